Context: an optimization exercise on an open-source flow, tuned for small area and a short achievable clock period. The choices shown serve that exercise and are no tape-out recipe. At most, simulation tests tie the RTL to the original design; equivalence was not proved. Runs are listed by start time; runs that overlapped did not see each other's results, and the first one shown may already differ from the original design. Not every run is shown, and edits may drop behaviour that the tests do not exercise. For runs 2 to 8, 14, 18, 19 and 21, only the layout was checked, not whether the RTL still works. The clock port is modelled as an ideal driver, which makes a skipped or thinned clock tree look cheaper than it is; a real chip needs a root buffer or a tree. Power and IR drop assume default switching activity.

<file path="config.mk">
export PLATFORM = sky130hd
export DESIGN_NAME = fifo_sync
export DESIGN_NICKNAME = fifo_sync
export VERILOG_FILES = /design/flow/design.v
export SDC_FILE = /design/flow/constraint.sdc
export NUM_CORES = 4
export LEC_CHECK = 0
export CAP_MARGIN = 20
export CORE_MARGIN = 2
export CORE_UTILIZATION = 40
export SLEW_MARGIN = 20
</file>
<file path="constraint.sdc">
create_clock -name core_clock -period 4.3 [get_ports {clk}]
set_input_delay 0.8600 -clock core_clock [delete_from_list [all_inputs] [get_ports {clk}]]
set_output_delay 0.8600 -clock core_clock [all_outputs]
set_load 0.01 [all_outputs]
</file>
<file path="design.v">
module fifo_sync #(
    parameter int WIDTH = 32,
    parameter int DEPTH = 16    
)(
    input  logic                 clk,
    input  logic                 rst_n,
    input  logic                 wr_en,
    input  logic [WIDTH-1:0]     wr_data,
    output logic                 full,
    input  logic                 rd_en,
    output logic [WIDTH-1:0]     rd_data,
    output logic                 empty,
    output logic [$clog2(DEPTH+1)-1:0] level
);
    localparam int PTR_W = $clog2(DEPTH);
    logic [WIDTH-1:0] mem [0:DEPTH-1];
    logic [PTR_W-1:0] wr_ptr, rd_ptr;
    logic [$clog2(DEPTH+1)-1:0] count;
    logic push, pop;
    assign push = wr_en && !full;
    assign pop  = rd_en && !empty;
    always_ff @(posedge clk or negedge rst_n) begin
        if (!rst_n) begin
            wr_ptr <= 0;
            rd_ptr <= 0;
            count <= 0;
        end else begin
            if (push) begin
                mem[wr_ptr] <= wr_data;
                wr_ptr <= wr_ptr + 1;
            end
            if (pop) begin
                rd_ptr <= rd_ptr + 1;
            end
            case ({push, pop})
                2'b10: count <= count + 1;
                2'b01: count <= count - 1;
                default: count <= count;
            endcase
        end
    end
    assign rd_data = mem[rd_ptr];
    assign full = (count == DEPTH);
    assign empty = (count == 0);
    assign level = count;
endmodule
</file>
<file path="run.sh">
#!/bin/bash
# synth_recipe.tcl (not shown) runs the flow's synth.tcl, then flattens the netlist and writes it again
# the make line also repeats each setting of config.mk as NAME=value (left out here)
make -C /OpenROAD-flow-scripts/flow DESIGN_CONFIG=/design/flow/config.mk WORK_HOME=/design/flow/orfs CLKGATE_MAP_FILE= SYNTH_SCRIPT=/design/flow/synth_recipe.tcl finish
</file>
==> flow_metrics.env, run 1 <==
export IMPL_status="timing/DRC/antenna clean"
export IMPL_final_hold_violation_count=0
export IMPL_avgSynthCellArea_um2=16.41
export IMPL_rsz0062_at_grt="no"
export IMPL_syn_area_um2=20140
export IMPL_synth_cells=1227
export IMPL_final_layout_size_suffix_gt1_share_pct=11.56
export IMPL_cp_max_fo=50
export IMPL_whs_ps=538.3
export IMPL_drc=0
export IMPL_wl_per_cell_um=24.34
export IMPL_cts_hold_buffers=0
export IMPL_cap_violations=0
export IMPL_clock_skew_ps=10.61
export IMPL_layout_commonest_cell="edfxtp_1"
export IMPL_arrival_ps=3290
export IMPL_cts_buffer_depth=3
export IMPL_cts_tree="done"
export IMPL_grt_pass1_wl_um=74110
export IMPL_ys_seq_area_share_pct=77.96
export IMPL_synth_enable_flop_cells=512
export IMPL_core_area_um2=49970
export IMPL_groute_usage_overall_pct=18.77
export IMPL_clk_pin_slew_ps=60
export IMPL_area_growth_pct=18.15
export IMPL_die_height_um=228.4
export IMPL_start_kind="register"
export IMPL_ctsRootBufferMaster="clkbuf_16"
export IMPL_cts_made_buffers=53
export IMPL_n_antenna_cell=0
export IMPL_h_tree_depth=2
export IMPL_synth_area_leaders="edfxtp_1 (76%), a22oi_1 (2.7%), mux2i_1 (2.2%)"
export IMPL_ys_async_sr_fraction_pct=2.476
export IMPL_layout_common_cells="edfxtp_1 (512), a21oi_1 (82), nor2_1 (73), a22oi_1 (73), clkdlybuf4s50_1 (73)"
export IMPL_clock_fmax_mhz=240.9
export IMPL_die_w_um=228.4
export IMPL_vias=11636
export IMPL_finalSetupViolCount=0
export IMPL_gr_total_overflow=0
export IMPL_p_per_area_nw_per_um2=686.3
export IMPL_p_leak_nw=7.628
export IMPL_io_pins=75
export IMPL_wl_um=49820
export IMPL_die_area_um2=52160
export IMPL_yosysWarnings=2
export IMPL_clock_sinks=525
export IMPL_max_slew_margin_rel_pct=48.21
export IMPL_yosysTopAreaCellShare_pct=76.34
export IMPL_place_hpwl_um=27490
export IMPL_clk_latency_ps=570
export IMPL_synth_nets=1276
export IMPL_antenna_found_initial=0
export IMPL_synth_seq_cells=525
export IMPL_period_share_pct=96.52
export IMPL_row_count=82
export IMPL_tns_ps=0
export IMPL_synth_top_cell_by_area="edfxtp_1"
export IMPL_end_kind="output pin"
export IMPL_hold_class="reg2reg"
export IMPL_synth_cell_types=47
export IMPL_portBuffers=74
export IMPL_grt_pass1_vias=11675
export IMPL_critPathKind="reg2out"
export IMPL_drt_iter0_markers=1049
export IMPL_ant_nets=0
export IMPL_ir_drop_mv=0.4773
export IMPL_drv_slew=0
export IMPL_cp_required_ps=3440
export IMPL_layout_nets=1381
export IMPL_grt_max_degree=114
export IMPL_multi_input_area_um2=4168
export IMPL_viasPerCell=5.684
export IMPL_gp_congestion=0.7434
export IMPL_seq_area_um2=15710
export IMPL_period_minus_slack_ps=4150
export IMPL_initial_core_util_pct=40.31
export IMPL_tightest_slew_ps=774.9
export IMPL_fillers=4253
export IMPL_drt_pass1_iterations=5
export IMPL_synth_flop_cell="edfxtp_1"
-- cell type report --
type / instances / share of cell area (%)
timing repair buffer: 137 / 5.968
inverter: 12 / 0.1893
tap: 672 / 3.534
clock inverter: 27 / 0.7414
multi-input combinational: 603 / 17.52
sequential: 525 / 66.01
clock buffer: 71 / 6.037
-- metal layers --
layer	GRT usage, %	vias to the layer above	wire length, µm
li1	-	5154	-
met2	30.47	413	23720
met5	0	-	0
met4	4.514	0	832
met1	26.51	6003	21850
met3	3.194	66	3410
-- flip-flops by register name (all words and copies together), names as in the netlist --
name    count
mem       512
count       5
rd_ptr      4
wr_ptr      4
-- cells in the mapped netlist (all sizes together) (2+ instances only) --
cell     number
ha           12
a22oi        73
mux2i        45
xor2          2
nor2b         7
a222oi       13
nand4         2
nor3          4
a2111oi      22
a211o         7
and2          3
dfrtp        13
nand3        20
a31oi        15
a21oi        82
a311oi       12
o32a          9
edfxtp      512
xnor2         8
o211ai        3
nand2b        4
o22ai        17
a221oi       37
nand3b        7
inv          12
nor2         85
a22o         20
clkbuf       40
a21o          8
o21ai        18
buf          47
nand2        59
-- per-stage QoR --
step / cell area, µm² / total power [mW] / instances / utilization (%) / setup slack [ps]
after floorplan: 20140 / 9.434 / 1227 / - / 204.6
after global placement: 22060 / 11.89 / 1942 / 44.14 / 396.9
after detailed placement: 22060 / 11.95 / 1942 / 44.14 / 340.4
after CTS: 23720 / 16.31 / 2045 / 47.47 / 5.384
after global routing: 23790 / 17.04 / 2047 / 47.62 / 10.10
final: 23790 / 16.33 / 2047 / 47.62 / 149.5
-- power breakdown --
part           switching, mW  internal (mW)
Clock                   1.85           2.46
Combinational           3.51           2.43
Sequential             0.144           5.94
Total                   5.50           10.8
-- path summary, 6_finish.rpt --
kind | start | endpoint | slack, ps | cells past startpoint
worst max register to register | count[0] | count[4] | 1220 | 12
worst min register to register | count[4] | count[4] | 540 | 1
min in group asynchronous | rst_n | count[3] | 590 | 1
worst min-delay path | count[4] | count[4] | 540 | 1
worst max-delay path | rd_ptr[0] | rd_data[16] | 150 | 9
max in group asynchronous | rst_n | rd_ptr[3] | 3200 | 2
-- logic make-up after synthesis --
family          after synthesis  share of synthesized area [%]
flops                       525                          77.96
buf+inv                      99                          2.094
fa+ha+maj                    13                         0.8449
simple gates                195                          4.175
compound gates              340                          12.26
xor+xnor                     10                         0.4349
mux                          45                          2.237
-- timing repair --
| action | CTS | global route |
|---|---|---|
| buffers inserted | 5 | 1 |
| resized for setup | 4 | 9 |
| pin swaps | 2 | 2 |
| cloned | 0 | 1 |
| endpoints found under the setup margin | 17 | 14 |
| endpoints found under the hold margin | 0 | 0 |
-- critical path: stages (launching register included) --
cell and delay, ps:
dfrtp_1 420, inv_1 170, ha_2 290, buf_12 290, inv_1 90, nor2_1 110
buf_4 290, a222oi_1 140, a31oi_1 280, clkdlybuf4s50_1 590
==> run 2: changes to the inputs <==
==> design.v (replaced) <==
module fifo_sync #(
    parameter int WIDTH = 32,
    parameter int DEPTH = 16    
)(
    input  logic                 clk,
    input  logic                 rst_n,
    input  logic                 wr_en,
    input  logic [WIDTH-1:0]     wr_data,
    output logic                 full,
    input  logic                 rd_en,
    output logic [WIDTH-1:0]     rd_data,
    output logic                 empty,
    output logic [$clog2(DEPTH+1)-1:0] level
);
    localparam int PTR_W = $clog2(DEPTH);
    localparam int MDEPTH = DEPTH - 1;        
    logic [WIDTH-1:0] mem [0:MDEPTH-1];
    logic [WIDTH-1:0] head;
    logic [PTR_W-1:0]            wr_ptr;            
    logic [MDEPTH-1:0]           rd_sel;            
    logic [$clog2(DEPTH+1)-1:0]  count;
    logic                        empty_r;           
    logic                        le1_r;             
    logic push, pop;
    assign push = wr_en && !count[PTR_W];
    assign pop  = rd_en && !empty_r;
    logic mem_push, mem_pop;
    assign mem_push = push && !(empty_r || (le1_r && rd_en));
    assign mem_pop  = pop && !le1_r;
    always_ff @(posedge clk) begin
        if (wr_en && !count[PTR_W]) mem[wr_ptr] <= wr_data;
    end
    always_ff @(posedge clk) begin
        if (rd_en || empty_r) head <= head_d;
    end
    logic [WIDTH-1:0] head_d;
    always_comb begin
        head_d = wr_data & {WIDTH{le1_r}};
        for (int i = 0; i < MDEPTH; i++)
            head_d = head_d | (mem[i] & {WIDTH{rd_sel[i] && !le1_r}});
    end
    always_ff @(posedge clk or negedge rst_n) begin
        if (!rst_n) begin
            wr_ptr  <= '0;
            rd_sel  <= MDEPTH'(1);
            count   <= '0;
            empty_r <= 1'b1;
            le1_r   <= 1'b1;
        end else begin
            if (mem_push) wr_ptr <= (wr_ptr == PTR_W'(MDEPTH-1)) ? '0 : wr_ptr + 1'b1;
            if (mem_pop)  rd_sel <= {rd_sel[MDEPTH-2:0], rd_sel[MDEPTH-1]};
            if (push && !pop) begin
                count   <= count + 1'b1;
                empty_r <= 1'b0;
                le1_r   <= empty_r;
            end else if (pop && !push) begin
                count   <= count - 1'b1;
                empty_r <= (count == 1);
                le1_r   <= (count <= 2);
            end
        end
    end
    assign rd_data = head;
    assign full    = count[PTR_W];
    assign empty   = empty_r;
    assign level   = count;
endmodule
--- a/config.mk
+++ b/config.mk
@@ -9,3 +9,4 @@
 export CORE_MARGIN = 2
 export CORE_UTILIZATION = 40
+export SETUP_SLACK_MARGIN = 2.0
 export SLEW_MARGIN = 20
==> run 2 against run 1 <==
  * Combinational power down 76%
  * Clock skew up 4.4 ps
  * Non-clock buffer count down 19
  * Count of clock-buffer cells in the layout fell by 3
  * Utilization shrank 0.11 points
  * First-iteration DRC count down 3.1%
  * Flip-flop and latch count up 13
  * Area after synthesis down 2.3%
  * Hold slack worse by 9.9 ps
  * Register-to-register slack better by 750 ps
  * Fmax up 78%
  * Final cell count decreased by 9.3%
==> flow_metrics.env, run 2 <==
export IMPL_status="timing/DRC/antenna clean"
export IMPL_cts_made_buffers=53
export IMPL_synth_area_leaders="edfxtp_1 (78%), a22oi_1 (3.7%), dfrtp_1 (2.9%)"
export IMPL_tns_ps=0
export IMPL_clk_pin_slew_ps=60
export IMPL_max_slew_margin_rel_pct=34.26
export IMPL_largest_register_ffs=480
export IMPL_avgSynthCellArea_um2=18.72
export IMPL_area_growth_pct=17.69
export IMPL_synth_mux_area_share_pct=0.9665
export IMPL_grt_pass1_vias=10775
export IMPL_critPathKind="reg2reg"
export IMPL_cts_tree="done"
export IMPL_design_area_um2=23160
export IMPL_synth_enable_flop_cells=512
export IMPL_synth_compound_area_share_pct=12.11
export IMPL_wl_um=47340
export IMPL_power_switching_mw=3.087
export IMPL_clock_fmax_mhz=429.2
export IMPL_final_layout_size_suffix_gt1_share_pct=14.17
export IMPL_initial_core_util_pct=40.37
export IMPL_die_w_um=225.8
export IMPL_die_area_um2=50980
export IMPL_synthAdderAreaFrac_pct=0.3179
export IMPL_grt_pass1_wl_um=70340
export IMPL_top_regs="mem (480), head (32), rd_sel (15)"
export IMPL_pwr_share_clk_pct=35.7
export IMPL_h_tree_depth=2
export IMPL_layout_nets=1190
export IMPL_swShare_pct=24.69
export IMPL_drv_slew=0
export IMPL_post_dp_cell_area_um2=21370
export IMPL_gr_total_overflow=0
export IMPL_vias=10561
export IMPL_stdcell_count=1857
export IMPL_core_area_um2=48750
export IMPL_clock_sinks=538
export IMPL_start_kind="register"
export IMPL_p_leak_nw=7.333
export IMPL_hold_class="reg2reg"
export IMPL_layout_common_cells="edfxtp_1 (512), a22oi_1 (96), a22o_1 (64), a221oi_1 (64), clkbuf_16 (53)"
export IMPL_rsz0062_at_grt="yes"
export IMPL_tightest_slew_ps=986.2
export IMPL_yosys_top_cells_count="edfxtp_1 (512), a22oi_1 (96), a221oi_1 (64), a22o_1 (64), buf_2 (47)"
export IMPL_cap_violations=0
export IMPL_portBuffers=74
export IMPL_fillers=4061
export IMPL_final_hold_violation_count=0
export IMPL_drt_iter0_markers=1017
export IMPL_end_kind="register"
export IMPL_period_share_pct=54.19
export IMPL_groute_usage_overall_pct=18.81
export IMPL_synth_flop_cell="edfxtp_1"
export IMPL_clk_latency_ps=590
export IMPL_synth_top_cell_by_area="edfxtp_1"
export IMPL_viasPerCell=5.687
export IMPL_drt_pass1_iterations=5
export IMPL_p_int_mw=9.415
export IMPL_clock_skew_ps=15.05
export IMPL_yosysTopAreaCellShare_pct=78.13
export IMPL_pwr_share_comb_pct=11.6
export IMPL_fin_util_pct=47.51
export IMPL_grt_max_degree=40
export IMPL_arrival_ps=2680
export IMPL_syn_area_um2=19680
export IMPL_synth_nets=1092
export IMPL_n_antenna_cell=0
export IMPL_io_pins=75
export IMPL_ctsRootBufferMaster="clkbuf_16"
export IMPL_finalSetupViolCount=0
export IMPL_period_minus_slack_ps=2330
export IMPL_ir_drop_mv=0.3326
export IMPL_cp_max_fo=18
export IMPL_gp_congestion=0.7482
export IMPL_synth_cells=1051
export IMPL_cts_buffer_depth=3
export IMPL_row_count=81
export IMPL_ys_async_sr_fraction_pct=4.833
export IMPL_antenna_found_initial=0
export IMPL_synth_xor_area_share_pct=0.2225
export IMPL_yosys_area_share_simple_pct=2.423
export IMPL_yosysWarnings=1
export IMPL_drc=0
export IMPL_dp_cells=1747
export IMPL_ant_nets=0
export IMPL_ys_seq_area_share_pct=81.46
export IMPL_seqPwrFrac_pct=52.7
export IMPL_p_per_area_nw_per_um2=539.8
export IMPL_largest_register="mem"
export IMPL_place_hpwl_um=25990
export IMPL_wl_per_cell_um=25.49
export IMPL_cp_required_ps=4650
export IMPL_die_height_um=225.8
export IMPL_synth_most_common_cell="edfxtp_1"
export IMPL_synth_seq_cells=538
export IMPL_synth_top_family_by_area="compound AO/OA/AOI/OAI gates"
export IMPL_layout_commonest_cell="edfxtp_1"
export IMPL_synth_cell_types=39
-- run 2: cell types whose count changed after synthesis, sizes merged, moves of 32 or more --
cell	change
nor2	-70
a32oi	+32
a21oi	-47
nand2	-53
and4	+32
mux2i	-44
a22o	+44
-- run 2: cell families after synthesis --
family / count (synthesis)
mux: 17
simple gates: 72
fa+ha+maj: 5
buf+inv: 111
compound gates: 303
xor+xnor: 5
flops: 538
-- run 2: worst paths after layout --
path                            slack (ps)  cells past startpoint        end      start
worst max-delay path                  1970                      4   head[27]  rd_sel[9]
worst min-delay path                   530                      1   count[2]   count[2]
worst max register to register        1970                      4   head[27]  rd_sel[9]
worst min register to register         530                      1   count[2]   count[2]
max in group asynchronous             3310                      2  rd_sel[0]      rst_n
min in group asynchronous              660                      2   count[4]      rst_n
-- run 2: power groups by stage --
stage               Sequential, mW  Clock, mW  Combinational [mW]
global route                  6.64       4.75                1.58
finish                        6.59       4.46                1.45
global placement              6.70          0                1.48
CTS                           6.59       4.56                1.47
detailed placement            6.71          0                1.50
floorplan                     6.60          0               0.805
-- run 2: per-layer routing --
| layer | GRT usage (%) | part of all wire, % | vias to the layer above |
|---|---|---|---|
| li1 | - | - | 4601 |
| met1 | 25.54 | 43 | 5461 |
| met2 | 30.66 | 48 | 412 |
| met3 | 3.409 | 6.5 | 87 |
| met4 | 6.409 | 3.0 | 0 |
| met5 | 0 | 0 | - |
-- run 2: timing repair --
action / CTS / global route
hold buffers: 0 / 0
pin swaps: 4 / 1
buffers inserted: 9 / 2
setup endpoints to repair: 279 / 120
resized for setup: 50 / 11
-- run 2: layout make-up --
cell class / count / area [µm²] / area share, %
flip-flops and latches: 538 / 16040 / 69.27
clock inverters: 31 / 250.2 / 1.081
well taps: 664 / 830.8 / 3.587
repair buffers: 118 / 1152 / 4.976
inverters: 36 / 135.1 / 0.5835
multi-input cells: 402 / 3324 / 14.36
clock buffers: 68 / 1423 / 6.143
-- run 2: per-stage QoR --
step / setup WS, ps / total power, mW / hold WS, ps
global placement: 1254 / 8.185 / 544.6
CTS: 1970 / 12.62 / 525.5
floorplan: 1653 / 7.404 / 549.0
finish: 1970 / 12.50 / 528.4
global route: 1977 / 12.96 / 546.3
detailed placement: 1185 / 8.212 / 557.1
-- run 2: worst max-delay path, cell delays in order, from the launching register on --
cell,delay [ps]
dfrtp_1,910
buf_4,430
a22o_1,220
a221oi_1,70
a32oi_1,450
==> run 3: changes to the inputs <==
--- a/config.mk
+++ b/config.mk
@@ -9,4 +9,3 @@
 export CORE_MARGIN = 2
 export CORE_UTILIZATION = 40
-export SETUP_SLACK_MARGIN = 2.0
 export SLEW_MARGIN = 20
==> run 3 against run 2 <==
  * Still clean on timing, DRC and antenna
  * Area after synthesis stayed put
  * Die area unchanged
  * Via count shrank 0.31%
  * Global-route usage grew 0.24 points
  * First-iteration DRC count fell by 1.6%
  * Final cell count decreased by 0.97%
  * Design area down 1.3%
  * Critical path depth rose by 1
  * Sequential share of layout area is 0.87 points higher
  * Count of clock-buffer cells in the layout shrank 6
  * Largest power group unchanged
==> flow_metrics.env, run 3 <==
export IMPL_wl_met1_um=20100
export IMPL_n_antenna_cell=0
export IMPL_gp_congestion=0.7632
export IMPL_cp_required_ps=4570
export IMPL_cts_resized_gates=0
export IMPL_final_hold_violation_count=0
export IMPL_layout_commonest_cell="edfxtp_1"
export IMPL_grt_pass1_vias=10640
export IMPL_seq_area_um2=16030
export IMPL_synth_cells=1051
export IMPL_ctsRootBufferMaster="clkbuf_16"
export IMPL_grt_pass1_wl_um=70900
export IMPL_synth_area_leaders="edfxtp_1 (78%), a22oi_1 (3.7%), dfrtp_1 (2.9%)"
export IMPL_stdcell_count=1839
export IMPL_clock_fmax_mhz=373.5
export IMPL_row_count=81
export IMPL_critPathKind="in2reg"
export IMPL_cap_violations=0
export IMPL_ant_nets=0
export IMPL_cts_buffer_depth=3
export IMPL_layout_common_cells="edfxtp_1 (512), a22oi_1 (96), clkdlybuf4s50_1 (74)"
export IMPL_drt_pass1_iterations=5
export IMPL_post_dp_cell_area_um2=21260
export IMPL_h_tree_depth=2
export IMPL_die_area_um2=50980
export IMPL_clock_sinks=538
export IMPL_power_switching_mw=3.088
export IMPL_p_per_area_nw_per_um2=540.8
export IMPL_yosys_top_cells_count="edfxtp_1 (512), a22oi_1 (96), a221oi_1 (64), a22o_1 (64), buf_2 (47)"
export IMPL_synth_flop_cell="edfxtp_1"
export IMPL_final_layout_size_suffix_gt1_share_pct=11.91
export IMPL_period_minus_slack_ps=2677
export IMPL_avgSynthCellArea_um2=18.72
export IMPL_dr_max_layer_used="met4"
export IMPL_place_hpwl_um=27690
export IMPL_wl_um=47930
export IMPL_arrival_ps=2950
export IMPL_io_pins=75
export IMPL_seqPwrFrac_pct=53.0
export IMPL_core_area_um2=48750
export IMPL_status="timing/DRC/antenna clean"
export IMPL_cts_tree="done"
export IMPL_pre_cts_slack_ps=997.8
export IMPL_synth_most_common_cell="edfxtp_1"
export IMPL_yosysTopAreaCellShare_pct=78.13
export IMPL_viasPerCell=5.725
export IMPL_area_growth_pct=16.15
export IMPL_max_slew_margin_rel_pct=29.99
export IMPL_die_w_um=225.8
export IMPL_swShare_pct=24.98
export IMPL_power_total_mw=12.36
export IMPL_ys_seq_area_share_pct=81.46
export IMPL_clock_skew_ps=17.51
export IMPL_gr_total_overflow=0
export IMPL_start_kind="input pin"
export IMPL_ys_async_sr_fraction_pct=4.833
export IMPL_fillers=4084
export IMPL_fin_util_pct=46.89
export IMPL_end_kind="register"
export IMPL_top_regs="mem (480), head (32), rd_sel (15)"
export IMPL_pwr_share_clk_pct=35.0
export IMPL_grt_max_degree=35
export IMPL_synth_enable_flop_cells=512
export IMPL_groute_usage_overall_pct=19.05
export IMPL_cts_made_buffers=53
export IMPL_drv_slew=0
export IMPL_design_area_um2=22860
export IMPL_portBuffers=74
export IMPL_p_int_mw=9.272
export IMPL_syn_area_um2=19680
export IMPL_synth_seq_cells=538
export IMPL_tightest_slew_ps=1050
export IMPL_period_share_pct=62.27
export IMPL_cts_hold_buffers=0
export IMPL_wl_per_cell_um=26.06
export IMPL_largest_register_ffs=480
export IMPL_die_height_um=225.8
export IMPL_dr_wl_met3_um=2512
export IMPL_vias=10528
export IMPL_synth_top_cell_by_area="edfxtp_1"
export IMPL_wl_met2_um=24300
export IMPL_synth_cell_types=39
export IMPL_finalSetupViolCount=0
export IMPL_initial_core_util_pct=40.37
export IMPL_hold_class="reg2reg"
export IMPL_dp_cells=1747
export IMPL_multi_input_area_um2=3262
export IMPL_yosysWarnings=1
export IMPL_tns_ps=0
export IMPL_layout_nets=1179
export IMPL_largest_register="mem"
export IMPL_drc=0
export IMPL_pwr_share_comb_pct=12.0
export IMPL_synth_nets=1092
export IMPL_clk_latency_ps=610
export IMPL_rsz0062_at_grt="no"
export IMPL_drt_iter0_markers=1001
export IMPL_antenna_found_initial=0
export IMPL_cts_setup_buffers=0
export IMPL_whs_ps=546.2
export IMPL_p_leak_nw=7.113
export IMPL_worst_slack_ps=1623
export IMPL_cp_max_fo=18
export IMPL_ir_drop_mv=0.3012
export IMPL_clk_pin_slew_ps=60
==> run 3: area by class of cell <==
cell class / count / share of cell area, %
timing repair buffer: 107 / 4.379
inverter: 36 / 0.5912
clock inverter: 30 / 0.9306
multi-input combinational: 402 / 14.27
sequential: 538 / 70.15
clock buffer: 62 / 6.044
tap: 664 / 3.635
==> run 3: worst paths after layout <==
check / slack, ps / depth (start not counted) / end / start
max: 1620 / 5 / mem[5][5] / wr_en
min: 550 / 1 / count[4] / count[4]
max reg2reg: 1800 / 4 / mem[5][5] / count[4]
min reg2reg: 550 / 1 / count[4] / count[4]
max in group asynchronous: 3000 / 2 / rd_sel[0] / rst_n
min in group asynchronous: 620 / 1 / count[0] / rst_n
==> run 3: worst max-delay path, stage by stage <==
cell	delay [ps]
clkdlybuf4s50_1	460
nand2b_1	160
or3_1	510
nor2_4	540
buf_4	400
==> run 3: cells by family after synthesis <==
logic type / count (synthesis) / synth area share, %
DFF: 538 / 81.46
muxes: 17 / 0.9665
and+or+nand+nor: 72 / 2.423
AOI/OAI and AO/OA: 303 / 12.11
buffers and inverters: 111 / 2.499
xor gates and xnor gates: 5 / 0.2225
adders and majority gates: 5 / 0.3179
==> run 3: power groups by stage <==
stage	clock network, mW	logic (mW)	registers [mW]
floorplan	0	0.710	6.61
global placement	0	1.50	6.65
detailed placement	0	1.51	6.66
CTS	4.39	1.52	6.55
global route	4.59	1.61	6.59
finish	4.32	1.49	6.55
==> run 3: per-layer routing <==
layer	vias up	global-route usage, %
met4	0	5.191
met1	5502	24.87
met3	69	3.123
met2	380	33.01
li1	4577	-
met5	-	0
==> run 4: changes to the inputs <==
--- a/config.mk
+++ b/config.mk
@@ -9,3 +9,4 @@
 export CORE_MARGIN = 2
 export CORE_UTILIZATION = 40
+export SETUP_SLACK_MARGIN = 2.2
 export SLEW_MARGIN = 20
==> run 4 against run 3 <==
  * Still clean
  * Final cell count rose by 2.1%
  * Register-to-register slack improved by 450 ps
  * Design area rose by 3.1%
  * Combinational power rose by 7%
  * First-iteration DRC count rose by 16%
  * Global-route usage rose by 0.68 points
  * Count of clock-buffer cells in the layout fell by 4
  * Synthesized cell count did not move
  * Flip-flop and latch count did not move
  * Power rose by 6.0%
  * Utilization rose by 1.5 points
  * Critical path type is now reg2out
  * Largest power group unchanged
  * Highest routed layer unchanged
==> flow_metrics.env, run 4 <==
export IMPL_status="timing/DRC/antenna clean"
export IMPL_dp_cells=1752
export IMPL_cts_tree="done"
export IMPL_drc=0
export IMPL_top_regs="mem (480), head (32), rd_sel (15)"
export IMPL_groute_usage_overall_pct=19.73
export IMPL_seq_area_um2=16060
export IMPL_io_pins=75
export IMPL_clk_latency_ps=600
export IMPL_max_slew_margin_rel_pct=42.33
export IMPL_ir_drop_mv=0.3034
export IMPL_startpoint="count[4]"
export IMPL_r2r_cells=4
export IMPL_design_area_um2=23570
export IMPL_gp_congestion=0.7698
export IMPL_grt_pass1_wl_um=73070
export IMPL_p_int_mw=9.885
export IMPL_portBuffers=74
export IMPL_clock_sinks=538
export IMPL_hold_class="in2async"
export IMPL_synth_flop_cell="edfxtp_1"
export IMPL_tns_ps=0
export IMPL_avgSynthCellArea_um2=18.72
export IMPL_fillers=4021
export IMPL_endpoint="level[4]"
export IMPL_cp_required_ps=3440
export IMPL_row_count=81
export IMPL_grt_max_degree=35
export IMPL_synth_cell_types=39
export IMPL_finalSetupViolCount=0
export IMPL_layout_common_cells="edfxtp_1 (512), a22oi_1 (96), a22o_1 (64)"
export IMPL_power_switching_mw=3.212
export IMPL_multi_input_area_um2=3361
export IMPL_power_total_mw=13.10
export IMPL_clk_pin_slew_ps=60
export IMPL_rsz0062_at_grt="yes"
export IMPL_clock_fmax_mhz=456.1
export IMPL_synth_enable_flop_cells=512
export IMPL_r2r_start="rd_sel[3]"
export IMPL_pre_cts_slack_ps=1164
export IMPL_cts_made_buffers=54
export IMPL_cap_violations=0
export IMPL_post_dp_cell_area_um2=21380
export IMPL_yosys_top_cells_count="edfxtp_1 (512), a22oi_1 (96), a221oi_1 (64), a22o_1 (64), buf_2 (47)"
export IMPL_clock_skew_ps=16.60
export IMPL_worst_slack_ps=2108
export IMPL_wl_per_cell_um=26.44
export IMPL_layout_nets=1212
export IMPL_die_height_um=225.8
export IMPL_ys_async_sr_fraction_pct=4.833
export IMPL_vias=10775
export IMPL_critical_path_max_stage_delay_ps=400
export IMPL_drt_iter0_markers=1161
export IMPL_reg2reg_to="head[9]"
export IMPL_stdcell_count=1877
export IMPL_antenna_found_initial=0
export IMPL_drv_slew=0
export IMPL_final_hold_violation_count=0
export IMPL_r2r_slack_ps=2250
export IMPL_h_tree_depth=2
export IMPL_synth_most_common_cell="edfxtp_1"
export IMPL_largest_register_ffs=480
export IMPL_wl_um=49640
export IMPL_core_area_um2=48750
export IMPL_ant_nets=0
export IMPL_end_kind="output pin"
export IMPL_place_hpwl_um=27020
export IMPL_synth_nets=1092
export IMPL_slowest_stage="dfrtp_1"
export IMPL_final_layout_size_suffix_gt1_share_pct=20.61
export IMPL_area_growth_pct=19.79
export IMPL_synth_seq_cells=538
export IMPL_p_per_area_nw_per_um2=555.6
export IMPL_p_leak_nw=7.495
export IMPL_synth_cells=1051
export IMPL_pwr_share_comb_pct=12.1
export IMPL_swShare_pct=24.53
export IMPL_gr_total_overflow=0
export IMPL_period_minus_slack_ps=2192
export IMPL_n_antenna_cell=0
export IMPL_critPathKind="reg2out"
export IMPL_synth_top_cell_by_area="edfxtp_1"
export IMPL_worstPathCellList="buf_6, buf_6, buf_6"
export IMPL_layout_commonest_cell="edfxtp_1"
export IMPL_cp_max_fo=3
export IMPL_syn_area_um2=19680
export IMPL_initial_core_util_pct=40.37
export IMPL_fin_util_pct=48.36
export IMPL_cts_buffer_depth=3
export IMPL_yosysTopAreaCellShare_pct=78.13
export IMPL_drt_pass1_iterations=5
export IMPL_start_kind="register"
export IMPL_ctsRootBufferMaster="clkbuf_16"
export IMPL_whs_ps=254.6
export IMPL_tightest_slew_ps=865.0
export IMPL_seqPwrFrac_pct=50.1
export IMPL_period_share_pct=50.98
export IMPL_largest_register="mem"
export IMPL_arrival_ps=1330
export IMPL_ys_seq_area_share_pct=81.46
export IMPL_die_w_um=225.8
export IMPL_pwr_share_clk_pct=37.8
export IMPL_yosysWarnings=1
export IMPL_synth_area_leaders="edfxtp_1 (78%), a22oi_1 (3.7%), dfrtp_1 (2.9%)"
export IMPL_die_area_um2=50980
export IMPL_grt_pass1_vias=11034
export IMPL_worst_path_most_repeated_cell="buf_6"
export IMPL_viasPerCell=5.741
run 4: cell counts after synthesis:
No cell type changed its count.
run 4: metal layers:
| layer | vias up | track usage (%) | part of all wire (%) |
|---|---|---|---|
| met5 | - | 0 | 0 |
| met4 | 0 | 5.298 | 2.0 |
| met3 | 71 | 3.643 | 6.1 |
| met2 | 390 | 33.33 | 49 |
| met1 | 5656 | 26.27 | 43 |
| li1 | 4658 | - | - |
run 4: power groups by stage:
stage / Combinational, mW / Sequential [mW] / Clock (mW)
after floorplan: 0.810 / 6.60 / 0
after detailed placement: 1.51 / 6.70 / 0
after global routing: 1.72 / 6.61 / 5.22
after CTS: 1.59 / 6.57 / 5.03
final: 1.59 / 6.56 / 4.95
after global placement: 1.49 / 6.69 / 0
run 4: repair_timing:
item | 4_1_cts | 5_1_grt
hold buffers | 0 | 0
setup endpoints to repair | 504 | 205
buffers inserted | 19 | 6
pin swaps | 6 | 1
gates resized for setup | 147 | 32
cloned | 2 | 0
run 4: final cells by class:
type                    instances  area share [%]
clock buffers                  58           5.796
well taps                     664           3.524
inverters                      36          0.5733
flip-flops and latches        538           68.14
repair buffers                139           5.579
clock inverters                40           2.134
multi-input cells             402           14.26
run 4: worst min path at each step:
stage	from	end	slack, ps
2_1_floorplan	empty_r	le1_r	550
3_3_place_gp	count[3]	count[3]	540
3_5_place_dp	count[3]	count[3]	550
4_1_cts	rst_n	count[4]	250
5_1_grt	rst_n	wr_ptr[3]	290
6_report	rst_n	count[4]	250
run 4: cell families (layout without fill, tap and decap cells):
kind of cell | Yosys count | in the layout | share of synthesized area (%)
adders and majority gates | 5 | 5 | 0.3179
AOI/OAI and AO/OA | 303 | 303 | 12.11
muxes | 17 | 17 | 0.9665
xor gates and xnor gates | 5 | 5 | 0.2225
DFF | 538 | 538 | 81.46
and+or+nand+nor | 72 | 72 | 2.423
buffers and inverters | 111 | 273 | 2.499
run 4: critical path: cells and delay by family, from the launching register on:
family,cells,cell delay [ps]
buffers and inverters,3,330
DFF,1,400
==> run 5: changes to the inputs <==
--- a/config.mk
+++ b/config.mk
@@ -9,4 +9,4 @@
 export CORE_MARGIN = 2
 export CORE_UTILIZATION = 40
-export SETUP_SLACK_MARGIN = 2.2
+export SETUP_SLACK_MARGIN = 3.0
 export SLEW_MARGIN = 20
==> run 5 against run 4 <==
  * Still clean
  * Sequential power about the same
  * Register-to-register slack worse by 110 ps
  * Die area unchanged
  * Global-route usage is 5.0 points higher
  * Fmax rose by 1.5%
  * Sequential share of layout area is 11 points lower
  * Design area is 19% higher
  * Utilization up 9.4 points
  * Critical endpoint is now mem[7][7]
==> flow_metrics.env, run 5 <==
export IMPL_arrival_ps=2470
export IMPL_cts_hold_buffers=0
export IMPL_gr_total_overflow=0
export IMPL_io_pins=75
export IMPL_die_height_um=225.8
export IMPL_seqPwrFrac_pct=46.0
export IMPL_period_minus_slack_ps=2159
export IMPL_drv_slew=0
export IMPL_p_per_area_nw_per_um2=505.5
export IMPL_synth_enable_flop_cells=512
export IMPL_die_w_um=225.8
export IMPL_wl_um=65400
export IMPL_clk_pin_slew_ps=60
export IMPL_synth_most_common_cell="edfxtp_1"
export IMPL_gp_congestion=0.7246
export IMPL_end_kind="register"
export IMPL_groute_usage_overall_pct=24.69
export IMPL_tightest_slew_ps=660.0
export IMPL_viasPerCell=6.017
export IMPL_worstPathCellList="nand2b_4, buf_12, or3_4, buf_4, buf_6, nor2_4, buf_12, clkbuf_16"
export IMPL_grt_max_degree=33
export IMPL_critical_path_max_stage_delay_ps=440
export IMPL_synth_cells=1051
export IMPL_synth_seq_cells=538
export IMPL_synth_top_cell_by_area="edfxtp_1"
export IMPL_design_area_um2=28150
export IMPL_power_switching_mw=3.731
export IMPL_synth_area_leaders="edfxtp_1 (78%), a22oi_1 (3.7%), dfrtp_1 (2.9%)"
export IMPL_status="timing/DRC/antenna clean"
export IMPL_p_int_mw=10.50
export IMPL_pwr_share_clk_pct=32.2
export IMPL_layout_nets=1424
export IMPL_ys_seq_area_share_pct=81.46
export IMPL_h_tree_depth=2
export IMPL_hold_class="reg2reg"
export IMPL_yosys_top_cells_count="edfxtp_1 (512), a22oi_1 (96), a221oi_1 (64), a22o_1 (64), buf_2 (47)"
export IMPL_stdcell_count=2088
export IMPL_pwr_share_comb_pct=21.8
export IMPL_cp_buffers_inverters=5
export IMPL_swShare_pct=26.21
export IMPL_syn_area_um2=19680
export IMPL_place_hpwl_um=26610
export IMPL_drc=0
export IMPL_synth_nets=1092
export IMPL_post_dp_cell_area_um2=21840
export IMPL_drt_pass1_iterations=6
export IMPL_vias=12563
export IMPL_synth_flop_cell="edfxtp_1"
export IMPL_cts_made_buffers=55
export IMPL_cts_buffer_depth=3
export IMPL_grt_pass1_vias=12257
export IMPL_clk_latency_ps=610
export IMPL_cts_tree="done"
export IMPL_p_leak_nw=9.542
export IMPL_wl_per_cell_um=31.32
export IMPL_clock_skew_ps=19.79
export IMPL_fillers=3487
export IMPL_top_regs="mem (480), head (32), rd_sel (15)"
export IMPL_initial_core_util_pct=40.37
export IMPL_largest_register="mem"
export IMPL_finalSetupViolCount=0
export IMPL_rsz0062_at_grt="yes"
export IMPL_die_area_um2=50980
export IMPL_area_growth_pct=43.08
export IMPL_yosysWarnings=1
export IMPL_power_total_mw=14.23
export IMPL_clock_fmax_mhz=463.2
export IMPL_critPathKind="reg2reg"
export IMPL_max_slew_margin_rel_pct=56.00
export IMPL_cp_required_ps=4610
export IMPL_antenna_found_initial=1
export IMPL_startpoint="count[4]"
export IMPL_row_count=81
export IMPL_ir_drop_mv=0.3378
export IMPL_final_layout_size_suffix_gt1_share_pct=40.97
export IMPL_grt_pass1_wl_um=88570
export IMPL_slowest_stage="dfrtp_2"
export IMPL_drt_iter0_markers=1734
export IMPL_period_share_pct=50.21
export IMPL_ant_nets=0
export IMPL_ys_async_sr_fraction_pct=4.833
export IMPL_layout_commonest_cell="edfxtp_1"
export IMPL_ctsRootBufferMaster="clkbuf_16"
export IMPL_final_hold_violation_count=0
export IMPL_cap_violations=0
export IMPL_r2r_start="count[4]"
export IMPL_layout_common_cells="edfxtp_1 (512), buf_12 (93), a22oi_1 (68)"
export IMPL_largest_register_ffs=480
export IMPL_avgSynthCellArea_um2=18.72
export IMPL_clock_sinks=538
export IMPL_crit_family="buffers and inverters"
export IMPL_tns_ps=0
export IMPL_dp_cells=1753
export IMPL_cp_max_fo=8
export IMPL_synth_cell_types=39
export IMPL_portBuffers=74
export IMPL_start_kind="register"
export IMPL_min_from="rd_sel[2]"
export IMPL_core_area_um2=48750
export IMPL_worst_path_most_repeated_cell="buf_12"
export IMPL_yosysTopAreaCellShare_pct=78.13
[run 5: layout make-up]
type / count / area, µm² / area share [%]
diodes: 1 / 2.502 / 0.008888
clock buffers: 76 / 1455 / 5.168
clock inverters: 21 / 220.2 / 0.7822
inverters: 36 / 138.9 / 0.4933
multi-input cells: 403 / 4234 / 15.04
flip-flops and latches: 538 / 16090 / 57.15
well taps: 664 / 830.8 / 2.951
repair buffers: 349 / 5182 / 18.41
[run 5: power by group through the flow]
stage / Clock, mW / Combinational (mW) / Sequential, mW
global route: 4.83 / 3.21 / 6.57
finish: 4.59 / 3.10 / 6.54
global placement: 0 / 1.55 / 6.72
CTS: 4.60 / 2.74 / 6.52
floorplan: 0 / 0.870 / 6.62
detailed placement: 0 / 1.56 / 6.73
[run 5: logic make-up (layout without fill, tap and decap cells)]
family / Yosys count / in the layout / share of synthesized area [%]
flops: 538 / 538 / 81.46
buf+inv: 111 / 482 / 2.499
xor+xnor: 5 / 5 / 0.2225
compound gates: 303 / 303 / 12.11
mux: 17 / 17 / 0.9665
fa+ha+maj: 5 / 5 / 0.3179
other cells: 0 / 1 / 0
simple gates: 72 / 73 / 2.423
[run 5: timing repair]
item                       CTS  global route
gates resized for setup    472            66
setup buffers              144            38
pin swaps                   81            57
setup endpoints to repair  999           699
gates cloned                44            11
[run 5: routing by layer]
| layer | routed length [µm] | GRT usage, % | vias up |
|---|---|---|---|
| met3 | 6729 | 4.567 | 178 |
| met5 | 0 | 0 | - |
| li1 | - | - | 5109 |
| met2 | 30340 | 37.75 | 783 |
| met4 | 3202 | 11.28 | 0 |
| met1 | 25130 | 34.51 | 6493 |
[run 5: final timing paths]
kind | to | slack (ps) | depth (start not counted)
min in group asynchronous | count[4] | 640 | 2
hold reg to reg | rd_sel[3] | 600 | 1
setup / recovery | mem[7][7] | 2140 | 8
max in group asynchronous | le1_r | 3350 | 2
hold / removal | rd_sel[3] | 600 | 1
setup reg to reg | mem[7][7] | 2140 | 8
[run 5: stage by stage]
step | setup slack (ps) | hold slack, ps | utilization (%)
6_report | 2141 | 595.9 | 57.76
5_1_grt | 2116 | 606.4 | 57.75
4_1_cts | 2184 | 568.0 | 55.76
3_5_place_dp | 1197 | 506.2 | 44.81
3_3_place_gp | 1209 | 501.8 | 44.81
2_1_floorplan | 1655 | 524.0 | -
==> run 6: changes to the inputs <==
==> flow/run.sh (new file) <==
#!/bin/bash
# Standard ORFS layout with faster port buffers and sizing free to change
# cell footprints; each tool's output goes to the ORFS logs and standard.log.
set -e
bash standard.sh MATCH_CELL_FOOTPRINT=0 \
  "BUFFER_PORTS_ARGS=-buffer_cell sky130_fd_sc_hd__buf_2" \
  SETUP_SLACK_MARGIN=2.4 finish > standard.log 2>&1
==> standard.sh (new file) <==
#!/bin/bash
# synth_recipe.tcl (not shown) runs the flow's synth.tcl, then flattens the netlist and writes it again
# the make line also repeats each setting of config.mk as NAME=value (left out here)
make -C /OpenROAD-flow-scripts/flow DESIGN_CONFIG=/design/flow/config.mk WORK_HOME=/design/flow/orfs CLKGATE_MAP_FILE= SYNTH_SCRIPT=/design/flow/synth_recipe.tcl "${@:-finish}"
--- a/config.mk
+++ b/config.mk
@@ -9,4 +9,3 @@
 export CORE_MARGIN = 2
 export CORE_UTILIZATION = 40
-export SETUP_SLACK_MARGIN = 3.0
 export SLEW_MARGIN = 20
removed: run.sh
==> run 6 against run 5 <==
  * Critical endpoint is now rd_data[27]
  * Critical path depth fell by 7
  * Still clean on timing, DRC and antenna
  * Clock power is 6.8% lower
  * Sequential share of layout area is 11 points higher
  * Setup slack improved by 26 ps
  * Final cell count is 9.0% lower
  * Fmax rose by 1.2%
  * Die area unchanged
  * Global-route usage fell by 4.5 points
  * Via count is 13% lower
  * Utilization shrank 9.2 points
  * Synthesized cell count is the same
  * Area after synthesis is the same
==> flow_metrics.env, run 6 <==
export IMPL_start_kind="register"
export IMPL_grt_pass1_wl_um=73930
export IMPL_grt_max_degree=35
export IMPL_synth_flop_cell="edfxtp_1"
export IMPL_viasPerCell=5.724
export IMPL_synth_cells=1051
export IMPL_top_regs="mem (480), head (32), rd_sel (15)"
export IMPL_n_antenna_cell=0
export IMPL_cp_buffers_inverters=1
export IMPL_place_hpwl_um=26840
export IMPL_fillers=3938
export IMPL_slowest_stage="edfxtp_1"
export IMPL_tns_ps=0
export IMPL_status="timing/DRC/antenna clean"
export IMPL_gr_total_overflow=0
export IMPL_design_area_um2=23650
export IMPL_ant_nets=0
export IMPL_critical_path_max_stage_delay_ps=490
export IMPL_synth_enable_flop_cells=512
export IMPL_met3_usage_pct=3.500
export IMPL_p_leak_nw=7.559
export IMPL_arrival_ps=1270
export IMPL_yosysTopAreaCellShare_pct=78.13
export IMPL_met2_usage_pct=33.77
export IMPL_die_w_um=225.8
export IMPL_die_area_um2=50980
export IMPL_die_height_um=225.8
export IMPL_ir_drop_mv=0.2424
export IMPL_syn_area_um2=19680
export IMPL_hold_class="in2async"
export IMPL_cts_buffer_depth=3
export IMPL_grt_pass1_vias=10989
export IMPL_use_met1_pct=26.06
export IMPL_finalSetupViolCount=0
export IMPL_synth_area_leaders="edfxtp_1 (78%), a22oi_1 (3.7%), dfrtp_1 (2.9%)"
export IMPL_synth_most_common_cell="edfxtp_1"
export IMPL_seqPwrFrac_pct=51.4
export IMPL_p_per_area_nw_per_um2=536.8
export IMPL_clk_pin_slew_ps=60
export IMPL_drt_pass1_iterations=7
export IMPL_yosys_top_cells_count="edfxtp_1 (512), a22oi_1 (96), a221oi_1 (64), a22o_1 (64), buf_2 (47)"
export IMPL_synth_seq_cells=538
export IMPL_drv_slew=0
export IMPL_initial_core_util_pct=40.37
export IMPL_cp_required_ps=3440
export IMPL_yosysWarnings=1
export IMPL_clk_latency_ps=600
export IMPL_layout_common_cells="edfxtp_1 (512), a22oi_1 (96), buf_2 (70)"
export IMPL_area_growth_pct=20.17
export IMPL_ys_seq_area_share_pct=81.46
export IMPL_cts_made_buffers=51
export IMPL_avgSynthCellArea_um2=18.72
export IMPL_period_minus_slack_ps=2133
export IMPL_top_usage_layer="met2"
export IMPL_ctsRootBufferMaster="clkbuf_16"
export IMPL_post_dp_cell_area_um2=20970
export IMPL_critPathKind="reg2out"
export IMPL_groute_usage_overall_pct=20.21
export IMPL_cts_tree="done"
export IMPL_final_hold_violation_count=0
export IMPL_rsz0062_at_grt="yes"
export IMPL_worstPathCellList="buf_2"
export IMPL_max_slew_margin_rel_pct=56.74
export IMPL_clock_skew_ps=15.85
export IMPL_antenna_found_initial=1
export IMPL_wl_per_cell_um=26.95
export IMPL_pwr_share_comb_pct=14.8
export IMPL_swShare_pct=26.05
export IMPL_period_share_pct=49.61
export IMPL_core_area_um2=48750
export IMPL_synth_cell_types=39
export IMPL_clock_fmax_mhz=468.8
export IMPL_wl_um=51230
export IMPL_row_count=81
export IMPL_h_tree_depth=2
export IMPL_p_int_mw=9.386
export IMPL_layout_nets=1235
export IMPL_synth_top_cell_by_area="edfxtp_1"
export IMPL_drc=0
export IMPL_drt_iter0_markers=1141
export IMPL_layout_commonest_cell="edfxtp_1"
export IMPL_cp_max_fo=1
export IMPL_crit_family="flip-flops"
export IMPL_power_switching_mw=3.307
export IMPL_vias=10881
export IMPL_cap_violations=0
export IMPL_final_layout_size_suffix_gt1_share_pct=26.52
export IMPL_largest_register="mem"
export IMPL_tightest_slew_ps=648.9
export IMPL_portBuffers=74
export IMPL_io_pins=75
export IMPL_largest_register_ffs=480
export IMPL_pwr_share_clk_pct=33.7
export IMPL_synth_nets=1092
export IMPL_end_kind="output pin"
export IMPL_gp_congestion=0.8127
export IMPL_ys_async_sr_fraction_pct=4.833
export IMPL_clock_sinks=538
## run 6: cell count changes in the layout (fill, tap and decap cells not counted), sizes merged, moves of 6 or more
cell          previous run  this run
dlymetal6s2s             6         0
dlygate4sd2             26         0
nor2                    15        21
clkinv                  15        24
buf                    302       156
clkbuf                  87        68
## run 6: layout make-up
cell class,instances,area [µm²],area share [%]
flip-flops and latches,538,16070,67.96
inverters,36,138.9,0.5873
clock buffers,65,1350,5.709
multi-input cells,408,3571,15.10
repair buffers,159,1463,6.186
clock inverters,31,222.7,0.9419
well taps,664,830.8,3.513
## run 6: cells by family after synthesis
group,Yosys count,share of synthesized area (%)
xor+xnor,5,0.2225
mux,17,0.9665
buf+inv,111,2.499
flops,538,81.46
simple gates,72,2.423
fa+ha+maj,5,0.3179
compound gates,303,12.11
## run 6: metal layers
metal	part of all wire [%]	vias to the layer above
met2	50	428
met3	6.3	93
met4	3.6	2
met1	41	5657
li1	-	4701
met5	0.025	-
## run 6: power by group through the flow
stage | combinational [mW] | sequential, mW | clock (mW)
detailed placement | 1.34 | 6.70 | 0
finish | 1.88 | 6.53 | 4.28
global route | 2.00 | 6.56 | 4.52
floorplan | 0.810 | 6.60 | 0
CTS | 1.82 | 6.52 | 4.35
global placement | 1.32 | 6.68 | 0
## run 6: stage by stage
stage	worst slack, ps	hold slack (ps)	cells	utilization [%]	total power [mW]
after floorplan	1655	549.0	1051	-	7.410
after global placement	1416	518.8	1740	42.86	7.999
after detailed placement	1396	531.8	1743	43.01	8.036
after CTS	2152	297.1	1896	48.12	12.69
after global routing	2169	319.6	1901	48.51	13.09
final	2167	287.6	1901	48.51	12.69
## run 6: timing repair
item	CTS	global route
endpoints found under the setup margin	569	297
resized for setup	67	36
hold buffers	0	0
gates cloned	10	0
setup buffers	47	5
pin swaps	20	2
## run 6: final timing paths
path | end | slack (ps) | startpoint | cells past startpoint
setup / recovery | rd_data[27] | 2170 | head[27] | 1
hold / removal | count[4] | 290 | rst_n | 1
setup reg to reg | count[3] | 2370 | count[4] | 6
hold reg to reg | count[3] | 560 | count[3] | 2
max in group asynchronous | rd_sel[10] | 3530 | rst_n | 1
min in group core_clock | count[3] | 560 | count[3] | 2
==> run 7: changes to the inputs <==
==> design.v (replaced) <==
module fifo_sync #(
    parameter int WIDTH = 32,
    parameter int DEPTH = 16    
)(
    input  logic                 clk,
    input  logic                 rst_n,
    input  logic                 wr_en,
    input  logic [WIDTH-1:0]     wr_data,
    output logic                 full,
    input  logic                 rd_en,
    output logic [WIDTH-1:0]     rd_data,
    output logic                 empty,
    output logic [$clog2(DEPTH+1)-1:0] level
);
    localparam int PTR_W  = $clog2(DEPTH);
    localparam int MDEPTH = DEPTH - 1;         
    logic [WIDTH-1:0] mem [0:MDEPTH-1];
    logic [WIDTH-1:0] head;
    logic [PTR_W-1:0]            wr_ptr;       
    logic [MDEPTH-1:0]           rd_sel;       
    logic [$clog2(DEPTH+1)-1:0]  count;
    logic                        nonempty_r;   
    logic                        le1_r;        
    logic push, pop;
    assign push = wr_en && !count[PTR_W];
    assign pop  = rd_en && nonempty_r;
    logic mem_push, mem_pop;
    assign mem_push = push && nonempty_r && !(le1_r && rd_en);
    assign mem_pop  = pop && !le1_r;
    always_ff @(posedge clk) begin
        if (push) mem[wr_ptr] <= wr_data;
    end
    logic             keep;
    logic [WIDTH-1:0] head_d;
    assign keep = !rd_en && nonempty_r;
    always_comb begin
        head_d = (head & {WIDTH{keep}}) | (wr_data & {WIDTH{!keep && le1_r}});
        for (int i = 0; i < MDEPTH; i++)
            head_d = head_d | (mem[i] & {WIDTH{!keep && !le1_r && rd_sel[i]}});
    end
    always_ff @(posedge clk) begin
        head <= head_d;
    end
    always_ff @(posedge clk or negedge rst_n) begin
        if (!rst_n) begin
            wr_ptr     <= '0;
            rd_sel     <= MDEPTH'(1);
            count      <= '0;
            nonempty_r <= 1'b0;
            le1_r      <= 1'b1;
        end else begin
            if (mem_push) wr_ptr <= (wr_ptr == PTR_W'(MDEPTH-1)) ? '0 : wr_ptr + 1'b1;
            if (mem_pop)  rd_sel <= {rd_sel[MDEPTH-2:0], rd_sel[MDEPTH-1]};
            if (push && !pop) begin
                count      <= count + 1'b1;
                nonempty_r <= 1'b1;
                le1_r      <= !nonempty_r;
            end else if (pop && !push) begin
                count      <= count - 1'b1;
                nonempty_r <= (count != 1);
                le1_r      <= (count <= 2);
            end
        end
    end
    assign rd_data = head;
    assign full    = count[PTR_W];
    assign empty   = !nonempty_r;
    assign level   = count;
endmodule
==> flow/run.sh (replaced) <==
#!/bin/bash
# Standard ORFS layout with faster port buffers and sizing free to change
# cell footprints; the tools' output goes to standard.log and the ORFS logs.
set -e
bash standard.sh MATCH_CELL_FOOTPRINT=0 \
  "BUFFER_PORTS_ARGS=-buffer_cell sky130_fd_sc_hd__buf_2" \
  SETUP_SLACK_MARGIN=2.4  finish > standard.log 2>&1
==> run 7 against run 6 <==
  * Sequential power fell by 2%
  * Synthesized cell count rose by 5.3%
  * Power fell by 0.34%
  * Clock skew fell by 2.4 ps
  * First-iteration DRC count fell by 3.1%
  * Count of clock-buffer cells in the layout did not move
  * Utilization rose by 0.78 points
  * Setup slack improved by 100 ps
  * Final cell count rose by 3.8%
  * Still clean
  * Wire length fell by 0.11%
  * Non-clock buffer count rose by 25
  * Largest cell class unchanged
  * Global-route usage fell by 0.55 points
==> flow_metrics.env, run 7 <==
export IMPL_die_w_um=226.3
export IMPL_ys_seq_area_share_pct=79.46
export IMPL_die_area_um2=51210
export IMPL_yosys_top_cells_count="edfxtp_1 (480), a22oi_1 (205), nor2_1 (43)"
export IMPL_io_pins=75
export IMPL_antenna_found_initial=0
export IMPL_design_area_um2=24080
export IMPL_synth_most_common_cell="edfxtp_1"
export IMPL_ys_async_sr_fraction_pct=4.833
export IMPL_crit_family="buffers and inverters"
export IMPL_drc=0
export IMPL_status="timing/DRC/antenna clean"
export IMPL_core_area_um2=48850
export IMPL_area_growth_pct=21.79
export IMPL_largest_register_ffs=480
export IMPL_layout_commonest_cell="edfxtp_1"
export IMPL_top_regs="mem (480), head (32), rd_sel (15)"
export IMPL_worstPathCellList="buf_4, nor2b_4, nand3b_1, buf_6, buf_4, nor2_4, buf_6, clkbuf_16"
export IMPL_final_hold_violation_count=0
export IMPL_cts_buffer_depth=3
export IMPL_synth_top_cell_by_area="edfxtp_1"
export IMPL_grt_pass1_wl_um=73590
export IMPL_period_share_pct=47.23
export IMPL_grt_max_degree=65
export IMPL_clk_latency_ps=590
export IMPL_yosysTopAreaCellShare_pct=72.92
export IMPL_arrival_ps=2340
export IMPL_max_slew_margin_rel_pct=45.06
export IMPL_rsz0062_at_grt="yes"
export IMPL_seq_area_um2=15790
export IMPL_row_count=81
export IMPL_drt_pass1_iterations=5
export IMPL_clk_pin_slew_ps=60
export IMPL_post_dp_cell_area_um2=20980
export IMPL_h_tree_depth=2
export IMPL_critPathKind="reg2reg"
export IMPL_fillers=4066
export IMPL_cp_max_fo=5
export IMPL_ctsRootBufferMaster="clkbuf_16"
export IMPL_stdcell_count=1973
export IMPL_layout_nets=1307
export IMPL_grt_pass1_vias=11235
export IMPL_swShare_pct=24.35
export IMPL_p_int_mw=9.569
export IMPL_cts_tree="done"
export IMPL_portBuffers=74
export IMPL_hold_class="in2async"
export IMPL_wl_um=51180
export IMPL_pwr_share_comb_pct=12.1
export IMPL_syn_area_um2=19770
export IMPL_cts_hold_buffers=0
export IMPL_initial_core_util_pct=40.47
export IMPL_p_per_area_nw_per_um2=525.4
export IMPL_wl_per_cell_um=25.94
export IMPL_n_antenna_cell=0
export IMPL_groute_usage_overall_pct=19.66
export IMPL_slowest_stage="dfrtp_2"
export IMPL_p_leak_nw=7.872
export IMPL_synth_seq_cells=538
export IMPL_tightest_slew_ps=822.1
export IMPL_drv_slew=0
export IMPL_cap_violations=0
export IMPL_synth_cells=1107
export IMPL_seqPwrFrac_pct=50.9
export IMPL_dp_cells=1797
export IMPL_period_minus_slack_ps=2031
export IMPL_vias=11298
export IMPL_synth_area_leaders="edfxtp_1 (73%), a22oi_1 (7.8%), dfxtp_1 (3.2%)"
export IMPL_final_layout_size_suffix_gt1_share_pct=28.65
export IMPL_finalSetupViolCount=0
export IMPL_ant_nets=0
export IMPL_synth_flop_cell="edfxtp_1"
export IMPL_clock_skew_ps=13.46
export IMPL_critical_path_max_stage_delay_ps=430
export IMPL_synth_cell_types=47
export IMPL_layout_common_cells="edfxtp_1 (480), a22oi_1 (205), buf_4 (68)"
export IMPL_gp_congestion=0.7687
export IMPL_multi_input_area_um2=3835
export IMPL_pwr_share_clk_pct=37.0
export IMPL_yosysWarnings=1
export IMPL_start_kind="register"
export IMPL_tns_ps=0
export IMPL_viasPerCell=5.726
export IMPL_synth_nets=1148
export IMPL_clock_sinks=538
export IMPL_synth_enable_flop_cells=480
export IMPL_drt_iter0_markers=1106
export IMPL_die_height_um=226.3
export IMPL_place_hpwl_um=26750
export IMPL_cp_buffers_inverters=5
export IMPL_largest_register="mem"
export IMPL_gr_total_overflow=0
export IMPL_avgSynthCellArea_um2=17.86
export IMPL_end_kind="register"
export IMPL_ir_drop_mv=0.3707
export IMPL_cp_required_ps=4610
export IMPL_cts_made_buffers=54
export IMPL_clock_fmax_mhz=492.4
export IMPL_power_switching_mw=3.080
run 7: changes by cell type after synthesis, sizes merged, moves of 25 or more:
cell	change
a21oi	-27
a221o	+25
a221oi	-39
a22o	-39
a22oi	+109
a32oi	-32
and3	+26
and4	-32
dfxtp	+32
edfxtp	-32
inv	-32
nand4	+33
nor2	+29
run 7: final cells by class:
cell class | instances | area share [%]
flip-flops and latches | 538 | 65.60
clock inverters | 34 | 1.247
clock buffers | 65 | 6.122
repair buffers | 184 | 7.588
multi-input cells | 484 | 15.93
well taps | 664 | 3.451
inverters | 4 | 0.06236
run 7: layer usage:
layer / global-route usage (%) / part of all wire (%)
met1: 28.02 / 43
met2: 31.72 / 48
met3: 3.097 / 6.9
met4: 4.987 / 1.6
met5: 0 / 0
run 7: through the flow:
stage	hold WS [ps]	power, mW	utilization (%)	worst slack, ps
finish	290.3	12.65	49.29	2269
global route	310.3	13.08	49.29	2218
CTS	287.0	12.58	48.16	2240
detailed placement	445.9	7.582	42.94	1145
global placement	444.2	7.537	42.94	1211
floorplan	473.4	7.054	-	1657
run 7: cell families (layout without fill, tap and decap cells):
kind of cell / count (synthesis) / in the layout / synth area share (%)
adder cells (fa/ha/maj): 5 / 5 / 0.3165
AO/OA/AOI/OAI: 311 / 311 / 12.87
XOR/XNOR: 5 / 5 / 0.2215
buffers and inverters: 86 / 287 / 2.367
multiplexers: 15 / 15 / 0.8545
AND/OR/NAND/NOR: 147 / 148 / 3.912
flip-flops: 538 / 538 / 79.46
run 7: final timing paths:
| path | startpoint | to | slack [ps] | cells after the start |
|---|---|---|---|---|
| worst max-delay path | count[4] | mem[14][18] | 2270 | 8 |
| worst min-delay path | rst_n | count[3] | 290 | 1 |
| worst max register to register | count[4] | mem[14][18] | 2270 | 8 |
| worst min register to register | head[13] | head[13] | 460 | 2 |
| max in group asynchronous | rst_n | rd_sel[10] | 3520 | 1 |
| min in group core_clock | head[13] | head[13] | 460 | 2 |
run 7: repair_timing:
action	CTS	global route
gates cloned	1	6
gates resized for setup	112	53
setup endpoints to repair	570	408
pin swaps	10	6
buffers inserted	46	24
run 7: worst register-to-register path, cell delays in order, from the launching register on:
cell and delay (ps):
dfrtp_2 430, buf_4 150, nor2b_4 190, nand3b_1 140, buf_6 170, buf_4 130, nor2_4 230, buf_6 170
clkbuf_16 140
run 7: power groups by stage:
stage | Sequential, mW | Combinational (mW) | Clock, mW
final | 6.43 | 1.54 | 4.68
after global routing | 6.47 | 1.63 | 4.97
after CTS | 6.43 | 1.40 | 4.75
after detailed placement | 6.53 | 1.06 | 0
after global placement | 6.51 | 1.03 | 0
after floorplan | 6.45 | 0.600 | 0
==> run 8: changes to the inputs <==
--- a/flow/run.sh
+++ b/flow/run.sh
@@ -5,3 +5,3 @@
 bash standard.sh MATCH_CELL_FOOTPRINT=0 \
   "BUFFER_PORTS_ARGS=-buffer_cell sky130_fd_sc_hd__buf_2" \
-  SETUP_SLACK_MARGIN=2.4  finish > standard.log 2>&1
+  SETUP_SLACK_MARGIN=2.4 CTS_CLUSTER_SIZE=30 CTS_CLUSTER_DIAMETER=150 finish > standard.log 2>&1
==> run 8 against run 7 <==
  * Critical path depth stayed put
  * Register-to-register slack worse by 30 ps
  * Still clean on timing, DRC and antenna
  * Utilization is 2.1 points lower
  * Non-clock buffer count is 5 higher
==> flow_metrics.env, run 8 <==
export IMPL_status="timing/DRC/antenna clean"
export IMPL_wl_per_cell_um=26.32
export IMPL_synth_mux_area_share_pct=0.8545
export IMPL_arrival_ps=2340
export IMPL_synth_cell_types=47
export IMPL_p_leak_nw=7.345
export IMPL_top_regs="mem (480), head (32), rd_sel (15)"
export IMPL_synth_seq_cells=538
export IMPL_antenna_found_initial=0
export IMPL_die_area_um2=51210
export IMPL_finalSetupViolCount=0
export IMPL_initial_core_util_pct=40.47
export IMPL_wl_um=50430
export IMPL_die_w_um=226.3
export IMPL_syn_area_um2=19770
export IMPL_slowest_stage="dfrtp_2"
export IMPL_largest_register_ffs=480
export IMPL_yosys_area_share_simple_pct=3.912
export IMPL_cap_violations=0
export IMPL_cts_tree="done"
export IMPL_grt_pass1_wl_um=71880
export IMPL_place_hpwl_um=26750
export IMPL_drt_pass1_iterations=5
export IMPL_fin_util_pct=47.16
export IMPL_synth_flop_cell="edfxtp_1"
export IMPL_clk_pin_slew_ps=110
export IMPL_critical_path_max_stage_delay_ps=450
export IMPL_clk_latency_ps=560
export IMPL_cts_buffer_depth=3
export IMPL_final_layout_size_suffix_gt1_share_pct=25.24
export IMPL_cp_max_fo=6
export IMPL_design_area_um2=23040
export IMPL_p_per_area_nw_per_um2=455.9
export IMPL_fillers=4137
export IMPL_synth_most_common_cell="edfxtp_1"
export IMPL_grt_pass1_vias=10798
export IMPL_critPathKind="reg2reg"
export IMPL_layout_common_cells="edfxtp_1 (480), a22oi_1 (205), buf_4 (64)"
export IMPL_worst_path_most_repeated_cell="buf_4"
export IMPL_tightest_slew_ps=711.6
export IMPL_groute_usage_overall_pct=19.04
export IMPL_yosys_top_cells_count="edfxtp_1 (480), a22oi_1 (205), nor2_1 (43)"
export IMPL_avgSynthCellArea_um2=17.86
export IMPL_yosysTopAreaCellShare_pct=72.92
export IMPL_portBuffers=74
export IMPL_post_dp_cell_area_um2=20980
export IMPL_dp_cells=1797
export IMPL_synth_xor_area_share_pct=0.2215
export IMPL_max_slew_margin_rel_pct=52.45
export IMPL_end_kind="register"
export IMPL_largest_register="mem"
export IMPL_ys_async_sr_fraction_pct=4.833
export IMPL_stdcell_count=1916
export IMPL_io_pins=75
export IMPL_gr_total_overflow=0
export IMPL_synth_area_leaders="edfxtp_1 (73%), a22oi_1 (7.8%), dfxtp_1 (3.2%)"
export IMPL_start_kind="register"
export IMPL_cts_made_buffers=21
export IMPL_gp_congestion=0.7687
export IMPL_synth_nets=1148
export IMPL_die_height_um=226.3
export IMPL_synth_enable_flop_cells=480
export IMPL_area_growth_pct=16.53
export IMPL_synth_top_family_by_area="compound AO/OA/AOI/OAI gates"
export IMPL_hold_class="in2async"
export IMPL_vias=11097
export IMPL_ys_seq_area_share_pct=79.46
export IMPL_n_antenna_cell=0
export IMPL_period_minus_slack_ps=2059
export IMPL_drt_iter0_markers=1155
export IMPL_ir_drop_mv=0.3216
export IMPL_synth_cells=1107
export IMPL_drv_slew=0
export IMPL_period_share_pct=47.88
export IMPL_clock_sinks=538
export IMPL_viasPerCell=5.792
export IMPL_ctsRootBufferMaster="clkbuf_16"
export IMPL_grt_max_degree=65
export IMPL_layout_commonest_cell="edfxtp_1"
export IMPL_worstPathCellList="buf_4, nor2b_4, nand3b_1, buf_6, buf_4, nor2_4, buf_12, clkbuf_16"
export IMPL_core_area_um2=48850
export IMPL_clock_fmax_mhz=485.7
export IMPL_layout_nets=1279
export IMPL_final_hold_violation_count=0
export IMPL_synth_compound_area_share_pct=12.87
export IMPL_synth_top_cell_by_area="edfxtp_1"
export IMPL_cts_hold_buffers=0
export IMPL_tns_ps=0
export IMPL_rsz0062_at_grt="yes"
export IMPL_h_tree_depth=1
export IMPL_cp_required_ps=4580
export IMPL_drc=0
export IMPL_row_count=81
export IMPL_ant_nets=0
export IMPL_yosysWarnings=1
export IMPL_clock_skew_ps=12.66
export IMPL_synthAdderAreaFrac_pct=0.3165
## run 8: cell count changes in the layout (fill, tap and decap cells not counted), moves of 4 or more
cell	change
clkbuf_8	-6
clkinv_2	-12
bufinv_16	-5
buf_8	+5
buf_12	+5
clkbuf_1	+10
clkbuf_16	-32
buf_4	-4
clkinv_1	-11
## run 8: metrics by stage
stage | power, mW | hold slack [ps] | worst slack, ps
3_5_place_dp | 7.582 | 445.9 | 1145
3_3_place_gp | 7.537 | 444.2 | 1211
6_report | 10.50 | 309.4 | 2241
2_1_floorplan | 7.054 | 473.4 | 1657
5_1_grt | 10.85 | 331.3 | 2180
4_1_cts | 10.24 | 320.5 | 2275
## run 8: routing by layer
metal	routed length, µm	vias up	GRT usage, %
met5	0	-	0
met4	783	0	2.504
met3	3328	47	2.695
met2	24190	416	31.43
met1	22130	5810	27.69
li1	-	4824	-
## run 8: worst paths after layout
| path | startpoint | to | slack [ps] | depth (start not counted) |
|---|---|---|---|---|
| max | count[4] | mem[14][5] | 2240 | 8 |
| min | rst_n | count[3] | 310 | 1 |
| max reg2reg | count[4] | mem[14][5] | 2240 | 8 |
| min reg2reg | head[13] | head[13] | 470 | 2 |
| max in group asynchronous | rst_n | rd_sel[11] | 3510 | 1 |
| min in group core_clock | head[13] | head[13] | 470 | 2 |
## run 8: repair_timing
action / CTS / global route
buffers inserted: 40 / 31
gates resized for setup: 103 / 73
cloned: 1 / 10
pin swaps: 10 / 7
endpoints found under the setup margin: 571 / 488
## run 8: report_power, final
group	switching (mW)	total (mW)	internal, mW
Combinational	0.911	1.62	0.709
Clock	1.50	2.46	0.960
Sequential	0.248	6.42	6.17
## run 8: kinds of logic after synthesis
group	after synthesis
adder cells (fa/ha/maj)	5
AND/OR/NAND/NOR	147
buffers and inverters	86
flip-flops	538
XOR/XNOR	5
multiplexers	15
AO/OA/AOI/OAI	311
## run 8: worst max-delay path, delay by kind of cell (launching register included)
family | cells | cell delay, ps
DFF | 1 | 450
buffers and inverters | 5 | 810
and+or+nand+nor | 3 | 530
## run 8: area by class of cell
| class | count | area (µm²) | area share (%) |
|---|---|---|---|
| well taps | 664 | 830.8 | 3.607 |
| multi-input cells | 484 | 3819 | 16.58 |
| inverters | 4 | 15.01 | 0.06518 |
| clock inverters | 1 | 8.758 | 0.03802 |
| clock buffers | 36 | 591.8 | 2.569 |
| flip-flops and latches | 538 | 15790 | 68.55 |
| repair buffers | 189 | 1979 | 8.593 |
==> run 9: changes to the inputs <==
--- a/design.v
+++ b/design.v
@@ -17,11 +17,12 @@
     logic [WIDTH-1:0] mem [0:MDEPTH-1];
     logic [WIDTH-1:0] head;
-    logic [PTR_W-1:0]            wr_ptr;       
+    logic [MDEPTH-1:0]           wr_sel;       
     logic [MDEPTH-1:0]           rd_sel;       
     logic [$clog2(DEPTH+1)-1:0]  count;
+    logic                        full_r;       
     logic                        nonempty_r;   
     logic                        le1_r;        
     logic push, pop;
-    assign push = wr_en && !count[PTR_W];
+    assign push = wr_en && !full_r;
     assign pop  = rd_en && nonempty_r;
     logic mem_push, mem_pop;
@@ -29,5 +30,6 @@
     assign mem_pop  = pop && !le1_r;
     always_ff @(posedge clk) begin
-        if (push) mem[wr_ptr] <= wr_data;
+        for (int i = 0; i < MDEPTH; i++)
+            if (push && wr_sel[i]) mem[i] <= wr_data;
     end
     logic             keep;
@@ -44,18 +46,21 @@
     always_ff @(posedge clk or negedge rst_n) begin
         if (!rst_n) begin
-            wr_ptr     <= '0;
+            wr_sel     <= MDEPTH'(1);
             rd_sel     <= MDEPTH'(1);
             count      <= '0;
+            full_r     <= 1'b0;
             nonempty_r <= 1'b0;
             le1_r      <= 1'b1;
         end else begin
-            if (mem_push) wr_ptr <= (wr_ptr == PTR_W'(MDEPTH-1)) ? '0 : wr_ptr + 1'b1;
+            if (mem_push) wr_sel <= {wr_sel[MDEPTH-2:0], wr_sel[MDEPTH-1]};
             if (mem_pop)  rd_sel <= {rd_sel[MDEPTH-2:0], rd_sel[MDEPTH-1]};
             if (push && !pop) begin
                 count      <= count + 1'b1;
+                full_r     <= (count == DEPTH-1);
                 nonempty_r <= 1'b1;
                 le1_r      <= !nonempty_r;
             end else if (pop && !push) begin
                 count      <= count - 1'b1;
+                full_r     <= 1'b0;
                 nonempty_r <= (count != 1);
                 le1_r      <= (count <= 2);
--- a/flow/run.sh
+++ b/flow/run.sh
@@ -5,3 +5,3 @@
 bash standard.sh MATCH_CELL_FOOTPRINT=0 \
   "BUFFER_PORTS_ARGS=-buffer_cell sky130_fd_sc_hd__buf_2" \
-  SETUP_SLACK_MARGIN=2.4 CTS_CLUSTER_SIZE=30 CTS_CLUSTER_DIAMETER=150 finish > standard.log 2>&1
+  SETUP_SLACK_MARGIN=2.3 CTS_CLUSTER_SIZE=30 CTS_CLUSTER_DIAMETER=150 finish > standard.log 2>&1
==> run 9 against run 8 <==
  * Clock power grew 4%
  * Combinational power shrank 51%
  * Non-clock buffer count shrank 79
  * Via count shrank 3.4%
  * Highest routed layer unchanged
  * Area after synthesis grew 0.56%
  * Setup slack lost 68 ps
  * Largest cell class unchanged
  * Die area grew 0.54%
  * Hold slack gained 100 ps
  * Count of clock-buffer cells in the layout grew 2
  * Critical endpoint is now mem[2][1]
  * Register-to-register slack lost 70 ps
  * Wire length shrank 4.2%
==> flow_metrics.env, run 9 <==
export IMPL_start_kind="register"
export IMPL_whs_ps=409.7
export IMPL_clock_fmax_mhz=470.2
export IMPL_final_hold_violation_count=0
export IMPL_ant_nets=0
export IMPL_worst_slack_ps=2173
export IMPL_synth_top_family_by_area="compound AO/OA/AOI/OAI gates"
export IMPL_stdcell_count=1874
export IMPL_drv_slew=0
export IMPL_synth_most_common_cell="edfxtp_1"
export IMPL_synth_top_cell_by_area="edfxtp_1"
export IMPL_drc=0
export IMPL_drt_iter0_markers=1278
export IMPL_clock_sinks=550
export IMPL_layout_commonest_cell="edfxtp_1"
export IMPL_top_regs="mem (480), head (32)"
export IMPL_layout_nets=1237
export IMPL_fillers=4225
export IMPL_cp_max_fo=32
export IMPL_synth_flop_cell="edfxtp_1"
export IMPL_n_antenna_cell=0
export IMPL_yosysWarnings=2
export IMPL_p_per_area_nw_per_um2=429.0
export IMPL_synth_nets=1182
export IMPL_ir_drop_mv=0.2235
export IMPL_cap_violations=0
export IMPL_h_tree_depth=1
export IMPL_groute_usage_overall_pct=18.49
export IMPL_yosys_area_share_simple_pct=3.135
export IMPL_hold_class="in2async"
export IMPL_clk_latency_ps=570
export IMPL_status="timing/DRC/antenna clean"
export IMPL_max_slew_margin_rel_pct=27.04
export IMPL_grt_pass1_wl_um=69960
export IMPL_yosys_top_cells_count="edfxtp_1 (480), a22oi_1 (132), a21oi_1 (77)"
export IMPL_period_share_pct=49.45
export IMPL_yosysTopAreaCellShare_pct=72.51
export IMPL_io_pins=75
export IMPL_place_hpwl_um=25580
export IMPL_wl_um=48330
export IMPL_synth_xor_area_share_pct=0.2203
export IMPL_synth_mux_area_share_pct=1.750
export IMPL_synth_cells=1140
export IMPL_vias=10719
export IMPL_final_layout_size_suffix_gt1_share_pct=18.02
export IMPL_syn_area_um2=19880
export IMPL_end_kind="register"
export IMPL_area_growth_pct=9.763
export IMPL_synth_cell_types=39
export IMPL_die_w_um=226.9
export IMPL_synthAdderAreaFrac_pct=0.3777
export IMPL_layout_common_cells="edfxtp_1 (480), a22oi_1 (132), a21oi_1 (76)"
export IMPL_ctsRootBufferMaster="clkbuf_16"
export IMPL_viasPerCell=5.720
export IMPL_antenna_found_initial=1
export IMPL_core_area_um2=48950
export IMPL_grt_max_degree=39
export IMPL_largest_register_ffs=480
export IMPL_r2r_start="full_r"
export IMPL_pre_cts_slack_ps=1326
export IMPL_die_area_um2=51490
export IMPL_critPathKind="reg2reg"
export IMPL_fin_util_pct=44.57
export IMPL_gr_total_overflow=0
export IMPL_arrival_ps=2320
export IMPL_clock_skew_ps=29.82
export IMPL_rsz0062_at_grt="yes"
export IMPL_tns_ps=0
export IMPL_synth_area_leaders="edfxtp_1 (73%), a22oi_1 (5.0%), dfrtp_1 (4.4%)"
export IMPL_ys_async_sr_fraction_pct=6.909
export IMPL_cts_tree="done"
export IMPL_wl_per_cell_um=25.79
export IMPL_tightest_slew_ps=1094
export IMPL_row_count=81
export IMPL_drt_pass1_iterations=8
export IMPL_synth_seq_cells=550
export IMPL_cts_made_buffers=22
export IMPL_startpoint="full_r"
export IMPL_finalSetupViolCount=0
export IMPL_cp_required_ps=4490
export IMPL_initial_core_util_pct=40.61
export IMPL_synth_enable_flop_cells=480
export IMPL_cts_buffer_depth=3
export IMPL_period_minus_slack_ps=2127
export IMPL_clk_pin_slew_ps=110
export IMPL_synth_compound_area_share_pct=12.02
export IMPL_portBuffers=74
export IMPL_p_leak_nw=7.133
export IMPL_ys_seq_area_share_pct=80.54
export IMPL_dp_cells=1818
export IMPL_grt_pass1_vias=10801
export IMPL_gp_congestion=0.7555
export IMPL_die_height_um=226.9
export IMPL_avgSynthCellArea_um2=17.44
export IMPL_largest_register="mem"
## run 9: repair_timing
action,in CTS,in global routing
pin swaps,1,2
gates cloned,0,1
hold buffers,0,0
setup endpoints to repair,490,421
buffers inserted,8,7
resized for setup,26,13
## run 9: kinds of logic after synthesis
family | count (synthesis)
mux | 31
flops | 550
simple gates | 124
xor+xnor | 5
fa+ha+maj | 6
buf+inv | 85
compound gates | 339
## run 9: power by group
part | switching, mW | total (mW) | internal (mW) | leakage, nW
Sequential | 0.0846 | 5.99 | 5.91 | 5.07
Clock | 1.54 | 2.57 | 1.03 | 0.311
Combinational | 0.496 | 0.795 | 0.299 | 1.76
## run 9: final timing paths
path                             end  slack [ps]  depth (start not counted)
hold / removal              count[3]         410                          1
hold reg to reg             head[13]         460                          2
max in group asynchronous  rd_sel[2]        3240                          1
setup / recovery           mem[2][1]        2170                          2
setup reg to reg           mem[2][1]        2170                          2
min in group core_clock     head[13]         460                          2
## run 9: worst max-delay path: stages, from the launching register on
cell and delay (ps):
dfrtp_1 420, nor2b_4 350, and2_2 940
## run 9: layer usage
| layer | GRT usage [%] | wire, µm | vias to the layer above | part of all wire [%] |
|---|---|---|---|---|
| li1 | - | - | 4757 | - |
| met1 | 26.52 | 20910 | 5550 | 43 |
| met2 | 30.35 | 23400 | 354 | 48 |
| met3 | 2.060 | 2984 | 58 | 6.2 |
| met4 | 4.542 | 1031 | 0 | 2.1 |
| met5 | 0 | 0 | - | 0 |
## run 9: metrics by stage
| stage | instance area (µm²) | power [mW] |
|---|---|---|
| finish | 21820 | 9.360 |
| global route | 21820 | 9.681 |
| CTS | 21680 | 9.405 |
| detailed placement | 20910 | 6.833 |
| global placement | 20910 | 6.816 |
| floorplan | 19940 | 6.475 |
## run 9: cell type report
class	instances	area [µm²]	area share, %
clock buffers	38	631.9	2.896
clock inverters	1	20.02	0.09175
well taps	664	830.8	3.808
multi-input cells	506	3553	16.29
flip-flops and latches	550	16050	73.56
inverters	5	21.27	0.09749
repair buffers	110	710.7	3.257
==> run 10: changes to the inputs <==
--- a/flow/run.sh
+++ b/flow/run.sh
@@ -5,3 +5,3 @@
 bash standard.sh MATCH_CELL_FOOTPRINT=0 \
   "BUFFER_PORTS_ARGS=-buffer_cell sky130_fd_sc_hd__buf_2" \
-  SETUP_SLACK_MARGIN=2.3 CTS_CLUSTER_SIZE=30 CTS_CLUSTER_DIAMETER=150 finish > standard.log 2>&1
+  SETUP_SLACK_MARGIN=2.4 CTS_CLUSTER_SIZE=30 CTS_CLUSTER_DIAMETER=150 finish > standard.log 2>&1
==> run 10 against run 9 <==
  * Still clean
  * Flip-flop and latch count is the same
  * Setup slack gained 87 ps
  * Clock power is essentially flat
  * Hold slack lost 23 ps
  * Die area is the same
  * Critical path depth is the same
  * Sequential share of layout area shrank 0.88 points
  * Power grew 1.8%
  * Combinational power grew 17%
  * Area after synthesis is the same
  * Final cell count grew 0.48%
  * Sequential power is essentially flat
  * Largest cell class unchanged
==> flow_metrics.env, run 10 <==
export IMPL_status="timing/DRC/antenna clean"
export IMPL_ys_async_sr_fraction_pct=6.909
export IMPL_avgSynthCellArea_um2=17.44
export IMPL_drc=0
export IMPL_wl_um=48370
export IMPL_synth_nets=1182
export IMPL_pwr_share_comb_pct=9.7
export IMPL_largest_register="mem"
export IMPL_grt_max_degree=39
export IMPL_ir_drop_mv=0.2514
export IMPL_portBuffers=74
export IMPL_power_switching_mw=2.150
export IMPL_clock_skew_ps=26.46
export IMPL_clk_pin_slew_ps=110
export IMPL_arrival_ps=1180
export IMPL_synth_cell_types=39
export IMPL_dr_max_layer_used="met5"
export IMPL_p_per_area_nw_per_um2=430.4
export IMPL_drt_iter0_markers=1289
export IMPL_pre_cts_slack_ps=1632
export IMPL_clock_sinks=550
export IMPL_cts_buffer_depth=3
export IMPL_cp_max_fo=3
export IMPL_viasPerCell=5.714
export IMPL_rsz0062_at_grt="yes"
export IMPL_synth_area_leaders="edfxtp_1 (73%), a22oi_1 (5.0%), dfrtp_1 (4.4%)"
export IMPL_synth_seq_cells=550
export IMPL_start_kind="register"
export IMPL_top_regs="mem (480), head (32)"
export IMPL_tightest_slew_ps=1082
export IMPL_cap_violations=0
export IMPL_drt_pass1_iterations=7
export IMPL_ctsRootBufferMaster="clkbuf_16"
export IMPL_clk_latency_ps=570
export IMPL_design_area_um2=22130
export IMPL_drv_slew=0
export IMPL_post_dp_cell_area_um2=20890
export IMPL_grt_pass1_vias=10439
export IMPL_area_growth_pct=11.34
export IMPL_syn_area_um2=19880
export IMPL_layout_common_cells="edfxtp_1 (480), a22oi_1 (132), a21oi_1 (76)"
export IMPL_tns_ps=0
export IMPL_period_minus_slack_ps=2039
export IMPL_p_leak_nw=7.214
export IMPL_synth_top_cell_by_area="edfxtp_1"
export IMPL_max_slew_margin_rel_pct=27.83
export IMPL_die_w_um=226.9
export IMPL_ant_nets=0
export IMPL_synth_most_common_cell="edfxtp_1"
export IMPL_r2r_cells=3
export IMPL_vias=10759
export IMPL_layout_commonest_cell="edfxtp_1"
export IMPL_ys_seq_area_share_pct=80.54
export IMPL_reg2reg_to="mem[6][5]"
export IMPL_pwr_share_clk_pct=27.1
export IMPL_gp_congestion=0.7562
export IMPL_yosysTopAreaCellShare_pct=72.51
export IMPL_synth_flop_cell="edfxtp_1"
export IMPL_antenna_found_initial=1
export IMPL_critPathKind="reg2out"
export IMPL_yosys_top_cells_count="edfxtp_1 (480), a22oi_1 (132), a21oi_1 (77)"
export IMPL_dr_wl_met3_um=2967
export IMPL_cts_made_buffers=22
export IMPL_place_hpwl_um=26180
export IMPL_row_count=81
export IMPL_grt_pass1_wl_um=69470
export IMPL_clock_fmax_mhz=490.3
export IMPL_seqPwrFrac_pct=63.1
export IMPL_die_area_um2=51490
export IMPL_gr_total_overflow=0
export IMPL_layout_nets=1245
export IMPL_initial_core_util_pct=40.61
export IMPL_cts_hold_buffers=0
export IMPL_end_kind="output pin"
export IMPL_h_tree_depth=1
export IMPL_io_pins=75
export IMPL_synth_enable_flop_cells=480
export IMPL_wl_met2_um=23110
export IMPL_core_area_um2=48950
export IMPL_n_antenna_cell=0
export IMPL_cp_required_ps=3440
export IMPL_cts_tree="done"
export IMPL_r2r_slack_ps=2320
export IMPL_period_share_pct=47.43
export IMPL_swShare_pct=22.57
export IMPL_synth_cells=1140
export IMPL_largest_register_ffs=480
export IMPL_hold_class="in2async"
export IMPL_final_hold_violation_count=0
export IMPL_wl_met1_um=21200
export IMPL_p_int_mw=7.376
export IMPL_finalSetupViolCount=0
export IMPL_groute_usage_overall_pct=18.46
export IMPL_die_height_um=226.9
export IMPL_final_layout_size_suffix_gt1_share_pct=20.43
export IMPL_wl_per_cell_um=25.69
export IMPL_r2r_start="full_r"
export IMPL_yosysWarnings=2
export IMPL_worst_slack_ps=2261
-- run 10: cell counts after synthesis --
No cell type changed its count.
-- run 10: routing by layer --
| layer | track usage [%] | vias up |
|---|---|---|
| li1 | - | 4764 |
| met1 | 26.81 | 5541 |
| met2 | 29.83 | 395 |
| met3 | 2.099 | 57 |
| met4 | 4.584 | 2 |
| met5 | 0 | - |
-- run 10: cells by family (layout without fill, tap and decap cells) --
| kind of cell | count (synthesis) | in the layout | synth area share, % |
|---|---|---|---|
| simple gates | 124 | 125 | 3.135 |
| buf+inv | 85 | 163 | 1.958 |
| compound gates | 339 | 339 | 12.02 |
| mux | 31 | 31 | 1.750 |
| flops | 550 | 550 | 80.54 |
| fa+ha+maj | 6 | 6 | 0.3777 |
| xor+xnor | 5 | 5 | 0.2203 |
-- run 10: critical path: stages, from the launching register on --
cell and delay (ps):
dfrtp_2 450, inv_4 70, buf_6 90
-- run 10: final cells by class --
| class | instances | area, µm² |
|---|---|---|
| well taps | 664 | 830.8 |
| repair buffers | 118 | 992.2 |
| clock inverters | 1 | 20.02 |
| flip-flops and latches | 550 | 16090 |
| clock buffers | 39 | 635.6 |
| multi-input cells | 506 | 3543 |
| fillers | 4207 | 26820 |
| inverters | 5 | 23.77 |
-- run 10: what timing repair did --
item | in CTS | in global routing
gates cloned | 0 | 1
resized for setup | 98 | 13
setup buffers | 13 | 13
pin swaps | 1 | 3
setup endpoints to repair | 577 | 559
-- run 10: worst max path at each step --
stage                    start          end  slack [ps]  cells past startpoint
global route        nonempty_r        empty        2220                      2
detailed placement       wr_en   mem[11][5]        1630                      3
floorplan                wr_en     count[3]        2110                      7
global placement         wr_en   mem[11][5]        1640                      3
finish              nonempty_r        empty        2260                      2
CTS                     full_r  mem[11][24]        2170                      2
-- run 10: metrics by stage --
step | cells | total power [mW] | utilization (%) | hold slack, ps
2_1_floorplan | 1140 | 6.475 | - | 483.2
3_3_place_gp | 1816 | 6.818 | 42.68 | 443.7
3_5_place_dp | 1816 | 6.827 | 42.68 | 445.1
4_1_cts | 1869 | 9.532 | 44.84 | 398.5
5_1_grt | 1883 | 9.842 | 45.21 | 427.8
6_report | 1883 | 9.525 | 45.21 | 387.0
-- run 10: power groups by stage --
stage	Clock, mW	Combinational, mW	Sequential, mW
after floorplan	0	0.336	6.14
after global placement	0	0.703	6.12
after detailed placement	0	0.711	6.12
after CTS	2.63	0.892	6.01
after global routing	2.80	1.02	6.03
final	2.58	0.929	6.01
==> run 11: changes to the inputs <==
--- a/config.mk
+++ b/config.mk
@@ -8,4 +8,5 @@
 export CAP_MARGIN = 20
 export CORE_MARGIN = 2
-export CORE_UTILIZATION = 40
+export CORE_UTILIZATION = 60
+export PLACE_DENSITY = 0.72
 export SLEW_MARGIN = 20
==> run 11 against run 10 <==
  * Still clean
  * Non-clock buffer count rose by 2
  * Flip-flop and latch count did not move
  * Count of clock-buffer cells in the layout fell by 1
  * Sequential power barely moved
  * Area after synthesis did not move
  * Critical path type unchanged
  * Critical endpoint unchanged
  * Largest cell class unchanged
==> flow_metrics.env, run 11 <==
export IMPL_status="timing/DRC/antenna clean"
export IMPL_start_kind="register"
export IMPL_cts_hold_buffers=0
export IMPL_place_hpwl_um=24740
export IMPL_io_pins=75
export IMPL_clk_latency_ps=560
export IMPL_h_tree_depth=1
export IMPL_p_leak_nw=7.226
export IMPL_wl_um=45480
export IMPL_yosys_top_cells_count="edfxtp_1 (480), a22oi_1 (132), a21oi_1 (77)"
export IMPL_synth_cell_types=39
export IMPL_final_layout_size_suffix_gt1_share_pct=20.98
export IMPL_cts_buffer_depth=3
export IMPL_drv_slew=0
export IMPL_r2r_cells=2
export IMPL_yosysWarnings=2
export IMPL_grt_pass1_wl_um=66240
export IMPL_die_height_um=186.0
export IMPL_ys_seq_area_share_pct=80.54
export IMPL_hold_class="in2async"
export IMPL_largest_register_ffs=480
export IMPL_gp_congestion=0.7582
export IMPL_clock_sinks=550
export IMPL_synth_top_cell_by_area="edfxtp_1"
export IMPL_synth_cells=1140
export IMPL_synth_flop_cell="edfxtp_1"
export IMPL_clk_pin_slew_ps=110
export IMPL_cp_required_ps=3440
export IMPL_gr_total_overflow=0
export IMPL_yosysTopAreaCellShare_pct=72.51
export IMPL_critPathKind="reg2out"
export IMPL_layout_common_cells="edfxtp_1 (480), a22oi_1 (132), a21oi_1 (76)"
export IMPL_clock_skew_ps=23.67
export IMPL_fillers=2162
export IMPL_die_w_um=186.0
export IMPL_crit_family="flip-flops"
export IMPL_drc=0
export IMPL_final_hold_violation_count=0
export IMPL_grt_pass1_vias=10720
export IMPL_viasPerCell=6.644
export IMPL_top_regs="mem (480), head (32)"
export IMPL_drt_pass1_iterations=8
export IMPL_pre_cts_slack_ps=1643
export IMPL_p_per_area_nw_per_um2=431.6
export IMPL_portBuffers=74
export IMPL_groute_usage_overall_pct=26.17
export IMPL_max_slew_margin_rel_pct=30.30
export IMPL_slowest_stage="dfrtp_2"
export IMPL_worstPathCellList="inv_4, buf_6"
export IMPL_cts_tree="done"
export IMPL_synth_nets=1182
export IMPL_clock_fmax_mhz=494.7
export IMPL_cp_buffers_inverters=2
export IMPL_rsz0062_at_grt="yes"
export IMPL_antenna_found_initial=0
export IMPL_cp_max_fo=3
export IMPL_end_kind="output pin"
export IMPL_worst_slack_ps=2278
export IMPL_area_growth_pct=10.05
export IMPL_largest_register="mem"
export IMPL_synth_enable_flop_cells=480
export IMPL_critical_path_max_stage_delay_ps=450
export IMPL_arrival_ps=1160
export IMPL_vias=11043
export IMPL_tightest_slew_ps=1046
export IMPL_layout_commonest_cell="edfxtp_1"
export IMPL_layout_nets=1247
export IMPL_initial_core_util_pct=60.94
export IMPL_n_antenna_cell=0
export IMPL_finalSetupViolCount=0
export IMPL_synth_seq_cells=550
export IMPL_period_share_pct=47.01
export IMPL_multi_input_area_um2=3577
export IMPL_die_area_um2=34600
export IMPL_seq_area_um2=16090
export IMPL_worstSetupPathDepth=2
export IMPL_synth_most_common_cell="edfxtp_1"
export IMPL_tns_ps=0
export IMPL_syn_area_um2=19880
export IMPL_grt_max_degree=39
export IMPL_avgSynthCellArea_um2=17.44
export IMPL_ctsRootBufferMaster="clkbuf_16"
export IMPL_ant_nets=0
export IMPL_cap_violations=0
export IMPL_wl_per_cell_um=27.36
export IMPL_drt_iter0_markers=1590
export IMPL_core_area_um2=32620
export IMPL_period_minus_slack_ps=2022
export IMPL_synth_area_leaders="edfxtp_1 (73%), a22oi_1 (5.0%), dfrtp_1 (4.4%)"
export IMPL_cts_made_buffers=22
export IMPL_ir_drop_mv=0.2875
export IMPL_row_count=66
export IMPL_ys_async_sr_fraction_pct=6.909
==> run 11: repair_timing <==
action	in CTS	in global routing
pin swaps	0	5
gates cloned	0	1
buffers inserted	9	20
resized for setup	78	35
hold endpoints to repair	0	0
endpoints found under the setup margin	577	557
==> run 11: layer usage <==
layer,up-vias,global-route usage (%),routed length (µm)
li1,4778,-,-
met1,5638,37.91,17940
met2,558,44.16,22670
met3,69,2.094,3914
met4,0,5.953,953
met5,-,0,0
==> run 11: worst reg2reg max path, cell delays in order (launching register included) <==
cell and delay, ps:
dfrtp_1 480, nor2b_4 220, and2_2 870
==> run 11: cells by family (layout without fill, tap and decap cells) <==
| logic type | after synthesis | count (layout) | synth area share (%) |
|---|---|---|---|
| buffers and inverters | 85 | 164 | 1.958 |
| AOI/OAI and AO/OA | 339 | 339 | 12.02 |
| adders and majority gates | 6 | 6 | 0.3777 |
| and+or+nand+nor | 124 | 125 | 3.135 |
| muxes | 31 | 31 | 1.750 |
| xor gates and xnor gates | 5 | 5 | 0.2203 |
| DFF | 550 | 550 | 80.54 |
==> run 11: stage by stage <==
stage	cell area (µm²)	power [mW]	cells	hold slack [ps]	utilization, %
2_1_floorplan	19940	6.475	1140	483.2	-
3_3_place_gp	20610	6.789	1593	430.5	63.18
3_5_place_dp	20610	6.811	1593	444.7	63.18
4_1_cts	21560	9.411	1641	457.5	66.08
5_1_grt	21870	9.726	1662	482.3	67.06
6_report	21870	9.441	1662	427.7	67.06
==> run 11: layout make-up <==
| class | count | share of cell area [%] |
|---|---|---|
| Clock inverter | 1 | 0.09152 |
| Tap cell | 442 | 2.528 |
| Inverter | 5 | 0.1087 |
| Sequential cell | 550 | 73.57 |
| Timing Repair Buffer | 120 | 4.461 |
| Multi-Input combinational cell | 506 | 16.35 |
| Clock buffer | 38 | 2.889 |
==> run 11: power by group <==
| group | total (mW) | leakage (nW) | switching [mW] | internal (mW) |
|---|---|---|---|---|
| clock network | 2.54 | 0.311 | 1.51 | 1.03 |
| registers | 6.01 | 5.07 | 0.0920 | 5.92 |
| logic | 0.888 | 1.85 | 0.497 | 0.391 |
| total | 9.44 | 7.23 | 2.10 | 7.34 |
==> run 11: final timing paths <==
check	start	to	slack [ps]
hold reg to reg	head[3]	head[3]	460
hold / removal	rst_n	rd_sel[5]	430
max in group asynchronous	rst_n	rd_sel[3]	3200
setup reg to reg	full_r	mem[6][10]	2330
setup / recovery	nonempty_r	empty	2280
min in group core_clock	head[3]	head[3]	460
==> run 12: changes to the inputs <==
--- a/config.mk
+++ b/config.mk
@@ -10,3 +10,3 @@
 export CORE_UTILIZATION = 60
 export PLACE_DENSITY = 0.72
-export SLEW_MARGIN = 20
+export SLEW_MARGIN = 60
==> run 12 against run 11 <==
  * Largest power group unchanged
  * Count of clock-buffer cells in the layout down 1
  * Setup slack better by 8.6 ps
  * Combinational power up 0.9%
  * Still clean
  * Clock power about the same
  * Die area unchanged
  * Utilization up 0.89 points
==> flow_metrics.env, run 12 <==
export IMPL_ys_async_sr_fraction_pct=6.909
export IMPL_r2r_cells=4
export IMPL_reg2reg_to="head[11]"
export IMPL_cp_max_fo=2
export IMPL_synth_flop_cell="edfxtp_1"
export IMPL_p_leak_nw=7.350
export IMPL_vias=11026
export IMPL_die_height_um=186.0
export IMPL_end_kind="output pin"
export IMPL_startpoint="nonempty_r"
export IMPL_yosysWarnings=2
export IMPL_max_slew_margin_rel_pct=62.73
export IMPL_cts_tree="done"
export IMPL_clk_latency_ps=560
export IMPL_antenna_found_initial=0
export IMPL_start_kind="register"
export IMPL_critPathKind="reg2out"
export IMPL_grt_pass1_vias=10678
export IMPL_cts_made_buffers=22
export IMPL_ant_nets=0
export IMPL_r2r_start="rd_sel[5]"
export IMPL_layout_commonest_cell="edfxtp_1"
export IMPL_largest_register="mem"
export IMPL_synth_seq_cells=550
export IMPL_synth_cells=1140
export IMPL_synth_cell_types=39
export IMPL_ir_drop_mv=0.2959
export IMPL_layout_nets=1259
export IMPL_worstSetupPathDepth=2
export IMPL_crit_family="flip-flops"
export IMPL_cts_buffer_depth=3
export IMPL_pre_cts_slack_ps=1834
export IMPL_stdcell_count=1673
export IMPL_p_per_area_nw_per_um2=425.9
export IMPL_fillers=2149
export IMPL_place_hpwl_um=24860
export IMPL_cap_violations=0
export IMPL_tightest_slew_ps=559.1
export IMPL_synth_top_cell_by_area="edfxtp_1"
export IMPL_power_total_mw=9.441
export IMPL_period_share_pct=46.81
export IMPL_fin_util_pct=67.95
export IMPL_clock_fmax_mhz=496.8
export IMPL_yosysTopAreaCellShare_pct=72.51
export IMPL_groute_usage_overall_pct=26.23
export IMPL_cp_required_ps=3440
export IMPL_slowest_stage="dfrtp_2"
export IMPL_syn_area_um2=19880
export IMPL_h_tree_depth=1
export IMPL_hold_class="in2async"
export IMPL_final_layout_size_suffix_gt1_share_pct=21.61
export IMPL_area_growth_pct=11.51
export IMPL_wl_per_cell_um=27.31
export IMPL_arrival_ps=1150
export IMPL_tns_ps=0
export IMPL_gr_total_overflow=0
export IMPL_final_hold_violation_count=0
export IMPL_status="timing/DRC/antenna clean"
export IMPL_r2r_slack_ps=2460
export IMPL_ys_seq_area_share_pct=80.54
export IMPL_endpoint="empty"
export IMPL_synth_most_common_cell="edfxtp_1"
export IMPL_die_w_um=186.0
export IMPL_drv_slew=0
export IMPL_dp_cells=1594
export IMPL_yosys_top_cells_count="edfxtp_1 (480), a22oi_1 (132), a21oi_1 (77)"
export IMPL_rsz0062_at_grt="yes"
export IMPL_worstPathCellList="inv_2, buf_6"
export IMPL_grt_max_degree=39
export IMPL_ctsRootBufferMaster="clkbuf_16"
export IMPL_seq_area_um2=16090
export IMPL_initial_core_util_pct=60.94
export IMPL_worst_slack_ps=2287
export IMPL_clock_skew_ps=28.30
export IMPL_critical_path_max_stage_delay_ps=430
export IMPL_synth_area_leaders="edfxtp_1 (73%), a22oi_1 (5.0%), dfrtp_1 (4.4%)"
export IMPL_viasPerCell=6.591
export IMPL_top_regs="mem (480), head (32)"
export IMPL_row_count=66
export IMPL_clock_sinks=550
export IMPL_period_minus_slack_ps=2013
export IMPL_cp_buffers_inverters=2
export IMPL_drt_iter0_markers=1719
export IMPL_cts_hold_buffers=0
export IMPL_layout_common_cells="edfxtp_1 (480), a22oi_1 (132), a21oi_1 (76)"
export IMPL_io_pins=75
export IMPL_finalSetupViolCount=0
export IMPL_grt_pass1_wl_um=66340
export IMPL_wl_um=45680
export IMPL_synth_enable_flop_cells=480
export IMPL_avgSynthCellArea_um2=17.44
export IMPL_largest_register_ffs=480
export IMPL_multi_input_area_um2=3552
export IMPL_drc=0
export IMPL_die_area_um2=34600
export IMPL_portBuffers=74
export IMPL_gp_congestion=0.7582
export IMPL_clk_pin_slew_ps=110
export IMPL_synth_nets=1182
export IMPL_drt_pass1_iterations=5
export IMPL_core_area_um2=32620
export IMPL_n_antenna_cell=0
## run 12: layout make-up
| type | instances | area share [%] |
|---|---|---|
| clock buffer | 37 | 2.834 |
| tap | 442 | 2.495 |
| sequential | 550 | 72.59 |
| multi-input combinational | 505 | 16.03 |
| inverter | 5 | 0.09596 |
| clock inverter | 1 | 0.09032 |
| timing repair buffer | 133 | 5.871 |
## run 12: worst min-delay path by stage
stage,endpoint,slack (ps),cells past startpoint
6_report,rd_sel[4],210,1
5_1_grt,rd_sel[14],220,1
4_1_cts,wr_sel[10],290,1
3_5_place_dp,head[30],440,2
3_3_place_gp,head[3],430,2
2_1_floorplan,head[13],480,2
## run 12: where the power goes
part / internal, mW / switching, mW / total [mW]
clock network: 1.03 / 1.50 / 2.53
logic: 0.402 / 0.494 / 0.896
registers: 5.92 / 0.0927 / 6.01
## run 12: cell families after synthesis
family	Yosys count	synth area share, %
DFF	550	80.54
AOI/OAI and AO/OA	339	12.02
and+or+nand+nor	124	3.135
buffers and inverters	85	1.958
muxes	31	1.750
adders and majority gates	6	0.3777
xor gates and xnor gates	5	0.2203
## run 12: routing by layer
metal  track usage (%)  wire [µm]  up-vias
met4             6.079        833        0
li1                  -          -     4797
met2             43.82      22800      520
met1             37.93      18570     5655
met5                 0          0        -
met3             2.700       3478       54
## run 12: repair_timing
| item | CTS | global route |
|---|---|---|
| setup buffers | 8 | 22 |
| setup endpoints to repair | 63 | 86 |
| resized for setup | 56 | 32 |
| endpoints found under the hold margin | 0 | 0 |
## run 12: metrics by stage
| stage | hold WS [ps] | area (µm²) |
|---|---|---|
| floorplan | 483.2 | 19940 |
| global placement | 430.5 | 20610 |
| detailed placement | 444.9 | 20680 |
| CTS | 290.7 | 21550 |
| global route | 215.4 | 22170 |
| finish | 205.6 | 22170 |
==> run 13: changes to the inputs <==
--- a/config.mk
+++ b/config.mk
@@ -6,7 +6,6 @@
 export NUM_CORES = 4
 export LEC_CHECK = 0
-export CAP_MARGIN = 20
+export CAP_MARGIN = 50
 export CORE_MARGIN = 2
-export CORE_UTILIZATION = 60
-export PLACE_DENSITY = 0.72
-export SLEW_MARGIN = 60
+export CORE_UTILIZATION = 40
+export SLEW_MARGIN = 70
==> run 13 against run 12 <==
  * Still clean
  * Register-to-register slack barely moved
  * Flip-flop and latch count did not move
  * Setup slack improved by 29 ps
  * Power rose by 0.17%
  * Area after synthesis did not move
  * Design area rose by 3.5%
  * Combinational power rose by 0.6%
  * Critical path type unchanged
  * Highest routed layer is now met5
==> flow_metrics.env, run 13 <==
export IMPL_status="timing/DRC/antenna clean"
export IMPL_top_regs="mem (480), head (32)"
export IMPL_initial_core_util_pct=40.61
export IMPL_layout_nets=1282
export IMPL_top_usage_layer="met2"
export IMPL_start_kind="register"
export IMPL_drt_pass1_iterations=5
export IMPL_die_area_um2=51490
export IMPL_groute_usage_overall_pct=18.58
export IMPL_multi_input_area_um2=3562
export IMPL_clock_sinks=550
export IMPL_end_kind="output pin"
export IMPL_ir_drop_mv=0.2896
export IMPL_reg2reg_to="wr_sel[2]"
export IMPL_startpoint="nonempty_r"
export IMPL_clock_skew_ps=26.89
export IMPL_cap_violations=0
export IMPL_r2r_cells=4
export IMPL_hold_class="in2async"
export IMPL_vias=10864
export IMPL_clk_latency_ps=560
export IMPL_syn_area_um2=19880
export IMPL_rsz0062_at_grt="yes"
export IMPL_drt_iter0_markers=1372
export IMPL_cts_buffer_depth=3
export IMPL_grt_max_degree=39
export IMPL_portBuffers=74
export IMPL_use_met1_pct=26.79
export IMPL_r2r_start="le1_r"
export IMPL_n_antenna_cell=0
export IMPL_io_pins=75
export IMPL_pre_cts_slack_ps=1867
export IMPL_ctsRootBufferMaster="clkbuf_16"
export IMPL_cts_made_buffers=22
export IMPL_clk_pin_slew_ps=110
export IMPL_tns_ps=0
export IMPL_synth_most_common_cell="edfxtp_1"
export IMPL_period_share_pct=46.14
export IMPL_area_growth_pct=15.43
export IMPL_met3_usage_pct=1.931
export IMPL_largest_register="mem"
export IMPL_synth_nets=1182
export IMPL_yosysWarnings=2
export IMPL_synth_top_cell_by_area="edfxtp_1"
export IMPL_gr_total_overflow=0
export IMPL_critPathKind="reg2out"
export IMPL_max_slew_margin_rel_pct=70.50
export IMPL_layout_commonest_cell="edfxtp_1"
export IMPL_ys_async_sr_fraction_pct=6.909
export IMPL_ys_seq_area_share_pct=80.54
export IMPL_endpoint="empty"
export IMPL_dp_cells=1850
export IMPL_yosys_top_cells_count="edfxtp_1 (480), a22oi_1 (132), a21oi_1 (77)"
export IMPL_synth_enable_flop_cells=480
export IMPL_wl_um=47730
export IMPL_gp_congestion=0.7562
export IMPL_synth_seq_cells=550
export IMPL_grt_pass1_vias=10721
export IMPL_cts_tree="done"
export IMPL_antenna_found_initial=2
export IMPL_final_hold_violation_count=0
export IMPL_die_w_um=226.9
export IMPL_h_tree_depth=1
export IMPL_largest_register_ffs=480
export IMPL_p_per_area_nw_per_um2=412.2
export IMPL_die_height_um=226.9
export IMPL_drv_slew=0
export IMPL_finalSetupViolCount=0
export IMPL_yosysTopAreaCellShare_pct=72.51
export IMPL_viasPerCell=5.658
export IMPL_place_hpwl_um=29720
export IMPL_layout_common_cells="edfxtp_1 (480), a22oi_1 (132), a21oi_1 (76)"
export IMPL_drc=0
export IMPL_grt_pass1_wl_um=70300
export IMPL_period_minus_slack_ps=1984
export IMPL_wl_per_cell_um=24.86
export IMPL_fillers=4102
export IMPL_arrival_ps=1120
export IMPL_synth_cells=1140
export IMPL_core_area_um2=48950
export IMPL_cp_required_ps=3440
export IMPL_synth_cell_types=39
export IMPL_stdcell_count=1920
export IMPL_met2_usage_pct=30.99
export IMPL_p_leak_nw=7.551
export IMPL_tightest_slew_ps=442.4
export IMPL_worst_slack_ps=2316
export IMPL_clock_fmax_mhz=504.0
export IMPL_avgSynthCellArea_um2=17.44
export IMPL_ant_nets=0
export IMPL_final_layout_size_suffix_gt1_share_pct=22.05
export IMPL_seq_area_um2=16090
export IMPL_cp_max_fo=2
export IMPL_row_count=81
export IMPL_r2r_slack_ps=2470
export IMPL_synth_flop_cell="edfxtp_1"
export IMPL_whs_ps=185.3
export IMPL_synth_area_leaders="edfxtp_1 (73%), a22oi_1 (5.0%), dfrtp_1 (4.4%)"
run 13: power by group:
| group | internal (mW) | switching (mW) | leakage (nW) |
|---|---|---|---|
| clock network | 1.03 | 1.51 | 0.312 |
| logic | 0.399 | 0.502 | 2.17 |
| registers | 5.92 | 0.0882 | 5.07 |
run 13: stage by stage:
step | total power [mW] | util, % | area (µm²)
2_1_floorplan | 6.475 | - | 19940
3_3_place_gp | 6.818 | 42.68 | 20890
3_5_place_dp | 6.843 | 44.39 | 21730
4_1_cts | 9.496 | 46.47 | 22750
5_1_grt | 9.789 | 46.87 | 22940
6_report | 9.457 | 46.87 | 22940
run 13: critical path: stages, from the launching register on:
cell,delay [ps]
dfrtp_2,420
inv_2,70
buf_6,100
run 13: metal layers:
| layer | vias to the layer above | wire length (µm) |
|---|---|---|
| met3 | 44 | 3271 |
| met4 | 2 | 769 |
| met5 | - | 13 |
| li1 | 4854 | - |
| met2 | 396 | 23210 |
| met1 | 5568 | 20460 |
run 13: worst min path at each step:
stage                         from    endpoint  slack [ps]
final                        rst_n   wr_sel[8]         190
after global routing         rst_n  wr_sel[11]         190
after CTS                    rst_n   wr_sel[8]         180
after detailed placement   head[3]     head[3]         450
after global placement     head[3]     head[3]         440
after floorplan           head[13]    head[13]         480
run 13: cell type report:
class                           instances  share of cell area [%]
Sequential cell                       550                   70.14
Multi-Input combinational cell        505                   15.53
Timing Repair Buffer                  156                   7.754
Tap cell                              664                   3.621
Clock buffer                           39                   2.770
Inverter                                5                  0.1036
Clock inverter                          1                 0.08725
run 13: cells by family (layout without fill, tap and decap cells):
kind of cell | count (synthesis) | count (layout) | synth area share, %
compound gates | 339 | 339 | 12.02
xor+xnor | 5 | 5 | 0.2203
fa+ha+maj | 6 | 6 | 0.3777
buf+inv | 85 | 201 | 1.958
flops | 550 | 550 | 80.54
mux | 31 | 31 | 1.750
simple gates | 124 | 124 | 3.135
run 13: timing repair:
item                                   CTS  global route
gates resized for setup                 82            16
endpoints found under the hold margin    0             0
hold buffers                             0             0
setup endpoints to repair               44            90
pin swaps                                2             4
buffers inserted                        15            10
==> run 14: changes to the inputs <==
--- a/design.v
+++ b/design.v
@@ -23,4 +23,5 @@
     logic                        nonempty_r;   
     logic                        le1_r;        
+    logic                        empty_r;      
     logic push, pop;
     assign push = wr_en && !full_r;
@@ -52,4 +53,5 @@
             nonempty_r <= 1'b0;
             le1_r      <= 1'b1;
+            empty_r    <= 1'b1;
         end else begin
             if (mem_push) wr_sel <= {wr_sel[MDEPTH-2:0], wr_sel[MDEPTH-1]};
@@ -60,4 +62,5 @@
                 nonempty_r <= 1'b1;
                 le1_r      <= !nonempty_r;
+                empty_r    <= 1'b0;
             end else if (pop && !push) begin
                 count      <= count - 1'b1;
@@ -65,4 +68,5 @@
                 nonempty_r <= (count != 1);
                 le1_r      <= (count <= 2);
+                empty_r    <= (count == 1);
             end
         end
@@ -70,5 +74,5 @@
     assign rd_data = head;
     assign full    = count[PTR_W];
-    assign empty   = !nonempty_r;
+    assign empty   = empty_r;
     assign level   = count;
 endmodule
==> run 14 against run 13 <==
  * Still clean on timing, DRC and antenna
  * Global-route usage is 0.23 points lower
  * Hold slack better by 14 ps
  * Flip-flop and latch count is 1 higher
  * Synthesized cell count is 1.9% lower
  * Final cell count is 0.63% lower
  * Die area is 1.3% higher
  * Power is 1.2% higher
  * Setup slack worse by 100 ps
  * Count of clock-buffer cells in the layout stayed put
  * Design area is 1.7% higher
  * Area after synthesis is 1.3% higher
  * Sequential share of layout area is 0.98 points lower
  * Critical endpoint unchanged
  * Largest power group unchanged
==> flow_metrics.env, run 14 <==
export IMPL_syn_area_um2=20140
export IMPL_ctsRootBufferMaster="clkbuf_16"
export IMPL_io_pins=75
export IMPL_whs_ps=199.3
export IMPL_arrival_ps=1220
export IMPL_clock_skew_ps=29.54
export IMPL_cts_tree="done"
export IMPL_ys_seq_area_share_pct=79.62
export IMPL_h_tree_depth=1
export IMPL_p_leak_nw=7.620
export IMPL_wl_per_cell_um=25.69
export IMPL_ir_drop_mv=0.2858
export IMPL_portBuffers=74
export IMPL_wl_um=49010
export IMPL_cp_buffers_inverters=1
export IMPL_grt_pass1_wl_um=72310
export IMPL_dr_wl_met3_um=3207
export IMPL_fillers=4213
export IMPL_post_dp_cell_area_um2=22020
export IMPL_drc=0
export IMPL_groute_usage_overall_pct=18.35
export IMPL_avgSynthCellArea_um2=18.01
export IMPL_drt_pass1_iterations=9
export IMPL_cts_made_buffers=22
export IMPL_synth_enable_flop_cells=480
export IMPL_yosysWarnings=2
export IMPL_clk_latency_ps=570
export IMPL_grt_max_degree=40
export IMPL_max_slew_margin_rel_pct=71.45
export IMPL_clock_sinks=551
export IMPL_viasPerCell=5.801
export IMPL_synth_flop_cell="edfxtp_1"
export IMPL_die_area_um2=52160
export IMPL_synth_seq_cells=551
export IMPL_cts_hold_buffers=0
export IMPL_gr_total_overflow=0
export IMPL_hold_class="in2async"
export IMPL_yosysTopAreaCellShare_pct=71.57
export IMPL_layout_common_cells="edfxtp_1 (480), a222oi_1 (78), a22oi_1 (77)"
export IMPL_layout_nets=1262
export IMPL_dp_cells=1832
export IMPL_dr_max_layer_used="met4"
export IMPL_stdcell_count=1908
export IMPL_clk_pin_slew_ps=110
export IMPL_core_area_um2=49970
export IMPL_synth_cell_types=44
export IMPL_period_minus_slack_ps=2084
export IMPL_cap_violations=0
export IMPL_cts_buffer_depth=3
export IMPL_ys_async_sr_fraction_pct=7.078
export IMPL_synth_cells=1118
export IMPL_layout_commonest_cell="edfxtp_1"
export IMPL_crit_family="flip-flops"
export IMPL_synth_most_common_cell="edfxtp_1"
export IMPL_final_hold_violation_count=0
export IMPL_design_area_um2=23330
export IMPL_yosys_top_cells_count="edfxtp_1 (480), a222oi_1 (78), a22oi_1 (77)"
export IMPL_finalSetupViolCount=0
export IMPL_die_height_um=228.4
export IMPL_final_layout_size_suffix_gt1_share_pct=24.51
export IMPL_p_per_area_nw_per_um2=410.0
export IMPL_area_growth_pct=15.86
export IMPL_die_w_um=228.4
export IMPL_slowest_stage="dfstp_2"
export IMPL_initial_core_util_pct=40.31
export IMPL_row_count=82
export IMPL_rsz0062_at_grt="yes"
export IMPL_cp_required_ps=3440
export IMPL_synth_top_cell_by_area="edfxtp_1"
export IMPL_synth_area_leaders="edfxtp_1 (72%), dfrtp_1 (4.3%), a222oi_1 (3.9%)"
export IMPL_end_kind="output pin"
export IMPL_cp_max_fo=2
export IMPL_clock_fmax_mhz=479.8
export IMPL_drt_iter0_markers=1380
export IMPL_n_antenna_cell=0
export IMPL_top_regs="mem (480), head (32)"
export IMPL_largest_register="mem"
export IMPL_wl_met2_um=23200
export IMPL_grt_pass1_vias=11117
export IMPL_worstPathCellList="buf_6"
export IMPL_antenna_found_initial=0
export IMPL_gp_congestion=0.7204
export IMPL_vias=11068
export IMPL_place_hpwl_um=30450
export IMPL_synth_nets=1160
export IMPL_ant_nets=0
export IMPL_wl_met1_um=21680
export IMPL_drv_slew=0
export IMPL_tightest_slew_ps=428.2
export IMPL_tns_ps=0
export IMPL_critical_path_max_stage_delay_ps=560
export IMPL_status="timing/DRC/antenna clean"
export IMPL_critPathKind="reg2out"
export IMPL_largest_register_ffs=480
export IMPL_period_share_pct=48.47
export IMPL_start_kind="register"
-- run 14: what timing repair did --
action                                 CTS  global route
buffers inserted                        18            16
endpoints found under the hold margin    0             0
resized for setup                       88            11
pin swaps                                2             4
setup endpoints to repair               63            94
cloned                                   1             1
-- run 14: power breakdown --
group | switching, mW | internal, mW
sequential | 0.0977 | 5.93
combinational | 0.493 | 0.464
clock | 1.55 | 1.03
-- run 14: kinds of logic after synthesis --
logic type                 Yosys count  share of synthesized area, %
AOI/OAI and AO/OA                  296                         11.80
adders and majority gates            6                        0.3727
DFF                                551                         79.62
muxes                               31                         1.913
xor gates and xnor gates             5                        0.2175
and+or+nand+nor                    113                         3.168
buffers and inverters              116                         2.907
-- run 14: path summary, 6_finish.rpt --
check | startpoint | to | slack (ps) | depth (start not counted)
max in group asynchronous | rst_n | rd_sel[0] | 3790 | 1
setup / recovery | empty_r | empty | 2220 | 1
hold reg to reg | full_r | full_r | 510 | 2
min in group core_clock | full_r | full_r | 510 | 2
setup reg to reg | rd_sel[13] | head[24] | 2460 | 4
hold / removal | rst_n | count[0] | 200 | 1
-- run 14: layout make-up --
| cell class | count | area (µm²) | share of cell area, % |
|---|---|---|---|
| clock buffers | 39 | 635.6 | 2.724 |
| clock inverters | 1 | 20.02 | 0.08579 |
| inverters | 29 | 108.9 | 0.4665 |
| multi-input cells | 453 | 3652 | 15.65 |
| flip-flops and latches | 551 | 16140 | 69.16 |
| well taps | 672 | 840.8 | 3.603 |
| repair buffers | 163 | 1939 | 8.311 |
-- run 14: per-layer routing --
layer  global-route usage, %  up-vias
met1                   26.90     5752
met5                       0        -
met3                   2.196       52
met2                   29.75      420
met4                   3.636        0
li1                        -     4844
-- run 14: metrics by stage --
step	total power [mW]	util [%]	worst slack [ps]
after floorplan	6.520	-	2071
after global placement	6.797	42.14	1413
after detailed placement	6.856	44.06	1535
after CTS	9.579	46.27	2195
after global routing	9.883	46.70	2185
final	9.568	46.70	2216
==> run 15: changes to the inputs <==
--- a/design.v
+++ b/design.v
@@ -23,5 +23,4 @@
     logic                        nonempty_r;   
     logic                        le1_r;        
-    logic                        empty_r;      
     logic push, pop;
     assign push = wr_en && !full_r;
@@ -53,5 +52,4 @@
             nonempty_r <= 1'b0;
             le1_r      <= 1'b1;
-            empty_r    <= 1'b1;
         end else begin
             if (mem_push) wr_sel <= {wr_sel[MDEPTH-2:0], wr_sel[MDEPTH-1]};
@@ -62,5 +60,4 @@
                 nonempty_r <= 1'b1;
                 le1_r      <= !nonempty_r;
-                empty_r    <= 1'b0;
             end else if (pop && !push) begin
                 count      <= count - 1'b1;
@@ -68,5 +65,4 @@
                 nonempty_r <= (count != 1);
                 le1_r      <= (count <= 2);
-                empty_r    <= (count == 1);
             end
         end
@@ -74,5 +70,5 @@
     assign rd_data = head;
     assign full    = count[PTR_W];
-    assign empty   = empty_r;
+    assign empty   = !nonempty_r;
     assign level   = count;
 endmodule
--- a/config.mk
+++ b/config.mk
@@ -8,4 +8,5 @@
 export CAP_MARGIN = 50
 export CORE_MARGIN = 2
-export CORE_UTILIZATION = 40
+export CORE_UTILIZATION = 60
+export PLACE_DENSITY = 0.72
 export SLEW_MARGIN = 70
==> run 15 against run 14 <==
  * Fmax up 3.2%
  * First-iteration DRC count up 15%
  * Setup slack better by 65 ps
  * Synthesized cell count up 2.0%
  * Flip-flop and latch count down 1
  * Combinational power down 3.3%
  * Count of clock-buffer cells in the layout unchanged
  * Highest routed layer unchanged
  * Via count up 1.4%
  * Utilization up 23 points
  * Critical endpoint unchanged
  * Largest power group unchanged
  * Global-route usage up 8.7 points
  * Sequential power about the same
  * Die area down 34%
==> flow_metrics.env, run 15 <==
export IMPL_hold_class="in2async"
export IMPL_stdcell_count=1699
export IMPL_worstSetupPathDepth=2
export IMPL_synth_cell_types=39
export IMPL_drc=0
export IMPL_io_pins=75
export IMPL_syn_area_um2=19880
export IMPL_crit_family="flip-flops"
export IMPL_gp_congestion=0.7582
export IMPL_layout_common_cells="edfxtp_1 (480), a22oi_1 (132), a21oi_1 (76)"
export IMPL_synth_enable_flop_cells=480
export IMPL_synth_seq_cells=550
export IMPL_final_layout_size_suffix_gt1_share_pct=23.15
export IMPL_ys_async_sr_fraction_pct=6.909
export IMPL_reg2reg_to="head[27]"
export IMPL_grt_max_degree=39
export IMPL_die_area_um2=34600
export IMPL_whs_ps=207.1
export IMPL_clock_fmax_mhz=495.2
export IMPL_synth_flop_cell="edfxtp_1"
export IMPL_rsz0062_at_grt="yes"
export IMPL_synth_nets=1182
export IMPL_viasPerCell=6.605
export IMPL_cap_violations=0
export IMPL_cp_required_ps=3440
export IMPL_gr_total_overflow=0
export IMPL_yosysWarnings=2
export IMPL_pwr_share_comb_pct=9.7
export IMPL_arrival_ps=1160
export IMPL_r2r_slack_ps=2460
export IMPL_grt_pass1_wl_um=68540
export IMPL_cp_max_fo=2
export IMPL_clk_pin_slew_ps=110
export IMPL_clock_sinks=550
export IMPL_worstPathCellList="inv_4, buf_6"
export IMPL_period_minus_slack_ps=2019
export IMPL_synth_cells=1140
export IMPL_endpoint="empty"
export IMPL_portBuffers=74
export IMPL_cts_buffer_depth=3
export IMPL_cts_tree="done"
export IMPL_h_tree_depth=1
export IMPL_drv_slew=0
export IMPL_end_kind="output pin"
export IMPL_clk_latency_ps=560
export IMPL_n_antenna_cell=0
export IMPL_drt_iter0_markers=1581
export IMPL_ctsRootBufferMaster="clkbuf_16"
export IMPL_start_kind="register"
export IMPL_status="timing/DRC/antenna clean"
export IMPL_yosys_top_cells_count="edfxtp_1 (480), a22oi_1 (132), a21oi_1 (77)"
export IMPL_tightest_slew_ps=454.2
export IMPL_yosysTopAreaCellShare_pct=72.51
export IMPL_cts_made_buffers=22
export IMPL_seqPwrFrac_pct=63.3
export IMPL_layout_nets=1283
export IMPL_r2r_start="rd_sel[3]"
export IMPL_vias=11222
export IMPL_period_share_pct=46.96
export IMPL_row_count=66
export IMPL_final_hold_violation_count=0
export IMPL_synth_area_leaders="edfxtp_1 (73%), a22oi_1 (5.0%), dfrtp_1 (4.4%)"
export IMPL_wl_per_cell_um=27.64
export IMPL_dp_cells=1623
export IMPL_critical_path_max_stage_delay_ps=440
export IMPL_r2r_cells=6
export IMPL_startpoint="nonempty_r"
export IMPL_cts_hold_buffers=0
export IMPL_tns_ps=0
export IMPL_area_growth_pct=14.43
export IMPL_power_switching_mw=2.129
export IMPL_synth_most_common_cell="edfxtp_1"
export IMPL_ys_seq_area_share_pct=80.54
export IMPL_groute_usage_overall_pct=27.07
export IMPL_die_height_um=186.0
export IMPL_core_area_um2=32620
export IMPL_pwr_share_clk_pct=26.9
export IMPL_slowest_stage="dfrtp_2"
export IMPL_ir_drop_mv=0.2907
export IMPL_place_hpwl_um=27690
export IMPL_drt_pass1_iterations=6
export IMPL_avgSynthCellArea_um2=17.44
export IMPL_finalSetupViolCount=0
export IMPL_largest_register_ffs=480
export IMPL_grt_pass1_vias=11058
export IMPL_p_leak_nw=7.592
export IMPL_layout_commonest_cell="edfxtp_1"
export IMPL_critPathKind="reg2out"
export IMPL_antenna_found_initial=0
export IMPL_ant_nets=0
export IMPL_die_w_um=186.0
export IMPL_p_int_mw=7.370
export IMPL_max_slew_margin_rel_pct=69.72
export IMPL_clock_skew_ps=24.68
export IMPL_synth_top_cell_by_area="edfxtp_1"
export IMPL_largest_register="mem"
export IMPL_initial_core_util_pct=60.94
export IMPL_p_per_area_nw_per_um2=417.6
export IMPL_top_regs="mem (480), head (32)"
export IMPL_wl_um=46960
export IMPL_swShare_pct=22.41
export IMPL_fillers=2033
export IMPL_cp_buffers_inverters=2
-- run 15: cell types whose count changed after synthesis, sizes merged, moves of 9 or more --
cell,change
a22oi,+55
a222oi,-20
or3,-22
buf,-15
a21oi,+64
a22o,-9
nor2,+11
o22ai,+21
nand3,+30
a31oi,-19
inv,-24
a221oi,-52
-- run 15: final cells by class --
class	instances	area (µm²)	area share, %
clock buffers	39	635.6	2.794
clock inverters	1	20.02	0.08801
inverters	5	26.28	0.1155
multi-input cells	505	3578	15.73
flip-flops and latches	550	16090	70.73
well taps	442	553.0	2.431
repair buffers	157	1844	8.108
-- run 15: how the worst min path moves through the flow --
stage | end | slack [ps] | cells past startpoint
5_1_grt | rd_sel[13] | 210 | 1
3_5_place_dp | head[3] | 450 | 2
3_3_place_gp | head[3] | 430 | 2
6_report | rd_sel[1] | 210 | 1
4_1_cts | rd_sel[11] | 190 | 1
2_1_floorplan | head[13] | 480 | 2
-- run 15: power by group through the flow --
stage / Combinational [mW] / Sequential [mW] / Clock, mW
2_1_floorplan: 0.336 / 6.14 / 0
3_3_place_gp: 0.675 / 6.11 / 0
3_5_place_dp: 0.705 / 6.12 / 0
4_1_cts: 0.853 / 6.01 / 2.58
5_1_grt: 1.00 / 6.03 / 2.76
6_report: 0.924 / 6.02 / 2.56
-- run 15: stage by stage --
step | utilization [%] | setup WS (ps) | total power, mW | cell area (µm²)
final | 69.74 | 2281 | 9.499 | 22750
after global routing | 69.74 | 2242 | 9.785 | 22750
after CTS | 68.74 | 2274 | 9.443 | 22420
after detailed placement | 65.69 | 1854 | 6.824 | 21430
after global placement | 63.18 | 1697 | 6.789 | 20610
after floorplan | - | 2108 | 6.475 | 19940
-- run 15: cell families (layout without fill, tap and decap cells) --
kind of cell | Yosys count | in the layout | share of synthesized area [%]
compound gates | 339 | 339 | 12.02
xor+xnor | 5 | 5 | 0.2203
fa+ha+maj | 6 | 6 | 0.3777
buf+inv | 85 | 202 | 1.958
flops | 550 | 550 | 80.54
mux | 31 | 31 | 1.750
simple gates | 124 | 124 | 3.135
-- run 15: per-layer routing --
metal  part of all wire [%]  wire length [µm]  global-route usage (%)
met2                     50             23460                   45.07
met4                    1.9               901                   5.669
met3                    8.0              3743                   2.876
met1                     40             18850                   39.50
met5                      0                 0                       0
-- run 15: timing repair --
item / in CTS / in global routing
setup endpoints to repair: 46 / 67
pin swaps: 0 / 7
resized for setup: 68 / 20
hold endpoints to repair: 0 / 0
setup buffers: 16 / 17
cloned: 0 / 1
-- run 15: worst register-to-register path, cell delays in order (launching register included) --
cell and delay (ps):
dfrtp_4 600, buf_4 250, a22oi_1 230, nand3_1 160, nor2_2 140, a31oi_1 90, a211o_1 270
==> run 16: changes to the inputs <==
--- a/flow/run.sh
+++ b/flow/run.sh
@@ -5,3 +5,3 @@
 bash standard.sh MATCH_CELL_FOOTPRINT=0 \
   "BUFFER_PORTS_ARGS=-buffer_cell sky130_fd_sc_hd__buf_2" \
-  SETUP_SLACK_MARGIN=2.4 CTS_CLUSTER_SIZE=30 CTS_CLUSTER_DIAMETER=150 finish > standard.log 2>&1
+  SETUP_SLACK_MARGIN=2.3 CTS_CLUSTER_SIZE=30 CTS_CLUSTER_DIAMETER=150 finish > standard.log 2>&1
--- a/config.mk
+++ b/config.mk
@@ -6,7 +6,6 @@
 export NUM_CORES = 4
 export LEC_CHECK = 0
-export CAP_MARGIN = 50
+export CAP_MARGIN = 20
 export CORE_MARGIN = 2
-export CORE_UTILIZATION = 60
-export PLACE_DENSITY = 0.72
-export SLEW_MARGIN = 70
+export CORE_UTILIZATION = 40
+export SLEW_MARGIN = 50
==> run 16 against run 15 <==
  * Sequential power about the same
  * Non-clock buffer count down 47
  * Area after synthesis unchanged
  * First-iteration DRC count down 16%
  * Design area down 4.0%
  * Sequential share of layout area up 2.8 points
  * Via count down 4.4%
  * Critical path depth unchanged
  * Flip-flop and latch count unchanged
  * Combinational power down 12%
  * Setup slack worse by 12 ps
  * Largest power group unchanged
  * Highest routed layer unchanged
==> flow_metrics.env, run 16 <==
export IMPL_status="timing/DRC/antenna clean"
export IMPL_period_share_pct=47.25
export IMPL_max_slew_margin_rel_pct=53.76
export IMPL_groute_usage_overall_pct=18.43
export IMPL_drc=0
export IMPL_start_kind="register"
export IMPL_cts_buffer_depth=3
export IMPL_drt_pass1_iterations=6
export IMPL_finalSetupViolCount=0
export IMPL_critPathKind="reg2out"
export IMPL_top_regs="mem (480), head (32)"
export IMPL_area_growth_pct=9.863
export IMPL_layout_nets=1236
export IMPL_ctsRootBufferMaster="clkbuf_16"
export IMPL_yosysTopAreaCellShare_pct=72.51
export IMPL_layout_common_cells="edfxtp_1 (480), a22oi_1 (132), a21oi_1 (76)"
export IMPL_grt_pass1_wl_um=69480
export IMPL_portBuffers=74
export IMPL_clk_latency_ps=580
export IMPL_syn_area_um2=19880
export IMPL_rsz0062_at_grt="yes"
export IMPL_end_kind="output pin"
export IMPL_synth_most_common_cell="edfxtp_1"
export IMPL_n_antenna_cell=0
export IMPL_fillers=4233
export IMPL_ir_drop_mv=0.2287
export IMPL_io_pins=75
export IMPL_cts_hold_buffers=0
export IMPL_synth_seq_cells=550
export IMPL_synth_cells=1140
export IMPL_yosysWarnings=2
export IMPL_power_total_mw=9.382
export IMPL_gr_total_overflow=0
export IMPL_cp_max_fo=2
export IMPL_wl_per_cell_um=25.59
export IMPL_drv_slew=0
export IMPL_grt_pass1_vias=10697
export IMPL_vias=10732
export IMPL_ys_async_sr_fraction_pct=6.909
export IMPL_hold_class="in2async"
export IMPL_synth_flop_cell="edfxtp_1"
export IMPL_cp_required_ps=3440
export IMPL_synth_cell_types=39
export IMPL_row_count=81
export IMPL_ant_nets=0
export IMPL_wl_um=47920
export IMPL_final_hold_violation_count=0
export IMPL_cap_violations=0
export IMPL_gp_congestion=0.7555
export IMPL_clock_sinks=550
export IMPL_core_area_um2=48950
export IMPL_die_w_um=226.9
export IMPL_die_area_um2=51490
export IMPL_tns_ps=0
export IMPL_avgSynthCellArea_um2=17.44
export IMPL_yosys_top_cells_count="edfxtp_1 (480), a22oi_1 (132), a21oi_1 (77)"
export IMPL_largest_register="mem"
export IMPL_largest_register_ffs=480
export IMPL_clock_skew_ps=31.05
export IMPL_initial_core_util_pct=40.61
export IMPL_grt_max_degree=39
export IMPL_cts_tree="done"
export IMPL_ys_seq_area_share_pct=80.54
export IMPL_clk_pin_slew_ps=120
export IMPL_layout_commonest_cell="edfxtp_1"
export IMPL_tightest_slew_ps=693.6
export IMPL_final_layout_size_suffix_gt1_share_pct=18.03
export IMPL_synth_enable_flop_cells=480
export IMPL_arrival_ps=1170
export IMPL_synth_nets=1182
export IMPL_period_minus_slack_ps=2032
export IMPL_die_height_um=226.9
export IMPL_h_tree_depth=1
export IMPL_synth_area_leaders="edfxtp_1 (73%), a22oi_1 (5.0%), dfrtp_1 (4.4%)"
export IMPL_p_leak_nw=7.139
export IMPL_viasPerCell=5.730
export IMPL_antenna_found_initial=1
export IMPL_clock_fmax_mhz=492.2
export IMPL_cts_made_buffers=22
export IMPL_place_hpwl_um=25680
export IMPL_drt_iter0_markers=1322
export IMPL_p_per_area_nw_per_um2=429.6
export IMPL_synth_top_cell_by_area="edfxtp_1"
## run 16: worst paths after layout
kind                                  from          to  slack [ps]  cells past startpoint
worst max-delay path            nonempty_r       empty        2270                      2
worst min-delay path                 rst_n  rd_sel[11]         250                      1
worst min register to register    head[13]    head[13]         460                      2
max in group asynchronous            rst_n   rd_sel[2]        3650                      1
min in group core_clock           head[13]    head[13]         460                      2
worst max register to register   rd_sel[4]    head[24]        2370                      6
## run 16: area by class of cell
cell class              count  area (µm²)  area share (%)
clock buffers              38       631.9           2.893
clock inverters             1       20.02         0.09167
inverters                   5       21.27         0.09740
multi-input cells         505        3562           16.31
flip-flops and latches    550       16060           73.52
well taps                 664       830.8           3.804
repair buffers            110       715.7           3.277
## run 16: cell families after synthesis
logic type      synth area share (%)
simple gates                   3.135
compound gates                 12.02
flops                          80.54
fa+ha+maj                     0.3777
mux                            1.750
xor+xnor                      0.2203
buf+inv                        1.958
## run 16: repair_timing
item	4_1_cts	5_1_grt
buffers inserted	8	7
pin swaps	0	1
endpoints found under the setup margin	18	42
cloned	0	0
gates resized for setup	20	15
## run 16: where the power goes
part	switching, mW	internal [mW]
Sequential	0.0875	5.91
Clock	1.54	1.03
Combinational	0.493	0.318
## run 16: metrics by stage
stage / worst slack (ps) / instances / area (µm²) / hold slack [ps] / util (%)
global placement: 1437 / 1818 / 20910 / 439.4 / 42.71
detailed placement: 1637 / 1819 / 20960 / 444.2 / 42.81
global route: 2229 / 1873 / 21840 / 265.9 / 44.61
floorplan: 2107 / 1140 / 19940 / 483.2 / -
finish: 2268 / 1873 / 21840 / 247.2 / 44.61
CTS: 2222 / 1866 / 21710 / 249.1 / 44.35
## run 16: worst max-delay path, stage by stage, from the launching register on
cell and delay (ps):
dfrtp_2 450, inv_4 60, buf_6 90
## run 16: routing by layer
metal	GRT usage (%)	share of wire [%]	vias to the layer above
met5	0	0	-
met4	4.520	2.2	0
met3	2.151	6.1	58
met2	30.66	48	364
met1	25.99	43	5563
li1	-	-	4747
==> run 17: changes to the inputs <==
--- a/design.v
+++ b/design.v
@@ -17,5 +17,5 @@
     logic [WIDTH-1:0] mem [0:MDEPTH-1];
     logic [WIDTH-1:0] head;
-    logic [MDEPTH-1:0]           wr_sel;       
+    logic [PTR_W-1:0]            wr_ptr;       
     logic [MDEPTH-1:0]           rd_sel;       
     logic [$clog2(DEPTH+1)-1:0]  count;
@@ -31,5 +31,5 @@
     always_ff @(posedge clk) begin
         for (int i = 0; i < MDEPTH; i++)
-            if (push && wr_sel[i]) mem[i] <= wr_data;
+            if (push && wr_ptr == PTR_W'(i)) mem[i] <= wr_data;
     end
     logic             keep;
@@ -46,5 +46,5 @@
     always_ff @(posedge clk or negedge rst_n) begin
         if (!rst_n) begin
-            wr_sel     <= MDEPTH'(1);
+            wr_ptr     <= '0;
             rd_sel     <= MDEPTH'(1);
             count      <= '0;
@@ -53,5 +53,5 @@
             le1_r      <= 1'b1;
         end else begin
-            if (mem_push) wr_sel <= {wr_sel[MDEPTH-2:0], wr_sel[MDEPTH-1]};
+            if (mem_push) wr_ptr <= (wr_ptr == PTR_W'(MDEPTH-1)) ? '0 : wr_ptr + 1'b1;
             if (mem_pop)  rd_sel <= {rd_sel[MDEPTH-2:0], rd_sel[MDEPTH-1]};
             if (push && !pop) begin
--- a/flow/run.sh
+++ b/flow/run.sh
@@ -5,3 +5,3 @@
 bash standard.sh MATCH_CELL_FOOTPRINT=0 \
   "BUFFER_PORTS_ARGS=-buffer_cell sky130_fd_sc_hd__buf_2" \
-  SETUP_SLACK_MARGIN=2.3 CTS_CLUSTER_SIZE=30 CTS_CLUSTER_DIAMETER=150 finish > standard.log 2>&1
+  SETUP_SLACK_MARGIN=2.35 CTS_CLUSTER_SIZE=30 CTS_CLUSTER_DIAMETER=150 finish > standard.log 2>&1
==> run 17 against run 16 <==
  * Still clean on timing, DRC and antenna
  * Global-route usage rose by 0.16 points
  * Hold slack got worse by 43 ps
  * First-iteration DRC count rose by 7.3%
  * Count of clock-buffer cells in the layout fell by 1
  * Sequential power rose by 8.3%
  * Design area rose by 0.76%
  * Critical path type unchanged
  * Highest routed layer unchanged
==> flow_metrics.env, run 17 <==
export IMPL_status="timing/DRC/antenna clean"
export IMPL_grt_max_degree=36
export IMPL_synth_cells=1107
export IMPL_drv_slew=0
export IMPL_end_kind="output pin"
export IMPL_cts_made_buffers=21
export IMPL_seqPwrFrac_pct=64.1
export IMPL_yosys_top_cells_count="edfxtp_1 (480), a221oi_1 (89), a22o_1 (60)"
export IMPL_viasPerCell=5.746
export IMPL_period_share_pct=46.59
export IMPL_gp_congestion=0.7568
export IMPL_worst_slack_ps=2297
export IMPL_die_height_um=226.2
export IMPL_layout_common_cells="edfxtp_1 (480), a221oi_1 (84), buf_2 (67)"
export IMPL_layout_nets=1225
export IMPL_synth_nets=1149
export IMPL_layout_commonest_cell="edfxtp_1"
export IMPL_ir_drop_mv=0.2400
export IMPL_largest_register="mem"
export IMPL_cp_required_ps=3440
export IMPL_drt_iter0_markers=1419
export IMPL_io_pins=75
export IMPL_pwr_share_comb_pct=12.1
export IMPL_cap_violations=0
export IMPL_row_count=81
export IMPL_wl_um=48780
export IMPL_crit_family="flip-flops"
export IMPL_core_area_um2=48850
export IMPL_drc=0
export IMPL_syn_area_um2=19740
export IMPL_cp_max_fo=3
export IMPL_period_minus_slack_ps=2003
export IMPL_place_hpwl_um=27520
export IMPL_p_per_area_nw_per_um2=461.2
export IMPL_p_leak_nw=7.015
export IMPL_arrival_ps=1140
export IMPL_portBuffers=74
export IMPL_clk_latency_ps=560
export IMPL_synth_enable_flop_cells=480
export IMPL_synth_flop_cell="edfxtp_1"
export IMPL_ys_seq_area_share_pct=79.70
export IMPL_h_tree_depth=1
export IMPL_area_growth_pct=11.47
export IMPL_critical_path_max_stage_delay_ps=460
export IMPL_cts_hold_buffers=0
export IMPL_drt_pass1_iterations=8
export IMPL_max_slew_margin_rel_pct=29.61
export IMPL_finalSetupViolCount=0
export IMPL_largest_register_ffs=480
export IMPL_synth_area_leaders="edfxtp_1 (73%), a221oi_1 (3.9%), dfxtp_1 (3.2%)"
export IMPL_start_kind="register"
export IMPL_gr_total_overflow=0
export IMPL_clock_fmax_mhz=499.2
export IMPL_final_layout_size_suffix_gt1_share_pct=20.38
export IMPL_synth_seq_cells=539
export IMPL_ctsRootBufferMaster="clkbuf_16"
export IMPL_top_regs="mem (480), head (32), rd_sel (15)"
export IMPL_p_int_mw=7.613
export IMPL_cts_tree="done"
export IMPL_ys_async_sr_fraction_pct=5.009
export IMPL_tightest_slew_ps=1056
export IMPL_die_w_um=226.2
export IMPL_n_antenna_cell=0
export IMPL_cp_buffers_inverters=1
export IMPL_clk_pin_slew_ps=120
export IMPL_wl_per_cell_um=26.21
export IMPL_ant_nets=0
export IMPL_final_hold_violation_count=0
export IMPL_worstPathCellList="buf_6"
export IMPL_antenna_found_initial=0
export IMPL_clock_skew_ps=15.53
export IMPL_grt_pass1_wl_um=70000
export IMPL_pwr_share_clk_pct=23.8
export IMPL_rsz0062_at_grt="yes"
export IMPL_synth_cell_types=46
export IMPL_die_area_um2=51140
export IMPL_synth_most_common_cell="edfxtp_1"
export IMPL_avgSynthCellArea_um2=17.83
export IMPL_clock_sinks=539
export IMPL_groute_usage_overall_pct=18.58
export IMPL_critPathKind="reg2out"
export IMPL_cts_buffer_depth=3
export IMPL_pre_cts_slack_ps=1102
export IMPL_tns_ps=0
export IMPL_yosysWarnings=2
export IMPL_grt_pass1_vias=10558
export IMPL_initial_core_util_pct=40.41
export IMPL_power_switching_mw=2.535
export IMPL_swShare_pct=24.98
export IMPL_synth_top_cell_by_area="edfxtp_1"
export IMPL_hold_class="in2async"
export IMPL_slowest_stage="dfrtp_2"
export IMPL_vias=10694
export IMPL_yosysTopAreaCellShare_pct=73.02
[run 17: cell count changes after synthesis, sizes merged, moves of 19 or more]
cell,previous run,this run
a22oi,132,23
a221oi,4,90
a22o,4,60
nand2,42,10
and3,4,33
inv,5,33
nand3,31,7
o22ai,22,2
a21oi,77,58
[run 17: path summary, 6_finish.rpt]
check | start | end | slack, ps | cells past startpoint
max | count[4] | level[4] | 2300 | 1
min | rst_n | count[1] | 200 | 1
max in group asynchronous | rst_n | rd_sel[3] | 3770 | 1
min reg2reg | head[18] | head[18] | 470 | 2
min in group core_clock | head[18] | head[18] | 470 | 2
max reg2reg | wr_ptr[0] | mem[6][27] | 2400 | 3
[run 17: area by class of cell]
cell class	instances	area, µm²
Clock buffer	37	585.6
Fill cell	4283	26850
Multi-Input combinational cell	450	3642
Tap cell	664	830.8
Inverter	33	123.9
Timing Repair Buffer	138	1027
Sequential cell	539	15790
[run 17: logic make-up (layout without fill, tap and decap cells)]
family                   after synthesis  in the layout  share of synthesized area [%]
AND/OR/NAND/NOR                       92             93                          2.599
flip-flops                           539            539                          79.70
adder cells (fa/ha/maj)                6              6                         0.3803
buffers and inverters                119            208                          2.909
multiplexers                          16             16                          1.096
AO/OA/AOI/OAI                        330            330                          13.10
XOR/XNOR                               5              5                         0.2219
[run 17: metal layers]
layer | vias up | part of all wire (%) | track usage, %
li1 | 4732 | - | -
met1 | 5596 | 42 | 25.38
met2 | 323 | 51 | 32.41
met3 | 43 | 5.7 | 2.030
met4 | 0 | 1.8 | 3.587
met5 | - | 0 | 0
[run 17: metrics by stage]
step | instances | instance area, µm² | total power, mW | utilization (%) | hold slack, ps
final | 1861 | 22000 | 10.15 | 45.04 | 204.5
after global routing | 1861 | 22000 | 10.53 | 45.04 | 209.0
after CTS | 1855 | 21870 | 10.17 | 44.76 | 324.0
after detailed placement | 1799 | 21010 | 7.713 | 43.02 | 462.2
after global placement | 1798 | 20980 | 7.673 | 42.94 | 459.3
after floorplan | 1107 | 19870 | 7.168 | - | 450.5
[run 17: power by group through the flow]
stage               clock network, mW  logic, mW  registers [mW]
floorplan                           0      0.614            6.55
global placement                    0       1.05            6.62
detailed placement                  0       1.08            6.64
CTS                              2.45       1.21            6.50
global route                     2.63       1.35            6.55
finish                           2.41       1.23            6.50
[run 17: timing repair]
action / in CTS / in global routing
resized for setup: 36 / 25
pin swaps: 8 / 1
endpoints found under the setup margin: 546 / 51
gates cloned: 0 / 1
buffers inserted: 19 / 5
==> run 18: changes to the inputs <==
--- a/design.v
+++ b/design.v
@@ -69,5 +69,5 @@
     end
     assign rd_data = head;
-    assign full    = count[PTR_W];
+    assign full    = full_r;
     assign empty   = !nonempty_r;
     assign level   = count;
==> flow/run.sh (replaced) <==
#!/bin/bash
# Standard ORFS layout with faster port buffers, sizing free to change cell
# footprints, larger clock-sink clusters and the clock tree's middle level
# bypassed (flow/flatten_cts.tcl). The tools' output goes to standard.log
# and the ORFS logs.
set -e
bash standard.sh MATCH_CELL_FOOTPRINT=0 \
  "BUFFER_PORTS_ARGS=-buffer_cell sky130_fd_sc_hd__buf_2" \
  "CTS_ARGS=-sink_clustering_enable -repair_clock_nets -sink_clustering_size 30 -sink_clustering_max_diameter 150 -dont_use_dummy_load" \
  "POST_CTS_TCL=$(pwd)/flow/flatten_cts.tcl" SETUP_SLACK_MARGIN=2.35 finish > standard.log 2>&1
==> flow/flatten_cts.tcl (new file) <==
# Bypass the clock tree's middle level: buffers fed by the root buffer whose
# loads are all clock buffers are removed, and their loads are driven by the
# root buffer's net directly. The clock port still feeds only the root buffer.
set block [ord::get_db_block]
set clk_net [$block findNet clk]
set roots {}
foreach it [$clk_net getITerms] { lappend roots [$it getInst] }
set removed 0
foreach root $roots {
  set rnet [[$root findITerm X] getNet]
  if {$rnet eq "NULL"} continue
  foreach it [$rnet getITerms] {
    set b [$it getInst]
    if {$b eq $root || ![string match "*clkbuf*" [[$b getMaster] getName]]} continue
    set onet [[$b findITerm X] getNet]
    set ok 1
    foreach lt [$onet getITerms] {
      if {[$lt getInst] eq $b} continue
      if {![string match "*clkbuf*" [[[$lt getInst] getMaster] getName]]} { set ok 0 }
    }
    if {!$ok} continue
    foreach lt [$onet getITerms] {
      if {[$lt getInst] eq $b} continue
      $lt disconnect
      $lt connect $rnet
    }
    puts "flatten_cts: bypassed [$b getName]"
    odb::dbInst_destroy $b
    odb::dbNet_destroy $onet
    incr removed
  }
}
puts "flatten_cts: removed $removed buffers"
estimate_parasitics -placement
report_clock_latency
==> run 18 against run 17 <==
  * First-iteration DRC count decreased by 8.5%
  * Flip-flop and latch count stayed put
  * Critical endpoint is now empty
  * Sequential share of layout area decreased by 0.90 points
  * Via count grew 2.6%
  * Setup slack worse by 3.7 ps
  * Power down 0.39%
  * Global-route usage rose by 0.96 points
  * Register-to-register slack lost 80 ps
  * Die area is essentially flat
  * Sequential power is essentially flat
  * Clock power is 7% lower
  * Non-clock buffer count up 20
==> flow_metrics.env, run 18 <==
export IMPL_yosysTopAreaCellShare_pct=73.05
export IMPL_ant_nets=0
export IMPL_period_minus_slack_ps=2007
export IMPL_crit_family="flip-flops"
export IMPL_clk_latency_ps=560
export IMPL_end_kind="output pin"
export IMPL_avgSynthCellArea_um2=17.84
export IMPL_slowest_stage="dfrtp_2"
export IMPL_layout_common_cells="edfxtp_1 (480), a221oi_1 (88), buf_2 (67)"
export IMPL_layout_nets=1243
export IMPL_cp_max_fo=2
export IMPL_wl_um=50410
export IMPL_p_per_area_nw_per_um2=453.4
export IMPL_clock_skew_ps=19.25
export IMPL_synth_nets=1148
export IMPL_synth_flop_cell="edfxtp_1"
export IMPL_clock_fmax_mhz=498.3
export IMPL_gr_total_overflow=0
export IMPL_cp_buffers_inverters=2
export IMPL_synth_most_common_cell="edfxtp_1"
export IMPL_max_slew_margin_rel_pct=27.67
export IMPL_n_antenna_cell=0
export IMPL_power_total_mw=10.11
export IMPL_cap_violations=0
export IMPL_synth_seq_cells=539
export IMPL_whs_ps=203.0
export IMPL_synth_cells=1106
export IMPL_initial_core_util_pct=40.39
export IMPL_drt_pass1_iterations=6
export IMPL_portBuffers=74
export IMPL_tightest_slew_ps=1085
export IMPL_grt_pass1_wl_um=71140
export IMPL_grt_pass1_vias=10620
export IMPL_largest_register_ffs=480
export IMPL_r2r_slack_ps=2320
export IMPL_area_growth_pct=12.99
export IMPL_wl_per_cell_um=27.06
export IMPL_die_area_um2=51120
export IMPL_critical_path_max_stage_delay_ps=430
export IMPL_synth_cell_types=46
export IMPL_clock_sinks=539
export IMPL_ir_drop_mv=0.3212
export IMPL_ys_seq_area_share_pct=79.73
export IMPL_arrival_ps=1150
export IMPL_critPathKind="reg2out"
export IMPL_antenna_found_initial=2
export IMPL_dp_cells=1799
export IMPL_synth_area_leaders="edfxtp_1 (73%), a221oi_1 (4.0%), dfxtp_1 (3.2%)"
export IMPL_tns_ps=0
export IMPL_start_kind="register"
export IMPL_core_area_um2=48850
export IMPL_grt_max_degree=45
export IMPL_place_hpwl_um=28590
export IMPL_fin_util_pct=45.64
export IMPL_hold_class="in2async"
export IMPL_ys_async_sr_fraction_pct=5.009
export IMPL_top_regs="mem (480), head (32), rd_sel (15)"
export IMPL_layout_commonest_cell="edfxtp_1"
export IMPL_drv_slew=0
export IMPL_clk_pin_slew_ps=120
export IMPL_syn_area_um2=19730
export IMPL_io_pins=75
export IMPL_final_hold_violation_count=0
export IMPL_period_share_pct=46.67
export IMPL_p_leak_nw=7.119
export IMPL_row_count=81
export IMPL_yosysWarnings=2
export IMPL_die_height_um=226.1
export IMPL_die_w_um=226.1
export IMPL_yosys_top_cells_count="edfxtp_1 (480), a221oi_1 (89), a22o_1 (60)"
export IMPL_drc=0
export IMPL_cp_required_ps=3440
export IMPL_synth_enable_flop_cells=480
export IMPL_drt_iter0_markers=1298
export IMPL_gp_congestion=0.7642
export IMPL_worstPathCellList="inv_2, buf_6"
export IMPL_stdcell_count=1863
export IMPL_vias=10968
export IMPL_finalSetupViolCount=0
export IMPL_viasPerCell=5.887
export IMPL_rsz0062_at_grt="yes"
export IMPL_synth_top_cell_by_area="edfxtp_1"
export IMPL_final_layout_size_suffix_gt1_share_pct=22.19
export IMPL_groute_usage_overall_pct=19.54
export IMPL_status="timing/DRC/antenna clean"
export IMPL_largest_register="mem"
-- run 18: cell type report --
class                   count  area, µm²
repair buffers            158       1436
inverters                  33      123.9
well taps                 664      830.8
multi-input cells         450       3627
flip-flops and latches    539      15800
clock buffers              19      475.5
fillers                  4228      26550
-- run 18: kinds of logic after synthesis --
kind of cell    Yosys count  share of synthesized area [%]
flops                   539                          79.73
compound gates          330                          13.10
buf+inv                 118                          2.872
simple gates             92                          2.600
mux                      16                          1.097
fa+ha+maj                 6                         0.3804
xor+xnor                  5                         0.2220
-- run 18: worst reg2reg max path: stages, from the launching register on --
cell	delay, ps
dfrtp_1	410
buf_6	130
nor2b_4	240
nand3b_1	160
buf_6	160
buf_4	140
nor2_4	230
buf_6	220
-- run 18: report_power, final --
group,internal (mW),switching [mW],leakage (nW)
Combinational,0.506,0.875,1.95
Clock,0.791,1.44,0.234
Sequential,6.26,0.230,4.93
Total,7.56,2.55,7.12
-- run 18: final timing paths --
check / startpoint / endpoint / cells after the start
worst max-delay path: nonempty_r / empty / 2
worst min-delay path: rst_n / count[2] / 1
worst max register to register: full_r / mem[2][6] / 7
worst min register to register: head[1] / head[1] / 2
max in group asynchronous: rst_n / rd_sel[0] / 1
min in group core_clock: head[1] / head[1] / 2
-- run 18: metal layers --
layer	GRT usage, %	wire length (µm)	vias to the layer above
li1	-	-	4749
met1	25.90	20760	5700
met2	33.02	25250	450
met3	3.435	3328	65
met4	5.815	1034	4
met5	0	33	-
-- run 18: through the flow --
stage	cell area, µm²	setup WS, ps
3_5_place_dp	21070	1015
5_1_grt	22300	2237
3_3_place_gp	21010	939.1
2_1_floorplan	19870	1654
6_report	22300	2293
==> run 19: changes to the inputs <==
==> flow/run.sh (replaced) <==
#!/bin/bash
# Standard ORFS layout with faster port buffers, sizing free to change cell
# footprints, larger clock-sink clusters. The tools' output goes to standard.log
# and the ORFS logs.
set -e
bash standard.sh MATCH_CELL_FOOTPRINT=0 \
  "BUFFER_PORTS_ARGS=-buffer_cell sky130_fd_sc_hd__buf_2" \
  "CTS_ARGS=-sink_clustering_enable -repair_clock_nets -sink_clustering_size 30 -sink_clustering_max_diameter 150 -dont_use_dummy_load" \
  SETUP_SLACK_MARGIN=2.35 finish > standard.log 2>&1
removed: flow/flatten_cts.tcl
==> run 19 against run 18 <==
  * Combinational power hardly changed
  * Global-route usage is 0.54 points lower
  * Die area stayed put
  * Count of clock-buffer cells in the layout is 2 higher
  * Critical path type unchanged
  * Design area hardly changed
  * Synthesized cell count stayed put
  * Fmax is 0.22% lower
  * Final cell count is 0.11% lower
  * Sequential share of layout area is 0.066 points lower
==> flow_metrics.env, run 19 <==
export IMPL_status="timing/DRC/antenna clean"
export IMPL_initial_core_util_pct=40.39
export IMPL_synth_enable_flop_cells=480
export IMPL_wl_per_cell_um=26.91
export IMPL_stdcell_count=1861
export IMPL_synth_nets=1148
export IMPL_ant_nets=0
export IMPL_n_antenna_cell=0
export IMPL_synth_flop_cell="edfxtp_1"
export IMPL_synth_most_common_cell="edfxtp_1"
export IMPL_cts_made_buffers=21
export IMPL_ir_drop_mv=0.3262
export IMPL_clock_skew_ps=21.36
export IMPL_antenna_found_initial=2
export IMPL_synth_top_cell_by_area="edfxtp_1"
export IMPL_layout_common_cells="edfxtp_1 (480), a221oi_1 (88), buf_2 (65)"
export IMPL_cap_violations=0
export IMPL_groute_usage_overall_pct=19.00
export IMPL_ys_seq_area_share_pct=79.73
export IMPL_grt_max_degree=45
export IMPL_die_height_um=226.1
export IMPL_cp_required_ps=3440
export IMPL_die_area_um2=51120
export IMPL_critPathKind="reg2out"
export IMPL_ys_async_sr_fraction_pct=5.009
export IMPL_clk_pin_slew_ps=120
export IMPL_largest_register="mem"
export IMPL_yosysTopAreaCellShare_pct=73.05
export IMPL_portBuffers=74
export IMPL_cp_max_fo=2
export IMPL_viasPerCell=5.882
export IMPL_row_count=81
export IMPL_arrival_ps=1150
export IMPL_gr_total_overflow=0
export IMPL_synth_area_leaders="edfxtp_1 (73%), a221oi_1 (4.0%), dfxtp_1 (3.2%)"
export IMPL_final_layout_size_suffix_gt1_share_pct=21.55
export IMPL_grt_pass1_vias=10647
export IMPL_synth_seq_cells=539
export IMPL_drt_iter0_markers=1279
export IMPL_synth_cell_types=46
export IMPL_finalSetupViolCount=0
export IMPL_dp_cells=1799
export IMPL_start_kind="register"
export IMPL_hold_class="in2async"
export IMPL_cts_buffer_depth=3
export IMPL_post_dp_cell_area_um2=21070
export IMPL_p_per_area_nw_per_um2=457.7
export IMPL_period_minus_slack_ps=2011
export IMPL_layout_commonest_cell="edfxtp_1"
export IMPL_r2r_cells=6
export IMPL_syn_area_um2=19730
export IMPL_gp_congestion=0.7642
export IMPL_core_area_um2=48850
export IMPL_drc=0
export IMPL_die_w_um=226.1
export IMPL_design_area_um2=22310
export IMPL_synth_cells=1106
export IMPL_h_tree_depth=1
export IMPL_top_regs="mem (480), head (32), rd_sel (15)"
export IMPL_grt_pass1_wl_um=71010
export IMPL_yosysWarnings=2
export IMPL_clock_sinks=539
export IMPL_cts_tree="done"
export IMPL_period_share_pct=46.77
export IMPL_ctsRootBufferMaster="clkbuf_16"
export IMPL_layout_nets=1241
export IMPL_io_pins=75
export IMPL_max_slew_margin_rel_pct=30.46
export IMPL_rsz0062_at_grt="yes"
export IMPL_place_hpwl_um=28590
export IMPL_r2r_start="full_r"
export IMPL_clock_fmax_mhz=497.2
export IMPL_end_kind="output pin"
export IMPL_reg2reg_to="mem[8][27]"
export IMPL_p_leak_nw=7.117
export IMPL_wl_um=50080
export IMPL_drv_slew=0
export IMPL_avgSynthCellArea_um2=17.84
export IMPL_r2r_slack_ps=2360
export IMPL_tightest_slew_ps=1043
export IMPL_fin_util_pct=45.66
export IMPL_vias=10946
export IMPL_area_growth_pct=13.04
export IMPL_yosys_top_cells_count="edfxtp_1 (480), a221oi_1 (89), a22o_1 (60)"
export IMPL_drt_pass1_iterations=5
export IMPL_clk_latency_ps=560
export IMPL_largest_register_ffs=480
export IMPL_tns_ps=0
export IMPL_final_hold_violation_count=0
run 19: cell counts after synthesis:
No cell type changed its count.
run 19: logic make-up (layout without fill, tap and decap cells):
logic type | Yosys count | count (layout) | share of synthesized area (%)
xor gates and xnor gates | 5 | 5 | 0.2220
muxes | 16 | 16 | 1.097
adders and majority gates | 6 | 6 | 0.3804
DFF | 539 | 539 | 79.73
and+or+nand+nor | 92 | 93 | 2.600
AOI/OAI and AO/OA | 330 | 330 | 13.10
buffers and inverters | 118 | 208 | 2.872
run 19: report_power, final:
part / leakage, nW / internal [mW] / switching [mW] / total (mW)
registers: 4.93 / 6.26 / 0.229 / 6.49
logic: 1.93 / 0.505 / 0.873 / 1.38
clock network: 0.259 / 0.887 / 1.46 / 2.34
run 19: layout make-up:
cell class | count | area (µm²)
fill | 4212 | 26540
sequential | 539 | 15800
multi-input combinational | 450 | 3627
timing repair buffer | 154 | 1404
tap | 664 | 830.8
clock buffer | 21 | 525.5
inverter | 33 | 123.9
run 19: what timing repair did:
action / in CTS / in global routing
gates resized for setup: 42 / 55
buffers inserted: 24 / 13
hold buffers: 0 / 0
pin swaps: 9 / 7
gates cloned: 0 / 4
setup endpoints to repair: 536 / 387
run 19: worst max path at each step:
stage	startpoint	to	slack (ps)	depth (start not counted)
after floorplan	wr_en	mem[1][0]	1650	4
after global placement	wr_en	mem[3][4]	940	5
after detailed placement	wr_en	mem[2][30]	1010	5
after CTS	nonempty_r	empty	2260	2
after global routing	nonempty_r	empty	2250	2
final	nonempty_r	empty	2290	2
run 19: metal layers:
layer	vias up	GRT usage (%)	share of wire, %
met1	5741	25.77	41
met5	-	0	0.062
met4	4	3.778	1.9
li1	4747	-	-
met3	55	2.420	6.1
met2	399	33.04	51
run 19: worst max-delay path, stage by stage, from the launching register on:
cell and delay (ps):
dfrtp_2 430, inv_2 70, buf_6 90
run 19: metrics by stage:
| step | hold WS [ps] | total power [mW] | setup slack [ps] |
|---|---|---|---|
| global route | 201.2 | 10.58 | 2248 |
| finish | 200.3 | 10.21 | 2289 |
| detailed placement | 456.3 | 7.720 | 1015 |
| floorplan | 507.1 | 7.160 | 1654 |
| CTS | 323.4 | 10.13 | 2261 |
| global placement | 452.9 | 7.674 | 939.1 |
==> run 20: changes to the inputs <==
--- a/design.v
+++ b/design.v
@@ -69,5 +69,5 @@
     end
     assign rd_data = head;
-    assign full    = full_r;
+    assign full    = count[PTR_W];
     assign empty   = !nonempty_r;
     assign level   = count;
==> flow/run.sh (replaced) <==
#!/bin/bash
# Standard ORFS layout with faster port buffers, sizing free to change cell
# footprints, larger clock-sink clusters, and an area-recovery pass after
# global routing (flow/grt_downsize.tcl). The tools' output goes to
# standard.log and the ORFS logs.
set -e
bash standard.sh MATCH_CELL_FOOTPRINT=0 \
  "BUFFER_PORTS_ARGS=-buffer_cell sky130_fd_sc_hd__buf_2" \
  "CTS_ARGS=-sink_clustering_enable -repair_clock_nets -sink_clustering_size 30 -sink_clustering_max_diameter 150 -dont_use_dummy_load" \
  "POST_GLOBAL_ROUTE_TCL=$(pwd)/flow/grt_downsize.tcl" SETUP_SLACK_MARGIN=2.35 finish > standard.log 2>&1
==> flow/downsize.tcl (new file) <==
# Area recovery: try each logic cell at a smaller drive strength of the same
# function, and keep the smaller cell only if the worst setup slack does not
# drop (clock-tree cells are left alone).
proc ds_ws {} { return [sta::worst_slack_cmd max] }
proc ds_viol {} {
  return [expr {[sta::max_slew_violation_count] + [sta::max_capacitance_violation_count]}]
}
set ds_target [expr {[ds_ws] - 0.002e-9}]
set ds_hold [expr {min(0.0, [sta::worst_slack_cmd min])}]
set ds_v0 [ds_viol]
set ds_saved 0.0
set ds_count 0
set ds_block [ord::get_db_block]
set ds_insts {}
foreach inst [$ds_block getInsts] {
  set m [[$inst getMaster] getName]
  if {![regexp {^(sky130_fd_sc_hd__[a-z0-9]+)_([0-9]+)$} $m -> base drv]} continue
  if {[string match "*clkbuf*" $base] || [string match "*clkinv*" $base] || [string match "*tap*" $base] || [string match "*fill*" $base] || [string match "*decap*" $base] || [string match "*conb*" $base]} continue
  set name [$inst getName]
  if {[string match "clkload*" $name]} continue
  if {$drv <= 1} continue
  lappend ds_insts [list $name $base $drv $m]
}
foreach e $ds_insts {
  lassign $e name base drv orig
  set cands {}
  foreach d {0 1 2 4 6 8 12} {
    if {$d >= $drv} break
    set lc [get_lib_cells -quiet */${base}_$d]
    if {[llength $lc]} { lappend cands $lc }
  }
  if {![llength $cands]} continue
  set oarea [get_property [get_lib_cells */$orig] area]
  foreach lc $cands {
    replace_cell [get_cells $name] $lc
    if {[ds_ws] >= $ds_target && [ds_viol] <= $ds_v0 && [sta::worst_slack_cmd min] >= $ds_hold} {
      set ds_saved [expr {$ds_saved + $oarea - [get_property $lc area]}]
      incr ds_count
      break
    }
    replace_cell [get_cells $name] [get_lib_cells */$orig]
  }
}
puts "downsize: violations [ds_viol] (before $ds_v0), worst hold slack [format %.3f [expr {[sta::worst_slack_cmd min]*1e9}]] ns"
puts "downsize: $ds_count cells smaller, [format %.1f $ds_saved] um2 saved, worst slack [format %.3f [expr {[ds_ws]*1e9}]] ns"
==> flow/grt_downsize.tcl (new file) <==
# After global routing and its timing repair: recover area by downsizing
# cells off the critical path (flow/downsize.tcl), then reroute the changed
# nets and rewrite the route guides.
global_route -start_incremental
source [file join [file dirname [info script]] downsize.tcl]
global_route -end_incremental
estimate_parasitics -global_routing
write_guides $::env(RESULTS_DIR)/route.guide
==> run 20 against run 19 <==
  * Now fails the layout checks on max-capacitance violations, max-slew violations
  * Final cell count is 0.86% lower
  * Synthesized cell count hardly changed
  * Area after synthesis hardly changed
  * Sequential power hardly changed
  * Power is 4.0% lower
  * Clock power hardly changed
  * Wire length is 3.1% lower
  * Global-route usage is 0.44 points lower
  * Critical path depth is 2 higher
  * Via count is 2.4% lower
  * Largest power group unchanged
  * Highest routed layer is now met4
==> flow_metrics.env, run 20 <==
export IMPL_cp_required_ps=4780
export IMPL_tns_ps=0
export IMPL_yosysWarnings=2
export IMPL_wl_um=48540
export IMPL_core_area_um2=48850
export IMPL_cts_made_buffers=21
export IMPL_drc=0
export IMPL_p_leak_nw=6.527
export IMPL_io_pins=75
export IMPL_ctsRootBufferMaster="clkbuf_16"
export IMPL_clk_latency_ps=560
export IMPL_gr_total_overflow=0
export IMPL_synth_flop_cell="edfxtp_1"
export IMPL_ant_nets=0
export IMPL_p_per_area_nw_per_um2=462.4
export IMPL_drv_slew=232
export IMPL_antenna_found_initial=1
export IMPL_clk_pin_slew_ps=120
export IMPL_critPathKind="reg2reg"
export IMPL_cts_tree="done"
export IMPL_synth_most_common_cell="edfxtp_1"
export IMPL_power_total_mw=9.803
export IMPL_wl_per_cell_um=26.31
export IMPL_synth_cells=1107
export IMPL_finalSetupViolCount=0
export IMPL_arrival_ps=3450
export IMPL_r2r_slack_ps=1330
export IMPL_so_violations="max-capacitance violations, max-slew violations"
export IMPL_grt_pass1_wl_um=69950
export IMPL_row_count=81
export IMPL_top_regs="mem (480), head (32), rd_sel (15)"
export IMPL_end_kind="register"
export IMPL_place_hpwl_um=27520
export IMPL_cap_violations=7
export IMPL_synth_nets=1149
export IMPL_synth_enable_flop_cells=480
export IMPL_tightest_slew_ps=2349
export IMPL_cts_resized_gates=36
export IMPL_largest_register="mem"
export IMPL_reg2reg_to="head[16]"
export IMPL_clock_fmax_mhz=336.4
export IMPL_synth_area_leaders="edfxtp_1 (73%), a221oi_1 (3.9%), dfxtp_1 (3.2%)"
export IMPL_die_height_um=226.2
export IMPL_portBuffers=74
export IMPL_synth_top_cell_by_area="edfxtp_1"
export IMPL_n_antenna_cell=0
export IMPL_ir_drop_mv=0.2274
export IMPL_ys_async_sr_fraction_pct=5.009
export IMPL_final_layout_size_suffix_gt1_share_pct=4.826
export IMPL_r2r_start="rd_sel[8]"
export IMPL_initial_core_util_pct=40.41
export IMPL_drt_pass1_iterations=8
export IMPL_worstPathCellList="buf_1, a222oi_1, and3_1, o21ai_0"
export IMPL_cts_setup_buffers=19
export IMPL_ys_seq_area_share_pct=79.70
export IMPL_yosys_top_cells_count="edfxtp_1 (480), a221oi_1 (89), a22o_1 (60)"
export IMPL_cts_hold_buffers=0
export IMPL_drt_iter0_markers=1329
export IMPL_viasPerCell=5.789
export IMPL_start_kind="register"
export IMPL_clock_skew_ps=21.63
export IMPL_cp_buffers_inverters=1
export IMPL_pre_cts_slack_ps=1102
export IMPL_die_w_um=226.2
export IMPL_clock_sinks=539
export IMPL_final_hold_violation_count=0
export IMPL_hold_class="in2async"
export IMPL_area_growth_pct=7.391
export IMPL_largest_register_ffs=480
export IMPL_period_minus_slack_ps=2973
export IMPL_critical_path_max_stage_delay_ps=1660
export IMPL_groute_usage_overall_pct=18.57
export IMPL_slowest_stage="buf_1"
export IMPL_synth_seq_cells=539
export IMPL_cp_max_fo=34
export IMPL_layout_common_cells="edfxtp_1 (480), buf_1 (108), a221oi_1 (90)"
export IMPL_worst_slack_ps=1327
export IMPL_vias=10680
export IMPL_yosysTopAreaCellShare_pct=73.02
export IMPL_grt_pass1_vias=10578
export IMPL_avgSynthCellArea_um2=17.83
export IMPL_cts_buffer_depth=3
export IMPL_gp_congestion=0.7568
export IMPL_syn_area_um2=19740
export IMPL_layout_commonest_cell="edfxtp_1"
export IMPL_period_share_pct=69.13
export IMPL_grt_max_degree=36
export IMPL_status="complete, but fails checks"
export IMPL_synth_cell_types=46
export IMPL_layout_nets=1225
export IMPL_r2r_cells=4
export IMPL_crit_family="buffers and inverters"
export IMPL_max_slew_margin_rel_pct=-56.62
export IMPL_h_tree_depth=1
export IMPL_die_area_um2=51140
==> run 20: cell count changes after synthesis <==
| cell | previous run | this run |
|---|---|---|
| buf_4 | 1 | 2 |
==> run 20: per-layer routing <==
metal	GRT usage [%]	vias up	part of all wire [%]
li1	-	4711	-
met1	25.30	5547	42
met2	32.37	377	50
met3	1.926	45	6.3
met4	3.926	0	2.1
met5	0	-	0
==> run 20: how the worst max path moves through the flow <==
stage / startpoint / to / depth (start not counted)
after detailed placement: wr_en / mem[11][19] / 5
after floorplan: wr_en / mem[1][0] / 4
final: rd_sel[8] / head[16] / 4
after global placement: wr_en / mem[11][29] / 5
after CTS: count[4] / level[4] / 1
==> run 20: cell type report <==
class                   instances  area (µm²)
well taps                     664       830.8
fillers                      4419       27650
clock buffers                  21       525.5
multi-input cells             450        3403
inverters                      33       123.9
flip-flops and latches        539       15740
repair buffers                138       579.3
==> run 20: cell families after synthesis <==
logic type,count (synthesis),synth area share [%]
muxes,16,1.096
adders and majority gates,6,0.3803
and+or+nand+nor,92,2.599
DFF,539,79.70
xor gates and xnor gates,5,0.2219
AOI/OAI and AO/OA,330,13.10
buffers and inverters,119,2.909
==> run 20: power breakdown <==
group          total, mW  leakage, nW  switching, mW  internal (mW)
Sequential          6.46         4.95          0.212           6.25
Clock               2.31        0.259           1.43          0.887
Combinational       1.03         1.32          0.774          0.251
==> run 20: worst register-to-register path, delay by kind of cell, from the launching register on <==
kind / cells / cell delay, ps
flip-flops: 1 / 340
AO/OA/AOI/OAI: 2 / 560
AND/OR/NAND/NOR: 1 / 350
buffers and inverters: 1 / 1660
==> run 20: metrics by stage <==
| step | cells | util (%) | hold WS (ps) | cell area (µm²) |
|---|---|---|---|---|
| floorplan | 1107 | - | 450.5 | 19870 |
| global placement | 1798 | 42.94 | 459.3 | 20980 |
| detailed placement | 1799 | 43.02 | 462.2 | 21010 |
| CTS | 1839 | 44.64 | 324.0 | 21810 |
| finish | 1845 | 43.40 | 316.0 | 21200 |
==> run 21: changes to the inputs <==
--- a/design.v
+++ b/design.v
@@ -69,5 +69,5 @@
     end
     assign rd_data = head;
-    assign full    = count[PTR_W];
+    assign full    = full_r;
     assign empty   = !nonempty_r;
     assign level   = count;
==> run 21 against run 20 <==
  * Still fails the layout checks on max-capacitance violations, max-slew violations
  * Die area is essentially flat
  * Utilization grew 0.31 points
  * Setup slack lost 140 ps
  * Register-to-register slack lost 140 ps
  * Hold slack gained 3.9 ps
==> flow_metrics.env, run 21 <==
export IMPL_yosys_top_cells_count="edfxtp_1 (480), a221oi_1 (89), a22o_1 (60)"
export IMPL_cp_required_ps=4780
export IMPL_tns_ps=0
export IMPL_cap_violations=4
export IMPL_top_usage_layer="met2"
export IMPL_period_share_pct=72.41
export IMPL_synth_flop_cell="edfxtp_1"
export IMPL_vias=10922
export IMPL_avgSynthCellArea_um2=17.84
export IMPL_layout_common_cells="edfxtp_1 (480), buf_1 (120), a221oi_1 (90)"
export IMPL_cts_tree="done"
export IMPL_grt_max_degree=45
export IMPL_cts_resized_gates=42
export IMPL_fillers=4402
export IMPL_end_kind="register"
export IMPL_ant_nets=0
export IMPL_h_tree_depth=1
export IMPL_yosysTopAreaCellShare_pct=73.05
export IMPL_startpoint="rd_sel[1]"
export IMPL_cp_buffers_inverters=1
export IMPL_cts_setup_buffers=24
export IMPL_power_total_mw=9.906
export IMPL_grt_pass1_vias=10647
export IMPL_synth_enable_flop_cells=480
export IMPL_synth_area_leaders="edfxtp_1 (73%), a221oi_1 (4.0%), dfxtp_1 (3.2%)"
export IMPL_wl_um=50170
export IMPL_portBuffers=74
export IMPL_r2r_cells=5
export IMPL_syn_area_um2=19730
export IMPL_synth_cells=1106
export IMPL_met2_usage_pct=33.04
export IMPL_ys_async_sr_fraction_pct=5.009
export IMPL_ys_seq_area_share_pct=79.73
export IMPL_crit_family="buffers and inverters"
export IMPL_drt_pass1_iterations=7
export IMPL_tightest_slew_ps=1943
export IMPL_largest_register="mem"
export IMPL_wl_per_cell_um=26.96
export IMPL_synth_most_common_cell="edfxtp_1"
export IMPL_clk_latency_ps=560
export IMPL_cts_made_buffers=21
export IMPL_layout_commonest_cell="edfxtp_1"
export IMPL_ir_drop_mv=0.3235
export IMPL_r2r_start="rd_sel[1]"
export IMPL_initial_core_util_pct=40.39
export IMPL_status="complete, but fails checks"
export IMPL_reg2reg_to="head[16]"
export IMPL_antenna_found_initial=2
export IMPL_area_growth_pct=8.192
export IMPL_groute_usage_overall_pct=19.00
export IMPL_top_regs="mem (480), head (32), rd_sel (15)"
export IMPL_gp_congestion=0.7642
export IMPL_core_area_um2=48850
export IMPL_max_slew_margin_rel_pct=-29.51
export IMPL_critical_path_max_stage_delay_ps=1340
export IMPL_row_count=81
export IMPL_final_hold_violation_count=0
export IMPL_drt_iter0_markers=1312
export IMPL_cts_buffer_depth=3
export IMPL_n_antenna_cell=0
export IMPL_worstPathCellList="buf_1, a222oi_1, a221oi_1, a21oi_1, o21ai_0"
export IMPL_critPathKind="reg2reg"
export IMPL_ctsRootBufferMaster="clkbuf_16"
export IMPL_layout_nets=1241
export IMPL_io_pins=75
export IMPL_cts_hold_buffers=0
export IMPL_yosysWarnings=2
export IMPL_clock_fmax_mhz=321.2
export IMPL_synth_top_cell_by_area="edfxtp_1"
export IMPL_drv_slew=104
export IMPL_largest_register_ffs=480
export IMPL_die_area_um2=51120
export IMPL_clk_pin_slew_ps=120
export IMPL_synth_nets=1148
export IMPL_synth_seq_cells=539
export IMPL_met3_usage_pct=2.420
export IMPL_hold_class="in2async"
export IMPL_slowest_stage="buf_1"
export IMPL_clock_sinks=539
export IMPL_arrival_ps=3590
export IMPL_viasPerCell=5.869
export IMPL_drc=0
export IMPL_place_hpwl_um=28590
export IMPL_die_w_um=226.1
export IMPL_start_kind="register"
export IMPL_gr_total_overflow=0
export IMPL_r2r_slack_ps=1190
export IMPL_synth_cell_types=46
export IMPL_clock_skew_ps=20.84
export IMPL_grt_pass1_wl_um=71010
export IMPL_p_leak_nw=6.577
export IMPL_final_layout_size_suffix_gt1_share_pct=5.681
export IMPL_die_height_um=226.1
export IMPL_period_minus_slack_ps=3114
export IMPL_use_met1_pct=25.77
export IMPL_finalSetupViolCount=0
export IMPL_so_violations="max-capacitance violations, max-slew violations"
export IMPL_cp_max_fo=23
export IMPL_p_per_area_nw_per_um2=464.0
-- run 21: cell count changes after synthesis --
cell,change
buf_4,-1
-- run 21: logic make-up (layout without fill, tap and decap cells) --
group | Yosys count | in the layout | synth area share [%]
fa+ha+maj | 6 | 6 | 0.3804
flops | 539 | 539 | 79.73
buf+inv | 118 | 208 | 2.872
xor+xnor | 5 | 5 | 0.2220
compound gates | 330 | 330 | 13.10
simple gates | 92 | 93 | 2.600
mux | 16 | 16 | 1.097
-- run 21: through the flow --
stage	util [%]	setup WS (ps)	hold WS, ps	cell area (µm²)	cells
detailed placement	43.13	1015	456.3	21070	1799
floorplan	-	1654	507.1	19870	1106
CTS	44.90	2261	323.4	21930	1844
global placement	43.01	939.1	452.9	21010	1796
finish	43.70	1186	319.9	21350	1861
-- run 21: worst max path at each step --
stage                 end  slack, ps  depth (start not counted)
2_1_floorplan   mem[1][0]       1650                          4
3_3_place_gp    mem[3][4]        940                          5
3_5_place_dp   mem[2][30]       1010                          5
4_1_cts             empty       2260                          2
6_report         head[16]       1190                          5
-- run 21: cell type report --
cell class                      instances  area, µm²  area share, %
Sequential cell                       539      15740          73.70
Multi-Input combinational cell        450       3426          16.05
Tap cell                              664      830.8          3.891
Timing Repair Buffer                  154      708.2          3.317
Clock buffer                           21      525.5          2.461
Inverter                               33      123.9         0.5802
-- run 21: metal layers --
layer  share of wire [%]  vias up
li1                    -     4740
met1                  42     5757
met2                  50      382
met3                 6.3       39
met4                 1.4        4
met5               0.062        -
-- run 21: report_power, final --
part	switching [mW]	leakage (nW)	internal [mW]
registers	0.209	4.94	6.25
clock network	1.46	0.259	0.888
logic	0.810	1.38	0.291
total	2.48	6.58	7.43
-- run 21: worst register-to-register path: stages (launching register included) --
cell and delay [ps]:
dfrtp_1 820, buf_1 1340, a222oi_1 350, a221oi_1 360, a21oi_1 70, o21ai_0 90
==> run 22: changes to the inputs <==
--- a/design.v
+++ b/design.v
@@ -69,5 +69,5 @@
     end
     assign rd_data = head;
-    assign full    = full_r;
+    assign full    = count[PTR_W];
     assign empty   = !nonempty_r;
     assign level   = count;
--- a/flow/downsize.tcl
+++ b/flow/downsize.tcl
@@ -2,5 +2,5 @@
 # function, and keep the smaller cell only if the worst setup slack does not
 # drop (clock-tree cells are left alone).
-proc ds_ws {} { return [sta::worst_slack_cmd max] }
+proc ds_ws {} { if {[info exists ::ds_est]} { eval estimate_parasitics $::ds_est }; return [sta::worst_slack_cmd max] }
 proc ds_viol {} {
   return [expr {[sta::max_slew_violation_count] + [sta::max_capacitance_violation_count]}]
==> flow/grt_downsize.tcl (replaced) <==
# After global routing and its timing repair: recover area by downsizing
# cells off the critical path (flow/downsize.tcl, re-estimating the routed
# parasitics after each change), then reroute the changed nets and rewrite
# the route guides.
global_route -start_incremental
set ::ds_est -global_routing
source [file join [file dirname [info script]] downsize.tcl]
global_route -end_incremental
estimate_parasitics -global_routing
puts "downsize: after reroute, worst slack [format %.3f [expr {[sta::worst_slack_cmd max]*1e9}]] ns"
write_guides $::env(RESULTS_DIR)/route.guide
==> run 22 against run 21 <==
  * Now clean on timing, DRC and antenna
  * Clock skew up 4.7 ps
  * Via count decreased by 1.9%
  * Critical endpoint is now empty
  * Critical path depth fell by 3
  * Synthesized cell count about the same
  * Design area about the same
  * Power down 0.63%
  * Combinational power down 4%
  * Area after synthesis barely moved
  * Wire length decreased by 3.1%
  * Setup slack gained 1100 ps
  * Die area about the same
==> flow_metrics.env, run 22 <==
export IMPL_h_tree_depth=1
export IMPL_synth_cell_types=46
export IMPL_gr_total_overflow=0
export IMPL_yosysWarnings=2
export IMPL_synth_seq_cells=539
export IMPL_layout_nets=1225
export IMPL_cap_violations=0
export IMPL_core_area_um2=48850
export IMPL_vias=10714
export IMPL_synth_most_common_cell="edfxtp_1"
export IMPL_largest_register="mem"
export IMPL_status="timing/DRC/antenna clean"
export IMPL_layout_commonest_cell="edfxtp_1"
export IMPL_pwr_share_comb_pct=10.7
export IMPL_tns_ps=0
export IMPL_cts_setup_buffers=19
export IMPL_n_antenna_cell=0
export IMPL_tightest_slew_ps=1080
export IMPL_yosys_top_cells_count="edfxtp_1 (480), a221oi_1 (89), a22o_1 (60)"
export IMPL_avgSynthCellArea_um2=17.83
export IMPL_clock_fmax_mhz=496.5
export IMPL_drc=0
export IMPL_final_layout_size_suffix_gt1_share_pct=8.298
export IMPL_wl_per_cell_um=26.34
export IMPL_area_growth_pct=8.221
export IMPL_gp_congestion=0.7568
export IMPL_cts_made_buffers=21
export IMPL_grt_pass1_vias=10578
export IMPL_top_usage_layer="met2"
export IMPL_clk_latency_ps=560
export IMPL_synth_cells=1107
export IMPL_end_kind="output pin"
export IMPL_ir_drop_mv=0.2273
export IMPL_hold_class="in2async"
export IMPL_cts_buffer_depth=3
export IMPL_p_leak_nw=6.633
export IMPL_synth_top_cell_by_area="edfxtp_1"
export IMPL_period_share_pct=46.84
export IMPL_use_met1_pct=25.30
export IMPL_synth_enable_flop_cells=480
export IMPL_drt_pass1_iterations=6
export IMPL_swShare_pct=24.71
export IMPL_die_area_um2=51140
export IMPL_met2_usage_pct=32.37
export IMPL_final_hold_violation_count=0
export IMPL_arrival_ps=1150
export IMPL_clk_pin_slew_ps=120
export IMPL_syn_area_um2=19740
export IMPL_portBuffers=74
export IMPL_row_count=81
export IMPL_synth_nets=1149
export IMPL_initial_core_util_pct=40.41
export IMPL_synth_area_leaders="edfxtp_1 (73%), a221oi_1 (3.9%), dfxtp_1 (3.2%)"
export IMPL_p_int_mw=7.412
export IMPL_cts_tree="done"
export IMPL_power_switching_mw=2.432
export IMPL_drv_slew=0
export IMPL_period_minus_slack_ps=2014
export IMPL_drt_iter0_markers=1407
export IMPL_cts_hold_buffers=0
export IMPL_place_hpwl_um=27520
export IMPL_critPathKind="reg2out"
export IMPL_largest_register_ffs=480
export IMPL_viasPerCell=5.807
export IMPL_wl_um=48590
export IMPL_max_slew_margin_rel_pct=27.99
export IMPL_design_area_um2=21360
export IMPL_finalSetupViolCount=0
export IMPL_die_w_um=226.2
export IMPL_cts_resized_gates=36
export IMPL_antenna_found_initial=1
export IMPL_start_kind="register"
export IMPL_ctsRootBufferMaster="clkbuf_16"
export IMPL_synth_flop_cell="edfxtp_1"
export IMPL_yosysTopAreaCellShare_pct=73.02
export IMPL_fillers=4386
export IMPL_ys_seq_area_share_pct=79.70
export IMPL_met3_usage_pct=1.926
export IMPL_grt_pass1_wl_um=69950
export IMPL_grt_max_degree=36
export IMPL_clock_skew_ps=25.57
export IMPL_p_per_area_nw_per_um2=460.8
export IMPL_ant_nets=0
export IMPL_groute_usage_overall_pct=18.57
export IMPL_seqPwrFrac_pct=65.8
export IMPL_io_pins=75
export IMPL_post_dp_cell_area_um2=21010
export IMPL_ys_async_sr_fraction_pct=5.009
export IMPL_cp_required_ps=3440
export IMPL_layout_common_cells="edfxtp_1 (480), a221oi_1 (89), buf_1 (85)"
export IMPL_cp_max_fo=2
export IMPL_top_regs="mem (480), head (32), rd_sel (15)"
export IMPL_clock_sinks=539
export IMPL_pwr_share_clk_pct=23.5
export IMPL_die_height_um=226.2
==> run 22: worst paths after layout <==
check                                 from        end  depth (start not counted)  slack (ps)
worst min register to register    head[17]   head[17]                          2         490
max in group asynchronous            rst_n  rd_sel[3]                          1        3510
worst max-delay path            nonempty_r      empty                          2        2290
min in group core_clock           head[17]   head[17]                          2         490
worst min-delay path                 rst_n   count[1]                          1         310
worst max register to register   wr_ptr[3]  mem[7][4]                          4        2310
==> run 22: final cells by class <==
class,count,area (µm²),area share [%]
Timing Repair Buffer,138,673.1,3.151
Inverter,33,123.9,0.5798
Clock buffer,21,525.5,2.460
Multi-Input combinational cell,450,3461,16.20
Sequential cell,539,15750,73.72
Tap cell,664,830.8,3.889
==> run 22: through the flow <==
stage,setup slack (ps),cells,total power [mW],hold slack [ps],utilization [%]
after detailed placement,1102,1799,7.713,462.2,43.02
after global placement,1139,1798,7.673,459.3,42.94
after CTS,2269,1839,10.08,324.0,44.64
after floorplan,1655,1107,7.168,450.5,-
final,2286,1845,9.844,312.3,43.73
==> run 22: metal layers <==
metal,up-vias,share of wire (%)
li1,4713,-
met3,39,6.1
met4,0,1.8
met5,-,0
met2,374,50
met1,5588,42
==> run 22: worst max-delay path, stage by stage (launching register included) <==
cell and delay, ps:
dfrtp_2 430, inv_2 70, buf_6 90
==> run 22: cells by family (layout without fill, tap and decap cells) <==
kind of cell | Yosys count | in the layout | synth area share [%]
DFF | 539 | 539 | 79.70
AOI/OAI and AO/OA | 330 | 330 | 13.10
buffers and inverters | 119 | 192 | 2.909
and+or+nand+nor | 92 | 93 | 2.599
muxes | 16 | 16 | 1.096
adders and majority gates | 6 | 6 | 0.3803
xor gates and xnor gates | 5 | 5 | 0.2219
==> run 22: power by group through the flow <==
stage               combinational, mW  sequential [mW]  clock, mW
finish                           1.06             6.47       2.31
CTS                              1.21             6.50       2.36
detailed placement               1.08             6.64          0
global placement                 1.05             6.62          0
floorplan                       0.614             6.55          0
==> run 23: changes to the inputs <==
==> flow/run.sh (replaced) <==
#!/bin/bash
# Standard ORFS layout with faster port buffers, sizing free to change cell
# footprints, larger clock-sink clusters, and an area-recovery pass after
# clock-tree synthesis (flow/downsize.tcl). Timing repair aims at 2.35 ns of
# setup slack up to CTS and 2.25 ns after global routing. The tools' output
# goes to standard.log and the ORFS logs.
set -e
ARGS=(MATCH_CELL_FOOTPRINT=0
  "BUFFER_PORTS_ARGS=-buffer_cell sky130_fd_sc_hd__buf_2"
  "CTS_ARGS=-sink_clustering_enable -repair_clock_nets -sink_clustering_size 30 -sink_clustering_max_diameter 150 -dont_use_dummy_load"
  "POST_CTS_TCL=$(pwd)/flow/downsize.tcl")
bash standard.sh "${ARGS[@]}" SETUP_SLACK_MARGIN=2.35 cts > standard.log 2>&1
bash standard.sh "${ARGS[@]}" SETUP_SLACK_MARGIN=2.25 finish >> standard.log 2>&1
--- a/flow/downsize.tcl
+++ b/flow/downsize.tcl
@@ -2,5 +2,5 @@
 # function, and keep the smaller cell only if the worst setup slack does not
 # drop (clock-tree cells are left alone).
-proc ds_ws {} { if {[info exists ::ds_est]} { eval estimate_parasitics $::ds_est }; return [sta::worst_slack_cmd max] }
+proc ds_ws {} { return [sta::worst_slack_cmd max] }
 proc ds_viol {} {
   return [expr {[sta::max_slew_violation_count] + [sta::max_capacitance_violation_count]}]
removed: flow/grt_downsize.tcl
==> run 23 against run 22 <==
  * Clock power is essentially flat
  * Global-route usage is essentially flat
  * Critical endpoint unchanged
  * Power shrank 0.34%
  * Register-to-register slack gained 20 ps
  * Utilization grew 0.36 points
  * Critical path depth is the same
  * Count of clock-buffer cells in the layout is the same
  * Fmax grew 0.92%
  * Critical path type unchanged
  * Still clean on timing, DRC and antenna
  * Setup slack gained 18 ps
  * Largest cell class unchanged
  * First-iteration DRC count shrank 5.8%
==> flow_metrics.env, run 23 <==
export IMPL_clock_fmax_mhz=501.1
export IMPL_arrival_ps=1140
export IMPL_io_pins=75
export IMPL_portBuffers=74
export IMPL_grt_pass1_wl_um=70020
export IMPL_gr_total_overflow=0
export IMPL_wl_per_cell_um=26.18
export IMPL_cp_required_ps=3440
export IMPL_wl_um=48390
export IMPL_top_regs="mem (480), head (32), rd_sel (15)"
export IMPL_core_area_um2=48850
export IMPL_synth_cells=1107
export IMPL_synth_most_common_cell="edfxtp_1"
export IMPL_p_leak_nw=6.724
export IMPL_die_area_um2=51140
export IMPL_layout_commonest_cell="edfxtp_1"
export IMPL_drc=0
export IMPL_start_kind="register"
export IMPL_clk_pin_slew_ps=120
export IMPL_ant_nets=0
export IMPL_viasPerCell=5.791
export IMPL_synth_seq_cells=539
export IMPL_r2r_start="full_r"
export IMPL_cap_violations=0
export IMPL_layout_nets=1228
export IMPL_ir_drop_mv=0.2276
export IMPL_groute_usage_overall_pct=18.58
export IMPL_period_share_pct=46.41
export IMPL_row_count=81
export IMPL_cp_max_fo=2
export IMPL_power_total_mw=9.810
export IMPL_reg2reg_to="mem[12][19]"
export IMPL_layout_common_cells="edfxtp_1 (480), a221oi_1 (86), buf_1 (65)"
export IMPL_synth_area_leaders="edfxtp_1 (73%), a221oi_1 (3.9%), dfxtp_1 (3.2%)"
export IMPL_tns_ps=0
export IMPL_whs_ps=203.0
export IMPL_finalSetupViolCount=0
export IMPL_yosysTopAreaCellShare_pct=73.02
export IMPL_synth_nets=1149
export IMPL_antenna_found_initial=1
export IMPL_avgSynthCellArea_um2=17.83
export IMPL_clock_sinks=539
export IMPL_drv_slew=0
export IMPL_grt_pass1_vias=10590
export IMPL_p_per_area_nw_per_um2=455.5
export IMPL_grt_max_degree=36
export IMPL_fillers=4369
export IMPL_end_kind="output pin"
export IMPL_ys_seq_area_share_pct=79.70
export IMPL_pre_cts_slack_ps=1102
export IMPL_synth_enable_flop_cells=480
export IMPL_period_minus_slack_ps=1996
export IMPL_drt_pass1_iterations=7
export IMPL_synth_flop_cell="edfxtp_1"
export IMPL_largest_register_ffs=480
export IMPL_max_slew_margin_rel_pct=31.73
export IMPL_rsz0062_at_grt="yes"
export IMPL_yosys_top_cells_count="edfxtp_1 (480), a221oi_1 (89), a22o_1 (60)"
export IMPL_n_antenna_cell=0
export IMPL_gp_congestion=0.7568
export IMPL_synth_cell_types=46
export IMPL_clock_skew_ps=21.21
export IMPL_die_height_um=226.2
export IMPL_yosysWarnings=2
export IMPL_area_growth_pct=9.102
export IMPL_endpoint="empty"
export IMPL_hold_class="in2async"
export IMPL_vias=10701
export IMPL_place_hpwl_um=27520
export IMPL_largest_register="mem"
export IMPL_initial_core_util_pct=40.41
export IMPL_final_layout_size_suffix_gt1_share_pct=9.966
export IMPL_synth_top_cell_by_area="edfxtp_1"
export IMPL_drt_iter0_markers=1326
export IMPL_clk_latency_ps=560
export IMPL_startpoint="nonempty_r"
export IMPL_tightest_slew_ps=1024
export IMPL_r2r_cells=4
export IMPL_ys_async_sr_fraction_pct=5.009
export IMPL_critPathKind="reg2out"
export IMPL_status="timing/DRC/antenna clean"
export IMPL_r2r_slack_ps=2330
export IMPL_cts_tree="done"
export IMPL_final_hold_violation_count=0
export IMPL_syn_area_um2=19740
export IMPL_worst_slack_ps=2304
export IMPL_die_w_um=226.2
-- run 23: cell counts after synthesis --
No cell type changed its count.
-- run 23: how the worst min path moves through the flow --
stage                   from        to  slack (ps)  cells after the start
floorplan             full_r    full_r         450                      2
global placement    head[17]  head[17]         460                      2
detailed placement  head[22]  head[22]         460                      2
global route           rst_n  count[1]         210                      1
finish                 rst_n  count[0]         200                      1
-- run 23: routing by layer --
metal	vias up	wire length (µm)	GRT usage (%)
met3	40	3145	2.186
met4	0	846	3.756
li1	4726	-	-
met1	5540	20010	25.23
met2	395	24380	32.37
met5	-	0	0
-- run 23: final cells by class --
cell class / instances / area [µm²] / area share [%]
clock buffers: 21 / 525.5 / 2.440
inverters: 33 / 123.9 / 0.5751
multi-input cells: 450 / 3445 / 15.99
flip-flops and latches: 539 / 15750 / 73.15
well taps: 664 / 830.8 / 3.858
repair buffers: 141 / 858.3 / 3.985
-- run 23: cell families (layout without fill, tap and decap cells) --
group / Yosys count / after routing / synth area share (%)
buffers and inverters: 119 / 195 / 2.909
flip-flops: 539 / 539 / 79.70
multiplexers: 16 / 16 / 1.096
AND/OR/NAND/NOR: 92 / 93 / 2.599
XOR/XNOR: 5 / 5 / 0.2219
AO/OA/AOI/OAI: 330 / 330 / 13.10
adder cells (fa/ha/maj): 6 / 6 / 0.3803
-- run 23: power by group --
| group | switching (mW) | leakage [nW] | internal [mW] |
|---|---|---|---|
| logic | 0.758 | 1.53 | 0.270 |
| registers | 0.220 | 4.94 | 6.25 |
| clock network | 1.42 | 0.259 | 0.887 |
| total | 2.40 | 6.72 | 7.41 |
-- run 23: per-stage QoR --
stage | util [%] | cell area (µm²) | std cells
floorplan | - | 19870 | 1107
global placement | 42.94 | 20980 | 1798
detailed placement | 43.02 | 21010 | 1799
global route | 44.09 | 21540 | 1848
finish | 44.09 | 21540 | 1848
-- run 23: critical path, cell delays in order, from the launching register on --
cell	delay [ps]
dfrtp_1	410
inv_2	70
buf_6	90
==> run 24: changes to the inputs <==
==> flow/run.sh (replaced) <==
#!/bin/bash
# Standard ORFS layout with faster port buffers, sizing free to change cell
# footprints, larger clock-sink clusters, and area-recovery passes after
# clock-tree synthesis and after global routing (flow/downsize.tcl,
# flow/grt_downsize.tcl). Timing repair aims at 2.35 ns of setup slack up to
# CTS and 2.25 ns after global routing. The tools' output goes to
# standard.log and the ORFS logs.
set -e
ARGS=(MATCH_CELL_FOOTPRINT=0
  "BUFFER_PORTS_ARGS=-buffer_cell sky130_fd_sc_hd__buf_2"
  "CTS_ARGS=-sink_clustering_enable -repair_clock_nets -sink_clustering_size 30 -sink_clustering_max_diameter 150 -dont_use_dummy_load"
  "POST_CTS_TCL=$(pwd)/flow/downsize.tcl"
  "POST_GLOBAL_ROUTE_TCL=$(pwd)/flow/grt_downsize.tcl")
bash standard.sh "${ARGS[@]}" SETUP_SLACK_MARGIN=2.35 cts > standard.log 2>&1
bash standard.sh "${ARGS[@]}" SETUP_SLACK_MARGIN=2.25 finish >> standard.log 2>&1
--- a/flow/downsize.tcl
+++ b/flow/downsize.tcl
@@ -2,5 +2,5 @@
 # function, and keep the smaller cell only if the worst setup slack does not
 # drop (clock-tree cells are left alone).
-proc ds_ws {} { return [sta::worst_slack_cmd max] }
+proc ds_ws {} { if {[info exists ::ds_est]} { eval estimate_parasitics $::ds_est }; return [sta::worst_slack_cmd max] }
 proc ds_viol {} {
   return [expr {[sta::max_slew_violation_count] + [sta::max_capacitance_violation_count]}]
==> flow/grt_downsize.tcl (new file) <==
# After global routing and its timing repair: recover area by downsizing
# cells off the critical path (flow/downsize.tcl, re-estimating the routed
# parasitics after each change), then reroute the changed nets and rewrite
# the route guides.
global_route -start_incremental
set ::ds_est -global_routing
source [file join [file dirname [info script]] downsize.tcl]
global_route -end_incremental
estimate_parasitics -global_routing
puts "downsize: after reroute, worst slack [format %.3f [expr {[sta::worst_slack_cmd max]*1e9}]] ns"
write_guides $::env(RESULTS_DIR)/route.guide
==> run 24 against run 23 <==
  * Flip-flop and latch count stayed put
  * Register-to-register slack hardly changed
  * Power hardly changed
  * Via count is 0.28% higher
  * Count of clock-buffer cells in the layout stayed put
  * Critical endpoint unchanged
==> flow_metrics.env, run 24 <==
export IMPL_post_dp_cell_area_um2=21010
export IMPL_layout_nets=1228
export IMPL_n_antenna_cell=0
export IMPL_critical_path_max_stage_delay_ps=410
export IMPL_drt_iter0_markers=1372
export IMPL_final_layout_size_suffix_gt1_share_pct=9.797
export IMPL_die_height_um=226.2
export IMPL_ys_seq_area_share_pct=79.70
export IMPL_synth_area_leaders="edfxtp_1 (73%), a221oi_1 (3.9%), dfxtp_1 (3.2%)"
export IMPL_clk_latency_ps=550
export IMPL_synth_nets=1149
export IMPL_groute_usage_overall_pct=18.58
export IMPL_period_minus_slack_ps=2005
export IMPL_wl_um=48320
export IMPL_yosysWarnings=2
export IMPL_clk_pin_slew_ps=120
export IMPL_grt_pass1_vias=10590
export IMPL_antenna_found_initial=1
export IMPL_status="timing/DRC/antenna clean"
export IMPL_synth_top_cell_by_area="edfxtp_1"
export IMPL_layout_common_cells="edfxtp_1 (480), a221oi_1 (87), buf_1 (65)"
export IMPL_clock_skew_ps=18.02
export IMPL_ant_nets=0
export IMPL_power_total_mw=9.809
export IMPL_worstPathCellList="inv_2, buf_2"
export IMPL_pre_cts_slack_ps=1102
export IMPL_synth_cell_types=46
export IMPL_clock_fmax_mhz=498.7
export IMPL_tns_ps=0
export IMPL_yosys_top_cells_count="edfxtp_1 (480), a221oi_1 (89), a22o_1 (60)"
export IMPL_final_hold_violation_count=0
export IMPL_initial_core_util_pct=40.41
export IMPL_ir_drop_mv=0.2269
export IMPL_p_leak_nw=6.687
export IMPL_core_area_um2=48850
export IMPL_largest_register="mem"
export IMPL_wl_per_cell_um=26.15
export IMPL_cap_violations=0
export IMPL_grt_max_degree=36
export IMPL_grt_pass1_wl_um=70020
export IMPL_portBuffers=74
export IMPL_synth_enable_flop_cells=480
export IMPL_critPathKind="reg2out"
export IMPL_design_area_um2=21400
export IMPL_drc=0
export IMPL_top_regs="mem (480), head (32), rd_sel (15)"
export IMPL_cp_required_ps=3440
export IMPL_synth_flop_cell="edfxtp_1"
export IMPL_cp_buffers_inverters=2
export IMPL_row_count=81
export IMPL_gr_total_overflow=0
export IMPL_yosysTopAreaCellShare_pct=73.02
export IMPL_place_hpwl_um=27520
export IMPL_clock_sinks=539
export IMPL_gp_congestion=0.7568
export IMPL_viasPerCell=5.807
export IMPL_die_area_um2=51140
export IMPL_drv_slew=0
export IMPL_tightest_slew_ps=1053
export IMPL_hold_class="in2async"
export IMPL_crit_family="flip-flops"
export IMPL_start_kind="register"
export IMPL_slowest_stage="dfrtp_1"
export IMPL_arrival_ps=1150
export IMPL_area_growth_pct=8.386
export IMPL_end_kind="output pin"
export IMPL_vias=10731
export IMPL_largest_register_ffs=480
export IMPL_syn_area_um2=19740
export IMPL_finalSetupViolCount=0
export IMPL_synth_cells=1107
export IMPL_synth_most_common_cell="edfxtp_1"
export IMPL_period_share_pct=46.63
export IMPL_synth_seq_cells=539
export IMPL_cts_tree="done"
export IMPL_layout_commonest_cell="edfxtp_1"
export IMPL_fillers=4385
export IMPL_max_slew_margin_rel_pct=29.80
export IMPL_p_per_area_nw_per_um2=458.5
export IMPL_drt_pass1_iterations=8
export IMPL_ys_async_sr_fraction_pct=5.009
export IMPL_worst_slack_ps=2295
export IMPL_io_pins=75
export IMPL_die_w_um=226.2
export IMPL_cp_max_fo=2
export IMPL_avgSynthCellArea_um2=17.83
[run 24: cell count changes in the layout (fill, tap and decap cells not counted), moves of 2 or more]
| cell | previous run | this run |
|---|---|---|
| buf_16 | 5 | 0 |
| buf_2 | 8 | 12 |
| buf_12 | 2 | 0 |
| buf_4 | 12 | 14 |
[run 24: worst paths after layout]
check	endpoint	slack (ps)	cells past startpoint	start
min	count[1]	320	1	rst_n
min in group core_clock	head[17]	490	2	head[17]
max reg2reg	head[6]	2340	5	rd_sel[1]
max	empty	2290	2	nonempty_r
min reg2reg	head[17]	490	2	head[17]
max in group asynchronous	rd_sel[12]	3490	1	rst_n
[run 24: per-layer routing]
layer / vias to the layer above / GRT usage, % / share of wire, %
met5: - / 0 / 0
met2: 416 / 32.37 / 50
met4: 0 / 3.756 / 2.0
met3: 43 / 2.186 / 6.6
met1: 5550 / 25.23 / 41
li1: 4722 / - / -
[run 24: layout make-up]
| class | instances | area, µm² | area share (%) |
|---|---|---|---|
| inverters | 33 | 123.9 | 0.5789 |
| flip-flops and latches | 539 | 15750 | 73.62 |
| clock buffers | 21 | 525.5 | 2.456 |
| multi-input cells | 450 | 3433 | 16.05 |
| repair buffers | 141 | 730.7 | 3.415 |
| well taps | 664 | 830.8 | 3.883 |
[run 24: power breakdown]
group	switching (mW)	internal (mW)	total, mW
clock network	1.42	0.887	2.31
logic	0.758	0.268	1.03
registers	0.220	6.25	6.47
[run 24: logic make-up after synthesis]
group | count (synthesis) | synth area share (%)
mux | 16 | 1.096
simple gates | 92 | 2.599
fa+ha+maj | 6 | 0.3803
buf+inv | 119 | 2.909
compound gates | 330 | 13.10
flops | 539 | 79.70
xor+xnor | 5 | 0.2219
[run 24: per-stage QoR]
step                      cells  utilization, %  hold WS, ps
after floorplan            1107               -        450.5
after global placement     1798           42.94        459.3
after detailed placement   1799           43.02        462.2
final                      1848           43.80        317.1
==> run 25: changes to the inputs <==
==> flow/run.sh (replaced) <==
#!/bin/bash
# Standard ORFS layout with faster port buffers, sizing free to change cell
# footprints and larger clock-sink clusters. After CTS the clock tree's root
# buffer is dropped, timing repaired again and area recovered
# (flow/cts_post.tcl); after global routing area is recovered again
# (flow/grt_downsize.tcl). Timing repair aims at 2.5 ns of setup slack up to
# CTS and 2.4 ns after global routing. The tools' output goes to standard.log
# and the ORFS logs.
set -e
ARGS=(MATCH_CELL_FOOTPRINT=0
  "BUFFER_PORTS_ARGS=-buffer_cell sky130_fd_sc_hd__buf_2"
  "CTS_ARGS=-sink_clustering_enable -repair_clock_nets -sink_clustering_size 30 -sink_clustering_max_diameter 150 -dont_use_dummy_load"
  "POST_CTS_TCL=$(pwd)/flow/cts_post.tcl"
  "POST_GLOBAL_ROUTE_TCL=$(pwd)/flow/grt_downsize.tcl")
bash standard.sh "${ARGS[@]}" SETUP_SLACK_MARGIN=2.5 cts > standard.log 2>&1
bash standard.sh "${ARGS[@]}" SETUP_SLACK_MARGIN=2.4 finish >> standard.log 2>&1
==> flow/cts_post.tcl (new file) <==
# After clock-tree synthesis: drop the tree's root buffer (flow/noroot.tcl),
# repair setup timing again for the new clock arrival, legalize, then
# recover area by downsizing cells off the critical path (flow/downsize.tcl).
set here [file dirname [info script]]
source [file join $here noroot.tcl]
estimate_parasitics -placement
repair_timing -setup -setup_margin $::env(SETUP_SLACK_MARGIN) -repair_tns 100 -verbose
detailed_placement
estimate_parasitics -placement
source [file join $here downsize.tcl]
--- a/flow/downsize.tcl
+++ b/flow/downsize.tcl
@@ -1,6 +1,8 @@
 # Area recovery: try each logic cell at a smaller drive strength of the same
 # function, and keep the smaller cell only if the worst setup slack does not
-# drop (clock-tree cells are left alone).
-proc ds_ws {} { if {[info exists ::ds_est]} { eval estimate_parasitics $::ds_est }; return [sta::worst_slack_cmd max] }
+# drop and no slew, capacitance or hold violation appears (clock-tree cells
+# are left alone).
+if {![info exists ::ds_est]} { set ::ds_est -placement }
+proc ds_ws {} { eval estimate_parasitics $::ds_est; return [sta::worst_slack_cmd max] }
 proc ds_viol {} {
   return [expr {[sta::max_slew_violation_count] + [sta::max_capacitance_violation_count]}]
@@ -16,5 +18,7 @@
   set m [[$inst getMaster] getName]
   if {![regexp {^(sky130_fd_sc_hd__[a-z0-9]+)_([0-9]+)$} $m -> base drv]} continue
-  if {[string match "*clkbuf*" $base] || [string match "*clkinv*" $base] || [string match "*tap*" $base] || [string match "*fill*" $base] || [string match "*decap*" $base] || [string match "*conb*" $base]} continue
+  set name [$inst getName]
+  if {[string match "clkbuf_*" $name] || [string match "clkload*" $name]} continue
+  if {[string match "*clkinv*" $base] || [string match "*tap*" $base] || [string match "*fill*" $base] || [string match "*decap*" $base] || [string match "*conb*" $base]} continue
   set name [$inst getName]
   if {[string match "clkload*" $name]} continue
==> flow/noroot.tcl (new file) <==
set nr_block [ord::get_db_block]
set nr_clk [$nr_block findNet clk]
set nr_its [$nr_clk getITerms]
if {[llength $nr_its] == 1} {
  set nr_root [[lindex $nr_its 0] getInst]
  set nr_net [[$nr_root findITerm X] getNet]
  set nr_n 0
  foreach it [$nr_net getITerms] { if {[$it getInst] ne $nr_root} { incr nr_n } }
  if {$nr_n <= 4} {
    foreach it [$nr_net getITerms] {
      if {[$it getInst] ne $nr_root} { $it disconnect; $it connect $nr_clk }
    }
    puts "noroot: removed [$nr_root getName], clock port now feeds $nr_n pins"
    odb::dbInst_destroy $nr_root
    odb::dbNet_destroy $nr_net
  }
}
==> run 25 against run 24 <==
  * Hold slack better by 120 ps
  * Power up 1.9%
  * Still clean on timing, DRC and antenna
  * Combinational power up about 20%
  * Critical endpoint is now head[11]
  * Sequential share of layout area down 1.4 points
  * Register-to-register slack better by 70 ps
  * Count of clock-buffer cells in the layout down 1
  * Wire length up 7.2%
  * Clock power about the same
  * Critical path depth up 2
==> flow_metrics.env, run 25 <==
export IMPL_status="timing/DRC/antenna clean"
export IMPL_dp_cells=1803
export IMPL_layout_commonest_cell="edfxtp_1"
export IMPL_ant_nets=0
export IMPL_arrival_ps=2210
export IMPL_clock_skew_ps=21.76
export IMPL_start_kind="register"
export IMPL_layout_common_cells="edfxtp_1 (480), a221oi_1 (87), buf_1 (77)"
export IMPL_cp_max_fo=24
export IMPL_syn_area_um2=19740
export IMPL_hold_class="in2async"
export IMPL_yosys_top_cells_count="edfxtp_1 (480), a221oi_1 (89), a22o_1 (60)"
export IMPL_portBuffers=74
export IMPL_synth_most_common_cell="edfxtp_1"
export IMPL_io_pins=75
export IMPL_synth_nets=1149
export IMPL_end_kind="register"
export IMPL_synth_seq_cells=539
export IMPL_initial_core_util_pct=40.41
export IMPL_period_share_pct=43.97
export IMPL_tightest_slew_ps=865.0
export IMPL_synth_area_leaders="edfxtp_1 (73%), a221oi_1 (3.9%), dfxtp_1 (3.2%)"
export IMPL_place_hpwl_um=28370
export IMPL_worstPathCellList="buf_4, a221oi_1, nand4_1, o2bb2ai_1"
export IMPL_groute_usage_overall_pct=20.15
export IMPL_critical_path_max_stage_delay_ps=590
export IMPL_grt_max_degree=62
export IMPL_drv_slew=0
export IMPL_clk_pin_slew_ps=110
export IMPL_final_hold_violation_count=0
export IMPL_period_minus_slack_ps=1891
export IMPL_wl_met2_um=24990
export IMPL_p_leak_nw=6.850
export IMPL_synth_flop_cell="edfxtp_1"
export IMPL_viasPerCell=5.900
export IMPL_p_per_area_nw_per_um2=458.6
export IMPL_synth_top_cell_by_area="edfxtp_1"
export IMPL_n_antenna_cell=0
export IMPL_max_slew_margin_rel_pct=42.33
export IMPL_critPathKind="reg2reg"
export IMPL_ys_async_sr_fraction_pct=5.009
export IMPL_dr_max_layer_used="met4"
export IMPL_wl_met1_um=22010
export IMPL_clock_fmax_mhz=528.9
export IMPL_core_area_um2=48850
export IMPL_final_layout_size_suffix_gt1_share_pct=11.49
export IMPL_ys_seq_area_share_pct=79.70
export IMPL_yosysWarnings=2
export IMPL_die_w_um=226.2
export IMPL_die_height_um=226.2
export IMPL_clk_latency_ps=430
export IMPL_synth_enable_flop_cells=480
export IMPL_vias=11157
export IMPL_cap_violations=0
export IMPL_finalSetupViolCount=0
export IMPL_grt_pass1_wl_um=74780
export IMPL_wl_um=51820
export IMPL_area_growth_pct=10.41
export IMPL_stdcell_count=1891
export IMPL_avgSynthCellArea_um2=17.83
export IMPL_largest_register="mem"
export IMPL_tns_ps=0
export IMPL_drt_pass1_iterations=8
export IMPL_cp_buffers_inverters=1
export IMPL_die_area_um2=51140
export IMPL_drc=0
export IMPL_grt_pass1_vias=10918
export IMPL_r2r_slack_ps=2410
export IMPL_fin_util_pct=44.62
export IMPL_yosysTopAreaCellShare_pct=73.02
export IMPL_ir_drop_mv=0.2538
export IMPL_crit_family="compound AO/OA/AOI/OAI gates"
export IMPL_gr_total_overflow=0
export IMPL_gp_congestion=0.7771
export IMPL_largest_register_ffs=480
export IMPL_row_count=81
export IMPL_wl_per_cell_um=27.40
export IMPL_dr_wl_met3_um=3325
export IMPL_slowest_stage="a221oi_1"
export IMPL_synth_cell_types=46
export IMPL_antenna_found_initial=1
export IMPL_top_regs="mem (480), head (32), rd_sel (15)"
export IMPL_synth_cells=1107
export IMPL_drt_iter0_markers=1411
export IMPL_cp_required_ps=4610
export IMPL_clock_sinks=539
export IMPL_layout_nets=1271
==> run 25: changes by cell type in the layout (fill, tap and decap cells not counted), moves of 3 or more <==
cell,change
clkbuf_1,+20
nor2_2,+6
buf_6,+15
buf_1,+12
nor2_1,-9
buf_2,+18
clkbuf_4,-12
nor2_4,+3
buf_4,+10
nor3_1,-4
nor3_2,+3
clkbuf_2,-27
clkbuf_8,+6
==> run 25: routing by layer <==
layer / vias up / GRT usage (%)
met1: 5834 / 28.14
met5: - / 0
li1: 4812 / -
met3: 53 / 2.147
met4: 0 / 5.730
met2: 458 / 33.65
==> run 25: power by group <==
part / internal [mW] / total [mW] / switching, mW
registers: 6.25 / 6.47 / 0.217
clock network: 0.847 / 2.29 / 1.44
logic: 0.364 / 1.24 / 0.878
total: 7.46 / 10.0 / 2.54
==> run 25: layout make-up <==
type	count	area [µm²]
Fill cell	4369	27050
Sequential cell	539	15740
Inverter	33	123.9
Timing Repair Buffer	185	1077
Multi-Input combinational cell	450	3521
Clock buffer	20	500.5
Tap cell	664	830.8
==> run 25: path summary, 6_finish.rpt <==
check / from / endpoint / depth (start not counted)
worst max register to register: rd_sel[3] / head[11] / 4
worst min register to register: head[26] / head[26] / 2
worst min-delay path: rst_n / count[0] / 1
max in group asynchronous: rst_n / rd_sel[12] / 1
min in group core_clock: head[26] / head[26] / 2
worst max-delay path: rd_sel[3] / head[11] / 4
==> run 25: cell families (layout without fill, tap and decap cells) <==
| family | Yosys count | in the layout | share of synthesized area [%] |
|---|---|---|---|
| fa+ha+maj | 6 | 6 | 0.3803 |
| mux | 16 | 16 | 1.096 |
| buf+inv | 119 | 238 | 2.909 |
| xor+xnor | 5 | 5 | 0.2219 |
| flops | 539 | 539 | 79.70 |
| simple gates | 92 | 93 | 2.599 |
| compound gates | 330 | 330 | 13.10 |
==> run 25: through the flow <==
stage	instance area [µm²]	hold WS, ps	setup slack [ps]	total power, mW
3_3_place_gp	21030	472.2	1276	7.679
3_5_place_dp	21070	468.9	1455	7.729
6_report	21800	439.3	2409	9.997
2_1_floorplan	19870	450.5	1655	7.168
==> run 26: changes to the inputs <==
--- a/design.v
+++ b/design.v
@@ -17,5 +17,5 @@
     logic [WIDTH-1:0] mem [0:MDEPTH-1];
     logic [WIDTH-1:0] head;
-    logic [PTR_W-1:0]            wr_ptr;       
+    logic [MDEPTH-1:0]           wr_sel;       
     logic [MDEPTH-1:0]           rd_sel;       
     logic [$clog2(DEPTH+1)-1:0]  count;
@@ -31,5 +31,5 @@
     always_ff @(posedge clk) begin
         for (int i = 0; i < MDEPTH; i++)
-            if (push && wr_ptr == PTR_W'(i)) mem[i] <= wr_data;
+            if (wr_en && wr_sel[i]) mem[i] <= wr_data;
     end
     logic             keep;
@@ -46,5 +46,5 @@
     always_ff @(posedge clk or negedge rst_n) begin
         if (!rst_n) begin
-            wr_ptr     <= '0;
+            wr_sel     <= MDEPTH'(1);
             rd_sel     <= MDEPTH'(1);
             count      <= '0;
@@ -53,5 +53,10 @@
             le1_r      <= 1'b1;
         end else begin
-            if (mem_push) wr_ptr <= (wr_ptr == PTR_W'(MDEPTH-1)) ? '0 : wr_ptr + 1'b1;
+            if (push && !pop && count == DEPTH-1)
+                wr_sel <= '0;
+            else if (full_r && pop)
+                wr_sel <= rd_sel;
+            else if (mem_push)
+                wr_sel <= {wr_sel[MDEPTH-2:0], wr_sel[MDEPTH-1]};
             if (mem_pop)  rd_sel <= {rd_sel[MDEPTH-2:0], rd_sel[MDEPTH-1]};
             if (push && !pop) begin
@@ -69,5 +74,5 @@
     end
     assign rd_data = head;
-    assign full    = count[PTR_W];
+    assign full    = full_r;
     assign empty   = !nonempty_r;
     assign level   = count;
==> run 26 against run 25 <==
  * Still clean
  * Final cell count is 1.6% higher
  * Clock skew is 35 ps higher
  * Register-to-register slack gained 30 ps
  * Wire length down 9.0%
  * Clock power up 3%
  * First-iteration DRC count down 29%
  * Combinational power down 42%
==> flow_metrics.env, run 26 <==
export IMPL_design_area_um2=21780
export IMPL_wl_per_cell_um=24.52
export IMPL_wl_um=47130
export IMPL_area_growth_pct=7.569
export IMPL_critical_path_max_stage_delay_ps=420
export IMPL_clock_sinks=550
export IMPL_period_share_pct=43.61
export IMPL_synth_top_cell_by_area="edfxtp_1"
export IMPL_ant_nets=0
export IMPL_top_regs="mem (480), head (32)"
export IMPL_synth_seq_cells=550
export IMPL_status="timing/DRC/antenna clean"
export IMPL_startpoint="nonempty_r"
export IMPL_n_antenna_cell=0
export IMPL_synth_cells=1199
export IMPL_io_pins=75
export IMPL_grt_pass1_wl_um=70400
export IMPL_largest_register="mem"
export IMPL_r2r_start="rd_sel[5]"
export IMPL_ys_async_sr_fraction_pct=6.909
export IMPL_hold_path_endpoint="head[4]"
export IMPL_p_per_area_nw_per_um2=414.3
export IMPL_power_total_mw=9.024
export IMPL_post_dp_cell_area_um2=21260
export IMPL_layout_common_cells="edfxtp_1 (480), a22oi_1 (247), buf_1 (78)"
export IMPL_gr_total_overflow=0
export IMPL_yosys_top_cells_count="edfxtp_1 (480), a22oi_1 (247), nand2_1 (76)"
export IMPL_final_layout_size_suffix_gt1_share_pct=7.200
export IMPL_layout_commonest_cell="edfxtp_1"
export IMPL_tightest_slew_ps=1057
export IMPL_yosysTopAreaCellShare_pct=71.18
export IMPL_ys_seq_area_share_pct=79.05
export IMPL_gp_congestion=0.7466
export IMPL_cp_required_ps=3440
export IMPL_synth_enable_flop_cells=480
export IMPL_syn_area_um2=20250
export IMPL_cap_violations=0
export IMPL_critPathKind="reg2out"
export IMPL_clk_latency_ps=430
export IMPL_synth_flop_cell="edfxtp_1"
export IMPL_pwr_share_clk_pct=26.0
export IMPL_reg2reg_to="head[23]"
export IMPL_die_height_um=229.0
export IMPL_p_leak_nw=6.958
export IMPL_synth_area_leaders="edfxtp_1 (71%), a22oi_1 (9.2%), dfrtp_1 (4.3%)"
export IMPL_drc=0
export IMPL_largest_register_ffs=480
export IMPL_hold_class="reg2reg"
export IMPL_min_from="head[4]"
export IMPL_power_switching_mw=2.020
export IMPL_hold_depth=2
export IMPL_place_hpwl_um=25080
export IMPL_end_kind="output pin"
export IMPL_row_count=82
export IMPL_die_w_um=229.0
export IMPL_clk_pin_slew_ps=110
export IMPL_r2r_slack_ps=2440
export IMPL_vias=10873
export IMPL_drt_iter0_markers=1008
export IMPL_groute_usage_overall_pct=17.76
export IMPL_grt_max_degree=65
export IMPL_portBuffers=74
export IMPL_ir_drop_mv=0.2756
export IMPL_synth_nets=1241
export IMPL_swShare_pct=22.38
export IMPL_synth_cell_types=41
export IMPL_grt_pass1_vias=10917
export IMPL_start_kind="register"
export IMPL_viasPerCell=5.657
export IMPL_core_area_um2=50070
export IMPL_drt_pass1_iterations=5
export IMPL_slowest_stage="dfrtp_1"
export IMPL_drv_slew=0
export IMPL_cp_max_fo=2
export IMPL_period_minus_slack_ps=1875
export IMPL_max_slew_margin_rel_pct=29.53
export IMPL_antenna_found_initial=0
export IMPL_synth_most_common_cell="edfxtp_1"
export IMPL_avgSynthCellArea_um2=16.89
export IMPL_yosysWarnings=2
export IMPL_die_area_um2=52440
export IMPL_worstPathCellList="inv_2, buf_6"
export IMPL_p_int_mw=7.004
export IMPL_arrival_ps=1020
export IMPL_tns_ps=0
export IMPL_r2r_cells=5
export IMPL_seqPwrFrac_pct=65.9
export IMPL_clock_fmax_mhz=533.3
export IMPL_pwr_share_comb_pct=8.0
export IMPL_initial_core_util_pct=40.45
export IMPL_final_hold_violation_count=0
export IMPL_finalSetupViolCount=0
export IMPL_layout_nets=1294
export IMPL_clock_skew_ps=56.29
run 26: cell types whose count changed after synthesis, sizes merged, moves of 24 or more:
cell and change:
a21oi -29, inv -28, nand4 +26, a222oi -55
nand2 +66, a22o -56, a22oi +224, a221oi -86
and3 -28, o22ai +24
run 26: cells by family after synthesis:
logic type                 after synthesis  synth area share, %
DFF                                    550                79.05
AOI/OAI and AO/OA                      370                12.89
and+or+nand+nor                        148                3.682
buffers and inverters                   89                2.156
muxes                                   31                1.625
adders and majority gates                6               0.3707
xor gates and xnor gates                 5               0.2163
run 26: critical path: cells and delay by family (launching register included):
kind | cells | cell delay, ps
flip-flops | 1 | 420
buffers and inverters | 2 | 170
run 26: power by group through the flow:
stage	Sequential (mW)	Combinational, mW	Clock [mW]
floorplan	6.12	0.345	0
global placement	6.10	0.667	0
detailed placement	6.10	0.693	0
finish	5.95	0.724	2.35
run 26: stage by stage:
stage               utilization, %  worst slack, ps  cells  hold WS, ps
floorplan                        -             2275   1199        465.5
global placement             42.36             1763   1876        468.0
detailed placement           42.47             1807   1878        468.3
finish                       43.51             2425   1922        498.7
run 26: worst max path at each step:
stage / endpoint / slack, ps / cells after the start
2_1_floorplan: count[3] / 2280 / 6
3_3_place_gp: head[19] / 1760 / 5
3_5_place_dp: le1_r / 1810 / 7
6_report: empty / 2420 / 2
run 26: layout make-up:
cell class / instances / area, µm²
Fill cell: 4491 / 28280
Tap cell: 672 / 840.8
Multi-Input combinational cell: 561 / 3851
Inverter: 5 / 21.27
Timing Repair Buffer: 113 / 516.7
Clock buffer: 21 / 525.5
Sequential cell: 550 / 16030
run 26: layer usage:
layer	vias to the layer above	GRT usage (%)	routed length, µm
li1	4912	-	-
met1	5621	24.05	20320
met2	289	30.86	23460
met3	51	2.291	2509
met4	0	3.612	837
met5	-	0	0
==> run 27: changes to the inputs <==
==> flow/run.sh (replaced) <==
#!/bin/bash
# Standard ORFS layout with faster port buffers, sizing free to change cell
# footprints and larger clock-sink clusters. After CTS the clock tree's root
# buffer is dropped, timing repaired again and area recovered
# (flow/cts_post.tcl); after global routing area is recovered again
# (flow/grt_downsize.tcl). Timing repair aims at 2.6 ns of setup slack up to
# CTS and 2.5 ns after global routing. The tools' output goes to standard.log
# and the ORFS logs.
set -e
ARGS=(MATCH_CELL_FOOTPRINT=0
  "BUFFER_PORTS_ARGS=-buffer_cell sky130_fd_sc_hd__buf_2"
  "CTS_ARGS=-sink_clustering_enable -repair_clock_nets -sink_clustering_size 30 -sink_clustering_max_diameter 150 -dont_use_dummy_load"
  "POST_CTS_TCL=$(pwd)/flow/cts_post.tcl"
  "POST_GLOBAL_ROUTE_TCL=$(pwd)/flow/grt_downsize.tcl")
bash standard.sh "${ARGS[@]}" SETUP_SLACK_MARGIN=2.6 cts > standard.log 2>&1
bash standard.sh "${ARGS[@]}" SETUP_SLACK_MARGIN=2.5 finish >> standard.log 2>&1
==> run 27 against run 26 <==
  * Sequential share of layout area shrank 0.27 points
  * Sequential power hardly changed
  * Clock power about the same
  * Wire length rose by 5.3%
  * Critical path depth unchanged
  * Largest power group unchanged
==> flow_metrics.env, run 27 <==
export IMPL_drt_iter0_markers=1011
export IMPL_p_leak_nw=7.008
export IMPL_place_hpwl_um=25710
export IMPL_yosysWarnings=2
export IMPL_tightest_slew_ps=968.1
export IMPL_pwr_share_clk_pct=26.0
export IMPL_critical_path_max_stage_delay_ps=430
export IMPL_yosys_top_cells_count="edfxtp_1 (480), a22oi_1 (247), nand2_1 (76)"
export IMPL_clk_latency_ps=430
export IMPL_stdcell_count=1941
export IMPL_pwr_share_comb_pct=8.0
export IMPL_r2r_start="count[0]"
export IMPL_hold_path_endpoint="head[4]"
export IMPL_fillers=4541
export IMPL_core_area_um2=50070
export IMPL_n_antenna_cell=0
export IMPL_ys_seq_area_share_pct=79.05
export IMPL_cp_max_fo=3
export IMPL_gr_total_overflow=0
export IMPL_synth_area_leaders="edfxtp_1 (71%), a22oi_1 (9.2%), dfrtp_1 (4.3%)"
export IMPL_dp_cells=1879
export IMPL_r2r_cells=9
export IMPL_largest_register_ffs=480
export IMPL_portBuffers=74
export IMPL_wl_um=49640
export IMPL_end_kind="output pin"
export IMPL_swShare_pct=22.47
export IMPL_synth_most_common_cell="edfxtp_1"
export IMPL_start_kind="register"
export IMPL_power_switching_mw=2.029
export IMPL_ant_nets=0
export IMPL_clock_skew_ps=54.84
export IMPL_r2r_slack_ps=2460
export IMPL_grt_pass1_wl_um=73020
export IMPL_period_minus_slack_ps=1896
export IMPL_min_from="head[4]"
export IMPL_p_int_mw=7.004
export IMPL_cap_violations=0
export IMPL_period_share_pct=44.09
export IMPL_antenna_found_initial=0
export IMPL_finalSetupViolCount=0
export IMPL_hold_class="reg2reg"
export IMPL_reg2reg_to="wr_sel[10]"
export IMPL_tns_ps=0
export IMPL_clk_pin_slew_ps=120
export IMPL_status="timing/DRC/antenna clean"
export IMPL_multi_input_area_um2=3855
export IMPL_synth_flop_cell="edfxtp_1"
export IMPL_syn_area_um2=20250
export IMPL_groute_usage_overall_pct=18.54
export IMPL_max_slew_margin_rel_pct=35.46
export IMPL_wl_per_cell_um=25.57
export IMPL_layout_nets=1313
export IMPL_initial_core_util_pct=40.45
export IMPL_seqPwrFrac_pct=66.0
export IMPL_die_height_um=229.0
export IMPL_p_per_area_nw_per_um2=413.5
export IMPL_critPathKind="reg2out"
export IMPL_worstPathCellList="inv_2, buf_6"
export IMPL_die_area_um2=52440
export IMPL_cp_required_ps=3440
export IMPL_top_regs="mem (480), head (32)"
export IMPL_grt_max_degree=43
export IMPL_yosysTopAreaCellShare_pct=71.18
export IMPL_layout_commonest_cell="edfxtp_1"
export IMPL_vias=11093
export IMPL_power_total_mw=9.033
export IMPL_seq_area_um2=16020
export IMPL_layout_common_cells="edfxtp_1 (480), a22oi_1 (247), nand2_1 (75)"
export IMPL_drv_slew=0
export IMPL_viasPerCell=5.715
export IMPL_avgSynthCellArea_um2=16.89
export IMPL_final_hold_violation_count=0
export IMPL_synth_enable_flop_cells=480
export IMPL_die_w_um=229.0
export IMPL_hold_depth=2
export IMPL_synth_cell_types=41
export IMPL_clock_sinks=550
export IMPL_synth_top_cell_by_area="edfxtp_1"
export IMPL_gp_congestion=0.7382
export IMPL_synth_seq_cells=550
export IMPL_ys_async_sr_fraction_pct=6.909
export IMPL_drc=0
export IMPL_clock_fmax_mhz=527.4
export IMPL_slowest_stage="dfrtp_1"
export IMPL_synth_cells=1199
export IMPL_io_pins=75
export IMPL_ir_drop_mv=0.2603
export IMPL_drt_pass1_iterations=5
export IMPL_row_count=82
export IMPL_area_growth_pct=7.884
export IMPL_synth_nets=1241
export IMPL_largest_register="mem"
export IMPL_grt_pass1_vias=11078
export IMPL_final_layout_size_suffix_gt1_share_pct=7.171
export IMPL_arrival_ps=1040
-- run 27: cell types whose count changed in the layout (fill, tap and decap cells not counted), sizes merged --
cell	delta
nand3	+1
clkbuf	+25
buf	-8
nor2b	+1
-- run 27: critical path: cells and delay by family, from the launching register on --
family | cells | cell delay [ps]
buffers and inverters | 2 | 170
flip-flops | 1 | 430
-- run 27: worst max path at each step --
stage	depth (start not counted)	endpoint	start
finish	2	empty	nonempty_r
detailed placement	5	head[11]	rd_en
global placement	5	head[25]	rd_en
floorplan	6	count[3]	wr_en
-- run 27: per-layer routing --
metal / share of wire (%) / track usage (%) / up-vias
li1: - / - / 4948
met1: 43 / 25.66 / 5726
met2: 50 / 31.81 / 368
met3: 5.5 / 1.905 / 51
met4: 1.4 / 4.038 / 0
met5: 0 / 0 / -
-- run 27: final cells by class --
cell class                 count  area share (%)
sequential                   550           73.31
tap                          672           3.849
clock buffer                  21           2.405
timing repair buffer         130           2.697
multi-input combinational    563           17.65
inverter                       5         0.09736
-- run 27: cell families (layout without fill, tap and decap cells) --
logic type | Yosys count | in the layout | share of synthesized area (%)
xor gates and xnor gates | 5 | 5 | 0.2163
DFF | 550 | 550 | 79.05
muxes | 31 | 31 | 1.625
AOI/OAI and AO/OA | 370 | 371 | 12.89
and+or+nand+nor | 148 | 150 | 3.682
buffers and inverters | 89 | 156 | 2.156
adders and majority gates | 6 | 6 | 0.3707
-- run 27: power groups by stage --
stage / registers (mW) / clock network, mW / logic, mW
after floorplan: 6.12 / 0 / 0.348
after global placement: 6.11 / 0 / 0.652
after detailed placement: 6.11 / 0 / 0.686
final: 5.96 / 2.35 / 0.726
-- run 27: stage by stage --
| stage | utilization (%) | worst slack (ps) | hold slack [ps] | cell area (µm²) |
|---|---|---|---|---|
| 2_1_floorplan | - | 2292 | 465.5 | 20330 |
| 3_3_place_gp | 42.40 | 1702 | 474.2 | 21230 |
| 3_5_place_dp | 42.49 | 1657 | 474.4 | 21270 |
| 6_report | 43.64 | 2404 | 502.5 | 21850 |
==> run 28: changes to the inputs <==
==> flow/run.sh (replaced) <==
#!/bin/bash
# Standard ORFS layout with faster port buffers, sizing free to change cell
# footprints and larger clock-sink clusters. After CTS the clock tree's root
# buffer is dropped, timing repaired again and area recovered
# (flow/cts_post.tcl); after global routing area is recovered again
# (flow/grt_downsize.tcl). Timing repair aims at 2.5 ns of setup slack up to
# CTS and 2.4 ns after global routing. The tools' output goes to standard.log
# and the ORFS logs.
set -e
ARGS=(MATCH_CELL_FOOTPRINT=0
  "BUFFER_PORTS_ARGS=-buffer_cell sky130_fd_sc_hd__buf_2"
  "CTS_ARGS=-sink_clustering_enable -repair_clock_nets -sink_clustering_size 30 -sink_clustering_max_diameter 150 -dont_use_dummy_load"
  "POST_CTS_TCL=$(pwd)/flow/cts_post.tcl"
  "POST_GLOBAL_ROUTE_TCL=$(pwd)/flow/grt_downsize.tcl")
bash standard.sh "${ARGS[@]}" SETUP_SLACK_MARGIN=2.5 cts > standard.log 2>&1
bash standard.sh "${ARGS[@]}" SETUP_SLACK_MARGIN=2.4 finish >> standard.log 2>&1
--- a/config.mk
+++ b/config.mk
@@ -9,3 +9,3 @@
 export CORE_MARGIN = 2
 export CORE_UTILIZATION = 40
-export SLEW_MARGIN = 50
+export SLEW_MARGIN = 20
==> run 28 against run 27 <==
  * Still clean
  * Final cell count shrank 1.1%
  * Setup slack gained 27 ps
  * Critical path depth is the same
  * Utilization shrank 0.062 points
  * Design area shrank 0.14%
  * Sequential power is essentially flat
  * Non-clock buffer count shrank 19
  * Via count shrank 1.5%
  * Clock power is essentially flat
  * Critical endpoint unchanged
==> flow_metrics.env, run 28 <==
export IMPL_clock_fmax_mhz=534.9
export IMPL_grt_pass1_wl_um=70510
export IMPL_grt_max_degree=65
export IMPL_largest_register="mem"
export IMPL_pre_cts_slack_ps=1750
export IMPL_layout_nets=1292
export IMPL_row_count=82
export IMPL_final_layout_size_suffix_gt1_share_pct=7.212
export IMPL_final_hold_violation_count=0
export IMPL_synth_area_leaders="edfxtp_1 (71%), a22oi_1 (9.2%), dfrtp_1 (4.3%)"
export IMPL_drc=0
export IMPL_portBuffers=74
export IMPL_synth_seq_cells=550
export IMPL_synth_enable_flop_cells=480
export IMPL_cap_violations=0
export IMPL_critPathKind="reg2out"
export IMPL_cp_required_ps=3440
export IMPL_hold_class="reg2reg"
export IMPL_max_slew_margin_rel_pct=38.41
export IMPL_clk_latency_ps=430
export IMPL_grt_pass1_vias=11051
export IMPL_place_hpwl_um=25040
export IMPL_cp_max_fo=2
export IMPL_gr_total_overflow=0
export IMPL_io_pins=75
export IMPL_end_kind="output pin"
export IMPL_layout_commonest_cell="edfxtp_1"
export IMPL_ys_async_sr_fraction_pct=6.909
export IMPL_yosysWarnings=2
export IMPL_tightest_slew_ps=923.8
export IMPL_status="timing/DRC/antenna clean"
export IMPL_vias=10924
export IMPL_area_growth_pct=7.729
export IMPL_finalSetupViolCount=0
export IMPL_synth_cell_types=41
export IMPL_post_dp_cell_area_um2=21230
export IMPL_ant_nets=0
export IMPL_synth_most_common_cell="edfxtp_1"
export IMPL_worstPathCellList="inv_2, buf_6"
export IMPL_avgSynthCellArea_um2=16.89
export IMPL_synth_nets=1241
export IMPL_core_area_um2=50070
export IMPL_ys_seq_area_share_pct=79.05
export IMPL_synth_top_cell_by_area="edfxtp_1"
export IMPL_layout_common_cells="edfxtp_1 (480), a22oi_1 (247), buf_1 (80)"
export IMPL_ir_drop_mv=0.2464
export IMPL_synth_flop_cell="edfxtp_1"
export IMPL_start_kind="register"
export IMPL_drt_pass1_iterations=7
export IMPL_fin_util_pct=43.57
export IMPL_syn_area_um2=20250
export IMPL_p_leak_nw=6.982
export IMPL_drt_iter0_markers=1092
export IMPL_critical_path_max_stage_delay_ps=420
export IMPL_wl_um=47170
export IMPL_whs_ps=499.4
export IMPL_tns_ps=0
export IMPL_n_antenna_cell=0
export IMPL_clock_sinks=550
export IMPL_top_regs="mem (480), head (32)"
export IMPL_period_minus_slack_ps=1869
export IMPL_worst_slack_ps=2431
export IMPL_period_share_pct=43.47
export IMPL_die_area_um2=52440
export IMPL_groute_usage_overall_pct=17.81
export IMPL_drv_slew=0
export IMPL_die_height_um=229.0
export IMPL_initial_core_util_pct=40.45
export IMPL_largest_register_ffs=480
export IMPL_gp_congestion=0.7466
export IMPL_clock_skew_ps=53.96
export IMPL_yosysTopAreaCellShare_pct=71.18
export IMPL_synth_cells=1199
export IMPL_antenna_found_initial=0
export IMPL_die_w_um=229.0
export IMPL_slowest_stage="dfrtp_1"
export IMPL_arrival_ps=1010
export IMPL_clk_pin_slew_ps=110
export IMPL_viasPerCell=5.690
export IMPL_yosys_top_cells_count="edfxtp_1 (480), a22oi_1 (247), nand2_1 (76)"
export IMPL_p_per_area_nw_per_um2=413.7
export IMPL_wl_per_cell_um=24.57
export IMPL_design_area_um2=21820
[run 28: cell counts after synthesis]
Identical to the previous run, type by type.
[run 28: power breakdown]
group          leakage (nW)  total [mW]  switching, mW  internal (mW)
Sequential             5.06        5.95         0.0617           5.89
Combinational          1.66       0.735          0.502          0.233
Clock                 0.259        2.34           1.45          0.887
[run 28: area by class of cell]
cell class              instances  area [µm²]
multi-input cells             561        3875
inverters                       5       21.27
clock buffers                  21       525.5
fillers                      4508       28250
flip-flops and latches        550       16030
repair buffers                111       524.3
well taps                     672       840.8
[run 28: per-stage QoR]
| step | total power [mW] | instances |
|---|---|---|
| 3_5_place_dp | 6.791 | 1877 |
| 3_3_place_gp | 6.765 | 1876 |
| 2_1_floorplan | 6.462 | 1199 |
| 6_report | 9.026 | 1920 |
[run 28: cell families after synthesis]
logic type,share of synthesized area [%]
buffers and inverters,2.156
AND/OR/NAND/NOR,3.682
flip-flops,79.05
multiplexers,1.625
adder cells (fa/ha/maj),0.3707
XOR/XNOR,0.2163
AO/OA/AOI/OAI,12.89
[run 28: critical path, delay by kind of cell (launching register included)]
family / cells / cell delay, ps
flops: 1 / 420
buf+inv: 2 / 160
[run 28: routing by layer]
metal | GRT usage, % | share of wire, % | vias to the layer above
met4 | 3.632 | 1.6 | 0
li1 | - | - | 4918
met5 | 0 | 0 | -
met1 | 23.35 | 42 | 5668
met3 | 2.639 | 5.5 | 55
met2 | 31.56 | 51 | 283
[run 28: final timing paths]
check	from	to	slack, ps	cells past startpoint
setup reg to reg	rd_sel[11]	head[11]	2490	5
min in group asynchronous	rst_n	wr_sel[2]	530	1
max in group asynchronous	rst_n	rd_sel[12]	3100	1
hold reg to reg	head[0]	head[0]	500	2
hold / removal	head[0]	head[0]	500	2
setup / recovery	nonempty_r	empty	2430	2
==> run 29: changes to the inputs <==
--- a/config.mk
+++ b/config.mk
@@ -8,4 +8,5 @@
 export CAP_MARGIN = 20
 export CORE_MARGIN = 2
-export CORE_UTILIZATION = 40
+export CORE_UTILIZATION = 65
+export PLACE_DENSITY = 0.76
 export SLEW_MARGIN = 20
==> run 29 against run 28 <==
  * Still clean on timing, DRC and antenna
  * Count of clock-buffer cells in the layout unchanged
  * Die area decreased by 38%
  * First-iteration DRC count increased by 17%
  * Area after synthesis unchanged
  * Critical path type unchanged
==> flow_metrics.env, run 29 <==
export IMPL_status="timing/DRC/antenna clean"
export IMPL_worst_slack_ps=2419
export IMPL_clk_pin_slew_ps=110
export IMPL_layout_common_cells="edfxtp_1 (480), a22oi_1 (247), buf_1 (84)"
export IMPL_core_area_um2=30670
export IMPL_ys_async_sr_fraction_pct=6.909
export IMPL_r2r_slack_ps=2460
export IMPL_cp_buffers_inverters=1
export IMPL_cp_max_fo=2
export IMPL_synth_enable_flop_cells=480
export IMPL_largest_register_ffs=480
export IMPL_synth_nets=1241
export IMPL_synth_cells=1199
export IMPL_avgSynthCellArea_um2=16.89
export IMPL_p_per_area_nw_per_um2=419.2
export IMPL_critical_path_max_stage_delay_ps=410
export IMPL_period_share_pct=43.75
export IMPL_area_growth_pct=6.005
export IMPL_ir_drop_mv=0.3300
export IMPL_min_from="head[18]"
export IMPL_hold_path_endpoint="head[18]"
export IMPL_wl_um=45420
export IMPL_crit_family="flip-flops"
export IMPL_initial_core_util_pct=66.03
export IMPL_tns_ps=0
export IMPL_r2r_cells=4
export IMPL_yosysWarnings=2
export IMPL_groute_usage_overall_pct=27.93
export IMPL_multi_input_area_um2=3897
export IMPL_final_hold_violation_count=0
export IMPL_synth_flop_cell="edfxtp_1"
export IMPL_dp_cells=1601
export IMPL_startpoint="head[19]"
export IMPL_gr_total_overflow=0
export IMPL_die_area_um2=32580
export IMPL_hold_depth=1
export IMPL_seq_area_um2=16020
export IMPL_vias=11436
export IMPL_finalSetupViolCount=0
export IMPL_start_kind="register"
export IMPL_die_height_um=180.5
export IMPL_largest_register="mem"
export IMPL_period_minus_slack_ps=1881
export IMPL_io_pins=75
export IMPL_row_count=64
export IMPL_slowest_stage="dfxtp_2"
export IMPL_clock_fmax_mhz=531.6
export IMPL_die_w_um=180.5
export IMPL_layout_nets=1291
export IMPL_reg2reg_to="head[11]"
export IMPL_grt_max_degree=65
export IMPL_max_slew_margin_rel_pct=37.57
export IMPL_drt_pass1_iterations=7
export IMPL_critPathKind="reg2out"
export IMPL_synth_top_cell_by_area="edfxtp_1"
export IMPL_clock_skew_ps=44.16
export IMPL_final_layout_size_suffix_gt1_share_pct=6.816
export IMPL_drt_iter0_markers=1274
export IMPL_syn_area_um2=20250
export IMPL_drc=0
export IMPL_yosysTopAreaCellShare_pct=71.18
export IMPL_worstPathCellList="buf_1"
export IMPL_top_regs="mem (480), head (32)"
export IMPL_synth_most_common_cell="edfxtp_1"
export IMPL_fillers=2043
export IMPL_ys_seq_area_share_pct=79.05
export IMPL_power_total_mw=8.999
export IMPL_cap_violations=0
export IMPL_synth_cell_types=41
export IMPL_drv_slew=0
export IMPL_end_kind="output pin"
export IMPL_grt_pass1_vias=11460
export IMPL_portBuffers=74
export IMPL_gp_congestion=0.7572
export IMPL_r2r_start="rd_sel[1]"
export IMPL_grt_pass1_wl_um=68720
export IMPL_layout_commonest_cell="edfxtp_1"
export IMPL_p_leak_nw=6.984
export IMPL_clk_latency_ps=430
export IMPL_arrival_ps=1020
export IMPL_antenna_found_initial=1
export IMPL_pre_cts_slack_ps=1789
export IMPL_viasPerCell=6.956
export IMPL_yosys_top_cells_count="edfxtp_1 (480), a22oi_1 (247), nand2_1 (76)"
export IMPL_synth_area_leaders="edfxtp_1 (71%), a22oi_1 (9.2%), dfrtp_1 (4.3%)"
export IMPL_ant_nets=0
export IMPL_stdcell_count=1644
export IMPL_tightest_slew_ps=936.4
export IMPL_wl_per_cell_um=27.63
export IMPL_hold_class="reg2reg"
export IMPL_synth_seq_cells=550
export IMPL_cp_required_ps=3440
export IMPL_clock_sinks=550
export IMPL_place_hpwl_um=23120
-- run 29: area by class of cell --
type / count / share of cell area [%]
timing repair buffer: 109 / 2.337
inverter: 5 / 0.09909
clock buffer: 21 / 2.448
multi-input combinational: 562 / 18.16
tap: 396 / 2.308
antenna: 1 / 0.01166
sequential: 550 / 74.64
-- run 29: worst max path at each step --
stage | endpoint | slack [ps] | cells after the start
finish | rd_data[19] | 2420 | 1
detailed placement | mem[14][10] | 1790 | 2
floorplan | count[3] | 2280 | 6
global placement | mem[12][14] | 1860 | 2
-- run 29: logic make-up (layout without fill, tap and decap cells) --
| kind of cell | Yosys count | count (layout) | share of synthesized area, % |
|---|---|---|---|
| xor gates and xnor gates | 5 | 5 | 0.2163 |
| adders and majority gates | 6 | 6 | 0.3707 |
| DFF | 550 | 550 | 79.05 |
| and+or+nand+nor | 148 | 149 | 3.682 |
| other | 0 | 1 | 0 |
| buffers and inverters | 89 | 135 | 2.156 |
| AOI/OAI and AO/OA | 370 | 371 | 12.89 |
| muxes | 31 | 31 | 1.625 |
-- run 29: metal layers --
metal	up-vias	wire length (µm)	global-route usage, %
li1	4908	-	-
met1	5851	17930	39.30
met2	587	22550	46.70
met3	90	3718	3.496
met4	0	1224	8.355
met5	-	0	0
-- run 29: report_power, final --
part           internal [mW]  switching [mW]  total [mW]
sequential              5.89          0.0632        5.95
combinational          0.228           0.506       0.734
clock                  0.885            1.43        2.31
total                   7.00            2.00        9.00
-- run 29: stage by stage --
stage               utilization [%]  hold slack, ps  cell area [µm²]
floorplan                         -           465.5            20300
global placement              68.04           466.0            20870
detailed placement            68.04           470.0            20870
finish                        69.99           492.5            21470
==> run 30: changes to the inputs <==
--- a/config.mk
+++ b/config.mk
@@ -8,5 +8,5 @@
 export CAP_MARGIN = 20
 export CORE_MARGIN = 2
-export CORE_UTILIZATION = 65
-export PLACE_DENSITY = 0.76
+export CORE_UTILIZATION = 55
+export PLACE_DENSITY = 0.68
 export SLEW_MARGIN = 20
==> run 30 against run 29 <==
  * Setup slack improved by 2.7 ps
  * Sequential share of layout area is 0.31 points lower
  * First-iteration DRC count fell by 4.7%
  * Still clean
  * Critical path depth is 1 higher
  * Clock skew up 3.5 ps
  * Power grew 0.44%
  * Fmax increased by 0.15%
==> flow_metrics.env, run 30 <==
export IMPL_seq_area_um2=16030
export IMPL_place_hpwl_um=23640
export IMPL_syn_area_um2=20250
export IMPL_end_kind="output pin"
export IMPL_groute_usage_overall_pct=24.22
export IMPL_ys_async_sr_fraction_pct=6.909
export IMPL_largest_register="mem"
export IMPL_core_area_um2=36430
export IMPL_largest_register_ffs=480
export IMPL_hold_class="reg2reg"
export IMPL_antenna_found_initial=1
export IMPL_wl_um=46320
export IMPL_gr_total_overflow=0
export IMPL_die_w_um=195.9
export IMPL_r2r_start="rd_sel[3]"
export IMPL_gp_congestion=0.7400
export IMPL_die_area_um2=38370
export IMPL_p_leak_nw=6.976
export IMPL_avgSynthCellArea_um2=16.89
export IMPL_wl_per_cell_um=26.93
export IMPL_critPathKind="reg2out"
export IMPL_ys_seq_area_share_pct=79.05
export IMPL_top_regs="mem (480), head (32)"
export IMPL_yosysTopAreaCellShare_pct=71.18
export IMPL_grt_max_degree=65
export IMPL_period_minus_slack_ps=1878
export IMPL_layout_nets=1295
export IMPL_whs_ps=502.8
export IMPL_min_from="head[2]"
export IMPL_r2r_slack_ps=2460
export IMPL_die_height_um=195.9
export IMPL_reg2reg_to="head[27]"
export IMPL_fillers=2757
export IMPL_hold_path_endpoint="head[2]"
export IMPL_portBuffers=74
export IMPL_clock_skew_ps=47.64
export IMPL_status="timing/DRC/antenna clean"
export IMPL_synth_cells=1199
export IMPL_finalSetupViolCount=0
export IMPL_area_growth_pct=6.506
export IMPL_cp_required_ps=3440
export IMPL_drc=0
export IMPL_period_share_pct=43.68
export IMPL_yosys_top_cells_count="edfxtp_1 (480), a22oi_1 (247), nand2_1 (76)"
export IMPL_pre_cts_slack_ps=1772
export IMPL_viasPerCell=6.480
export IMPL_initial_core_util_pct=55.58
export IMPL_cap_violations=0
export IMPL_yosysWarnings=2
export IMPL_drt_pass1_iterations=5
export IMPL_synth_nets=1241
export IMPL_synth_cell_types=41
export IMPL_ant_nets=0
export IMPL_layout_commonest_cell="edfxtp_1"
export IMPL_synth_area_leaders="edfxtp_1 (71%), a22oi_1 (9.2%), dfrtp_1 (4.3%)"
export IMPL_final_hold_violation_count=0
export IMPL_drt_iter0_markers=1214
export IMPL_clock_fmax_mhz=532.4
export IMPL_synth_enable_flop_cells=480
export IMPL_hold_depth=2
export IMPL_fin_util_pct=59.20
export IMPL_r2r_cells=5
export IMPL_grt_pass1_wl_um=69060
export IMPL_io_pins=75
export IMPL_max_slew_margin_rel_pct=35.26
export IMPL_layout_common_cells="edfxtp_1 (480), a22oi_1 (247), buf_1 (84)"
export IMPL_tns_ps=0
export IMPL_synth_seq_cells=550
export IMPL_p_per_area_nw_per_um2=419.1
export IMPL_arrival_ps=1020
export IMPL_start_kind="register"
export IMPL_drv_slew=0
export IMPL_synth_flop_cell="edfxtp_1"
export IMPL_clk_latency_ps=430
export IMPL_synth_top_cell_by_area="edfxtp_1"
export IMPL_clk_pin_slew_ps=110
export IMPL_vias=11146
export IMPL_synth_most_common_cell="edfxtp_1"
export IMPL_design_area_um2=21570
export IMPL_clock_sinks=550
export IMPL_row_count=70
export IMPL_cp_max_fo=2
export IMPL_ir_drop_mv=0.3030
export IMPL_worst_slack_ps=2422
export IMPL_multi_input_area_um2=3892
export IMPL_post_dp_cell_area_um2=20950
export IMPL_tightest_slew_ps=971.1
export IMPL_grt_pass1_vias=11016
export IMPL_final_layout_size_suffix_gt1_share_pct=7.434
==> run 30: cell type report <==
type | count | share of cell area, %
Sequential cell | 550 | 74.33
Multi-Input combinational cell | 562 | 18.05
Tap cell | 468 | 2.715
Clock buffer | 21 | 2.436
Timing Repair Buffer | 113 | 2.361
Inverter | 5 | 0.09862
Antenna cell | 1 | 0.01160
==> run 30: critical path, stage by stage, from the launching register on <==
cell,delay (ps)
dfrtp_1,420
inv_2,70
buf_4,110
==> run 30: kinds of logic (layout without fill, tap and decap cells) <==
| family | after synthesis | count (layout) | synth area share (%) |
|---|---|---|---|
| xor gates and xnor gates | 5 | 5 | 0.2163 |
| buffers and inverters | 89 | 139 | 2.156 |
| AOI/OAI and AO/OA | 370 | 371 | 12.89 |
| adders and majority gates | 6 | 6 | 0.3707 |
| DFF | 550 | 550 | 79.05 |
| and+or+nand+nor | 148 | 149 | 3.682 |
| muxes | 31 | 31 | 1.625 |
| other | 0 | 1 | 0 |
==> run 30: report_power, final <==
| part | internal, mW | switching (mW) | total [mW] | leakage [nW] |
|---|---|---|---|---|
| clock network | 0.886 | 1.47 | 2.35 | 0.259 |
| registers | 5.89 | 0.0605 | 5.95 | 5.06 |
| logic | 0.232 | 0.505 | 0.737 | 1.66 |
| total | 7.01 | 2.03 | 9.04 | 6.98 |
==> run 30: layer usage <==
metal	wire length, µm	GRT usage [%]	vias up
met2	22830	41.60	418
met3	3125	2.682	45
li1	-	-	4916
met1	19510	34.24	5767
met5	0	0	-
met4	856	4.574	0
==> run 30: how the worst max path moves through the flow <==
stage / from / to / slack [ps] / cells after the start
2_1_floorplan: wr_en / count[3] / 2280 / 6
3_3_place_gp: wr_en / mem[12][13] / 1820 / 2
3_5_place_dp: wr_en / mem[12][14] / 1770 / 2
6_report: nonempty_r / empty / 2420 / 2
==> run 30: stage by stage <==
stage                     power, mW  std cells
after global placement        6.744       1672
final                         9.039       1720
after detailed placement      6.762       1672
after floorplan               6.462       1199
==> run 31: changes to the inputs <==
--- a/config.mk
+++ b/config.mk
@@ -10,3 +10,3 @@
 export CORE_UTILIZATION = 55
 export PLACE_DENSITY = 0.68
-export SLEW_MARGIN = 20
+export SLEW_MARGIN = 50
==> run 31 against run 30 <==
  * Area after synthesis stayed put
  * Power hardly changed
  * Die area stayed put
  * Flip-flop and latch count stayed put
==> flow_metrics.env, run 31 <==
export IMPL_wl_um=46310
export IMPL_ant_nets=0
export IMPL_r2r_start="rd_sel[8]"
export IMPL_synth_area_leaders="edfxtp_1 (71%), a22oi_1 (9.2%), dfrtp_1 (4.3%)"
export IMPL_avgSynthCellArea_um2=16.89
export IMPL_antenna_found_initial=0
export IMPL_drc=0
export IMPL_ys_seq_area_share_pct=79.05
export IMPL_final_layout_size_suffix_gt1_share_pct=7.183
export IMPL_clock_skew_ps=54.06
export IMPL_synth_top_cell_by_area="edfxtp_1"
export IMPL_critPathKind="reg2out"
export IMPL_r2r_cells=5
export IMPL_drv_slew=0
export IMPL_n_antenna_cell=0
export IMPL_viasPerCell=6.432
export IMPL_ir_drop_mv=0.3226
export IMPL_p_leak_nw=6.984
export IMPL_seq_area_um2=16030
export IMPL_layout_commonest_cell="edfxtp_1"
export IMPL_clock_sinks=550
export IMPL_initial_core_util_pct=55.58
export IMPL_top_regs="mem (480), head (32)"
export IMPL_grt_pass1_vias=11007
export IMPL_yosysWarnings=2
export IMPL_hold_depth=2
export IMPL_largest_register="mem"
export IMPL_period_share_pct=43.38
export IMPL_portBuffers=74
export IMPL_groute_usage_overall_pct=24.26
export IMPL_r2r_slack_ps=2490
export IMPL_synth_nets=1241
export IMPL_gp_congestion=0.7400
export IMPL_cap_violations=0
export IMPL_end_kind="output pin"
export IMPL_io_pins=75
export IMPL_syn_area_um2=20250
export IMPL_drt_pass1_iterations=8
export IMPL_largest_register_ffs=480
export IMPL_synth_flop_cell="edfxtp_1"
export IMPL_synth_most_common_cell="edfxtp_1"
export IMPL_final_hold_violation_count=0
export IMPL_multi_input_area_um2=3864
export IMPL_synth_seq_cells=550
export IMPL_status="timing/DRC/antenna clean"
export IMPL_synth_cells=1199
export IMPL_layout_common_cells="edfxtp_1 (480), a22oi_1 (247), buf_1 (83)"
export IMPL_arrival_ps=1010
export IMPL_drt_iter0_markers=1119
export IMPL_period_minus_slack_ps=1865
export IMPL_reg2reg_to="head[15]"
export IMPL_max_slew_margin_rel_pct=38.02
export IMPL_place_hpwl_um=23990
export IMPL_hold_class="reg2reg"
export IMPL_die_w_um=195.9
export IMPL_synth_cell_types=41
export IMPL_clock_fmax_mhz=536.1
export IMPL_cp_required_ps=3440
export IMPL_wl_per_cell_um=26.91
export IMPL_die_area_um2=38370
export IMPL_die_height_um=195.9
export IMPL_grt_pass1_wl_um=69370
export IMPL_yosys_top_cells_count="edfxtp_1 (480), a22oi_1 (247), nand2_1 (76)"
export IMPL_fillers=2748
export IMPL_core_area_um2=36430
export IMPL_synth_enable_flop_cells=480
export IMPL_layout_nets=1297
export IMPL_start_kind="register"
export IMPL_cp_max_fo=2
export IMPL_finalSetupViolCount=0
export IMPL_clk_latency_ps=430
export IMPL_startpoint="nonempty_r"
export IMPL_row_count=70
export IMPL_clk_pin_slew_ps=110
export IMPL_whs_ps=503.7
export IMPL_tightest_slew_ps=929.7
export IMPL_area_growth_pct=6.450
export IMPL_p_per_area_nw_per_um2=418.9
export IMPL_gr_total_overflow=0
export IMPL_vias=11070
export IMPL_grt_max_degree=65
export IMPL_ys_async_sr_fraction_pct=6.909
export IMPL_endpoint="empty"
export IMPL_yosysTopAreaCellShare_pct=71.18
export IMPL_tns_ps=0
==> run 31: cell types whose count changed in the layout (fill, tap and decap cells not counted), moves of 2 or more <==
cell,delta
and2_2,+2
and2_4,-2
buf_6,+4
clkbuf_1,+4
clkbuf_4,-4
nand3_2,+2
nor2b_2,+2
nor2b_4,-2
==> run 31: worst min-delay path by stage <==
stage	slack, ps	end	startpoint
final	500	head[2]	head[2]
after global placement	470	head[1]	head[1]
after detailed placement	470	head[18]	head[18]
after floorplan	470	wr_sel[0]	wr_sel[0]
==> run 31: cells by family (layout without fill, tap and decap cells) <==
family	count (synthesis)	in the layout	share of synthesized area (%)
mux	31	31	1.625
xor+xnor	5	5	0.2163
flops	550	550	79.05
fa+ha+maj	6	6	0.3707
buf+inv	89	141	2.156
simple gates	148	149	3.682
compound gates	370	371	12.89
==> run 31: report_power, final <==
part	total [mW]	switching [mW]	internal, mW
Combinational	0.728	0.496	0.231
Sequential	5.95	0.0607	5.89
Clock	2.35	1.47	0.887
Total	9.03	2.02	7.01
==> run 31: per-stage QoR <==
stage,instance area [µm²],utilization [%],worst slack (ps),std cells,power [mW]
finish,21560,59.17,2435,1721,9.031
detailed placement,21010,57.65,1820,1674,6.775
global placement,20950,57.50,1820,1672,6.744
floorplan,20300,-,2275,1199,6.462
==> run 31: cell type report <==
| type | instances | share of cell area (%) |
|---|---|---|
| clock buffers | 21 | 2.438 |
| inverters | 5 | 0.09867 |
| multi-input cells | 562 | 17.92 |
| flip-flops and latches | 550 | 74.36 |
| well taps | 468 | 2.716 |
| repair buffers | 115 | 2.467 |
==> run 31: per-layer routing <==
metal / track usage, % / vias to the layer above / share of wire, % / routed length, µm
li1: - / 4921 / - / -
met1: 34.19 / 5715 / 42 / 19360
met2: 41.77 / 386 / 50 / 22990
met3: 2.768 / 48 / 6.7 / 3086
met4: 4.433 / 0 / 1.9 / 868
met5: 0 / - / 0 / 0
==> run 31: critical path, cell delays in order, from the launching register on <==
cell,delay (ps)
dfrtp_1,420
inv_2,70
buf_6,100
==> run 32: changes to the inputs <==
--- a/flow/run.sh
+++ b/flow/run.sh
@@ -10,5 +10,5 @@
 ARGS=(MATCH_CELL_FOOTPRINT=0
   "BUFFER_PORTS_ARGS=-buffer_cell sky130_fd_sc_hd__buf_2"
-  "CTS_ARGS=-sink_clustering_enable -repair_clock_nets -sink_clustering_size 30 -sink_clustering_max_diameter 150 -dont_use_dummy_load"
+  "CTS_ARGS=-sink_clustering_enable -repair_clock_nets -sink_clustering_size 25 -sink_clustering_max_diameter 120 -dont_use_dummy_load"
   "POST_CTS_TCL=$(pwd)/flow/cts_post.tcl"
   "POST_GLOBAL_ROUTE_TCL=$(pwd)/flow/grt_downsize.tcl")
==> run 32 against run 31 <==
  * Flip-flop and latch count stayed put
  * Critical path depth unchanged
  * Hold slack worse by 1.6 ps
  * Via count grew 0.51%
  * Critical endpoint unchanged
  * Highest routed layer unchanged
==> flow_metrics.env, run 32 <==
export IMPL_status="timing/DRC/antenna clean"
export IMPL_synth_seq_cells=550
export IMPL_use_met1_pct=34.05
export IMPL_pre_cts_slack_ps=1820
export IMPL_place_hpwl_um=23990
export IMPL_start_kind="register"
export IMPL_portBuffers=74
export IMPL_seqPwrFrac_pct=65.0
export IMPL_met2_usage_pct=41.99
export IMPL_r2r_slack_ps=2430
export IMPL_fin_util_pct=59.21
export IMPL_die_area_um2=38370
export IMPL_initial_core_util_pct=55.58
export IMPL_dp_cells=1674
export IMPL_yosysTopAreaCellShare_pct=71.18
export IMPL_top_usage_layer="met2"
export IMPL_clock_fmax_mhz=522.4
export IMPL_synth_flop_cell="edfxtp_1"
export IMPL_ys_async_sr_fraction_pct=6.909
export IMPL_worstSetupPathDepth=2
export IMPL_drc=0
export IMPL_antenna_found_initial=0
export IMPL_synthAdderAreaFrac_pct=0.3707
export IMPL_swShare_pct=22.24
export IMPL_tightest_slew_ps=1020
export IMPL_r2r_cells=8
export IMPL_startpoint="nonempty_r"
export IMPL_pwr_share_clk_pct=27.2
export IMPL_final_hold_violation_count=0
export IMPL_stdcell_count=1722
export IMPL_area_growth_pct=6.537
export IMPL_avgSynthCellArea_um2=16.89
export IMPL_synth_compound_area_share_pct=12.89
export IMPL_tns_ps=0
export IMPL_row_count=70
export IMPL_vias=11127
export IMPL_drt_iter0_markers=1128
export IMPL_synth_mux_area_share_pct=1.625
export IMPL_gr_total_overflow=0
export IMPL_final_layout_size_suffix_gt1_share_pct=8.293
export IMPL_power_switching_mw=2.035
export IMPL_synth_top_cell_by_area="edfxtp_1"
export IMPL_synth_xor_area_share_pct=0.2162
export IMPL_groute_usage_overall_pct=24.30
export IMPL_hold_class="reg2reg"
export IMPL_cp_max_fo=2
export IMPL_viasPerCell=6.462
export IMPL_grt_pass1_wl_um=69520
export IMPL_worst_slack_ps=2386
export IMPL_worstPathCellList="inv_2, buf_1"
export IMPL_critPathKind="reg2out"
export IMPL_yosysWarnings=2
export IMPL_period_minus_slack_ps=1914
export IMPL_wl_um=46150
export IMPL_slowest_stage="dfrtp_1"
export IMPL_crit_family="flip-flops"
export IMPL_core_area_um2=36430
export IMPL_largest_register="mem"
export IMPL_syn_area_um2=20250
export IMPL_max_slew_margin_rel_pct=31.98
export IMPL_io_pins=75
export IMPL_period_share_pct=44.51
export IMPL_layout_nets=1298
export IMPL_drv_slew=0
export IMPL_pwr_share_comb_pct=7.8
export IMPL_grt_max_degree=65
export IMPL_finalSetupViolCount=0
export IMPL_reg2reg_to="wr_sel[6]"
export IMPL_clock_sinks=550
export IMPL_n_antenna_cell=0
export IMPL_yosys_area_share_simple_pct=3.682
export IMPL_clock_skew_ps=10.50
export IMPL_gp_congestion=0.7400
export IMPL_grt_pass1_vias=11092
export IMPL_clk_latency_ps=430
export IMPL_critical_path_max_stage_delay_ps=410
export IMPL_ir_drop_mv=0.3287
export IMPL_met3_usage_pct=3.008
export IMPL_clk_pin_slew_ps=100
export IMPL_largest_register_ffs=480
export IMPL_die_height_um=195.9
export IMPL_synth_top_family_by_area="compound AO/OA/AOI/OAI gates"
export IMPL_p_leak_nw=6.977
export IMPL_cp_buffers_inverters=2
export IMPL_yosys_top_cells_count="edfxtp_1 (480), a22oi_1 (247), nand2_1 (76)"
export IMPL_cap_violations=0
export IMPL_endpoint="empty"
export IMPL_ys_seq_area_share_pct=79.05
export IMPL_die_w_um=195.9
export IMPL_synth_most_common_cell="edfxtp_1"
export IMPL_r2r_start="count[0]"
export IMPL_min_from="head[2]"
export IMPL_ant_nets=0
export IMPL_synth_enable_flop_cells=480
export IMPL_p_int_mw=7.115
export IMPL_drt_pass1_iterations=6
export IMPL_p_per_area_nw_per_um2=424.1
export IMPL_top_regs="mem (480), head (32)"
export IMPL_synth_cell_types=41
export IMPL_synth_area_leaders="edfxtp_1 (71%), a22oi_1 (9.2%), dfrtp_1 (4.3%)"
export IMPL_power_total_mw=9.151
export IMPL_layout_commonest_cell="edfxtp_1"
export IMPL_synth_cells=1199
export IMPL_synth_nets=1241
export IMPL_wl_per_cell_um=26.80
export IMPL_fillers=2754
export IMPL_arrival_ps=1050
export IMPL_cp_required_ps=3440
export IMPL_layout_common_cells="edfxtp_1 (480), a22oi_1 (247), buf_1 (83)"
export IMPL_end_kind="output pin"
==> run 32: cell counts after synthesis <==
Identical to the previous run, type by type.
==> run 32: through the flow <==
stage | hold WS (ps) | instance area [µm²]
global placement | 466.8 | 20950
floorplan | 465.5 | 20300
detailed placement | 474.1 | 21010
finish | 502.1 | 21570
==> run 32: power by group through the flow <==
stage | Combinational, mW | Clock, mW | Sequential [mW]
detailed placement | 0.683 | 0 | 6.09
finish | 0.712 | 2.49 | 5.95
global placement | 0.653 | 0 | 6.09
floorplan | 0.345 | 0 | 6.12
==> run 32: cell families (layout without fill, tap and decap cells) <==
kind of cell / Yosys count / count (layout)
mux: 31 / 31
simple gates: 148 / 149
fa+ha+maj: 6 / 6
xor+xnor: 5 / 5
buf+inv: 89 / 142
flops: 550 / 550
compound gates: 370 / 371
==> run 32: layout make-up <==
cell class,instances,area [µm²],share of cell area (%)
inverter,5,21.27,0.09859
sequential,550,16030,74.29
multi-input combinational,562,3845,17.82
timing repair buffer,113,495.5,2.297
tap,468,585.6,2.714
clock buffer,24,600.6,2.784
==> run 32: worst min-delay path by stage <==
stage / endpoint / cells after the start / slack, ps
floorplan: wr_sel[0] / 2 / 470
global placement: head[1] / 2 / 470
detailed placement: head[18] / 1 / 470
finish: head[2] / 2 / 500
==> run 32: layer usage <==
layer | routed length, µm | vias up
met5 | 0 | -
met4 | 819 | 0
met3 | 3256 | 52
met2 | 22830 | 432
met1 | 19240 | 5722
li1 | - | 4921
==> run 32: worst reg2reg max path, delay by kind of cell (launching register included) <==
family          cells  cell delay [ps]
compound gates      2              380
fa+ha+maj           2              430
buf+inv             1              170
flops               1              400
simple gates        3              420
==> run 33: changes to the inputs <==
==> flow/run.sh (replaced) <==
#!/bin/bash
# Standard ORFS layout with faster port buffers, sizing free to change cell
# footprints and larger clock-sink clusters. After CTS the clock tree's root
# buffer is dropped and its first-level buffers split in two, timing repaired
# again and area recovered (flow/cts_post.tcl); after global routing area is recovered again
# (flow/grt_downsize.tcl). Timing repair aims at 2.5 ns of setup slack up to
# CTS and 2.4 ns after global routing. The tools' output goes to standard.log
# and the ORFS logs.
set -e
ARGS=(MATCH_CELL_FOOTPRINT=0
  "BUFFER_PORTS_ARGS=-buffer_cell sky130_fd_sc_hd__buf_2"
  "CTS_ARGS=-sink_clustering_enable -repair_clock_nets -sink_clustering_size 30 -sink_clustering_max_diameter 150 -dont_use_dummy_load"
  "POST_CTS_TCL=$(pwd)/flow/cts_post.tcl"
  "POST_GLOBAL_ROUTE_TCL=$(pwd)/flow/grt_downsize.tcl")
bash standard.sh "${ARGS[@]}" SETUP_SLACK_MARGIN=2.5 cts > standard.log 2>&1
bash standard.sh "${ARGS[@]}" SETUP_SLACK_MARGIN=2.4 finish >> standard.log 2>&1
==> flow/cts_post.tcl (replaced) <==
# After clock-tree synthesis: drop the tree's root buffer (flow/noroot.tcl)
# and split each first-level buffer in two (flow/split_branch.tcl), so the
# clock port drives four buffers; legalize, repair setup timing again for
# the new clock arrival, legalize, then recover area by downsizing cells off
# the critical path (flow/downsize.tcl).
set here [file dirname [info script]]
source [file join $here noroot.tcl]
source [file join $here split_branch.tcl]
detailed_placement
estimate_parasitics -placement
report_clock_latency
repair_timing -setup -setup_margin $::env(SETUP_SLACK_MARGIN) -repair_tns 100 -verbose
detailed_placement
estimate_parasitics -placement
source [file join $here downsize.tcl]
==> flow/split_branch.tcl (new file) <==
set sb_block [ord::get_db_block]
set sb_clk [$sb_block findNet clk]
set sb_bufs {}
foreach it [$sb_clk getITerms] { lappend sb_bufs [$it getInst] }
if {[llength $sb_bufs] * 2 <= 4} {
  set sb_k 0
  foreach b $sb_bufs {
    set onet [[$b findITerm X] getNet]
    set loads {}
    foreach it [$onet getITerms] { if {[$it getInst] ne $b} { lappend loads $it } }
    if {[llength $loads] < 2} continue
    # split along the longer side of the loads' bounding box
    set xs {}; set ys {}
    foreach it $loads { lassign [[$it getInst] getLocation] x y; lappend xs $x; lappend ys $y }
    set dx [expr {[tcl::mathfunc::max {*}$xs] - [tcl::mathfunc::min {*}$xs]}]
    set dy [expr {[tcl::mathfunc::max {*}$ys] - [tcl::mathfunc::min {*}$ys]}]
    set axis [expr {$dx >= $dy ? 0 : 1}]
    set keyed {}
    foreach it $loads { lappend keyed [list [lindex [[$it getInst] getLocation] $axis] $it] }
    set sorted {}
    foreach kv [lsort -integer -index 0 $keyed] { lappend sorted [lindex $kv 1] }
    set half [expr {[llength $sorted] / 2}]
    set second [lrange $sorted $half end]
    set nb [odb::dbInst_create $sb_block [$b getMaster] "[$b getName]_split$sb_k"]
    set nn [odb::dbNet_create $sb_block "[$onet getName]_split$sb_k"]
    $nn setSigType CLOCK
    # place the new buffer at the centre of its loads
    set cx 0; set cy 0
    foreach it $second { lassign [[$it getInst] getLocation] x y; incr cx $x; incr cy $y }
    set cx [expr {$cx / [llength $second]}]; set cy [expr {$cy / [llength $second]}]
    $nb setLocation $cx $cy
    $nb setPlacementStatus PLACED
    [$nb findITerm A] connect $sb_clk
    [$nb findITerm X] connect $nn
    foreach it $second { $it disconnect; $it connect $nn }
    # and the old one at the centre of the loads it keeps
    set cx 0; set cy 0; set first [lrange $sorted 0 [expr {$half - 1}]]
    foreach it $first { lassign [[$it getInst] getLocation] x y; incr cx $x; incr cy $y }
    $b setLocation [expr {$cx / [llength $first]}] [expr {$cy / [llength $first]}]
    # power pins
    foreach mt [[$nb getMaster] getMTerms] {
      set sig [$mt getSigType]
      if {$sig eq "POWER" || $sig eq "GROUND"} {
        set pn [$sb_block findNet [expr {$sig eq "POWER" ? "VDD" : "VSS"}]]
        if {$pn ne "NULL"} { odb::dbITerm_connect [$nb findITerm [$mt getName]] $pn }
      }
    }
    puts "split_branch: [$b getName] -> +[$nb getName] ([llength $second] of [llength $loads] loads)"
    incr sb_k
  }
}
==> run 33 against run 32 <==
  * Utilization up 0.16 points
  * Global-route usage increased by 0.15 points
  * Area after synthesis unchanged
  * Hold slack improved by 1.6 ps
  * Critical path depth is the same
  * Critical path type unchanged
  * Flip-flop and latch count is the same
  * Sequential share of layout area fell by 0.19 points
  * Power down 0.46%
  * Still clean
  * Via count is 0.31% lower
  * Fmax rose by 2.4%
  * Sequential power is essentially flat
  * Synthesized cell count unchanged
==> flow_metrics.env, run 33 <==
export IMPL_post_dp_cell_area_um2=21010
export IMPL_period_minus_slack_ps=1870
export IMPL_layout_common_cells="edfxtp_1 (480), a22oi_1 (247), buf_1 (84)"
export IMPL_critical_path_max_stage_delay_ps=410
export IMPL_drc=0
export IMPL_synth_cells=1199
export IMPL_clock_skew_ps=54.40
export IMPL_pre_cts_slack_ps=1820
export IMPL_wl_met1_um=19120
export IMPL_worstPathCellList="inv_1, buf_1"
export IMPL_end_kind="output pin"
export IMPL_initial_core_util_pct=55.58
export IMPL_period_share_pct=43.48
export IMPL_clock_fmax_mhz=534.9
export IMPL_drv_slew=0
export IMPL_clock_sinks=550
export IMPL_tns_ps=0
export IMPL_synth_enable_flop_cells=480
export IMPL_grt_pass1_vias=11045
export IMPL_yosys_top_cells_count="edfxtp_1 (480), a22oi_1 (247), nand2_1 (76)"
export IMPL_layout_nets=1298
export IMPL_finalSetupViolCount=0
export IMPL_synth_area_leaders="edfxtp_1 (71%), a22oi_1 (9.2%), dfrtp_1 (4.3%)"
export IMPL_largest_register="mem"
export IMPL_ys_seq_area_share_pct=79.05
export IMPL_groute_usage_overall_pct=24.45
export IMPL_drt_pass1_iterations=7
export IMPL_critPathKind="reg2out"
export IMPL_r2r_start="rd_sel[7]"
export IMPL_synth_top_cell_by_area="edfxtp_1"
export IMPL_synth_nets=1241
export IMPL_top_regs="mem (480), head (32)"
export IMPL_clk_pin_slew_ps=110
export IMPL_synth_cell_types=41
export IMPL_p_per_area_nw_per_um2=421.1
export IMPL_yosysTopAreaCellShare_pct=71.18
export IMPL_dr_max_layer_used="met4"
export IMPL_r2r_cells=4
export IMPL_ir_drop_mv=0.3056
export IMPL_io_pins=75
export IMPL_p_leak_nw=7.015
export IMPL_reg2reg_to="head[11]"
export IMPL_grt_max_degree=65
export IMPL_final_layout_size_suffix_gt1_share_pct=7.097
export IMPL_final_hold_violation_count=0
export IMPL_wl_per_cell_um=26.83
export IMPL_yosysWarnings=2
export IMPL_synth_flop_cell="edfxtp_1"
export IMPL_wl_um=46200
export IMPL_place_hpwl_um=23990
export IMPL_vias=11092
export IMPL_row_count=70
export IMPL_die_w_um=195.9
export IMPL_clk_latency_ps=350
export IMPL_ys_async_sr_fraction_pct=6.909
export IMPL_endpoint="empty"
export IMPL_viasPerCell=6.441
export IMPL_slowest_stage="dfrtp_1"
export IMPL_antenna_found_initial=0
export IMPL_wl_met2_um=23070
export IMPL_tightest_slew_ps=925.1
export IMPL_gr_total_overflow=0
export IMPL_grt_pass1_wl_um=69430
export IMPL_dr_wl_met3_um=3257
export IMPL_cp_max_fo=2
export IMPL_layout_commonest_cell="edfxtp_1"
export IMPL_synth_most_common_cell="edfxtp_1"
export IMPL_start_kind="register"
export IMPL_core_area_um2=36430
export IMPL_power_total_mw=9.109
export IMPL_synth_seq_cells=550
export IMPL_status="timing/DRC/antenna clean"
export IMPL_r2r_slack_ps=2470
export IMPL_startpoint="nonempty_r"
export IMPL_gp_congestion=0.7400
export IMPL_design_area_um2=21630
export IMPL_portBuffers=74
export IMPL_worst_slack_ps=2430
export IMPL_avgSynthCellArea_um2=16.89
export IMPL_syn_area_um2=20250
export IMPL_cp_required_ps=3440
export IMPL_hold_class="reg2reg"
export IMPL_area_growth_pct=6.821
export IMPL_die_area_um2=38370
export IMPL_drt_iter0_markers=1064
export IMPL_largest_register_ffs=480
export IMPL_ant_nets=0
export IMPL_n_antenna_cell=0
export IMPL_max_slew_margin_rel_pct=38.33
export IMPL_arrival_ps=1010
export IMPL_die_height_um=195.9
export IMPL_cap_violations=0
run 33: worst max-delay path: cells and delay by family, from the launching register on:
family / cells / cell delay (ps)
flops: 1 / 410
buf+inv: 2 / 260
run 33: cell families after synthesis:
| kind of cell | count (synthesis) | synth area share [%] |
|---|---|---|
| buffers and inverters | 89 | 2.156 |
| adders and majority gates | 6 | 0.3707 |
| DFF | 550 | 79.05 |
| muxes | 31 | 1.625 |
| AOI/OAI and AO/OA | 370 | 12.89 |
| and+or+nand+nor | 148 | 3.682 |
| xor gates and xnor gates | 5 | 0.2163 |
run 33: how the worst min path moves through the flow:
stage               from        end  slack, ps  cells past startpoint
3_5_place_dp    head[18]   head[18]        470                      1
3_3_place_gp     head[1]    head[1]        470                      2
2_1_floorplan  wr_sel[0]  wr_sel[0]        470                      2
6_report         head[2]    head[2]        500                      2
run 33: metal layers:
layer | GRT usage, % | up-vias
met1 | 34.17 | 5717
li1 | - | 4916
met3 | 3.094 | 48
met2 | 41.80 | 411
met5 | 0 | -
met4 | 5.275 | 0
run 33: power by group:
group / total, mW / leakage, nW / internal [mW] / switching (mW)
Sequential: 5.95 / 5.06 / 5.89 / 0.0606
Combinational: 0.731 / 1.67 / 0.233 / 0.498
Clock: 2.43 / 0.283 / 0.977 / 1.45
run 33: metrics by stage:
stage,hold WS [ps],std cells,util [%]
floorplan,465.5,1199,-
finish,503.6,1722,59.37
detailed placement,474.1,1674,57.65
global placement,466.8,1672,57.50
run 33: cell type report, clock buffers not listed:
type                            count  area [µm²]
Inverter                            5       21.27
Multi-Input combinational cell    562        3879
Buffer                              2       50.05
Sequential cell                   550       16030
Timing Repair Buffer              114       541.8
Fill cell                        2740       14800
Tap cell                          468       585.6
==> run 34: changes to the inputs <==
==> flow/run.sh (replaced) <==
#!/bin/bash
# Standard ORFS layout with faster port buffers, sizing free to change cell
# footprints and larger clock-sink clusters. After CTS the clock tree's root
# buffer is dropped and its first-level buffers split in two, timing repaired
# again and area recovered (flow/cts_post.tcl); after global routing area is recovered again
# (flow/grt_downsize.tcl). Timing repair aims at 2.55 ns of setup slack up to
# CTS and 2.45 ns after global routing. The tools' output goes to standard.log
# and the ORFS logs.
set -e
ARGS=(MATCH_CELL_FOOTPRINT=0
  "BUFFER_PORTS_ARGS=-buffer_cell sky130_fd_sc_hd__buf_2"
  "CTS_ARGS=-sink_clustering_enable -repair_clock_nets -sink_clustering_size 30 -sink_clustering_max_diameter 150 -dont_use_dummy_load"
  "POST_CTS_TCL=$(pwd)/flow/cts_post.tcl"
  "POST_GLOBAL_ROUTE_TCL=$(pwd)/flow/grt_downsize.tcl")
bash standard.sh "${ARGS[@]}" SETUP_SLACK_MARGIN=2.55 cts > standard.log 2>&1
bash standard.sh "${ARGS[@]}" SETUP_SLACK_MARGIN=2.45 finish >> standard.log 2>&1
==> run 34 against run 33 <==
  * Clock power is essentially flat
  * Hold slack worse by 2.7 ps
  * Setup slack better by 34 ps
  * Global-route usage fell by 0.075 points
  * Clock skew fell by 6.0 ps
  * Combinational power increased by 2%
==> flow_metrics.env, run 34 <==
export IMPL_status="timing/DRC/antenna clean"
export IMPL_groute_usage_overall_pct=24.37
export IMPL_synth_top_cell_by_area="edfxtp_1"
export IMPL_ys_async_sr_fraction_pct=6.909
export IMPL_design_area_um2=21670
export IMPL_multi_input_area_um2=3891
export IMPL_clock_sinks=550
export IMPL_r2r_start="rd_sel[8]"
export IMPL_tns_ps=0
export IMPL_drt_pass1_iterations=5
export IMPL_synth_nets=1241
export IMPL_p_int_mw=7.099
export IMPL_hold_path_endpoint="head[31]"
export IMPL_n_antenna_cell=0
export IMPL_hold_depth=2
export IMPL_yosys_top_cells_count="edfxtp_1 (480), a22oi_1 (247), nand2_1 (76)"
export IMPL_worstPathCellList="buf_1"
export IMPL_pwr_share_clk_pct=26.5
export IMPL_gp_congestion=0.7422
export IMPL_pre_cts_slack_ps=1835
export IMPL_clock_fmax_mhz=544.8
export IMPL_critical_path_max_stage_delay_ps=450
export IMPL_seq_area_um2=16030
export IMPL_synth_cells=1199
export IMPL_r2r_slack_ps=2510
export IMPL_power_switching_mw=2.002
export IMPL_die_height_um=195.9
export IMPL_drv_slew=0
export IMPL_drc=0
export IMPL_layout_nets=1302
export IMPL_cp_required_ps=3440
export IMPL_initial_core_util_pct=55.58
export IMPL_io_pins=75
export IMPL_fillers=2754
export IMPL_row_count=70
export IMPL_drt_iter0_markers=1199
export IMPL_largest_register_ffs=480
export IMPL_r2r_cells=6
export IMPL_synth_most_common_cell="edfxtp_1"
export IMPL_cap_violations=0
export IMPL_cp_max_fo=2
export IMPL_final_layout_size_suffix_gt1_share_pct=7.393
export IMPL_ant_nets=0
export IMPL_cp_buffers_inverters=1
export IMPL_area_growth_pct=7.000
export IMPL_wl_um=46750
export IMPL_p_leak_nw=7.023
export IMPL_finalSetupViolCount=0
export IMPL_yosysWarnings=2
export IMPL_synth_seq_cells=550
export IMPL_end_kind="output pin"
export IMPL_synth_enable_flop_cells=480
export IMPL_hold_class="reg2reg"
export IMPL_slowest_stage="dfxtp_1"
export IMPL_swShare_pct=21.99
export IMPL_clk_latency_ps=350
export IMPL_syn_area_um2=20250
export IMPL_wl_per_cell_um=27.09
export IMPL_synth_flop_cell="edfxtp_1"
export IMPL_gr_total_overflow=0
export IMPL_antenna_found_initial=0
export IMPL_period_minus_slack_ps=1836
export IMPL_largest_register="mem"
export IMPL_viasPerCell=6.412
export IMPL_ys_seq_area_share_pct=79.05
export IMPL_final_hold_violation_count=0
export IMPL_synth_area_leaders="edfxtp_1 (71%), a22oi_1 (9.2%), dfrtp_1 (4.3%)"
export IMPL_grt_max_degree=65
export IMPL_clock_skew_ps=48.40
export IMPL_startpoint="head[3]"
export IMPL_pwr_share_comb_pct=8.2
export IMPL_die_w_um=195.9
export IMPL_crit_family="flip-flops"
export IMPL_seqPwrFrac_pct=65.3
export IMPL_reg2reg_to="head[3]"
export IMPL_grt_pass1_vias=10890
export IMPL_critPathKind="reg2out"
export IMPL_min_from="head[31]"
export IMPL_post_dp_cell_area_um2=21020
export IMPL_yosysTopAreaCellShare_pct=71.18
export IMPL_grt_pass1_wl_um=68920
export IMPL_start_kind="register"
export IMPL_tightest_slew_ps=911.0
export IMPL_layout_common_cells="edfxtp_1 (480), a22oi_1 (247), buf_1 (81)"
export IMPL_worst_slack_ps=2464
export IMPL_portBuffers=74
export IMPL_layout_commonest_cell="edfxtp_1"
export IMPL_period_share_pct=42.69
export IMPL_top_regs="mem (480), head (32)"
export IMPL_clk_pin_slew_ps=110
export IMPL_core_area_um2=36430
export IMPL_worstSetupPathDepth=1
export IMPL_arrival_ps=980
export IMPL_die_area_um2=38370
export IMPL_place_hpwl_um=24120
export IMPL_synth_cell_types=41
export IMPL_avgSynthCellArea_um2=16.89
export IMPL_vias=11067
export IMPL_p_per_area_nw_per_um2=420.0
export IMPL_ir_drop_mv=0.3112
export IMPL_max_slew_margin_rel_pct=39.26
## run 34: cell counts after synthesis
No cell type changed its count.
## run 34: kinds of logic after synthesis
logic type,Yosys count,share of synthesized area [%]
flops,550,79.05
xor+xnor,5,0.2163
fa+ha+maj,6,0.3707
mux,31,1.625
simple gates,148,3.682
compound gates,370,12.89
buf+inv,89,2.156
## run 34: through the flow
step	std cells	hold slack, ps	power (mW)	utilization [%]
after floorplan	1199	465.5	6.465	-
after global placement	1672	466.1	6.740	57.53
after detailed placement	1674	476.3	6.779	57.68
final	1726	501.0	9.101	59.47
## run 34: layout make-up, clock buffers not listed
class,count,share of cell area (%)
buffer,2,0.2310
inverter,5,0.09816
multi-input combinational,561,17.96
sequential,550,73.99
tap,468,2.702
timing repair buffer,119,2.593
## run 34: how the worst max path moves through the flow
stage / endpoint / slack [ps]
after floorplan: count[3] / 2290
after global placement: mem[14][15] / 1840
after detailed placement: le1_r / 1830
final: rd_data[3] / 2460
## run 34: power groups by stage
stage               Clock, mW  Combinational [mW]  Sequential (mW)
detailed placement          0               0.690             6.09
floorplan                   0               0.348             6.12
finish                   2.41               0.743             5.95
global placement            0               0.653             6.09
## run 34: worst min-delay path, cell delays in order, from the launching register on
cell and delay (ps):
dfxtp_1 340, a22oi_1 80, o21ai_0 60
## run 34: metal layers
layer | wire [µm] | track usage (%) | part of all wire (%)
met1 | 19550 | 34.08 | 42
met2 | 23050 | 40.90 | 49
met3 | 3162 | 3.421 | 6.8
met4 | 992 | 6.313 | 2.1
met5 | 0 | 0 | 0
==> run 35: changes to the inputs <==
--- a/design.v
+++ b/design.v
@@ -17,5 +17,5 @@
     logic [WIDTH-1:0] mem [0:MDEPTH-1];
     logic [WIDTH-1:0] head;
-    logic [MDEPTH-1:0]           wr_sel;       
+    logic [PTR_W-1:0]            wr_ptr;       
     logic [MDEPTH-1:0]           rd_sel;       
     logic [$clog2(DEPTH+1)-1:0]  count;
@@ -31,5 +31,5 @@
     always_ff @(posedge clk) begin
         for (int i = 0; i < MDEPTH; i++)
-            if (wr_en && wr_sel[i]) mem[i] <= wr_data;
+            if (push && wr_ptr == PTR_W'(i)) mem[i] <= wr_data;
     end
     logic             keep;
@@ -46,5 +46,5 @@
     always_ff @(posedge clk or negedge rst_n) begin
         if (!rst_n) begin
-            wr_sel     <= MDEPTH'(1);
+            wr_ptr     <= '0;
             rd_sel     <= MDEPTH'(1);
             count      <= '0;
@@ -53,10 +53,5 @@
             le1_r      <= 1'b1;
         end else begin
-            if (push && !pop && count == DEPTH-1)
-                wr_sel <= '0;
-            else if (full_r && pop)
-                wr_sel <= rd_sel;
-            else if (mem_push)
-                wr_sel <= {wr_sel[MDEPTH-2:0], wr_sel[MDEPTH-1]};
+            if (mem_push) wr_ptr <= (wr_ptr == PTR_W'(MDEPTH-1)) ? '0 : wr_ptr + 1'b1;
             if (mem_pop)  rd_sel <= {rd_sel[MDEPTH-2:0], rd_sel[MDEPTH-1]};
             if (push && !pop) begin
@@ -74,5 +69,5 @@
     end
     assign rd_data = head;
-    assign full    = full_r;
+    assign full    = count[PTR_W];
     assign empty   = !nonempty_r;
     assign level   = count;
==> run 35 against run 34 <==
  * Synthesized cell count fell by 7.7%
  * Die area fell by 2.5%
  * Critical endpoint is now head[0]
  * Largest power group unchanged
  * Wire length rose by 16%
  * Combinational power rose by 83%
  * Final cell count rose by 0.58%
  * Highest routed layer unchanged
  * Global-route usage rose by 3.9 points
  * Sequential power rose by 9.1%
  * Hold slack got worse by 19 ps
  * Clock power fell by 2%
  * Design area rose by 0.64%
  * Utilization rose by 2.0 points
  * Sequential share of layout area fell by 1.8 points
==> flow_metrics.env, run 35 <==
export IMPL_status="timing/DRC/antenna clean"
export IMPL_max_slew_margin_rel_pct=41.06
export IMPL_critPathKind="reg2reg"
export IMPL_drc=0
export IMPL_cp_required_ps=4550
export IMPL_die_area_um2=37420
export IMPL_initial_core_util_pct=55.63
export IMPL_cap_violations=0
export IMPL_synth_cell_types=46
export IMPL_gr_total_overflow=0
export IMPL_syn_area_um2=19740
export IMPL_p_per_area_nw_per_um2=467.6
export IMPL_synth_most_common_cell="edfxtp_1"
export IMPL_finalSetupViolCount=0
export IMPL_period_minus_slack_ps=2076
export IMPL_synth_flop_cell="edfxtp_1"
export IMPL_layout_common_cells="edfxtp_1 (480), a221oi_1 (89), buf_1 (85)"
export IMPL_groute_usage_overall_pct=28.30
export IMPL_r2r_slack_ps=2220
export IMPL_yosysTopAreaCellShare_pct=73.02
export IMPL_clock_fmax_mhz=481.8
export IMPL_clock_sinks=539
export IMPL_clock_skew_ps=17.16
export IMPL_n_antenna_cell=0
export IMPL_ant_nets=0
export IMPL_avgSynthCellArea_um2=17.83
export IMPL_portBuffers=74
export IMPL_die_height_um=193.5
export IMPL_clk_latency_ps=350
export IMPL_p_leak_nw=7.078
export IMPL_synth_top_cell_by_area="edfxtp_1"
export IMPL_ys_seq_area_share_pct=79.70
export IMPL_cp_max_fo=6
export IMPL_largest_register="mem"
export IMPL_top_regs="mem (480), head (32), rd_sel (15)"
export IMPL_viasPerCell=6.798
export IMPL_grt_max_degree=35
export IMPL_final_layout_size_suffix_gt1_share_pct=13.10
export IMPL_r2r_cells=4
export IMPL_wl_um=54180
export IMPL_drt_iter0_markers=1736
export IMPL_worstPathCellList="buf_1, a221oi_1, nand4_1, o221a_1"
export IMPL_row_count=69
export IMPL_ir_drop_mv=0.3685
export IMPL_final_hold_violation_count=0
export IMPL_slowest_stage="a221oi_1"
export IMPL_tns_ps=0
export IMPL_synth_cells=1107
export IMPL_wl_per_cell_um=31.21
export IMPL_area_growth_pct=10.47
export IMPL_die_w_um=193.5
export IMPL_gp_congestion=0.7738
export IMPL_arrival_ps=2330
export IMPL_tightest_slew_ps=884.2
export IMPL_vias=11802
export IMPL_reg2reg_to="head[0]"
export IMPL_min_from="head[30]"
export IMPL_core_area_um2=35480
export IMPL_start_kind="register"
export IMPL_hold_class="reg2reg"
export IMPL_end_kind="register"
export IMPL_drv_slew=0
export IMPL_grt_pass1_vias=11310
export IMPL_largest_register_ffs=480
export IMPL_r2r_start="rd_sel[7]"
export IMPL_ys_async_sr_fraction_pct=5.009
export IMPL_antenna_found_initial=0
export IMPL_crit_family="compound AO/OA/AOI/OAI gates"
export IMPL_place_hpwl_um=26390
export IMPL_yosys_top_cells_count="edfxtp_1 (480), a221oi_1 (89), a22o_1 (60)"
export IMPL_critical_path_max_stage_delay_ps=590
export IMPL_io_pins=75
export IMPL_grt_pass1_wl_um=77240
export IMPL_drt_pass1_iterations=6
export IMPL_clk_pin_slew_ps=120
export IMPL_hold_path_endpoint="head[30]"
export IMPL_synth_nets=1149
export IMPL_synth_enable_flop_cells=480
export IMPL_fin_util_pct=61.46
export IMPL_synth_area_leaders="edfxtp_1 (73%), a221oi_1 (3.9%), dfxtp_1 (3.2%)"
export IMPL_period_share_pct=48.27
export IMPL_hold_depth=2
export IMPL_yosysWarnings=2
export IMPL_layout_commonest_cell="edfxtp_1"
export IMPL_synth_seq_cells=539
export IMPL_layout_nets=1319
export IMPL_cp_buffers_inverters=1
[run 35: changes by cell type in the layout (fill, tap and decap cells not counted), moves of 30 or more]
cell,delta
a22o_1,+56
buf_2,+47
nand2_1,-65
a221oi_1,+87
a222oi_1,+55
inv_1,+30
a22oi_1,-224
[run 35: metal layers]
| metal | share of wire [%] | vias to the layer above | global-route usage, % |
|---|---|---|---|
| li1 | - | 4904 | - |
| met1 | 37 | 6028 | 38.71 |
| met2 | 49 | 747 | 46.52 |
| met3 | 10 | 123 | 4.934 |
| met4 | 3.4 | 0 | 9.641 |
| met5 | 0 | - | 0 |
[run 35: worst reg2reg max path, cell delays in order, from the launching register on]
cell	delay, ps
dfrtp_1	510
buf_1	340
a221oi_1	600
nand4_1	280
o221a_1	270
[run 35: metrics by stage]
step / power (mW) / area [µm²] / setup slack, ps / instances / hold WS, ps
after detailed placement: 7.706 / 20800 / 1323 / 1596 / 456.0
final: 10.20 / 21810 / 2224 / 1736 / 481.7
after floorplan: 7.169 / 19880 / 1655 / 1107 / 450.5
after global placement: 7.652 / 20760 / 1085 / 1594 / 445.1
[run 35: worst max path at each step]
stage | end | cells after the start | slack (ps) | startpoint
final | head[0] | 4 | 2220 | rd_sel[7]
after detailed placement | mem[3][11] | 5 | 1320 | wr_en
after global placement | mem[9][8] | 5 | 1090 | wr_en
after floorplan | mem[1][0] | 4 | 1650 | wr_en
[run 35: cell type report, clock buffers not listed]
type / instances / area, µm²
inverter: 33 / 123.9
multi-input combinational: 450 / 3517
buffer: 2 / 50.05
timing repair buffer: 231 / 1299
tap: 461 / 576.8
sequential: 539 / 15740
fill: 2667 / 13680
[run 35: power by group]
| part | switching, mW | total (mW) | internal [mW] |
|---|---|---|---|
| Clock | 1.41 | 2.35 | 0.935 |
| Combinational | 0.962 | 1.36 | 0.400 |
| Sequential | 0.238 | 6.49 | 6.25 |
[run 35: kinds of logic after synthesis]
logic type	synth area share (%)
AO/OA/AOI/OAI	13.10
AND/OR/NAND/NOR	2.599
buffers and inverters	2.909
multiplexers	1.096
adder cells (fa/ha/maj)	0.3803
XOR/XNOR	0.2219
flip-flops	79.70
==> run 36: changes to the inputs <==
--- a/design.v
+++ b/design.v
@@ -17,5 +17,5 @@
     logic [WIDTH-1:0] mem [0:MDEPTH-1];
     logic [WIDTH-1:0] head;
-    logic [PTR_W-1:0]            wr_ptr;       
+    logic [MDEPTH-1:0]           wr_sel;       
     logic [MDEPTH-1:0]           rd_sel;       
     logic [$clog2(DEPTH+1)-1:0]  count;
@@ -31,5 +31,5 @@
     always_ff @(posedge clk) begin
         for (int i = 0; i < MDEPTH; i++)
-            if (push && wr_ptr == PTR_W'(i)) mem[i] <= wr_data;
+            if (wr_en && wr_sel[i]) mem[i] <= wr_data;
     end
     logic             keep;
@@ -46,5 +46,5 @@
     always_ff @(posedge clk or negedge rst_n) begin
         if (!rst_n) begin
-            wr_ptr     <= '0;
+            wr_sel     <= MDEPTH'(1);
             rd_sel     <= MDEPTH'(1);
             count      <= '0;
@@ -53,5 +53,10 @@
             le1_r      <= 1'b1;
         end else begin
-            if (mem_push) wr_ptr <= (wr_ptr == PTR_W'(MDEPTH-1)) ? '0 : wr_ptr + 1'b1;
+            if (push && !pop && count == DEPTH-1)
+                wr_sel <= '0;
+            else if (full_r && pop)
+                wr_sel <= rd_sel;
+            else if (mem_push)
+                wr_sel <= {wr_sel[MDEPTH-2:0], wr_sel[MDEPTH-1]};
             if (mem_pop)  rd_sel <= {rd_sel[MDEPTH-2:0], rd_sel[MDEPTH-1]};
             if (push && !pop) begin
@@ -69,5 +74,5 @@
     end
     assign rd_data = head;
-    assign full    = count[PTR_W];
+    assign full    = full_r;
     assign empty   = !nonempty_r;
     assign level   = count;
--- a/flow/run.sh
+++ b/flow/run.sh
@@ -4,5 +4,5 @@
 # buffer is dropped and its first-level buffers split in two, timing repaired
 # again and area recovered (flow/cts_post.tcl); after global routing area is recovered again
-# (flow/grt_downsize.tcl). Timing repair aims at 2.55 ns of setup slack up to
+# (flow/grt_downsize.tcl). Timing repair aims at 2.6 ns of setup slack up to
 # CTS and 2.45 ns after global routing. The tools' output goes to standard.log
 # and the ORFS logs.
@@ -13,4 +13,4 @@
   "POST_CTS_TCL=$(pwd)/flow/cts_post.tcl"
   "POST_GLOBAL_ROUTE_TCL=$(pwd)/flow/grt_downsize.tcl")
-bash standard.sh "${ARGS[@]}" SETUP_SLACK_MARGIN=2.55 cts > standard.log 2>&1
+bash standard.sh "${ARGS[@]}" SETUP_SLACK_MARGIN=2.6 cts > standard.log 2>&1
 bash standard.sh "${ARGS[@]}" SETUP_SLACK_MARGIN=2.45 finish >> standard.log 2>&1
==> run 36 against run 35 <==
  * Register-to-register slack better by 240 ps
  * Critical path depth grew 2
  * Sequential share of layout area grew 1.8 points
  * Flip-flop and latch count grew 11
  * Setup slack improved by 240 ps
  * Hold slack better by 27 ps
  * Combinational power is 46% lower
  * Area after synthesis up 2.6%
  * Global-route usage fell by 4.0 points
  * Via count down 6.2%
  * Sequential power decreased by 8.3%
  * Critical endpoint is now count[3]
  * Largest cell class unchanged
  * Largest power group unchanged
  * Highest routed layer unchanged
==> flow_metrics.env, run 36 <==
export IMPL_drt_pass1_iterations=5
export IMPL_clock_skew_ps=70.59
export IMPL_gp_congestion=0.7355
export IMPL_clock_sinks=550
export IMPL_ir_drop_mv=0.2872
export IMPL_die_w_um=195.9
export IMPL_largest_register="mem"
export IMPL_place_hpwl_um=23370
export IMPL_vias=11076
export IMPL_drt_iter0_markers=1186
export IMPL_cp_max_fo=17
export IMPL_ys_seq_area_share_pct=79.05
export IMPL_antenna_found_initial=1
export IMPL_ys_async_sr_fraction_pct=6.909
export IMPL_layout_nets=1303
export IMPL_groute_usage_overall_pct=24.31
export IMPL_yosysTopAreaCellShare_pct=71.18
export IMPL_clk_pin_slew_ps=110
export IMPL_top_regs="mem (480), head (32)"
export IMPL_wl_um=46230
export IMPL_cp_required_ps=4590
export IMPL_start_kind="input pin"
export IMPL_largest_register_ffs=480
export IMPL_core_area_um2=36430
export IMPL_clk_latency_ps=360
export IMPL_synth_nets=1241
export IMPL_synth_cells=1199
export IMPL_critPathKind="in2reg"
export IMPL_worstPathCellList="buf_4, nor2b_4, ha_4, or4_1, a21oi_1, xor2_1"
export IMPL_end_kind="register"
export IMPL_critical_path_max_stage_delay_ps=410
export IMPL_yosys_top_cells_count="edfxtp_1 (480), a22oi_1 (247), nand2_1 (76)"
export IMPL_grt_max_degree=65
export IMPL_arrival_ps=2130
export IMPL_tns_ps=0
export IMPL_clock_fmax_mhz=543.5
export IMPL_layout_commonest_cell="edfxtp_1"
export IMPL_synth_enable_flop_cells=480
export IMPL_yosysWarnings=2
export IMPL_wl_per_cell_um=26.77
export IMPL_p_per_area_nw_per_um2=420.0
export IMPL_drv_slew=0
export IMPL_die_height_um=195.9
export IMPL_initial_core_util_pct=55.58
export IMPL_design_area_um2=21650
export IMPL_drc=0
export IMPL_synth_area_leaders="edfxtp_1 (71%), a22oi_1 (9.2%), dfrtp_1 (4.3%)"
export IMPL_period_share_pct=42.79
export IMPL_finalSetupViolCount=0
export IMPL_grt_pass1_vias=10855
export IMPL_layout_common_cells="edfxtp_1 (480), a22oi_1 (247), buf_1 (85)"
export IMPL_portBuffers=74
export IMPL_slowest_stage="or4_1"
export IMPL_tightest_slew_ps=931.6
export IMPL_n_antenna_cell=0
export IMPL_cap_violations=0
export IMPL_whs_ps=509.1
export IMPL_fillers=2753
export IMPL_synth_flop_cell="edfxtp_1"
export IMPL_row_count=70
export IMPL_status="timing/DRC/antenna clean"
export IMPL_syn_area_um2=20250
export IMPL_cp_buffers_inverters=1
export IMPL_max_slew_margin_rel_pct=37.89
export IMPL_die_area_um2=38370
export IMPL_gr_total_overflow=0
export IMPL_p_leak_nw=7.049
export IMPL_period_minus_slack_ps=1840
export IMPL_final_layout_size_suffix_gt1_share_pct=7.625
export IMPL_synth_cell_types=41
export IMPL_ant_nets=0
export IMPL_area_growth_pct=6.914
export IMPL_synth_top_cell_by_area="edfxtp_1"
export IMPL_io_pins=75
export IMPL_post_dp_cell_area_um2=21020
export IMPL_avgSynthCellArea_um2=16.89
export IMPL_grt_pass1_wl_um=68830
export IMPL_final_hold_violation_count=0
export IMPL_synth_most_common_cell="edfxtp_1"
export IMPL_viasPerCell=6.413
export IMPL_hold_class="reg2reg"
export IMPL_synth_seq_cells=550
export IMPL_crit_family="simple AND/OR/NAND/NOR gates"
==> run 36: changes by cell type after synthesis, sizes merged, moves of 24 or more <==
cell    delta
a222oi    -55
o22ai     +24
a21oi     -29
nand4     +26
a221oi    -86
a22oi    +224
and3      -28
nand2     +66
a22o      -56
inv       -28
==> run 36: logic make-up after synthesis <==
logic type | after synthesis | share of synthesized area, %
buffers and inverters | 89 | 2.156
and+or+nand+nor | 148 | 3.682
DFF | 550 | 79.05
AOI/OAI and AO/OA | 370 | 12.89
xor gates and xnor gates | 5 | 0.2163
adders and majority gates | 6 | 0.3707
muxes | 31 | 1.625
==> run 36: report_power, final <==
part           switching (mW)  leakage (nW)  internal (mW)
Clock                    1.43         0.283          0.976
Sequential             0.0619          5.06           5.89
Combinational           0.496          1.70          0.236
==> run 36: final timing paths <==
| kind | from | endpoint | slack, ps | cells past startpoint |
|---|---|---|---|---|
| min reg2reg | head[1] | head[1] | 510 | 2 |
| min in group asynchronous | rst_n | wr_sel[11] | 630 | 1 |
| min | head[1] | head[1] | 510 | 2 |
| max in group asynchronous | rst_n | rd_sel[1] | 3030 | 1 |
| max | wr_en | count[3] | 2460 | 6 |
| max reg2reg | rd_sel[12] | head[11] | 2460 | 4 |
==> run 36: area by class of cell, clock buffers not listed <==
class / instances / area, µm² / area share [%]
buffer: 2 / 50.05 / 0.2312
inverter: 5 / 21.27 / 0.09824
multi-input combinational: 561 / 3879 / 17.91
sequential: 550 / 16020 / 74.01
tap: 468 / 585.6 / 2.705
timing repair buffer: 120 / 566.8 / 2.618
==> run 36: metrics by stage <==
step	utilization, %	std cells	setup WS [ps]	total power, mW
floorplan	-	1199	2292	6.465
global placement	57.57	1673	1908	6.745
detailed placement	57.69	1675	1918	6.780
finish	59.42	1727	2460	9.093
==> run 36: metal layers <==
layer	share of wire (%)	vias to the layer above	GRT usage (%)	wire [µm]
li1	-	4933	-	-
met3	6.7	50	3.644	3098
met4	1.7	0	4.938	806
met5	0	-	0	0
met1	43	5678	34.54	19680
met2	49	415	40.69	22650
==> run 36: tightest hold or removal path, cell delays in order (launching register included) <==
cell	delay, ps
dfxtp_1	350
a22oi_1	70
o21ai_0	60
==> run 37: changes to the inputs <==
==> flow/run.sh (replaced) <==
#!/bin/bash
# Standard ORFS layout with faster port buffers, sizing free to change cell
# footprints and larger clock-sink clusters. After CTS the clock tree's root
# buffer is dropped and its first-level buffers split in two, timing repaired
# again and area recovered (flow/cts_post.tcl); after global routing area is recovered again
# (flow/grt_downsize.tcl). Timing repair aims at 2.55 ns of setup slack up to
# CTS and 2.5 ns after global routing. The tools' output goes to standard.log
# and the ORFS logs.
set -e
ARGS=(MATCH_CELL_FOOTPRINT=0
  "BUFFER_PORTS_ARGS=-buffer_cell sky130_fd_sc_hd__buf_2"
  "CTS_ARGS=-sink_clustering_enable -repair_clock_nets -sink_clustering_size 30 -sink_clustering_max_diameter 150 -dont_use_dummy_load"
  "POST_CTS_TCL=$(pwd)/flow/cts_post.tcl"
  "POST_GLOBAL_ROUTE_TCL=$(pwd)/flow/grt_downsize.tcl")
bash standard.sh "${ARGS[@]}" SETUP_SLACK_MARGIN=2.55 cts > standard.log 2>&1
bash standard.sh "${ARGS[@]}" SETUP_SLACK_MARGIN=2.5 finish >> standard.log 2>&1
==> run 37 against run 36 <==
  * Still clean
  * Via count down 0.30%
  * Clock power about the same
  * Synthesized cell count unchanged
  * Area after synthesis unchanged
  * Power about the same
  * Clock skew down 23 ps
  * Fmax up 0.46%
  * Hold slack worse by 7.2 ps
  * Wire length up 0.59%
  * First-iteration DRC count down 10%
  * Critical path depth down 4
  * Combinational power up 1%
==> flow_metrics.env, run 37 <==
export IMPL_ys_async_sr_fraction_pct=6.909
export IMPL_period_minus_slack_ps=1832
export IMPL_slowest_stage="dfrtp_1"
export IMPL_hold_class="reg2reg"
export IMPL_layout_commonest_cell="edfxtp_1"
export IMPL_groute_usage_overall_pct=24.37
export IMPL_grt_pass1_vias=10890
export IMPL_synth_top_cell_by_area="edfxtp_1"
export IMPL_die_height_um=195.9
export IMPL_synthAdderAreaFrac_pct=0.3707
export IMPL_start_kind="register"
export IMPL_synth_xor_area_share_pct=0.2162
export IMPL_synth_nets=1241
export IMPL_cp_buffers_inverters=2
export IMPL_cp_max_fo=2
export IMPL_p_per_area_nw_per_um2=419.7
export IMPL_clock_fmax_mhz=545.9
export IMPL_wl_per_cell_um=26.94
export IMPL_crit_family="flip-flops"
export IMPL_clock_sinks=550
export IMPL_io_pins=75
export IMPL_period_share_pct=42.60
export IMPL_cap_violations=0
export IMPL_largest_register="mem"
export IMPL_synth_compound_area_share_pct=12.89
export IMPL_synth_cells=1199
export IMPL_layout_nets=1302
export IMPL_end_kind="output pin"
export IMPL_yosys_area_share_simple_pct=3.682
export IMPL_min_from="head[31]"
export IMPL_synth_mux_area_share_pct=1.625
export IMPL_core_area_um2=36430
export IMPL_synth_most_common_cell="edfxtp_1"
export IMPL_synth_cell_types=41
export IMPL_yosysWarnings=2
export IMPL_synth_top_family_by_area="compound AO/OA/AOI/OAI gates"
export IMPL_ant_nets=0
export IMPL_grt_pass1_wl_um=68920
export IMPL_syn_area_um2=20250
export IMPL_top_regs="mem (480), head (32)"
export IMPL_layout_common_cells="edfxtp_1 (480), a22oi_1 (247), buf_1 (79)"
export IMPL_arrival_ps=970
export IMPL_viasPerCell=6.398
export IMPL_hold_depth=2
export IMPL_tightest_slew_ps=910.5
export IMPL_drv_slew=0
export IMPL_grt_max_degree=65
export IMPL_tns_ps=0
export IMPL_max_slew_margin_rel_pct=39.30
export IMPL_antenna_found_initial=0
export IMPL_place_hpwl_um=24120
export IMPL_portBuffers=74
export IMPL_initial_core_util_pct=55.58
export IMPL_final_hold_violation_count=0
export IMPL_critical_path_max_stage_delay_ps=420
export IMPL_hold_path_endpoint="head[31]"
export IMPL_fin_util_pct=59.43
export IMPL_p_leak_nw=7.005
export IMPL_die_area_um2=38370
export IMPL_clock_skew_ps=48.04
export IMPL_reg2reg_to="head[3]"
export IMPL_area_growth_pct=6.926
export IMPL_power_total_mw=9.089
export IMPL_synth_flop_cell="edfxtp_1"
export IMPL_gp_congestion=0.7422
export IMPL_clk_pin_slew_ps=110
export IMPL_synth_seq_cells=550
export IMPL_yosysTopAreaCellShare_pct=71.18
export IMPL_r2r_slack_ps=2510
export IMPL_drt_pass1_iterations=5
export IMPL_clk_latency_ps=350
export IMPL_vias=11043
export IMPL_ir_drop_mv=0.3086
export IMPL_whs_ps=501.9
export IMPL_final_layout_size_suffix_gt1_share_pct=8.506
export IMPL_synth_area_leaders="edfxtp_1 (71%), a22oi_1 (9.2%), dfrtp_1 (4.3%)"
export IMPL_finalSetupViolCount=0
export IMPL_die_w_um=195.9
export IMPL_gr_total_overflow=0
export IMPL_status="timing/DRC/antenna clean"
export IMPL_wl_um=46510
export IMPL_row_count=70
export IMPL_synth_enable_flop_cells=480
export IMPL_r2r_start="le1_r"
export IMPL_ys_seq_area_share_pct=79.05
export IMPL_drc=0
export IMPL_r2r_cells=6
export IMPL_worstPathCellList="inv_2, buf_1"
export IMPL_largest_register_ffs=480
export IMPL_n_antenna_cell=0
export IMPL_yosys_top_cells_count="edfxtp_1 (480), a22oi_1 (247), nand2_1 (76)"
export IMPL_cp_required_ps=3440
export IMPL_critPathKind="reg2out"
export IMPL_drt_iter0_markers=1067
export IMPL_avgSynthCellArea_um2=16.89
-- run 37: final cells by class, clock buffers not listed --
class	count	area [µm²]
well taps	468	585.6
inverters	5	21.27
plain buffers	2	50.05
repair buffers	119	563.0
flip-flops and latches	550	16030
fillers	2753	14780
multi-input cells	561	3877
-- run 37: kinds of logic (layout without fill, tap and decap cells) --
kind of cell	Yosys count	in the layout
flops	550	550
xor+xnor	5	5
buf+inv	89	147
mux	31	31
compound gates	370	371
simple gates	148	148
fa+ha+maj	6	6
-- run 37: worst max-delay path by stage --
stage                  endpoint  depth (start not counted)  slack [ps]       start
floorplan              count[3]                          6        2290       wr_en
global placement    mem[14][15]                          2        1840       wr_en
detailed placement        le1_r                          7        1830       wr_en
finish                    empty                          2        2470  nonempty_r
-- run 37: worst register-to-register path, stage by stage (launching register included) --
cell	delay (ps)
dfstp_2	600
buf_12	250
nor2_1	120
buf_4	210
buf_6	180
a32oi_1	200
o211ai_1	110
-- run 37: layer usage --
metal,GRT usage [%],vias to the layer above,routed length [µm]
li1,-,4929,-
met1,34.08,5678,19520
met2,40.90,376,23020
met4,6.313,0,1099
met5,0,-,0
met3,3.421,60,2869
-- run 37: where the power goes --
| group | total, mW | internal [mW] | switching, mW |
|---|---|---|---|
| registers | 5.95 | 5.89 | 0.0585 |
| clock network | 2.40 | 0.975 | 1.43 |
| logic | 0.739 | 0.238 | 0.502 |
| total | 9.09 | 7.10 | 1.99 |
-- run 37: through the flow --
stage	instances	setup slack, ps	cell area, µm²
floorplan	1199	2292	20320
detailed placement	1674	1835	21020
finish	1726	2468	21650
global placement	1672	1837	20960
==> run 38: changes to the inputs <==
--- a/flow/run.sh
+++ b/flow/run.sh
@@ -5,5 +5,5 @@
 # again and area recovered (flow/cts_post.tcl); after global routing area is recovered again
 # (flow/grt_downsize.tcl). Timing repair aims at 2.55 ns of setup slack up to
-# CTS and 2.5 ns after global routing. The tools' output goes to standard.log
+# CTS and 2.45 ns after global routing. The tools' output goes to standard.log
 # and the ORFS logs.
 set -e
@@ -14,3 +14,3 @@
   "POST_GLOBAL_ROUTE_TCL=$(pwd)/flow/grt_downsize.tcl")
 bash standard.sh "${ARGS[@]}" SETUP_SLACK_MARGIN=2.55 cts > standard.log 2>&1
-bash standard.sh "${ARGS[@]}" SETUP_SLACK_MARGIN=2.5 finish >> standard.log 2>&1
+bash standard.sh "${ARGS[@]}" SETUP_SLACK_MARGIN=2.45 finish >> standard.log 2>&1
--- a/config.mk
+++ b/config.mk
@@ -10,3 +10,3 @@
 export CORE_UTILIZATION = 55
 export PLACE_DENSITY = 0.68
-export SLEW_MARGIN = 50
+export SLEW_MARGIN = 20
==> run 38 against run 37 <==
  * Die area stayed put
  * Clock power hardly changed
  * Sequential share of layout area is 0.095 points lower
  * Utilization is 0.058 points higher
  * Flip-flop and latch count stayed put
  * Global-route usage is 0.58 points higher
  * Setup slack worse by 9.5 ps
  * Design area hardly changed
  * Power is 0.41% higher
  * Critical path depth stayed put
==> flow_metrics.env, run 38 <==
export IMPL_layout_common_cells="edfxtp_1 (480), a22oi_1 (247), buf_1 (90)"
export IMPL_vias=11185
export IMPL_avgSynthCellArea_um2=16.89
export IMPL_viasPerCell=6.458
export IMPL_clock_fmax_mhz=543.1
export IMPL_yosysWarnings=2
export IMPL_wl_met1_um=20100
export IMPL_io_pins=75
export IMPL_worstPathCellList="inv_2, buf_2"
export IMPL_yosysTopAreaCellShare_pct=71.18
export IMPL_end_kind="output pin"
export IMPL_wl_um=47480
export IMPL_hold_path_endpoint="head[0]"
export IMPL_dp_cells=1672
export IMPL_ys_seq_area_share_pct=79.05
export IMPL_cp_required_ps=3440
export IMPL_reg2reg_to="head[17]"
export IMPL_clk_latency_ps=350
export IMPL_power_switching_mw=2.025
export IMPL_syn_area_um2=20250
export IMPL_max_slew_margin_rel_pct=40.19
export IMPL_layout_commonest_cell="edfxtp_1"
export IMPL_dr_max_layer_used="met4"
export IMPL_largest_register="mem"
export IMPL_hold_depth=2
export IMPL_clk_pin_slew_ps=120
export IMPL_pwr_share_clk_pct=26.5
export IMPL_tns_ps=0
export IMPL_drc=0
export IMPL_largest_register_ffs=480
export IMPL_top_regs="mem (480), head (32)"
export IMPL_dr_wl_met3_um=2834
export IMPL_synth_nets=1241
export IMPL_clock_skew_ps=50.98
export IMPL_synth_cells=1199
export IMPL_gr_total_overflow=0
export IMPL_synth_seq_cells=550
export IMPL_r2r_cells=5
export IMPL_period_share_pct=42.82
export IMPL_place_hpwl_um=23800
export IMPL_status="timing/DRC/antenna clean"
export IMPL_stdcell_count=1732
export IMPL_wl_met2_um=23290
export IMPL_drv_slew=0
export IMPL_core_area_um2=36430
export IMPL_r2r_slack_ps=2500
export IMPL_synth_enable_flop_cells=480
export IMPL_finalSetupViolCount=0
export IMPL_area_growth_pct=7.031
export IMPL_synth_flop_cell="edfxtp_1"
export IMPL_p_int_mw=7.101
export IMPL_period_minus_slack_ps=1841
export IMPL_grt_pass1_vias=11030
export IMPL_grt_max_degree=39
export IMPL_slowest_stage="dfrtp_1"
export IMPL_r2r_start="rd_sel[12]"
export IMPL_drt_iter0_markers=1089
export IMPL_seqPwrFrac_pct=65.2
export IMPL_arrival_ps=980
export IMPL_die_height_um=195.9
export IMPL_cp_max_fo=2
export IMPL_die_w_um=195.9
export IMPL_ant_nets=0
export IMPL_tightest_slew_ps=897.1
export IMPL_ys_async_sr_fraction_pct=6.909
export IMPL_initial_core_util_pct=55.58
export IMPL_cap_violations=0
export IMPL_row_count=70
export IMPL_critical_path_max_stage_delay_ps=430
export IMPL_pwr_share_comb_pct=8.3
export IMPL_grt_pass1_wl_um=70230
export IMPL_die_area_um2=38370
export IMPL_swShare_pct=22.19
export IMPL_start_kind="register"
export IMPL_fillers=2756
export IMPL_wl_per_cell_um=27.41
export IMPL_portBuffers=74
export IMPL_yosys_top_cells_count="edfxtp_1 (480), a22oi_1 (247), nand2_1 (76)"
export IMPL_ir_drop_mv=0.2886
export IMPL_layout_nets=1306
export IMPL_critPathKind="reg2out"
export IMPL_final_layout_size_suffix_gt1_share_pct=7.528
export IMPL_drt_pass1_iterations=6
export IMPL_fin_util_pct=59.49
export IMPL_antenna_found_initial=2
export IMPL_synth_area_leaders="edfxtp_1 (71%), a22oi_1 (9.2%), dfrtp_1 (4.3%)"
export IMPL_clock_sinks=550
export IMPL_p_leak_nw=7.043
export IMPL_min_from="head[0]"
export IMPL_groute_usage_overall_pct=24.96
export IMPL_hold_class="reg2reg"
export IMPL_synth_top_cell_by_area="edfxtp_1"
export IMPL_synth_cell_types=41
export IMPL_p_per_area_nw_per_um2=421.0
export IMPL_final_hold_violation_count=0
export IMPL_synth_most_common_cell="edfxtp_1"
export IMPL_gp_congestion=0.7422
[run 38: kinds of logic after synthesis]
family / after synthesis / share of synthesized area [%]
DFF: 550 / 79.05
AOI/OAI and AO/OA: 370 / 12.89
and+or+nand+nor: 148 / 3.682
buffers and inverters: 89 / 2.156
muxes: 31 / 1.625
adders and majority gates: 6 / 0.3707
xor gates and xnor gates: 5 / 0.2163
[run 38: area by class of cell, clock buffers not listed]
| cell class | instances | area [µm²] | share of cell area [%] |
|---|---|---|---|
| tap | 468 | 585.6 | 2.702 |
| timing repair buffer | 122 | 561.8 | 2.592 |
| buffer | 2 | 50.05 | 0.2309 |
| sequential | 550 | 16030 | 73.94 |
| antenna | 2 | 5.005 | 0.02309 |
| inverter | 5 | 21.27 | 0.09814 |
| multi-input combinational | 562 | 3900 | 17.99 |
[run 38: layer usage]
| metal | vias up | global-route usage [%] |
|---|---|---|
| met2 | 358 | 41.64 |
| met5 | - | 0 |
| met4 | 0 | 7.435 |
| met3 | 69 | 3.473 |
| met1 | 5815 | 34.74 |
| li1 | 4943 | - |
[run 38: critical path: cells and delay by family, from the launching register on]
| kind | cells | cell delay [ps] |
|---|---|---|
| buffers and inverters | 2 | 210 |
| flip-flops | 1 | 430 |
[run 38: per-stage QoR]
stage | power, mW | setup slack, ps | hold slack (ps) | cell area, µm²
floorplan | 6.465 | 2292 | 465.5 | 20320
global placement | 6.740 | 1837 | 466.1 | 20960
detailed placement | 6.764 | 1778 | 473.3 | 20960
finish | 9.126 | 2459 | 497.8 | 21670
[run 38: worst max-delay path by stage]
stage / from / endpoint / slack, ps / cells past startpoint
detailed placement: wr_en / mem[14][14] / 1780 / 2
global placement: wr_en / mem[14][15] / 1840 / 2
floorplan: wr_en / count[3] / 2290 / 6
finish: nonempty_r / empty / 2460 / 2
[run 38: power groups by stage]
stage          clock network [mW]  registers [mW]  logic (mW)
6_report                     2.42            5.95       0.759
3_5_place_dp                    0            6.09       0.675
3_3_place_gp                    0            6.09       0.653
2_1_floorplan                   0            6.12       0.348

[static timing again, ports no longer ideal]
How much do the figures lean on ideal ports? The routed layouts below were timed once more, with nothing changed but the port constraints.
Step 1 sets driving cells, clkbuf_16 on the clock port and buf_2 on the other inputs (assumed; they add their load-dependent delay and slew).
Step 2 adds t to the input delays and takes it off the output delays; t is the mean of the earliest and latest rising clock arrival at the registers after step 1. Input paths then give back, and output paths get back, about the clock's delay inside the block.
Slacks: ideal ports / drivers / drivers and shift; pairs: ideal ports / drivers.
| run | t, ns | setup slack, ns | hold WS [ns] | clock arrival spread, ns | worst slew at a driven data input, ns |
|---|---|---|---|---|---|
| run 1 | 0.629 | 0.150 / 0.091 / 0.720 | 0.538 / 0.538 / 0.538 | 0.014 / 0.015 | 0.07 |
| run 2 | 0.636 | 1.970 / 1.970 / 1.423 | 0.528 / 0.528 / 0.528 | 0.020 / 0.020 | 0.04 |
| run 3 | 0.649 | 1.623 / 1.650 / 1.001 | 0.546 / 0.546 / 0.546 | 0.022 / 0.022 | 0.06 |
| run 4 | 0.657 | 2.108 / 2.048 / 1.672 | 0.255 / 0.216 / 0.571 | 0.020 / 0.021 | 0.04 |
| run 5 | 0.655 | 2.141 / 2.100 / 1.597 | 0.596 / 0.596 / 0.596 | 0.020 / 0.021 | 0.04 |
| run 6 | 0.647 | 2.167 / 2.113 / 1.850 | 0.288 / 0.254 / 0.565 | 0.020 / 0.021 | 0.07 |
| run 7 | 0.645 | 2.269 / 2.215 / 1.851 | 0.290 / 0.259 / 0.464 | 0.017 / 0.016 | 0.05 |
| run 8 | 0.608 | 2.241 / 2.232 / 1.841 | 0.309 / 0.277 / 0.475 | 0.016 / 0.016 | 0.04 |
| run 9 | 0.607 | 2.173 / 2.173 / 1.635 | 0.410 / 0.378 / 0.465 | 0.031 / 0.031 | 0.08 |
| run 10 | 0.615 | 2.261 / 2.205 / 1.789 | 0.387 / 0.354 / 0.477 | 0.029 / 0.029 | 0.07 |
| run 11 | 0.594 | 2.278 / 2.230 / 1.814 | 0.428 / 0.405 / 0.460 | 0.025 / 0.026 | 0.03 |
| run 12 | 0.599 | 2.287 / 2.235 / 1.969 | 0.206 / 0.193 / 0.456 | 0.029 / 0.029 | 0.04 |
| run 13 | 0.603 | 2.316 / 2.260 / 1.980 | 0.185 / 0.166 / 0.474 | 0.027 / 0.027 | 0.08 |
| run 14 | 0.611 | 2.216 / 2.159 / 1.983 | 0.199 / 0.176 / 0.506 | 0.031 / 0.031 | 0.08 |
| run 15 | 0.599 | 2.281 / 2.231 / 1.934 | 0.207 / 0.195 / 0.473 | 0.025 / 0.025 | 0.04 |
| run 16 | 0.616 | 2.268 / 2.213 / 1.851 | 0.247 / 0.214 / 0.463 | 0.031 / 0.032 | 0.08 |
| run 17 | 0.601 | 2.297 / 2.245 / 1.893 | 0.204 / 0.176 / 0.475 | 0.017 / 0.017 | 0.06 |
| run 18 | 0.601 | 2.293 / 2.238 / 1.848 | 0.203 / 0.175 / 0.472 | 0.020 / 0.020 | 0.06 |
| run 19 | 0.607 | 2.289 / 2.233 / 1.882 | 0.200 / 0.172 / 0.473 | 0.024 / 0.023 | 0.06 |
| run 20 | 0.601 | 1.327 / 1.327 / 1.327 | 0.316 / 0.282 / 0.485 | 0.022 / 0.023 | 0.06 |
| run 21 | 0.607 | 1.186 / 1.186 / 1.186 | 0.320 / 0.289 / 0.484 | 0.023 / 0.023 | 0.06 |
| run 22 | 0.605 | 2.286 / 2.230 / 1.781 | 0.312 / 0.277 / 0.486 | 0.027 / 0.027 | 0.06 |
| run 23 | 0.600 | 2.304 / 2.252 / 1.773 | 0.203 / 0.173 / 0.486 | 0.021 / 0.022 | 0.06 |
| run 24 | 0.599 | 2.295 / 2.242 / 1.788 | 0.317 / 0.285 / 0.486 | 0.019 / 0.019 | 0.06 |
| run 25 | 0.492 | 2.409 / 2.352 / 1.951 | 0.439 / 0.389 / 0.491 | 0.022 / 0.022 | 0.06 |
| run 26 | 0.473 | 2.425 / 2.356 / 1.994 | 0.499 / 0.499 / 0.499 | 0.057 / 0.057 | 0.10 |
| run 27 | 0.467 | 2.404 / 2.337 / 1.987 | 0.503 / 0.503 / 0.503 | 0.055 / 0.055 | 0.09 |
| run 28 | 0.478 | 2.431 / 2.360 / 2.021 | 0.499 / 0.482 / 0.499 | 0.054 / 0.054 | 0.09 |
| run 29 | 0.481 | 2.419 / 2.352 / 2.019 | 0.493 / 0.490 / 0.493 | 0.051 / 0.051 | 0.08 |
| run 30 | 0.474 | 2.422 / 2.355 / 2.035 | 0.503 / 0.503 / 0.503 | 0.049 / 0.049 | 0.07 |
| run 31 | 0.467 | 2.435 / 2.371 / 2.041 | 0.504 / 0.504 / 0.504 | 0.054 / 0.054 | 0.06 |
| run 32 | 0.484 | 2.386 / 2.322 / 1.966 | 0.502 / 0.502 / 0.502 | 0.013 / 0.013 | 0.06 |
| run 33 | 0.436 | 2.430 / 2.318 / 2.103 | 0.504 / 0.504 / 0.504 | 0.057 / 0.058 | 0.06 |
| run 34 | 0.439 | 2.464 / 2.352 / 2.174 | 0.501 / 0.501 / 0.501 | 0.056 / 0.055 | 0.08 |
| run 35 | 0.450 | 2.224 / 2.224 / 1.853 | 0.482 / 0.482 / 0.482 | 0.026 / 0.027 | 0.04 |
| run 36 | 0.432 | 2.460 / 2.376 / 2.118 | 0.509 / 0.509 / 0.509 | 0.073 / 0.072 | 0.08 |
| run 37 | 0.434 | 2.468 / 2.358 / 2.149 | 0.502 / 0.502 / 0.502 | 0.052 / 0.053 | 0.08 |
| run 38 | 0.440 | 2.459 / 2.347 / 2.172 | 0.498 / 0.498 / 0.498 | 0.058 / 0.058 | 0.08 |
For run 3, which loses most, drivers alone change the setup slack by +0.027 ns; drivers and shift together by -0.622 ns.
